Background: an optimization exercise with open tools, aiming at small area and a short achievable clock period. Do not read the settings as production practice. Where RTL was checked, it was by simulation tests only, not by an equivalence proof against the original. Runs are listed by start time; runs that overlapped did not see each other's results, and the first one shown may already differ from the original design. The series may have gaps, and a smaller design here may also do less where the tests do not look. Only the layout flow was run in runs 2 to 4 and 6 to 10; the RTL was not checked for function there. Power and IR drop assume default switching activity.

==> flow/config.mk <==
export PLATFORM = sky130hd
export DESIGN_NAME = mesh
export DESIGN_NICKNAME = mesh
export VERILOG_FILES = /design/flow/design.v
export SDC_FILE = /design/flow/constraint.sdc
export NUM_CORES = 4
export LEC_CHECK = 0
export CAP_MARGIN = 20
export CORE_MARGIN = 2
export CORE_UTILIZATION = 40
export PLACE_DENSITY = 0.6
export SLEW_MARGIN = 20
==> flow/constraint.sdc <==
create_clock -name core_clock -period 7.0 [get_ports {clk}]
set_input_delay 1.4000 -clock core_clock [delete_from_list [all_inputs] [get_ports {clk}]]
set_output_delay 1.4000 -clock core_clock [all_outputs]
set_load 0.01 [all_outputs]
==> flow/design.v <==
`timescale 1ns / 1ps
module MAC (
    input  wire [17:0] A,
    input  wire [17:0] B,
    input  wire [34:0] C,
    input  wire        SUBTRACT,
    output wire [34:0] P,
    output wire [34:0] PCOUT
    );
    wire signed [35:0] prod;
    assign prod = $signed(A) * $signed(B);
    assign P = SUBTRACT ? (C - prod[34:0]) : (C + prod[34:0]);
    assign PCOUT = P;
endmodule
`timescale 1ns / 1ps
module dly # (
    parameter integer DATA_WIDTH = 18,
    parameter integer CYC_DLY = 1
)
(
    input wire clk,
    input wire rstn,
    input wire [DATA_WIDTH-1:0] din,
    output wire [DATA_WIDTH-1:0] dout
    );
    reg [DATA_WIDTH-1:0] dlys [CYC_DLY-1:0];
    always @ (posedge clk)
    begin
        if(1'b0 == rstn)
        begin
            dlys[0][DATA_WIDTH-1:0] <= {DATA_WIDTH{1'b0}};
        end
        else
        begin
            dlys[0][DATA_WIDTH-1:0] <= din[DATA_WIDTH-1:0];
        end
    end
    genvar i;
    generate
    for(i = 1; i < CYC_DLY; i = i + 1)
    begin
        always @ (posedge clk)
        begin
            if(1'b0 == rstn)
            begin
                dlys[i][DATA_WIDTH-1:0] <= {DATA_WIDTH{1'b0}};
            end
            else
            begin
                dlys[i][DATA_WIDTH-1:0] <= dlys[i-1][DATA_WIDTH-1:0];
            end
        end
    end
    endgenerate
    assign dout = dlys[CYC_DLY-1][DATA_WIDTH-1:0];
endmodule
`timescale 1ns / 1ps
module node(
    input wire clk,
    input wire rstn,
    input wire subtract,
    input wire [17:0] ain,   
    input wire [17:0] bin,   
    input wire csel,
    output wire [17:0] aout,
    output wire [17:0] res
    );
    reg [17:0] bufa;
    reg [17:0] bufb;
    assign aout = bufa;
    always @ (posedge clk)
    begin
        if(1'b0 == rstn)
        begin
            bufa <= 18'd0;
            bufb <= 18'd0;
        end
        else
        begin
            bufa <= ain;
            bufb <= bin;
        end
    end
    wire [34:0] p;
    reg [34:0] p_reg;
    wire [34:0] cmux;
    assign cmux = csel ? p_reg[34:0] : 34'd0;
    MAC dspcore (
        .A(bufa),
        .B(bufb),
        .C(cmux[34:0]),
        .SUBTRACT(subtract),
        .P(p),
        .PCOUT()
    );
    always @ (posedge clk)
    begin
        p_reg <= p;
    end
    assign res = p_reg[34:17];
endmodule
`timescale 1ns / 1ps
module mesh # (
    parameter integer IDX_WIDTH_FOR_NODES = 3,
    parameter integer NUM_NODES = 2 ** IDX_WIDTH_FOR_NODES
)
(
    input clk,
    input rstn,
    input [17:0] init,   
    input [1:0] asel,   
    input [NUM_NODES-1:0] csels,   
    input [IDX_WIDTH_FOR_NODES-1:0] ressel,   
    input [1:0] dinsel,   
    input [18*NUM_NODES-1:0] mbram_dout,   
    input [17:0] vbram0_dout,   
    input [17:0] vbram1_dout,   
    output [17:0] vbram0_din,   
    output [17:0] vbram1_din    
    );
    wire [17:0] bdly [NUM_NODES-1:0];   
    assign bdly[0][17:0] = mbram_dout[17:0];   
    genvar i;
    generate
    for(i = 1; i < NUM_NODES; i = i + 1)
    begin
        dly # (
            .DATA_WIDTH(18),
            .CYC_DLY(i)
        ) dly_inst (
            .clk(clk),
            .rstn(rstn),
            .din(mbram_dout[18*i +: 18]),
            .dout(bdly[i][17:0])
        );
    end
    endgenerate
    wire [17:0] ress [NUM_NODES-1:0];   
    wire [17:0] aout2in [NUM_NODES:0];   
    wire [17:0] vbram_dout_selected;
    wire [17:0] ain_selected;
    assign vbram_dout_selected = asel[0] ? vbram1_dout[17:0] : vbram0_dout[17:0];
    assign ain_selected = asel[1] ? init[17:0] : vbram_dout_selected[17:0];
    assign aout2in[0][17:0] = ain_selected[17:0];   
    generate
    for(i = 0; i < NUM_NODES; i = i + 1)
    begin
        node node_in_mesh (
            .clk(clk),
            .rstn(rstn),
            .subtract(1'b0),
            .ain(aout2in[i][17:0]),
            .bin(bdly[i][17:0]),
            .csel(csels[i]),
            .aout(aout2in[i+1][17:0]),
            .res(ress[i][17:0])
        );
    end
    endgenerate
    reg [17:0] res_bufs [NUM_NODES-1:0];   
    generate
    for(i = 0; i < NUM_NODES; i = i + 1)
    begin
        always @ (posedge clk)
        begin
            res_bufs[i] <= ress[i][17:0];
        end
    end
    endgenerate
    reg [17:0] res_selected;   
    always @ (negedge clk)   
    begin
        res_selected <= res_bufs[ressel][17:0];
    end
    assign vbram0_din = dinsel[0] ? vbram1_dout : res_selected;
    assign vbram1_din = dinsel[1] ? vbram0_dout : res_selected;
endmodule
==> flow/run.sh <==
#!/bin/bash
# synth_recipe.tcl (not shown) runs the flow's synth.tcl, then flattens the netlist and writes it again
# the make line also repeats each setting of config.mk as NAME=value (left out here)
make -C /OpenROAD-flow-scripts/flow DESIGN_CONFIG=/design/flow/config.mk WORK_HOME=/design/flow/orfs CLKGATE_MAP_FILE= SYNTH_SCRIPT=/design/flow/synth_recipe.tcl finish
==> results by group, run 1 <==
Finish
  – Max FFs per register: 504
  – Layout Utilization: 45.0%
  – Fin nets: 18059
  – Share of cells above drive strength 1: 7.02%
  – Area delta synth->final: 12.1%

Setup path
  – Worst r2r dst: genblk2[1].node_in_mesh.p_reg[34]$_DFF_P_
  – Crit path buf inv count: 1
  – Reg2Reg Depth: 21
  – Worst path depth: 2
  – Worst path arrival time: 5530 ps
  – CP Class: flip-flop to output pin
  – Reg2reg setup slack: 200 ps
  – Worst Setup EP: vbram1_din[10]
  – CP peak stage delay: 480 ps
  – Crit path launch: res_selected[10]$_DFF_N_
  – CP cell instances: mux2_2 > clkdlybuf4s50_1
  – CP delay by family, top: buffers and inverters
  – Crit path required time: 5600 ps
  – CP Max Fanout: 2
  – R2R Path Start: genblk2[1].node_in_mesh.bufa[14]$_SDFF_PN0_
  – Crit. End Element: output pin
  – Critical Path Start Type: flip-flop
  – Slowest cell on crit path: clkdlybuf4s50_1

Power
  – Static Leak: 78.6 nW
  – Peak supply drop: 0.000348 V
  – Clk network pwr share: 36.2%
  – Sequential Power Share: 35.3%
  – Comb power frac: 28.6%
  – Sw Ratio: 33.1%
  – Psw: 7.67 mW
  – Internal Pwr Total: 15.5 mW
  – Pwr/cell area: 152 mW/mm^2

Job
  – Max-cap violations: 0

Timing
  – WHS: 294 ps
  – Slew HR: 36.0%
  – # setup viols final: 0
  – Setup TNS: 0 ps
  – Setup Skew: 115 ps
  – Final WS setup: 68.1 ps
  – Fin. max-slew vios: 0
  – Worst-margin pin slew: 934 ps
  – RSZ-0062 raised after global routing: false
  – Hold Violations, Final: 0

Synthesis
  – Synthesized instance count: 13633
  – Synth Register Bits: 1234
  – Sequential area share after synthesis: 18.2%
  – XOR/XNOR Fraction of Synth Area: 2.00%
  – Post-synthesis compound-gate area fraction: 3.62%
  – Post-synthesis mux area share: 0.685%
  – Largest family of logic cells by synthesized area: adder cells
  – Post-Syn Area: 0.136 sq mm
  – Post-synth ARST share: 0%
  – Post-synth EDFFs: 0
  – Distinct cells, synth: 82
  – Post-Synth Adder-Cell Area: 49.8%
  – YS warnings: 18
  – Mapped Avg Cell Area: 9.98 sq um
  – Synth Area in Simple Gates: 16.5%
  – Dominant synthesized flop cell: dfxtp_1

Place
  – Final HPWL DP: 293 mm
  – IO buf count: 250
  – DP Worst Slack: -117 ps
  – GPL Wtd Cong: 0.936

Die
  – Site Rows: 214
  – Core area: 0.339 sq mm
  – Die H: 587 microns
  – Die Area: 0.345 sq mm
  – Die Width: 587 microns
  – IO Pins: 251
  – Starting Density: 40.1%

Clock tree
  – Hold_buf cts: 0
  – CTS tree: yes
  – Reg clk slew, reported paths: 60 ps
  – H-tree depth: 4
  – Worst skew pair latency: 900 ps
  – CTS Buf Count: 154
  – Max clock buf depth: 4
  – CTS Root Cell: clkbuf_16
  – Clk sinks: 1234

Drt
  – 1st-pass router iterations: 6
  – Drt total wl: 351 mm
  – Vias per cell: 4.75
  – DRT iter0 DRCs: 5310
  – Antenna-violating nets left: 0
  – Residual DRC: 0
  – Vias: 89331
  – Routed wire per std cell: 18.7 microns

Status
  – Status: no timing/DRC/antenna violations

Min path
  – Worst Hold Class: flip-flop to flip-flop
  – Cell count of the worst hold path: 0

GRT
  – Gr ovfl total: 0
  – Antenna violations before repair: 23
  – First-pass GRT wire length: 566 mm
  – Largest net degree at the start of global routing: 249
  – All-layer global routing usage: 21.0%
  – Vias in the first global route: 97171
-- power groups by stage --
stage	clock, mW	combinational, mW	sequential (mW)
2_1_floorplan	0.0166	4.64	7.93
3_3_place_gp	0.0166	6.53	8.31
3_5_place_dp	0.0166	6.60	8.29
4_1_cts	8.65	6.67	8.16
5_1_grt	8.90	7.51	8.20
6_report	8.37	6.61	8.16
-- worst min path at each step --
| stage | startpoint | endpoint | slack, ps |
|---|---|---|---|
| 2_1_floorplan | genblk2[3].node_in_mesh.p_reg[31]$_DFF_P_ | res_bufs[3][14]$_DFF_P_ | 320 |
| 3_3_place_gp | genblk2[3].node_in_mesh.p_reg[25]$_DFF_P_ | res_bufs[3][8]$_DFF_P_ | 330 |
| 3_5_place_dp | genblk2[0].node_in_mesh.p_reg[27]$_DFF_P_ | res_bufs[0][10]$_DFF_P_ | 330 |
| 4_1_cts | genblk2[1].node_in_mesh.p_reg[32]$_DFF_P_ | res_bufs[1][15]$_DFF_P_ | 300 |
| 5_1_grt | genblk2[1].node_in_mesh.p_reg[32]$_DFF_P_ | res_bufs[1][15]$_DFF_P_ | 310 |
| 6_report | genblk2[1].node_in_mesh.p_reg[32]$_DFF_P_ | res_bufs[1][15]$_DFF_P_ | 290 |
-- cell type report --
class	count	area (sq um)
Inverter	2791	10500
Fill cell	32603	186000
Clock buffer	191	4230
Timing Repair Buffer	867	7420
Clock inverter	102	1080
Sequential cell	1234	24800
Antenna cell	12	30.0
Tap cell	4536	5680
Multi-Input combinational cell	9066	98800
-- layout by cell type, fill, tap and decap left out, drive strengths merged, types with 101 or more instances in the layout --
| cell | n |
|---|---|
| and2 | 2284 |
| fa | 2840 |
| dfxtp | 1234 |
| nor2 | 191 |
| clkdlybuf4s50 | 246 |
| inv | 2836 |
| ha | 872 |
| o21ai | 151 |
| a21o | 101 |
| buf | 621 |
| xnor2 | 247 |
| nand2 | 1377 |
| clkbuf | 191 |
| nor2b | 135 |
| a21oi | 201 |
-- kinds of logic (layout without fill, tap and decap cells) --
family	after synthesis	after routing
and+or+nand+nor	4223	4223
adders and majority gates	3712	3712
buffers and inverters	3333	3951
DFF	1234	1234
AOI/OAI and AO/OA	738	738
xor gates and xnor gates	311	311
muxes	82	82
other	0	12
-- routing by layer --
layer,share of wire (%),up-vias,track usage [%]
li1,-,41077,-
met1,46,45712,30.0
met2,45,2143,33.2
met3,6.0,395,3.33
met4,2.9,4,5.41
met5,0.0063,-,0
-- Yosys cell counts, drive strengths merged, types with 39 or more instances --
library cell / instances / area, sq um
inv: 2792 / 10500
and2: 2284 / 14300
dfxtp: 1234 / 24700
xnor2: 247 / 2160
a21oi: 201 / 1020
o21bai: 46 / 345
nand2: 1377 / 5170
nor2b: 135 / 845
nand3: 52 / 260
a21o: 101 / 758
clkbuf: 531 / 1990
o21ai: 151 / 763
nand2b: 62 / 388
mux2: 39 / 439
nor2: 191 / 717
ha: 872 / 10900
xor2: 64 / 561
fa: 2840 / 56900
nor3: 40 / 200
-- stage by stage --
| stage | cells | total power, mW | area, sq um |
|---|---|---|---|
| floorplan | 13633 | 12.6 | 136000 |
| global placement | 18494 | 14.9 | 147000 |
| detailed placement | 18494 | 14.9 | 147000 |
| CTS | 18786 | 23.5 | 152000 |
| global route | 18789 | 24.6 | 152000 |
| finish | 18799 | 23.1 | 152000 |
-- repair_timing --
item                                    4_1_cts  5_1_grt
buffers inserted                              0        1
pin swaps                                     0        3
endpoints found under the setup margin        6       29
resized for setup                             4       49
==> run 2, diff against run 1 <==
==> flow/design.v (replaced) <==
module MAC (
    input  wire [17:0] A,
    input  wire [8:0]  NEG,
    input  wire [8:0]  ONE,
    input  wire [8:0]  TWO,
    input  wire        CSEL,
    input  wire [34:0] ACC_S,
    input  wire [3:0] ACC_C,
    output wire [34:0] P_S,
    output wire [3:0] P_C
    );
    wire pp1, pp2, pp3, pp4, pp5, pp6, pp7, pp8, pp9, pp10, pp11, pp12;
    wire pp13, pp14, pp15, pp16, pp17, pp18, pp19, pp20, pp21, pp22, pp23, pp24;
    wire pp25, pp26, pp27, pp28, pp29, pp30, pp31, pp32, pp33, pp34, pp35, pp36;
    wire pp37, pp38, pp39, pp40, pp41, pp42, pp43, pp44, pp45, pp46, pp47, pp48;
    wire pp49, pp50, pp51, pp52, pp53, pp54, pp55, pp56, pp57, pp58, pp59, pp60;
    wire pp61, pp62, pp63, pp64, pp65, pp66, pp67, pp68, pp69, pp70, pp71, pp72;
    wire pp73, pp74, pp75, pp76, pp77, pp78, pp79, pp80, pp81, pp82, pp83, pp84;
    wire pp85, pp86, pp87, pp88, pp89, pp90, pp91, pp92, pp93, pp94, pp95, pp96;
    wire pp97, pp98, pp99, pp100, pp101, pp102, pp103, pp104, pp105, pp106, pp107, pp108;
    wire pp109, pp110, pp111, pp112, pp113, pp114, pp115, pp116, pp117, pp118, pp119, pp120;
    wire pp121, pp122, pp123, pp124, pp125, pp126, pp127, pp128, pp129, pp130, pp131, pp132;
    wire pp133, pp134, pp135, pp136, pp137, pp138, pp139, pp140, pp141, pp142, pp143, pp144;
    wire pp145, pp146, pp147, pp148, pp149, pp150, pp151, pp152, pp153, pp154, pp155, pp156;
    wire pp157, pp158, pp159, pp160, pp161, pp162, pp163, pp164, pp165, pp166, pp167, pp168;
    wire pp169, pp170, pp171, ac172, ac173, ac174, ac175, ac176, ac177, ac178, ac179, ac180;
    wire ac181, ac182, ac183, ac184, ac185, ac186, ac187, ac188, ac189, ac190, ac191, ac192;
    wire ac193, ac194, ac195, ac196, ac197, ac198, ac199, ac200, ac201, ac202, ac203, ac204;
    wire ac205, ac206, ac207, ac208, ac209, ac210, s211, c212, s213, c214, s215, c216;
    wire s217, c218, s219, c220, s221, c222, s223, c224, s225, c226, s227, c228;
    wire s229, c230, s231, c232, s233, c234, s235, c236, s237, c238, s239, c240;
    wire s241, c242, s243, c244, s245, c246, s247, c248, s249, c250, s251, c252;
    wire s253, c254, s255, c256, s257, c258, s259, c260, s261, c262, s263, c264;
    wire s265, c266, s267, c268, s269, c270, s271, c272, s273, c274, s275, c276;
    wire s277, c278, s279, c280, s281, c282, s283, c284, s285, c286, s287, c288;
    wire s289, c290, s291, c292, s293, c294, s295, c296, s297, c298, s299, c300;
    wire s301, c302, s303, c304, s305, c306, s307, c308, s309, c310, s311, c312;
    wire s313, c314, s315, c316, s317, c318, s319, c320, s321, c322, s323, c324;
    wire s325, c326, s327, c328, s329, c330, s331, c332, s333, c334, s335, c336;
    wire s337, c338, s339, c340, s341, c342, s343, c344, s345, c346, s347, c348;
    wire s349, c350, s351, c352, s353, c354, s355, c356, s357, c358, s359, c360;
    wire s361, c362, s363, c364, s365, c366, s367, c368, s369, c370, s371, c372;
    wire s373, c374, s375, c376, s377, c378, s379, c380, s381, c382, s383, c384;
    wire s385, c386, s387, c388, s389, c390, s391, c392, s393, c394, s395, c396;
    wire s397, c398, s399, c400, s401, c402, s403, c404, s405, c406, s407, c408;
    wire s409, c410, s411, c412, s413, c414, s415, c416, s417, c418, s419, c420;
    wire s421, c422, s423, c424, s425, c426, s427, c428, s429, c430, s431, c432;
    wire s433, c434, s435, c436, s437, c438, s439, c440, s441, c442, s443, c444;
    wire s445, c446, s447, c448, s449, c450, s451, c452, s453, c454, s455, c456;
    wire s457, c458, s459, c460, s461, c462, s463, c464, s465, c466, s467, c468;
    wire s469, c470, s471, c472, s473, c474, s475, c476, s477, c478, s479, c480;
    wire s481, c482, s483, c484, s485, c486, s487, c488, s489, c490, s491, c492;
    wire s493, c494, s495, c496, s497, c498, s499, c500, s501, c502, s503, c504;
    wire s505, c506, s507, c508, s509, c510, s511, c512, s513, c514, s515, c516;
    wire s517, c518, s519, c520, s521, c522, s523, c524, s525, c526, s527, c528;
    wire s529, c530, s531, c532, s533, c534, s535, c536, s537, c538, s539, c540;
    wire s541, c542, s543, c544, s545, c546, s547, c548, s549, c550, s551, c552;
    wire s553, c554, s555, c556, s557, c558, s559, c560, s561, c562, s563, c564;
    wire s565, c566, s567, c568, s569, c570;
    assign pp1 = (A[0] & ONE[0]) ^ NEG[0];
    assign pp2 = ((A[1] & ONE[0]) | (A[0] & TWO[0])) ^ NEG[0];
    assign pp3 = ((A[2] & ONE[0]) | (A[1] & TWO[0])) ^ NEG[0];
    assign pp4 = ((A[3] & ONE[0]) | (A[2] & TWO[0])) ^ NEG[0];
    assign pp5 = ((A[4] & ONE[0]) | (A[3] & TWO[0])) ^ NEG[0];
    assign pp6 = ((A[5] & ONE[0]) | (A[4] & TWO[0])) ^ NEG[0];
    assign pp7 = ((A[6] & ONE[0]) | (A[5] & TWO[0])) ^ NEG[0];
    assign pp8 = ((A[7] & ONE[0]) | (A[6] & TWO[0])) ^ NEG[0];
    assign pp9 = ((A[8] & ONE[0]) | (A[7] & TWO[0])) ^ NEG[0];
    assign pp10 = ((A[9] & ONE[0]) | (A[8] & TWO[0])) ^ NEG[0];
    assign pp11 = ((A[10] & ONE[0]) | (A[9] & TWO[0])) ^ NEG[0];
    assign pp12 = ((A[11] & ONE[0]) | (A[10] & TWO[0])) ^ NEG[0];
    assign pp13 = ((A[12] & ONE[0]) | (A[11] & TWO[0])) ^ NEG[0];
    assign pp14 = ((A[13] & ONE[0]) | (A[12] & TWO[0])) ^ NEG[0];
    assign pp15 = ((A[14] & ONE[0]) | (A[13] & TWO[0])) ^ NEG[0];
    assign pp16 = ((A[15] & ONE[0]) | (A[14] & TWO[0])) ^ NEG[0];
    assign pp17 = ((A[16] & ONE[0]) | (A[15] & TWO[0])) ^ NEG[0];
    assign pp18 = ((A[17] & ONE[0]) | (A[16] & TWO[0])) ^ NEG[0];
    assign pp19 = ~(((A[17] & ONE[0]) | (A[17] & TWO[0])) ^ NEG[0]);
    assign pp20 = (A[0] & ONE[1]) ^ NEG[1];
    assign pp21 = ((A[1] & ONE[1]) | (A[0] & TWO[1])) ^ NEG[1];
    assign pp22 = ((A[2] & ONE[1]) | (A[1] & TWO[1])) ^ NEG[1];
    assign pp23 = ((A[3] & ONE[1]) | (A[2] & TWO[1])) ^ NEG[1];
    assign pp24 = ((A[4] & ONE[1]) | (A[3] & TWO[1])) ^ NEG[1];
    assign pp25 = ((A[5] & ONE[1]) | (A[4] & TWO[1])) ^ NEG[1];
    assign pp26 = ((A[6] & ONE[1]) | (A[5] & TWO[1])) ^ NEG[1];
    assign pp27 = ((A[7] & ONE[1]) | (A[6] & TWO[1])) ^ NEG[1];
    assign pp28 = ((A[8] & ONE[1]) | (A[7] & TWO[1])) ^ NEG[1];
    assign pp29 = ((A[9] & ONE[1]) | (A[8] & TWO[1])) ^ NEG[1];
    assign pp30 = ((A[10] & ONE[1]) | (A[9] & TWO[1])) ^ NEG[1];
    assign pp31 = ((A[11] & ONE[1]) | (A[10] & TWO[1])) ^ NEG[1];
    assign pp32 = ((A[12] & ONE[1]) | (A[11] & TWO[1])) ^ NEG[1];
    assign pp33 = ((A[13] & ONE[1]) | (A[12] & TWO[1])) ^ NEG[1];
    assign pp34 = ((A[14] & ONE[1]) | (A[13] & TWO[1])) ^ NEG[1];
    assign pp35 = ((A[15] & ONE[1]) | (A[14] & TWO[1])) ^ NEG[1];
    assign pp36 = ((A[16] & ONE[1]) | (A[15] & TWO[1])) ^ NEG[1];
    assign pp37 = ((A[17] & ONE[1]) | (A[16] & TWO[1])) ^ NEG[1];
    assign pp38 = ~(((A[17] & ONE[1]) | (A[17] & TWO[1])) ^ NEG[1]);
    assign pp39 = (A[0] & ONE[2]) ^ NEG[2];
    assign pp40 = ((A[1] & ONE[2]) | (A[0] & TWO[2])) ^ NEG[2];
    assign pp41 = ((A[2] & ONE[2]) | (A[1] & TWO[2])) ^ NEG[2];
    assign pp42 = ((A[3] & ONE[2]) | (A[2] & TWO[2])) ^ NEG[2];
    assign pp43 = ((A[4] & ONE[2]) | (A[3] & TWO[2])) ^ NEG[2];
    assign pp44 = ((A[5] & ONE[2]) | (A[4] & TWO[2])) ^ NEG[2];
    assign pp45 = ((A[6] & ONE[2]) | (A[5] & TWO[2])) ^ NEG[2];
    assign pp46 = ((A[7] & ONE[2]) | (A[6] & TWO[2])) ^ NEG[2];
    assign pp47 = ((A[8] & ONE[2]) | (A[7] & TWO[2])) ^ NEG[2];
    assign pp48 = ((A[9] & ONE[2]) | (A[8] & TWO[2])) ^ NEG[2];
    assign pp49 = ((A[10] & ONE[2]) | (A[9] & TWO[2])) ^ NEG[2];
    assign pp50 = ((A[11] & ONE[2]) | (A[10] & TWO[2])) ^ NEG[2];
    assign pp51 = ((A[12] & ONE[2]) | (A[11] & TWO[2])) ^ NEG[2];
    assign pp52 = ((A[13] & ONE[2]) | (A[12] & TWO[2])) ^ NEG[2];
    assign pp53 = ((A[14] & ONE[2]) | (A[13] & TWO[2])) ^ NEG[2];
    assign pp54 = ((A[15] & ONE[2]) | (A[14] & TWO[2])) ^ NEG[2];
    assign pp55 = ((A[16] & ONE[2]) | (A[15] & TWO[2])) ^ NEG[2];
    assign pp56 = ((A[17] & ONE[2]) | (A[16] & TWO[2])) ^ NEG[2];
    assign pp57 = ~(((A[17] & ONE[2]) | (A[17] & TWO[2])) ^ NEG[2]);
    assign pp58 = (A[0] & ONE[3]) ^ NEG[3];
    assign pp59 = ((A[1] & ONE[3]) | (A[0] & TWO[3])) ^ NEG[3];
    assign pp60 = ((A[2] & ONE[3]) | (A[1] & TWO[3])) ^ NEG[3];
    assign pp61 = ((A[3] & ONE[3]) | (A[2] & TWO[3])) ^ NEG[3];
    assign pp62 = ((A[4] & ONE[3]) | (A[3] & TWO[3])) ^ NEG[3];
    assign pp63 = ((A[5] & ONE[3]) | (A[4] & TWO[3])) ^ NEG[3];
    assign pp64 = ((A[6] & ONE[3]) | (A[5] & TWO[3])) ^ NEG[3];
    assign pp65 = ((A[7] & ONE[3]) | (A[6] & TWO[3])) ^ NEG[3];
    assign pp66 = ((A[8] & ONE[3]) | (A[7] & TWO[3])) ^ NEG[3];
    assign pp67 = ((A[9] & ONE[3]) | (A[8] & TWO[3])) ^ NEG[3];
    assign pp68 = ((A[10] & ONE[3]) | (A[9] & TWO[3])) ^ NEG[3];
    assign pp69 = ((A[11] & ONE[3]) | (A[10] & TWO[3])) ^ NEG[3];
    assign pp70 = ((A[12] & ONE[3]) | (A[11] & TWO[3])) ^ NEG[3];
    assign pp71 = ((A[13] & ONE[3]) | (A[12] & TWO[3])) ^ NEG[3];
    assign pp72 = ((A[14] & ONE[3]) | (A[13] & TWO[3])) ^ NEG[3];
    assign pp73 = ((A[15] & ONE[3]) | (A[14] & TWO[3])) ^ NEG[3];
    assign pp74 = ((A[16] & ONE[3]) | (A[15] & TWO[3])) ^ NEG[3];
    assign pp75 = ((A[17] & ONE[3]) | (A[16] & TWO[3])) ^ NEG[3];
    assign pp76 = ~(((A[17] & ONE[3]) | (A[17] & TWO[3])) ^ NEG[3]);
    assign pp77 = (A[0] & ONE[4]) ^ NEG[4];
    assign pp78 = ((A[1] & ONE[4]) | (A[0] & TWO[4])) ^ NEG[4];
    assign pp79 = ((A[2] & ONE[4]) | (A[1] & TWO[4])) ^ NEG[4];
    assign pp80 = ((A[3] & ONE[4]) | (A[2] & TWO[4])) ^ NEG[4];
    assign pp81 = ((A[4] & ONE[4]) | (A[3] & TWO[4])) ^ NEG[4];
    assign pp82 = ((A[5] & ONE[4]) | (A[4] & TWO[4])) ^ NEG[4];
    assign pp83 = ((A[6] & ONE[4]) | (A[5] & TWO[4])) ^ NEG[4];
    assign pp84 = ((A[7] & ONE[4]) | (A[6] & TWO[4])) ^ NEG[4];
    assign pp85 = ((A[8] & ONE[4]) | (A[7] & TWO[4])) ^ NEG[4];
    assign pp86 = ((A[9] & ONE[4]) | (A[8] & TWO[4])) ^ NEG[4];
    assign pp87 = ((A[10] & ONE[4]) | (A[9] & TWO[4])) ^ NEG[4];
    assign pp88 = ((A[11] & ONE[4]) | (A[10] & TWO[4])) ^ NEG[4];
    assign pp89 = ((A[12] & ONE[4]) | (A[11] & TWO[4])) ^ NEG[4];
    assign pp90 = ((A[13] & ONE[4]) | (A[12] & TWO[4])) ^ NEG[4];
    assign pp91 = ((A[14] & ONE[4]) | (A[13] & TWO[4])) ^ NEG[4];
    assign pp92 = ((A[15] & ONE[4]) | (A[14] & TWO[4])) ^ NEG[4];
    assign pp93 = ((A[16] & ONE[4]) | (A[15] & TWO[4])) ^ NEG[4];
    assign pp94 = ((A[17] & ONE[4]) | (A[16] & TWO[4])) ^ NEG[4];
    assign pp95 = ~(((A[17] & ONE[4]) | (A[17] & TWO[4])) ^ NEG[4]);
    assign pp96 = (A[0] & ONE[5]) ^ NEG[5];
    assign pp97 = ((A[1] & ONE[5]) | (A[0] & TWO[5])) ^ NEG[5];
    assign pp98 = ((A[2] & ONE[5]) | (A[1] & TWO[5])) ^ NEG[5];
    assign pp99 = ((A[3] & ONE[5]) | (A[2] & TWO[5])) ^ NEG[5];
    assign pp100 = ((A[4] & ONE[5]) | (A[3] & TWO[5])) ^ NEG[5];
    assign pp101 = ((A[5] & ONE[5]) | (A[4] & TWO[5])) ^ NEG[5];
    assign pp102 = ((A[6] & ONE[5]) | (A[5] & TWO[5])) ^ NEG[5];
    assign pp103 = ((A[7] & ONE[5]) | (A[6] & TWO[5])) ^ NEG[5];
    assign pp104 = ((A[8] & ONE[5]) | (A[7] & TWO[5])) ^ NEG[5];
    assign pp105 = ((A[9] & ONE[5]) | (A[8] & TWO[5])) ^ NEG[5];
    assign pp106 = ((A[10] & ONE[5]) | (A[9] & TWO[5])) ^ NEG[5];
    assign pp107 = ((A[11] & ONE[5]) | (A[10] & TWO[5])) ^ NEG[5];
    assign pp108 = ((A[12] & ONE[5]) | (A[11] & TWO[5])) ^ NEG[5];
    assign pp109 = ((A[13] & ONE[5]) | (A[12] & TWO[5])) ^ NEG[5];
    assign pp110 = ((A[14] & ONE[5]) | (A[13] & TWO[5])) ^ NEG[5];
    assign pp111 = ((A[15] & ONE[5]) | (A[14] & TWO[5])) ^ NEG[5];
    assign pp112 = ((A[16] & ONE[5]) | (A[15] & TWO[5])) ^ NEG[5];
    assign pp113 = ((A[17] & ONE[5]) | (A[16] & TWO[5])) ^ NEG[5];
    assign pp114 = ~(((A[17] & ONE[5]) | (A[17] & TWO[5])) ^ NEG[5]);
    assign pp115 = (A[0] & ONE[6]) ^ NEG[6];
    assign pp116 = ((A[1] & ONE[6]) | (A[0] & TWO[6])) ^ NEG[6];
    assign pp117 = ((A[2] & ONE[6]) | (A[1] & TWO[6])) ^ NEG[6];
    assign pp118 = ((A[3] & ONE[6]) | (A[2] & TWO[6])) ^ NEG[6];
    assign pp119 = ((A[4] & ONE[6]) | (A[3] & TWO[6])) ^ NEG[6];
    assign pp120 = ((A[5] & ONE[6]) | (A[4] & TWO[6])) ^ NEG[6];
    assign pp121 = ((A[6] & ONE[6]) | (A[5] & TWO[6])) ^ NEG[6];
    assign pp122 = ((A[7] & ONE[6]) | (A[6] & TWO[6])) ^ NEG[6];
    assign pp123 = ((A[8] & ONE[6]) | (A[7] & TWO[6])) ^ NEG[6];
    assign pp124 = ((A[9] & ONE[6]) | (A[8] & TWO[6])) ^ NEG[6];
    assign pp125 = ((A[10] & ONE[6]) | (A[9] & TWO[6])) ^ NEG[6];
    assign pp126 = ((A[11] & ONE[6]) | (A[10] & TWO[6])) ^ NEG[6];
    assign pp127 = ((A[12] & ONE[6]) | (A[11] & TWO[6])) ^ NEG[6];
    assign pp128 = ((A[13] & ONE[6]) | (A[12] & TWO[6])) ^ NEG[6];
    assign pp129 = ((A[14] & ONE[6]) | (A[13] & TWO[6])) ^ NEG[6];
    assign pp130 = ((A[15] & ONE[6]) | (A[14] & TWO[6])) ^ NEG[6];
    assign pp131 = ((A[16] & ONE[6]) | (A[15] & TWO[6])) ^ NEG[6];
    assign pp132 = ((A[17] & ONE[6]) | (A[16] & TWO[6])) ^ NEG[6];
    assign pp133 = ~(((A[17] & ONE[6]) | (A[17] & TWO[6])) ^ NEG[6]);
    assign pp134 = (A[0] & ONE[7]) ^ NEG[7];
    assign pp135 = ((A[1] & ONE[7]) | (A[0] & TWO[7])) ^ NEG[7];
    assign pp136 = ((A[2] & ONE[7]) | (A[1] & TWO[7])) ^ NEG[7];
    assign pp137 = ((A[3] & ONE[7]) | (A[2] & TWO[7])) ^ NEG[7];
    assign pp138 = ((A[4] & ONE[7]) | (A[3] & TWO[7])) ^ NEG[7];
    assign pp139 = ((A[5] & ONE[7]) | (A[4] & TWO[7])) ^ NEG[7];
    assign pp140 = ((A[6] & ONE[7]) | (A[5] & TWO[7])) ^ NEG[7];
    assign pp141 = ((A[7] & ONE[7]) | (A[6] & TWO[7])) ^ NEG[7];
    assign pp142 = ((A[8] & ONE[7]) | (A[7] & TWO[7])) ^ NEG[7];
    assign pp143 = ((A[9] & ONE[7]) | (A[8] & TWO[7])) ^ NEG[7];
    assign pp144 = ((A[10] & ONE[7]) | (A[9] & TWO[7])) ^ NEG[7];
    assign pp145 = ((A[11] & ONE[7]) | (A[10] & TWO[7])) ^ NEG[7];
    assign pp146 = ((A[12] & ONE[7]) | (A[11] & TWO[7])) ^ NEG[7];
    assign pp147 = ((A[13] & ONE[7]) | (A[12] & TWO[7])) ^ NEG[7];
    assign pp148 = ((A[14] & ONE[7]) | (A[13] & TWO[7])) ^ NEG[7];
    assign pp149 = ((A[15] & ONE[7]) | (A[14] & TWO[7])) ^ NEG[7];
    assign pp150 = ((A[16] & ONE[7]) | (A[15] & TWO[7])) ^ NEG[7];
    assign pp151 = ((A[17] & ONE[7]) | (A[16] & TWO[7])) ^ NEG[7];
    assign pp152 = ~(((A[17] & ONE[7]) | (A[17] & TWO[7])) ^ NEG[7]);
    assign pp153 = (A[0] & ONE[8]) ^ NEG[8];
    assign pp154 = ((A[1] & ONE[8]) | (A[0] & TWO[8])) ^ NEG[8];
    assign pp155 = ((A[2] & ONE[8]) | (A[1] & TWO[8])) ^ NEG[8];
    assign pp156 = ((A[3] & ONE[8]) | (A[2] & TWO[8])) ^ NEG[8];
    assign pp157 = ((A[4] & ONE[8]) | (A[3] & TWO[8])) ^ NEG[8];
    assign pp158 = ((A[5] & ONE[8]) | (A[4] & TWO[8])) ^ NEG[8];
    assign pp159 = ((A[6] & ONE[8]) | (A[5] & TWO[8])) ^ NEG[8];
    assign pp160 = ((A[7] & ONE[8]) | (A[6] & TWO[8])) ^ NEG[8];
    assign pp161 = ((A[8] & ONE[8]) | (A[7] & TWO[8])) ^ NEG[8];
    assign pp162 = ((A[9] & ONE[8]) | (A[8] & TWO[8])) ^ NEG[8];
    assign pp163 = ((A[10] & ONE[8]) | (A[9] & TWO[8])) ^ NEG[8];
    assign pp164 = ((A[11] & ONE[8]) | (A[10] & TWO[8])) ^ NEG[8];
    assign pp165 = ((A[12] & ONE[8]) | (A[11] & TWO[8])) ^ NEG[8];
    assign pp166 = ((A[13] & ONE[8]) | (A[12] & TWO[8])) ^ NEG[8];
    assign pp167 = ((A[14] & ONE[8]) | (A[13] & TWO[8])) ^ NEG[8];
    assign pp168 = ((A[15] & ONE[8]) | (A[14] & TWO[8])) ^ NEG[8];
    assign pp169 = ((A[16] & ONE[8]) | (A[15] & TWO[8])) ^ NEG[8];
    assign pp170 = ((A[17] & ONE[8]) | (A[16] & TWO[8])) ^ NEG[8];
    assign pp171 = ~(((A[17] & ONE[8]) | (A[17] & TWO[8])) ^ NEG[8]);
    assign ac172 = ACC_S[0] & CSEL;
    assign ac173 = ACC_S[1] & CSEL;
    assign ac174 = ACC_S[2] & CSEL;
    assign ac175 = ACC_S[3] & CSEL;
    assign ac176 = ACC_S[4] & CSEL;
    assign ac177 = ACC_S[5] & CSEL;
    assign ac178 = ACC_S[6] & CSEL;
    assign ac179 = ACC_S[7] & CSEL;
    assign ac180 = ACC_S[8] & CSEL;
    assign ac181 = ACC_S[9] & CSEL;
    assign ac182 = ACC_S[10] & CSEL;
    assign ac183 = ACC_S[11] & CSEL;
    assign ac184 = ACC_S[12] & CSEL;
    assign ac185 = ACC_S[13] & CSEL;
    assign ac186 = ACC_S[14] & CSEL;
    assign ac187 = ACC_S[15] & CSEL;
    assign ac188 = ACC_S[16] & CSEL;
    assign ac189 = ACC_S[17] & CSEL;
    assign ac190 = ACC_S[18] & CSEL;
    assign ac191 = ACC_S[19] & CSEL;
    assign ac192 = ACC_S[20] & CSEL;
    assign ac193 = ACC_S[21] & CSEL;
    assign ac194 = ACC_S[22] & CSEL;
    assign ac195 = ACC_S[23] & CSEL;
    assign ac196 = ACC_S[24] & CSEL;
    assign ac197 = ACC_S[25] & CSEL;
    assign ac198 = ACC_S[26] & CSEL;
    assign ac199 = ACC_S[27] & CSEL;
    assign ac200 = ACC_S[28] & CSEL;
    assign ac201 = ACC_S[29] & CSEL;
    assign ac202 = ACC_S[30] & CSEL;
    assign ac203 = ACC_S[31] & CSEL;
    assign ac204 = ACC_S[32] & CSEL;
    assign ac205 = ACC_S[33] & CSEL;
    assign ac206 = ACC_S[34] & CSEL;
    assign ac207 = ACC_C[0] & CSEL;
    assign ac208 = ACC_C[1] & CSEL;
    assign ac209 = ACC_C[2] & CSEL;
    assign ac210 = ACC_C[3] & CSEL;
    assign s211 = NEG[0] ^ pp1 ^ ac172;
    assign c212 = (NEG[0] & pp1) | (NEG[0] & ac172) | (pp1 & ac172);
    assign s213 = pp2 ^ ac173;
    assign c214 = pp2 & ac173;
    assign s215 = NEG[1] ^ pp3 ^ pp20;
    assign c216 = (NEG[1] & pp3) | (NEG[1] & pp20) | (pp3 & pp20);
    assign s217 = ac174 ^ c214 ^ s215;
    assign c218 = (ac174 & c214) | (ac174 & s215) | (c214 & s215);
    assign s219 = pp4 ^ pp21 ^ ac175;
    assign c220 = (pp4 & pp21) | (pp4 & ac175) | (pp21 & ac175);
    assign s221 = c216 ^ s219;
    assign c222 = c216 & s219;
    assign s223 = NEG[2] ^ pp5 ^ pp22;
    assign c224 = (NEG[2] & pp5) | (NEG[2] & pp22) | (pp5 & pp22);
    assign s225 = pp39 ^ ac176 ^ c220;
    assign c226 = (pp39 & ac176) | (pp39 & c220) | (ac176 & c220);
    assign s227 = s223 ^ c222 ^ s225;
    assign c228 = (s223 & c222) | (s223 & s225) | (c222 & s225);
    assign s229 = pp6 ^ pp23 ^ pp40;
    assign c230 = (pp6 & pp23) | (pp6 & pp40) | (pp23 & pp40);
    assign s231 = ac177 ^ c224 ^ s229;
    assign c232 = (ac177 & c224) | (ac177 & s229) | (c224 & s229);
    assign s233 = c226 ^ s231;
    assign c234 = c226 & s231;
    assign s235 = NEG[3] ^ pp7 ^ pp24;
    assign c236 = (NEG[3] & pp7) | (NEG[3] & pp24) | (pp7 & pp24);
    assign s237 = pp41 ^ pp58 ^ ac178;
    assign c238 = (pp41 & pp58) | (pp41 & ac178) | (pp58 & ac178);
    assign s239 = c230 ^ s235 ^ s237;
    assign c240 = (c230 & s235) | (c230 & s237) | (s235 & s237);
    assign s241 = c232 ^ s239;
    assign c242 = c232 & s239;
    assign s243 = pp8 ^ pp25 ^ pp42;
    assign c244 = (pp8 & pp25) | (pp8 & pp42) | (pp25 & pp42);
    assign s245 = pp59 ^ ac179 ^ ac207;
    assign c246 = (pp59 & ac179) | (pp59 & ac207) | (ac179 & ac207);
    assign s247 = c236 ^ c238 ^ s243;
    assign c248 = (c236 & c238) | (c236 & s243) | (c238 & s243);
    assign s249 = s245 ^ c240 ^ s247;
    assign c250 = (s245 & c240) | (s245 & s247) | (c240 & s247);
    assign s251 = NEG[4] ^ pp9 ^ pp26;
    assign c252 = (NEG[4] & pp9) | (NEG[4] & pp26) | (pp9 & pp26);
    assign s253 = pp43 ^ pp60 ^ pp77;
    assign c254 = (pp43 & pp60) | (pp43 & pp77) | (pp60 & pp77);
    assign s255 = ac180 ^ c244 ^ c246;
    assign c256 = (ac180 & c244) | (ac180 & c246) | (c244 & c246);
    assign s257 = s251 ^ s253 ^ s255;
    assign c258 = (s251 & s253) | (s251 & s255) | (s253 & s255);
    assign s259 = c248 ^ c250 ^ s257;
    assign c260 = (c248 & c250) | (c248 & s257) | (c250 & s257);
    assign s261 = pp10 ^ pp27 ^ pp44;
    assign c262 = (pp10 & pp27) | (pp10 & pp44) | (pp27 & pp44);
    assign s263 = pp61 ^ pp78 ^ ac181;
    assign c264 = (pp61 & pp78) | (pp61 & ac181) | (pp78 & ac181);
    assign s265 = c252 ^ c254 ^ s261;
    assign c266 = (c252 & c254) | (c252 & s261) | (c254 & s261);
    assign s267 = s263 ^ c256 ^ s265;
    assign c268 = (s263 & c256) | (s263 & s265) | (c256 & s265);
    assign s269 = c258 ^ s267;
    assign c270 = c258 & s267;
    assign s271 = NEG[5] ^ pp11 ^ pp28;
    assign c272 = (NEG[5] & pp11) | (NEG[5] & pp28) | (pp11 & pp28);
    assign s273 = pp45 ^ pp62 ^ pp79;
    assign c274 = (pp45 & pp62) | (pp45 & pp79) | (pp62 & pp79);
    assign s275 = pp96 ^ ac182 ^ c262;
    assign c276 = (pp96 & ac182) | (pp96 & c262) | (ac182 & c262);
    assign s277 = c264 ^ s271 ^ s273;
    assign c278 = (c264 & s271) | (c264 & s273) | (s271 & s273);
    assign s279 = s275 ^ c266 ^ s277;
    assign c280 = (s275 & c266) | (s275 & s277) | (c266 & s277);
    assign s281 = c268 ^ s279;
    assign c282 = c268 & s279;
    assign s283 = pp12 ^ pp29 ^ pp46;
    assign c284 = (pp12 & pp29) | (pp12 & pp46) | (pp29 & pp46);
    assign s285 = pp63 ^ pp80 ^ pp97;
    assign c286 = (pp63 & pp80) | (pp63 & pp97) | (pp80 & pp97);
    assign s287 = ac183 ^ c272 ^ c274;
    assign c288 = (ac183 & c272) | (ac183 & c274) | (c272 & c274);
    assign s289 = s283 ^ s285 ^ c276;
    assign c290 = (s283 & s285) | (s283 & c276) | (s285 & c276);
    assign s291 = s287 ^ c278 ^ s289;
    assign c292 = (s287 & c278) | (s287 & s289) | (c278 & s289);
    assign s293 = c280 ^ c282 ^ s291;
    assign c294 = (c280 & c282) | (c280 & s291) | (c282 & s291);
    assign s295 = NEG[6] ^ pp13 ^ pp30;
    assign c296 = (NEG[6] & pp13) | (NEG[6] & pp30) | (pp13 & pp30);
    assign s297 = pp47 ^ pp64 ^ pp81;
    assign c298 = (pp47 & pp64) | (pp47 & pp81) | (pp64 & pp81);
    assign s299 = pp98 ^ pp115 ^ ac184;
    assign c300 = (pp98 & pp115) | (pp98 & ac184) | (pp115 & ac184);
    assign s301 = c284 ^ c286 ^ s295;
    assign c302 = (c284 & c286) | (c284 & s295) | (c286 & s295);
    assign s303 = s297 ^ s299 ^ c288;
    assign c304 = (s297 & s299) | (s297 & c288) | (s299 & c288);
    assign s305 = s301 ^ c290 ^ s303;
    assign c306 = (s301 & c290) | (s301 & s303) | (c290 & s303);
    assign s307 = c292 ^ s305;
    assign c308 = c292 & s305;
    assign s309 = pp14 ^ pp31 ^ pp48;
    assign c310 = (pp14 & pp31) | (pp14 & pp48) | (pp31 & pp48);
    assign s311 = pp65 ^ pp82 ^ pp99;
    assign c312 = (pp65 & pp82) | (pp65 & pp99) | (pp82 & pp99);
    assign s313 = pp116 ^ ac185 ^ c296;
    assign c314 = (pp116 & ac185) | (pp116 & c296) | (ac185 & c296);
    assign s315 = c298 ^ c300 ^ s309;
    assign c316 = (c298 & c300) | (c298 & s309) | (c300 & s309);
    assign s317 = s311 ^ s313 ^ c302;
    assign c318 = (s311 & s313) | (s311 & c302) | (s313 & c302);
    assign s319 = s315 ^ c304 ^ s317;
    assign c320 = (s315 & c304) | (s315 & s317) | (c304 & s317);
    assign s321 = c306 ^ s319;
    assign c322 = c306 & s319;
    assign s323 = NEG[7] ^ pp15 ^ pp32;
    assign c324 = (NEG[7] & pp15) | (NEG[7] & pp32) | (pp15 & pp32);
    assign s325 = pp49 ^ pp66 ^ pp83;
    assign c326 = (pp49 & pp66) | (pp49 & pp83) | (pp66 & pp83);
    assign s327 = pp100 ^ pp117 ^ pp134;
    assign c328 = (pp100 & pp117) | (pp100 & pp134) | (pp117 & pp134);
    assign s329 = ac186 ^ ac208 ^ c310;
    assign c330 = (ac186 & ac208) | (ac186 & c310) | (ac208 & c310);
    assign s331 = c312 ^ s323 ^ s325;
    assign c332 = (c312 & s323) | (c312 & s325) | (s323 & s325);
    assign s333 = s327 ^ c314 ^ s329;
    assign c334 = (s327 & c314) | (s327 & s329) | (c314 & s329);
    assign s335 = c316 ^ s331 ^ c318;
    assign c336 = (c316 & s331) | (c316 & c318) | (s331 & c318);
    assign s337 = s333 ^ c320 ^ s335;
    assign c338 = (s333 & c320) | (s333 & s335) | (c320 & s335);
    assign s339 = pp16 ^ pp33 ^ pp50;
    assign c340 = (pp16 & pp33) | (pp16 & pp50) | (pp33 & pp50);
    assign s341 = pp67 ^ pp84 ^ pp101;
    assign c342 = (pp67 & pp84) | (pp67 & pp101) | (pp84 & pp101);
    assign s343 = pp118 ^ pp135 ^ ac187;
    assign c344 = (pp118 & pp135) | (pp118 & ac187) | (pp135 & ac187);
    assign s345 = c324 ^ c326 ^ c328;
    assign c346 = (c324 & c326) | (c324 & c328) | (c326 & c328);
    assign s347 = s339 ^ s341 ^ s343;
    assign c348 = (s339 & s341) | (s339 & s343) | (s341 & s343);
    assign s349 = c330 ^ s345 ^ c332;
    assign c350 = (c330 & s345) | (c330 & c332) | (s345 & c332);
    assign s351 = s347 ^ c334 ^ s349;
    assign c352 = (s347 & c334) | (s347 & s349) | (c334 & s349);
    assign s353 = c336 ^ s351;
    assign c354 = c336 & s351;
    assign s355 = NEG[8] ^ pp17 ^ pp34;
    assign c356 = (NEG[8] & pp17) | (NEG[8] & pp34) | (pp17 & pp34);
    assign s357 = pp51 ^ pp68 ^ pp85;
    assign c358 = (pp51 & pp68) | (pp51 & pp85) | (pp68 & pp85);
    assign s359 = pp102 ^ pp119 ^ pp136;
    assign c360 = (pp102 & pp119) | (pp102 & pp136) | (pp119 & pp136);
    assign s361 = pp153 ^ ac188 ^ c340;
    assign c362 = (pp153 & ac188) | (pp153 & c340) | (ac188 & c340);
    assign s363 = c342 ^ c344 ^ s355;
    assign c364 = (c342 & c344) | (c342 & s355) | (c344 & s355);
    assign s365 = s357 ^ s359 ^ c346;
    assign c366 = (s357 & s359) | (s357 & c346) | (s359 & c346);
    assign s367 = s361 ^ c348 ^ s363;
    assign c368 = (s361 & c348) | (s361 & s363) | (c348 & s363);
    assign s369 = c350 ^ s365 ^ s367;
    assign c370 = (c350 & s365) | (c350 & s367) | (s365 & s367);
    assign s371 = c352 ^ s369;
    assign c372 = c352 & s369;
    assign s373 = pp18 ^ pp35 ^ pp52;
    assign c374 = (pp18 & pp35) | (pp18 & pp52) | (pp35 & pp52);
    assign s375 = pp69 ^ pp86 ^ pp103;
    assign c376 = (pp69 & pp86) | (pp69 & pp103) | (pp86 & pp103);
    assign s377 = pp120 ^ pp137 ^ pp154;
    assign c378 = (pp120 & pp137) | (pp120 & pp154) | (pp137 & pp154);
    assign s379 = ac189 ^ c356 ^ c358;
    assign c380 = (ac189 & c356) | (ac189 & c358) | (c356 & c358);
    assign s381 = c360 ^ s373 ^ s375;
    assign c382 = (c360 & s373) | (c360 & s375) | (s373 & s375);
    assign s383 = s377 ^ c362 ^ s379;
    assign c384 = (s377 & c362) | (s377 & s379) | (c362 & s379);
    assign s385 = c364 ^ s381 ^ c366;
    assign c386 = (c364 & s381) | (c364 & c366) | (s381 & c366);
    assign s387 = c368 ^ s383 ^ s385;
    assign c388 = (c368 & s383) | (c368 & s385) | (s383 & s385);
    assign s389 = c370 ^ c372 ^ s387;
    assign c390 = (c370 & c372) | (c370 & s387) | (c372 & s387);
    assign s391 = ~(pp19 ^ pp36);
    assign c392 = pp19 | pp36;
    assign s393 = pp53 ^ pp70 ^ pp87;
    assign c394 = (pp53 & pp70) | (pp53 & pp87) | (pp70 & pp87);
    assign s395 = pp104 ^ pp121 ^ pp138;
    assign c396 = (pp104 & pp121) | (pp104 & pp138) | (pp121 & pp138);
    assign s397 = pp155 ^ ac190 ^ c374;
    assign c398 = (pp155 & ac190) | (pp155 & c374) | (ac190 & c374);
    assign s399 = c376 ^ c378 ^ s391;
    assign c400 = (c376 & c378) | (c376 & s391) | (c378 & s391);
    assign s401 = s393 ^ s395 ^ c380;
    assign c402 = (s393 & s395) | (s393 & c380) | (s395 & c380);
    assign s403 = s397 ^ c382 ^ s399;
    assign c404 = (s397 & c382) | (s397 & s399) | (c382 & s399);
    assign s405 = c384 ^ s401 ^ s403;
    assign c406 = (c384 & s401) | (c384 & s403) | (s401 & s403);
    assign s407 = c386 ^ s405 ^ c388;
    assign c408 = (c386 & s405) | (c386 & c388) | (s405 & c388);
    assign s409 = ~(pp37 ^ pp54);
    assign c410 = pp37 | pp54;
    assign s411 = pp71 ^ pp88 ^ pp105;
    assign c412 = (pp71 & pp88) | (pp71 & pp105) | (pp88 & pp105);
    assign s413 = pp122 ^ pp139 ^ pp156;
    assign c414 = (pp122 & pp139) | (pp122 & pp156) | (pp139 & pp156);
    assign s415 = ac191 ^ c392 ^ c394;
    assign c416 = (ac191 & c392) | (ac191 & c394) | (c392 & c394);
    assign s417 = c396 ^ s409 ^ s411;
    assign c418 = (c396 & s409) | (c396 & s411) | (s409 & s411);
    assign s419 = s413 ^ c398 ^ s415;
    assign c420 = (s413 & c398) | (s413 & s415) | (c398 & s415);
    assign s421 = c400 ^ s417 ^ c402;
    assign c422 = (c400 & s417) | (c400 & c402) | (s417 & c402);
    assign s423 = c404 ^ s419 ^ s421;
    assign c424 = (c404 & s419) | (c404 & s421) | (s419 & s421);
    assign s425 = c406 ^ s423;
    assign c426 = c406 & s423;
    assign s427 = pp38 ^ pp55 ^ pp72;
    assign c428 = (pp38 & pp55) | (pp38 & pp72) | (pp55 & pp72);
    assign s429 = pp89 ^ pp106 ^ pp123;
    assign c430 = (pp89 & pp106) | (pp89 & pp123) | (pp106 & pp123);
    assign s431 = pp140 ^ pp157 ^ ac192;
    assign c432 = (pp140 & pp157) | (pp140 & ac192) | (pp157 & ac192);
    assign s433 = c410 ^ c412 ^ c414;
    assign c434 = (c410 & c412) | (c410 & c414) | (c412 & c414);
    assign s435 = s427 ^ s429 ^ s431;
    assign c436 = (s427 & s429) | (s427 & s431) | (s429 & s431);
    assign s437 = c416 ^ s433 ^ c418;
    assign c438 = (c416 & s433) | (c416 & c418) | (s433 & c418);
    assign s439 = s435 ^ c420 ^ s437;
    assign c440 = (s435 & c420) | (s435 & s437) | (c420 & s437);
    assign s441 = c422 ^ s439 ^ c424;
    assign c442 = (c422 & s439) | (c422 & c424) | (s439 & c424);
    assign s443 = ~(pp56 ^ pp73);
    assign c444 = pp56 | pp73;
    assign s445 = pp90 ^ pp107 ^ pp124;
    assign c446 = (pp90 & pp107) | (pp90 & pp124) | (pp107 & pp124);
    assign s447 = pp141 ^ pp158 ^ ac193;
    assign c448 = (pp141 & pp158) | (pp141 & ac193) | (pp158 & ac193);
    assign s449 = ac209 ^ c428 ^ c430;
    assign c450 = (ac209 & c428) | (ac209 & c430) | (c428 & c430);
    assign s451 = c432 ^ s443 ^ s445;
    assign c452 = (c432 & s443) | (c432 & s445) | (s443 & s445);
    assign s453 = s447 ^ c434 ^ s449;
    assign c454 = (s447 & c434) | (s447 & s449) | (c434 & s449);
    assign s455 = c436 ^ s451 ^ c438;
    assign c456 = (c436 & s451) | (c436 & c438) | (s451 & c438);
    assign s457 = s453 ^ c440 ^ s455;
    assign c458 = (s453 & c440) | (s453 & s455) | (c440 & s455);
    assign s459 = pp57 ^ pp74 ^ pp91;
    assign c460 = (pp57 & pp74) | (pp57 & pp91) | (pp74 & pp91);
    assign s461 = pp108 ^ pp125 ^ pp142;
    assign c462 = (pp108 & pp125) | (pp108 & pp142) | (pp125 & pp142);
    assign s463 = pp159 ^ ac194 ^ c444;
    assign c464 = (pp159 & ac194) | (pp159 & c444) | (ac194 & c444);
    assign s465 = c446 ^ c448 ^ s459;
    assign c466 = (c446 & c448) | (c446 & s459) | (c448 & s459);
    assign s467 = s461 ^ c450 ^ s463;
    assign c468 = (s461 & c450) | (s461 & s463) | (c450 & s463);
    assign s469 = c452 ^ s465 ^ c454;
    assign c470 = (c452 & s465) | (c452 & c454) | (s465 & c454);
    assign s471 = s467 ^ c456 ^ s469;
    assign c472 = (s467 & c456) | (s467 & s469) | (c456 & s469);
    assign s473 = ~(pp75 ^ pp92);
    assign c474 = pp75 | pp92;
    assign s475 = pp109 ^ pp126 ^ pp143;
    assign c476 = (pp109 & pp126) | (pp109 & pp143) | (pp126 & pp143);
    assign s477 = pp160 ^ ac195 ^ c460;
    assign c478 = (pp160 & ac195) | (pp160 & c460) | (ac195 & c460);
    assign s479 = c462 ^ s473 ^ s475;
    assign c480 = (c462 & s473) | (c462 & s475) | (s473 & s475);
    assign s481 = c464 ^ s477 ^ c466;
    assign c482 = (c464 & s477) | (c464 & c466) | (s477 & c466);
    assign s483 = s479 ^ c468 ^ s481;
    assign c484 = (s479 & c468) | (s479 & s481) | (c468 & s481);
    assign s485 = c470 ^ s483;
    assign c486 = c470 & s483;
    assign s487 = pp76 ^ pp93 ^ pp110;
    assign c488 = (pp76 & pp93) | (pp76 & pp110) | (pp93 & pp110);
    assign s489 = pp127 ^ pp144 ^ pp161;
    assign c490 = (pp127 & pp144) | (pp127 & pp161) | (pp144 & pp161);
    assign s491 = ac196 ^ c474 ^ c476;
    assign c492 = (ac196 & c474) | (ac196 & c476) | (c474 & c476);
    assign s493 = s487 ^ s489 ^ c478;
    assign c494 = (s487 & s489) | (s487 & c478) | (s489 & c478);
    assign s495 = s491 ^ c480 ^ c482;
    assign c496 = (s491 & c480) | (s491 & c482) | (c480 & c482);
    assign s497 = s493 ^ c484 ^ s495;
    assign c498 = (s493 & c484) | (s493 & s495) | (c484 & s495);
    assign s499 = ~(pp94 ^ pp111);
    assign c500 = pp94 | pp111;
    assign s501 = pp128 ^ pp145 ^ pp162;
    assign c502 = (pp128 & pp145) | (pp128 & pp162) | (pp145 & pp162);
    assign s503 = ac197 ^ c488 ^ c490;
    assign c504 = (ac197 & c488) | (ac197 & c490) | (c488 & c490);
    assign s505 = s499 ^ s501 ^ c492;
    assign c506 = (s499 & s501) | (s499 & c492) | (s501 & c492);
    assign s507 = s503 ^ c494 ^ s505;
    assign c508 = (s503 & c494) | (s503 & s505) | (c494 & s505);
    assign s509 = c496 ^ s507;
    assign c510 = c496 & s507;
    assign s511 = pp95 ^ pp112 ^ pp129;
    assign c512 = (pp95 & pp112) | (pp95 & pp129) | (pp112 & pp129);
    assign s513 = pp146 ^ pp163 ^ ac198;
    assign c514 = (pp146 & pp163) | (pp146 & ac198) | (pp163 & ac198);
    assign s515 = c500 ^ c502 ^ s511;
    assign c516 = (c500 & c502) | (c500 & s511) | (c502 & s511);
    assign s517 = s513 ^ c504 ^ s515;
    assign c518 = (s513 & c504) | (s513 & s515) | (c504 & s515);
    assign s519 = c506 ^ s517 ^ c508;
    assign c520 = (c506 & s517) | (c506 & c508) | (s517 & c508);
    assign s521 = ~(pp113 ^ pp130);
    assign c522 = pp113 | pp130;
    assign s523 = pp147 ^ pp164 ^ ac199;
    assign c524 = (pp147 & pp164) | (pp147 & ac199) | (pp164 & ac199);
    assign s525 = c512 ^ c514 ^ s521;
    assign c526 = (c512 & c514) | (c512 & s521) | (c514 & s521);
    assign s527 = s523 ^ c516 ^ s525;
    assign c528 = (s523 & c516) | (s523 & s525) | (c516 & s525);
    assign s529 = c518 ^ s527;
    assign c530 = c518 & s527;
    assign s531 = pp114 ^ pp131 ^ pp148;
    assign c532 = (pp114 & pp131) | (pp114 & pp148) | (pp131 & pp148);
    assign s533 = pp165 ^ ac200 ^ ac210;
    assign c534 = (pp165 & ac200) | (pp165 & ac210) | (ac200 & ac210);
    assign s535 = c522 ^ c524 ^ s531;
    assign c536 = (c522 & c524) | (c522 & s531) | (c524 & s531);
    assign s537 = s533 ^ c526 ^ s535;
    assign c538 = (s533 & c526) | (s533 & s535) | (c526 & s535);
    assign s539 = c528 ^ s537;
    assign c540 = c528 & s537;
    assign s541 = ~(pp132 ^ pp149);
    assign c542 = pp132 | pp149;
    assign s543 = pp166 ^ ac201 ^ c532;
    assign c544 = (pp166 & ac201) | (pp166 & c532) | (ac201 & c532);
    assign s545 = c534 ^ s541 ^ s543;
    assign c546 = (c534 & s541) | (c534 & s543) | (s541 & s543);
    assign s547 = c536 ^ c538 ^ s545;
    assign c548 = (c536 & c538) | (c536 & s545) | (c538 & s545);
    assign s549 = pp133 ^ pp150 ^ pp167;
    assign c550 = (pp133 & pp150) | (pp133 & pp167) | (pp150 & pp167);
    assign s551 = ac202 ^ c542 ^ s549;
    assign c552 = (ac202 & c542) | (ac202 & s549) | (c542 & s549);
    assign s553 = c544 ^ s551 ^ c546;
    assign c554 = (c544 & s551) | (c544 & c546) | (s551 & c546);
    assign s555 = ~(pp151 ^ pp168);
    assign c556 = pp151 | pp168;
    assign s557 = ac203 ^ c550 ^ s555;
    assign c558 = (ac203 & c550) | (ac203 & s555) | (c550 & s555);
    assign s559 = c552 ^ s557;
    assign c560 = c552 & s557;
    assign s561 = pp152 ^ pp169 ^ ac204;
    assign c562 = (pp152 & pp169) | (pp152 & ac204) | (pp169 & ac204);
    assign s563 = c556 ^ s561 ^ c558;
    assign c564 = (c556 & s561) | (c556 & c558) | (s561 & c558);
    assign s565 = ~(pp170 ^ ac205);
    assign c566 = pp170 | ac205;
    assign s567 = c562 ^ s565;
    assign c568 = c562 & s565;
    assign s569 = pp171 ^ ac206 ^ c566;
    assign c570 = (pp171 & ac206) | (pp171 & c566) | (ac206 & c566);
    wire [34:0] X = {c568, c564, c560, c554, c548, c540, c530, c520, c510, c498, c486, c472, c458, c442, c426, c408, c390, s389, c354, c338, c322, c308, c294, s293, c270, c260, s259, c242, c234, c228, s227, c218, s217, c212, s211};
    wire [34:0] Y = {s569, s567, s563, s559, s553, s547, s539, s529, s519, s509, s497, s485, s471, s457, s441, s425, s407, 1'b0, s371, s353, s337, s321, s307, 1'b0, s281, s269, 1'b0, s249, s241, s233, 1'b0, s221, 1'b0, s213, 1'b0};
    assign {P_C[0], P_S[6:0]} = {1'b0, X[6:0]} + {1'b0, Y[6:0]};
    assign {P_C[1], P_S[13:7]} = {1'b0, X[13:7]} + {1'b0, Y[13:7]};
    assign {P_C[2], P_S[20:14]} = {1'b0, X[20:14]} + {1'b0, Y[20:14]};
    assign {P_C[3], P_S[27:21]} = {1'b0, X[27:21]} + {1'b0, Y[27:21]};
    assign P_S[34:28] = X[34:28] + Y[34:28];
endmodule
`timescale 1ns / 1ps
module dly # (
    parameter integer DATA_WIDTH = 18,
    parameter integer CYC_DLY = 1
)
(
    input wire clk,
    input wire [DATA_WIDTH-1:0] din,
    output wire [DATA_WIDTH-1:0] dout
    );
    reg [DATA_WIDTH-1:0] dlys [CYC_DLY-1:0];
    always @ (posedge clk)
        dlys[0] <= din;
    genvar i;
    generate
    for(i = 1; i < CYC_DLY; i = i + 1)
    begin : stage
        always @ (posedge clk)
            dlys[i] <= dlys[i-1];
    end
    endgenerate
    assign dout = dlys[CYC_DLY-1];
endmodule
`timescale 1ns / 1ps
module node(
    input wire clk,
    input wire rstn,
    input wire [17:0] ain,
    input wire vin,
    input wire [17:0] bin,
    input wire csel,
    output wire [17:0] aout,
    output wire vout,
    output wire [17:0] res
    );
    reg [17:0] bufa;
    reg v;
    assign aout = bufa;
    assign vout = v;
    always @ (posedge clk)
    begin
        if(1'b0 == rstn)
        begin
            bufa <= 18'd0;
            v <= 1'b0;
        end
        else
        begin
            bufa <= ain;
            v <= vin;
        end
    end
    wire [18:0] bx = {bin, 1'b0};
    wire [8:0] neg_d, one_d, two_d;
    genvar k;
    generate
    for(k = 0; k < 9; k = k + 1)
    begin : rec
        assign one_d[k] = bx[2*k+1] ^ bx[2*k];
        assign two_d[k] = (bx[2*k+2] & ~bx[2*k+1] & ~bx[2*k]) |
                          (~bx[2*k+2] & bx[2*k+1] & bx[2*k]);
        assign neg_d[k] = bx[2*k+2] & ~(bx[2*k+1] & bx[2*k]);
    end
    endgenerate
    reg [8:0] bneg, bone, btwo;
    always @ (posedge clk)
    begin
        bneg <= neg_d & {9{rstn & vin}};
        bone <= one_d;
        btwo <= two_d;
    end
    reg [34:0] p_s;
    reg [3:0] p_c;
    wire [34:0] n_s;
    wire [3:0] n_c;
    MAC dspcore (
        .A(bufa),
        .NEG(bneg),
        .ONE(bone),
        .TWO(btwo),
        .CSEL(csel),
        .ACC_S(p_s),
        .ACC_C(p_c),
        .P_S(n_s),
        .P_C(n_c)
    );
    always @ (posedge clk)
    begin
        p_s <= n_s;
        p_c <= n_c;
    end
    wire [34:0] p = p_s + {6'd0, p_c[3], 6'd0, p_c[2], 6'd0, p_c[1], 6'd0, p_c[0], 7'd0};
    assign res = p[34:17];
endmodule
`timescale 1ns / 1ps
module mesh # (
    parameter integer IDX_WIDTH_FOR_NODES = 3,
    parameter integer NUM_NODES = 2 ** IDX_WIDTH_FOR_NODES
)
(
    input clk,
    input rstn,
    input [17:0] init,
    input [1:0] asel,
    input [NUM_NODES-1:0] csels,
    input [IDX_WIDTH_FOR_NODES-1:0] ressel,
    input [1:0] dinsel,
    input [18*NUM_NODES-1:0] mbram_dout,
    input [17:0] vbram0_dout,
    input [17:0] vbram1_dout,
    output [17:0] vbram0_din,
    output [17:0] vbram1_din
    );
    wire [17:0] bdly [NUM_NODES-1:0];
    assign bdly[0] = mbram_dout[17:0];
    genvar i;
    generate
    for(i = 1; i < NUM_NODES; i = i + 1)
    begin : lane
        dly # (
            .DATA_WIDTH(18),
            .CYC_DLY(i)
        ) dly_inst (
            .clk(clk),
            .din(mbram_dout[18*i +: 18]),
            .dout(bdly[i])
        );
    end
    endgenerate
    wire [17:0] ress [NUM_NODES-1:0];
    wire [17:0] aout2in [NUM_NODES:0];
    wire [NUM_NODES:0] v2in;
    wire [17:0] vbram_dout_selected = asel[0] ? vbram1_dout : vbram0_dout;
    assign aout2in[0] = asel[1] ? init : vbram_dout_selected;
    assign v2in[0] = 1'b1;
    generate
    for(i = 0; i < NUM_NODES; i = i + 1)
    begin : nd
        node node_in_mesh (
            .clk(clk),
            .rstn(rstn),
            .ain(aout2in[i]),
            .vin(v2in[i]),
            .bin(bdly[i]),
            .csel(csels[i]),
            .aout(aout2in[i+1]),
            .vout(v2in[i+1]),
            .res(ress[i])
        );
    end
    endgenerate
    reg [17:0] res_bufs [NUM_NODES-1:0];
    generate
    for(i = 0; i < NUM_NODES; i = i + 1)
    begin : rb
        always @ (posedge clk)
            res_bufs[i] <= ress[i];
    end
    endgenerate
    wire [17:0] res_selected = res_bufs[ressel];
    assign vbram0_din = dinsel[0] ? vbram1_dout : res_selected;
    assign vbram1_din = dinsel[1] ? vbram0_dout : res_selected;
endmodule
==> run 2 against run 1 <==
Compared with the run above: still clean on timing, DRC and antenna; final area fell by 26%; die area shrank 26%; flip-flop and latch count increased by 93; sequential power grew 31%; area after synthesis is 26% lower; via count fell by 20%; clock-buffer cell count unchanged; critical path type is now input pin to output pin; critical endpoint is now vbram0_din[3]; largest cell class unchanged; largest power group is now combinational cells.
==> results by group, run 2 <==
Drt
  – Drt total wl: 283 mm
  – Residual DRC: 0
  – 1st-pass router iterations: 6
  – DRT iter0 DRCs: 6067
  – Antenna-violating nets left: 0
  – Met1 WL: 120 mm
  – Vias per cell: 5.25
  – Routed wire per std cell: 20.8 microns
  – WL met3: 20.2 mm
  – Met2 WL post-DR: 129 mm
  – Vias: 71105
  – Max layer used: met5

Synthesis
  – Post-Syn Area: 0.101 sq mm
  – Distinct cells, synth: 59
  – Yosys top cell by area: dfxtp_1
  – Synth Register Bits: 1327
  – Synth top area share: 26.3%
  – Top cells by area, synth: dfxtp_1 26%, fa_1 24%, a22oi_1 9.1%, xnor2_1 9.0%, ha_1 6.6%
  – Most frequent cell after synthesis: inv_1
  – Post-synth EDFFs: 0
  – Mapped Avg Cell Area: 9.96 sq um
  – YS warnings: 18
  – Sequential area share after synthesis: 26.3%
  – Commonest cells in the netlist: 1419 x inv_1, 1327 x dfxtp_1, 1232 x fa_1
  – Synthesized instance count: 10130
  – Post-synth ARST share: 0%
  – Dominant synthesized flop cell: dfxtp_1

Finish
  – Most frequent cells in the layout: 1419 x inv_1, 1327 x dfxtp_1, 1232 x fa_1, 1226 x a22oi_1, 1039 x xnor2_1
  – Max FFs per register: 504
  – Most common cell after layout, fill and taps aside: inv_1
  – Share of cells above drive strength 1: 6.57%
  – Final Non-Filler Cells: 13556
  – Area delta synth->final: 11.5%
  – Layout Utilization: 44.8%
  – Fin nets: 12049
  – Reg with most FFs: lane.dly_inst.dlys

Setup path
  – Worst r2r dst: nd[4].node_in_mesh.p_s[20]$_DFF_P_
  – CP Class: input pin to output pin
  – Reg2Reg Depth: 17
  – Crit path required time: 5600 ps
  – R2R Path Start: nd[4].node_in_mesh.bone[1]$_DFF_P_
  – Reg2reg setup slack: 1490 ps
  – Critical Path Start Type: input pin
  – CP Max Fanout: 19
  – Crit. End Element: output pin
  – Worst path arrival time: 4350 ps

Die
  – Die H: 506 microns
  – Die Width: 506 microns
  – IO Pins: 251
  – Core area: 0.251 sq mm
  – Die Area: 0.256 sq mm
  – Site Rows: 184
  – Starting Density: 40.2%

Timing
  – Setup TNS: 0 ps
  – Min cycle time layout: 5750 ps
  – # setup viols final: 0
  – Slew HR: 23.4%
  – Worst-margin pin slew: 1150 ps
  – WHS: 314 ps
  – Setup Skew: 45.9 ps
  – Final Cycle Share: 82.1%
  – FMAX: 174 MHz
  – Hold Violations, Final: 0
  – Fin. max-slew vios: 0
  – RSZ-0062 raised after global routing: false

Min path
  – Worst Hold Class: flip-flop to flip-flop
  – Worst hold endpoint: lane[4].dly_inst.dlys[3][14]$_DFF_P_
  – Cell count of the worst hold path: 0
  – Worst min-delay path startpoint: lane[4].dly_inst.dlys[2][14]$_DFF_P_

Place
  – Final HPWL DP: 213 mm
  – IO buf count: 250
  – GPL Wtd Cong: 0.931
  – Cell count after placement: 13255

Job
  – Max-cap violations: 0

GRT
  – Largest net degree at the start of global routing: 107
  – Vias in the first global route: 76189
  – First-pass GRT wire length: 445 mm
  – All-layer global routing usage: 22.1%
  – Antenna violations before repair: 20
  – Gr ovfl total: 0

Clock tree
  – Postcts setup bufs: 0
  – CTS Buf Count: 157
  – CTS resizes: 0
  – CTS Root Cell: clkbuf_16
  – Reg clk slew, reported paths: 70 ps
  – CTS tree: yes
  – Worst skew pair latency: 850 ps
  – H-tree depth: 4
  – Hold_buf cts: 0
  – Max clock buf depth: 3
  – Clk sinks: 1327

Power
  – Peak supply drop: 0.000428 V
  – Static Leak: 48.1 nW
  – Pwr/cell area: 308 mW/mm^2

Status
  – Status: no timing/DRC/antenna violations
run 2: changes by cell type in the layout (fill, tap and decap cells not counted), moves of 86 or more:
| cell | previous run | this run |
|---|---|---|
| inv_1 | 2811 | 1419 |
| dfxtp_1 | 1186 | 1327 |
| nand2_1 | 1377 | 547 |
| o21ai_0 | 124 | 237 |
| and2_1 | 2284 | 274 |
| xor2_1 | 64 | 679 |
| fa_1 | 2840 | 1232 |
| a22oi_1 | 2 | 1226 |
| buf_4 | 593 | 324 |
| a21oi_1 | 196 | 110 |
| nor2b_1 | 135 | 23 |
| ha_1 | 872 | 536 |
| xnor2_1 | 247 | 1039 |
run 2: logic make-up after synthesis:
family	after synthesis	share of synthesized area [%]
buf+inv	2232	8.31
compound gates	1820	12.8
fa+ha+maj	1768	31.1
xor+xnor	1718	14.9
flops	1327	26.3
simple gates	1203	5.85
mux	62	0.780
run 2: final cells by class:
| type | count | area [sq um] |
|---|---|---|
| Inverter | 1435 | 5390 |
| Sequential cell | 1327 | 26600 |
| Clock inverter | 97 | 1210 |
| Tap cell | 3348 | 4190 |
| Fill cell | 23685 | 139000 |
| Antenna cell | 13 | 32.5 |
| Timing Repair Buffer | 574 | 4910 |
| Multi-Input combinational cell | 6571 | 66000 |
| Clock buffer | 191 | 4280 |
run 2: power by group:
| part | leakage, nW | internal [mW] | total, mW | switching [mW] |
|---|---|---|---|---|
| registers | 11.1 | 9.23 | 10.7 | 1.46 |
| logic | 34.4 | 7.10 | 15.4 | 8.30 |
| clock network | 2.65 | 5.00 | 8.56 | 3.56 |
| total | 48.1 | 21.3 | 34.6 | 13.3 |
run 2: metal layers:
layer,global-route usage (%),up-vias
met5,0.0926,-
met4,9.54,6
met3,3.86,565
met2,35.3,2702
met1,29.3,35500
li1,-,32332
run 2: critical path: stages:
cell	delay [ps]
buf_2	360
inv_1	330
nor2_1	440
a22o_1	260
a221o_1	190
o21ai_0	340
o21ai_0	390
clkdlybuf4s50_1	610
run 2: stage by stage:
| stage | setup slack (ps) | power (mW) | cell area, sq um |
|---|---|---|---|
| after detailed placement | 554 | 26.1 | 107000 |
| after global routing | 1140 | 37.6 | 113000 |
| after global placement | 722 | 25.7 | 107000 |
| final | 1250 | 34.6 | 113000 |
| after CTS | 1270 | 35.0 | 113000 |
| after floorplan | 1400 | 21.9 | 101000 |
run 2: worst max-delay path by stage:
| stage | start | endpoint | slack [ps] |
|---|---|---|---|
| 2_1_floorplan | csels[1] | nd[1].node_in_mesh.p_s[20]$_DFF_P_ | 1400 |
| 3_3_place_gp | csels[6] | nd[6].node_in_mesh.p_s[27]$_DFF_P_ | 720 |
| 3_5_place_dp | csels[6] | nd[6].node_in_mesh.p_c[3]$_DFF_P_ | 550 |
| 4_1_cts | ressel[1] | vbram0_din[3] | 1270 |
| 5_1_grt | ressel[1] | vbram0_din[3] | 1140 |
| 6_report | ressel[1] | vbram0_din[3] | 1250 |
==> run 3, diff against run 2 <==
--- a/flow/config.mk
+++ b/flow/config.mk
@@ -7,2 +7,3 @@
 export LEC_CHECK = 0
+export ABC_CLOCK_PERIOD_IN_PS = 4000
 export CAP_MARGIN = 20
@@ -11,2 +12,3 @@
 export PLACE_DENSITY = 0.6
+export SETUP_SLACK_MARGIN = 3.2
 export SLEW_MARGIN = 20
==> run 3 against run 2 <==
Compared with the run above: final area increased by 17%; via count increased by 8.6%; global-route usage increased by 1.4 points; highest routed layer unchanged; largest power group unchanged.
==> results by group, run 3 <==
Finish
  – Layout fillers: 21371
  – Area delta synth->final: 30.3%
  – Fin nets: 12947
  – Most common cell after layout, fill and taps aside: inv_1
  – Seq. cell area: 0.0276 sq mm
  – Multi-input logic area: 0.0738 sq mm
  – Layout Utilization: 52.4%
  – Reg with most FFs: lane.dly_inst.dlys
  – Final Non-Filler Cells: 14442
  – Max FFs per register: 504
  – Share of cells above drive strength 1: 32.7%
  – Most frequent cells in the layout: 1136 x inv_1, 1035 x dfxtp_1, 918 x xnor2_1, 853 x a22oi_1, 787 x fa_1

Synthesis
  – Top cells by area, synth: dfxtp_1 26%, fa_1 24%, a22oi_1 9.1%, xnor2_1 9.0%, ha_1 6.6%
  – Synthesized instance count: 10130
  – Synth Register Bits: 1327
  – Sequential area share after synthesis: 26.3%
  – Commonest cells in the netlist: 1419 x inv_1, 1327 x dfxtp_1, 1232 x fa_1
  – Mapped Avg Cell Area: 9.96 sq um
  – Distinct cells, synth: 59
  – YS warnings: 18
  – Dominant synthesized flop cell: dfxtp_1
  – Post-synth EDFFs: 0
  – Yosys top cell by area: dfxtp_1
  – Post-synth ARST share: 0%
  – Post-Syn Area: 0.101 sq mm
  – Most frequent cell after synthesis: inv_1
  – Synth top area share: 26.3%

GRT
  – Antenna violations before repair: 24
  – Vias in the first global route: 81806
  – First-pass GRT wire length: 474 mm
  – Gr ovfl total: 0
  – Largest net degree at the start of global routing: 80
  – All-layer global routing usage: 23.5%

Clock tree
  – Worst skew pair latency: 850 ps
  – CTS Root Cell: clkbuf_16
  – Hold_buf cts: 0
  – Clk sinks: 1327
  – Reg clk slew, reported paths: 70 ps
  – CTS tree: yes
  – CTS Buf Count: 151
  – H-tree depth: 4
  – Max clock buf depth: 3

Power
  – Clk network pwr share: 20.6%
  – Peak supply drop: 0.000546 V
  – Sw Ratio: 38.2%
  – Sequential Power Share: 26.1%
  – Comb power frac: 53.4%
  – Static Leak: 54.7 nW
  – Psw: 15.7 mW
  – Pwr/cell area: 312 mW/mm^2
  – Internal Pwr Total: 25.4 mW

Place
  – Cell count after placement: 13189
  – IO buf count: 250
  – GPL Wtd Cong: 0.908
  – Final HPWL DP: 208 mm

Setup path
  – Slowest cell on crit path: fa_2
  – Reg2reg setup slack: 2370 ps
  – Worst path arrival time: 5370 ps
  – CP peak stage delay: 560 ps
  – Crit path required time: 7740 ps
  – R2R Path Start: nd[5].node_in_mesh.bufa[11]$_SDFF_PN0_
  – CP Class: flip-flop to flip-flop
  – Crit. End Element: flip-flop
  – Reg2Reg Depth: 20
  – Most used cell, CP: fa_2
  – Worst r2r dst: nd[5].node_in_mesh.p_s[27]$_DFF_P_
  – CP delay by family, top: adder cells
  – CP Max Fanout: 6
  – Crit path buf inv count: 6
  – Critical Path Start Type: flip-flop
  – CP cell instances: buf_12 > a22oi_2 > xor2_1 > fa_2 > fa_2 > fa_2 > inv_2 > fa_2 > inv_2 > fa_2 > inv_2 > ha_4 > inv_2 > fa_2 > inv_2 > a21oi_2 > o21bai_1 > a21o_1 > a21oi_2 > xnor2_1

Timing
  – RSZ-0062 raised after global routing: true
  – Slew HR: 37.0%
  – Setup TNS: 0 ps
  – Final Cycle Share: 66.1%
  – Min cycle time layout: 4630 ps
  – Fin. max-slew vios: 0
  – Setup Skew: 64.7 ps
  – Worst-margin pin slew: 937 ps
  – FMAX: 216 MHz
  – # setup viols final: 0
  – Hold Violations, Final: 0

Drt
  – Antenna-violating nets left: 0
  – Vias per cell: 5.35
  – 1st-pass router iterations: 8
  – Residual DRC: 0
  – Drt total wl: 309 mm
  – Vias: 77232
  – DRT iter0 DRCs: 6582
  – Routed wire per std cell: 21.4 microns

Die
  – Core area: 0.251 sq mm
  – Die Width: 506 microns
  – Starting Density: 40.2%
  – Site Rows: 184
  – Die H: 506 microns
  – Die Area: 0.256 sq mm
  – IO Pins: 251

Min path
  – Worst Hold Class: flip-flop to flip-flop
  – Cell count of the worst hold path: 0
  – Worst min-delay path startpoint: lane[7].dly_inst.dlys[5][2]$_DFF_P_
  – Worst hold endpoint: lane[7].dly_inst.dlys[6][2]$_DFF_P_

Job
  – Max-cap violations: 0

Status
  – Status: no timing/DRC/antenna violations
-- run 3: cell types whose count changed in the layout (fill, tap and decap cells not counted), moves of 276 or more --
cell and change:
inv_1 -283, fa_1 -445, a22oi_1 -373, buf_6 +276
fa_2 +445, dfxtp_1 -292, a22oi_2 +373, buf_4 +423
-- run 3: stage by stage --
stage / setup WS, ps / power, mW / area (sq um) / hold slack (ps)
floorplan: 2090 / 23.9 / 104000 / 310
global placement: 969 / 27.4 / 109000 / 310
detailed placement: 945 / 27.9 / 109000 / 312
CTS: 2450 / 39.7 / 128000 / 303
global route: 2170 / 44.2 / 132000 / 312
finish: 2370 / 41.1 / 132000 / 298
-- run 3: worst max path at each step --
stage                                                       from                            endpoint  slack (ps)  depth (start not counted)
after floorplan                                         csels[3]   nd[3].node_in_mesh.p_c[2]$_DFF_P_        2090                         17
after global routing       nd[5].node_in_mesh.bufa[3]$_SDFF_PN0_  nd[5].node_in_mesh.p_s[27]$_DFF_P_        2170                         21
after detailed placement                                csels[5]   nd[5].node_in_mesh.p_c[3]$_DFF_P_         950                         17
final                     nd[5].node_in_mesh.bufa[11]$_SDFF_PN0_  nd[5].node_in_mesh.p_s[27]$_DFF_P_        2370                         20
after CTS                 nd[6].node_in_mesh.bufa[10]$_SDFF_PN0_  nd[6].node_in_mesh.p_s[27]$_DFF_P_        2450                         20
after global placement                                  csels[5]   nd[5].node_in_mesh.p_c[3]$_DFF_P_         970                         17
-- run 3: final cells by class --
| cell class | instances | share of cell area [%] |
|---|---|---|
| Multi-Input combinational cell | 6571 | 56.1 |
| Timing Repair inverter | 3 | 0.0171 |
| Clock inverter | 78 | 0.845 |
| Timing Repair Buffer | 1475 | 11.4 |
| Sequential cell | 1327 | 20.9 |
| Clock buffer | 199 | 3.27 |
| Inverter | 1435 | 4.16 |
| Tap cell | 3348 | 3.18 |
| Antenna cell | 6 | 0.0114 |
-- run 3: power by group through the flow --
| stage | sequential [mW] | clock, mW | combinational (mW) |
|---|---|---|---|
| after floorplan | 9.98 | 0 | 13.9 |
| after global placement | 10.9 | 0 | 16.5 |
| after detailed placement | 10.9 | 0 | 17.0 |
| after CTS | 10.7 | 8.67 | 20.4 |
| after global routing | 10.8 | 8.98 | 24.4 |
| final | 10.7 | 8.44 | 21.9 |
-- run 3: worst register-to-register path: cells and delay by family (launching register included) --
| kind | cells | cell delay (ps) |
|---|---|---|
| AO/OA/AOI/OAI | 5 | 620 |
| flip-flops | 1 | 380 |
| adder cells (fa/ha/maj) | 7 | 2770 |
| XOR/XNOR | 2 | 330 |
| buffers and inverters | 6 | 400 |
-- run 3: cells by family after synthesis --
| family | synth area share (%) |
|---|---|
| fa+ha+maj | 31.1 |
| mux | 0.780 |
| simple gates | 5.85 |
| buf+inv | 8.31 |
| flops | 26.3 |
| xor+xnor | 14.9 |
| compound gates | 12.8 |
-- run 3: layer usage --
metal | share of wire, % | track usage, %
met1 | 41 | 30.6
met4 | 5.0 | 10.3
met2 | 46 | 38.0
met3 | 7.8 | 4.45
met5 | 0.017 | 0
-- run 3: what timing repair did --
action                     4_1_cts  5_1_grt
hold endpoints to repair         0        0
gates resized for setup       2214      541
buffers inserted               784      167
setup endpoints to repair      286      224
pin swaps                      949      507
gates cloned                    12        7
==> run 4, diff against run 3 <==
==> flow/design.v (replaced) <==
module MAC (
    input  wire [8:0]  NEG,
    input  wire [8:0]  ONE,
    input  wire [8:0]  TWO,
    input  wire [17:0] B,
    input  wire        CSEL,
    input  wire [34:0] ACC_S,
    input  wire [4:0] ACC_C,
    output wire [34:0] P_S,
    output wire [4:0] P_C
    );
    wire pp1, pp2, pp3, pp4, pp5, pp6, pp7, pp8, pp9, pp10, pp11, pp12;
    wire pp13, pp14, pp15, pp16, pp17, pp18, pp19, pp20, pp21, pp22, pp23, pp24;
    wire pp25, pp26, pp27, pp28, pp29, pp30, pp31, pp32, pp33, pp34, pp35, pp36;
    wire pp37, pp38, pp39, pp40, pp41, pp42, pp43, pp44, pp45, pp46, pp47, pp48;
    wire pp49, pp50, pp51, pp52, pp53, pp54, pp55, pp56, pp57, pp58, pp59, pp60;
    wire pp61, pp62, pp63, pp64, pp65, pp66, pp67, pp68, pp69, pp70, pp71, pp72;
    wire pp73, pp74, pp75, pp76, pp77, pp78, pp79, pp80, pp81, pp82, pp83, pp84;
    wire pp85, pp86, pp87, pp88, pp89, pp90, pp91, pp92, pp93, pp94, pp95, pp96;
    wire pp97, pp98, pp99, pp100, pp101, pp102, pp103, pp104, pp105, pp106, pp107, pp108;
    wire pp109, pp110, pp111, pp112, pp113, pp114, pp115, pp116, pp117, pp118, pp119, pp120;
    wire pp121, pp122, pp123, pp124, pp125, pp126, pp127, pp128, pp129, pp130, pp131, pp132;
    wire pp133, pp134, pp135, pp136, pp137, pp138, pp139, pp140, pp141, pp142, pp143, pp144;
    wire pp145, pp146, pp147, pp148, pp149, pp150, pp151, pp152, pp153, pp154, pp155, pp156;
    wire pp157, pp158, pp159, pp160, pp161, pp162, pp163, pp164, pp165, pp166, pp167, pp168;
    wire pp169, pp170, pp171, ac172, ac173, ac174, ac175, ac176, ac177, ac178, ac179, ac180;
    wire ac181, ac182, ac183, ac184, ac185, ac186, ac187, ac188, ac189, ac190, ac191, ac192;
    wire ac193, ac194, ac195, ac196, ac197, ac198, ac199, ac200, ac201, ac202, ac203, ac204;
    wire ac205, ac206, ac207, ac208, ac209, ac210, ac211, s212, c213, s214, c215, s216;
    wire c217, s218, c219, s220, c221, s222, c223, s224, c225, s226, c227, s228;
    wire c229, s230, c231, s232, c233, s234, c235, s236, c237, s238, c239, s240;
    wire c241, s242, c243, s244, c245, s246, c247, s248, c249, s250, c251, s252;
    wire c253, s254, c255, s256, c257, s258, c259, s260, c261, s262, c263, s264;
    wire c265, s266, c267, s268, c269, s270, c271, s272, c273, s274, c275, s276;
    wire c277, s278, c279, s280, c281, s282, c283, s284, c285, s286, c287, s288;
    wire c289, s290, c291, s292, c293, s294, c295, s296, c297, s298, c299, s300;
    wire c301, s302, c303, s304, c305, s306, c307, s308, c309, s310, c311, s312;
    wire c313, s314, c315, s316, c317, s318, c319, s320, c321, s322, c323, s324;
    wire c325, s326, c327, s328, c329, s330, c331, s332, c333, s334, c335, s336;
    wire c337, s338, c339, s340, c341, s342, c343, s344, c345, s346, c347, s348;
    wire c349, s350, c351, s352, c353, s354, c355, s356, c357, s358, c359, s360;
    wire c361, s362, c363, s364, c365, s366, c367, s368, c369, s370, c371, s372;
    wire c373, s374, c375, s376, c377, s378, c379, s380, c381, s382, c383, s384;
    wire c385, s386, c387, s388, c389, s390, c391, s392, c393, s394, c395, s396;
    wire c397, s398, c399, s400, c401, s402, c403, s404, c405, s406, c407, s408;
    wire c409, s410, c411, s412, c413, s414, c415, s416, c417, s418, c419, s420;
    wire c421, s422, c423, s424, c425, s426, c427, s428, c429, s430, c431, s432;
    wire c433, s434, c435, s436, c437, s438, c439, s440, c441, s442, c443, s444;
    wire c445, s446, c447, s448, c449, s450, c451, s452, c453, s454, c455, s456;
    wire c457, s458, c459, s460, c461, s462, c463, s464, c465, s466, c467, s468;
    wire c469, s470, c471, s472, c473, s474, c475, s476, c477, s478, c479, s480;
    wire c481, s482, c483, s484, c485, s486, c487, s488, c489, s490, c491, s492;
    wire c493, s494, c495, s496, c497, s498, c499, s500, c501, s502, c503, s504;
    wire c505, s506, c507, s508, c509, s510, c511, s512, c513, s514, c515, s516;
    wire c517, s518, c519, s520, c521, s522, c523, s524, c525, s526, c527, s528;
    wire c529, s530, c531, s532, c533;
    assign pp1 = (B[0] & ONE[0]) ^ NEG[0];
    assign pp2 = ((B[1] & ONE[0]) | (B[0] & TWO[0])) ^ NEG[0];
    assign pp3 = ((B[2] & ONE[0]) | (B[1] & TWO[0])) ^ NEG[0];
    assign pp4 = ((B[3] & ONE[0]) | (B[2] & TWO[0])) ^ NEG[0];
    assign pp5 = ((B[4] & ONE[0]) | (B[3] & TWO[0])) ^ NEG[0];
    assign pp6 = ((B[5] & ONE[0]) | (B[4] & TWO[0])) ^ NEG[0];
    assign pp7 = ((B[6] & ONE[0]) | (B[5] & TWO[0])) ^ NEG[0];
    assign pp8 = ((B[7] & ONE[0]) | (B[6] & TWO[0])) ^ NEG[0];
    assign pp9 = ((B[8] & ONE[0]) | (B[7] & TWO[0])) ^ NEG[0];
    assign pp10 = ((B[9] & ONE[0]) | (B[8] & TWO[0])) ^ NEG[0];
    assign pp11 = ((B[10] & ONE[0]) | (B[9] & TWO[0])) ^ NEG[0];
    assign pp12 = ((B[11] & ONE[0]) | (B[10] & TWO[0])) ^ NEG[0];
    assign pp13 = ((B[12] & ONE[0]) | (B[11] & TWO[0])) ^ NEG[0];
    assign pp14 = ((B[13] & ONE[0]) | (B[12] & TWO[0])) ^ NEG[0];
    assign pp15 = ((B[14] & ONE[0]) | (B[13] & TWO[0])) ^ NEG[0];
    assign pp16 = ((B[15] & ONE[0]) | (B[14] & TWO[0])) ^ NEG[0];
    assign pp17 = ((B[16] & ONE[0]) | (B[15] & TWO[0])) ^ NEG[0];
    assign pp18 = ((B[17] & ONE[0]) | (B[16] & TWO[0])) ^ NEG[0];
    assign pp19 = ~(((B[17] & ONE[0]) | (B[17] & TWO[0])) ^ NEG[0]);
    assign pp20 = (B[0] & ONE[1]) ^ NEG[1];
    assign pp21 = ((B[1] & ONE[1]) | (B[0] & TWO[1])) ^ NEG[1];
    assign pp22 = ((B[2] & ONE[1]) | (B[1] & TWO[1])) ^ NEG[1];
    assign pp23 = ((B[3] & ONE[1]) | (B[2] & TWO[1])) ^ NEG[1];
    assign pp24 = ((B[4] & ONE[1]) | (B[3] & TWO[1])) ^ NEG[1];
    assign pp25 = ((B[5] & ONE[1]) | (B[4] & TWO[1])) ^ NEG[1];
    assign pp26 = ((B[6] & ONE[1]) | (B[5] & TWO[1])) ^ NEG[1];
    assign pp27 = ((B[7] & ONE[1]) | (B[6] & TWO[1])) ^ NEG[1];
    assign pp28 = ((B[8] & ONE[1]) | (B[7] & TWO[1])) ^ NEG[1];
    assign pp29 = ((B[9] & ONE[1]) | (B[8] & TWO[1])) ^ NEG[1];
    assign pp30 = ((B[10] & ONE[1]) | (B[9] & TWO[1])) ^ NEG[1];
    assign pp31 = ((B[11] & ONE[1]) | (B[10] & TWO[1])) ^ NEG[1];
    assign pp32 = ((B[12] & ONE[1]) | (B[11] & TWO[1])) ^ NEG[1];
    assign pp33 = ((B[13] & ONE[1]) | (B[12] & TWO[1])) ^ NEG[1];
    assign pp34 = ((B[14] & ONE[1]) | (B[13] & TWO[1])) ^ NEG[1];
    assign pp35 = ((B[15] & ONE[1]) | (B[14] & TWO[1])) ^ NEG[1];
    assign pp36 = ((B[16] & ONE[1]) | (B[15] & TWO[1])) ^ NEG[1];
    assign pp37 = ((B[17] & ONE[1]) | (B[16] & TWO[1])) ^ NEG[1];
    assign pp38 = ~(((B[17] & ONE[1]) | (B[17] & TWO[1])) ^ NEG[1]);
    assign pp39 = (B[0] & ONE[2]) ^ NEG[2];
    assign pp40 = ((B[1] & ONE[2]) | (B[0] & TWO[2])) ^ NEG[2];
    assign pp41 = ((B[2] & ONE[2]) | (B[1] & TWO[2])) ^ NEG[2];
    assign pp42 = ((B[3] & ONE[2]) | (B[2] & TWO[2])) ^ NEG[2];
    assign pp43 = ((B[4] & ONE[2]) | (B[3] & TWO[2])) ^ NEG[2];
    assign pp44 = ((B[5] & ONE[2]) | (B[4] & TWO[2])) ^ NEG[2];
    assign pp45 = ((B[6] & ONE[2]) | (B[5] & TWO[2])) ^ NEG[2];
    assign pp46 = ((B[7] & ONE[2]) | (B[6] & TWO[2])) ^ NEG[2];
    assign pp47 = ((B[8] & ONE[2]) | (B[7] & TWO[2])) ^ NEG[2];
    assign pp48 = ((B[9] & ONE[2]) | (B[8] & TWO[2])) ^ NEG[2];
    assign pp49 = ((B[10] & ONE[2]) | (B[9] & TWO[2])) ^ NEG[2];
    assign pp50 = ((B[11] & ONE[2]) | (B[10] & TWO[2])) ^ NEG[2];
    assign pp51 = ((B[12] & ONE[2]) | (B[11] & TWO[2])) ^ NEG[2];
    assign pp52 = ((B[13] & ONE[2]) | (B[12] & TWO[2])) ^ NEG[2];
    assign pp53 = ((B[14] & ONE[2]) | (B[13] & TWO[2])) ^ NEG[2];
    assign pp54 = ((B[15] & ONE[2]) | (B[14] & TWO[2])) ^ NEG[2];
    assign pp55 = ((B[16] & ONE[2]) | (B[15] & TWO[2])) ^ NEG[2];
    assign pp56 = ((B[17] & ONE[2]) | (B[16] & TWO[2])) ^ NEG[2];
    assign pp57 = ~(((B[17] & ONE[2]) | (B[17] & TWO[2])) ^ NEG[2]);
    assign pp58 = (B[0] & ONE[3]) ^ NEG[3];
    assign pp59 = ((B[1] & ONE[3]) | (B[0] & TWO[3])) ^ NEG[3];
    assign pp60 = ((B[2] & ONE[3]) | (B[1] & TWO[3])) ^ NEG[3];
    assign pp61 = ((B[3] & ONE[3]) | (B[2] & TWO[3])) ^ NEG[3];
    assign pp62 = ((B[4] & ONE[3]) | (B[3] & TWO[3])) ^ NEG[3];
    assign pp63 = ((B[5] & ONE[3]) | (B[4] & TWO[3])) ^ NEG[3];
    assign pp64 = ((B[6] & ONE[3]) | (B[5] & TWO[3])) ^ NEG[3];
    assign pp65 = ((B[7] & ONE[3]) | (B[6] & TWO[3])) ^ NEG[3];
    assign pp66 = ((B[8] & ONE[3]) | (B[7] & TWO[3])) ^ NEG[3];
    assign pp67 = ((B[9] & ONE[3]) | (B[8] & TWO[3])) ^ NEG[3];
    assign pp68 = ((B[10] & ONE[3]) | (B[9] & TWO[3])) ^ NEG[3];
    assign pp69 = ((B[11] & ONE[3]) | (B[10] & TWO[3])) ^ NEG[3];
    assign pp70 = ((B[12] & ONE[3]) | (B[11] & TWO[3])) ^ NEG[3];
    assign pp71 = ((B[13] & ONE[3]) | (B[12] & TWO[3])) ^ NEG[3];
    assign pp72 = ((B[14] & ONE[3]) | (B[13] & TWO[3])) ^ NEG[3];
    assign pp73 = ((B[15] & ONE[3]) | (B[14] & TWO[3])) ^ NEG[3];
    assign pp74 = ((B[16] & ONE[3]) | (B[15] & TWO[3])) ^ NEG[3];
    assign pp75 = ((B[17] & ONE[3]) | (B[16] & TWO[3])) ^ NEG[3];
    assign pp76 = ~(((B[17] & ONE[3]) | (B[17] & TWO[3])) ^ NEG[3]);
    assign pp77 = (B[0] & ONE[4]) ^ NEG[4];
    assign pp78 = ((B[1] & ONE[4]) | (B[0] & TWO[4])) ^ NEG[4];
    assign pp79 = ((B[2] & ONE[4]) | (B[1] & TWO[4])) ^ NEG[4];
    assign pp80 = ((B[3] & ONE[4]) | (B[2] & TWO[4])) ^ NEG[4];
    assign pp81 = ((B[4] & ONE[4]) | (B[3] & TWO[4])) ^ NEG[4];
    assign pp82 = ((B[5] & ONE[4]) | (B[4] & TWO[4])) ^ NEG[4];
    assign pp83 = ((B[6] & ONE[4]) | (B[5] & TWO[4])) ^ NEG[4];
    assign pp84 = ((B[7] & ONE[4]) | (B[6] & TWO[4])) ^ NEG[4];
    assign pp85 = ((B[8] & ONE[4]) | (B[7] & TWO[4])) ^ NEG[4];
    assign pp86 = ((B[9] & ONE[4]) | (B[8] & TWO[4])) ^ NEG[4];
    assign pp87 = ((B[10] & ONE[4]) | (B[9] & TWO[4])) ^ NEG[4];
    assign pp88 = ((B[11] & ONE[4]) | (B[10] & TWO[4])) ^ NEG[4];
    assign pp89 = ((B[12] & ONE[4]) | (B[11] & TWO[4])) ^ NEG[4];
    assign pp90 = ((B[13] & ONE[4]) | (B[12] & TWO[4])) ^ NEG[4];
    assign pp91 = ((B[14] & ONE[4]) | (B[13] & TWO[4])) ^ NEG[4];
    assign pp92 = ((B[15] & ONE[4]) | (B[14] & TWO[4])) ^ NEG[4];
    assign pp93 = ((B[16] & ONE[4]) | (B[15] & TWO[4])) ^ NEG[4];
    assign pp94 = ((B[17] & ONE[4]) | (B[16] & TWO[4])) ^ NEG[4];
    assign pp95 = ~(((B[17] & ONE[4]) | (B[17] & TWO[4])) ^ NEG[4]);
    assign pp96 = (B[0] & ONE[5]) ^ NEG[5];
    assign pp97 = ((B[1] & ONE[5]) | (B[0] & TWO[5])) ^ NEG[5];
    assign pp98 = ((B[2] & ONE[5]) | (B[1] & TWO[5])) ^ NEG[5];
    assign pp99 = ((B[3] & ONE[5]) | (B[2] & TWO[5])) ^ NEG[5];
    assign pp100 = ((B[4] & ONE[5]) | (B[3] & TWO[5])) ^ NEG[5];
    assign pp101 = ((B[5] & ONE[5]) | (B[4] & TWO[5])) ^ NEG[5];
    assign pp102 = ((B[6] & ONE[5]) | (B[5] & TWO[5])) ^ NEG[5];
    assign pp103 = ((B[7] & ONE[5]) | (B[6] & TWO[5])) ^ NEG[5];
    assign pp104 = ((B[8] & ONE[5]) | (B[7] & TWO[5])) ^ NEG[5];
    assign pp105 = ((B[9] & ONE[5]) | (B[8] & TWO[5])) ^ NEG[5];
    assign pp106 = ((B[10] & ONE[5]) | (B[9] & TWO[5])) ^ NEG[5];
    assign pp107 = ((B[11] & ONE[5]) | (B[10] & TWO[5])) ^ NEG[5];
    assign pp108 = ((B[12] & ONE[5]) | (B[11] & TWO[5])) ^ NEG[5];
    assign pp109 = ((B[13] & ONE[5]) | (B[12] & TWO[5])) ^ NEG[5];
    assign pp110 = ((B[14] & ONE[5]) | (B[13] & TWO[5])) ^ NEG[5];
    assign pp111 = ((B[15] & ONE[5]) | (B[14] & TWO[5])) ^ NEG[5];
    assign pp112 = ((B[16] & ONE[5]) | (B[15] & TWO[5])) ^ NEG[5];
    assign pp113 = ((B[17] & ONE[5]) | (B[16] & TWO[5])) ^ NEG[5];
    assign pp114 = ~(((B[17] & ONE[5]) | (B[17] & TWO[5])) ^ NEG[5]);
    assign pp115 = (B[0] & ONE[6]) ^ NEG[6];
    assign pp116 = ((B[1] & ONE[6]) | (B[0] & TWO[6])) ^ NEG[6];
    assign pp117 = ((B[2] & ONE[6]) | (B[1] & TWO[6])) ^ NEG[6];
    assign pp118 = ((B[3] & ONE[6]) | (B[2] & TWO[6])) ^ NEG[6];
    assign pp119 = ((B[4] & ONE[6]) | (B[3] & TWO[6])) ^ NEG[6];
    assign pp120 = ((B[5] & ONE[6]) | (B[4] & TWO[6])) ^ NEG[6];
    assign pp121 = ((B[6] & ONE[6]) | (B[5] & TWO[6])) ^ NEG[6];
    assign pp122 = ((B[7] & ONE[6]) | (B[6] & TWO[6])) ^ NEG[6];
    assign pp123 = ((B[8] & ONE[6]) | (B[7] & TWO[6])) ^ NEG[6];
    assign pp124 = ((B[9] & ONE[6]) | (B[8] & TWO[6])) ^ NEG[6];
    assign pp125 = ((B[10] & ONE[6]) | (B[9] & TWO[6])) ^ NEG[6];
    assign pp126 = ((B[11] & ONE[6]) | (B[10] & TWO[6])) ^ NEG[6];
    assign pp127 = ((B[12] & ONE[6]) | (B[11] & TWO[6])) ^ NEG[6];
    assign pp128 = ((B[13] & ONE[6]) | (B[12] & TWO[6])) ^ NEG[6];
    assign pp129 = ((B[14] & ONE[6]) | (B[13] & TWO[6])) ^ NEG[6];
    assign pp130 = ((B[15] & ONE[6]) | (B[14] & TWO[6])) ^ NEG[6];
    assign pp131 = ((B[16] & ONE[6]) | (B[15] & TWO[6])) ^ NEG[6];
    assign pp132 = ((B[17] & ONE[6]) | (B[16] & TWO[6])) ^ NEG[6];
    assign pp133 = ~(((B[17] & ONE[6]) | (B[17] & TWO[6])) ^ NEG[6]);
    assign pp134 = (B[0] & ONE[7]) ^ NEG[7];
    assign pp135 = ((B[1] & ONE[7]) | (B[0] & TWO[7])) ^ NEG[7];
    assign pp136 = ((B[2] & ONE[7]) | (B[1] & TWO[7])) ^ NEG[7];
    assign pp137 = ((B[3] & ONE[7]) | (B[2] & TWO[7])) ^ NEG[7];
    assign pp138 = ((B[4] & ONE[7]) | (B[3] & TWO[7])) ^ NEG[7];
    assign pp139 = ((B[5] & ONE[7]) | (B[4] & TWO[7])) ^ NEG[7];
    assign pp140 = ((B[6] & ONE[7]) | (B[5] & TWO[7])) ^ NEG[7];
    assign pp141 = ((B[7] & ONE[7]) | (B[6] & TWO[7])) ^ NEG[7];
    assign pp142 = ((B[8] & ONE[7]) | (B[7] & TWO[7])) ^ NEG[7];
    assign pp143 = ((B[9] & ONE[7]) | (B[8] & TWO[7])) ^ NEG[7];
    assign pp144 = ((B[10] & ONE[7]) | (B[9] & TWO[7])) ^ NEG[7];
    assign pp145 = ((B[11] & ONE[7]) | (B[10] & TWO[7])) ^ NEG[7];
    assign pp146 = ((B[12] & ONE[7]) | (B[11] & TWO[7])) ^ NEG[7];
    assign pp147 = ((B[13] & ONE[7]) | (B[12] & TWO[7])) ^ NEG[7];
    assign pp148 = ((B[14] & ONE[7]) | (B[13] & TWO[7])) ^ NEG[7];
    assign pp149 = ((B[15] & ONE[7]) | (B[14] & TWO[7])) ^ NEG[7];
    assign pp150 = ((B[16] & ONE[7]) | (B[15] & TWO[7])) ^ NEG[7];
    assign pp151 = ((B[17] & ONE[7]) | (B[16] & TWO[7])) ^ NEG[7];
    assign pp152 = ~(((B[17] & ONE[7]) | (B[17] & TWO[7])) ^ NEG[7]);
    assign pp153 = (B[0] & ONE[8]) ^ NEG[8];
    assign pp154 = ((B[1] & ONE[8]) | (B[0] & TWO[8])) ^ NEG[8];
    assign pp155 = ((B[2] & ONE[8]) | (B[1] & TWO[8])) ^ NEG[8];
    assign pp156 = ((B[3] & ONE[8]) | (B[2] & TWO[8])) ^ NEG[8];
    assign pp157 = ((B[4] & ONE[8]) | (B[3] & TWO[8])) ^ NEG[8];
    assign pp158 = ((B[5] & ONE[8]) | (B[4] & TWO[8])) ^ NEG[8];
    assign pp159 = ((B[6] & ONE[8]) | (B[5] & TWO[8])) ^ NEG[8];
    assign pp160 = ((B[7] & ONE[8]) | (B[6] & TWO[8])) ^ NEG[8];
    assign pp161 = ((B[8] & ONE[8]) | (B[7] & TWO[8])) ^ NEG[8];
    assign pp162 = ((B[9] & ONE[8]) | (B[8] & TWO[8])) ^ NEG[8];
    assign pp163 = ((B[10] & ONE[8]) | (B[9] & TWO[8])) ^ NEG[8];
    assign pp164 = ((B[11] & ONE[8]) | (B[10] & TWO[8])) ^ NEG[8];
    assign pp165 = ((B[12] & ONE[8]) | (B[11] & TWO[8])) ^ NEG[8];
    assign pp166 = ((B[13] & ONE[8]) | (B[12] & TWO[8])) ^ NEG[8];
    assign pp167 = ((B[14] & ONE[8]) | (B[13] & TWO[8])) ^ NEG[8];
    assign pp168 = ((B[15] & ONE[8]) | (B[14] & TWO[8])) ^ NEG[8];
    assign pp169 = ((B[16] & ONE[8]) | (B[15] & TWO[8])) ^ NEG[8];
    assign pp170 = ((B[17] & ONE[8]) | (B[16] & TWO[8])) ^ NEG[8];
    assign pp171 = ~(((B[17] & ONE[8]) | (B[17] & TWO[8])) ^ NEG[8]);
    assign ac172 = ACC_S[0] & CSEL;
    assign ac173 = ACC_S[1] & CSEL;
    assign ac174 = ACC_S[2] & CSEL;
    assign ac175 = ACC_S[3] & CSEL;
    assign ac176 = ACC_S[4] & CSEL;
    assign ac177 = ACC_S[5] & CSEL;
    assign ac178 = ACC_S[6] & CSEL;
    assign ac179 = ACC_S[7] & CSEL;
    assign ac180 = ACC_S[8] & CSEL;
    assign ac181 = ACC_S[9] & CSEL;
    assign ac182 = ACC_S[10] & CSEL;
    assign ac183 = ACC_S[11] & CSEL;
    assign ac184 = ACC_S[12] & CSEL;
    assign ac185 = ACC_S[13] & CSEL;
    assign ac186 = ACC_S[14] & CSEL;
    assign ac187 = ACC_S[15] & CSEL;
    assign ac188 = ACC_S[16] & CSEL;
    assign ac189 = ACC_S[17] & CSEL;
    assign ac190 = ACC_S[18] & CSEL;
    assign ac191 = ACC_S[19] & CSEL;
    assign ac192 = ACC_S[20] & CSEL;
    assign ac193 = ACC_S[21] & CSEL;
    assign ac194 = ACC_S[22] & CSEL;
    assign ac195 = ACC_S[23] & CSEL;
    assign ac196 = ACC_S[24] & CSEL;
    assign ac197 = ACC_S[25] & CSEL;
    assign ac198 = ACC_S[26] & CSEL;
    assign ac199 = ACC_S[27] & CSEL;
    assign ac200 = ACC_S[28] & CSEL;
    assign ac201 = ACC_S[29] & CSEL;
    assign ac202 = ACC_S[30] & CSEL;
    assign ac203 = ACC_S[31] & CSEL;
    assign ac204 = ACC_S[32] & CSEL;
    assign ac205 = ACC_S[33] & CSEL;
    assign ac206 = ACC_S[34] & CSEL;
    assign ac207 = ACC_C[0] & CSEL;
    assign ac208 = ACC_C[1] & CSEL;
    assign ac209 = ACC_C[2] & CSEL;
    assign ac210 = ACC_C[3] & CSEL;
    assign ac211 = ACC_C[4] & CSEL;
    FA us212 (.a(NEG[1]), .b(pp3), .ci(pp20), .s(s212), .co(c213));
    FA us214 (.a(pp4), .b(pp21), .ci(ac175), .s(s214), .co(c215));
    FA us216 (.a(NEG[2]), .b(pp5), .ci(pp22), .s(s216), .co(c217));
    FA us218 (.a(pp39), .b(ac176), .ci(c215), .s(s218), .co(c219));
    FA us220 (.a(pp6), .b(pp23), .ci(pp40), .s(s220), .co(c221));
    FA us222 (.a(ac177), .b(c217), .ci(s220), .s(s222), .co(c223));
    FA us224 (.a(NEG[3]), .b(pp7), .ci(pp24), .s(s224), .co(c225));
    FA us226 (.a(pp41), .b(pp58), .ci(ac178), .s(s226), .co(c227));
    FA us228 (.a(c221), .b(s224), .ci(s226), .s(s228), .co(c229));
    FA us230 (.a(pp8), .b(pp25), .ci(pp42), .s(s230), .co(c231));
    FA us232 (.a(pp59), .b(ac179), .ci(c225), .s(s232), .co(c233));
    FA us234 (.a(c227), .b(s230), .ci(c229), .s(s234), .co(c235));
    FA us236 (.a(NEG[4]), .b(pp9), .ci(pp26), .s(s236), .co(c237));
    FA us238 (.a(pp43), .b(pp60), .ci(pp77), .s(s238), .co(c239));
    FA us240 (.a(ac180), .b(c231), .ci(s236), .s(s240), .co(c241));
    FA us242 (.a(s238), .b(c233), .ci(s240), .s(s242), .co(c243));
    FA us244 (.a(pp10), .b(pp27), .ci(pp44), .s(s244), .co(c245));
    FA us246 (.a(pp61), .b(pp78), .ci(ac181), .s(s246), .co(c247));
    FA us248 (.a(c237), .b(c239), .ci(s244), .s(s248), .co(c249));
    FA us250 (.a(s246), .b(c241), .ci(s248), .s(s250), .co(c251));
    FA us252 (.a(NEG[5]), .b(pp11), .ci(pp28), .s(s252), .co(c253));
    FA us254 (.a(pp45), .b(pp62), .ci(pp79), .s(s254), .co(c255));
    FA us256 (.a(pp96), .b(ac182), .ci(c245), .s(s256), .co(c257));
    FA us258 (.a(c247), .b(s252), .ci(s254), .s(s258), .co(c259));
    FA us260 (.a(c249), .b(s256), .ci(s258), .s(s260), .co(c261));
    FA us262 (.a(pp12), .b(pp29), .ci(pp46), .s(s262), .co(c263));
    FA us264 (.a(pp63), .b(pp80), .ci(pp97), .s(s264), .co(c265));
    FA us266 (.a(ac183), .b(c253), .ci(c255), .s(s266), .co(c267));
    FA us268 (.a(s262), .b(s264), .ci(c257), .s(s268), .co(c269));
    FA us270 (.a(c259), .b(s266), .ci(s268), .s(s270), .co(c271));
    FA us272 (.a(NEG[6]), .b(pp13), .ci(pp30), .s(s272), .co(c273));
    FA us274 (.a(pp47), .b(pp64), .ci(pp81), .s(s274), .co(c275));
    FA us276 (.a(pp98), .b(pp115), .ci(ac184), .s(s276), .co(c277));
    FA us278 (.a(c263), .b(c265), .ci(s272), .s(s278), .co(c279));
    FA us280 (.a(s274), .b(s276), .ci(c267), .s(s280), .co(c281));
    FA us282 (.a(s278), .b(c269), .ci(s280), .s(s282), .co(c283));
    FA us284 (.a(pp14), .b(pp31), .ci(pp48), .s(s284), .co(c285));
    FA us286 (.a(pp65), .b(pp82), .ci(pp99), .s(s286), .co(c287));
    FA us288 (.a(pp116), .b(ac185), .ci(c273), .s(s288), .co(c289));
    FA us290 (.a(c275), .b(c277), .ci(s284), .s(s290), .co(c291));
    FA us292 (.a(s286), .b(c279), .ci(s288), .s(s292), .co(c293));
    FA us294 (.a(s290), .b(c281), .ci(s292), .s(s294), .co(c295));
    FA us296 (.a(NEG[7]), .b(pp15), .ci(pp32), .s(s296), .co(c297));
    FA us298 (.a(pp49), .b(pp66), .ci(pp83), .s(s298), .co(c299));
    FA us300 (.a(pp100), .b(pp117), .ci(pp134), .s(s300), .co(c301));
    FA us302 (.a(ac186), .b(c285), .ci(c287), .s(s302), .co(c303));
    FA us304 (.a(s296), .b(s298), .ci(s300), .s(s304), .co(c305));
    FA us306 (.a(c289), .b(c291), .ci(s302), .s(s306), .co(c307));
    FA us308 (.a(s304), .b(c293), .ci(s306), .s(s308), .co(c309));
    FA us310 (.a(pp16), .b(pp33), .ci(pp50), .s(s310), .co(c311));
    FA us312 (.a(pp67), .b(pp84), .ci(pp101), .s(s312), .co(c313));
    FA us314 (.a(pp118), .b(pp135), .ci(ac187), .s(s314), .co(c315));
    FA us316 (.a(c297), .b(c299), .ci(c301), .s(s316), .co(c317));
    FA us318 (.a(s310), .b(s312), .ci(s314), .s(s318), .co(c319));
    FA us320 (.a(c303), .b(c305), .ci(s316), .s(s320), .co(c321));
    FA us322 (.a(s318), .b(c307), .ci(s320), .s(s322), .co(c323));
    FA us324 (.a(NEG[8]), .b(pp17), .ci(pp34), .s(s324), .co(c325));
    FA us326 (.a(pp51), .b(pp68), .ci(pp85), .s(s326), .co(c327));
    FA us328 (.a(pp102), .b(pp119), .ci(pp136), .s(s328), .co(c329));
    FA us330 (.a(pp153), .b(ac188), .ci(c311), .s(s330), .co(c331));
    FA us332 (.a(c313), .b(c315), .ci(s324), .s(s332), .co(c333));
    FA us334 (.a(s326), .b(s328), .ci(c317), .s(s334), .co(c335));
    FA us336 (.a(c319), .b(s330), .ci(s332), .s(s336), .co(c337));
    FA us338 (.a(c321), .b(s334), .ci(s336), .s(s338), .co(c339));
    FA us340 (.a(pp18), .b(pp35), .ci(pp52), .s(s340), .co(c341));
    FA us342 (.a(pp69), .b(pp86), .ci(pp103), .s(s342), .co(c343));
    FA us344 (.a(pp120), .b(pp137), .ci(pp154), .s(s344), .co(c345));
    FA us346 (.a(ac189), .b(c325), .ci(c327), .s(s346), .co(c347));
    FA us348 (.a(c329), .b(s340), .ci(s342), .s(s348), .co(c349));
    FA us350 (.a(s344), .b(c331), .ci(c333), .s(s350), .co(c351));
    FA us352 (.a(s346), .b(s348), .ci(c335), .s(s352), .co(c353));
    FA us354 (.a(c337), .b(s350), .ci(s352), .s(s354), .co(c355));
    assign s356 = ~(pp19 ^ pp36);
    assign c357 = pp19 | pp36;
    FA us358 (.a(pp53), .b(pp70), .ci(pp87), .s(s358), .co(c359));
    FA us360 (.a(pp104), .b(pp121), .ci(pp138), .s(s360), .co(c361));
    FA us362 (.a(pp155), .b(ac190), .ci(c341), .s(s362), .co(c363));
    FA us364 (.a(c343), .b(c345), .ci(s356), .s(s364), .co(c365));
    FA us366 (.a(s358), .b(s360), .ci(c347), .s(s366), .co(c367));
    FA us368 (.a(c349), .b(s362), .ci(s364), .s(s368), .co(c369));
    FA us370 (.a(c351), .b(s366), .ci(c353), .s(s370), .co(c371));
    FA us372 (.a(s368), .b(c355), .ci(s370), .s(s372), .co(c373));
    assign s374 = ~(pp37 ^ pp54);
    assign c375 = pp37 | pp54;
    FA us376 (.a(pp71), .b(pp88), .ci(pp105), .s(s376), .co(c377));
    FA us378 (.a(pp122), .b(pp139), .ci(pp156), .s(s378), .co(c379));
    FA us380 (.a(ac191), .b(c357), .ci(c359), .s(s380), .co(c381));
    FA us382 (.a(c361), .b(s374), .ci(s376), .s(s382), .co(c383));
    FA us384 (.a(s378), .b(c363), .ci(c365), .s(s384), .co(c385));
    FA us386 (.a(s380), .b(s382), .ci(c367), .s(s386), .co(c387));
    FA us388 (.a(c369), .b(s384), .ci(s386), .s(s388), .co(c389));
    HA us390 (.a(c371), .b(s388), .s(s390), .co(c391));
    FA us392 (.a(pp38), .b(pp55), .ci(pp72), .s(s392), .co(c393));
    FA us394 (.a(pp89), .b(pp106), .ci(pp123), .s(s394), .co(c395));
    FA us396 (.a(pp140), .b(pp157), .ci(ac192), .s(s396), .co(c397));
    FA us398 (.a(c375), .b(c377), .ci(c379), .s(s398), .co(c399));
    FA us400 (.a(s392), .b(s394), .ci(s396), .s(s400), .co(c401));
    FA us402 (.a(c381), .b(c383), .ci(s398), .s(s402), .co(c403));
    FA us404 (.a(s400), .b(c385), .ci(s402), .s(s404), .co(c405));
    FA us406 (.a(c387), .b(s404), .ci(c389), .s(s406), .co(c407));
    assign s408 = ~(pp56 ^ pp73);
    assign c409 = pp56 | pp73;
    FA us410 (.a(pp90), .b(pp107), .ci(pp124), .s(s410), .co(c411));
    FA us412 (.a(pp141), .b(pp158), .ci(ac193), .s(s412), .co(c413));
    FA us414 (.a(c393), .b(c395), .ci(c397), .s(s414), .co(c415));
    FA us416 (.a(s408), .b(s410), .ci(s412), .s(s416), .co(c417));
    FA us418 (.a(c399), .b(c401), .ci(s414), .s(s418), .co(c419));
    FA us420 (.a(s416), .b(c403), .ci(s418), .s(s420), .co(c421));
    HA us422 (.a(c405), .b(s420), .s(s422), .co(c423));
    FA us424 (.a(pp57), .b(pp74), .ci(pp91), .s(s424), .co(c425));
    FA us426 (.a(pp108), .b(pp125), .ci(pp142), .s(s426), .co(c427));
    FA us428 (.a(pp159), .b(ac194), .ci(c409), .s(s428), .co(c429));
    FA us430 (.a(c411), .b(c413), .ci(s424), .s(s430), .co(c431));
    FA us432 (.a(s426), .b(c415), .ci(c417), .s(s432), .co(c433));
    FA us434 (.a(s428), .b(s430), .ci(c419), .s(s434), .co(c435));
    FA us436 (.a(s432), .b(c421), .ci(s434), .s(s436), .co(c437));
    assign s438 = ~(pp75 ^ pp92);
    assign c439 = pp75 | pp92;
    FA us440 (.a(pp109), .b(pp126), .ci(pp143), .s(s440), .co(c441));
    FA us442 (.a(pp160), .b(ac195), .ci(c425), .s(s442), .co(c443));
    FA us444 (.a(c427), .b(s438), .ci(s440), .s(s444), .co(c445));
    FA us446 (.a(c429), .b(c431), .ci(s442), .s(s446), .co(c447));
    FA us448 (.a(s444), .b(c433), .ci(s446), .s(s448), .co(c449));
    HA us450 (.a(c435), .b(s448), .s(s450), .co(c451));
    FA us452 (.a(pp76), .b(pp93), .ci(pp110), .s(s452), .co(c453));
    FA us454 (.a(pp127), .b(pp144), .ci(pp161), .s(s454), .co(c455));
    FA us456 (.a(ac196), .b(c439), .ci(c441), .s(s456), .co(c457));
    FA us458 (.a(s452), .b(s454), .ci(c443), .s(s458), .co(c459));
    FA us460 (.a(c445), .b(s456), .ci(c447), .s(s460), .co(c461));
    FA us462 (.a(s458), .b(c449), .ci(s460), .s(s462), .co(c463));
    assign s464 = ~(pp94 ^ pp111);
    assign c465 = pp94 | pp111;
    FA us466 (.a(pp128), .b(pp145), .ci(pp162), .s(s466), .co(c467));
    FA us468 (.a(ac197), .b(c453), .ci(c455), .s(s468), .co(c469));
    FA us470 (.a(s464), .b(s466), .ci(c457), .s(s470), .co(c471));
    FA us472 (.a(s468), .b(c459), .ci(s470), .s(s472), .co(c473));
    HA us474 (.a(c461), .b(s472), .s(s474), .co(c475));
    FA us476 (.a(pp95), .b(pp112), .ci(pp129), .s(s476), .co(c477));
    FA us478 (.a(pp146), .b(pp163), .ci(ac198), .s(s478), .co(c479));
    FA us480 (.a(c465), .b(c467), .ci(s476), .s(s480), .co(c481));
    FA us482 (.a(s478), .b(c469), .ci(s480), .s(s482), .co(c483));
    FA us484 (.a(c471), .b(s482), .ci(c473), .s(s484), .co(c485));
    assign s486 = ~(pp113 ^ pp130);
    assign c487 = pp113 | pp130;
    FA us488 (.a(pp147), .b(pp164), .ci(ac199), .s(s488), .co(c489));
    FA us490 (.a(c477), .b(c479), .ci(s486), .s(s490), .co(c491));
    FA us492 (.a(s488), .b(c481), .ci(s490), .s(s492), .co(c493));
    HA us494 (.a(c483), .b(s492), .s(s494), .co(c495));
    FA us496 (.a(pp114), .b(pp131), .ci(pp148), .s(s496), .co(c497));
    FA us498 (.a(pp165), .b(ac200), .ci(c487), .s(s498), .co(c499));
    FA us500 (.a(c489), .b(s496), .ci(c491), .s(s500), .co(c501));
    FA us502 (.a(s498), .b(c493), .ci(s500), .s(s502), .co(c503));
    assign s504 = ~(pp132 ^ pp149);
    assign c505 = pp132 | pp149;
    FA us506 (.a(pp166), .b(ac201), .ci(c497), .s(s506), .co(c507));
    FA us508 (.a(s504), .b(c499), .ci(s506), .s(s508), .co(c509));
    HA us510 (.a(c501), .b(s508), .s(s510), .co(c511));
    FA us512 (.a(pp133), .b(pp150), .ci(pp167), .s(s512), .co(c513));
    FA us514 (.a(ac202), .b(c505), .ci(s512), .s(s514), .co(c515));
    FA us516 (.a(c507), .b(s514), .ci(c509), .s(s516), .co(c517));
    assign s518 = ~(pp151 ^ pp168);
    assign c519 = pp151 | pp168;
    FA us520 (.a(ac203), .b(c513), .ci(s518), .s(s520), .co(c521));
    HA us522 (.a(c515), .b(s520), .s(s522), .co(c523));
    FA us524 (.a(pp152), .b(pp169), .ci(ac204), .s(s524), .co(c525));
    FA us526 (.a(c519), .b(s524), .ci(c521), .s(s526), .co(c527));
    assign s528 = ~(pp170 ^ ac205);
    assign c529 = pp170 | ac205;
    HA us530 (.a(c525), .b(s528), .s(s530), .co(c531));
    FA us532 (.a(pp171), .b(ac206), .ci(c529), .s(s532), .co(c533));
    wire [34:0] X = {c531, c527, c523, c517, c511, c503, c495, c485, c475, c463, c451, c437, c423, c407, c391, c373, s372, c339, c323, c309, c295, c283, c271, c261, c251, c243, c235, s232, c223, c219, s216, c213, ac174, pp2, pp1};
    wire [34:0] Y = {s532, s530, s526, s522, s516, s510, s502, s494, s484, s474, s462, s450, s436, s422, s406, s390, 1'b0, s354, s338, s322, s308, s294, s282, s270, s260, s250, s242, s234, s228, s222, s218, s214, s212, ac173, ac172};
    assign {P_C[0], P_S[10:0]} = {1'b0, X[10:0]} + {1'b0, Y[10:0]} + NEG[0];
    assign {P_C[1], P_S[16:11]} = {1'b0, X[16:11]} + {1'b0, Y[16:11]} + ac207;
    assign {P_C[2], P_S[20:17]} = {1'b0, X[20:17]} + {1'b0, Y[20:17]} + ac208;
    assign {P_C[3], P_S[24:21]} = {1'b0, X[24:21]} + {1'b0, Y[24:21]} + ac209;
    assign {P_C[4], P_S[28:25]} = {1'b0, X[28:25]} + {1'b0, Y[28:25]} + ac210;
    assign P_S[34:29] = X[34:29] + Y[34:29] + ac211;
endmodule
module MACRES (
    input  wire [34:0] S,
    input  wire [4:0] C,
    output wire [17:0] R
    );
    wire [34:0] cv = {1'b0, 1'b0, 1'b0, 1'b0, 1'b0, C[4], 1'b0, 1'b0, 1'b0, C[3], 1'b0, 1'b0, 1'b0, C[2], 1'b0, 1'b0, 1'b0, C[1], 1'b0, 1'b0, 1'b0, 1'b0, 1'b0, C[0], 1'b0, 1'b0, 1'b0, 1'b0, 1'b0, 1'b0, 1'b0, 1'b0, 1'b0, 1'b0, 1'b0};
    wire [34:0] p = S + cv;
    assign R = p[34:17];
endmodule
module FA (input wire a, input wire b, input wire ci, output wire s, output wire co);
    assign s = a ^ b ^ ci;
    assign co = (a & b) | (a & ci) | (b & ci);
endmodule
module HA (input wire a, input wire b, output wire s, output wire co);
    assign s = a ^ b;
    assign co = a & b;
endmodule
`timescale 1ns / 1ps
module dly # (
    parameter integer DATA_WIDTH = 18,
    parameter integer CYC_DLY = 1
)
(
    input wire clk,
    input wire [DATA_WIDTH-1:0] din,
    output wire [DATA_WIDTH-1:0] dout
    );
    reg [DATA_WIDTH-1:0] dlys [CYC_DLY-1:0];
    always @ (posedge clk)
        dlys[0] <= din;
    genvar i;
    generate
    for(i = 1; i < CYC_DLY; i = i + 1)
    begin : stage
        always @ (posedge clk)
            dlys[i] <= dlys[i-1];
    end
    endgenerate
    assign dout = dlys[CYC_DLY-1];
endmodule
`timescale 1ns / 1ps
module node(
    input wire clk,
    input wire rstn,
    input wire [8:0] ain_neg,
    input wire [8:0] ain_one,
    input wire [8:0] ain_two,
    input wire [17:0] bin,
    input wire csel,
    output wire [8:0] aout_neg,
    output wire [8:0] aout_one,
    output wire [8:0] aout_two,
    output wire [17:0] res
    );
    reg [8:0] bufa_neg, bufa_one, bufa_two;
    assign aout_neg = bufa_neg;
    assign aout_one = bufa_one;
    assign aout_two = bufa_two;
    always @ (posedge clk)
    begin
        if(1'b0 == rstn)
        begin
            bufa_neg <= 9'd0;
            bufa_one <= 9'd0;
            bufa_two <= 9'd0;
        end
        else
        begin
            bufa_neg <= ain_neg;
            bufa_one <= ain_one;
            bufa_two <= ain_two;
        end
    end
    reg [17:0] bufb;
    always @ (posedge clk)
        bufb <= bin;
    reg [34:0] p_s;
    reg [4:0] p_c;
    wire [34:0] n_s;
    wire [4:0] n_c;
    MAC dspcore (
        .NEG(bufa_neg),
        .ONE(bufa_one),
        .TWO(bufa_two),
        .B(bufb),
        .CSEL(csel),
        .ACC_S(p_s),
        .ACC_C(p_c),
        .P_S(n_s),
        .P_C(n_c)
    );
    always @ (posedge clk)
    begin
        p_s <= n_s;
        p_c <= n_c;
    end
    MACRES resadd (
        .S(p_s),
        .C(p_c),
        .R(res)
    );
endmodule
`timescale 1ns / 1ps
module mesh # (
    parameter integer IDX_WIDTH_FOR_NODES = 3,
    parameter integer NUM_NODES = 2 ** IDX_WIDTH_FOR_NODES
)
(
    input clk,
    input rstn,
    input [17:0] init,
    input [1:0] asel,
    input [NUM_NODES-1:0] csels,
    input [IDX_WIDTH_FOR_NODES-1:0] ressel,
    input [1:0] dinsel,
    input [18*NUM_NODES-1:0] mbram_dout,
    input [17:0] vbram0_dout,
    input [17:0] vbram1_dout,
    output [17:0] vbram0_din,
    output [17:0] vbram1_din
    );
    wire [17:0] bdly [NUM_NODES-1:0];
    assign bdly[0] = mbram_dout[17:0];
    genvar i;
    generate
    for(i = 1; i < NUM_NODES; i = i + 1)
    begin : lane
        dly # (
            .DATA_WIDTH(18),
            .CYC_DLY(i)
        ) dly_inst (
            .clk(clk),
            .din(mbram_dout[18*i +: 18]),
            .dout(bdly[i])
        );
    end
    endgenerate
    wire [17:0] vbram_dout_selected = asel[0] ? vbram1_dout : vbram0_dout;
    wire [17:0] ain_selected = asel[1] ? init : vbram_dout_selected;
    wire [18:0] ax = {ain_selected, 1'b0};
    wire [8:0] dneg [NUM_NODES:0];
    wire [8:0] done [NUM_NODES:0];
    wire [8:0] dtwo [NUM_NODES:0];
    generate
    for(i = 0; i < 9; i = i + 1)
    begin : rec
        assign done[0][i] = ax[2*i+1] ^ ax[2*i];
        assign dtwo[0][i] = (ax[2*i+2] & ~ax[2*i+1] & ~ax[2*i]) |
                            (~ax[2*i+2] & ax[2*i+1] & ax[2*i]);
        assign dneg[0][i] = ax[2*i+2] & ~(ax[2*i+1] & ax[2*i]);
    end
    endgenerate
    wire [17:0] ress [NUM_NODES-1:0];
    generate
    for(i = 0; i < NUM_NODES; i = i + 1)
    begin : nd
        node node_in_mesh (
            .clk(clk),
            .rstn(rstn),
            .ain_neg(dneg[i]),
            .ain_one(done[i]),
            .ain_two(dtwo[i]),
            .bin(bdly[i]),
            .csel(csels[i]),
            .aout_neg(dneg[i+1]),
            .aout_one(done[i+1]),
            .aout_two(dtwo[i+1]),
            .res(ress[i])
        );
    end
    endgenerate
    reg [17:0] res_bufs [NUM_NODES-1:0];
    generate
    for(i = 0; i < NUM_NODES; i = i + 1)
    begin : rb
        always @ (posedge clk)
            res_bufs[i] <= ress[i];
    end
    endgenerate
    wire [NUM_NODES-1:0] rsel_oh;
    wire [17:0] rsel_terms [NUM_NODES:0];
    assign rsel_terms[0] = 18'd0;
    generate
    for(i = 0; i < NUM_NODES; i = i + 1)
    begin : rs
        assign rsel_oh[i] = (ressel == i);
        assign rsel_terms[i+1] = rsel_terms[i] | (res_bufs[i] & {18{rsel_oh[i]}});
    end
    endgenerate
    wire [17:0] res_selected = rsel_terms[NUM_NODES];
    assign vbram0_din = dinsel[0] ? vbram1_dout : res_selected;
    assign vbram1_din = dinsel[1] ? vbram0_dout : res_selected;
endmodule
--- a/flow/config.mk
+++ b/flow/config.mk
@@ -10,5 +10,7 @@
 export CORE_MARGIN = 2
-export CORE_UTILIZATION = 40
-export PLACE_DENSITY = 0.6
-export SETUP_SLACK_MARGIN = 3.2
+export CORE_UTILIZATION = 60
+export PLACE_DENSITY = 0.72
+export SETUP_SLACK_MARGIN = 2.9
 export SLEW_MARGIN = 20
+export SYNTH_HIERARCHICAL = 1
+export SYNTH_MINIMUM_KEEP_SIZE = 0
==> run 4 against run 3 <==
Compared with the run above: non-clock buffer count fell by 232; clock-buffer cell count shrank 20; highest routed layer unchanged; worst setup slack better by 220 ps.
==> results by group, run 4 <==
Clock tree
  – Clk sinks: 1328
  – Hold_buf cts: 0
  – H-tree depth: 4
  – CTS tree: yes
  – Max clock buf depth: 3
  – Worst skew pair latency: 800 ps
  – CTS Buf Count: 140
  – Reg clk slew, reported paths: 60 ps
  – CTS Root Cell: clkbuf_16

Timing
  – Hold Violations, Final: 0
  – FMAX: 227 MHz
  – Setup TNS: 0 ps
  – RSZ-0062 raised after global routing: true
  – Worst-margin pin slew: 1260 ps
  – Min cycle time layout: 4410 ps
  – Slew HR: 13.6%
  – # setup viols final: 0
  – Final WS setup: 2590 ps
  – Final Cycle Share: 63.0%
  – Setup Skew: 37.8 ps
  – Fin. max-slew vios: 0

Synthesis
  – YS warnings: 24
  – Distinct cells, synth: 59
  – Post-synth ARST share: 0%
  – Dominant synthesized flop cell: dfxtp_1
  – Synth Register Bits: 1328
  – Mapped Avg Cell Area: 11.0 sq um
  – Post-Syn Area: 0.0974 sq mm
  – Synth top area share: 27.3%
  – Commonest cells in the netlist: 1384 x xnor2_1, 1328 x dfxtp_1, 1232 x fa_1
  – Top cells by area, synth: dfxtp_1 27%, fa_1 25%, xnor2_1 12%, a22oi_1 9.4%, ha_1 5.1%
  – Yosys top cell by area: dfxtp_1
  – Synthesized instance count: 8864
  – Most frequent cell after synthesis: xnor2_1
  – Post-synth EDFFs: 0
  – Sequential area share after synthesis: 27.3%

Finish
  – Area delta synth->final: 23.8%
  – Max FFs per register: 504
  – Reg with most FFs: lane.dly_inst.dlys
  – Most common cell after layout, fill and taps aside: xnor2_1
  – Most frequent cells in the layout: 1286 x xnor2_1, 1055 x dfxtp_1, 984 x a22oi_1, 721 x fa_1, 667 x buf_4
  – Fin nets: 11294
  – Share of cells above drive strength 1: 31.9%
  – Final Non-Filler Cells: 11723

Drt
  – Vias: 74293
  – Residual DRC: 0
  – Vias per cell: 6.34
  – DRT iter0 DRCs: 7789
  – 1st-pass router iterations: 9
  – Drt total wl: 309 mm
  – Antenna-violating nets left: 0
  – Routed wire per std cell: 26.3 microns

Setup path
  – Reg2reg setup slack: 2590 ps
  – CP cell instances: buf_12 > buf_4 > a22oi_2 > xnor2_2 > fa_2 > fa_1 > fa_1 > fa_2 > ha_4 > inv_2 > fa_2 > inv_2 > fa_2 > a21o_1 > a21o_1
  – Crit path required time: 7680 ps
  – CP Max Fanout: 9
  – CP peak stage delay: 610 ps
  – CP Class: flip-flop to flip-flop
  – Crit. End Element: flip-flop
  – Critical Path Start Type: flip-flop
  – Most used cell, CP: fa_2
  – Worst path depth: 15
  – CP delay by family, top: adder cells
  – Worst path arrival time: 5090 ps
  – Crit path buf inv count: 4
  – Slowest cell on crit path: fa_2
  – Reg2Reg Depth: 15

Die
  – Starting Density: 60.5%
  – Die H: 407 microns
  – Core area: 0.161 sq mm
  – Site Rows: 147
  – Die Width: 407 microns
  – IO Pins: 251
  – Die Area: 0.165 sq mm

GRT
  – Largest net degree at the start of global routing: 117
  – Gr ovfl total: 0
  – All-layer global routing usage: 35.9%
  – First-pass GRT wire length: 452 mm
  – Antenna violations before repair: 9
  – Vias in the first global route: 76848

Place
  – Final HPWL DP: 198 mm
  – IO buf count: 250
  – GPL Wtd Cong: 0.949
  – Cell count after placement: 10712
  – DP Worst Slack: 1060 ps

Power
  – Peak supply drop: 0.000518 V
  – Pwr/cell area: 313 mW/mm^2
  – Static Leak: 48.9 nW
  – Pwr Total: 37.7 mW

Status
  – Status: no timing/DRC/antenna violations

Min path
  – Worst Hold Class: flip-flop to flip-flop
  – Cell count of the worst hold path: 0

Job
  – Max-cap violations: 0
[run 4: final cells by class]
type                    count  area, sq um
inverters                 338         1270
clock inverters            76          882
well taps                2160         2700
diodes                      3         7.51
multi-input cells        6396        71600
flip-flops and latches   1328        27600
fillers                 10376        40400
clock buffers             179         3950
repair buffers           1243        12600
[run 4: cell families after synthesis]
group | Yosys count | share of synthesized area (%)
xor gates and xnor gates | 1672 | 15.0
adders and majority gates | 1632 | 30.5
muxes | 99 | 1.12
buffers and inverters | 1143 | 4.96
and+or+nand+nor | 1101 | 6.70
AOI/OAI and AO/OA | 1889 | 14.4
DFF | 1328 | 27.3
[run 4: final timing paths]
path / from / end
hold reg to reg: lane[6].dly_inst.dlys[2][14]$_DFF_P_ / lane[6].dly_inst.dlys[3][14]$_DFF_P_
setup / recovery: nd[2].node_in_mesh.bufa_two[2]$_SDFF_PN0_ / nd[2].node_in_mesh.p_c[3]$_DFF_P_
setup reg to reg: nd[2].node_in_mesh.bufa_two[2]$_SDFF_PN0_ / nd[2].node_in_mesh.p_c[3]$_DFF_P_
hold / removal: lane[6].dly_inst.dlys[2][14]$_DFF_P_ / lane[6].dly_inst.dlys[3][14]$_DFF_P_
[run 4: power breakdown]
part / switching, mW / internal [mW]
logic: 9.72 / 9.53
registers: 1.46 / 9.19
clock network: 3.28 / 4.49
total: 14.5 / 23.2
[run 4: worst register-to-register path, delay by kind of cell, from the launching register on]
kind | cells | cell delay [ps]
buf+inv | 4 | 400
compound gates | 3 | 670
flops | 1 | 330
fa+ha+maj | 7 | 2750
xor+xnor | 1 | 150
[run 4: per-module statistics from Yosys (local to each module, per instance), excerpt]
module  flops+latches  cells inside
mesh              144           488
HA                  0             1
node               85           114
MAC                 0           644
MACRES              0            74
FA                  0             1
[run 4: layer usage]
metal  vias to the layer above  global-route usage (%)  part of all wire (%)
met1                     36719                    43.0                    35
met4                         6                    21.1                   7.4
met3                      1529                    9.21                    11
li1                      31209                       -                     -
met5                         -                       0                 0.012
met2                      4830                    58.3                    47
[run 4: timing repair]
item / in CTS / in global routing
setup endpoints to repair: 270 / 149
gates resized for setup: 1440 / 634
setup buffers: 443 / 290
pin swaps: 253 / 434
cloned: 12 / 8
[run 4: per-stage QoR]
stage                     area (sq um)  utilization [%]  hold WS [ps]
after floorplan                  99100                -           310
after global placement          102000             63.6           311
after detailed placement        102000             63.6           312
after CTS                       115000             71.6           318
after global routing            120000             74.9           325
final                           121000             74.9           312
==> run 5, diff against run 4 <==
--- a/flow/design.v
+++ b/flow/design.v
@@ -1,2 +1,3 @@
 module MAC (
+    input  wire [17:0] A,
     input  wire [8:0]  NEG,
@@ -4,3 +5,2 @@
     input  wire [8:0]  TWO,
-    input  wire [17:0] B,
     input  wire        CSEL,
@@ -56,173 +56,173 @@
     wire c529, s530, c531, s532, c533;
-    assign pp1 = (B[0] & ONE[0]) ^ NEG[0];
-    assign pp2 = ((B[1] & ONE[0]) | (B[0] & TWO[0])) ^ NEG[0];
-    assign pp3 = ((B[2] & ONE[0]) | (B[1] & TWO[0])) ^ NEG[0];
-    assign pp4 = ((B[3] & ONE[0]) | (B[2] & TWO[0])) ^ NEG[0];
-    assign pp5 = ((B[4] & ONE[0]) | (B[3] & TWO[0])) ^ NEG[0];
-    assign pp6 = ((B[5] & ONE[0]) | (B[4] & TWO[0])) ^ NEG[0];
-    assign pp7 = ((B[6] & ONE[0]) | (B[5] & TWO[0])) ^ NEG[0];
-    assign pp8 = ((B[7] & ONE[0]) | (B[6] & TWO[0])) ^ NEG[0];
-    assign pp9 = ((B[8] & ONE[0]) | (B[7] & TWO[0])) ^ NEG[0];
-    assign pp10 = ((B[9] & ONE[0]) | (B[8] & TWO[0])) ^ NEG[0];
-    assign pp11 = ((B[10] & ONE[0]) | (B[9] & TWO[0])) ^ NEG[0];
-    assign pp12 = ((B[11] & ONE[0]) | (B[10] & TWO[0])) ^ NEG[0];
-    assign pp13 = ((B[12] & ONE[0]) | (B[11] & TWO[0])) ^ NEG[0];
-    assign pp14 = ((B[13] & ONE[0]) | (B[12] & TWO[0])) ^ NEG[0];
-    assign pp15 = ((B[14] & ONE[0]) | (B[13] & TWO[0])) ^ NEG[0];
-    assign pp16 = ((B[15] & ONE[0]) | (B[14] & TWO[0])) ^ NEG[0];
-    assign pp17 = ((B[16] & ONE[0]) | (B[15] & TWO[0])) ^ NEG[0];
-    assign pp18 = ((B[17] & ONE[0]) | (B[16] & TWO[0])) ^ NEG[0];
-    assign pp19 = ~(((B[17] & ONE[0]) | (B[17] & TWO[0])) ^ NEG[0]);
-    assign pp20 = (B[0] & ONE[1]) ^ NEG[1];
-    assign pp21 = ((B[1] & ONE[1]) | (B[0] & TWO[1])) ^ NEG[1];
-    assign pp22 = ((B[2] & ONE[1]) | (B[1] & TWO[1])) ^ NEG[1];
-    assign pp23 = ((B[3] & ONE[1]) | (B[2] & TWO[1])) ^ NEG[1];
-    assign pp24 = ((B[4] & ONE[1]) | (B[3] & TWO[1])) ^ NEG[1];
-    assign pp25 = ((B[5] & ONE[1]) | (B[4] & TWO[1])) ^ NEG[1];
-    assign pp26 = ((B[6] & ONE[1]) | (B[5] & TWO[1])) ^ NEG[1];
-    assign pp27 = ((B[7] & ONE[1]) | (B[6] & TWO[1])) ^ NEG[1];
-    assign pp28 = ((B[8] & ONE[1]) | (B[7] & TWO[1])) ^ NEG[1];
-    assign pp29 = ((B[9] & ONE[1]) | (B[8] & TWO[1])) ^ NEG[1];
-    assign pp30 = ((B[10] & ONE[1]) | (B[9] & TWO[1])) ^ NEG[1];
-    assign pp31 = ((B[11] & ONE[1]) | (B[10] & TWO[1])) ^ NEG[1];
-    assign pp32 = ((B[12] & ONE[1]) | (B[11] & TWO[1])) ^ NEG[1];
-    assign pp33 = ((B[13] & ONE[1]) | (B[12] & TWO[1])) ^ NEG[1];
-    assign pp34 = ((B[14] & ONE[1]) | (B[13] & TWO[1])) ^ NEG[1];
-    assign pp35 = ((B[15] & ONE[1]) | (B[14] & TWO[1])) ^ NEG[1];
-    assign pp36 = ((B[16] & ONE[1]) | (B[15] & TWO[1])) ^ NEG[1];
-    assign pp37 = ((B[17] & ONE[1]) | (B[16] & TWO[1])) ^ NEG[1];
-    assign pp38 = ~(((B[17] & ONE[1]) | (B[17] & TWO[1])) ^ NEG[1]);
-    assign pp39 = (B[0] & ONE[2]) ^ NEG[2];
-    assign pp40 = ((B[1] & ONE[2]) | (B[0] & TWO[2])) ^ NEG[2];
-    assign pp41 = ((B[2] & ONE[2]) | (B[1] & TWO[2])) ^ NEG[2];
-    assign pp42 = ((B[3] & ONE[2]) | (B[2] & TWO[2])) ^ NEG[2];
-    assign pp43 = ((B[4] & ONE[2]) | (B[3] & TWO[2])) ^ NEG[2];
-    assign pp44 = ((B[5] & ONE[2]) | (B[4] & TWO[2])) ^ NEG[2];
-    assign pp45 = ((B[6] & ONE[2]) | (B[5] & TWO[2])) ^ NEG[2];
-    assign pp46 = ((B[7] & ONE[2]) | (B[6] & TWO[2])) ^ NEG[2];
-    assign pp47 = ((B[8] & ONE[2]) | (B[7] & TWO[2])) ^ NEG[2];
-    assign pp48 = ((B[9] & ONE[2]) | (B[8] & TWO[2])) ^ NEG[2];
-    assign pp49 = ((B[10] & ONE[2]) | (B[9] & TWO[2])) ^ NEG[2];
-    assign pp50 = ((B[11] & ONE[2]) | (B[10] & TWO[2])) ^ NEG[2];
-    assign pp51 = ((B[12] & ONE[2]) | (B[11] & TWO[2])) ^ NEG[2];
-    assign pp52 = ((B[13] & ONE[2]) | (B[12] & TWO[2])) ^ NEG[2];
-    assign pp53 = ((B[14] & ONE[2]) | (B[13] & TWO[2])) ^ NEG[2];
-    assign pp54 = ((B[15] & ONE[2]) | (B[14] & TWO[2])) ^ NEG[2];
-    assign pp55 = ((B[16] & ONE[2]) | (B[15] & TWO[2])) ^ NEG[2];
-    assign pp56 = ((B[17] & ONE[2]) | (B[16] & TWO[2])) ^ NEG[2];
-    assign pp57 = ~(((B[17] & ONE[2]) | (B[17] & TWO[2])) ^ NEG[2]);
-    assign pp58 = (B[0] & ONE[3]) ^ NEG[3];
-    assign pp59 = ((B[1] & ONE[3]) | (B[0] & TWO[3])) ^ NEG[3];
-    assign pp60 = ((B[2] & ONE[3]) | (B[1] & TWO[3])) ^ NEG[3];
-    assign pp61 = ((B[3] & ONE[3]) | (B[2] & TWO[3])) ^ NEG[3];
-    assign pp62 = ((B[4] & ONE[3]) | (B[3] & TWO[3])) ^ NEG[3];
-    assign pp63 = ((B[5] & ONE[3]) | (B[4] & TWO[3])) ^ NEG[3];
-    assign pp64 = ((B[6] & ONE[3]) | (B[5] & TWO[3])) ^ NEG[3];
-    assign pp65 = ((B[7] & ONE[3]) | (B[6] & TWO[3])) ^ NEG[3];
-    assign pp66 = ((B[8] & ONE[3]) | (B[7] & TWO[3])) ^ NEG[3];
-    assign pp67 = ((B[9] & ONE[3]) | (B[8] & TWO[3])) ^ NEG[3];
-    assign pp68 = ((B[10] & ONE[3]) | (B[9] & TWO[3])) ^ NEG[3];
-    assign pp69 = ((B[11] & ONE[3]) | (B[10] & TWO[3])) ^ NEG[3];
-    assign pp70 = ((B[12] & ONE[3]) | (B[11] & TWO[3])) ^ NEG[3];
-    assign pp71 = ((B[13] & ONE[3]) | (B[12] & TWO[3])) ^ NEG[3];
-    assign pp72 = ((B[14] & ONE[3]) | (B[13] & TWO[3])) ^ NEG[3];
-    assign pp73 = ((B[15] & ONE[3]) | (B[14] & TWO[3])) ^ NEG[3];
-    assign pp74 = ((B[16] & ONE[3]) | (B[15] & TWO[3])) ^ NEG[3];
-    assign pp75 = ((B[17] & ONE[3]) | (B[16] & TWO[3])) ^ NEG[3];
-    assign pp76 = ~(((B[17] & ONE[3]) | (B[17] & TWO[3])) ^ NEG[3]);
-    assign pp77 = (B[0] & ONE[4]) ^ NEG[4];
-    assign pp78 = ((B[1] & ONE[4]) | (B[0] & TWO[4])) ^ NEG[4];
-    assign pp79 = ((B[2] & ONE[4]) | (B[1] & TWO[4])) ^ NEG[4];
-    assign pp80 = ((B[3] & ONE[4]) | (B[2] & TWO[4])) ^ NEG[4];
-    assign pp81 = ((B[4] & ONE[4]) | (B[3] & TWO[4])) ^ NEG[4];
-    assign pp82 = ((B[5] & ONE[4]) | (B[4] & TWO[4])) ^ NEG[4];
-    assign pp83 = ((B[6] & ONE[4]) | (B[5] & TWO[4])) ^ NEG[4];
-    assign pp84 = ((B[7] & ONE[4]) | (B[6] & TWO[4])) ^ NEG[4];
-    assign pp85 = ((B[8] & ONE[4]) | (B[7] & TWO[4])) ^ NEG[4];
-    assign pp86 = ((B[9] & ONE[4]) | (B[8] & TWO[4])) ^ NEG[4];
-    assign pp87 = ((B[10] & ONE[4]) | (B[9] & TWO[4])) ^ NEG[4];
-    assign pp88 = ((B[11] & ONE[4]) | (B[10] & TWO[4])) ^ NEG[4];
-    assign pp89 = ((B[12] & ONE[4]) | (B[11] & TWO[4])) ^ NEG[4];
-    assign pp90 = ((B[13] & ONE[4]) | (B[12] & TWO[4])) ^ NEG[4];
-    assign pp91 = ((B[14] & ONE[4]) | (B[13] & TWO[4])) ^ NEG[4];
-    assign pp92 = ((B[15] & ONE[4]) | (B[14] & TWO[4])) ^ NEG[4];
-    assign pp93 = ((B[16] & ONE[4]) | (B[15] & TWO[4])) ^ NEG[4];
-    assign pp94 = ((B[17] & ONE[4]) | (B[16] & TWO[4])) ^ NEG[4];
-    assign pp95 = ~(((B[17] & ONE[4]) | (B[17] & TWO[4])) ^ NEG[4]);
-    assign pp96 = (B[0] & ONE[5]) ^ NEG[5];
-    assign pp97 = ((B[1] & ONE[5]) | (B[0] & TWO[5])) ^ NEG[5];
-    assign pp98 = ((B[2] & ONE[5]) | (B[1] & TWO[5])) ^ NEG[5];
-    assign pp99 = ((B[3] & ONE[5]) | (B[2] & TWO[5])) ^ NEG[5];
-    assign pp100 = ((B[4] & ONE[5]) | (B[3] & TWO[5])) ^ NEG[5];
-    assign pp101 = ((B[5] & ONE[5]) | (B[4] & TWO[5])) ^ NEG[5];
-    assign pp102 = ((B[6] & ONE[5]) | (B[5] & TWO[5])) ^ NEG[5];
-    assign pp103 = ((B[7] & ONE[5]) | (B[6] & TWO[5])) ^ NEG[5];
-    assign pp104 = ((B[8] & ONE[5]) | (B[7] & TWO[5])) ^ NEG[5];
-    assign pp105 = ((B[9] & ONE[5]) | (B[8] & TWO[5])) ^ NEG[5];
-    assign pp106 = ((B[10] & ONE[5]) | (B[9] & TWO[5])) ^ NEG[5];
-    assign pp107 = ((B[11] & ONE[5]) | (B[10] & TWO[5])) ^ NEG[5];
-    assign pp108 = ((B[12] & ONE[5]) | (B[11] & TWO[5])) ^ NEG[5];
-    assign pp109 = ((B[13] & ONE[5]) | (B[12] & TWO[5])) ^ NEG[5];
-    assign pp110 = ((B[14] & ONE[5]) | (B[13] & TWO[5])) ^ NEG[5];
-    assign pp111 = ((B[15] & ONE[5]) | (B[14] & TWO[5])) ^ NEG[5];
-    assign pp112 = ((B[16] & ONE[5]) | (B[15] & TWO[5])) ^ NEG[5];
-    assign pp113 = ((B[17] & ONE[5]) | (B[16] & TWO[5])) ^ NEG[5];
-    assign pp114 = ~(((B[17] & ONE[5]) | (B[17] & TWO[5])) ^ NEG[5]);
-    assign pp115 = (B[0] & ONE[6]) ^ NEG[6];
-    assign pp116 = ((B[1] & ONE[6]) | (B[0] & TWO[6])) ^ NEG[6];
-    assign pp117 = ((B[2] & ONE[6]) | (B[1] & TWO[6])) ^ NEG[6];
-    assign pp118 = ((B[3] & ONE[6]) | (B[2] & TWO[6])) ^ NEG[6];
-    assign pp119 = ((B[4] & ONE[6]) | (B[3] & TWO[6])) ^ NEG[6];
-    assign pp120 = ((B[5] & ONE[6]) | (B[4] & TWO[6])) ^ NEG[6];
-    assign pp121 = ((B[6] & ONE[6]) | (B[5] & TWO[6])) ^ NEG[6];
-    assign pp122 = ((B[7] & ONE[6]) | (B[6] & TWO[6])) ^ NEG[6];
-    assign pp123 = ((B[8] & ONE[6]) | (B[7] & TWO[6])) ^ NEG[6];
-    assign pp124 = ((B[9] & ONE[6]) | (B[8] & TWO[6])) ^ NEG[6];
-    assign pp125 = ((B[10] & ONE[6]) | (B[9] & TWO[6])) ^ NEG[6];
-    assign pp126 = ((B[11] & ONE[6]) | (B[10] & TWO[6])) ^ NEG[6];
-    assign pp127 = ((B[12] & ONE[6]) | (B[11] & TWO[6])) ^ NEG[6];
-    assign pp128 = ((B[13] & ONE[6]) | (B[12] & TWO[6])) ^ NEG[6];
-    assign pp129 = ((B[14] & ONE[6]) | (B[13] & TWO[6])) ^ NEG[6];
-    assign pp130 = ((B[15] & ONE[6]) | (B[14] & TWO[6])) ^ NEG[6];
-    assign pp131 = ((B[16] & ONE[6]) | (B[15] & TWO[6])) ^ NEG[6];
-    assign pp132 = ((B[17] & ONE[6]) | (B[16] & TWO[6])) ^ NEG[6];
-    assign pp133 = ~(((B[17] & ONE[6]) | (B[17] & TWO[6])) ^ NEG[6]);
-    assign pp134 = (B[0] & ONE[7]) ^ NEG[7];
-    assign pp135 = ((B[1] & ONE[7]) | (B[0] & TWO[7])) ^ NEG[7];
-    assign pp136 = ((B[2] & ONE[7]) | (B[1] & TWO[7])) ^ NEG[7];
-    assign pp137 = ((B[3] & ONE[7]) | (B[2] & TWO[7])) ^ NEG[7];
-    assign pp138 = ((B[4] & ONE[7]) | (B[3] & TWO[7])) ^ NEG[7];
-    assign pp139 = ((B[5] & ONE[7]) | (B[4] & TWO[7])) ^ NEG[7];
-    assign pp140 = ((B[6] & ONE[7]) | (B[5] & TWO[7])) ^ NEG[7];
-    assign pp141 = ((B[7] & ONE[7]) | (B[6] & TWO[7])) ^ NEG[7];
-    assign pp142 = ((B[8] & ONE[7]) | (B[7] & TWO[7])) ^ NEG[7];
-    assign pp143 = ((B[9] & ONE[7]) | (B[8] & TWO[7])) ^ NEG[7];
-    assign pp144 = ((B[10] & ONE[7]) | (B[9] & TWO[7])) ^ NEG[7];
-    assign pp145 = ((B[11] & ONE[7]) | (B[10] & TWO[7])) ^ NEG[7];
-    assign pp146 = ((B[12] & ONE[7]) | (B[11] & TWO[7])) ^ NEG[7];
-    assign pp147 = ((B[13] & ONE[7]) | (B[12] & TWO[7])) ^ NEG[7];
-    assign pp148 = ((B[14] & ONE[7]) | (B[13] & TWO[7])) ^ NEG[7];
-    assign pp149 = ((B[15] & ONE[7]) | (B[14] & TWO[7])) ^ NEG[7];
-    assign pp150 = ((B[16] & ONE[7]) | (B[15] & TWO[7])) ^ NEG[7];
-    assign pp151 = ((B[17] & ONE[7]) | (B[16] & TWO[7])) ^ NEG[7];
-    assign pp152 = ~(((B[17] & ONE[7]) | (B[17] & TWO[7])) ^ NEG[7]);
-    assign pp153 = (B[0] & ONE[8]) ^ NEG[8];
-    assign pp154 = ((B[1] & ONE[8]) | (B[0] & TWO[8])) ^ NEG[8];
-    assign pp155 = ((B[2] & ONE[8]) | (B[1] & TWO[8])) ^ NEG[8];
-    assign pp156 = ((B[3] & ONE[8]) | (B[2] & TWO[8])) ^ NEG[8];
-    assign pp157 = ((B[4] & ONE[8]) | (B[3] & TWO[8])) ^ NEG[8];
-    assign pp158 = ((B[5] & ONE[8]) | (B[4] & TWO[8])) ^ NEG[8];
-    assign pp159 = ((B[6] & ONE[8]) | (B[5] & TWO[8])) ^ NEG[8];
-    assign pp160 = ((B[7] & ONE[8]) | (B[6] & TWO[8])) ^ NEG[8];
-    assign pp161 = ((B[8] & ONE[8]) | (B[7] & TWO[8])) ^ NEG[8];
-    assign pp162 = ((B[9] & ONE[8]) | (B[8] & TWO[8])) ^ NEG[8];
-    assign pp163 = ((B[10] & ONE[8]) | (B[9] & TWO[8])) ^ NEG[8];
-    assign pp164 = ((B[11] & ONE[8]) | (B[10] & TWO[8])) ^ NEG[8];
-    assign pp165 = ((B[12] & ONE[8]) | (B[11] & TWO[8])) ^ NEG[8];
-    assign pp166 = ((B[13] & ONE[8]) | (B[12] & TWO[8])) ^ NEG[8];
-    assign pp167 = ((B[14] & ONE[8]) | (B[13] & TWO[8])) ^ NEG[8];
-    assign pp168 = ((B[15] & ONE[8]) | (B[14] & TWO[8])) ^ NEG[8];
-    assign pp169 = ((B[16] & ONE[8]) | (B[15] & TWO[8])) ^ NEG[8];
-    assign pp170 = ((B[17] & ONE[8]) | (B[16] & TWO[8])) ^ NEG[8];
-    assign pp171 = ~(((B[17] & ONE[8]) | (B[17] & TWO[8])) ^ NEG[8]);
+    assign pp1 = (A[0] & ONE[0]) ^ NEG[0];
+    assign pp2 = ((A[1] & ONE[0]) | (A[0] & TWO[0])) ^ NEG[0];
+    assign pp3 = ((A[2] & ONE[0]) | (A[1] & TWO[0])) ^ NEG[0];
+    assign pp4 = ((A[3] & ONE[0]) | (A[2] & TWO[0])) ^ NEG[0];
+    assign pp5 = ((A[4] & ONE[0]) | (A[3] & TWO[0])) ^ NEG[0];
+    assign pp6 = ((A[5] & ONE[0]) | (A[4] & TWO[0])) ^ NEG[0];
+    assign pp7 = ((A[6] & ONE[0]) | (A[5] & TWO[0])) ^ NEG[0];
+    assign pp8 = ((A[7] & ONE[0]) | (A[6] & TWO[0])) ^ NEG[0];
+    assign pp9 = ((A[8] & ONE[0]) | (A[7] & TWO[0])) ^ NEG[0];
+    assign pp10 = ((A[9] & ONE[0]) | (A[8] & TWO[0])) ^ NEG[0];
+    assign pp11 = ((A[10] & ONE[0]) | (A[9] & TWO[0])) ^ NEG[0];
+    assign pp12 = ((A[11] & ONE[0]) | (A[10] & TWO[0])) ^ NEG[0];
+    assign pp13 = ((A[12] & ONE[0]) | (A[11] & TWO[0])) ^ NEG[0];
+    assign pp14 = ((A[13] & ONE[0]) | (A[12] & TWO[0])) ^ NEG[0];
+    assign pp15 = ((A[14] & ONE[0]) | (A[13] & TWO[0])) ^ NEG[0];
+    assign pp16 = ((A[15] & ONE[0]) | (A[14] & TWO[0])) ^ NEG[0];
+    assign pp17 = ((A[16] & ONE[0]) | (A[15] & TWO[0])) ^ NEG[0];
+    assign pp18 = ((A[17] & ONE[0]) | (A[16] & TWO[0])) ^ NEG[0];
+    assign pp19 = ~(((A[17] & ONE[0]) | (A[17] & TWO[0])) ^ NEG[0]);
+    assign pp20 = (A[0] & ONE[1]) ^ NEG[1];
+    assign pp21 = ((A[1] & ONE[1]) | (A[0] & TWO[1])) ^ NEG[1];
+    assign pp22 = ((A[2] & ONE[1]) | (A[1] & TWO[1])) ^ NEG[1];
+    assign pp23 = ((A[3] & ONE[1]) | (A[2] & TWO[1])) ^ NEG[1];
+    assign pp24 = ((A[4] & ONE[1]) | (A[3] & TWO[1])) ^ NEG[1];
+    assign pp25 = ((A[5] & ONE[1]) | (A[4] & TWO[1])) ^ NEG[1];
+    assign pp26 = ((A[6] & ONE[1]) | (A[5] & TWO[1])) ^ NEG[1];
+    assign pp27 = ((A[7] & ONE[1]) | (A[6] & TWO[1])) ^ NEG[1];
+    assign pp28 = ((A[8] & ONE[1]) | (A[7] & TWO[1])) ^ NEG[1];
+    assign pp29 = ((A[9] & ONE[1]) | (A[8] & TWO[1])) ^ NEG[1];
+    assign pp30 = ((A[10] & ONE[1]) | (A[9] & TWO[1])) ^ NEG[1];
+    assign pp31 = ((A[11] & ONE[1]) | (A[10] & TWO[1])) ^ NEG[1];
+    assign pp32 = ((A[12] & ONE[1]) | (A[11] & TWO[1])) ^ NEG[1];
+    assign pp33 = ((A[13] & ONE[1]) | (A[12] & TWO[1])) ^ NEG[1];
+    assign pp34 = ((A[14] & ONE[1]) | (A[13] & TWO[1])) ^ NEG[1];
+    assign pp35 = ((A[15] & ONE[1]) | (A[14] & TWO[1])) ^ NEG[1];
+    assign pp36 = ((A[16] & ONE[1]) | (A[15] & TWO[1])) ^ NEG[1];
+    assign pp37 = ((A[17] & ONE[1]) | (A[16] & TWO[1])) ^ NEG[1];
+    assign pp38 = ~(((A[17] & ONE[1]) | (A[17] & TWO[1])) ^ NEG[1]);
+    assign pp39 = (A[0] & ONE[2]) ^ NEG[2];
+    assign pp40 = ((A[1] & ONE[2]) | (A[0] & TWO[2])) ^ NEG[2];
+    assign pp41 = ((A[2] & ONE[2]) | (A[1] & TWO[2])) ^ NEG[2];
+    assign pp42 = ((A[3] & ONE[2]) | (A[2] & TWO[2])) ^ NEG[2];
+    assign pp43 = ((A[4] & ONE[2]) | (A[3] & TWO[2])) ^ NEG[2];
+    assign pp44 = ((A[5] & ONE[2]) | (A[4] & TWO[2])) ^ NEG[2];
+    assign pp45 = ((A[6] & ONE[2]) | (A[5] & TWO[2])) ^ NEG[2];
+    assign pp46 = ((A[7] & ONE[2]) | (A[6] & TWO[2])) ^ NEG[2];
+    assign pp47 = ((A[8] & ONE[2]) | (A[7] & TWO[2])) ^ NEG[2];
+    assign pp48 = ((A[9] & ONE[2]) | (A[8] & TWO[2])) ^ NEG[2];
+    assign pp49 = ((A[10] & ONE[2]) | (A[9] & TWO[2])) ^ NEG[2];
+    assign pp50 = ((A[11] & ONE[2]) | (A[10] & TWO[2])) ^ NEG[2];
+    assign pp51 = ((A[12] & ONE[2]) | (A[11] & TWO[2])) ^ NEG[2];
+    assign pp52 = ((A[13] & ONE[2]) | (A[12] & TWO[2])) ^ NEG[2];
+    assign pp53 = ((A[14] & ONE[2]) | (A[13] & TWO[2])) ^ NEG[2];
+    assign pp54 = ((A[15] & ONE[2]) | (A[14] & TWO[2])) ^ NEG[2];
+    assign pp55 = ((A[16] & ONE[2]) | (A[15] & TWO[2])) ^ NEG[2];
+    assign pp56 = ((A[17] & ONE[2]) | (A[16] & TWO[2])) ^ NEG[2];
+    assign pp57 = ~(((A[17] & ONE[2]) | (A[17] & TWO[2])) ^ NEG[2]);
+    assign pp58 = (A[0] & ONE[3]) ^ NEG[3];
+    assign pp59 = ((A[1] & ONE[3]) | (A[0] & TWO[3])) ^ NEG[3];
+    assign pp60 = ((A[2] & ONE[3]) | (A[1] & TWO[3])) ^ NEG[3];
+    assign pp61 = ((A[3] & ONE[3]) | (A[2] & TWO[3])) ^ NEG[3];
+    assign pp62 = ((A[4] & ONE[3]) | (A[3] & TWO[3])) ^ NEG[3];
+    assign pp63 = ((A[5] & ONE[3]) | (A[4] & TWO[3])) ^ NEG[3];
+    assign pp64 = ((A[6] & ONE[3]) | (A[5] & TWO[3])) ^ NEG[3];
+    assign pp65 = ((A[7] & ONE[3]) | (A[6] & TWO[3])) ^ NEG[3];
+    assign pp66 = ((A[8] & ONE[3]) | (A[7] & TWO[3])) ^ NEG[3];
+    assign pp67 = ((A[9] & ONE[3]) | (A[8] & TWO[3])) ^ NEG[3];
+    assign pp68 = ((A[10] & ONE[3]) | (A[9] & TWO[3])) ^ NEG[3];
+    assign pp69 = ((A[11] & ONE[3]) | (A[10] & TWO[3])) ^ NEG[3];
+    assign pp70 = ((A[12] & ONE[3]) | (A[11] & TWO[3])) ^ NEG[3];
+    assign pp71 = ((A[13] & ONE[3]) | (A[12] & TWO[3])) ^ NEG[3];
+    assign pp72 = ((A[14] & ONE[3]) | (A[13] & TWO[3])) ^ NEG[3];
+    assign pp73 = ((A[15] & ONE[3]) | (A[14] & TWO[3])) ^ NEG[3];
+    assign pp74 = ((A[16] & ONE[3]) | (A[15] & TWO[3])) ^ NEG[3];
+    assign pp75 = ((A[17] & ONE[3]) | (A[16] & TWO[3])) ^ NEG[3];
+    assign pp76 = ~(((A[17] & ONE[3]) | (A[17] & TWO[3])) ^ NEG[3]);
+    assign pp77 = (A[0] & ONE[4]) ^ NEG[4];
+    assign pp78 = ((A[1] & ONE[4]) | (A[0] & TWO[4])) ^ NEG[4];
+    assign pp79 = ((A[2] & ONE[4]) | (A[1] & TWO[4])) ^ NEG[4];
+    assign pp80 = ((A[3] & ONE[4]) | (A[2] & TWO[4])) ^ NEG[4];
+    assign pp81 = ((A[4] & ONE[4]) | (A[3] & TWO[4])) ^ NEG[4];
+    assign pp82 = ((A[5] & ONE[4]) | (A[4] & TWO[4])) ^ NEG[4];
+    assign pp83 = ((A[6] & ONE[4]) | (A[5] & TWO[4])) ^ NEG[4];
+    assign pp84 = ((A[7] & ONE[4]) | (A[6] & TWO[4])) ^ NEG[4];
+    assign pp85 = ((A[8] & ONE[4]) | (A[7] & TWO[4])) ^ NEG[4];
+    assign pp86 = ((A[9] & ONE[4]) | (A[8] & TWO[4])) ^ NEG[4];
+    assign pp87 = ((A[10] & ONE[4]) | (A[9] & TWO[4])) ^ NEG[4];
+    assign pp88 = ((A[11] & ONE[4]) | (A[10] & TWO[4])) ^ NEG[4];
+    assign pp89 = ((A[12] & ONE[4]) | (A[11] & TWO[4])) ^ NEG[4];
+    assign pp90 = ((A[13] & ONE[4]) | (A[12] & TWO[4])) ^ NEG[4];
+    assign pp91 = ((A[14] & ONE[4]) | (A[13] & TWO[4])) ^ NEG[4];
+    assign pp92 = ((A[15] & ONE[4]) | (A[14] & TWO[4])) ^ NEG[4];
+    assign pp93 = ((A[16] & ONE[4]) | (A[15] & TWO[4])) ^ NEG[4];
+    assign pp94 = ((A[17] & ONE[4]) | (A[16] & TWO[4])) ^ NEG[4];
+    assign pp95 = ~(((A[17] & ONE[4]) | (A[17] & TWO[4])) ^ NEG[4]);
+    assign pp96 = (A[0] & ONE[5]) ^ NEG[5];
+    assign pp97 = ((A[1] & ONE[5]) | (A[0] & TWO[5])) ^ NEG[5];
+    assign pp98 = ((A[2] & ONE[5]) | (A[1] & TWO[5])) ^ NEG[5];
+    assign pp99 = ((A[3] & ONE[5]) | (A[2] & TWO[5])) ^ NEG[5];
+    assign pp100 = ((A[4] & ONE[5]) | (A[3] & TWO[5])) ^ NEG[5];
+    assign pp101 = ((A[5] & ONE[5]) | (A[4] & TWO[5])) ^ NEG[5];
+    assign pp102 = ((A[6] & ONE[5]) | (A[5] & TWO[5])) ^ NEG[5];
+    assign pp103 = ((A[7] & ONE[5]) | (A[6] & TWO[5])) ^ NEG[5];
+    assign pp104 = ((A[8] & ONE[5]) | (A[7] & TWO[5])) ^ NEG[5];
+    assign pp105 = ((A[9] & ONE[5]) | (A[8] & TWO[5])) ^ NEG[5];
+    assign pp106 = ((A[10] & ONE[5]) | (A[9] & TWO[5])) ^ NEG[5];
+    assign pp107 = ((A[11] & ONE[5]) | (A[10] & TWO[5])) ^ NEG[5];
+    assign pp108 = ((A[12] & ONE[5]) | (A[11] & TWO[5])) ^ NEG[5];
+    assign pp109 = ((A[13] & ONE[5]) | (A[12] & TWO[5])) ^ NEG[5];
+    assign pp110 = ((A[14] & ONE[5]) | (A[13] & TWO[5])) ^ NEG[5];
+    assign pp111 = ((A[15] & ONE[5]) | (A[14] & TWO[5])) ^ NEG[5];
+    assign pp112 = ((A[16] & ONE[5]) | (A[15] & TWO[5])) ^ NEG[5];
+    assign pp113 = ((A[17] & ONE[5]) | (A[16] & TWO[5])) ^ NEG[5];
+    assign pp114 = ~(((A[17] & ONE[5]) | (A[17] & TWO[5])) ^ NEG[5]);
+    assign pp115 = (A[0] & ONE[6]) ^ NEG[6];
+    assign pp116 = ((A[1] & ONE[6]) | (A[0] & TWO[6])) ^ NEG[6];
+    assign pp117 = ((A[2] & ONE[6]) | (A[1] & TWO[6])) ^ NEG[6];
+    assign pp118 = ((A[3] & ONE[6]) | (A[2] & TWO[6])) ^ NEG[6];
+    assign pp119 = ((A[4] & ONE[6]) | (A[3] & TWO[6])) ^ NEG[6];
+    assign pp120 = ((A[5] & ONE[6]) | (A[4] & TWO[6])) ^ NEG[6];
+    assign pp121 = ((A[6] & ONE[6]) | (A[5] & TWO[6])) ^ NEG[6];
+    assign pp122 = ((A[7] & ONE[6]) | (A[6] & TWO[6])) ^ NEG[6];
+    assign pp123 = ((A[8] & ONE[6]) | (A[7] & TWO[6])) ^ NEG[6];
+    assign pp124 = ((A[9] & ONE[6]) | (A[8] & TWO[6])) ^ NEG[6];
+    assign pp125 = ((A[10] & ONE[6]) | (A[9] & TWO[6])) ^ NEG[6];
+    assign pp126 = ((A[11] & ONE[6]) | (A[10] & TWO[6])) ^ NEG[6];
+    assign pp127 = ((A[12] & ONE[6]) | (A[11] & TWO[6])) ^ NEG[6];
+    assign pp128 = ((A[13] & ONE[6]) | (A[12] & TWO[6])) ^ NEG[6];
+    assign pp129 = ((A[14] & ONE[6]) | (A[13] & TWO[6])) ^ NEG[6];
+    assign pp130 = ((A[15] & ONE[6]) | (A[14] & TWO[6])) ^ NEG[6];
+    assign pp131 = ((A[16] & ONE[6]) | (A[15] & TWO[6])) ^ NEG[6];
+    assign pp132 = ((A[17] & ONE[6]) | (A[16] & TWO[6])) ^ NEG[6];
+    assign pp133 = ~(((A[17] & ONE[6]) | (A[17] & TWO[6])) ^ NEG[6]);
+    assign pp134 = (A[0] & ONE[7]) ^ NEG[7];
+    assign pp135 = ((A[1] & ONE[7]) | (A[0] & TWO[7])) ^ NEG[7];
+    assign pp136 = ((A[2] & ONE[7]) | (A[1] & TWO[7])) ^ NEG[7];
+    assign pp137 = ((A[3] & ONE[7]) | (A[2] & TWO[7])) ^ NEG[7];
+    assign pp138 = ((A[4] & ONE[7]) | (A[3] & TWO[7])) ^ NEG[7];
+    assign pp139 = ((A[5] & ONE[7]) | (A[4] & TWO[7])) ^ NEG[7];
+    assign pp140 = ((A[6] & ONE[7]) | (A[5] & TWO[7])) ^ NEG[7];
+    assign pp141 = ((A[7] & ONE[7]) | (A[6] & TWO[7])) ^ NEG[7];
+    assign pp142 = ((A[8] & ONE[7]) | (A[7] & TWO[7])) ^ NEG[7];
+    assign pp143 = ((A[9] & ONE[7]) | (A[8] & TWO[7])) ^ NEG[7];
+    assign pp144 = ((A[10] & ONE[7]) | (A[9] & TWO[7])) ^ NEG[7];
+    assign pp145 = ((A[11] & ONE[7]) | (A[10] & TWO[7])) ^ NEG[7];
+    assign pp146 = ((A[12] & ONE[7]) | (A[11] & TWO[7])) ^ NEG[7];
+    assign pp147 = ((A[13] & ONE[7]) | (A[12] & TWO[7])) ^ NEG[7];
+    assign pp148 = ((A[14] & ONE[7]) | (A[13] & TWO[7])) ^ NEG[7];
+    assign pp149 = ((A[15] & ONE[7]) | (A[14] & TWO[7])) ^ NEG[7];
+    assign pp150 = ((A[16] & ONE[7]) | (A[15] & TWO[7])) ^ NEG[7];
+    assign pp151 = ((A[17] & ONE[7]) | (A[16] & TWO[7])) ^ NEG[7];
+    assign pp152 = ~(((A[17] & ONE[7]) | (A[17] & TWO[7])) ^ NEG[7]);
+    assign pp153 = (A[0] & ONE[8]) ^ NEG[8];
+    assign pp154 = ((A[1] & ONE[8]) | (A[0] & TWO[8])) ^ NEG[8];
+    assign pp155 = ((A[2] & ONE[8]) | (A[1] & TWO[8])) ^ NEG[8];
+    assign pp156 = ((A[3] & ONE[8]) | (A[2] & TWO[8])) ^ NEG[8];
+    assign pp157 = ((A[4] & ONE[8]) | (A[3] & TWO[8])) ^ NEG[8];
+    assign pp158 = ((A[5] & ONE[8]) | (A[4] & TWO[8])) ^ NEG[8];
+    assign pp159 = ((A[6] & ONE[8]) | (A[5] & TWO[8])) ^ NEG[8];
+    assign pp160 = ((A[7] & ONE[8]) | (A[6] & TWO[8])) ^ NEG[8];
+    assign pp161 = ((A[8] & ONE[8]) | (A[7] & TWO[8])) ^ NEG[8];
+    assign pp162 = ((A[9] & ONE[8]) | (A[8] & TWO[8])) ^ NEG[8];
+    assign pp163 = ((A[10] & ONE[8]) | (A[9] & TWO[8])) ^ NEG[8];
+    assign pp164 = ((A[11] & ONE[8]) | (A[10] & TWO[8])) ^ NEG[8];
+    assign pp165 = ((A[12] & ONE[8]) | (A[11] & TWO[8])) ^ NEG[8];
+    assign pp166 = ((A[13] & ONE[8]) | (A[12] & TWO[8])) ^ NEG[8];
+    assign pp167 = ((A[14] & ONE[8]) | (A[13] & TWO[8])) ^ NEG[8];
+    assign pp168 = ((A[15] & ONE[8]) | (A[14] & TWO[8])) ^ NEG[8];
+    assign pp169 = ((A[16] & ONE[8]) | (A[15] & TWO[8])) ^ NEG[8];
+    assign pp170 = ((A[17] & ONE[8]) | (A[16] & TWO[8])) ^ NEG[8];
+    assign pp171 = ~(((A[17] & ONE[8]) | (A[17] & TWO[8])) ^ NEG[8]);
     assign ac172 = ACC_S[0] & CSEL;
@@ -490,16 +490,14 @@
     input wire rstn,
-    input wire [8:0] ain_neg,
-    input wire [8:0] ain_one,
-    input wire [8:0] ain_two,
+    input wire [17:0] ain,
+    input wire vin,
     input wire [17:0] bin,
     input wire csel,
-    output wire [8:0] aout_neg,
-    output wire [8:0] aout_one,
-    output wire [8:0] aout_two,
+    output wire [17:0] aout,
+    output wire vout,
     output wire [17:0] res
     );
-    reg [8:0] bufa_neg, bufa_one, bufa_two;
-    assign aout_neg = bufa_neg;
-    assign aout_one = bufa_one;
-    assign aout_two = bufa_two;
+    reg [17:0] bufa;
+    reg v;
+    assign aout = bufa;
+    assign vout = v;
     always @ (posedge clk)
@@ -508,5 +506,4 @@
         begin
-            bufa_neg <= 9'd0;
-            bufa_one <= 9'd0;
-            bufa_two <= 9'd0;
+            bufa <= 18'd0;
+            v <= 1'b0;
         end
@@ -514,10 +511,25 @@
         begin
-            bufa_neg <= ain_neg;
-            bufa_one <= ain_one;
-            bufa_two <= ain_two;
+            bufa <= ain;
+            v <= vin;
         end
     end
-    reg [17:0] bufb;
+    wire [18:0] bx = {bin, 1'b0};
+    wire [8:0] neg_d, one_d, two_d;
+    genvar k;
+    generate
+    for(k = 0; k < 9; k = k + 1)
+    begin : rec
+        assign one_d[k] = bx[2*k+1] ^ bx[2*k];
+        assign two_d[k] = (bx[2*k+2] & ~bx[2*k+1] & ~bx[2*k]) |
+                          (~bx[2*k+2] & bx[2*k+1] & bx[2*k]);
+        assign neg_d[k] = bx[2*k+2] & ~(bx[2*k+1] & bx[2*k]);
+    end
+    endgenerate
+    reg [8:0] bneg, bone, btwo;
     always @ (posedge clk)
-        bufb <= bin;
+    begin
+        bneg <= neg_d & {9{rstn & vin}};
+        bone <= one_d;
+        btwo <= two_d;
+    end
     reg [34:0] p_s;
@@ -527,6 +539,6 @@
     MAC dspcore (
-        .NEG(bufa_neg),
-        .ONE(bufa_one),
-        .TWO(bufa_two),
-        .B(bufb),
+        .A(bufa),
+        .NEG(bneg),
+        .ONE(bone),
+        .TWO(btwo),
         .CSEL(csel),
@@ -583,18 +595,8 @@
     endgenerate
-    wire [17:0] vbram_dout_selected = asel[0] ? vbram1_dout : vbram0_dout;
-    wire [17:0] ain_selected = asel[1] ? init : vbram_dout_selected;
-    wire [18:0] ax = {ain_selected, 1'b0};
-    wire [8:0] dneg [NUM_NODES:0];
-    wire [8:0] done [NUM_NODES:0];
-    wire [8:0] dtwo [NUM_NODES:0];
-    generate
-    for(i = 0; i < 9; i = i + 1)
-    begin : rec
-        assign done[0][i] = ax[2*i+1] ^ ax[2*i];
-        assign dtwo[0][i] = (ax[2*i+2] & ~ax[2*i+1] & ~ax[2*i]) |
-                            (~ax[2*i+2] & ax[2*i+1] & ax[2*i]);
-        assign dneg[0][i] = ax[2*i+2] & ~(ax[2*i+1] & ax[2*i]);
-    end
-    endgenerate
     wire [17:0] ress [NUM_NODES-1:0];
+    wire [17:0] aout2in [NUM_NODES:0];
+    wire [NUM_NODES:0] v2in;
+    wire [17:0] vbram_dout_selected = asel[0] ? vbram1_dout : vbram0_dout;
+    assign aout2in[0] = asel[1] ? init : vbram_dout_selected;
+    assign v2in[0] = 1'b1;
     generate
@@ -605,10 +607,8 @@
             .rstn(rstn),
-            .ain_neg(dneg[i]),
-            .ain_one(done[i]),
-            .ain_two(dtwo[i]),
+            .ain(aout2in[i]),
+            .vin(v2in[i]),
             .bin(bdly[i]),
             .csel(csels[i]),
-            .aout_neg(dneg[i+1]),
-            .aout_one(done[i+1]),
-            .aout_two(dtwo[i+1]),
+            .aout(aout2in[i+1]),
+            .vout(v2in[i+1]),
             .res(ress[i])
@@ -625,13 +625,3 @@
     endgenerate
-    wire [NUM_NODES-1:0] rsel_oh;
-    wire [17:0] rsel_terms [NUM_NODES:0];
-    assign rsel_terms[0] = 18'd0;
-    generate
-    for(i = 0; i < NUM_NODES; i = i + 1)
-    begin : rs
-        assign rsel_oh[i] = (ressel == i);
-        assign rsel_terms[i+1] = rsel_terms[i] | (res_bufs[i] & {18{rsel_oh[i]}});
-    end
-    endgenerate
-    wire [17:0] res_selected = rsel_terms[NUM_NODES];
+    wire [17:0] res_selected = res_bufs[ressel];
     assign vbram0_din = dinsel[0] ? vbram1_dout : res_selected;
--- a/flow/config.mk
+++ b/flow/config.mk
@@ -10,5 +10,5 @@
 export CORE_MARGIN = 2
-export CORE_UTILIZATION = 60
-export PLACE_DENSITY = 0.72
-export SETUP_SLACK_MARGIN = 2.9
+export CORE_UTILIZATION = 40
+export PLACE_DENSITY = 0.6
+export SETUP_SLACK_MARGIN = 2.8
 export SLEW_MARGIN = 20
==> run 5 against run 4 <==
Compared with the run above: area after synthesis increased by 1.2%; synthesized cell count rose by 1.3%; highest routed layer unchanged; non-clock buffer count shrank 187; hold slack lost 7.6 ps; clock-buffer cell count rose by 10; maximum frequency grew 2.8%.
==> results by group, run 5 <==
Status
  – Status: no timing/DRC/antenna violations

Power
  – Static Leak: 48.1 nW
  – Peak supply drop: 0.000291 V
  – Pwr Total: 33.0 mW
  – Pwr/cell area: 276 mW/mm^2

Drt
  – 1st-pass router iterations: 6
  – Residual DRC: 0
  – Vias: 70825
  – Drt total wl: 293 mm
  – Antenna-violating nets left: 0
  – Vias per cell: 5.56
  – DRT iter0 DRCs: 6492
  – Routed wire per std cell: 23.0 microns

Clock tree
  – Hold_buf cts: 0
  – CTS Root Cell: clkbuf_16
  – H-tree depth: 4
  – CTS tree: yes
  – Reg clk slew, reported paths: 60 ps
  – CTS Buf Count: 154
  – Clk sinks: 1335
  – Worst skew pair latency: 860 ps
  – Max clock buf depth: 3

Finish
  – Final Non-Filler Cells: 12733
  – Layout fillers: 21782
  – Final instance area: 0.120 sq mm
  – Most common cell after layout, fill and taps aside: xnor2_1
  – Max FFs per register: 504
  – Fin nets: 11283
  – Area delta synth->final: 21.5%
  – Share of cells above drive strength 1: 27.2%
  – Reg with most FFs: lane.dly_inst.dlys
  – Most frequent cells in the layout: 1323 x xnor2_1, 1062 x a22oi_1, 1062 x dfxtp_1, 792 x fa_1, 588 x buf_4

Place
  – GPL Wtd Cong: 0.920
  – Post-placement cell area: 0.105 sq mm
  – Cell count after placement: 11846
  – IO buf count: 250
  – Final HPWL DP: 201 mm

Setup path
  – CP Class: input pin to output pin
  – Worst path arrival time: 2890 ps
  – Crit path required time: 5600 ps
  – Critical Path Start Type: input pin
  – Crit. End Element: output pin
  – CP Max Fanout: 6

Die
  – Starting Density: 40.1%
  – Die H: 500 microns
  – Die Area: 0.250 sq mm
  – Die Width: 500 microns
  – IO Pins: 251
  – Site Rows: 182
  – Core area: 0.245 sq mm

Timing
  – Final Cycle Share: 61.3%
  – Fin. max-slew vios: 0
  – Min cycle time layout: 4290 ps
  – RSZ-0062 raised after global routing: true
  – Worst-margin pin slew: 906 ps
  – Setup Skew: 57.8 ps
  – Hold Violations, Final: 0
  – FMAX: 233 MHz
  – # setup viols final: 0
  – Slew HR: 39.6%
  – Setup TNS: 0 ps

GRT
  – Vias in the first global route: 74264
  – All-layer global routing usage: 22.9%
  – Antenna violations before repair: 14
  – Largest net degree at the start of global routing: 84
  – Gr ovfl total: 0
  – First-pass GRT wire length: 448 mm

Job
  – Max-cap violations: 0

Synthesis
  – Synthesized instance count: 8975
  – Mapped Avg Cell Area: 11.0 sq um
  – YS warnings: 24
  – Post-Syn Area: 0.0985 sq mm

Min path
  – Worst Hold Class: flip-flop to flip-flop
## run 5: what timing repair did
action | 4_1_cts | 5_1_grt
hold endpoints to repair | 0 | 0
endpoints found under the setup margin | 226 | 114
gates resized for setup | 1257 | 414
buffers inserted | 368 | 214
pin swaps | 133 | 272
gates cloned | 11 | 5
## run 5: final cells by class
class / count / area, sq um / share of cell area, %
clock inverters: 97 / 1230 / 1.03
multi-input cells: 6537 / 71200 / 59.5
flip-flops and latches: 1335 / 27700 / 23.1
clock buffers: 189 / 4140 / 3.45
repair buffers: 1056 / 10300 / 8.60
diodes: 3 / 7.51 / 0.00627
well taps: 3220 / 4030 / 3.37
inverters: 296 / 1120 / 0.934
## run 5: final timing paths
kind                                         start                                   to  slack (ps)  cells after the start
min reg2reg    lane[7].dly_inst.dlys[5][7]$_DFF_P_  lane[7].dly_inst.dlys[6][7]$_DFF_P_         300                      0
max reg2reg  nd[6].node_in_mesh.bufa[6]$_SDFF_PN0_    nd[6].node_in_mesh.p_c[3]$_DFF_P_        2770                     14
max                                      ressel[1]                       vbram0_din[12]        2710                      9
min            lane[7].dly_inst.dlys[5][7]$_DFF_P_  lane[7].dly_inst.dlys[6][7]$_DFF_P_         300                      0
## run 5: worst max-delay path, cell delays in order
cell     delay (ps)
buf_16          130
buf_16          150
buf_8           130
mux2i_1         100
o22ai_1         240
a21oi_2          70
buf_6           140
o31ai_4         300
buf_2           200
## run 5: where the power goes
part           internal, mW  leakage (nW)  total [mW]  switching [mW]
clock                  4.74          2.57        8.40            3.65
combinational          6.82          34.2        13.9            7.05
sequential             9.15          11.3        10.7            1.58
total                  20.7          48.1        33.0            12.3
## run 5: stage by stage
step / hold WS, ps / setup WS [ps] / utilization (%)
after CTS: 298 / 2700 / 47.3
after global placement: 309 / 809 / 42.6
after detailed placement: 312 / 776 / 42.6
after floorplan: 310 / 2300 / -
final: 304 / 2710 / 48.8
after global routing: 309 / 2670 / 48.8
## run 5: routing by layer
layer | up-vias | part of all wire [%] | global-route usage (%)
met1 | 35746 | 41 | 29.3
met2 | 3090 | 48 | 38.4
met4 | 10 | 4.8 | 9.16
met3 | 787 | 7.0 | 3.96
met5 | - | 0.024 | 0
li1 | 31192 | - | -
==> run 6, diff against run 5 <==
==> flow/design.v: back to that of run 4 <==
==> flow/flow/run.sh (new file) <==
#!/bin/bash
# Layout flow: the standard flow, with the port buffers that
# buffer_ports inserts made of the plain buffer sky130_fd_sc_hd__buf_1
# (the resizer may still resize them) instead of its default pick.
# Each tool's output goes to the ORFS logs; make's own output to flow.log.
set -o pipefail
export BUFFER_PORTS_ARGS="-buffer_cell sky130_fd_sc_hd__buf_1"
bash standard.sh > flow.log 2>&1
==> flow/standard.sh (new file) <==
#!/bin/bash
# synth_recipe.tcl (not shown) runs the flow's synth.tcl, then flattens the netlist and writes it again
# the make line also repeats each setting of config.mk as NAME=value (left out here)
make -C /OpenROAD-flow-scripts/flow DESIGN_CONFIG=/design/flow/config.mk WORK_HOME=/design/flow/orfs CLKGATE_MAP_FILE= SYNTH_SCRIPT=/design/flow/synth_recipe.tcl "${@:-finish}"
--- a/flow/config.mk
+++ b/flow/config.mk
@@ -7,8 +7,8 @@
 export LEC_CHECK = 0
-export ABC_CLOCK_PERIOD_IN_PS = 4000
 export CAP_MARGIN = 20
 export CORE_MARGIN = 2
-export CORE_UTILIZATION = 40
-export PLACE_DENSITY = 0.6
-export SETUP_SLACK_MARGIN = 2.8
+export CORE_UTILIZATION = 60
+export CTS_BUF_LIST = sky130_fd_sc_hd__clkbuf_4 sky130_fd_sc_hd__clkbuf_8
+export PLACE_DENSITY = 0.72
+export SETUP_SLACK_MARGIN = 2.9
 export SLEW_MARGIN = 20
removed: flow/run.sh
==> run 6 against run 5 <==
Compared with the run above: via count rose by 6.7%; die area down 34%; critical path depth up 4; register-to-register slack worse by 100 ps; clock power shrank 5.5%; final area decreased by 0.83%; hold slack worse by 6.4 ps; cell count fell by 7.0%; critical endpoint is now nd[2].node_in_mesh.p_c[3]$_DFF_P_.
==> results by group, run 6 <==
Drt
  – Antenna-violating nets left: 0
  – Residual DRC: 0
  – Drt total wl: 312 mm
  – DRT iter0 DRCs: 9186
  – Routed wire per std cell: 26.3 microns
  – Vias per cell: 6.38
  – Vias: 75562
  – 1st-pass router iterations: 10

Clock tree
  – Clk sinks: 1328
  – Reg clk slew, reported paths: 80 ps
  – CTS Buf Count: 213
  – Max clock buf depth: 3
  – CTS tree: yes
  – Worst skew pair latency: 1010 ps
  – CTS Root Cell: clkbuf_8
  – Hold_buf cts: 0
  – H-tree depth: 4

Timing
  – Min cycle time layout: 4330 ps
  – Setup Skew: 70.7 ps
  – Slew HR: 29.3%
  – Final WS setup: 2670 ps
  – Worst-margin pin slew: 1040 ps
  – Setup TNS: 0 ps
  – RSZ-0062 raised after global routing: true
  – Hold Violations, Final: 0
  – # setup viols final: 0
  – Final Cycle Share: 61.9%
  – FMAX: 231 MHz
  – Fin. max-slew vios: 0

Synthesis
  – Post-synth ARST share: 0%
  – Mapped Avg Cell Area: 11.0 sq um
  – YS warnings: 24
  – Dominant synthesized flop cell: dfxtp_1
  – Top cells by area, synth: dfxtp_1 27%, fa_1 25%, xnor2_1 12%, a22oi_1 9.4%, ha_1 5.1%
  – Most frequent cell after synthesis: xnor2_1
  – Sequential area share after synthesis: 27.3%
  – Commonest cells in the netlist: 1384 x xnor2_1, 1328 x dfxtp_1, 1232 x fa_1
  – Distinct cells, synth: 59
  – Yosys top cell by area: dfxtp_1
  – Synth Register Bits: 1328
  – Post-synth EDFFs: 0
  – Synthesized instance count: 8864
  – Post-Syn Area: 0.0974 sq mm
  – Synth top area share: 27.3%

Finish
  – Reg with most FFs: lane.dly_inst.dlys
  – Share of cells above drive strength 1: 32.1%
  – Most common cell after layout, fill and taps aside: xnor2_1
  – Fin nets: 11349
  – Seq. cell area: 0.0277 sq mm
  – Area delta synth->final: 22.0%
  – Layout fillers: 10328
  – Max FFs per register: 504
  – Multi-input logic area: 0.0710 sq mm
  – Most frequent cells in the layout: 1290 x xnor2_1, 1029 x dfxtp_1, 984 x a22oi_1, 743 x fa_1, 680 x buf_4

Setup path
  – R2R Path Start: nd[2].node_in_mesh.bufb[8]$_DFF_P_
  – Most used cell, CP: fa_2
  – Slowest cell on crit path: dfxtp_4
  – CP Class: flip-flop to flip-flop
  – Crit. End Element: flip-flop
  – CP Max Fanout: 18
  – Critical Path Start Type: flip-flop
  – CP delay by family, top: adder cells
  – Crit path launch: nd[2].node_in_mesh.bufb[8]$_DFF_P_
  – CP cell instances: a22oi_1 > xnor2_1 > fa_2 > fa_2 > fa_1 > fa_1 > fa_2 > inv_2 > fa_2 > inv_2 > fa_2 > a21o_1 > a21o_1
  – Reg2reg setup slack: 2670 ps
  – Worst Setup EP: nd[2].node_in_mesh.p_c[3]$_DFF_P_
  – Worst r2r dst: nd[2].node_in_mesh.p_c[3]$_DFF_P_
  – Reg2Reg Depth: 13
  – CP peak stage delay: 510 ps
  – Worst path depth: 13
  – Crit path required time: 7870 ps
  – Crit path buf inv count: 2
  – Worst path arrival time: 5200 ps

Die
  – Die Area: 0.165 sq mm
  – Starting Density: 60.5%
  – Die Width: 407 microns
  – Die H: 407 microns
  – Core area: 0.161 sq mm
  – IO Pins: 251
  – Site Rows: 147

Place
  – Final HPWL DP: 194 mm
  – DP Worst Slack: 1470 ps
  – GPL Wtd Cong: 0.960
  – IO buf count: 250

Power
  – Comb power frac: 50.3%
  – Sw Ratio: 38.6%
  – Static Leak: 48.5 nW
  – Peak supply drop: 0.000480 V
  – Pwr/cell area: 315 mW/mm^2
  – Internal Pwr Total: 23.0 mW
  – Clk network pwr share: 21.2%
  – Psw: 14.4 mW
  – Sequential Power Share: 28.5%

GRT
  – Vias in the first global route: 77011
  – Gr ovfl total: 0
  – Largest net degree at the start of global routing: 123
  – First-pass GRT wire length: 451 mm
  – Antenna violations before repair: 9
  – All-layer global routing usage: 35.7%

Job
  – Max-cap violations: 0

Min path
  – Worst Hold Class: flip-flop to flip-flop

Status
  – Status: no timing/DRC/antenna violations
[run 6: worst min path at each step]
stage                                                     from                              endpoint  slack, ps  cells past startpoint
after global placement     lane[5].dly_inst.dlys[0][2]$_DFF_P_   lane[5].dly_inst.dlys[1][2]$_DFF_P_        310                      0
after floorplan            lane[2].dly_inst.dlys[0][0]$_DFF_P_   lane[2].dly_inst.dlys[1][0]$_DFF_P_        310                      0
after global routing       lane[6].dly_inst.dlys[5][9]$_DFF_P_    nd[6].node_in_mesh.bufb[9]$_DFF_P_        300                      0
final                     lane[6].dly_inst.dlys[3][14]$_DFF_P_  lane[6].dly_inst.dlys[4][14]$_DFF_P_        300                      0
after detailed placement   lane[2].dly_inst.dlys[0][4]$_DFF_P_   lane[2].dly_inst.dlys[1][4]$_DFF_P_        310                      0
after CTS                 lane[4].dly_inst.dlys[3][17]$_DFF_P_   nd[4].node_in_mesh.bufb[17]$_DFF_P_        300                      0
[run 6: layout make-up]
type	instances	share of cell area, %
antenna	6	0.0126
inverter	338	1.07
multi-input combinational	6396	59.8
clock inverter	91	1.08
clock buffer	302	3.29
sequential	1328	23.3
tap	2160	2.28
timing repair buffer	1225	9.16
[run 6: per-layer routing]
metal  vias up  wire, microns  part of all wire (%)  track usage (%)
met2      5414         143000                    46             57.0
met3      1749          35900                    12             10.2
met1     37007         108000                    35             42.3
met5         -             13                0.0042                0
li1      31390              -                     -                -
met4         2          25400                   8.1             22.6
[run 6: power groups by stage]
stage / Clock [mW] / Sequential (mW) / Combinational [mW]
3_5_place_dp: 0 / 10.8 / 16.8
6_report: 7.94 / 10.7 / 18.8
5_1_grt: 8.43 / 10.7 / 20.9
4_1_cts: 8.06 / 10.5 / 17.7
2_1_floorplan: 0 / 9.93 / 13.7
3_3_place_gp: 0 / 10.8 / 16.0
[run 6: logic make-up after synthesis]
group,count (synthesis),synth area share [%]
AO/OA/AOI/OAI,1889,14.4
XOR/XNOR,1672,15.0
adder cells (fa/ha/maj),1632,30.5
buffers and inverters,1143,4.96
flip-flops,1328,27.3
multiplexers,99,1.12
AND/OR/NAND/NOR,1101,6.70
[run 6: Yosys stat by module (local to each module, per instance), a selection]
module | cell area (sq um) | flops+latches | copies in the design | cells inside
node | 1920 | 85 | 8 | 114
MACRES | 548 | 0 | 8 | 74
HA | 12.5 | 0 | 64 | 1
mesh | 5220 | 144 | 1 | 488
MAC | 4810 | 0 | 8 | 644
FA | 20.0 | 0 | 1152 | 1
[run 6: what timing repair did]
| action | in CTS | in global routing |
|---|---|---|
| pin swaps | 213 | 460 |
| resized for setup | 1133 | 628 |
| hold endpoints to repair | 0 | 0 |
| setup buffers | 421 | 321 |
| cloned | 12 | 14 |
| setup endpoints to repair | 252 | 153 |
[run 6: metrics by stage]
| stage | area [sq um] | hold slack (ps) | std cells | utilization [%] | power (mW) |
|---|---|---|---|---|---|
| 6_report | 119000 | 298 | 11846 | 73.8 | 37.4 |
| 5_1_grt | 119000 | 299 | 11844 | 73.8 | 40.0 |
| 4_1_cts | 113000 | 297 | 11505 | 70.2 | 36.3 |
| 3_5_place_dp | 101000 | 312 | 10679 | 62.5 | 27.6 |
| 3_3_place_gp | 101000 | 311 | 10679 | 62.5 | 26.8 |
| 2_1_floorplan | 99100 | 310 | 8864 | - | 23.6 |
==> run 7, diff against run 6 <==
==> flow/run.sh (new file) <==
#!/bin/bash
# synth_recipe.tcl (not shown) runs the flow's synth.tcl, then flattens the netlist and writes it again
# the make line also repeats each setting of config.mk as NAME=value (left out here)
make -C /OpenROAD-flow-scripts/flow DESIGN_CONFIG=/design/flow/config.mk WORK_HOME=/design/flow/orfs CLKGATE_MAP_FILE= SYNTH_SCRIPT=/design/flow/synth_recipe.tcl finish
--- a/flow/config.mk
+++ b/flow/config.mk
@@ -9,5 +9,4 @@
 export CORE_MARGIN = 2
-export CORE_UTILIZATION = 60
-export CTS_BUF_LIST = sky130_fd_sc_hd__clkbuf_4 sky130_fd_sc_hd__clkbuf_8
-export PLACE_DENSITY = 0.72
+export CORE_UTILIZATION = 40
+export PLACE_DENSITY = 0.6
 export SETUP_SLACK_MARGIN = 2.9
removed: flow/flow/run.sh
removed: flow/standard.sh
==> run 7 against run 6 <==
Compared with the run above: hold slack hardly changed; via count is 4.2% lower; synthesized cell count stayed put; total power is 1.7% higher; final area is 3.6% higher; global-route usage is 11 points lower; area after synthesis stayed put; die area is 49% higher; clock skew is 30 ps lower; register-to-register slack better by 50 ps; critical path type is now input pin to output pin.
==> results by group, run 7 <==
Status
  – Status: no timing/DRC/antenna violations

Drt
  – Routed wire per std cell: 25.1 microns
  – Residual DRC: 0
  – Antenna-violating nets left: 0
  – 1st-pass router iterations: 7
  – Vias: 72415
  – Vias per cell: 5.66
  – Drt total wl: 321 mm
  – DRT iter0 DRCs: 6674

Clock tree
  – Worst skew pair latency: 820 ps
  – H-tree depth: 4
  – Hold_buf cts: 0
  – CTS Root Cell: clkbuf_16
  – Reg clk slew, reported paths: 60 ps
  – CTS Buf Count: 155
  – Clk sinks: 1328
  – Max clock buf depth: 3
  – CTS tree: yes

GRT
  – Vias in the first global route: 76152
  – Gr ovfl total: 0
  – Antenna violations before repair: 12
  – Largest net degree at the start of global routing: 217
  – First-pass GRT wire length: 478 mm
  – All-layer global routing usage: 25.1%

Place
  – Cell count after placement: 11749
  – DP Worst Slack: 1150 ps
  – GPL Wtd Cong: 0.916
  – IO buf count: 250
  – Final HPWL DP: 213 mm

Synthesis
  – Dominant synthesized flop cell: dfxtp_1
  – Post-synth EDFFs: 0
  – Distinct cells, synth: 59
  – Commonest cells in the netlist: 1384 x xnor2_1, 1328 x dfxtp_1, 1232 x fa_1
  – Synthesized instance count: 8864
  – Yosys top cell by area: dfxtp_1
  – Sequential area share after synthesis: 27.3%
  – Post-Syn Area: 0.0974 sq mm
  – Synth top area share: 27.3%
  – YS warnings: 24
  – Mapped Avg Cell Area: 11.0 sq um
  – Most frequent cell after synthesis: xnor2_1
  – Synth Register Bits: 1328
  – Top cells by area, synth: dfxtp_1 27%, fa_1 25%, xnor2_1 12%, a22oi_1 9.4%, ha_1 5.1%
  – Post-synth ARST share: 0%

Timing
  – Setup Skew: 40.9 ps
  – FMAX: 229 MHz
  – RSZ-0062 raised after global routing: true
  – Worst-margin pin slew: 1120 ps
  – # setup viols final: 0
  – Hold Violations, Final: 0
  – Setup TNS: 0 ps
  – Final Cycle Share: 62.3%
  – Min cycle time layout: 4360 ps
  – Final WS setup: 2640 ps
  – Fin. max-slew vios: 0
  – Slew HR: 22.9%

Finish
  – Reg with most FFs: lane.dly_inst.dlys
  – Max FFs per register: 504
  – Layout fillers: 20787
  – Most frequent cells in the layout: 1291 x xnor2_1, 1035 x dfxtp_1, 970 x a22oi_1, 700 x fa_1, 645 x buf_4
  – Most common cell after layout, fill and taps aside: xnor2_1
  – Area delta synth->final: 26.3%
  – Fin nets: 11304
  – Share of cells above drive strength 1: 32.7%
  – Layout Utilization: 50.7%
  – Final Non-Filler Cells: 12788

Power
  – Peak supply drop: 0.000490 V
  – Static Leak: 49.3 nW
  – Pwr Total: 38.0 mW
  – Pwr/cell area: 309 mW/mm^2

Setup path
  – Crit. End Element: output pin
  – Critical Path Start Type: input pin
  – CP cell instances: buf_16 > buf_16 > buf_12 > buf_12 > mux2i_4 > o22ai_4 > buf_4 > nor3_2 > a21oi_2 > buf_2
  – Worst path arrival time: 2960 ps
  – Crit path required time: 5600 ps
  – Slowest cell on crit path: o22ai_4
  – CP peak stage delay: 250 ps
  – CP Max Fanout: 7
  – CP Class: input pin to output pin

Die
  – Die H: 497 microns
  – Core area: 0.243 sq mm
  – Starting Density: 40.1%
  – IO Pins: 251
  – Die Area: 0.247 sq mm
  – Site Rows: 181
  – Die Width: 497 microns

Job
  – Max-cap violations: 0

Min path
  – Worst Hold Class: flip-flop to flip-flop
## run 7: area by class of cell
cell class	instances	area, sq um	share of cell area [%]
repair buffers	1241	12900	10.5
multi-input cells	6393	71700	58.3
clock inverters	88	1080	0.881
well taps	3202	4010	3.26
inverters	338	1270	1.03
clock buffers	195	4320	3.51
diodes	3	7.51	0.00610
flip-flops and latches	1328	27600	22.5
## run 7: cells by family after synthesis
logic type,after synthesis,synth area share [%]
AO/OA/AOI/OAI,1889,14.4
XOR/XNOR,1672,15.0
adder cells (fa/ha/maj),1632,30.5
flip-flops,1328,27.3
buffers and inverters,1143,4.96
AND/OR/NAND/NOR,1101,6.70
multiplexers,99,1.12
## run 7: worst paths after layout
check                                                               start                             endpoint  slack, ps  cells past startpoint
worst max register to register  nd[4].node_in_mesh.bufa_one[3]$_SDFF_PN0_    nd[4].node_in_mesh.p_c[3]$_DFF_P_       2720                     15
worst min-delay path                 lane[6].dly_inst.dlys[5][17]$_DFF_P_  nd[6].node_in_mesh.bufb[17]$_DFF_P_        300                      0
worst min register to register       lane[6].dly_inst.dlys[5][17]$_DFF_P_  nd[6].node_in_mesh.bufb[17]$_DFF_P_        300                      0
worst max-delay path                                            ressel[0]                       vbram0_din[11]       2640                     10
## run 7: power by group
| part | switching, mW | internal (mW) | leakage, nW |
|---|---|---|---|
| combinational | 9.47 | 9.30 | 35.4 |
| sequential | 1.49 | 9.19 | 11.3 |
| clock | 3.51 | 5.08 | 2.61 |
## run 7: worst max-delay path: cells and delay by family
| kind | cells | cell delay (ps) |
|---|---|---|
| AOI/OAI and AO/OA | 2 | 400 |
| buffers and inverters | 6 | 880 |
| muxes | 1 | 190 |
| and+or+nand+nor | 1 | 40 |
## run 7: what timing repair did
| action | in CTS | in global routing |
|---|---|---|
| buffers inserted | 464 | 257 |
| setup endpoints to repair | 261 | 149 |
| pin swaps | 229 | 449 |
| gates resized for setup | 1555 | 673 |
| gates cloned | 22 | 10 |
## run 7: layer usage
| layer | routed length [microns] | vias to the layer above | global-route usage [%] |
|---|---|---|---|
| met2 | 152000 | 3591 | 41.3 |
| li1 | - | 31259 | - |
| met1 | 121000 | 36485 | 30.2 |
| met4 | 23500 | 12 | 15.5 |
| met3 | 25100 | 1068 | 5.08 |
| met5 | 82 | - | 0 |
## run 7: modules after synthesis, one instance, submodules excluded, a selection
module / flops+latches / cell area [sq um]
MAC: 0 / 4810
HA: 0 / 12.5
MACRES: 0 / 548
mesh: 144 / 5220
FA: 0 / 20.0
node: 85 / 1920
## run 7: stage by stage
| step | hold WS, ps | instance area (sq um) |
|---|---|---|
| after global routing | 310 | 123000 |
| after floorplan | 310 | 99100 |
| final | 298 | 123000 |
| after detailed placement | 312 | 104000 |
| after CTS | 301 | 118000 |
| after global placement | 310 | 104000 |
==> run 8, diff against run 7 <==
--- a/flow/design.v
+++ b/flow/design.v
@@ -270,3 +270,3 @@
     FA us216 (.a(NEG[2]), .b(pp5), .ci(pp22), .s(s216), .co(c217));
-    FA us218 (.a(pp39), .b(ac176), .ci(c215), .s(s218), .co(c219));
+    FAL us218 (.a(pp39), .b(ac176), .cl(c215), .s(s218), .co(c219));
     FA us220 (.a(pp6), .b(pp23), .ci(pp40), .s(s220), .co(c221));
@@ -277,4 +277,4 @@
     FA us230 (.a(pp8), .b(pp25), .ci(pp42), .s(s230), .co(c231));
-    FA us232 (.a(pp59), .b(ac179), .ci(c225), .s(s232), .co(c233));
-    FA us234 (.a(c227), .b(s230), .ci(c229), .s(s234), .co(c235));
+    FAL us232 (.a(pp59), .b(ac179), .cl(c225), .s(s232), .co(c233));
+    FA us234 (.a(c227), .b(s230), .ci(s232), .s(s234), .co(c235));
     FA us236 (.a(NEG[4]), .b(pp9), .ci(pp26), .s(s236), .co(c237));
@@ -282,3 +282,3 @@
     FA us240 (.a(ac180), .b(c231), .ci(s236), .s(s240), .co(c241));
-    FA us242 (.a(s238), .b(c233), .ci(s240), .s(s242), .co(c243));
+    FAL us242 (.a(s238), .b(c233), .cl(c235), .s(s242), .co(c243));
     FA us244 (.a(pp10), .b(pp27), .ci(pp44), .s(s244), .co(c245));
@@ -289,5 +289,5 @@
     FA us254 (.a(pp45), .b(pp62), .ci(pp79), .s(s254), .co(c255));
-    FA us256 (.a(pp96), .b(ac182), .ci(c245), .s(s256), .co(c257));
+    FAL us256 (.a(pp96), .b(ac182), .cl(c245), .s(s256), .co(c257));
     FA us258 (.a(c247), .b(s252), .ci(s254), .s(s258), .co(c259));
-    FA us260 (.a(c249), .b(s256), .ci(s258), .s(s260), .co(c261));
+    FA us260 (.a(s256), .b(c249), .ci(s258), .s(s260), .co(c261));
     FA us262 (.a(pp12), .b(pp29), .ci(pp46), .s(s262), .co(c263));
@@ -296,3 +296,3 @@
     FA us268 (.a(s262), .b(s264), .ci(c257), .s(s268), .co(c269));
-    FA us270 (.a(c259), .b(s266), .ci(s268), .s(s270), .co(c271));
+    FAL us270 (.a(c259), .b(s266), .cl(s268), .s(s270), .co(c271));
     FA us272 (.a(NEG[6]), .b(pp13), .ci(pp30), .s(s272), .co(c273));
@@ -301,9 +301,9 @@
     FA us278 (.a(c263), .b(c265), .ci(s272), .s(s278), .co(c279));
-    FA us280 (.a(s274), .b(s276), .ci(c267), .s(s280), .co(c281));
-    FA us282 (.a(s278), .b(c269), .ci(s280), .s(s282), .co(c283));
+    FAL us280 (.a(s274), .b(s276), .cl(c267), .s(s280), .co(c281));
+    FA us282 (.a(c269), .b(s278), .ci(s280), .s(s282), .co(c283));
     FA us284 (.a(pp14), .b(pp31), .ci(pp48), .s(s284), .co(c285));
     FA us286 (.a(pp65), .b(pp82), .ci(pp99), .s(s286), .co(c287));
-    FA us288 (.a(pp116), .b(ac185), .ci(c273), .s(s288), .co(c289));
+    FAL us288 (.a(pp116), .b(ac185), .cl(c273), .s(s288), .co(c289));
     FA us290 (.a(c275), .b(c277), .ci(s284), .s(s290), .co(c291));
-    FA us292 (.a(s286), .b(c279), .ci(s288), .s(s292), .co(c293));
+    FAL us292 (.a(s286), .b(s288), .cl(c279), .s(s292), .co(c293));
     FA us294 (.a(s290), .b(c281), .ci(s292), .s(s294), .co(c295));
@@ -315,3 +315,3 @@
     FA us306 (.a(c289), .b(c291), .ci(s302), .s(s306), .co(c307));
-    FA us308 (.a(s304), .b(c293), .ci(s306), .s(s308), .co(c309));
+    FAL us308 (.a(s304), .b(c293), .cl(s306), .s(s308), .co(c309));
     FA us310 (.a(pp16), .b(pp33), .ci(pp50), .s(s310), .co(c311));
@@ -326,7 +326,7 @@
     FA us328 (.a(pp102), .b(pp119), .ci(pp136), .s(s328), .co(c329));
-    FA us330 (.a(pp153), .b(ac188), .ci(c311), .s(s330), .co(c331));
+    FAL us330 (.a(pp153), .b(ac188), .cl(c311), .s(s330), .co(c331));
     FA us332 (.a(c313), .b(c315), .ci(s324), .s(s332), .co(c333));
-    FA us334 (.a(s326), .b(s328), .ci(c317), .s(s334), .co(c335));
-    FA us336 (.a(c319), .b(s330), .ci(s332), .s(s336), .co(c337));
-    FA us338 (.a(c321), .b(s334), .ci(s336), .s(s338), .co(c339));
+    FA us334 (.a(s326), .b(s328), .ci(s330), .s(s334), .co(c335));
+    FA us336 (.a(c317), .b(c319), .ci(s332), .s(s336), .co(c337));
+    FAL us338 (.a(s334), .b(c321), .cl(s336), .s(s338), .co(c339));
     FA us340 (.a(pp18), .b(pp35), .ci(pp52), .s(s340), .co(c341));
@@ -336,5 +336,5 @@
     FA us348 (.a(c329), .b(s340), .ci(s342), .s(s348), .co(c349));
-    FA us350 (.a(s344), .b(c331), .ci(c333), .s(s350), .co(c351));
-    FA us352 (.a(s346), .b(s348), .ci(c335), .s(s352), .co(c353));
-    FA us354 (.a(c337), .b(s350), .ci(s352), .s(s354), .co(c355));
+    FAL us350 (.a(s344), .b(c331), .cl(c333), .s(s350), .co(c351));
+    FA us352 (.a(s346), .b(c335), .ci(s348), .s(s352), .co(c353));
+    FA us354 (.a(s350), .b(c337), .ci(s352), .s(s354), .co(c355));
     assign s356 = ~(pp19 ^ pp36);
@@ -343,8 +343,8 @@
     FA us360 (.a(pp104), .b(pp121), .ci(pp138), .s(s360), .co(c361));
-    FA us362 (.a(pp155), .b(ac190), .ci(c341), .s(s362), .co(c363));
+    FAL us362 (.a(pp155), .b(ac190), .cl(c341), .s(s362), .co(c363));
     FA us364 (.a(c343), .b(c345), .ci(s356), .s(s364), .co(c365));
-    FA us366 (.a(s358), .b(s360), .ci(c347), .s(s366), .co(c367));
-    FA us368 (.a(c349), .b(s362), .ci(s364), .s(s368), .co(c369));
-    FA us370 (.a(c351), .b(s366), .ci(c353), .s(s370), .co(c371));
-    FA us372 (.a(s368), .b(c355), .ci(s370), .s(s372), .co(c373));
+    FA us366 (.a(s358), .b(s360), .ci(s362), .s(s366), .co(c367));
+    FA us368 (.a(c347), .b(c349), .ci(s364), .s(s368), .co(c369));
+    FAL us370 (.a(s366), .b(c351), .cl(c353), .s(s370), .co(c371));
+    HA us372 (.a(s368), .b(s370), .s(s372), .co(c373));
     assign s374 = ~(pp37 ^ pp54);
@@ -355,6 +355,6 @@
     FA us382 (.a(c361), .b(s374), .ci(s376), .s(s382), .co(c383));
-    FA us384 (.a(s378), .b(c363), .ci(c365), .s(s384), .co(c385));
-    FA us386 (.a(s380), .b(s382), .ci(c367), .s(s386), .co(c387));
-    FA us388 (.a(c369), .b(s384), .ci(s386), .s(s388), .co(c389));
-    HA us390 (.a(c371), .b(s388), .s(s390), .co(c391));
+    FAL us384 (.a(s378), .b(c363), .cl(c365), .s(s384), .co(c385));
+    FA us386 (.a(s380), .b(c367), .ci(s382), .s(s386), .co(c387));
+    FA us388 (.a(s384), .b(c369), .ci(s386), .s(s388), .co(c389));
+    FA us390 (.a(c371), .b(c373), .ci(s388), .s(s390), .co(c391));
     FA us392 (.a(pp38), .b(pp55), .ci(pp72), .s(s392), .co(c393));
@@ -365,4 +365,4 @@
     FA us402 (.a(c381), .b(c383), .ci(s398), .s(s402), .co(c403));
-    FA us404 (.a(s400), .b(c385), .ci(s402), .s(s404), .co(c405));
-    FA us406 (.a(c387), .b(s404), .ci(c389), .s(s406), .co(c407));
+    FAL us404 (.a(s400), .b(c385), .cl(c387), .s(s404), .co(c405));
+    FAL us406 (.a(s402), .b(s404), .cl(c389), .s(s406), .co(c407));
     assign s408 = ~(pp56 ^ pp73);
@@ -378,7 +378,7 @@
     FA us426 (.a(pp108), .b(pp125), .ci(pp142), .s(s426), .co(c427));
-    FA us428 (.a(pp159), .b(ac194), .ci(c409), .s(s428), .co(c429));
+    FAL us428 (.a(pp159), .b(ac194), .cl(c409), .s(s428), .co(c429));
     FA us430 (.a(c411), .b(c413), .ci(s424), .s(s430), .co(c431));
-    FA us432 (.a(s426), .b(c415), .ci(c417), .s(s432), .co(c433));
-    FA us434 (.a(s428), .b(s430), .ci(c419), .s(s434), .co(c435));
-    FA us436 (.a(s432), .b(c421), .ci(s434), .s(s436), .co(c437));
+    FAL us432 (.a(s426), .b(s428), .cl(c415), .s(s432), .co(c433));
+    FA us434 (.a(c417), .b(s430), .ci(s432), .s(s434), .co(c435));
+    FAL us436 (.a(c419), .b(s434), .cl(c421), .s(s436), .co(c437));
     assign s438 = ~(pp75 ^ pp92);
@@ -386,5 +386,5 @@
     FA us440 (.a(pp109), .b(pp126), .ci(pp143), .s(s440), .co(c441));
-    FA us442 (.a(pp160), .b(ac195), .ci(c425), .s(s442), .co(c443));
+    FAL us442 (.a(pp160), .b(ac195), .cl(c425), .s(s442), .co(c443));
     FA us444 (.a(c427), .b(s438), .ci(s440), .s(s444), .co(c445));
-    FA us446 (.a(c429), .b(c431), .ci(s442), .s(s446), .co(c447));
+    FAL us446 (.a(s442), .b(c429), .cl(c431), .s(s446), .co(c447));
     FA us448 (.a(s444), .b(c433), .ci(s446), .s(s448), .co(c449));
@@ -395,4 +395,4 @@
     FA us458 (.a(s452), .b(s454), .ci(c443), .s(s458), .co(c459));
-    FA us460 (.a(c445), .b(s456), .ci(c447), .s(s460), .co(c461));
-    FA us462 (.a(s458), .b(c449), .ci(s460), .s(s462), .co(c463));
+    FAL us460 (.a(c445), .b(s456), .cl(s458), .s(s460), .co(c461));
+    FA us462 (.a(c447), .b(s460), .ci(c449), .s(s462), .co(c463));
     assign s464 = ~(pp94 ^ pp111);
@@ -401,3 +401,3 @@
     FA us468 (.a(ac197), .b(c453), .ci(c455), .s(s468), .co(c469));
-    FA us470 (.a(s464), .b(s466), .ci(c457), .s(s470), .co(c471));
+    FAL us470 (.a(s464), .b(s466), .cl(c457), .s(s470), .co(c471));
     FA us472 (.a(s468), .b(c459), .ci(s470), .s(s472), .co(c473));
@@ -407,3 +407,3 @@
     FA us480 (.a(c465), .b(c467), .ci(s476), .s(s480), .co(c481));
-    FA us482 (.a(s478), .b(c469), .ci(s480), .s(s482), .co(c483));
+    FAL us482 (.a(s478), .b(c469), .cl(s480), .s(s482), .co(c483));
     FA us484 (.a(c471), .b(s482), .ci(c473), .s(s484), .co(c485));
@@ -416,9 +416,9 @@
     FA us496 (.a(pp114), .b(pp131), .ci(pp148), .s(s496), .co(c497));
-    FA us498 (.a(pp165), .b(ac200), .ci(c487), .s(s498), .co(c499));
-    FA us500 (.a(c489), .b(s496), .ci(c491), .s(s500), .co(c501));
-    FA us502 (.a(s498), .b(c493), .ci(s500), .s(s502), .co(c503));
+    FAL us498 (.a(pp165), .b(ac200), .cl(c487), .s(s498), .co(c499));
+    FA us500 (.a(c489), .b(s496), .ci(s498), .s(s500), .co(c501));
+    FAL us502 (.a(c491), .b(s500), .cl(c493), .s(s502), .co(c503));
     assign s504 = ~(pp132 ^ pp149);
     assign c505 = pp132 | pp149;
-    FA us506 (.a(pp166), .b(ac201), .ci(c497), .s(s506), .co(c507));
-    FA us508 (.a(s504), .b(c499), .ci(s506), .s(s508), .co(c509));
+    FAL us506 (.a(pp166), .b(ac201), .cl(c497), .s(s506), .co(c507));
+    FA us508 (.a(s504), .b(s506), .ci(c499), .s(s508), .co(c509));
     HA us510 (.a(c501), .b(s508), .s(s510), .co(c511));
@@ -426,3 +426,3 @@
     FA us514 (.a(ac202), .b(c505), .ci(s512), .s(s514), .co(c515));
-    FA us516 (.a(c507), .b(s514), .ci(c509), .s(s516), .co(c517));
+    FA us516 (.a(c507), .b(c509), .ci(s514), .s(s516), .co(c517));
     assign s518 = ~(pp151 ^ pp168);
@@ -432,3 +432,3 @@
     FA us524 (.a(pp152), .b(pp169), .ci(ac204), .s(s524), .co(c525));
-    FA us526 (.a(c519), .b(s524), .ci(c521), .s(s526), .co(c527));
+    FAL us526 (.a(c519), .b(s524), .cl(c521), .s(s526), .co(c527));
     assign s528 = ~(pp170 ^ ac205);
@@ -436,5 +436,5 @@
     HA us530 (.a(c525), .b(s528), .s(s530), .co(c531));
-    FA us532 (.a(pp171), .b(ac206), .ci(c529), .s(s532), .co(c533));
-    wire [34:0] X = {c531, c527, c523, c517, c511, c503, c495, c485, c475, c463, c451, c437, c423, c407, c391, c373, s372, c339, c323, c309, c295, c283, c271, c261, c251, c243, c235, s232, c223, c219, s216, c213, ac174, pp2, pp1};
-    wire [34:0] Y = {s532, s530, s526, s522, s516, s510, s502, s494, s484, s474, s462, s450, s436, s422, s406, s390, 1'b0, s354, s338, s322, s308, s294, s282, s270, s260, s250, s242, s234, s228, s222, s218, s214, s212, ac173, ac172};
+    FAL us532 (.a(pp171), .b(ac206), .cl(c529), .s(s532), .co(c533));
+    wire [34:0] X = {c531, c527, c523, c517, c511, c503, c495, c485, c475, c463, c451, c437, c423, c407, c391, s390, c355, c339, c323, c309, c295, c283, c271, c261, c251, c243, s240, c229, c223, c219, s216, c213, ac174, pp2, pp1};
+    wire [34:0] Y = {s532, s530, s526, s522, s516, s510, s502, s494, s484, s474, s462, s450, s436, s422, s406, 1'b0, s372, s354, s338, s322, s308, s294, s282, s270, s260, s250, s242, s234, s228, s222, s218, s214, s212, ac173, ac172};
     assign {P_C[0], P_S[10:0]} = {1'b0, X[10:0]} + {1'b0, Y[10:0]} + NEG[0];
@@ -459,2 +459,14 @@
 endmodule
+module FAL (input wire a, input wire b, input wire cl, output wire s, output wire co);
+    wire p, g;
+    HA h (.a(a), .b(b), .s(p), .co(g));
+    XOR2 x (.a(p), .b(cl), .y(s));
+    AO21 o (.a(p), .b(cl), .c(g), .y(co));
+endmodule
+module XOR2 (input wire a, input wire b, output wire y);
+    assign y = a ^ b;
+endmodule
+module AO21 (input wire a, input wire b, input wire c, output wire y);
+    assign y = (a & b) | c;
+endmodule
 module HA (input wire a, input wire b, output wire s, output wire co);
@@ -625,15 +637,49 @@
     endgenerate
-    wire [NUM_NODES-1:0] rsel_oh;
-    wire [17:0] rsel_terms [NUM_NODES:0];
-    assign rsel_terms[0] = 18'd0;
+    wire [NUM_NODES:0] osel0, osel1;
     generate
     for(i = 0; i < NUM_NODES; i = i + 1)
-    begin : rs
-        assign rsel_oh[i] = (ressel == i);
-        assign rsel_terms[i+1] = rsel_terms[i] | (res_bufs[i] & {18{rsel_oh[i]}});
+    begin : dec
+        assign osel0[i] = ~dinsel[0] & (ressel == i);
+        assign osel1[i] = ~dinsel[1] & (ressel == i);
     end
     endgenerate
-    wire [17:0] res_selected = rsel_terms[NUM_NODES];
-    assign vbram0_din = dinsel[0] ? vbram1_dout : res_selected;
-    assign vbram1_din = dinsel[1] ? vbram0_dout : res_selected;
+    assign osel0[NUM_NODES] = dinsel[0];
+    assign osel1[NUM_NODES] = dinsel[1];
+    generate
+    for(i = 0; i < 18; i = i + 1)
+    begin : ob
+        OSEL9 o0 (
+            .s(osel0),
+            .d({vbram1_dout[i], res_bufs[7][i], res_bufs[6][i], res_bufs[5][i], res_bufs[4][i],
+                res_bufs[3][i], res_bufs[2][i], res_bufs[1][i], res_bufs[0][i]}),
+            .y(vbram0_din[i])
+        );
+        OSEL9 o1 (
+            .s(osel1),
+            .d({vbram0_dout[i], res_bufs[7][i], res_bufs[6][i], res_bufs[5][i], res_bufs[4][i],
+                res_bufs[3][i], res_bufs[2][i], res_bufs[1][i], res_bufs[0][i]}),
+            .y(vbram1_din[i])
+        );
+    end
+    endgenerate
+endmodule
+module OSEL9 (
+    input wire [8:0] s,
+    input wire [8:0] d,
+    output wire y
+    );
+    wire [2:0] n;
+    AOI222 g0 (.a1(s[0]), .a2(d[0]), .b1(s[1]), .b2(d[1]), .c1(s[2]), .c2(d[2]), .y(n[0]));
+    AOI222 g1 (.a1(s[3]), .a2(d[3]), .b1(s[4]), .b2(d[4]), .c1(s[5]), .c2(d[5]), .y(n[1]));
+    AOI222 g2 (.a1(s[6]), .a2(d[6]), .b1(s[7]), .b2(d[7]), .c1(s[8]), .c2(d[8]), .y(n[2]));
+    NAND3 g3 (.a(n[0]), .b(n[1]), .c(n[2]), .y(y));
+endmodule
+module AOI222 (
+    input wire a1, input wire a2, input wire b1, input wire b2, input wire c1, input wire c2,
+    output wire y
+    );
+    assign y = ~((a1 & a2) | (b1 & b2) | (c1 & c2));
+endmodule
+module NAND3 (input wire a, input wire b, input wire c, output wire y);
+    assign y = ~(a & b & c);
 endmodule
--- a/flow/config.mk
+++ b/flow/config.mk
@@ -11,3 +11,3 @@
 export PLACE_DENSITY = 0.6
-export SETUP_SLACK_MARGIN = 2.9
+export SETUP_SLACK_MARGIN = 3.1
 export SLEW_MARGIN = 20
==> run 8 against run 7 <==
Compared with the run above: area after synthesis grew 2.1%; non-clock buffer count up 17; final area is 2.3% higher; maximum frequency is 3.9% higher; clock skew is 33 ps higher; combinational power increased by 5%; routed wire length up 4.8%; critical endpoint is now vbram0_din[16].
==> results by group, run 8 <==
Status
  – Status: no timing/DRC/antenna violations

Power
  – Sw Ratio: 39.6%
  – Peak supply drop: 0.000681 V
  – Pwr Total: 39.3 mW
  – Internal Pwr Total: 23.7 mW
  – Pwr/cell area: 312 mW/mm^2
  – Comb power frac: 50.1%
  – Sequential Power Share: 28.0%
  – Static Leak: 53.5 nW
  – Clk network pwr share: 21.9%
  – Psw: 15.5 mW

Setup path
  – Worst r2r dst: nd[4].node_in_mesh.p_c[3]$_DFF_P_
  – Worst path arrival time: 2800 ps
  – CP Class: input pin to output pin
  – Reg2reg setup slack: 2890 ps
  – R2R Path Start: nd[4].node_in_mesh.bufa_one[4]$_SDFF_PN0_
  – Crit. End Element: output pin
  – CP Max Fanout: 12
  – Critical Path Start Type: input pin
  – Crit path required time: 5600 ps
  – Reg2Reg Depth: 14

GRT
  – Largest net degree at the start of global routing: 93
  – Gr ovfl total: 0
  – Antenna violations before repair: 17
  – First-pass GRT wire length: 501 mm
  – Vias in the first global route: 80090
  – All-layer global routing usage: 25.9%

Clock tree
  – Reg clk slew, reported paths: 60 ps
  – H-tree depth: 4
  – Worst skew pair latency: 860 ps
  – CTS Buf Count: 156
  – Hold_buf cts: 0
  – CTS tree: yes
  – CTS Root Cell: clkbuf_16
  – Max clock buf depth: 3
  – Clk sinks: 1328

Timing
  – Setup TNS: 0 ps
  – Final Cycle Share: 60.0%
  – Final WS setup: 2800 ps
  – Fin. max-slew vios: 0
  – RSZ-0062 raised after global routing: true
  – Slew HR: 24.0%
  – FMAX: 238 MHz
  – Setup Skew: 73.8 ps
  – Worst-margin pin slew: 1130 ps
  – # setup viols final: 0
  – Hold Violations, Final: 0
  – Min cycle time layout: 4200 ps

Die
  – Die Area: 0.252 sq mm
  – IO Pins: 251
  – Die Width: 502 microns
  – Core area: 0.246 sq mm
  – Die H: 502 microns
  – Site Rows: 182
  – Starting Density: 40.3%

Min path
  – Worst min-delay path startpoint: lane[7].dly_inst.dlys[5][14]$_DFF_P_
  – Worst hold endpoint: lane[7].dly_inst.dlys[6][14]$_DFF_P_
  – Cell count of the worst hold path: 0
  – Worst Hold Class: flip-flop to flip-flop

Synthesis
  – Mapped Avg Cell Area: 10.7 sq um
  – YS warnings: 24
  – Synthesized instance count: 9257
  – Post-Syn Area: 0.0994 sq mm

Finish
  – Share of cells above drive strength 1: 31.8%
  – Fin nets: 11735
  – Most common cell after layout, fill and taps aside: xnor2_1
  – Max FFs per register: 504
  – Most frequent cells in the layout: 1262 x xnor2_1, 1041 x dfxtp_1, 892 x a22oi_1, 592 x buf_4, 561 x ha_1
  – Area delta synth->final: 26.7%
  – Reg with most FFs: lane.dly_inst.dlys

Place
  – GPL Wtd Cong: 0.914
  – Final HPWL DP: 222 mm
  – DP Worst Slack: 1060 ps
  – IO buf count: 250

Drt
  – Vias per cell: 5.71
  – DRT iter0 DRCs: 7592
  – Routed wire per std cell: 25.2 microns
  – 1st-pass router iterations: 13
  – Vias: 76298
  – Antenna-violating nets left: 0
  – Residual DRC: 0
  – Drt total wl: 337 mm

Job
  – Max-cap violations: 0
## run 8: worst max path at each step
stage	endpoint	slack (ps)	depth (start not counted)	start
finish	vbram0_din[16]	2800	9	dinsel[0]
global route	nd[4].node_in_mesh.p_c[3]$_DFF_P_	2770	14	nd[4].node_in_mesh.bufa_one[4]$_SDFF_PN0_
floorplan	nd[0].node_in_mesh.p_c[3]$_DFF_P_	2300	13	csels[0]
CTS	vbram0_din[7]	2850	9	dinsel[0]
global placement	vbram0_din[6]	1090	6	ressel[2]
detailed placement	vbram0_din[4]	1060	6	ressel[2]
## run 8: power by group through the flow
stage | clock, mW | combinational [mW] | sequential (mW)
2_1_floorplan | 0 | 14.4 | 10.0
3_3_place_gp | 0 | 17.6 | 11.3
3_5_place_dp | 0 | 18.2 | 11.3
4_1_cts | 8.83 | 19.0 | 10.9
5_1_grt | 9.15 | 22.1 | 11.1
6_report | 8.61 | 19.7 | 11.0
## run 8: per-layer routing
layer / part of all wire (%) / routed length [microns] / GRT usage (%) / vias to the layer above
met5: 0.021 / 70 / 0 / -
met4: 7.4 / 24900 / 16.2 / 10
met3: 8.0 / 27100 / 5.45 / 1128
met2: 47 / 159000 / 42.9 / 3757
met1: 38 / 126000 / 30.8 / 38099
li1: - / - / - / 33304
## run 8: worst max-delay path, cell delays in order
cell and delay [ps]:
buf_8 80, buf_12 100, nand2b_4 170, buf_6 110, nor3_4 40, buf_12 150
a222oi_1 300, nand3_1 240, buf_2 210
## run 8: area by class of cell
cell class | instances | area, sq um
Tap cell | 3312 | 4140
Clock buffer | 198 | 4250
Multi-Input combinational cell | 6841 | 74000
Fill cell | 21383 | 121000
Inverter | 303 | 1140
Sequential cell | 1328 | 27600
Antenna cell | 28 | 70.1
Timing Repair Buffer | 1258 | 13500
Clock inverter | 90 | 1260
## run 8: per-stage QoR
| stage | util, % | instances | hold WS, ps | area (sq um) |
|---|---|---|---|---|
| 2_1_floorplan | - | 9257 | 310 | 101000 |
| 3_3_place_gp | 43.0 | 12242 | 310 | 106000 |
| 3_5_place_dp | 43.0 | 12242 | 312 | 106000 |
| 4_1_cts | 48.8 | 13128 | 294 | 120000 |
| 5_1_grt | 51.1 | 13354 | 298 | 126000 |
| 6_report | 51.1 | 13358 | 284 | 126000 |
## run 8: repair_timing
| action | in CTS | in global routing |
|---|---|---|
| pin swaps | 335 | 623 |
| gates resized for setup | 1379 | 801 |
| buffers inserted | 572 | 191 |
| endpoints found under the setup margin | 252 | 167 |
| hold endpoints to repair | 0 | 0 |
| cloned | 26 | 11 |
==> run 9, diff against run 8 <==
==> flow/design.v (replaced) <==
module MAC (
    input  wire [8:0]  NEG,
    input  wire [8:0]  ONE,
    input  wire [8:0]  TWO,
    input  wire [17:0] B,
    input  wire        CSEL,
    input  wire [34:0] ACC_S,
    input  wire [5:0] ACC_C,
    output wire [34:0] P_S,
    output wire [5:0] P_C
    );
    wire pp0_0, pp0_1, pp0_2, pp0_3, pp0_4, pp0_5, pp0_6, pp0_7, pp0_8, pp0_9, pp0_10, pp0_11;
    wire pp0_12, pp0_13, pp0_14, pp0_15, pp0_16, pp0_17, pp0_18, pp1_0, pp1_1, pp1_2, pp1_3, pp1_4;
    wire pp1_5, pp1_6, pp1_7, pp1_8, pp1_9, pp1_10, pp1_11, pp1_12, pp1_13, pp1_14, pp1_15, pp1_16;
    wire pp1_17, pp1_18, pp2_0, pp2_1, pp2_2, pp2_3, pp2_4, pp2_5, pp2_6, pp2_7, pp2_8, pp2_9;
    wire pp2_10, pp2_11, pp2_12, pp2_13, pp2_14, pp2_15, pp2_16, pp2_17, pp2_18, pp3_0, pp3_1, pp3_2;
    wire pp3_3, pp3_4, pp3_5, pp3_6, pp3_7, pp3_8, pp3_9, pp3_10, pp3_11, pp3_12, pp3_13, pp3_14;
    wire pp3_15, pp3_16, pp3_17, pp3_18, pp4_0, pp4_1, pp4_2, pp4_3, pp4_4, pp4_5, pp4_6, pp4_7;
    wire pp4_8, pp4_9, pp4_10, pp4_11, pp4_12, pp4_13, pp4_14, pp4_15, pp4_16, pp4_17, pp4_18, pp5_0;
    wire pp5_1, pp5_2, pp5_3, pp5_4, pp5_5, pp5_6, pp5_7, pp5_8, pp5_9, pp5_10, pp5_11, pp5_12;
    wire pp5_13, pp5_14, pp5_15, pp5_16, pp5_17, pp5_18, pp6_0, pp6_1, pp6_2, pp6_3, pp6_4, pp6_5;
    wire pp6_6, pp6_7, pp6_8, pp6_9, pp6_10, pp6_11, pp6_12, pp6_13, pp6_14, pp6_15, pp6_16, pp6_17;
    wire pp6_18, pp7_0, pp7_1, pp7_2, pp7_3, pp7_4, pp7_5, pp7_6, pp7_7, pp7_8, pp7_9, pp7_10;
    wire pp7_11, pp7_12, pp7_13, pp7_14, pp7_15, pp7_16, pp7_17, pp7_18, pp8_0, pp8_1, pp8_2, pp8_3;
    wire pp8_4, pp8_5, pp8_6, pp8_7, pp8_8, pp8_9, pp8_10, pp8_11, pp8_12, pp8_13, pp8_14, pp8_15;
    wire pp8_16, pp8_17, pp8_18, as0, as1, as2, as3, as4, as5, as6, as7, as8;
    wire as9, as10, as11, as12, as13, as14, as15, as16, as17, as18, as19, as20;
    wire as21, as22, as23, as24, as25, as26, as27, as28, as29, as30, as31, as32;
    wire as33, as34, s1, c1, s2, c2, s3, c3, s4, c4, s5, c5;
    wire s6, c6, s7, c7, s8, c8, s9, c9, s10, c10, s11, c11;
    wire s12, c12, s13, c13, s14, c14, s15, c15, s16, c16, s17, c17;
    wire s18, c18, s19, c19, s20, c20, s21, c21, s22, c22, s23, c23;
    wire s24, c24, s25, c25, s26, c26, s27, c27, s28, c28, s29, c29;
    wire s30, c30, s31, c31, s32, c32, s33, c33, s34, c34, s35, c35;
    wire s36, c36, s37, c37, s38, c38, s39, c39, s40, c40, s41, c41;
    wire s42, c42, s43, c43, s44, c44, s45, c45, s46, c46, s47, c47;
    wire s48, c48, s49, c49, s50, c50, s51, c51, s52, c52, s53, c53;
    wire s54, c54, s55, c55, s56, c56, s57, c57, s58, c58, s59, c59;
    wire s60, c60, s61, c61, s62, c62, s63, c63, s64, c64, s65, c65;
    wire s66, c66, s67, c67, s68, c68, s69, c69, s70, c70, s71, c71;
    wire s72, c72, s73, c73, s74, c74, s75, c75, s76, c76, s77, c77;
    wire s78, c78, s79, c79, s80, c80, s81, c81, s82, c82, s83, c83;
    wire s84, c84, s85, c85, s86, c86, s87, c87, s88, c88, s89, c89;
    wire s90, c90, s91, c91, s92, c92, s93, c93, s94, c94, s95, c95;
    wire s96, c96, s97, c97, s98, c98, s99, c99, s100, c100, s101, c101;
    wire s102, c102, s103, c103, s104, c104, s105, c105, s106, c106, s107, c107;
    wire s108, c108, s109, c109, s110, c110, s111, c111, s112, c112, s113, c113;
    wire s114, c114, s115, c115, s116, c116, s117, c117, s118, c118, s119, c119;
    wire s120, c120, s121, c121, s122, c122, s123, c123, s124, c124, s125, c125;
    wire s126, c126, s127, c127, s128, c128, s129, c129, s130, c130, s131, c131;
    wire s132, c132, s133, c133, s134, c134, s135, c135, s136, c136, s137, c137;
    wire s138, c138, s139, c139, s140, c140, s141, c141, s142, c142, s143, c143;
    wire s144, c144, s145, c145, s146, c146, s147, c147, s148, c148, s149, c149;
    wire s150, c150, s151, c151, s152, c152, s153, c153, s154, c154, s155, c155;
    wire s156, c156, s157, c157, s158, c158, s159, c159, s160, c160, s161, c161;
    wire ac0, ac1, ac2, ac3, ac4, ac5;
    assign pp0_0 = (B[0] & ONE[0]) ^ NEG[0];
    assign pp0_1 = ((B[1] & ONE[0]) | (B[0] & TWO[0])) ^ NEG[0];
    assign pp0_2 = ((B[2] & ONE[0]) | (B[1] & TWO[0])) ^ NEG[0];
    assign pp0_3 = ((B[3] & ONE[0]) | (B[2] & TWO[0])) ^ NEG[0];
    assign pp0_4 = ((B[4] & ONE[0]) | (B[3] & TWO[0])) ^ NEG[0];
    assign pp0_5 = ((B[5] & ONE[0]) | (B[4] & TWO[0])) ^ NEG[0];
    assign pp0_6 = ((B[6] & ONE[0]) | (B[5] & TWO[0])) ^ NEG[0];
    assign pp0_7 = ((B[7] & ONE[0]) | (B[6] & TWO[0])) ^ NEG[0];
    assign pp0_8 = ((B[8] & ONE[0]) | (B[7] & TWO[0])) ^ NEG[0];
    assign pp0_9 = ((B[9] & ONE[0]) | (B[8] & TWO[0])) ^ NEG[0];
    assign pp0_10 = ((B[10] & ONE[0]) | (B[9] & TWO[0])) ^ NEG[0];
    assign pp0_11 = ((B[11] & ONE[0]) | (B[10] & TWO[0])) ^ NEG[0];
    assign pp0_12 = ((B[12] & ONE[0]) | (B[11] & TWO[0])) ^ NEG[0];
    assign pp0_13 = ((B[13] & ONE[0]) | (B[12] & TWO[0])) ^ NEG[0];
    assign pp0_14 = ((B[14] & ONE[0]) | (B[13] & TWO[0])) ^ NEG[0];
    assign pp0_15 = ((B[15] & ONE[0]) | (B[14] & TWO[0])) ^ NEG[0];
    assign pp0_16 = ((B[16] & ONE[0]) | (B[15] & TWO[0])) ^ NEG[0];
    assign pp0_17 = ((B[17] & ONE[0]) | (B[16] & TWO[0])) ^ NEG[0];
    assign pp0_18 = ~(((B[17] & ONE[0]) | (B[17] & TWO[0])) ^ NEG[0]);
    assign pp1_0 = (B[0] & ONE[1]) ^ NEG[1];
    assign pp1_1 = ((B[1] & ONE[1]) | (B[0] & TWO[1])) ^ NEG[1];
    assign pp1_2 = ((B[2] & ONE[1]) | (B[1] & TWO[1])) ^ NEG[1];
    assign pp1_3 = ((B[3] & ONE[1]) | (B[2] & TWO[1])) ^ NEG[1];
    assign pp1_4 = ((B[4] & ONE[1]) | (B[3] & TWO[1])) ^ NEG[1];
    assign pp1_5 = ((B[5] & ONE[1]) | (B[4] & TWO[1])) ^ NEG[1];
    assign pp1_6 = ((B[6] & ONE[1]) | (B[5] & TWO[1])) ^ NEG[1];
    assign pp1_7 = ((B[7] & ONE[1]) | (B[6] & TWO[1])) ^ NEG[1];
    assign pp1_8 = ((B[8] & ONE[1]) | (B[7] & TWO[1])) ^ NEG[1];
    assign pp1_9 = ((B[9] & ONE[1]) | (B[8] & TWO[1])) ^ NEG[1];
    assign pp1_10 = ((B[10] & ONE[1]) | (B[9] & TWO[1])) ^ NEG[1];
    assign pp1_11 = ((B[11] & ONE[1]) | (B[10] & TWO[1])) ^ NEG[1];
    assign pp1_12 = ((B[12] & ONE[1]) | (B[11] & TWO[1])) ^ NEG[1];
    assign pp1_13 = ((B[13] & ONE[1]) | (B[12] & TWO[1])) ^ NEG[1];
    assign pp1_14 = ((B[14] & ONE[1]) | (B[13] & TWO[1])) ^ NEG[1];
    assign pp1_15 = ((B[15] & ONE[1]) | (B[14] & TWO[1])) ^ NEG[1];
    assign pp1_16 = ((B[16] & ONE[1]) | (B[15] & TWO[1])) ^ NEG[1];
    assign pp1_17 = ((B[17] & ONE[1]) | (B[16] & TWO[1])) ^ NEG[1];
    assign pp1_18 = ~(((B[17] & ONE[1]) | (B[17] & TWO[1])) ^ NEG[1]);
    assign pp2_0 = (B[0] & ONE[2]) ^ NEG[2];
    assign pp2_1 = ((B[1] & ONE[2]) | (B[0] & TWO[2])) ^ NEG[2];
    assign pp2_2 = ((B[2] & ONE[2]) | (B[1] & TWO[2])) ^ NEG[2];
    assign pp2_3 = ((B[3] & ONE[2]) | (B[2] & TWO[2])) ^ NEG[2];
    assign pp2_4 = ((B[4] & ONE[2]) | (B[3] & TWO[2])) ^ NEG[2];
    assign pp2_5 = ((B[5] & ONE[2]) | (B[4] & TWO[2])) ^ NEG[2];
    assign pp2_6 = ((B[6] & ONE[2]) | (B[5] & TWO[2])) ^ NEG[2];
    assign pp2_7 = ((B[7] & ONE[2]) | (B[6] & TWO[2])) ^ NEG[2];
    assign pp2_8 = ((B[8] & ONE[2]) | (B[7] & TWO[2])) ^ NEG[2];
    assign pp2_9 = ((B[9] & ONE[2]) | (B[8] & TWO[2])) ^ NEG[2];
    assign pp2_10 = ((B[10] & ONE[2]) | (B[9] & TWO[2])) ^ NEG[2];
    assign pp2_11 = ((B[11] & ONE[2]) | (B[10] & TWO[2])) ^ NEG[2];
    assign pp2_12 = ((B[12] & ONE[2]) | (B[11] & TWO[2])) ^ NEG[2];
    assign pp2_13 = ((B[13] & ONE[2]) | (B[12] & TWO[2])) ^ NEG[2];
    assign pp2_14 = ((B[14] & ONE[2]) | (B[13] & TWO[2])) ^ NEG[2];
    assign pp2_15 = ((B[15] & ONE[2]) | (B[14] & TWO[2])) ^ NEG[2];
    assign pp2_16 = ((B[16] & ONE[2]) | (B[15] & TWO[2])) ^ NEG[2];
    assign pp2_17 = ((B[17] & ONE[2]) | (B[16] & TWO[2])) ^ NEG[2];
    assign pp2_18 = ~(((B[17] & ONE[2]) | (B[17] & TWO[2])) ^ NEG[2]);
    assign pp3_0 = (B[0] & ONE[3]) ^ NEG[3];
    assign pp3_1 = ((B[1] & ONE[3]) | (B[0] & TWO[3])) ^ NEG[3];
    assign pp3_2 = ((B[2] & ONE[3]) | (B[1] & TWO[3])) ^ NEG[3];
    assign pp3_3 = ((B[3] & ONE[3]) | (B[2] & TWO[3])) ^ NEG[3];
    assign pp3_4 = ((B[4] & ONE[3]) | (B[3] & TWO[3])) ^ NEG[3];
    assign pp3_5 = ((B[5] & ONE[3]) | (B[4] & TWO[3])) ^ NEG[3];
    assign pp3_6 = ((B[6] & ONE[3]) | (B[5] & TWO[3])) ^ NEG[3];
    assign pp3_7 = ((B[7] & ONE[3]) | (B[6] & TWO[3])) ^ NEG[3];
    assign pp3_8 = ((B[8] & ONE[3]) | (B[7] & TWO[3])) ^ NEG[3];
    assign pp3_9 = ((B[9] & ONE[3]) | (B[8] & TWO[3])) ^ NEG[3];
    assign pp3_10 = ((B[10] & ONE[3]) | (B[9] & TWO[3])) ^ NEG[3];
    assign pp3_11 = ((B[11] & ONE[3]) | (B[10] & TWO[3])) ^ NEG[3];
    assign pp3_12 = ((B[12] & ONE[3]) | (B[11] & TWO[3])) ^ NEG[3];
    assign pp3_13 = ((B[13] & ONE[3]) | (B[12] & TWO[3])) ^ NEG[3];
    assign pp3_14 = ((B[14] & ONE[3]) | (B[13] & TWO[3])) ^ NEG[3];
    assign pp3_15 = ((B[15] & ONE[3]) | (B[14] & TWO[3])) ^ NEG[3];
    assign pp3_16 = ((B[16] & ONE[3]) | (B[15] & TWO[3])) ^ NEG[3];
    assign pp3_17 = ((B[17] & ONE[3]) | (B[16] & TWO[3])) ^ NEG[3];
    assign pp3_18 = ~(((B[17] & ONE[3]) | (B[17] & TWO[3])) ^ NEG[3]);
    assign pp4_0 = (B[0] & ONE[4]) ^ NEG[4];
    assign pp4_1 = ((B[1] & ONE[4]) | (B[0] & TWO[4])) ^ NEG[4];
    assign pp4_2 = ((B[2] & ONE[4]) | (B[1] & TWO[4])) ^ NEG[4];
    assign pp4_3 = ((B[3] & ONE[4]) | (B[2] & TWO[4])) ^ NEG[4];
    assign pp4_4 = ((B[4] & ONE[4]) | (B[3] & TWO[4])) ^ NEG[4];
    assign pp4_5 = ((B[5] & ONE[4]) | (B[4] & TWO[4])) ^ NEG[4];
    assign pp4_6 = ((B[6] & ONE[4]) | (B[5] & TWO[4])) ^ NEG[4];
    assign pp4_7 = ((B[7] & ONE[4]) | (B[6] & TWO[4])) ^ NEG[4];
    assign pp4_8 = ((B[8] & ONE[4]) | (B[7] & TWO[4])) ^ NEG[4];
    assign pp4_9 = ((B[9] & ONE[4]) | (B[8] & TWO[4])) ^ NEG[4];
    assign pp4_10 = ((B[10] & ONE[4]) | (B[9] & TWO[4])) ^ NEG[4];
    assign pp4_11 = ((B[11] & ONE[4]) | (B[10] & TWO[4])) ^ NEG[4];
    assign pp4_12 = ((B[12] & ONE[4]) | (B[11] & TWO[4])) ^ NEG[4];
    assign pp4_13 = ((B[13] & ONE[4]) | (B[12] & TWO[4])) ^ NEG[4];
    assign pp4_14 = ((B[14] & ONE[4]) | (B[13] & TWO[4])) ^ NEG[4];
    assign pp4_15 = ((B[15] & ONE[4]) | (B[14] & TWO[4])) ^ NEG[4];
    assign pp4_16 = ((B[16] & ONE[4]) | (B[15] & TWO[4])) ^ NEG[4];
    assign pp4_17 = ((B[17] & ONE[4]) | (B[16] & TWO[4])) ^ NEG[4];
    assign pp4_18 = ~(((B[17] & ONE[4]) | (B[17] & TWO[4])) ^ NEG[4]);
    assign pp5_0 = (B[0] & ONE[5]) ^ NEG[5];
    assign pp5_1 = ((B[1] & ONE[5]) | (B[0] & TWO[5])) ^ NEG[5];
    assign pp5_2 = ((B[2] & ONE[5]) | (B[1] & TWO[5])) ^ NEG[5];
    assign pp5_3 = ((B[3] & ONE[5]) | (B[2] & TWO[5])) ^ NEG[5];
    assign pp5_4 = ((B[4] & ONE[5]) | (B[3] & TWO[5])) ^ NEG[5];
    assign pp5_5 = ((B[5] & ONE[5]) | (B[4] & TWO[5])) ^ NEG[5];
    assign pp5_6 = ((B[6] & ONE[5]) | (B[5] & TWO[5])) ^ NEG[5];
    assign pp5_7 = ((B[7] & ONE[5]) | (B[6] & TWO[5])) ^ NEG[5];
    assign pp5_8 = ((B[8] & ONE[5]) | (B[7] & TWO[5])) ^ NEG[5];
    assign pp5_9 = ((B[9] & ONE[5]) | (B[8] & TWO[5])) ^ NEG[5];
    assign pp5_10 = ((B[10] & ONE[5]) | (B[9] & TWO[5])) ^ NEG[5];
    assign pp5_11 = ((B[11] & ONE[5]) | (B[10] & TWO[5])) ^ NEG[5];
    assign pp5_12 = ((B[12] & ONE[5]) | (B[11] & TWO[5])) ^ NEG[5];
    assign pp5_13 = ((B[13] & ONE[5]) | (B[12] & TWO[5])) ^ NEG[5];
    assign pp5_14 = ((B[14] & ONE[5]) | (B[13] & TWO[5])) ^ NEG[5];
    assign pp5_15 = ((B[15] & ONE[5]) | (B[14] & TWO[5])) ^ NEG[5];
    assign pp5_16 = ((B[16] & ONE[5]) | (B[15] & TWO[5])) ^ NEG[5];
    assign pp5_17 = ((B[17] & ONE[5]) | (B[16] & TWO[5])) ^ NEG[5];
    assign pp5_18 = ~(((B[17] & ONE[5]) | (B[17] & TWO[5])) ^ NEG[5]);
    assign pp6_0 = (B[0] & ONE[6]) ^ NEG[6];
    assign pp6_1 = ((B[1] & ONE[6]) | (B[0] & TWO[6])) ^ NEG[6];
    assign pp6_2 = ((B[2] & ONE[6]) | (B[1] & TWO[6])) ^ NEG[6];
    assign pp6_3 = ((B[3] & ONE[6]) | (B[2] & TWO[6])) ^ NEG[6];
    assign pp6_4 = ((B[4] & ONE[6]) | (B[3] & TWO[6])) ^ NEG[6];
    assign pp6_5 = ((B[5] & ONE[6]) | (B[4] & TWO[6])) ^ NEG[6];
    assign pp6_6 = ((B[6] & ONE[6]) | (B[5] & TWO[6])) ^ NEG[6];
    assign pp6_7 = ((B[7] & ONE[6]) | (B[6] & TWO[6])) ^ NEG[6];
    assign pp6_8 = ((B[8] & ONE[6]) | (B[7] & TWO[6])) ^ NEG[6];
    assign pp6_9 = ((B[9] & ONE[6]) | (B[8] & TWO[6])) ^ NEG[6];
    assign pp6_10 = ((B[10] & ONE[6]) | (B[9] & TWO[6])) ^ NEG[6];
    assign pp6_11 = ((B[11] & ONE[6]) | (B[10] & TWO[6])) ^ NEG[6];
    assign pp6_12 = ((B[12] & ONE[6]) | (B[11] & TWO[6])) ^ NEG[6];
    assign pp6_13 = ((B[13] & ONE[6]) | (B[12] & TWO[6])) ^ NEG[6];
    assign pp6_14 = ((B[14] & ONE[6]) | (B[13] & TWO[6])) ^ NEG[6];
    assign pp6_15 = ((B[15] & ONE[6]) | (B[14] & TWO[6])) ^ NEG[6];
    assign pp6_16 = ((B[16] & ONE[6]) | (B[15] & TWO[6])) ^ NEG[6];
    assign pp6_17 = ((B[17] & ONE[6]) | (B[16] & TWO[6])) ^ NEG[6];
    assign pp6_18 = ~(((B[17] & ONE[6]) | (B[17] & TWO[6])) ^ NEG[6]);
    assign pp7_0 = (B[0] & ONE[7]) ^ NEG[7];
    assign pp7_1 = ((B[1] & ONE[7]) | (B[0] & TWO[7])) ^ NEG[7];
    assign pp7_2 = ((B[2] & ONE[7]) | (B[1] & TWO[7])) ^ NEG[7];
    assign pp7_3 = ((B[3] & ONE[7]) | (B[2] & TWO[7])) ^ NEG[7];
    assign pp7_4 = ((B[4] & ONE[7]) | (B[3] & TWO[7])) ^ NEG[7];
    assign pp7_5 = ((B[5] & ONE[7]) | (B[4] & TWO[7])) ^ NEG[7];
    assign pp7_6 = ((B[6] & ONE[7]) | (B[5] & TWO[7])) ^ NEG[7];
    assign pp7_7 = ((B[7] & ONE[7]) | (B[6] & TWO[7])) ^ NEG[7];
    assign pp7_8 = ((B[8] & ONE[7]) | (B[7] & TWO[7])) ^ NEG[7];
    assign pp7_9 = ((B[9] & ONE[7]) | (B[8] & TWO[7])) ^ NEG[7];
    assign pp7_10 = ((B[10] & ONE[7]) | (B[9] & TWO[7])) ^ NEG[7];
    assign pp7_11 = ((B[11] & ONE[7]) | (B[10] & TWO[7])) ^ NEG[7];
    assign pp7_12 = ((B[12] & ONE[7]) | (B[11] & TWO[7])) ^ NEG[7];
    assign pp7_13 = ((B[13] & ONE[7]) | (B[12] & TWO[7])) ^ NEG[7];
    assign pp7_14 = ((B[14] & ONE[7]) | (B[13] & TWO[7])) ^ NEG[7];
    assign pp7_15 = ((B[15] & ONE[7]) | (B[14] & TWO[7])) ^ NEG[7];
    assign pp7_16 = ((B[16] & ONE[7]) | (B[15] & TWO[7])) ^ NEG[7];
    assign pp7_17 = ((B[17] & ONE[7]) | (B[16] & TWO[7])) ^ NEG[7];
    assign pp7_18 = ~(((B[17] & ONE[7]) | (B[17] & TWO[7])) ^ NEG[7]);
    assign pp8_0 = (B[0] & ONE[8]) ^ NEG[8];
    assign pp8_1 = ((B[1] & ONE[8]) | (B[0] & TWO[8])) ^ NEG[8];
    assign pp8_2 = ((B[2] & ONE[8]) | (B[1] & TWO[8])) ^ NEG[8];
    assign pp8_3 = ((B[3] & ONE[8]) | (B[2] & TWO[8])) ^ NEG[8];
    assign pp8_4 = ((B[4] & ONE[8]) | (B[3] & TWO[8])) ^ NEG[8];
    assign pp8_5 = ((B[5] & ONE[8]) | (B[4] & TWO[8])) ^ NEG[8];
    assign pp8_6 = ((B[6] & ONE[8]) | (B[5] & TWO[8])) ^ NEG[8];
    assign pp8_7 = ((B[7] & ONE[8]) | (B[6] & TWO[8])) ^ NEG[8];
    assign pp8_8 = ((B[8] & ONE[8]) | (B[7] & TWO[8])) ^ NEG[8];
    assign pp8_9 = ((B[9] & ONE[8]) | (B[8] & TWO[8])) ^ NEG[8];
    assign pp8_10 = ((B[10] & ONE[8]) | (B[9] & TWO[8])) ^ NEG[8];
    assign pp8_11 = ((B[11] & ONE[8]) | (B[10] & TWO[8])) ^ NEG[8];
    assign pp8_12 = ((B[12] & ONE[8]) | (B[11] & TWO[8])) ^ NEG[8];
    assign pp8_13 = ((B[13] & ONE[8]) | (B[12] & TWO[8])) ^ NEG[8];
    assign pp8_14 = ((B[14] & ONE[8]) | (B[13] & TWO[8])) ^ NEG[8];
    assign pp8_15 = ((B[15] & ONE[8]) | (B[14] & TWO[8])) ^ NEG[8];
    assign pp8_16 = ((B[16] & ONE[8]) | (B[15] & TWO[8])) ^ NEG[8];
    assign pp8_17 = ((B[17] & ONE[8]) | (B[16] & TWO[8])) ^ NEG[8];
    assign pp8_18 = ~(((B[17] & ONE[8]) | (B[17] & TWO[8])) ^ NEG[8]);
    assign as0 = ACC_S[0] & CSEL;
    assign as1 = ACC_S[1] & CSEL;
    assign as2 = ACC_S[2] & CSEL;
    assign as3 = ACC_S[3] & CSEL;
    assign as4 = ACC_S[4] & CSEL;
    assign as5 = ACC_S[5] & CSEL;
    assign as6 = ACC_S[6] & CSEL;
    assign as7 = ACC_S[7] & CSEL;
    assign as8 = ACC_S[8] & CSEL;
    assign as9 = ACC_S[9] & CSEL;
    assign as10 = ACC_S[10] & CSEL;
    assign as11 = ACC_S[11] & CSEL;
    assign as12 = ACC_S[12] & CSEL;
    assign as13 = ACC_S[13] & CSEL;
    assign as14 = ACC_S[14] & CSEL;
    assign as15 = ACC_S[15] & CSEL;
    assign as16 = ACC_S[16] & CSEL;
    assign as17 = ACC_S[17] & CSEL;
    assign as18 = ACC_S[18] & CSEL;
    assign as19 = ACC_S[19] & CSEL;
    assign as20 = ACC_S[20] & CSEL;
    assign as21 = ACC_S[21] & CSEL;
    assign as22 = ACC_S[22] & CSEL;
    assign as23 = ACC_S[23] & CSEL;
    assign as24 = ACC_S[24] & CSEL;
    assign as25 = ACC_S[25] & CSEL;
    assign as26 = ACC_S[26] & CSEL;
    assign as27 = ACC_S[27] & CSEL;
    assign as28 = ACC_S[28] & CSEL;
    assign as29 = ACC_S[29] & CSEL;
    assign as30 = ACC_S[30] & CSEL;
    assign as31 = ACC_S[31] & CSEL;
    assign as32 = ACC_S[32] & CSEL;
    assign as33 = ACC_S[33] & CSEL;
    assign as34 = ACC_S[34] & CSEL;
    assign ac0 = ACC_C[0] & CSEL;
    assign ac1 = ACC_C[1] & CSEL;
    assign ac2 = ACC_C[2] & CSEL;
    assign ac3 = ACC_C[3] & CSEL;
    assign ac4 = ACC_C[4] & CSEL;
    assign ac5 = ACC_C[5] & CSEL;
    FA us1 (.a(NEG[1]), .b(pp0_2), .ci(pp1_0), .s(s1), .co(c1));
    FA us2 (.a(pp0_3), .b(pp1_1), .ci(as3), .s(s2), .co(c2));
    FA us3 (.a(NEG[2]), .b(pp1_2), .ci(pp0_4), .s(s3), .co(c3));
    FAL us4 (.a(pp2_0), .b(as4), .cl(c2), .s(s4), .co(c4));
    FA us5 (.a(pp1_3), .b(pp0_5), .ci(pp2_1), .s(s5), .co(c5));
    FA us6 (.a(as5), .b(c3), .ci(s5), .s(s6), .co(c6));
    FA us7 (.a(NEG[3]), .b(pp1_4), .ci(as6), .s(s7), .co(c7));
    FA us8 (.a(pp2_2), .b(pp0_6), .ci(pp3_0), .s(s8), .co(c8));
    FA us9 (.a(c5), .b(s7), .ci(s8), .s(s9), .co(c9));
    FA us10 (.a(pp1_5), .b(pp2_3), .ci(as7), .s(s10), .co(c10));
    FAL us11 (.a(pp3_1), .b(pp0_7), .cl(c7), .s(s11), .co(c11));
    FA us12 (.a(c8), .b(s10), .ci(s11), .s(s12), .co(c12));
    FA us13 (.a(NEG[4]), .b(pp4_0), .ci(pp0_8), .s(s13), .co(c13));
    FA us14 (.a(pp3_2), .b(pp2_4), .ci(pp1_6), .s(s14), .co(c14));
    FA us15 (.a(as8), .b(c10), .ci(s13), .s(s15), .co(c15));
    FAL us16 (.a(s14), .b(c11), .cl(s15), .s(s16), .co(c16));
    FA us17 (.a(pp3_3), .b(pp2_5), .ci(as9), .s(s17), .co(c17));
    FA us18 (.a(pp1_7), .b(pp0_9), .ci(pp4_1), .s(s18), .co(c18));
    FA us19 (.a(c13), .b(c14), .ci(s17), .s(s19), .co(c19));
    FAL us20 (.a(s18), .b(c15), .cl(s19), .s(s20), .co(c20));
    FA us21 (.a(NEG[5]), .b(pp4_2), .ci(pp5_0), .s(s21), .co(c21));
    FA us22 (.a(pp0_10), .b(pp2_6), .ci(pp3_4), .s(s22), .co(c22));
    FAL us23 (.a(pp1_8), .b(as10), .cl(c17), .s(s23), .co(c23));
    FA us24 (.a(c18), .b(s21), .ci(s23), .s(s24), .co(c24));
    FAL us25 (.a(s22), .b(c19), .cl(s24), .s(s25), .co(c25));
    FA us26 (.a(pp1_9), .b(pp3_5), .ci(pp5_1), .s(s26), .co(c26));
    FA us27 (.a(pp2_7), .b(pp0_11), .ci(pp4_3), .s(s27), .co(c27));
    FA us28 (.a(as11), .b(c21), .ci(c22), .s(s28), .co(c28));
    FA us29 (.a(s27), .b(s26), .ci(c23), .s(s29), .co(c29));
    FA us30 (.a(s28), .b(c24), .ci(s29), .s(s30), .co(c30));
    FA us31 (.a(NEG[6]), .b(pp5_2), .ci(pp0_12), .s(s31), .co(c31));
    FA us32 (.a(pp4_4), .b(pp1_10), .ci(pp6_0), .s(s32), .co(c32));
    FA us33 (.a(pp3_6), .b(pp2_8), .ci(as12), .s(s33), .co(c33));
    FA us34 (.a(c27), .b(c26), .ci(s31), .s(s34), .co(c34));
    FAL us35 (.a(s33), .b(s32), .cl(c28), .s(s35), .co(c35));
    FA us36 (.a(c29), .b(s34), .ci(s35), .s(s36), .co(c36));
    FA us37 (.a(pp6_1), .b(pp1_11), .ci(pp4_5), .s(s37), .co(c37));
    FA us38 (.a(pp3_7), .b(pp5_3), .ci(as13), .s(s38), .co(c38));
    FAL us39 (.a(pp2_9), .b(pp0_13), .cl(c31), .s(s39), .co(c39));
    FA us40 (.a(c33), .b(c32), .ci(s38), .s(s40), .co(c40));
    FAL us41 (.a(s37), .b(s39), .cl(c34), .s(s41), .co(c41));
    FA us42 (.a(s40), .b(c35), .ci(s41), .s(s42), .co(c42));
    FA us43 (.a(NEG[7]), .b(pp2_10), .ci(pp5_4), .s(s43), .co(c43));
    FA us44 (.a(pp6_2), .b(pp1_12), .ci(pp4_6), .s(s44), .co(c44));
    FA us45 (.a(pp3_8), .b(pp0_14), .ci(pp7_0), .s(s45), .co(c45));
    FA us46 (.a(as14), .b(c38), .ci(c37), .s(s46), .co(c46));
    FA us47 (.a(s43), .b(s44), .ci(s45), .s(s47), .co(c47));
    FA us48 (.a(c39), .b(c40), .ci(s46), .s(s48), .co(c48));
    FAL us49 (.a(s47), .b(c41), .cl(s48), .s(s49), .co(c49));
    FA us50 (.a(pp7_1), .b(pp1_13), .ci(pp6_3), .s(s50), .co(c50));
    FA us51 (.a(pp2_11), .b(pp3_9), .ci(pp0_15), .s(s51), .co(c51));
    FA us52 (.a(pp5_5), .b(pp4_7), .ci(as15), .s(s52), .co(c52));
    FA us53 (.a(c43), .b(c45), .ci(c44), .s(s53), .co(c53));
    FA us54 (.a(s51), .b(s52), .ci(s50), .s(s54), .co(c54));
    FA us55 (.a(c46), .b(c47), .ci(s53), .s(s55), .co(c55));
    FA us56 (.a(s54), .b(c48), .ci(s55), .s(s56), .co(c56));
    FA us57 (.a(NEG[8]), .b(pp7_2), .ci(pp1_14), .s(s57), .co(c57));
    FA us58 (.a(pp0_16), .b(pp4_8), .ci(pp2_12), .s(s58), .co(c58));
    FA us59 (.a(pp3_10), .b(pp6_4), .ci(pp5_6), .s(s59), .co(c59));
    FAL us60 (.a(pp8_0), .b(as16), .cl(c52), .s(s60), .co(c60));
    FA us61 (.a(c50), .b(c51), .ci(s59), .s(s61), .co(c61));
    FA us62 (.a(s57), .b(s58), .ci(s60), .s(s62), .co(c62));
    FA us63 (.a(c53), .b(c54), .ci(s61), .s(s63), .co(c63));
    FAL us64 (.a(s62), .b(c55), .cl(s63), .s(s64), .co(c64));
    FA us65 (.a(pp7_3), .b(pp3_11), .ci(pp4_9), .s(s65), .co(c65));
    FA us66 (.a(pp0_17), .b(pp1_15), .ci(pp6_5), .s(s66), .co(c66));
    FA us67 (.a(pp8_1), .b(pp2_13), .ci(pp5_7), .s(s67), .co(c67));
    FA us68 (.a(as17), .b(c57), .ci(c59), .s(s68), .co(c68));
    FA us69 (.a(c58), .b(s67), .ci(s65), .s(s69), .co(c69));
    FAL us70 (.a(s66), .b(c60), .cl(c61), .s(s70), .co(c70));
    FA us71 (.a(s68), .b(c62), .ci(s69), .s(s71), .co(c71));
    FA us72 (.a(s70), .b(c63), .ci(s71), .s(s72), .co(c72));
    assign s73 = ~(pp3_12 ^ pp7_4);
    assign c73 = pp3_12 | pp7_4;
    FA us74 (.a(pp4_10), .b(pp8_2), .ci(as18), .s(s74), .co(c74));
    FA us75 (.a(pp6_6), .b(pp2_14), .ci(pp1_16), .s(s75), .co(c75));
    FAL us76 (.a(pp5_8), .b(pp0_18), .cl(s73), .s(s76), .co(c76));
    FA us77 (.a(c67), .b(c65), .ci(c66), .s(s77), .co(c77));
    FA us78 (.a(s76), .b(s75), .ci(s74), .s(s78), .co(c78));
    FA us79 (.a(c68), .b(c69), .ci(s77), .s(s79), .co(c79));
    FAL us80 (.a(s78), .b(c70), .cl(c71), .s(s80), .co(c80));
    HA us81 (.a(s79), .b(s80), .s(s81), .co(c81));
    assign s82 = ~(pp6_7 ^ as19);
    assign c82 = pp6_7 | as19;
    FA us83 (.a(pp1_17), .b(pp2_15), .ci(pp7_5), .s(s83), .co(c83));
    FA us84 (.a(pp8_3), .b(pp5_9), .ci(pp3_13), .s(s84), .co(c84));
    FA us85 (.a(pp4_11), .b(c73), .ci(s82), .s(s85), .co(c85));
    FA us86 (.a(c75), .b(c74), .ci(c76), .s(s86), .co(c86));
    FAL us87 (.a(s84), .b(s83), .cl(s85), .s(s87), .co(c87));
    FA us88 (.a(c77), .b(c78), .ci(s86), .s(s88), .co(c88));
    FA us89 (.a(s87), .b(c79), .ci(s88), .s(s89), .co(c89));
    HA us90 (.a(c80), .b(c81), .s(s90), .co(c90));
    FA us91 (.a(pp3_14), .b(pp1_18), .ci(pp6_8), .s(s91), .co(c91));
    FA us92 (.a(pp5_10), .b(pp2_16), .ci(pp8_4), .s(s92), .co(c92));
    FA us93 (.a(pp4_12), .b(pp7_6), .ci(as20), .s(s93), .co(c93));
    FA us94 (.a(c82), .b(c83), .ci(c84), .s(s94), .co(c94));
    FA us95 (.a(s92), .b(s91), .ci(c85), .s(s95), .co(c95));
    FA us96 (.a(s93), .b(c86), .ci(s94), .s(s96), .co(c96));
    FAL us97 (.a(c87), .b(s95), .cl(c88), .s(s97), .co(c97));
    FAL us98 (.a(s96), .b(s97), .cl(c89), .s(s98), .co(c98));
    assign s99 = ~(pp7_7 ^ pp4_13);
    assign c99 = pp7_7 | pp4_13;
    FA us100 (.a(pp6_9), .b(pp2_17), .ci(as21), .s(s100), .co(c100));
    FA us101 (.a(pp3_15), .b(pp5_11), .ci(pp8_5), .s(s101), .co(c101));
    FA us102 (.a(s99), .b(c92), .ci(c93), .s(s102), .co(c102));
    FA us103 (.a(c91), .b(s100), .ci(s101), .s(s103), .co(c103));
    FA us104 (.a(c94), .b(s102), .ci(c95), .s(s104), .co(c104));
    FAL us105 (.a(s103), .b(c96), .cl(s104), .s(s105), .co(c105));
    HA us106 (.a(c97), .b(s105), .s(s106), .co(c106));
    FA us107 (.a(pp2_18), .b(pp8_6), .ci(pp4_14), .s(s107), .co(c107));
    FA us108 (.a(pp7_8), .b(pp3_16), .ci(pp5_12), .s(s108), .co(c108));
    FAL us109 (.a(pp6_10), .b(as22), .cl(c99), .s(s109), .co(c109));
    FA us110 (.a(c101), .b(c100), .ci(s109), .s(s110), .co(c110));
    FAL us111 (.a(s108), .b(s107), .cl(c102), .s(s111), .co(c111));
    FA us112 (.a(c103), .b(s111), .ci(s110), .s(s112), .co(c112));
    FAL us113 (.a(c104), .b(s112), .cl(c105), .s(s113), .co(c113));
    assign s114 = ~(pp6_11 ^ pp3_17);
    assign c114 = pp6_11 | pp3_17;
    FA us115 (.a(pp8_7), .b(pp5_13), .ci(pp4_15), .s(s115), .co(c115));
    FAL us116 (.a(pp7_9), .b(as23), .cl(s114), .s(s116), .co(c116));
    FA us117 (.a(c108), .b(c107), .ci(c109), .s(s117), .co(c117));
    FAL us118 (.a(s115), .b(s116), .cl(c110), .s(s118), .co(c118));
    FA us119 (.a(c111), .b(s117), .ci(s118), .s(s119), .co(c119));
    HA us120 (.a(c112), .b(s119), .s(s120), .co(c120));
    FA us121 (.a(pp5_14), .b(pp7_10), .ci(pp3_18), .s(s121), .co(c121));
    FA us122 (.a(pp8_8), .b(pp6_12), .ci(pp4_16), .s(s122), .co(c122));
    FAL us123 (.a(as24), .b(c114), .cl(s121), .s(s123), .co(c123));
    FA us124 (.a(c115), .b(s122), .ci(c116), .s(s124), .co(c124));
    FA us125 (.a(s123), .b(c117), .ci(s124), .s(s125), .co(c125));
    FA us126 (.a(c118), .b(c119), .ci(s125), .s(s126), .co(c126));
    assign s127 = ~(pp5_15 ^ pp7_11);
    assign c127 = pp5_15 | pp7_11;
    FA us128 (.a(pp8_9), .b(pp6_13), .ci(as25), .s(s128), .co(c128));
    FAL us129 (.a(pp4_17), .b(s127), .cl(c122), .s(s129), .co(c129));
    FAL us130 (.a(c121), .b(s128), .cl(s129), .s(s130), .co(c130));
    FA us131 (.a(c123), .b(c124), .ci(s130), .s(s131), .co(c131));
    HA us132 (.a(c125), .b(s131), .s(s132), .co(c132));
    FA us133 (.a(pp5_16), .b(pp4_18), .ci(as26), .s(s133), .co(c133));
    FA us134 (.a(pp6_14), .b(pp8_10), .ci(pp7_12), .s(s134), .co(c134));
    FA us135 (.a(c127), .b(c128), .ci(s134), .s(s135), .co(c135));
    FAL us136 (.a(s133), .b(c129), .cl(s135), .s(s136), .co(c136));
    FAL us137 (.a(c130), .b(s136), .cl(c131), .s(s137), .co(c137));
    assign s138 = ~(pp5_17 ^ pp6_15);
    assign c138 = pp5_17 | pp6_15;
    FA us139 (.a(pp8_11), .b(pp7_13), .ci(as27), .s(s139), .co(c139));
    FA us140 (.a(s138), .b(c134), .ci(c133), .s(s140), .co(c140));
    FA us141 (.a(s139), .b(c135), .ci(s140), .s(s141), .co(c141));
    HA us142 (.a(c136), .b(s141), .s(s142), .co(c142));
    FA us143 (.a(pp8_12), .b(pp6_16), .ci(pp5_18), .s(s143), .co(c143));
    FAL us144 (.a(pp7_14), .b(as28), .cl(c138), .s(s144), .co(c144));
    FA us145 (.a(c139), .b(s143), .ci(s144), .s(s145), .co(c145));
    FAL us146 (.a(c140), .b(s145), .cl(c141), .s(s146), .co(c146));
    assign s147 = ~(pp8_13 ^ as29);
    assign c147 = pp8_13 | as29;
    FAL us148 (.a(pp7_15), .b(pp6_17), .cl(s147), .s(s148), .co(c148));
    FA us149 (.a(c143), .b(s148), .ci(c144), .s(s149), .co(c149));
    HA us150 (.a(c145), .b(s149), .s(s150), .co(c150));
    FA us151 (.a(pp7_16), .b(pp8_14), .ci(as30), .s(s151), .co(c151));
    FAL us152 (.a(pp6_18), .b(c147), .cl(c148), .s(s152), .co(c152));
    FAL us153 (.a(s151), .b(s152), .cl(c149), .s(s153), .co(c153));
    assign s154 = ~(pp8_15 ^ pp7_17);
    assign c154 = pp8_15 | pp7_17;
    FAL us155 (.a(as31), .b(s154), .cl(c151), .s(s155), .co(c155));
    HA us156 (.a(s155), .b(c152), .s(s156), .co(c156));
    FA us157 (.a(pp8_16), .b(pp7_18), .ci(as32), .s(s157), .co(c157));
    FAL us158 (.a(c154), .b(s157), .cl(c155), .s(s158), .co(c158));
    assign s159 = ~(pp8_17 ^ as33);
    assign c159 = pp8_17 | as33;
    HA us160 (.a(s159), .b(c157), .s(s160), .co(c160));
    FAL us161 (.a(pp8_18), .b(as34), .cl(c159), .s(s161), .co(c161));
    wire [34:0] X = {c160, c158, c156, c153, c150, c146, c142, c137, c132, c126, c120, c113, c106, c98, c90, s89, c72, c64, c56, c49, c42, c36, c30, c25, c20, c16, c12, c9, c6, c4, s3, c1, as2, pp0_1, pp0_0};
    wire [34:0] Y = {s161, s160, s158, s156, s153, s150, s146, s142, s137, s132, s126, s120, s113, s106, s98, s90, s81, s72, s64, s56, s49, s42, s36, s30, s25, s20, s16, s12, s9, s6, s4, s2, s1, as1, as0};
    wire [11:0] blk0 = {1'b0, X[9:0], NEG[0]} + {1'b0, Y[9:0], NEG[0]};
    assign {P_C[0], P_S[9:0]} = blk0[11:1];
    wire [9:0] blk1 = {1'b0, X[17:10], ac0} + {1'b0, Y[17:10], ac0};
    assign {P_C[1], P_S[17:10]} = blk1[9:1];
    wire [3:0] blk2 = {1'b0, X[19:18], ac1} + {1'b0, Y[19:18], ac1};
    assign {P_C[2], P_S[19:18]} = blk2[3:1];
    wire [3:0] blk3 = {1'b0, X[21:20], ac2} + {1'b0, Y[21:20], ac2};
    assign {P_C[3], P_S[21:20]} = blk3[3:1];
    wire [4:0] blk4 = {1'b0, X[24:22], ac3} + {1'b0, Y[24:22], ac3};
    assign {P_C[4], P_S[24:22]} = blk4[4:1];
    wire [4:0] blk5 = {1'b0, X[27:25], ac4} + {1'b0, Y[27:25], ac4};
    assign {P_C[5], P_S[27:25]} = blk5[4:1];
    wire [8:0] blk6 = {1'b0, X[34:28], ac5} + {1'b0, Y[34:28], ac5};
    assign P_S[34:28] = blk6[7:1];
endmodule
module MACRES (
    input  wire [34:0] S,
    input  wire [5:0] C,
    output wire [17:0] R
    );
    wire [34:0] cv = {1'b0, 1'b0, 1'b0, 1'b0, 1'b0, 1'b0, C[5], 1'b0, 1'b0, C[4], 1'b0, 1'b0, C[3], 1'b0, C[2], 1'b0, C[1], 1'b0, 1'b0, 1'b0, 1'b0, 1'b0, 1'b0, 1'b0, C[0], 1'b0, 1'b0, 1'b0, 1'b0, 1'b0, 1'b0, 1'b0, 1'b0, 1'b0, 1'b0};
    wire [34:0] p = S + cv;
    assign R = p[34:17];
endmodule
module FA (input wire a, input wire b, input wire ci, output wire s, output wire co);
    assign s = a ^ b ^ ci;
    assign co = (a & b) | (a & ci) | (b & ci);
endmodule
module FAL (input wire a, input wire b, input wire cl, output wire s, output wire co);
    wire p, g;
    HA h (.a(a), .b(b), .s(p), .co(g));
    XOR2 x (.a(p), .b(cl), .y(s));
    AO21 o (.a(p), .b(cl), .c(g), .y(co));
endmodule
module XOR2 (input wire a, input wire b, output wire y);
    assign y = a ^ b;
endmodule
module AO21 (input wire a, input wire b, input wire c, output wire y);
    assign y = (a & b) | c;
endmodule
module HA (input wire a, input wire b, output wire s, output wire co);
    assign s = a ^ b;
    assign co = a & b;
endmodule
`timescale 1ns / 1ps
module dly # (
    parameter integer DATA_WIDTH = 18,
    parameter integer CYC_DLY = 1
)
(
    input wire clk,
    input wire [DATA_WIDTH-1:0] din,
    output wire [DATA_WIDTH-1:0] dout
    );
    reg [DATA_WIDTH-1:0] dlys [CYC_DLY-1:0];
    always @ (posedge clk)
        dlys[0] <= din;
    genvar i;
    generate
    for(i = 1; i < CYC_DLY; i = i + 1)
    begin : stage
        always @ (posedge clk)
            dlys[i] <= dlys[i-1];
    end
    endgenerate
    assign dout = dlys[CYC_DLY-1];
endmodule
`timescale 1ns / 1ps
module node(
    input wire clk,
    input wire rstn,
    input wire [8:0] ain_neg,
    input wire [8:0] ain_one,
    input wire [8:0] ain_two,
    input wire [17:0] bin,
    input wire csel,
    output wire [8:0] aout_neg,
    output wire [8:0] aout_one,
    output wire [8:0] aout_two,
    output wire [17:0] res
    );
    reg [8:0] bufa_neg, bufa_one, bufa_two;
    assign aout_neg = bufa_neg;
    assign aout_one = bufa_one;
    assign aout_two = bufa_two;
    always @ (posedge clk)
    begin
        if(1'b0 == rstn)
        begin
            bufa_neg <= 9'd0;
            bufa_one <= 9'd0;
            bufa_two <= 9'd0;
        end
        else
        begin
            bufa_neg <= ain_neg;
            bufa_one <= ain_one;
            bufa_two <= ain_two;
        end
    end
    reg [17:0] bufb;
    always @ (posedge clk)
        bufb <= bin;
    reg [34:0] p_s;
    reg [5:0] p_c;
    wire [34:0] n_s;
    wire [5:0] n_c;
    MAC dspcore (
        .NEG(bufa_neg),
        .ONE(bufa_one),
        .TWO(bufa_two),
        .B(bufb),
        .CSEL(csel),
        .ACC_S(p_s),
        .ACC_C(p_c),
        .P_S(n_s),
        .P_C(n_c)
    );
    always @ (posedge clk)
    begin
        p_s <= n_s;
        p_c <= n_c;
    end
    MACRES resadd (
        .S(p_s),
        .C(p_c),
        .R(res)
    );
endmodule
`timescale 1ns / 1ps
module mesh # (
    parameter integer IDX_WIDTH_FOR_NODES = 3,
    parameter integer NUM_NODES = 2 ** IDX_WIDTH_FOR_NODES
)
(
    input clk,
    input rstn,
    input [17:0] init,
    input [1:0] asel,
    input [NUM_NODES-1:0] csels,
    input [IDX_WIDTH_FOR_NODES-1:0] ressel,
    input [1:0] dinsel,
    input [18*NUM_NODES-1:0] mbram_dout,
    input [17:0] vbram0_dout,
    input [17:0] vbram1_dout,
    output [17:0] vbram0_din,
    output [17:0] vbram1_din
    );
    wire [17:0] bdly [NUM_NODES-1:0];
    assign bdly[0] = mbram_dout[17:0];
    genvar i;
    generate
    for(i = 1; i < NUM_NODES; i = i + 1)
    begin : lane
        dly # (
            .DATA_WIDTH(18),
            .CYC_DLY(i)
        ) dly_inst (
            .clk(clk),
            .din(mbram_dout[18*i +: 18]),
            .dout(bdly[i])
        );
    end
    endgenerate
    wire [17:0] vbram_dout_selected = asel[0] ? vbram1_dout : vbram0_dout;
    wire [17:0] ain_selected = asel[1] ? init : vbram_dout_selected;
    wire [18:0] ax = {ain_selected, 1'b0};
    wire [8:0] dneg [NUM_NODES:0];
    wire [8:0] done [NUM_NODES:0];
    wire [8:0] dtwo [NUM_NODES:0];
    generate
    for(i = 0; i < 9; i = i + 1)
    begin : rec
        assign done[0][i] = ax[2*i+1] ^ ax[2*i];
        assign dtwo[0][i] = (ax[2*i+2] & ~ax[2*i+1] & ~ax[2*i]) |
                            (~ax[2*i+2] & ax[2*i+1] & ax[2*i]);
        assign dneg[0][i] = ax[2*i+2] & ~(ax[2*i+1] & ax[2*i]);
    end
    endgenerate
    wire [17:0] ress [NUM_NODES-1:0];
    generate
    for(i = 0; i < NUM_NODES; i = i + 1)
    begin : nd
        node node_in_mesh (
            .clk(clk),
            .rstn(rstn),
            .ain_neg(dneg[i]),
            .ain_one(done[i]),
            .ain_two(dtwo[i]),
            .bin(bdly[i]),
            .csel(csels[i]),
            .aout_neg(dneg[i+1]),
            .aout_one(done[i+1]),
            .aout_two(dtwo[i+1]),
            .res(ress[i])
        );
    end
    endgenerate
    reg [17:0] res_bufs [NUM_NODES-1:0];
    generate
    for(i = 0; i < NUM_NODES; i = i + 1)
    begin : rb
        always @ (posedge clk)
            res_bufs[i] <= ress[i];
    end
    endgenerate
    wire [NUM_NODES:0] osel0, osel1;
    generate
    for(i = 0; i < NUM_NODES; i = i + 1)
    begin : dec
        assign osel0[i] = ~dinsel[0] & (ressel == i);
        assign osel1[i] = ~dinsel[1] & (ressel == i);
    end
    endgenerate
    assign osel0[NUM_NODES] = dinsel[0];
    assign osel1[NUM_NODES] = dinsel[1];
    generate
    for(i = 0; i < 18; i = i + 1)
    begin : ob
        OSEL9 o0 (
            .s(osel0),
            .d({vbram1_dout[i], res_bufs[7][i], res_bufs[6][i], res_bufs[5][i], res_bufs[4][i],
                res_bufs[3][i], res_bufs[2][i], res_bufs[1][i], res_bufs[0][i]}),
            .y(vbram0_din[i])
        );
        OSEL9 o1 (
            .s(osel1),
            .d({vbram0_dout[i], res_bufs[7][i], res_bufs[6][i], res_bufs[5][i], res_bufs[4][i],
                res_bufs[3][i], res_bufs[2][i], res_bufs[1][i], res_bufs[0][i]}),
            .y(vbram1_din[i])
        );
    end
    endgenerate
endmodule
module OSEL9 (
    input wire [8:0] s,
    input wire [8:0] d,
    output wire y
    );
    wire [2:0] n;
    AOI222 g0 (.a1(s[0]), .a2(d[0]), .b1(s[1]), .b2(d[1]), .c1(s[2]), .c2(d[2]), .y(n[0]));
    AOI222 g1 (.a1(s[3]), .a2(d[3]), .b1(s[4]), .b2(d[4]), .c1(s[5]), .c2(d[5]), .y(n[1]));
    AOI222 g2 (.a1(s[6]), .a2(d[6]), .b1(s[7]), .b2(d[7]), .c1(s[8]), .c2(d[8]), .y(n[2]));
    NAND3 g3 (.a(n[0]), .b(n[1]), .c(n[2]), .y(y));
endmodule
module AOI222 (
    input wire a1, input wire a2, input wire b1, input wire b2, input wire c1, input wire c2,
    output wire y
    );
    assign y = ~((a1 & a2) | (b1 & b2) | (c1 & c2));
endmodule
module NAND3 (input wire a, input wire b, input wire c, output wire y);
    assign y = ~(a & b & c);
endmodule
==> flow/flow/run.sh (new file) <==
#!/bin/bash
# Layout flow: the standard flow, with the port buffers that
# buffer_ports inserts made of the plain buffer sky130_fd_sc_hd__buf_1
# (the resizer may still resize them) instead of its default pick.
# Each tool's output goes to the ORFS logs; make's own output to flow.log.
set -o pipefail
export BUFFER_PORTS_ARGS="-buffer_cell sky130_fd_sc_hd__buf_1"
bash standard.sh > flow.log 2>&1
==> flow/standard.sh (new file) <==
#!/bin/bash
# synth_recipe.tcl (not shown) runs the flow's synth.tcl, then flattens the netlist and writes it again
# the make line also repeats each setting of config.mk as NAME=value (left out here)
make -C /OpenROAD-flow-scripts/flow DESIGN_CONFIG=/design/flow/config.mk WORK_HOME=/design/flow/orfs CLKGATE_MAP_FILE= SYNTH_SCRIPT=/design/flow/synth_recipe.tcl "${@:-finish}"
--- a/flow/config.mk
+++ b/flow/config.mk
@@ -9,4 +9,4 @@
 export CORE_MARGIN = 2
-export CORE_UTILIZATION = 40
-export PLACE_DENSITY = 0.6
+export CORE_UTILIZATION = 45
+export PLACE_DENSITY = 0.65
 export SETUP_SLACK_MARGIN = 3.1
removed: flow/run.sh
==> run 9 against run 8 <==
Compared with the run above: maximum frequency shrank 5.9%; still clean on timing, DRC and antenna; clock skew shrank 22 ps; routed wire length shrank 2.0%; critical path type unchanged; area after synthesis grew 1.8%; clock power shrank 5.6%; hold slack gained 28 ps; critical endpoint is now vbram0_din[2]; die area shrank 9.5%; clock-buffer cell count shrank 10; combinational power grew 12%; flip-flop and latch count grew 8; total power grew 5.6%.
==> results by group, run 9 <==
Clock tree
  – Clk sinks: 1336
  – CTS Root Cell: clkbuf_16
  – Reg clk slew, reported paths: 70 ps
  – H-tree depth: 4
  – CTS tree: yes
  – Worst skew pair latency: 860 ps
  – CTS Buf Count: 151
  – Max clock buf depth: 3

GRT
  – Antenna violations before repair: 31
  – Gr ovfl total: 0
  – All-layer global routing usage: 27.1%
  – Vias in the first global route: 79090
  – Largest net degree at the start of global routing: 217
  – First-pass GRT wire length: 482 mm

Finish
  – Max FFs per register: 504
  – Fin nets: 11742
  – Final Non-Filler Cells: 13012
  – Most frequent cells in the layout: 1370 x xnor2_1, 1183 x a22oi_1, 1044 x dfxtp_1, 649 x fa_1, 619 x ha_1
  – Seq. cell area: 0.0278 sq mm
  – Share of cells above drive strength 1: 22.0%
  – Area delta synth->final: 17.8%
  – Multi-input logic area: 0.0734 sq mm
  – Reg with most FFs: lane.dly_inst.dlys
  – Layout fillers: 19418
  – Most common cell after layout, fill and taps aside: xnor2_1

Timing
  – Hold Violations, Final: 0
  – Final Cycle Share: 63.7%
  – Fin. max-slew vios: 0
  – FMAX: 224 MHz
  – Worst-margin pin slew: 1220 ps
  – # setup viols final: 0
  – WHS: 312 ps
  – RSZ-0062 raised after global routing: true
  – Setup Skew: 51.9 ps
  – Min cycle time layout: 4460 ps
  – Setup TNS: 0 ps
  – Slew HR: 16.4%

Status
  – Status: no timing/DRC/antenna violations

Drt
  – 1st-pass router iterations: 12
  – Drt total wl: 330 mm
  – Vias per cell: 5.96
  – Max layer used: met5
  – WL met3: 28.2 mm
  – Residual DRC: 0
  – DRT iter0 DRCs: 7748
  – Antenna-violating nets left: 0
  – Met2 WL post-DR: 153 mm
  – Met1 WL: 125 mm
  – Vias: 77544
  – Routed wire per std cell: 25.4 microns

Setup path
  – CP Max Fanout: 5
  – Crit. End Element: output pin
  – Critical Path Start Type: input pin
  – Crit path required time: 5600 ps
  – CP Class: input pin to output pin
  – Worst path arrival time: 3060 ps

Place
  – GPL Wtd Cong: 0.954
  – IO buf count: 250
  – Final HPWL DP: 213 mm
  – Cell count after placement: 12226

Power
  – Static Leak: 50.6 nW
  – Pwr/cell area: 348 mW/mm^2
  – Peak supply drop: 0.000537 V

Die
  – Die Area: 0.229 sq mm
  – Die Width: 478 microns
  – Die H: 478 microns
  – Site Rows: 174
  – Starting Density: 45.1%
  – IO Pins: 251
  – Core area: 0.224 sq mm

Synthesis
  – YS warnings: 24
  – Synthesized instance count: 9673
  – Mapped Avg Cell Area: 10.5 sq um
  – Post-Syn Area: 0.101 sq mm

Min path
  – Worst Hold Class: flip-flop to flip-flop

Job
  – Max-cap violations: 0
[run 9: area by class of cell]
type | instances | share of cell area (%)
antenna | 20 | 0.0420
clock buffer | 188 | 3.41
clock inverter | 94 | 0.885
inverter | 335 | 1.06
multi-input combinational | 7209 | 61.6
sequential | 1336 | 23.4
tap | 2992 | 3.14
timing repair buffer | 838 | 6.49
[run 9: what timing repair did]
| action | in CTS | in global routing |
|---|---|---|
| resized for setup | 597 | 385 |
| pin swaps | 101 | 159 |
| setup buffers | 61 | 409 |
| hold buffers | 0 | 0 |
| setup endpoints to repair | 226 | 151 |
| gates cloned | 8 | 6 |
[run 9: path summary, 6_finish.rpt]
check | startpoint | end | slack [ps] | cells past startpoint
setup / recovery | dinsel[0] | vbram0_din[2] | 2540 | 8
hold / removal | lane[6].dly_inst.dlys[4][8]$_DFF_P_ | lane[6].dly_inst.dlys[5][8]$_DFF_P_ | 310 | 0
setup reg to reg | nd[0].node_in_mesh.bufa_one[2]$_SDFF_PN0_ | nd[0].node_in_mesh.p_s[24]$_DFF_P_ | 3100 | 13
hold reg to reg | lane[6].dly_inst.dlys[4][8]$_DFF_P_ | lane[6].dly_inst.dlys[5][8]$_DFF_P_ | 310 | 0
[run 9: critical path, stage by stage]
cell and delay (ps):
clkbuf_16 110, buf_12 110, nand2b_4 200, nor2_4 100, bufbuf_16 280, a222oi_1 320, nand3_2 300, buf_6 230
[run 9: stage by stage]
step / total power, mW / setup slack (ps) / cell area [sq um] / util [%]
after floorplan: 27.0 / 2560 / 104000 / -
after global placement: 31.5 / 1470 / 106000 / 47.3
after detailed placement: 32.2 / 1480 / 106000 / 47.3
after CTS: 40.7 / 2580 / 113000 / 50.6
after global routing: 44.5 / 2510 / 119000 / 53.2
final: 41.4 / 2540 / 119000 / 53.2
[run 9: power by group]
part           internal (mW)  total, mW  switching (mW)  leakage [nW]
sequential              9.31       11.2            1.88          11.3
clock                   4.54       8.13            3.59          2.45
combinational           10.8       22.1            11.4          36.8
total                   24.6       41.4            16.8          50.6
[run 9: layer usage]
layer	up-vias	global-route usage, %
li1	33841	-
met1	38217	33.1
met2	4293	44.3
met3	1183	5.24
met4	10	16.4
met5	-	0
==> run 10, diff against run 9 <==
--- a/flow/design.v
+++ b/flow/design.v
@@ -646,3 +646,3 @@
     endgenerate
-    wire [NUM_NODES:0] osel0, osel1;
+    wire [NUM_NODES-1:0] oh;
     generate
@@ -650,8 +650,6 @@
     begin : dec
-        assign osel0[i] = ~dinsel[0] & (ressel == i);
-        assign osel1[i] = ~dinsel[1] & (ressel == i);
+        assign oh[i] = (ressel == i);
     end
     endgenerate
-    assign osel0[NUM_NODES] = dinsel[0];
-    assign osel1[NUM_NODES] = dinsel[1];
+    wire [1:0] dn = ~dinsel;
     generate
@@ -659,14 +657,11 @@
     begin : ob
-        OSEL9 o0 (
-            .s(osel0),
-            .d({vbram1_dout[i], res_bufs[7][i], res_bufs[6][i], res_bufs[5][i], res_bufs[4][i],
-                res_bufs[3][i], res_bufs[2][i], res_bufs[1][i], res_bufs[0][i]}),
-            .y(vbram0_din[i])
-        );
-        OSEL9 o1 (
-            .s(osel1),
-            .d({vbram0_dout[i], res_bufs[7][i], res_bufs[6][i], res_bufs[5][i], res_bufs[4][i],
-                res_bufs[3][i], res_bufs[2][i], res_bufs[1][i], res_bufs[0][i]}),
-            .y(vbram1_din[i])
-        );
+        wire [3:0] n;
+        wire m;
+        AOI22 g0 (.a1(oh[0]), .a2(res_bufs[0][i]), .b1(oh[1]), .b2(res_bufs[1][i]), .y(n[0]));
+        AOI22 g1 (.a1(oh[2]), .a2(res_bufs[2][i]), .b1(oh[3]), .b2(res_bufs[3][i]), .y(n[1]));
+        AOI22 g2 (.a1(oh[4]), .a2(res_bufs[4][i]), .b1(oh[5]), .b2(res_bufs[5][i]), .y(n[2]));
+        AOI22 g3 (.a1(oh[6]), .a2(res_bufs[6][i]), .b1(oh[7]), .b2(res_bufs[7][i]), .y(n[3]));
+        NAND4 g4 (.a(n[0]), .b(n[1]), .c(n[2]), .d(n[3]), .y(m));
+        MUXN o0 (.s(dinsel[0]), .sn(dn[0]), .d1(vbram1_dout[i]), .d0(m), .y(vbram0_din[i]));
+        MUXN o1 (.s(dinsel[1]), .sn(dn[1]), .d1(vbram0_dout[i]), .d0(m), .y(vbram1_din[i]));
     end
@@ -674,21 +669,16 @@
 endmodule
-module OSEL9 (
-    input wire [8:0] s,
-    input wire [8:0] d,
-    output wire y
-    );
-    wire [2:0] n;
-    AOI222 g0 (.a1(s[0]), .a2(d[0]), .b1(s[1]), .b2(d[1]), .c1(s[2]), .c2(d[2]), .y(n[0]));
-    AOI222 g1 (.a1(s[3]), .a2(d[3]), .b1(s[4]), .b2(d[4]), .c1(s[5]), .c2(d[5]), .y(n[1]));
-    AOI222 g2 (.a1(s[6]), .a2(d[6]), .b1(s[7]), .b2(d[7]), .c1(s[8]), .c2(d[8]), .y(n[2]));
-    NAND3 g3 (.a(n[0]), .b(n[1]), .c(n[2]), .y(y));
+module AOI22 (input wire a1, input wire a2, input wire b1, input wire b2, output wire y);
+    assign y = ~((a1 & a2) | (b1 & b2));
 endmodule
-module AOI222 (
-    input wire a1, input wire a2, input wire b1, input wire b2, input wire c1, input wire c2,
-    output wire y
-    );
-    assign y = ~((a1 & a2) | (b1 & b2) | (c1 & c2));
+module NAND4 (input wire a, input wire b, input wire c, input wire d, output wire y);
+    assign y = ~(a & b & c & d);
 endmodule
-module NAND3 (input wire a, input wire b, input wire c, output wire y);
-    assign y = ~(a & b & c);
+module NAND2 (input wire a, input wire b, output wire y);
+    assign y = ~(a & b);
+endmodule
+module MUXN (input wire s, input wire sn, input wire d1, input wire d0, output wire y);
+    wire t1, t0;
+    NAND2 n1 (.a(s), .b(d1), .y(t1));
+    NAND2 n0 (.a(sn), .b(d0), .y(t0));
+    NAND2 n2 (.a(t1), .b(t0), .y(y));
 endmodule
--- a/flow/config.mk
+++ b/flow/config.mk
@@ -11,3 +11,3 @@
 export PLACE_DENSITY = 0.65
-export SETUP_SLACK_MARGIN = 3.1
+export SETUP_SLACK_MARGIN = 3.0
 export SLEW_MARGIN = 20
==> run 10 against run 9 <==
Compared with the run above: non-clock buffer count down 344; combinational power is essentially flat; critical path depth increased by 2.
==> results by group, run 10 <==
Timing
  – FMAX: 239 MHz
  – Setup Skew: 32.4 ps
  – # setup viols final: 0
  – Slew HR: 45.6%
  – Hold Violations, Final: 0
  – Min cycle time layout: 4180 ps
  – RSZ-0062 raised after global routing: true
  – Fin. max-slew vios: 0
  – Worst-margin pin slew: 816 ps
  – Setup TNS: 0 ps
  – Final Cycle Share: 59.7%

Setup path
  – Critical Path Start Type: input pin
  – R2R Path Start: nd[3].node_in_mesh.bufb[9]$_DFF_P_
  – Slowest cell on crit path: nor3b_4
  – Crit path required time: 5600 ps
  – Worst Setup EP: vbram1_din[0]
  – Worst path depth: 10
  – Crit path buf inv count: 5
  – CP cell instances: buf_12 > nor3b_4 > buf_4 > buf_8 > a22oi_2 > nand4_1 > buf_12 > nand2_1 > nand2_1 > buf_2
  – Crit path launch: ressel[0]
  – Reg2reg setup slack: 3070 ps
  – Crit. End Element: output pin
  – Worst r2r dst: nd[3].node_in_mesh.p_s[17]$_DFF_P_
  – Reg2Reg Depth: 9
  – CP Class: input pin to output pin
  – CP Max Fanout: 8
  – CP peak stage delay: 320 ps
  – Worst path arrival time: 2780 ps
  – CP delay by family, top: buffers and inverters

Power
  – Comb power frac: 52.6%
  – Sequential Power Share: 26.9%
  – Clk network pwr share: 20.5%
  – Internal Pwr Total: 25.3 mW
  – Pwr/cell area: 361 mW/mm^2
  – Sw Ratio: 40.2%
  – Psw: 17.0 mW
  – Peak supply drop: 0.000376 V
  – Static Leak: 49.3 nW

Finish
  – Most frequent cells in the layout: 1376 x xnor2_1, 1240 x a22oi_1, 1049 x dfxtp_1, 662 x fa_1, 639 x ha_1
  – Fin nets: 11771
  – Reg with most FFs: lane.dly_inst.dlys
  – Most common cell after layout, fill and taps aside: xnor2_1
  – Layout fillers: 20208
  – Final instance area: 0.117 sq mm
  – Max FFs per register: 504
  – Share of cells above drive strength 1: 18.9%
  – Area delta synth->final: 13.0%

Die
  – IO Pins: 251
  – Site Rows: 176
  – Die Width: 484 microns
  – Core area: 0.230 sq mm
  – Starting Density: 45.2%
  – Die Area: 0.235 sq mm
  – Die H: 484 microns

Synthesis
  – Post-Syn Area: 0.104 sq mm
  – Mapped Avg Cell Area: 10.3 sq um
  – Synthesized instance count: 10071
  – YS warnings: 24

Drt
  – Antenna-violating nets left: 0
  – Residual DRC: 0
  – Vias: 77818
  – Routed wire per std cell: 23.7 microns
  – Vias per cell: 5.96
  – Drt total wl: 309 mm
  – DRT iter0 DRCs: 6894
  – 1st-pass router iterations: 6

Min path
  – Cell count of the worst hold path: 0
  – Worst Hold Class: flip-flop to flip-flop

GRT
  – Antenna violations before repair: 8
  – Largest net degree at the start of global routing: 91
  – Vias in the first global route: 82365
  – Gr ovfl total: 0
  – All-layer global routing usage: 25.6%
  – First-pass GRT wire length: 476 mm

Clock tree
  – CTS Root Cell: clkbuf_16
  – Worst skew pair latency: 840 ps
  – CTS Buf Count: 155
  – Max clock buf depth: 3
  – CTS tree: yes
  – Hold_buf cts: 0
  – Reg clk slew, reported paths: 60 ps
  – Clk sinks: 1336
  – H-tree depth: 4

Place
  – Final HPWL DP: 214 mm
  – Post-placement cell area: 0.108 sq mm
  – IO buf count: 250
  – GPL Wtd Cong: 0.946

Job
  – Max-cap violations: 0

Status
  – Status: no timing/DRC/antenna violations
## run 10: metrics by stage
stage	power [mW]	instances	setup slack (ps)	util (%)	hold WS, ps
final	42.3	13049	2820	51.1	314
after global routing	45.6	13047	2790	51.1	320
after CTS	42.3	12933	2880	50.1	314
after detailed placement	33.2	12609	1690	47.1	312
after global placement	32.4	12606	1790	47.1	310
after floorplan	28.1	10071	2560	-	310
## run 10: layout make-up
type	count	area, sq um	area share [%]
clock buffers	183	4140	3.53
flip-flops and latches	1336	27800	23.7
repair buffers	494	3860	3.29
well taps	3026	3790	3.23
clock inverters	101	1380	1.18
multi-input cells	7576	75100	64.0
diodes	4	10.0	0.00853
inverters	329	1240	1.06
## run 10: worst min path at each step
stage	slack, ps	startpoint	end
6_report	310	lane[6].dly_inst.dlys[5][7]$_DFF_P_	nd[6].node_in_mesh.bufb[7]$_DFF_P_
5_1_grt	320	lane[3].dly_inst.dlys[1][8]$_DFF_P_	lane[3].dly_inst.dlys[2][8]$_DFF_P_
4_1_cts	310	lane[6].dly_inst.dlys[5][0]$_DFF_P_	nd[6].node_in_mesh.bufb[0]$_DFF_P_
3_5_place_dp	310	lane[3].dly_inst.dlys[1][2]$_DFF_P_	lane[3].dly_inst.dlys[2][2]$_DFF_P_
3_3_place_gp	310	lane[7].dly_inst.dlys[4][7]$_DFF_P_	lane[7].dly_inst.dlys[5][7]$_DFF_P_
2_1_floorplan	310	lane[2].dly_inst.dlys[0][0]$_DFF_P_	lane[2].dly_inst.dlys[1][0]$_DFF_P_
## run 10: power groups by stage
stage / clock network [mW] / registers, mW / logic, mW
after detailed placement: 0 / 11.5 / 21.7
after floorplan: 0 / 10.1 / 18.0
after global routing: 9.20 / 11.4 / 24.9
final: 8.67 / 11.4 / 22.3
after CTS: 8.90 / 11.3 / 22.1
after global placement: 0 / 11.5 / 20.9
## run 10: repair_timing
action	CTS	global route
cloned	3	1
resized for setup	458	337
setup endpoints to repair	209	141
pin swaps	53	30
buffers inserted	37	111
## run 10: metal layers
layer  GRT usage (%)  share of wire, %  vias up
li1                -                 -    34583
met1            31.5                40    38463
met2            42.6                47     3795
met3            4.64               8.0      977
met4            13.4               5.6        0
met5               0                 0        -
==> run 11, diff against run 10 <==
--- a/flow/design.v
+++ b/flow/design.v
@@ -646,9 +646,5 @@
     endgenerate
-    wire [NUM_NODES-1:0] oh;
-    generate
-    for(i = 0; i < NUM_NODES; i = i + 1)
-    begin : dec
-        assign oh[i] = (ressel == i);
-    end
-    endgenerate
+    wire [NUM_NODES-1:0] oh [1:0];
+    DEC3 dec0 (.s(ressel), .oh(oh[0]));
+    DEC3 dec1 (.s(ressel), .oh(oh[1]));
     wire [1:0] dn = ~dinsel;
@@ -657,11 +653,22 @@
     begin : ob
+        wire [NUM_NODES-1:0] h = oh[i / 9];
         wire [3:0] n;
-        wire m;
-        AOI22 g0 (.a1(oh[0]), .a2(res_bufs[0][i]), .b1(oh[1]), .b2(res_bufs[1][i]), .y(n[0]));
-        AOI22 g1 (.a1(oh[2]), .a2(res_bufs[2][i]), .b1(oh[3]), .b2(res_bufs[3][i]), .y(n[1]));
-        AOI22 g2 (.a1(oh[4]), .a2(res_bufs[4][i]), .b1(oh[5]), .b2(res_bufs[5][i]), .y(n[2]));
-        AOI22 g3 (.a1(oh[6]), .a2(res_bufs[6][i]), .b1(oh[7]), .b2(res_bufs[7][i]), .y(n[3]));
-        NAND4 g4 (.a(n[0]), .b(n[1]), .c(n[2]), .d(n[3]), .y(m));
-        MUXN o0 (.s(dinsel[0]), .sn(dn[0]), .d1(vbram1_dout[i]), .d0(m), .y(vbram0_din[i]));
-        MUXN o1 (.s(dinsel[1]), .sn(dn[1]), .d1(vbram0_dout[i]), .d0(m), .y(vbram1_din[i]));
+        wire m0, m1;
+        AOI22 g0 (.a1(h[0]), .a2(res_bufs[0][i]), .b1(h[1]), .b2(res_bufs[1][i]), .y(n[0]));
+        AOI22 g1 (.a1(h[2]), .a2(res_bufs[2][i]), .b1(h[3]), .b2(res_bufs[3][i]), .y(n[1]));
+        AOI22 g2 (.a1(h[4]), .a2(res_bufs[4][i]), .b1(h[5]), .b2(res_bufs[5][i]), .y(n[2]));
+        AOI22 g3 (.a1(h[6]), .a2(res_bufs[6][i]), .b1(h[7]), .b2(res_bufs[7][i]), .y(n[3]));
+        NAND4 g4 (.a(n[0]), .b(n[1]), .c(n[2]), .d(n[3]), .y(m0));
+        NAND4 g5 (.a(n[0]), .b(n[1]), .c(n[2]), .d(n[3]), .y(m1));
+        MUXN o0 (.s(dinsel[0]), .sn(dn[0]), .d1(vbram1_dout[i]), .d0(m0), .y(vbram0_din[i]));
+        MUXN o1 (.s(dinsel[1]), .sn(dn[1]), .d1(vbram0_dout[i]), .d0(m1), .y(vbram1_din[i]));
+    end
+    endgenerate
+endmodule
+module DEC3 (input wire [2:0] s, output wire [7:0] oh);
+    genvar i;
+    generate
+    for(i = 0; i < 8; i = i + 1)
+    begin : d
+        assign oh[i] = (s == i);
     end
==> run 11 against run 10 <==
Compared with the run above: area after synthesis is 0.19% higher; total power is 2.3% lower; still clean; synthesized cell count is 0.41% higher.
==> results by group, run 11 <==
Timing
  – # setup viols final: 0
  – Slew HR: 29.1%
  – Worst-margin pin slew: 1030 ps
  – Fin. max-slew vios: 0
  – Setup TNS: 0 ps
  – Setup Skew: 82.0 ps
  – RSZ-0062 raised after global routing: true
  – Final WS setup: 2690 ps
  – WHS: 321 ps
  – Hold Violations, Final: 0
  – Final Cycle Share: 61.6%
  – FMAX: 232 MHz
  – Min cycle time layout: 4310 ps

Clock tree
  – CTS Root Cell: clkbuf_16
  – Max clock buf depth: 3
  – Clk sinks: 1336
  – H-tree depth: 4
  – Reg clk slew, reported paths: 60 ps
  – Hold_buf cts: 0
  – CTS Buf Count: 152
  – Worst skew pair latency: 850 ps
  – CTS tree: yes

Job
  – Max-cap violations: 0

Finish
  – Most frequent cells in the layout: 1390 x xnor2_1, 1230 x a22oi_1, 1050 x dfxtp_1, 680 x ha_1, 645 x fa_1
  – Area delta synth->final: 14.3%
  – Share of cells above drive strength 1: 19.7%
  – Reg with most FFs: lane.dly_inst.dlys
  – Layout fillers: 20254
  – Most common cell after layout, fill and taps aside: xnor2_1
  – Final instance area: 0.119 sq mm
  – Max FFs per register: 504
  – Fin nets: 12053

Die
  – Die Area: 0.235 sq mm
  – IO Pins: 251
  – Core area: 0.230 sq mm
  – Starting Density: 45.2%
  – Site Rows: 176
  – Die Width: 485 microns
  – Die H: 485 microns

Setup path
  – CP Class: input pin to output pin
  – CP Max Fanout: 9
  – Crit. End Element: output pin
  – Crit path required time: 5600 ps
  – Critical Path Start Type: input pin
  – Worst path arrival time: 2910 ps

Power
  – Static Leak: 50.4 nW
  – Pwr Total: 41.3 mW
  – Peak supply drop: 0.000439 V
  – Pwr/cell area: 347 mW/mm^2

GRT
  – Vias in the first global route: 83131
  – Busiest grt layer: met2
  – Largest net degree at the start of global routing: 217
  – GR Util met1: 31.4%
  – GR Util met3: 5.40%
  – First-pass GRT wire length: 484 mm
  – Antenna violations before repair: 7
  – All-layer global routing usage: 26.1%
  – GR Layer Usage met2: 43.5%
  – Gr ovfl total: 0

Min path
  – Worst Hold Class: flip-flop to flip-flop

Synthesis
  – YS warnings: 24
  – Synthesized instance count: 10112
  – Post-Syn Area: 0.104 sq mm
  – Mapped Avg Cell Area: 10.3 sq um

Drt
  – Residual DRC: 0
  – Antenna-violating nets left: 0
  – Vias per cell: 5.96
  – DRT iter0 DRCs: 7190
  – Drt total wl: 318 mm
  – Vias: 79507
  – 1st-pass router iterations: 6
  – Routed wire per std cell: 23.9 microns

Place
  – IO buf count: 250
  – Post-placement cell area: 0.108 sq mm
  – Final HPWL DP: 220 mm
  – DP Worst Slack: 1780 ps
  – GPL Wtd Cong: 0.952

Status
  – Status: no timing/DRC/antenna violations
## run 11: worst paths after layout
path                                        start                                   end  slack (ps)  cells after the start
min reg2reg  lane[6].dly_inst.dlys[1][10]$_DFF_P_  lane[6].dly_inst.dlys[2][10]$_DFF_P_         320                      0
min          lane[6].dly_inst.dlys[1][10]$_DFF_P_  lane[6].dly_inst.dlys[2][10]$_DFF_P_         320                      0
max reg2reg    nd[6].node_in_mesh.bufb[8]$_DFF_P_    nd[6].node_in_mesh.p_s[16]$_DFF_P_        3070                     11
max                                     ressel[2]                        vbram0_din[12]        2690                      9
## run 11: worst max-delay path, stage by stage
cell	delay [ps]
buf_12	130
buf_12	150
nor3b_4	160
buf_12	150
a22oi_2	320
nand4_1	270
nand2_1	130
nand2_1	60
clkbuf_2	120
## run 11: what timing repair did
item | 4_1_cts | 5_1_grt
pin swaps | 33 | 46
cloned | 5 | 3
gates resized for setup | 519 | 332
setup endpoints to repair | 206 | 138
setup buffers | 42 | 297
## run 11: per-layer routing
metal,routed length [microns],vias up
li1,-,35278
met1,123000,39290
met2,150000,3938
met3,25600,997
met4,19000,4
met5,27,-
## run 11: report_power, final
part	leakage, nW	internal [mW]	switching, mW
combinational	36.5	10.5	11.3
sequential	11.3	9.26	1.96
clock	2.58	4.81	3.51
total	50.4	24.6	16.7
## run 11: layout make-up
class	instances	area (sq um)	share of cell area, %
Multi-Input combinational cell	7612	74600	62.8
Sequential cell	1336	27800	23.4
Timing Repair Buffer	735	6080	5.12
Clock buffer	181	4070	3.43
Tap cell	3026	3790	3.19
Inverter	337	1260	1.06
Clock inverter	97	1230	1.03
Antenna cell	6	15.0	0.0126
## run 11: stage by stage
| step | instances | utilization [%] |
|---|---|---|
| floorplan | 10112 | - |
| global placement | 12699 | 47.1 |
| detailed placement | 12699 | 47.1 |
| CTS | 13024 | 50.0 |
| global route | 13327 | 51.7 |
| finish | 13330 | 51.7 |
==> run 12, diff against run 11 <==
--- a/flow/config.mk
+++ b/flow/config.mk
@@ -10,2 +10,4 @@
 export CORE_UTILIZATION = 45
+export CTS_CLUSTER_DIAMETER = 100
+export CTS_CLUSTER_SIZE = 24
 export PLACE_DENSITY = 0.65
==> run 12 against run 11 <==
Compared with the run above: clock-buffer cell count fell by 89; clock power decreased by 33%; via count increased by 0.17%; register-to-register slack is essentially flat; still clean.
==> results by group, run 12 <==
Setup path
  – Worst path arrival time: 2870 ps
  – CP Class: input pin to output pin
  – Reg2reg setup slack: 3060 ps
  – R2R Path Start: nd[1].node_in_mesh.bufa_one[4]$_SDFF_PN0_
  – Worst Setup EP: vbram0_din[12]
  – Critical Path Start Type: input pin
  – Reg2Reg Depth: 12
  – Worst r2r dst: nd[1].node_in_mesh.p_s[16]$_DFF_P_
  – Crit. End Element: output pin
  – Crit path launch: ressel[2]
  – Crit path required time: 5600 ps
  – CP Max Fanout: 9

Timing
  – Fin. max-slew vios: 0
  – Setup Skew: 77.4 ps
  – Slew HR: 14.9%
  – Hold Violations, Final: 0
  – Worst-margin pin slew: 1240 ps
  – Final Cycle Share: 61.1%
  – Final WS setup: 2730 ps
  – RSZ-0062 raised after global routing: true
  – Setup TNS: 0 ps
  – WHS: 306 ps
  – Min cycle time layout: 4270 ps
  – # setup viols final: 0
  – FMAX: 234 MHz

Die
  – Die H: 485 microns
  – Site Rows: 176
  – Core area: 0.230 sq mm
  – Die Width: 485 microns
  – IO Pins: 251
  – Starting Density: 45.2%
  – Die Area: 0.235 sq mm

Drt
  – Vias per cell: 6.00
  – Antenna-violating nets left: 0
  – DRT iter0 DRCs: 7494
  – Drt total wl: 320 mm
  – 1st-pass router iterations: 9
  – Vias: 79642
  – Residual DRC: 0
  – Routed wire per std cell: 24.1 microns

Job
  – Max-cap violations: 0

GRT
  – First-pass GRT wire length: 481 mm
  – Largest net degree at the start of global routing: 217
  – Vias in the first global route: 82096
  – Gr ovfl total: 0
  – All-layer global routing usage: 26.0%
  – Antenna violations before repair: 6

Finish
  – Reg with most FFs: lane.dly_inst.dlys
  – Layout Utilization: 51.2%
  – Most common cell after layout, fill and taps aside: xnor2_1
  – Multi-input logic area: 0.0747 sq mm
  – Layout fillers: 20400
  – Area delta synth->final: 13.2%
  – Final instance area: 0.118 sq mm
  – Final Non-Filler Cells: 13267
  – Most frequent cells in the layout: 1386 x xnor2_1, 1225 x a22oi_1, 1046 x dfxtp_1, 680 x ha_1, 638 x fa_1
  – Fin nets: 12072
  – Seq. cell area: 0.0278 sq mm
  – Max FFs per register: 504
  – Share of cells above drive strength 1: 19.6%

Clock tree
  – CTS Buf Count: 86
  – Hold_buf cts: 0
  – H-tree depth: 3
  – Clk sinks: 1336
  – Max clock buf depth: 3
  – Worst skew pair latency: 820 ps
  – Reg clk slew, reported paths: 80 ps
  – CTS tree: yes
  – CTS Root Cell: clkbuf_16

Power
  – Pwr Total: 38.6 mW
  – Pwr/cell area: 328 mW/mm^2
  – Peak supply drop: 0.000439 V
  – Static Leak: 49.9 nW

Synthesis
  – Mapped Avg Cell Area: 10.3 sq um
  – YS warnings: 24
  – Synthesized instance count: 10112
  – Post-Syn Area: 0.104 sq mm

Place
  – GPL Wtd Cong: 0.952
  – Final HPWL DP: 220 mm
  – IO buf count: 250
  – Cell count after placement: 12699
  – Post-placement cell area: 0.108 sq mm
  – DP Worst Slack: 1780 ps

Status
  – Status: no timing/DRC/antenna violations

Min path
  – Worst Hold Class: flip-flop to flip-flop
run 12: how the worst min path moves through the flow:
stage | from | endpoint | slack (ps) | cells after the start
after floorplan | lane[2].dly_inst.dlys[0][0]$_DFF_P_ | lane[2].dly_inst.dlys[1][0]$_DFF_P_ | 310 | 0
after global placement | lane[3].dly_inst.dlys[0][14]$_DFF_P_ | lane[3].dly_inst.dlys[1][14]$_DFF_P_ | 310 | 0
after detailed placement | lane[7].dly_inst.dlys[3][16]$_DFF_P_ | lane[7].dly_inst.dlys[4][16]$_DFF_P_ | 310 | 0
after CTS | lane[2].dly_inst.dlys[1][10]$_DFF_P_ | nd[2].node_in_mesh.bufb[10]$_DFF_P_ | 300 | 0
after global routing | lane[2].dly_inst.dlys[1][10]$_DFF_P_ | nd[2].node_in_mesh.bufb[10]$_DFF_P_ | 300 | 0
final | lane[7].dly_inst.dlys[3][5]$_DFF_P_ | lane[7].dly_inst.dlys[4][5]$_DFF_P_ | 310 | 0
run 12: power by group:
part	total (mW)	leakage [nW]	internal (mW)	switching [mW]
sequential	11.2	11.3	9.24	1.95
clock	5.59	1.41	2.49	3.10
combinational	21.9	37.1	10.5	11.3
run 12: final cells by class:
cell class	count	share of cell area [%]
well taps	3026	3.22
flip-flops and latches	1336	23.6
diodes	2	0.00425
clock buffers	92	1.90
multi-input cells	7612	63.5
repair buffers	820	6.09
inverters	337	1.07
clock inverters	42	0.593
run 12: critical path, cell delays in order:
cell and delay [ps]:
buf_12 130, buf_12 150, nor3b_4 160, buf_12 150
a22oi_2 310, nand4_1 250, nand2_1 130, nand2_1 60
clkbuf_2 120
run 12: routing by layer:
metal | routed length, microns | up-vias | track usage (%) | part of all wire (%)
met4 | 19200 | 4 | 14.0 | 6.0
met1 | 124000 | 39537 | 31.7 | 39
met3 | 25700 | 987 | 4.83 | 8.0
met2 | 151000 | 3881 | 43.3 | 47
met5 | 27 | - | 0 | 0.0084
li1 | - | 35233 | - | -
run 12: timing repair:
| item | in CTS | in global routing |
|---|---|---|
| endpoints found under the setup margin | 209 | 127 |
| gates cloned | 5 | 9 |
| pin swaps | 37 | 65 |
| resized for setup | 580 | 333 |
| buffers inserted | 49 | 369 |
==> run 13, diff against run 12 <==
--- a/flow/design.v
+++ b/flow/design.v
@@ -646,5 +646,9 @@
     endgenerate
-    wire [NUM_NODES-1:0] oh [1:0];
-    DEC3 dec0 (.s(ressel), .oh(oh[0]));
-    DEC3 dec1 (.s(ressel), .oh(oh[1]));
+    wire [NUM_NODES-1:0] oh [5:0];
+    generate
+    for(i = 0; i < 6; i = i + 1)
+    begin : dc
+        DEC3 dec (.s(ressel), .oh(oh[i]));
+    end
+    endgenerate
     wire [1:0] dn = ~dinsel;
@@ -653,3 +657,3 @@
     begin : ob
-        wire [NUM_NODES-1:0] h = oh[i / 9];
+        wire [NUM_NODES-1:0] h = oh[i / 3];
         wire [3:0] n;
--- a/flow/config.mk
+++ b/flow/config.mk
@@ -11,3 +11,3 @@
 export CTS_CLUSTER_DIAMETER = 100
-export CTS_CLUSTER_SIZE = 24
+export CTS_CLUSTER_SIZE = 20
 export PLACE_DENSITY = 0.65
==> run 13 against run 12 <==
Compared with the run above: register-to-register slack barely moved; combinational power barely moved; clock-buffer cell count rose by 3; non-clock buffer count fell by 114; worst setup slack improved by 110 ps; critical endpoint is now vbram0_din[2]; largest power group unchanged.
==> results by group, run 13 <==
Place
  – Cell count after placement: 12729
  – Final HPWL DP: 212 mm
  – IO buf count: 250
  – DP Worst Slack: 1680 ps
  – GPL Wtd Cong: 0.945
  – Post-placement cell area: 0.108 sq mm

Setup path
  – Reg2reg setup slack: 3060 ps
  – Crit path required time: 5600 ps
  – Crit path launch: ressel[1]
  – R2R Path Start: nd[4].node_in_mesh.bufa_two[3]$_SDFF_PN0_
  – CP Max Fanout: 10
  – Crit. End Element: output pin
  – CP Class: input pin to output pin
  – Worst r2r dst: nd[4].node_in_mesh.p_s[17]$_DFF_P_
  – Reg2Reg Depth: 14
  – Worst Setup EP: vbram0_din[2]
  – Worst path arrival time: 2760 ps
  – Critical Path Start Type: input pin

Clock tree
  – CTS tree: yes
  – Clk sinks: 1336
  – Max clock buf depth: 3
  – H-tree depth: 3
  – Worst skew pair latency: 820 ps
  – Hold_buf cts: 0
  – Reg clk slew, reported paths: 80 ps
  – CTS Buf Count: 90
  – CTS Root Cell: clkbuf_16

Power
  – Clk network pwr share: 14.4%
  – Peak supply drop: 0.000981 V
  – Internal Pwr Total: 22.3 mW
  – Pwr/cell area: 328 mW/mm^2
  – Static Leak: 49.2 nW
  – Comb power frac: 56.6%
  – Sequential Power Share: 29.0%
  – Sw Ratio: 41.8%
  – Psw: 16.0 mW

Drt
  – Residual DRC: 0
  – Vias: 78593
  – Vias per cell: 5.96
  – DRT iter0 DRCs: 7242
  – 1st-pass router iterations: 8
  – Drt total wl: 313 mm
  – Routed wire per std cell: 23.8 microns
  – Antenna-violating nets left: 0

Synthesis
  – Synthesized instance count: 10144
  – YS warnings: 24
  – Post-Syn Area: 0.104 sq mm
  – Mapped Avg Cell Area: 10.3 sq um

GRT
  – Vias in the first global route: 81333
  – Gr ovfl total: 0
  – First-pass GRT wire length: 478 mm
  – Antenna violations before repair: 8
  – Largest net degree at the start of global routing: 217
  – All-layer global routing usage: 25.6%

Timing
  – Final Cycle Share: 59.5%
  – Fin. max-slew vios: 0
  – Hold Violations, Final: 0
  – Setup Skew: 66.3 ps
  – Final WS setup: 2840 ps
  – FMAX: 240 MHz
  – Slew HR: 34.4%
  – WHS: 283 ps
  – Setup TNS: 0 ps
  – Min cycle time layout: 4160 ps
  – # setup viols final: 0
  – Worst-margin pin slew: 984 ps
  – RSZ-0062 raised after global routing: true

Min path
  – Worst Hold Class: flip-flop to flip-flop

Finish
  – Fin nets: 11991
  – Final Non-Filler Cells: 13184
  – Share of cells above drive strength 1: 18.5%
  – Most common cell after layout, fill and taps aside: xnor2_1
  – Max FFs per register: 504
  – Reg with most FFs: lane.dly_inst.dlys
  – Most frequent cells in the layout: 1390 x xnor2_1, 1232 x a22oi_1, 1061 x dfxtp_1, 680 x ha_1, 639 x fa_1
  – Final instance area: 0.117 sq mm
  – Area delta synth->final: 12.0%

Die
  – Die H: 485 microns
  – IO Pins: 251
  – Core area: 0.230 sq mm
  – Starting Density: 45.3%
  – Die Area: 0.236 sq mm
  – Site Rows: 176
  – Die Width: 485 microns

Status
  – Status: no timing/DRC/antenna violations

Job
  – Max-cap violations: 0
==> run 13: cell types whose count changed in the layout (fill, tap and decap cells not counted), sizes merged, moves of 6 or more <==
cell,delta
inv,-6
buf,-124
clkinv,-7
clkbuf,+12
clkinvlp,+6
nor3b,+12
and3b,+9
==> run 13: worst min path at each step <==
stage                                               startpoint                                    to  slack [ps]  depth (start not counted)
after floorplan            lane[2].dly_inst.dlys[0][0]$_DFF_P_   lane[2].dly_inst.dlys[1][0]$_DFF_P_         310                          0
after global placement     lane[3].dly_inst.dlys[1][3]$_DFF_P_   lane[3].dly_inst.dlys[2][3]$_DFF_P_         310                          0
after detailed placement  lane[6].dly_inst.dlys[0][13]$_DFF_P_  lane[6].dly_inst.dlys[1][13]$_DFF_P_         310                          0
after CTS                 lane[4].dly_inst.dlys[1][10]$_DFF_P_  lane[4].dly_inst.dlys[2][10]$_DFF_P_         290                          0
after global routing      lane[4].dly_inst.dlys[1][10]$_DFF_P_  lane[4].dly_inst.dlys[2][10]$_DFF_P_         310                          0
final                     lane[4].dly_inst.dlys[1][10]$_DFF_P_  lane[4].dly_inst.dlys[2][10]$_DFF_P_         280                          0
==> run 13: layout make-up <==
class | count | area, sq um
fill | 20248 | 113000
multi-input combinational | 7641 | 75000
antenna | 6 | 15.0
timing repair buffer | 706 | 6050
clock buffer | 95 | 2300
clock inverter | 37 | 514
tap | 3026 | 3790
sequential | 1336 | 27800
inverter | 337 | 1270
==> run 13: power groups by stage <==
stage / clock network [mW] / registers (mW) / logic (mW)
finish: 5.50 / 11.1 / 21.7
detailed placement: 0 / 11.3 / 21.0
CTS: 5.72 / 11.2 / 21.4
global placement: 0 / 11.4 / 20.3
floorplan: 0 / 10.1 / 17.4
global route: 5.98 / 11.2 / 24.4
==> run 13: timing repair <==
action / 4_1_cts / 5_1_grt
endpoints found under the setup margin: 209 / 133
gates resized for setup: 558 / 337
pin swaps: 77 / 75
cloned: 16 / 4
setup buffers: 49 / 248
==> run 13: critical path, cell delays in order <==
cell and delay, ps:
clkbuf_16 160, buf_6 150, and3b_2 250, a22oi_2 190, nand4_1 260, nand2_1 150, nand2_1 70, buf_1 130
==> run 13: routing by layer <==
metal  wire length (microns)  GRT usage (%)
met1                  126000           32.5
met2                  146000           42.4
met3                   25500           4.65
met4                   16100           11.9
met5                      59              0
==> run 13: through the flow <==
step / power, mW / utilization, %
floorplan: 27.5 / -
global placement: 31.7 / 47.1
detailed placement: 32.4 / 47.1
CTS: 38.3 / 49.2
global route: 41.6 / 50.7
finish: 38.3 / 50.7
==> run 14, diff against run 13 <==
--- a/flow/design.v
+++ b/flow/design.v
@@ -658,10 +658,14 @@
         wire [NUM_NODES-1:0] h = oh[i / 3];
-        wire [3:0] n;
+        wire [3:0] n0, n1;
         wire m0, m1;
-        AOI22 g0 (.a1(h[0]), .a2(res_bufs[0][i]), .b1(h[1]), .b2(res_bufs[1][i]), .y(n[0]));
-        AOI22 g1 (.a1(h[2]), .a2(res_bufs[2][i]), .b1(h[3]), .b2(res_bufs[3][i]), .y(n[1]));
-        AOI22 g2 (.a1(h[4]), .a2(res_bufs[4][i]), .b1(h[5]), .b2(res_bufs[5][i]), .y(n[2]));
-        AOI22 g3 (.a1(h[6]), .a2(res_bufs[6][i]), .b1(h[7]), .b2(res_bufs[7][i]), .y(n[3]));
-        NAND4 g4 (.a(n[0]), .b(n[1]), .c(n[2]), .d(n[3]), .y(m0));
-        NAND4 g5 (.a(n[0]), .b(n[1]), .c(n[2]), .d(n[3]), .y(m1));
+        AOI22 g0 (.a1(h[0]), .a2(res_bufs[0][i]), .b1(h[1]), .b2(res_bufs[1][i]), .y(n0[0]));
+        AOI22 g1 (.a1(h[2]), .a2(res_bufs[2][i]), .b1(h[3]), .b2(res_bufs[3][i]), .y(n0[1]));
+        AOI22 g2 (.a1(h[4]), .a2(res_bufs[4][i]), .b1(h[5]), .b2(res_bufs[5][i]), .y(n0[2]));
+        AOI22 g3 (.a1(h[6]), .a2(res_bufs[6][i]), .b1(h[7]), .b2(res_bufs[7][i]), .y(n0[3]));
+        AOI22 g4 (.a1(h[0]), .a2(res_bufs[0][i]), .b1(h[1]), .b2(res_bufs[1][i]), .y(n1[0]));
+        AOI22 g5 (.a1(h[2]), .a2(res_bufs[2][i]), .b1(h[3]), .b2(res_bufs[3][i]), .y(n1[1]));
+        AOI22 g6 (.a1(h[4]), .a2(res_bufs[4][i]), .b1(h[5]), .b2(res_bufs[5][i]), .y(n1[2]));
+        AOI22 g7 (.a1(h[6]), .a2(res_bufs[6][i]), .b1(h[7]), .b2(res_bufs[7][i]), .y(n1[3]));
+        NAND4 g8 (.a(n0[0]), .b(n0[1]), .c(n0[2]), .d(n0[3]), .y(m0));
+        NAND4 g9 (.a(n1[0]), .b(n1[1]), .c(n1[2]), .d(n1[3]), .y(m1));
         MUXN o0 (.s(dinsel[0]), .sn(dn[0]), .d1(vbram1_dout[i]), .d0(m0), .y(vbram0_din[i]));
--- a/flow/config.mk
+++ b/flow/config.mk
@@ -11,5 +11,5 @@
 export CTS_CLUSTER_DIAMETER = 100
-export CTS_CLUSTER_SIZE = 20
+export CTS_CLUSTER_SIZE = 24
 export PLACE_DENSITY = 0.65
-export SETUP_SLACK_MARGIN = 3.0
+export SETUP_SLACK_MARGIN = 2.85
 export SLEW_MARGIN = 20
==> run 14 against run 13 <==
Compared with the run above: still clean; worst setup slack worse by 0.60 ps; critical path depth down 1; first-iteration DRC count down 1.8%; clock-buffer cell count down 8; critical endpoint is now vbram1_din[16]; largest cell class unchanged.
==> results by group, run 14 <==
Clock tree
  – Max clock buf depth: 3
  – Worst skew pair latency: 790 ps
  – Clk sinks: 1336
  – Reg clk slew, reported paths: 90 ps
  – CTS Buf Count: 82
  – CTS tree: yes
  – H-tree depth: 3
  – CTS Root Cell: clkbuf_16

Finish
  – Area delta synth->final: 9.13%
  – Share of cells above drive strength 1: 15.6%
  – Fin nets: 11480
  – Max FFs per register: 504
  – Layout Utilization: 49.5%
  – Reg with most FFs: lane.dly_inst.dlys
  – Most frequent cells in the layout: 1438 x xnor2_1, 1222 x a22oi_1, 1082 x dfxtp_1, 703 x ha_1, 690 x fa_1
  – Most common cell after layout, fill and taps aside: xnor2_1

GRT
  – Largest net degree at the start of global routing: 217
  – Vias in the first global route: 78164
  – All-layer global routing usage: 26.0%
  – Antenna violations before repair: 14
  – First-pass GRT wire length: 468 mm
  – Gr ovfl total: 0

Timing
  – RSZ-0062 raised after global routing: true
  – Min cycle time layout: 4170 ps
  – Fin. max-slew vios: 0
  – Worst-margin pin slew: 1180 ps
  – Final Cycle Share: 59.5%
  – Setup Skew: 55.5 ps
  – FMAX: 240 MHz
  – Hold Violations, Final: 0
  – Setup TNS: 0 ps
  – Slew HR: 21.1%
  – # setup viols final: 0

Drt
  – DRT iter0 DRCs: 7110
  – Residual DRC: 0
  – 1st-pass router iterations: 7
  – Vias: 74764
  – Antenna-violating nets left: 0
  – Vias per cell: 5.91
  – Drt total wl: 306 mm
  – Routed wire per std cell: 24.2 microns

Setup path
  – CP delay by family, top: simple AND/OR/NAND/NOR gates
  – Crit path launch: ressel[1]
  – R2R Path Start: nd[0].node_in_mesh.bufb[17]$_DFF_P_
  – CP Max Fanout: 6
  – Worst path arrival time: 2770 ps
  – Crit. End Element: output pin
  – CP peak stage delay: 340 ps
  – Reg2reg setup slack: 2970 ps
  – Slowest cell on crit path: a22oi_2
  – Most used cell, CP: nand2_1
  – Crit path required time: 5600 ps
  – Crit path buf inv count: 2
  – CP cell instances: clkbuf_16 > and3b_2 > a22oi_2 > nand4_1 > nand2_1 > nand2_1 > buf_2
  – CP Class: input pin to output pin
  – Critical Path Start Type: input pin

Synthesis
  – Mapped Avg Cell Area: 10.4 sq um
  – YS warnings: 24
  – Post-Syn Area: 0.102 sq mm
  – Synthesized instance count: 9816

Power
  – Sw Ratio: 42.1%
  – Pwr/cell area: 333 mW/mm^2
  – Clk network pwr share: 14.6%
  – Comb power frac: 54.8%
  – Sequential Power Share: 30.7%
  – Static Leak: 46.7 nW
  – Peak supply drop: 0.000436 V
  – Internal Pwr Total: 21.5 mW
  – Psw: 15.6 mW

Job
  – Max-cap violations: 0

Min path
  – Worst min-delay path startpoint: lane[1].dly_inst.dlys[0][12]$_DFF_P_
  – Worst Hold Class: flip-flop to flip-flop

Die
  – IO Pins: 251
  – Die Width: 480 microns
  – Starting Density: 45.3%
  – Core area: 0.225 sq mm
  – Die Area: 0.230 sq mm
  – Die H: 480 microns
  – Site Rows: 174

Place
  – IO buf count: 250
  – GPL Wtd Cong: 0.922
  – Final HPWL DP: 216 mm

Status
  – Status: no timing/DRC/antenna violations
[run 14: repair_timing]
item	CTS	global route
hold buffers	0	0
setup endpoints to repair	178	130
pin swaps	9	25
buffers inserted	7	70
gates cloned	7	2
resized for setup	326	310
[run 14: final timing paths]
check / end / depth (start not counted)
max: vbram1_din[16] / 7
min: nd[1].node_in_mesh.bufb[12]$_DFF_P_ / 0
max reg2reg: nd[0].node_in_mesh.p_s[24]$_DFF_P_ / 12
min reg2reg: nd[1].node_in_mesh.bufb[12]$_DFF_P_ / 0
[run 14: power by group through the flow]
stage	logic, mW	clock network [mW]	registers [mW]
detailed placement	20.0	0	11.5
global placement	19.2	0	11.5
CTS	20.2	5.60	11.4
global route	22.8	5.85	11.5
finish	20.3	5.40	11.4
floorplan	16.0	0	10.3
[run 14: final cells by class]
cell class,instances,area (sq um)
well taps,2992,3740
diodes,15,37.5
clock inverters,42,672
inverters,337,1270
fillers,20160,114000
multi-input cells,7353,72400
repair buffers,499,3530
flip-flops and latches,1336,27500
clock buffers,87,2090
[run 14: layer usage]
layer	GRT usage, %	vias up	wire (microns)
li1	-	33236	-
met1	32.3	37023	120000
met2	42.8	3623	143000
met3	3.95	878	22500
met4	15.6	4	20200
met5	0	-	29
[run 14: per-stage QoR]
| step | instance area, sq um | std cells | worst slack (ps) | hold slack, ps | power [mW] |
|---|---|---|---|---|---|
| after floorplan | 104000 | 9816 | 2560 | 310 | 26.3 |
| after detailed placement | 106000 | 12431 | 1730 | 312 | 31.5 |
| after CTS | 110000 | 12574 | 2850 | 300 | 37.2 |
| final | 111000 | 12661 | 2830 | 294 | 37.1 |
| after global placement | 106000 | 12431 | 1730 | 310 | 30.8 |
| after global routing | 111000 | 12656 | 2810 | 304 | 40.1 |
[run 14: worst reg2reg max path: cells and delay by family, from the launching register on]
family                     cells  cell delay [ps]
adders and majority gates      5             2020
AOI/OAI and AO/OA              4              760
xor gates and xnor gates       3              510
DFF                            1              700
==> run 15, diff against run 14 <==
--- a/flow/config.mk
+++ b/flow/config.mk
@@ -11,5 +11,5 @@
 export CTS_CLUSTER_DIAMETER = 100
-export CTS_CLUSTER_SIZE = 24
+export CTS_CLUSTER_SIZE = 20
 export PLACE_DENSITY = 0.65
-export SETUP_SLACK_MARGIN = 2.85
+export SETUP_SLACK_MARGIN = 3.0
 export SLEW_MARGIN = 20
==> run 15 against run 14 <==
Compared with the run above: worst setup slack improved by 54 ps; total power increased by 3.1%; non-clock buffer count is 357 higher; global-route usage is 0.74 points higher; first-iteration DRC count up 0.93%; sequential power barely moved; largest cell class unchanged; hold slack lost 13 ps; clock skew increased by 20 ps; routed wire length grew 5.2%.
==> results by group, run 15 <==
Timing
  – Setup Skew: 75.1 ps
  – Slew HR: 20.3%
  – Min cycle time layout: 4110 ps
  – Final WS setup: 2890 ps
  – RSZ-0062 raised after global routing: true
  – Worst-margin pin slew: 1190 ps
  – Final Cycle Share: 58.7%
  – Hold Violations, Final: 0
  – # setup viols final: 0
  – Fin. max-slew vios: 0
  – FMAX: 243 MHz
  – Setup TNS: 0 ps

GRT
  – Vias in the first global route: 79530
  – Antenna violations before repair: 12
  – Gr ovfl total: 0
  – All-layer global routing usage: 26.8%
  – Largest net degree at the start of global routing: 217
  – First-pass GRT wire length: 479 mm

Min path
  – Worst Hold Class: flip-flop to flip-flop
  – Worst min-delay path startpoint: lane[4].dly_inst.dlys[0][9]$_DFF_P_
  – Cell count of the worst hold path: 0
  – Worst hold endpoint: lane[4].dly_inst.dlys[1][9]$_DFF_P_

Clock tree
  – H-tree depth: 3
  – CTS tree: yes
  – CTS Root Cell: clkbuf_16
  – Worst skew pair latency: 830 ps
  – Hold_buf cts: 0
  – Clk sinks: 1336
  – Reg clk slew, reported paths: 80 ps
  – CTS Buf Count: 92
  – Max clock buf depth: 3

Die
  – Die Area: 0.230 sq mm
  – Die Width: 480 microns
  – Starting Density: 45.3%
  – Die H: 480 microns
  – Site Rows: 174
  – Core area: 0.225 sq mm
  – IO Pins: 251

Finish
  – Fin nets: 11847
  – Most common cell after layout, fill and taps aside: xnor2_1
  – Layout Utilization: 51.9%
  – Most frequent cells in the layout: 1437 x xnor2_1, 1197 x a22oi_1, 1067 x dfxtp_1, 667 x ha_1, 637 x fa_1
  – Max FFs per register: 504
  – Share of cells above drive strength 1: 20.6%
  – Final instance area: 0.117 sq mm
  – Multi-input logic area: 0.0733 sq mm
  – Seq. cell area: 0.0277 sq mm
  – Area delta synth->final: 14.5%
  – Reg with most FFs: lane.dly_inst.dlys
  – Layout fillers: 19712

Setup path
  – CP Class: input pin to output pin
  – Reg2Reg Depth: 13
  – Worst r2r dst: nd[4].node_in_mesh.p_s[16]$_DFF_P_
  – Crit. End Element: output pin
  – CP Max Fanout: 6
  – Reg2reg setup slack: 3010 ps
  – Critical Path Start Type: input pin
  – Worst path arrival time: 2710 ps
  – R2R Path Start: nd[4].node_in_mesh.bufa_two[3]$_SDFF_PN0_
  – Crit path required time: 5600 ps

Drt
  – Antenna-violating nets left: 0
  – 1st-pass router iterations: 7
  – DRT iter0 DRCs: 7176
  – Vias per cell: 5.89
  – Routed wire per std cell: 24.7 microns
  – Residual DRC: 0
  – Drt total wl: 322 mm
  – Vias: 76784

Place
  – Final HPWL DP: 220 mm
  – Post-placement cell area: 0.106 sq mm
  – IO buf count: 250
  – GPL Wtd Cong: 0.917
  – DP Worst Slack: 1670 ps

Status
  – Status: no timing/DRC/antenna violations

Synthesis
  – YS warnings: 24
  – Synthesized instance count: 9816
  – Post-Syn Area: 0.102 sq mm
  – Mapped Avg Cell Area: 10.4 sq um

Power
  – Pwr/cell area: 328 mW/mm^2
  – Static Leak: 49.0 nW
  – Peak supply drop: 0.000491 V

Job
  – Max-cap violations: 0
## run 15: where the power goes
part           internal [mW]  switching [mW]
clock                   2.65            3.05
combinational           10.2            11.0
sequential              9.30            2.03
total                   22.2            16.1
## run 15: timing repair
| action | in CTS | in global routing |
|---|---|---|
| resized for setup | 559 | 380 |
| endpoints found under the hold margin | 0 | 0 |
| endpoints found under the setup margin | 212 | 134 |
| setup buffers | 48 | 381 |
| gates cloned | 13 | 8 |
| pin swaps | 60 | 110 |
## run 15: cell type report
type                       instances  share of cell area, %
multi-input combinational       7353                   62.8
sequential                      1336                   23.8
timing repair buffer             856                   6.54
tap                             2992                   3.21
clock buffer                      99                   2.05
inverter                         337                   1.09
clock inverter                    40                  0.503
antenna                           21                 0.0450
## run 15: layer usage
metal	track usage (%)	vias to the layer above	part of all wire (%)
met4	17.1	8	7.1
met1	32.7	38135	39
met3	4.31	985	7.4
met2	43.9	3646	47
li1	-	34010	-
met5	0	-	0.036
## run 15: metrics by stage
stage	hold WS [ps]	cells	power (mW)
finish	281	13034	38.2
global route	288	13030	41.3
CTS	287	12624	38.0
detailed placement	312	12424	32.0
global placement	310	12424	31.3
floorplan	310	9816	26.6
## run 15: critical path: stages
cell and delay [ps]:
clkbuf_16 130, and3b_2 270, a22oi_2 350, nand4_1 230
nand2_1 130, nand2_1 60, clkbuf_2 120
## run 15: how the worst max path moves through the flow
stage	startpoint	slack [ps]	depth (start not counted)	to
finish	ressel[1]	2890	7	vbram1_din[16]
CTS	ressel[1]	2900	7	vbram1_din[16]
global placement	csels[1]	1720	12	nd[1].node_in_mesh.p_s[24]$_DFF_P_
detailed placement	csels[1]	1670	12	nd[1].node_in_mesh.p_s[24]$_DFF_P_
global route	ressel[1]	2860	7	vbram0_din[17]
floorplan	csels[0]	2560	13	nd[0].node_in_mesh.p_s[24]$_DFF_P_
==> run 16, diff against run 15 <==
--- a/flow/config.mk
+++ b/flow/config.mk
@@ -11,5 +11,5 @@
 export CTS_CLUSTER_DIAMETER = 100
-export CTS_CLUSTER_SIZE = 20
+export CTS_CLUSTER_SIZE = 24
 export PLACE_DENSITY = 0.65
-export SETUP_SLACK_MARGIN = 3.0
+export SETUP_SLACK_MARGIN = 2.7
 export SLEW_MARGIN = 20
==> run 16 against run 15 <==
Compared with the run above: clock power is 8.6% lower; register-to-register slack got worse by 200 ps; synthesized cell count unchanged; critical path type unchanged.
==> results by group, run 16 <==
Setup path
  – Crit. End Element: output pin
  – CP Max Fanout: 24
  – Crit path required time: 5600 ps
  – Critical Path Start Type: input pin
  – CP Class: input pin to output pin
  – Reg2Reg Depth: 11
  – Worst path arrival time: 2830 ps

Timing
  – Worst-margin pin slew: 1310 ps
  – Final WS setup: 2770 ps
  – Final Cycle Share: 60.4%
  – Fin. max-slew vios: 0
  – Min cycle time layout: 4230 ps
  – Slew HR: 12.3%
  – # setup viols final: 0
  – Setup TNS: 0 ps
  – Setup Skew: 47.2 ps
  – Hold Violations, Final: 0
  – FMAX: 237 MHz
  – RSZ-0062 raised after global routing: false

Power
  – Clk network pwr share: 14.2%
  – Sequential Power Share: 31.6%
  – Internal Pwr Total: 21.2 mW
  – Pwr/cell area: 336 mW/mm^2
  – Sw Ratio: 42.1%
  – Peak supply drop: 0.000478 V
  – Psw: 15.4 mW
  – Comb power frac: 54.2%
  – Static Leak: 45.9 nW

Drt
  – 1st-pass router iterations: 6
  – Vias per cell: 5.88
  – Drt total wl: 303 mm
  – Met1 WL: 120 mm
  – DRT iter0 DRCs: 6192
  – Antenna-violating nets left: 0
  – Met2 WL post-DR: 141 mm
  – Vias: 73817
  – Residual DRC: 0
  – Routed wire per std cell: 24.1 microns
  – WL met3: 22.2 mm
  – Max layer used: met5

Job
  – Max-cap violations: 0

GRT
  – Largest net degree at the start of global routing: 100
  – All-layer global routing usage: 25.8%
  – First-pass GRT wire length: 464 mm
  – Gr ovfl total: 0
  – Vias in the first global route: 77106
  – Antenna violations before repair: 8

Finish
  – Reg with most FFs: lane.dly_inst.dlys
  – Max FFs per register: 504
  – Share of cells above drive strength 1: 13.9%
  – Multi-input logic area: 0.0720 sq mm
  – Most frequent cells in the layout: 1440 x xnor2_1, 1224 x a22oi_1, 1066 x dfxtp_1, 733 x fa_1, 711 x ha_1
  – Seq. cell area: 0.0272 sq mm
  – Area delta synth->final: 7.05%
  – Layout fillers: 20433
  – Most common cell after layout, fill and taps aside: xnor2_1
  – Fin nets: 11374

Clock tree
  – Reg clk slew, reported paths: 90 ps
  – CTS Root Cell: clkbuf_16
  – Worst skew pair latency: 770 ps
  – CTS Buf Count: 80
  – Max clock buf depth: 3
  – H-tree depth: 3
  – Clk sinks: 1336
  – Hold_buf cts: 0
  – CTS tree: yes

Place
  – GPL Wtd Cong: 0.939
  – IO buf count: 250
  – DP Worst Slack: 1750 ps
  – Final HPWL DP: 218 mm

Synthesis
  – Post-Syn Area: 0.102 sq mm
  – Synthesized instance count: 9816
  – Mapped Avg Cell Area: 10.4 sq um
  – YS warnings: 24

Min path
  – Worst Hold Class: flip-flop to flip-flop
  – Cell count of the worst hold path: 0

Die
  – Die H: 480 microns
  – Die Area: 0.230 sq mm
  – Die Width: 480 microns
  – Starting Density: 45.3%
  – IO Pins: 251
  – Site Rows: 174
  – Core area: 0.225 sq mm

Status
  – Status: no timing/DRC/antenna violations
[run 16: routing by layer]
| metal | vias up | global-route usage [%] |
|---|---|---|
| met5 | - | 0 |
| met4 | 2 | 14.9 |
| met3 | 808 | 4.21 |
| met2 | 3309 | 42.5 |
| met1 | 36628 | 32.0 |
| li1 | 33070 | - |
[run 16: what timing repair did]
action | CTS | global route
setup endpoints to repair | 120 | 153
pin swaps | 1 | 2
hold endpoints to repair | 0 | 0
buffers inserted | 3 | 1
gates cloned | 0 | 3
resized for setup | 240 | 155
[run 16: power groups by stage]
stage               Sequential (mW)  Clock (mW)  Combinational (mW)
CTS                            11.5        5.43                19.8
global route                   11.7        5.66                22.4
global placement               11.7           0                19.0
detailed placement             11.7           0                19.6
floorplan                      10.3           0                15.9
finish                         11.6        5.21                19.8
[run 16: cell type report]
| cell class | instances | area share, % |
|---|---|---|
| Multi-Input combinational cell | 7353 | 66.0 |
| Sequential cell | 1336 | 24.9 |
| Tap cell | 2992 | 3.43 |
| Timing Repair Buffer | 395 | 2.00 |
| Clock buffer | 86 | 1.89 |
| Inverter | 337 | 1.16 |
| Clock inverter | 39 | 0.512 |
| Antenna cell | 20 | 0.0459 |
[run 16: path summary, 6_finish.rpt]
kind | start | end | slack, ps
max | ressel[2] | vbram1_din[6] | 2770
min | lane[3].dly_inst.dlys[0][10]$_DFF_P_ | lane[3].dly_inst.dlys[1][10]$_DFF_P_ | 300
max reg2reg | nd[0].node_in_mesh.bufa_two[6]$_SDFF_PN0_ | nd[0].node_in_mesh.p_s[16]$_DFF_P_ | 2810
min reg2reg | lane[3].dly_inst.dlys[0][10]$_DFF_P_ | lane[3].dly_inst.dlys[1][10]$_DFF_P_ | 300
[run 16: critical path: stages]
cell and delay, ps:
buf_6 220, nor3_2 540, a22oi_2 160, nand4_1 160
nand2_1 100, nand2_1 90, buf_1 150
[run 16: metrics by stage]
stage	area, sq um	util, %	hold slack (ps)	instances	power (mW)
2_1_floorplan	103000	-	310	9816	26.1
3_3_place_gp	106000	46.9	310	12406	30.6
3_5_place_dp	106000	46.9	312	12406	31.3
4_1_cts	109000	48.3	295	12534	36.8
5_1_grt	109000	48.5	287	12549	39.7
6_report	109000	48.5	304	12558	36.6
==> run 17, diff against run 16 <==
--- a/flow/config.mk
+++ b/flow/config.mk
@@ -13,3 +13,3 @@
 export PLACE_DENSITY = 0.65
-export SETUP_SLACK_MARGIN = 2.7
+export SETUP_SLACK_MARGIN = 2.5
 export SLEW_MARGIN = 20
==> run 17 against run 16 <==
Compared with the run above: still clean; hold slack better by 9.2 ps; area after synthesis unchanged; register-to-register slack worse by 180 ps; die area is the same; flip-flop and latch count stayed put; sequential share of layout area is 0.081 points higher; clock-buffer cell count rose by 7; critical endpoint is now vbram0_din[15]; highest routed layer unchanged.
==> results by group, run 17 <==
Die
  – Core area: 0.225 sq mm
  – Die Area: 0.230 sq mm
  – IO Pins: 251
  – Starting Density: 45.3%
  – Site Rows: 174
  – Die Width: 480 microns
  – Die H: 480 microns

Power
  – Comb power frac: 52.9%
  – Sequential Power Share: 31.6%
  – Psw: 14.9 mW
  – Internal Pwr Total: 20.9 mW
  – Peak supply drop: 0.000412 V
  – Clk network pwr share: 15.6%
  – Pwr/cell area: 331 mW/mm^2
  – Static Leak: 46.1 nW
  – Sw Ratio: 41.6%

Setup path
  – Slowest cell on crit path: nand4_1
  – Critical Path Start Type: input pin
  – Reg2Reg Depth: 12
  – R2R Path Start: nd[3].node_in_mesh.bufa_neg[4]$_SDFF_PN0_
  – Most used cell, CP: nand2_1
  – Crit. End Element: output pin
  – CP cell instances: clkbuf_16 > and3b_2 > a22oi_2 > nand4_1 > nand2_1 > nand2_1 > buf_1
  – CP Max Fanout: 24
  – Worst r2r dst: nd[3].node_in_mesh.p_s[17]$_DFF_P_
  – CP peak stage delay: 430 ps
  – Reg2reg setup slack: 2630 ps
  – CP Class: input pin to output pin
  – Crit path required time: 5600 ps
  – Worst path arrival time: 3100 ps

Finish
  – Most common cell after layout, fill and taps aside: xnor2_1
  – Fin nets: 11380
  – Area delta synth->final: 6.09%
  – Reg with most FFs: lane.dly_inst.dlys
  – Max FFs per register: 504
  – Layout Utilization: 48.1%
  – Share of cells above drive strength 1: 11.5%
  – Most frequent cells in the layout: 1440 x xnor2_1, 1224 x a22oi_1, 1094 x dfxtp_1, 857 x fa_1, 744 x ha_1

Timing
  – # setup viols final: 0
  – Fin. max-slew vios: 0
  – Setup TNS: 0 ps
  – Final Cycle Share: 64.3%
  – FMAX: 222 MHz
  – Min cycle time layout: 4500 ps
  – Slew HR: 22.3%
  – RSZ-0062 raised after global routing: false
  – Worst-margin pin slew: 1140 ps
  – Setup Skew: 47.5 ps
  – Hold Violations, Final: 0

Synthesis
  – Post-Syn Area: 0.102 sq mm
  – Synthesized instance count: 9816
  – YS warnings: 24
  – Mapped Avg Cell Area: 10.4 sq um

Drt
  – 1st-pass router iterations: 8
  – Antenna-violating nets left: 0
  – Vias per cell: 5.93
  – Drt total wl: 300 mm
  – DRT iter0 DRCs: 7033
  – Routed wire per std cell: 23.9 microns
  – Vias: 74488
  – Residual DRC: 0

Min path
  – Worst hold endpoint: nd[4].node_in_mesh.bufb[6]$_DFF_P_
  – Worst Hold Class: flip-flop to flip-flop
  – Worst min-delay path startpoint: lane[4].dly_inst.dlys[3][6]$_DFF_P_
  – Cell count of the worst hold path: 0

Clock tree
  – CTS Root Cell: clkbuf_16
  – CTS Buf Count: 85
  – Worst skew pair latency: 800 ps
  – Hold_buf cts: 0
  – Reg clk slew, reported paths: 90 ps
  – H-tree depth: 3
  – Clk sinks: 1336
  – CTS tree: yes
  – Max clock buf depth: 3

GRT
  – Gr ovfl total: 0
  – First-pass GRT wire length: 462 mm
  – Largest net degree at the start of global routing: 88
  – Antenna violations before repair: 10
  – All-layer global routing usage: 25.6%
  – Vias in the first global route: 78361

Place
  – IO buf count: 250
  – GPL Wtd Cong: 0.966
  – Final HPWL DP: 212 mm

Status
  – Status: no timing/DRC/antenna violations

Job
  – Max-cap violations: 0
-- run 17: changes by cell type in the layout (fill, tap and decap cells not counted), sizes merged --
cell and change:
bufinv +1, clkbuf +8, clkinv +1, diode -14, inv +7
-- run 17: critical path: cells and delay by family --
family / cells / cell delay, ps
AND/OR/NAND/NOR: 4 / 1040
AO/OA/AOI/OAI: 1 / 310
buffers and inverters: 2 / 310
-- run 17: metrics by stage --
| stage | total power, mW | hold slack (ps) | cells | setup slack, ps | area (sq um) |
|---|---|---|---|---|---|
| after floorplan | 25.5 | 310 | 9816 | 2490 | 102000 |
| after global placement | 29.5 | 310 | 12408 | 1490 | 105000 |
| after detailed placement | 30.0 | 312 | 12409 | 1500 | 105000 |
| after CTS | 35.9 | 313 | 12550 | 2500 | 108000 |
| after global routing | 38.8 | 322 | 12558 | 2500 | 108000 |
| final | 35.8 | 313 | 12561 | 2500 | 108000 |
-- run 17: metal layers --
layer	GRT usage (%)	part of all wire [%]	vias to the layer above
li1	-	-	33088
met1	32.5	40	36979
met2	41.5	46	3589
met3	4.52	7.9	826
met4	13.5	5.7	6
met5	0	0.013	-
-- run 17: area by class of cell --
cell class	instances	area, sq um
diodes	6	15.0
repair buffers	396	2140
multi-input cells	7353	71000
clock buffers	93	2220
flip-flops and latches	1336	27100
well taps	2992	3740
inverters	337	1260
clock inverters	48	696
fillers	20522	117000
-- run 17: worst max-delay path by stage --
| stage | depth (start not counted) | to | start |
|---|---|---|---|
| 3_3_place_gp | 14 | nd[2].node_in_mesh.p_s[20]$_DFF_P_ | csels[2] |
| 2_1_floorplan | 12 | nd[0].node_in_mesh.p_s[16]$_DFF_P_ | csels[0] |
| 6_report | 7 | vbram0_din[15] | ressel[2] |
| 3_5_place_dp | 14 | nd[2].node_in_mesh.p_s[21]$_DFF_P_ | csels[2] |
| 5_1_grt | 11 | nd[1].node_in_mesh.p_s[16]$_DFF_P_ | nd[1].node_in_mesh.bufa_two[5]$_SDFF_PN0_ |
| 4_1_cts | 11 | nd[1].node_in_mesh.p_s[16]$_DFF_P_ | nd[1].node_in_mesh.bufb[10]$_DFF_P_ |
-- run 17: power by group through the flow --
stage                     combinational, mW  sequential, mW  clock [mW]
after CTS                              18.9            11.2        5.77
after floorplan                        15.2            10.3           0
after global routing                   21.4            11.4        6.04
final                                  18.9            11.3        5.57
after global placement                 18.1            11.4           0
after detailed placement               18.7            11.4           0
-- run 17: repair_timing --
action | CTS | global route
pin swaps | 5 | 4
endpoints found under the setup margin | 66 | 108
cloned | 0 | 4
gates resized for setup | 80 | 215
buffers inserted | 0 | 1

separate check: timing with driven ports:
How much do the figures lean on ideal ports? The routed layouts below were timed once more, with nothing changed but the port constraints.
Step 1 (the two cells are an assumption about what drives the block):
set clk [get_ports {clk}]
set_driving_cell -lib_cell sky130_fd_sc_hd__clkbuf_16 $clk
set_driving_cell -lib_cell sky130_fd_sc_hd__buf_2 [delete_from_list [all_inputs] $clk]
Step 2 adds t to the input delays and takes it off the output delays; t is the mean of the earliest and latest rising clock arrival at the registers after step 1. Input paths then give back, and output paths get back, about the clock's delay inside the block.
a / b / c = ideal ports / drivers / drivers and shift; a / b = the first two.
run | t, ns | slack for setup (ns) | clock arrival spread, ns | worst slew at a driven data input, ns | pins driven straight from the clock port
run 2 | 0.918 | 1.253 / 1.090 / 0.584 | 0.047 / 0.047 | 0.23 | 1
run 3 | 0.920 | 2.374 / 2.288 / 1.650 | 0.083 / 0.083 | 0.41 | 1
run 4 | 0.873 | 2.590 / 2.263 / 1.907 | 0.047 / 0.046 | 0.53 | 1
run 5 | 0.925 | 2.711 / 2.386 / 1.920 | 0.070 / 0.069 | 0.42 | 1
run 6 | 1.061 | 2.669 / 2.503 / 1.843 | 0.082 / 0.082 | 0.36 | 1
run 7 | 0.887 | 2.636 / 2.292 / 1.925 | 0.055 / 0.055 | 0.39 | 1
run 8 | 0.918 | 2.801 / 2.733 / 1.948 | 0.076 / 0.077 | 0.17 | 1
run 9 | 0.942 | 2.539 / 2.378 / 2.225 | 0.066 / 0.066 | 0.24 | 1
run 10 | 0.919 | 2.823 / 2.662 / 2.179 | 0.033 / 0.033 | 0.19 | 1
run 11 | 0.906 | 2.686 / 2.639 / 2.136 | 0.083 / 0.083 | 0.14 | 1
run 12 | 0.875 | 2.726 / 2.679 / 2.192 | 0.085 / 0.085 | 0.14 | 1
run 13 | 0.867 | 2.835 / 2.300 / 2.205 | 0.077 / 0.077 | 0.60 | 1
run 14 | 0.862 | 2.835 / 2.622 / 2.161 | 0.056 / 0.056 | 0.22 | 1
run 15 | 0.896 | 2.889 / 2.657 / 2.106 | 0.076 / 0.076 | 0.31 | 1
run 16 | 0.841 | 2.773 / 2.675 / 2.013 | 0.053 / 0.053 | 0.15 | 1
run 17 | 0.862 | 2.499 / 2.267 / 1.926 | 0.058 / 0.058 | 0.26 | 1
After both steps every run listed still meets setup and hold. The setup slack of run 8, which loses most, moves by -0.068 ns with the drivers and by -0.853 ns with both steps.
